Source: an optimization exercise on an open RTL-to-GDS flow (aim: small area). Production flows keep margins and buffers that such runs may drop. RTL that was checked went through simulation tests only; none was proved equivalent to the original. Runs are listed by start time; runs that overlapped did not see each other's results, and the first one shown may already differ from the original design. The series may have gaps, and a smaller design here may also do less where the tests do not look. No functional check of the RTL was part of runs 1, 3 to 13, 17 and 18. The clock port is modelled as an ideal driver; clocking choices that lean on that would not hold on a real chip.

## flow/run.sh

```bash
#!/bin/bash
# synth_recipe.tcl (not shown) runs the flow's synth.tcl, then flattens the netlist and writes it again
# the make line also repeats each setting of config.mk as NAME=value (left out here)
make -C /OpenROAD-flow-scripts/flow DESIGN_CONFIG=/design/flow/config.mk WORK_HOME=/design/flow/orfs CLKGATE_MAP_FILE= SYNTH_SCRIPT=/design/flow/synth_recipe.tcl finish
```

## flow/config.mk

```make
export PLATFORM = sky130hd
export DESIGN_NAME = top
export DESIGN_NICKNAME = top
export VERILOG_FILES = /design/flow/design.v
export SDC_FILE = /design/flow/constraint.sdc
export NUM_CORES = 4
export LEC_CHECK = 0
export CAP_MARGIN = 20
export CORE_MARGIN = 2
export CORE_UTILIZATION = 40
export SLEW_MARGIN = 20
```

## flow/constraint.sdc

```tcl
create_clock -name core_clock -period 30.0 [get_ports {clk}]
set_input_delay 6.0000 -clock core_clock [delete_from_list [all_inputs] [get_ports {clk}]]
set_output_delay 6.0000 -clock core_clock [all_outputs]
set_load 0.01 [all_outputs]
```

## flow/design.v

```verilog
module clk_generator
	#(parameter CLK_PER_BIT=200) (
	    input wire clk,
	    input wire rst,
	    input wire enable,
	    output reg out_clk,
	    output wire rise,
	    output wire fall);
    reg [30:0] cnt;
    wire [30:0] cnt_inc = enable ? cnt + 1 : 31'd0;
    wire toggle = (cnt_inc >= CLK_PER_BIT);
    assign rise = toggle & ~out_clk;
    assign fall = toggle &  out_clk;
    always @(posedge clk)
    begin
		if (rst) begin
			cnt <= 0;
			out_clk <= 0;
		end else if (toggle) begin
			cnt <= 0;
			out_clk <= ~out_clk;
		end else begin
			cnt <= cnt_inc;
		end
    end
endmodule
module uart_tx_8n1 (
    input wire clk,
    input wire rst,
    input wire baud_tick,
    input wire en,
    input wire [7:0] data,
    output reg busy,
    output reg uart_tx
);
    parameter UART_HIGH = 1'b1;
    parameter UART_LOW = 1'b0;
    wire [0:9] send_data = {UART_LOW, data[0],data[1],data[2],data[3],data[4],data[5],data[6],data[7], UART_HIGH};
    reg [4:0] counter;  
    always @ (posedge clk) begin
        if (rst) begin
            busy <= 0;               
            uart_tx <= UART_HIGH;    
            counter <= 0;
        end else if (baud_tick) begin
            if (busy==1)
            begin
                uart_tx <= send_data[counter];
                counter <= counter + 1;
                if(counter==9) busy <= 0;
            end else begin
                counter <= 0;
                busy <= en;
            end
        end
    end
endmodule
module SPI (
    input wire clk,
    input wire rst,
    input wire spi_miso,
    input wire en,
    input wire rw,
    input wire [0:7] wdata,
    output wire [0:7] rdata,
    input wire [0:5] address,
    output reg busy,
    output wire spi_clk,
    output reg spi_cs,
    output reg spi_mosi
);
    wire spi_clk_gen;
    wire spi_clk_rise;
    wire spi_clk_fall;
    clk_generator spi_clk_generator(
	.clk( clk ),
	.rst( rst ),
	.enable (1'b1),
	.out_clk (spi_clk_gen),
	.rise (spi_clk_rise),
	.fall (spi_clk_fall)
    );
    parameter SPI_HIGH = 1'b1;
    parameter SPI_LOW = 1'b0;
    parameter STATE_IDLE = 0;
    parameter STATE_SENDADDRESS = 1;
    parameter STATE_SENDDATA = 2;
    parameter STATE_READDATA = 3;
    reg internal_busy;
    assign spi_clk = spi_cs || spi_clk_gen || ~internal_busy;  
    wire [0:7] send_address = {rw, SPI_LOW, address[0],address[1],address[2],address[3],address[4],address[5]};
    reg [0:7] read_data;
    assign rdata = read_data;
    reg [4:0] counter;
    reg [2:0] state;
    always @ (posedge clk) begin
        if (rst) begin
            busy <= 0;  
            internal_busy <= 0;
            spi_cs <= 1;  
            read_data <= 0;
            counter <= 0;
            state <= 0;
        end else if (spi_clk_rise) begin
            if (internal_busy==1) begin
                if(state == STATE_READDATA) begin
                        read_data[counter] <= spi_miso;
                end
                if (counter==7) begin
                    case (state)
                        STATE_SENDADDRESS : begin
                            state <= (rw==0)? STATE_SENDDATA : STATE_READDATA;
                            counter <= 0;
                        end
                        default : begin
                            state <= STATE_IDLE;
                            internal_busy <= 0;
                        end
                    endcase
                end
                else begin
                    counter <= counter + 1;
                end
            end else begin
                counter <= 0;
                if(state == STATE_IDLE) begin
                    spi_cs <= 1;
                    state <= STATE_SENDADDRESS;
                end
                else begin
                    state <= STATE_SENDADDRESS;
                    busy <= en;
                    spi_cs <= ~en;
                    internal_busy <= en;
                end
            end
        end
    end
    always @ (posedge clk) begin
        if (rst) begin
            spi_mosi <= 0;
        end else if (spi_clk_fall) begin
            if (internal_busy==1) begin
                case (state)
                    STATE_SENDADDRESS : begin
                        spi_mosi <= send_address[counter];
                    end
                    STATE_SENDDATA : begin
                        spi_mosi <= wdata[counter];
                    end
                    STATE_READDATA : begin
                        spi_mosi <= 0;
                    end
                endcase
            end
        end
    end
endmodule
module threshold
	#(parameter THRESHOLD=35) (
    input signed [15:0] data_x,
    output is_over_threshold
);
assign is_over_threshold = (data_x > THRESHOLD) | (data_x < -THRESHOLD);
endmodule
module mavg
	#(parameter N=10) (
    input clk,
    input rst,
    input update,
    input signed [15:0] data_x,
    output reg signed [15:0] data_out
);
reg[15:0] mem[0:N-1];  
integer i;
always @(posedge clk) begin  
  if (rst) begin
    for ( i = 0; i < N; i = i + 1) begin
        mem[i] <= 0;
    end
  end else if (update) begin
    mem[0]<=data_x;
    for ( i = 1; i < N; i = i + 1) begin
        mem[i] <= mem[i-1];
    end
  end
end
always @* begin
    data_out = 0;
    for ( i = 0; i < N; i = i + 1) begin
        data_out = data_out + ( mem[i] / N );
    end
end
endmodule
module processing (
    input clk,
    input rst,
    input update,
    input [15:0] data_x,
    output signed [15:0] data_mavg_out,  
    output thres_val
);
    threshold thres(data_mavg_out, thres_val);
    mavg movavg(clk, rst, update, data_x, data_mavg_out);
endmodule
module top(
    input clk,
    input rst,
    input spi_miso,
    output uart_tx,
    output spi_clk,
    output spi_cs,
    output spi_mosi,
    output led_green,
    output led_blue
);
    reg [7:0] data_x0;
    reg [7:0] data_x1;
    wire [15:0] data_x = {data_x1, data_x0};
    assign led_blue = data_x[15];
    wire signed [15:0] data_mavg;
    reg [7:0] state;
    wire update_data = (state == STATE_UPDATE_DATA);
    processing proc(clk, rst, update_data, data_x, data_mavg, led_green);
    wire baud_clk;
    wire baud_tick;
    reg uart_send_enable;
    reg [7:0] uart_send_data;
    wire uart_busy;
    clk_generator #( .CLK_PER_BIT(625) ) uart_baud_clk_generator(clk, rst, 1'b1, baud_clk, baud_tick, );
    uart_tx_8n1 uart(  clk, rst, baud_tick,
		    uart_send_enable,
		    uart_send_data,
		    uart_busy,
		    uart_tx       );
    parameter SENSOR_ADDRESS_ID = 6'h00;  
    parameter SENSOR_ADDRESS_POWER_CTL = 6'b101101; 
    parameter SENSOR_ADDRESS_DATA_FORMAT = 6'b110001; 
    parameter SENSOR_ADDRESS_DATAX0 = 6'b110010; 
    parameter SENSOR_ADDRESS_DATAX1 = 6'h33;  
    parameter SENSOR_ADDRESS_DATAZ0 = 6'h36;
    parameter SENSOR_ADDRESS_BWRATE = 6'h2C;
    parameter DATA_FOR_POWER_CTRL = 8'b00001000;  
    parameter DATA_FOR_DATA_FORMAT = 8'b00000001;  
    reg [0:7] set_spi_data;
    wire [0:7] spi_rdata;
    reg spi_enable;
    reg spi_rw;  
    wire [0:7] spi_data = (spi_rw) ? spi_rdata : set_spi_data;
    wire spi_busy;
    reg [0:5] spi_address;
    SPI spi_sensor(
        .clk( clk ),
        .rst( rst ),
        .spi_miso (spi_miso),
        .en (spi_enable),
        .rw (spi_rw),
        .wdata (set_spi_data),
        .rdata (spi_rdata),
        .address (spi_address),
        .busy (spi_busy),
        .spi_clk (spi_clk),
        .spi_cs (spi_cs),
        .spi_mosi (spi_mosi)
    );
    reg[11:0] wait_cnt;  
    parameter STATE_IDLE = 0;
    parameter STATE_START_WAIT= 1;
    parameter STATE_INIT1_START= 2;
    parameter STATE_INIT1_WAIT= 3;
    parameter STATE_INIT2_START= 4;
    parameter STATE_INIT2_WAIT= 5;
    parameter STATE_START_READ_SPI = 6;
    parameter STATE_WAIT_READ_SPI = 7;
    parameter STATE_START_READ_SPI_2 = 8;
    parameter STATE_WAIT_READ_SPI_2 = 9;
    parameter STATE_UPDATE_DATA = 10;
    parameter STATE_START_SEND_UART_SEP = 11;
    parameter STATE_WAIT_SEND_UART_SEP = 12;
    parameter STATE_START_SEND_UART = 13;
    parameter STATE_WAIT_SEND_UART = 14;
    parameter STATE_START_SEND_UART_2 = 15;
    parameter STATE_WAIT_SEND_UART_2 = 16;
    parameter UART_SEP = 10;
    always @(posedge clk)
    begin
      if (rst) begin
        state <= STATE_START_WAIT;
        wait_cnt <= 0;
        data_x0 <= 0;
        data_x1 <= 0;
        set_spi_data <= 8'b10101010;
        spi_enable <= 0;
        spi_rw <= 1;
        spi_address <= 0;
        uart_send_enable <= 1;
        uart_send_data <= 0;
      end else begin
        case (state)
            STATE_START_WAIT : begin
                    state <= STATE_INIT1_START;
            end
            STATE_INIT1_START : begin
                if(spi_busy == 0 && spi_enable == 0)
                begin
                    spi_rw <= 0;
                    set_spi_data <= DATA_FOR_DATA_FORMAT;
                    spi_address <= SENSOR_ADDRESS_DATA_FORMAT;
                    spi_enable <= 1;
                end
                else if(spi_busy == 1 && spi_enable == 1)
                begin
                    spi_enable <= 0;
                    state <= STATE_INIT1_WAIT;
                end
            end
            STATE_INIT1_WAIT : begin
                if(spi_busy == 0)
                begin
                    wait_cnt <= wait_cnt + 1;
                    if(wait_cnt == 0) begin
                        state <= STATE_INIT2_START;
                    end
                end
            end
            STATE_INIT2_START : begin
                if(spi_busy == 0 && spi_enable == 0)
                begin
                    spi_rw <= 0;
                    set_spi_data <= DATA_FOR_POWER_CTRL;  
                    spi_address <= SENSOR_ADDRESS_POWER_CTL;
                    spi_enable <= 1;
                end
                else if(spi_busy == 1 && spi_enable == 1)
                begin
                    spi_enable <= 0;
                    state <= STATE_INIT2_WAIT;
                end
            end
            STATE_INIT2_WAIT : begin
                if(spi_busy == 0)
                begin
                    wait_cnt <= wait_cnt + 1;
                    if(wait_cnt == 0) begin
                        state <= STATE_IDLE;
                    end
                end
            end
            STATE_IDLE : begin
                wait_cnt <= wait_cnt + 1;
                if(wait_cnt == 0) begin
                    state <= STATE_START_READ_SPI;
                end
            end
            STATE_START_READ_SPI : begin
                if(spi_busy == 0 && spi_enable == 0)
                begin
                    spi_rw <= 1;
                    set_spi_data <= 0;
                    spi_address <= SENSOR_ADDRESS_DATAX0;
                    spi_enable <= 1;
                end
                else if(spi_busy == 1 && spi_enable == 1)
                begin
                    spi_enable <= 0;
                    state <= STATE_WAIT_READ_SPI;
                end
            end
            STATE_WAIT_READ_SPI : begin
                if(spi_busy == 0)
                begin
                    data_x0 <= spi_data;
                    state <= STATE_START_READ_SPI_2;
                end
            end
            STATE_START_READ_SPI_2 : begin
                if(spi_busy == 0 && spi_enable == 0)
                begin
                    spi_rw <= 1;
                    set_spi_data <= 0;
                    spi_address <= SENSOR_ADDRESS_DATAX1;
                    spi_enable <= 1;
                end
                else if(spi_busy == 1 && spi_enable == 1)
                begin
                    spi_enable <= 0;
                    state <= STATE_WAIT_READ_SPI_2;
                end
            end
            STATE_WAIT_READ_SPI_2 : begin
                if(spi_busy == 0)
                begin
                    data_x1 <= spi_data;
                    state <= STATE_UPDATE_DATA;
                end
            end
            STATE_UPDATE_DATA : begin
                state <= STATE_START_SEND_UART_SEP;
            end
            STATE_START_SEND_UART_SEP : begin
                if(uart_busy == 0 && uart_send_enable == 0)
                begin
                    uart_send_data <= UART_SEP;
                    uart_send_enable <= 1;
                end
                else if(uart_busy == 1 && uart_send_enable == 1)
                begin
                    uart_send_enable <= 0;
                    state <= STATE_WAIT_SEND_UART_SEP;
                end
            end
            STATE_WAIT_SEND_UART_SEP : begin
                if(uart_busy == 0)
                begin
                    state <= STATE_START_SEND_UART;
                end
            end
            STATE_START_SEND_UART : begin
                if(uart_busy == 0 && uart_send_enable == 0)
                begin
                    uart_send_data <= data_mavg[15:8];
                    uart_send_enable <= 1;
                end
                else if(uart_busy == 1 && uart_send_enable == 1)
                begin
                    uart_send_enable <= 0;
                    state <= STATE_WAIT_SEND_UART;
                end
            end
            STATE_WAIT_SEND_UART : begin
                if(uart_busy == 0)
                begin
                    state <= STATE_START_SEND_UART_2;
                end
            end
            STATE_START_SEND_UART_2 : begin
                if(uart_busy == 0 && uart_send_enable == 0)
                begin
                    uart_send_data <= data_mavg[7:0];
                    uart_send_enable <= 1;
                end
                else if(uart_busy == 1 && uart_send_enable == 1)
                begin
                    uart_send_enable <= 0;
                    state <= STATE_WAIT_SEND_UART_2;
                end
            end
            STATE_WAIT_SEND_UART_2 : begin
                if(uart_busy == 0)
                begin
                    state <= STATE_START_WAIT;
                end
            end
            default : begin
            end
        endcase
      end
    end
endmodule
```

==> parameters.txt, run 1 <==
Parameter                              Value

Status
  Run status ... no timing/DRC/antenna violations

Clock network
  Root cell of the clock tree ... clkbuf_16
  Number of buffers added by the clock tree synthesis step ... 41
  TritonCTS clock tree ... yes
  Clock transition time at the flip-flop clock pins of the worst setup and hold paths ... 0.06 ns
  Post-CTS setup buffer count ... 0
  Maximum buffer depth of the clock tree ... 3
  Number of buffers inserted for hold repair after clock tree synthesis ... 0
  Post-CTS Resized ... 0
  Worst skew pair latency ... 0.64 ns
  Sink count of the clock tree ... 302
  Number of levels the H-tree was split into ... 2

Finish
  Final Util ... 0.420
  Commonest non-fill, non-tap cell in the layout ... nand2_1
  Diode count ... 0
  Storage cell area ... 0.00605 mm²
  Final nets ... ~7400
  Fin area ... 0.0528 mm²
  Share of cells above drive strength 1 ... 0.0603
  Most frequent cells in the layout ... nand2_1, nor2_1, a21oi_1
  Total area of multi-input combinational cells ... 0.0416 mm²
  Growth of design area from synthesis to finish ... 4.22%
  Fillcell total ... around 13000

Timing
  Final Hold Vio Count ... 0
  Final period demand of the worst path ... roughly 25 ns
  Worst Clk Skew ... 0.0549 ns
  Ratio of final minimum period to clock period ... 0.848
  Count of final max-slew check failures ... 0
  Worst-case hold slack ... around 0.45 ns
  Max Freq ... 39.3 MHz
  Relative slew margins ... 0.281
  Setup TNS after final layout ... 0 ns
  Transition time at the pin with the least slew margin ... 1.08 ns
  Final-report setup violation count ... 0
  Setup repair after global routing missed its margin ... false

Drt
  DRC violation count after routing ... 0
  Final routed wirelength across all metal layers ... 166 mm
  Vias per cell ... 6.37
  Post-detailed-route count of antenna-violating nets ... 0
  Post-detailed-route wirelength per cell ... 18.6 µm
  Via count ... around 57000
  Violation count after the first detailed-route iteration ... roughly 5500
  First-pass iteration count of the detailed router ... 6

Place
  Count of input and output buffers ... 8
  Routability Congestion ... about 0.95
  Cell Area, Placed ... a little over 0.05 mm²
  Post-DP HPWL ... 126 mm

Hold path
  Hold Startpoint ... spi_address[0]$_SDFFE_PP0P_
  Hold path endpoint ... spi_address[0]$_SDFFE_PP0P_
  HP Class ... reg -> reg
  Hold depth ... 2

Critical path
  Worst Path Class, Setup ... reg -> out
  Required time worst endpoint ... 24.00 ns
  CP startpoint kind ... register
  Kind of end point of the critical path ... primary output
  Critical path's slowest cell ... dfxtp_1
  Register-to-register setup slack ... 11.95 ns
  Crit-path max FO ... 27
  Worst Path Arrival ... approximately 19 ns
  Reg-to-reg critical path startpoint ... proc.movavg.mem[6][13]$_SDFFE_PP0P_
  Highest cell delay on the worst timing path ... 0.97 ns
  Endpoint of the worst-slack reg-to-reg timing path ... uart_send_data[7]$_SDFFE_PP0P_
  FF-to-FF path depth ... 55
  Library cell appearing most often on the critical path ... a21oi_1

Floorplan
  Die Outline Area ... between 0.1 and 0.15 mm²
  Area of the core region ... 0.126 mm²
  Initial cell density of the core ... 0.403
  Boundary Pins ... 9
  Number of cell rows ... 130
  Width of the die ... 360 µm
  Y dimension of the die ... 360 µm

GRT
  Largest net degree at the start of global routing ... 97
  Vias in the first global route ... 51200
  First-pass GRT wire length ... 272 mm
  Global routing usage summed across all routing layers ... 0.244
  Global route total overflow ... 0
  Antenna violations before repair ... 1

Logic synthesis
  Number of enable-type register cells in the synthesized netlist ... 0
  Seq/Total Area, Yosys ... 0.119
  Cells after synthesis ... 7546
  Number of register bits inferred by synthesis ... 302
  Count of distinct cell types in the synthesized netlist ... approximately 150
  Netlist area before placement ... 0.0506 mm²
  Async set-or-reset flop fraction in the synthesized netlist ... 0
  Post-synthesis area per instance ... ~6.7 µm²
  Count of yosys warnings during synthesis ... 7
  Main flop type after synthesis ... dfxtp_1

Run
  Number of violations of the max-capacitance limit ... 0
==> critical path: cells and delay by family, from the launching register on <==
kind | cells | cell delay (ns)
fa+ha+maj | 7 | 3.29
mux | 3 | 1.18
flops | 1 | 0.97
buf+inv | 4 | 0.95
xor+xnor | 2 | 0.66
simple gates | 11 | 4.03
compound gates | 28 | 7.69
==> per-layer routing <==
layer	vias to the layer above	wire length [µm]	GRT usage
met1	26800	76600	0.344
met5	-	12	0
li1	27700	-	-
met4	2	3800	0.0615
met2	2019	74600	0.394
met3	243	10600	0.0256
==> stage by stage <==
| step | setup slack (ns) | instances |
|---|---|---|
| floorplan | 9.68 | 7589 |
| detailed placement | 5.47 | 8836 |
| global route | 3.09 | 8910 |
| CTS | 4.73 | 8910 |
| global placement | 5.36 | 8836 |
| finish | 4.57 | 8910 |
==> logic make-up after synthesis <==
group / count (synthesis) / synth area share
simple gates: 3203 / 0.318
buf+inv: 803 / 0.0640
flops: 302 / 0.119
other cells: 1 / 0.0000741
fa+ha+maj: 194 / 0.0609
xor+xnor: 313 / 0.0544
mux: 115 / 0.0239
compound gates: 2615 / 0.359
==> worst max path at each step <==
stage	depth (start not counted)	end	start	slack, ns
2_1_floorplan	58	led_green	proc.movavg.mem[3][13]$_SDFFE_PP0P_	9.68
3_5_place_dp	55	led_green	proc.movavg.mem[6][13]$_SDFFE_PP0P_	5.47
4_1_cts	55	led_green	proc.movavg.mem[6][13]$_SDFFE_PP0P_	4.73
3_3_place_gp	56	led_green	proc.movavg.mem[6][13]$_SDFFE_PP0P_	5.36
6_report	55	led_green	proc.movavg.mem[6][13]$_SDFFE_PP0P_	4.57
5_1_grt	55	led_green	proc.movavg.mem[6][13]$_SDFFE_PP0P_	3.09
==> cell usage after synthesis, types with 45 or more instances <==
cell type	number	area, µm²
nor2b_1	81	507
mux2i_1	83	831
nand3b_1	46	345
nand2_1	919	3450
nand2b_1	79	494
and3_1	120	751
o211ai_1	113	848
buf_2	85	425
or3_1	91	569
o21ai_0	444	2220
nand4_1	106	663
nand3_1	281	1410
xnor2_1	223	1950
and2_1	104	651
or2_2	71	444
nor3_1	267	1340
a211oi_1	103	773
ha_1	52	651
a21oi_1	650	3250
nor2_1	686	2570
fa_1	101	2020
a21o_1	81	608
o22ai_1	75	469
o31ai_1	68	510
dfxtp_1	302	6050
o21a_1	82	616
a31oi_1	127	795
o2111ai_1	45	394
nor4_1	106	663
xor2_1	88	771
inv_1	318	1190
clkbuf_1	320	1200
==> flip-flops by register name, summed over array words and instances, names as in the netlist, 8 cells and up <==
name and flops:
spi_sensor.spi_clk_generator.cnt 31, proc.movavg.mem 160, wait_cnt 12, data_x1 8, data_x0 8, uart_send_data 8, uart_baud_clk_generator.cnt 31, spi_sensor.read_data 8
==> cell type report <==
cell class | instances | area share
clock buffers | 55 | 0.0214
clock inverters | 19 | 0.00493
inverters | 351 | 0.0252
multi-input cells | 6484 | 0.787
flip-flops and latches | 302 | 0.115
well taps | 1650 | 0.0391
repair buffers | 49 | 0.00749
Power of run 1 is not shown: the default activity estimate is doubtful for this run.
==> run 2: changes to the inputs <==
==> flow/design.v (replaced) <==
module top(
    input clk,
    input rst,
    input spi_miso,
    output uart_tx,
    output spi_clk,
    output spi_cs,
    output spi_mosi,
    output led_green,
    output led_blue
);
    reg [5:0] p;     
    reg [2:0] s;     
    reg [4:0] u;     
    wire pt   = (p == 6'd49);
    wire rise = pt & (s == 3'd3);               
    wire tick = (p == 6'd24) & (u == 5'd12);    
    wire oclk = s[2];                           
    always @(posedge clk) begin
        if (rst) begin
            p <= 6'd0;
            s <= 3'd0;
            u <= 5'd0;
        end else begin
            p <= pt ? 6'd0 : p + 6'd1;
            if (pt) begin
                s <= s + 3'd1;
                u <= (u == 5'd24) ? 5'd0 : u + 5'd1;
            end
        end
    end
    reg [6:0] m;
    reg       r1;    
    reg [3:0] b;     
    wire frame_end = tick & (b == 4'd9);
    always @(posedge clk) begin
        if (rst) begin
            m <= 7'd0;
        end else if (m < 7'd107) begin
            if (rise) m <= (m == 7'd20 && r1) ? 7'd31 : m + 7'd1;
        end else if (m == 7'd110) begin
            if (rise) m <= 7'd2;
        end else if (frame_end) begin
            m <= m + 7'd1;
        end
    end
    always @(posedge clk) begin
        if (rst)
            r1 <= 1'b1;
        else if (frame_end && m == 7'd107)
            r1 <= 1'b0;
    end
    reg        in_tr;
    reg [4:0]  j;
    reg [1:0]  tr;
    always @* begin
        in_tr = 1'b1;
        tr = 2'd0;
        j = 5'd0;
        if (m >= 7'd2 && m <= 7'd19) begin
            tr = 2'd0; j = m - 7'd2;
        end else if (m >= 7'd31 && m <= 7'd48) begin
            tr = 2'd1; j = m - 7'd31;
        end else if (m >= 7'd70 && m <= 7'd87) begin
            tr = 2'd2; j = m - 7'd70;
        end else if (m >= 7'd89 && m <= 7'd106) begin
            tr = 2'd3; j = m - 7'd89;
        end else begin
            in_tr = 1'b0;
        end
    end
    function [15:0] frame(input [1:0] t);
        case (t)
            2'd0: frame = 16'h3101;
            2'd1: frame = 16'h2D08;
            2'd2: frame = 16'hB200;
            default: frame = 16'hB300;
        endcase
    endfunction
    reg mosi;
    reg [4:0] k;
    always @* begin
        k = oclk ? j - 5'd1 : j;
        if (m <= 7'd1)
            mosi = 1'b0;
        else if (in_tr) begin
            if (oclk && j == 5'd0)
                mosi = (tr == 2'd1);             
            else if (k >= 5'd15)
                mosi = frame(tr) >> 0;
            else
                mosi = frame(tr) >> (15 - k);
        end else if (m >= 7'd20 && m <= 7'd30)
            mosi = 1'b1;
        else
            mosi = 1'b0;
    end
    assign spi_mosi = mosi;
    assign spi_cs   = ~(in_tr && j <= 5'd16);
    assign spi_clk  = ~(in_tr && j <= 5'd15 && !oclk);
    wire run = r1 | (m >= 7'd107 && m <= 7'd109);
    always @(posedge clk) begin
        if (rst)
            b <= 4'd10;
        else if (tick) begin
            if (b == 4'd10)
                b <= run ? 4'd0 : 4'd10;
            else
                b <= b + 4'd1;
        end
    end
    reg [15:0] sum;
    wire data_bit = r1 ? 1'b0 :
                    (m == 7'd107) ? (b == 4'd3 || b == 4'd5) :
                    sum[8];
    assign uart_tx = (b == 4'd1) ? 1'b0 :
                     (b >= 4'd2 && b <= 4'd9) ? data_bit : 1'b1;
    wire urot = tick && b >= 4'd2 && b <= 4'd9 && (m == 7'd108 || m == 7'd109);
    reg  [12:0] d;       
    reg  [3:0]  r;       
    reg         pend;    
    reg         blue, green;
    wire rd1  = rise && m >= 7'd78 && m <= 7'd85;     
    wire rd2  = rise && m >= 7'd97 && m <= 7'd104;    
    wire rdq  = rise && m >= 7'd100 && m <= 7'd104;   
    wire slot0 = (s == 3'd4);                         
    wire post = (m == 7'd105) && slot0 && (p < 6'd8);  
    wire       dvb = rd2 ? spi_miso : d[12];
    wire [4:0] r5  = {r, dvb};
    wire       qb  = (r5 >= 5'd10);
    wire [4:0] rn  = qb ? r5 - 5'd10 : r5;
    reg  [7:0] c;        
    reg        xpend, act;
    wire       xact = act && (c < 8'd13);
    always @(posedge clk) begin
        if (rd1)
            d <= {d[11:0], spi_miso};
        else if (rdq || post)
            d <= {d[11:0], qb};
        else if (xact)
            d <= {d[12], d[12:1]};
    end
    always @(posedge clk) begin
        if (rd2 || post)
            r <= rn[3:0];
        else if (m < 7'd97)
            r <= 4'd0;
    end
    always @(posedge clk) begin
        if (rise && m == 7'd97)
            pend <= spi_miso;
    end
    reg [129:0] ring;
    always @(posedge clk) begin
        ring <= {ring[128:0], xact ? d[0] : (ring[129] & (m != 7'd0))};
    end
    always @(posedge clk) begin
        if (rst) begin
            c <= 8'd0;
            xpend <= 1'b0;
            act <= 1'b0;
        end else begin
            if (act && c == 8'd15)
                c <= 8'd3;
            else if (c == 8'd129)
                c <= 8'd0;
            else
                c <= c + 8'd1;
            if (m == 7'd105 && slot0 && p == 6'd8)
                xpend <= 1'b1;
            else if (c == 8'd129)
                xpend <= 1'b0;
            if (xpend && c == 8'd129)
                act <= 1'b1;
            else if (c == 8'd15)
                act <= 1'b0;
        end
    end
    reg  bw, cy;
    wire nb  = xact & d[0];
    wire ob  = xact & ring[129];
    wire db  = nb ^ ob ^ bw;
    wire sb  = sum[0] ^ db ^ cy;
    always @(posedge clk) begin
        if (act) begin
            bw <= (~nb & ob) | (~(nb ^ ob) & bw);
            cy <= (sum[0] & db) | (cy & (sum[0] ^ db));
        end else begin
            bw <= 1'b0;
            cy <= 1'b0;
        end
    end
    always @(posedge clk) begin
        if (act)
            sum <= {sb, sum[15:1]};
        else if (urot)
            sum <= {sum[0], sum[15:1]};
        else if (m == 7'd0)
            sum <= {1'b0, sum[15:1]};
    end
    always @(posedge clk) begin
        if (rst) begin
            blue <= 1'b0;
            green <= 1'b0;
        end else if (m == 7'd107 && slot0) begin
            if (p == 6'd0) blue <= pend;
            if (p == 6'd1) green <= (sum >= 16'd36) && (sum <= 16'd65500);
        end
    end
    assign led_blue  = blue;
    assign led_green = green;
endmodule
==> run 2 against run 1 <==
Still clean. Via count decreased by 91%. Final cell count fell by 90%. Critical path depth fell by 39. Utilization grew 3.3 points. Non-clock buffer count down 38. Synthesized cell count fell by 91%. Register-to-register slack improved by 15 ns. Global-route usage is 10 points lower. Clock-buffer cell count fell by 26. First-iteration DRC count fell by 94%. Final area down 84%. Setup slack improved by 14 ns. Critical path type unchanged.
==> parameters.txt, run 2 <==
Parameter                              Value

Logic synthesis
  Cell type with the highest aggregate area in the netlist ... dfxtp_1
  Cells after synthesis ... 674
  Count of yosys warnings during synthesis ... 1
  Post-synth top area share ... 0.445
  Post-synthesis area per instance ... about 11 µm²
  Count of distinct cell types in the synthesized netlist ... slightly below 100
  Number of register bits inferred by synthesis ... 204
  Main flop type after synthesis ... dfxtp_1
  Seq/Total Area, Yosys ... 0.578
  Top cells by count, synth ... dfxtp_1, nor2_1, nand2_1, edfxtp_1, ha_1
  Netlist area before placement ... 0.00765 mm²
  Number of enable-type register cells in the synthesized netlist ... 34
  Most used standard cell by instance count after synthesis ... dfxtp_1
  Biggest area contributors in the synthesized netlist ... dfxtp_1, edfxtp_1, ha_1
  Async set-or-reset flop fraction in the synthesized netlist ... 0

Timing
  Setup TNS after final layout ... 0 ns
  Setup repair after global routing missed its margin ... false
  Max Freq ... 88.0 MHz
  Relative slew margins ... 0.322
  Ratio of final minimum period to clock period ... 0.379
  Worst Clk Skew ... 0.0120 ns
  Transition time at the pin with the least slew margin ... 1.02 ns
  Worst-case hold slack ... 0.321 ns
  Final Hold Vio Count ... 0
  Final-report setup violation count ... 0
  Final period demand of the worst path ... 11.36 ns
  Count of final max-slew check failures ... 0

Finish
  Register bank with the most flops ... ring
  Fillcell total ... roughly 1800
  Final nets ... slightly above 700
  Number of flip-flops under the largest register name ... 130
  Fin area ... 0.00851 mm²
  Share of cells above drive strength 1 ... 0.120
  Commonest non-fill, non-tap cell in the layout ... dfxtp_1
  Growth of design area from synthesis to finish ... 11.2%
  Diode count ... 0
  Most frequent cells in the layout ... dfxtp_1, nor2_1, nand2_1
  Final Util ... 0.453
  Registers with the most flip-flops ... ring (130), sum (16), d (13)

Critical path
  CP startpoint kind ... register
  Family of cells with the greatest summed delay on the critical path ... compound AO/OA/AOI/OAI gates
  Chain of cells forming the critical path ... clkinv_1, ha_1, nand2b_1, o311ai_4, o32ai_1, or3_1, ha_1, nand2_1, o21ai_0, a221o_2, o32ai_4, o221ai_2, a2bb2oi_2, o31ai_1, a31o_1, clkdlybuf4s50_1
  Highest cell delay on the worst timing path ... 0.67 ns
  Worst path bufs/invs ... 2
  Crit-path max FO ... 16
  Critical path's slowest cell ... dfxtp_1
  Worst Path Class, Setup ... reg -> out
  Required time worst endpoint ... 24.00 ns
  Kind of end point of the critical path ... primary output
  Register-to-register setup slack ... about 27 ns
  Library cell appearing most often on the critical path ... ha_1
  Worst Path Arrival ... 5.36 ns

Drt
  Violation count after the first detailed-route iteration ... 334
  First-pass iteration count of the detailed router ... 4
  Post-detailed-route count of antenna-violating nets ... 0
  Vias per cell ... 5.24
  DRC violation count after routing ... 0
  Post-detailed-route wirelength per cell ... 15.3 µm
  Via count ... 4861
  Final routed wirelength across all metal layers ... 14.2 mm

Clock network
  Number of levels the H-tree was split into ... 1
  Post-CTS setup buffer count ... 0
  Worst skew pair latency ... 0.49 ns
  Number of buffers added by the clock tree synthesis step ... 21
  Number of buffers inserted for hold repair after clock tree synthesis ... 0
  Root cell of the clock tree ... clkbuf_16
  Sink count of the clock tree ... roughly 200
  Post-CTS Resized ... 0
  Clock transition time at the flip-flop clock pins of the worst setup and hold paths ... 0.06 ns
  TritonCTS clock tree ... yes
  Maximum buffer depth of the clock tree ... 3

GRT
  First-pass GRT wire length ... around 24 mm
  Vias in the first global route ... 4863
  Global route total overflow ... 0
  Antenna violations before repair ... 0
  Global routing usage summed across all routing layers ... 0.144
  Largest net degree at the start of global routing ... 32

Floorplan
  Area of the core region ... approximately 0.019 mm²
  Initial cell density of the core ... 0.408
  Die Outline Area ... around 0.02 mm²
  Width of the die ... around 140 µm
  Boundary Pins ... 9
  Y dimension of the die ... 142 µm
  Number of cell rows ... 50

Place
  Post-DP HPWL ... 9.52 mm
  Cell Area, Placed ... around 0.0079 mm²
  Count of input and output buffers ... 8
  Routability Congestion ... 0.864

Run
  Number of violations of the max-capacitance limit ... 0

Hold path
  HP Class ... reg -> reg

Status
  Run status ... no timing/DRC/antenna violations
run 2: cell count changes after synthesis, moves of 102 or more:
cell      previous run  this run
nand2_1            919        40
nor2_1             686        59
a21oi_1            650        24
o21ai_0            444        19
clkbuf_1           320        11
inv_1              318        26
nand3_1            281        19
nor3_1             267        18
xnor2_1            223        12
dfxtp_1            302       170
a31oi_1            127         5
and3_1             120         3
o211ai_1           113         4
nor4_1             106         4
run 2: layout make-up:
| class | instances | area [µm²] | share of cell area |
|---|---|---|---|
| repair buffers | 11 | 103 | 0.0121 |
| inverters | 29 | 111 | 0.0131 |
| well taps | 234 | 293 | 0.0344 |
| clock buffers | 29 | 566 | 0.0665 |
| clock inverters | 9 | 75.1 | 0.00882 |
| multi-input cells | 412 | 2940 | 0.345 |
| flip-flops and latches | 204 | 4420 | 0.520 |
run 2: worst reg2reg max path, stage by stage, from the launching register on:
cell	delay [ns]
dfxtp_1	0.67
clkinv_1	0.43
ha_1	0.34
a21bo_2	0.25
nor3_1	0.07
nor4b_1	0.33
mux2_2	0.41
o31ai_1	0.29
a21oi_2	0.16
nor2b_1	0.15
a211oi_1	0.06
run 2: cell families (layout without fill, tap and decap cells):
group,Yosys count,count (layout),share of synthesized area
AOI/OAI and AO/OA,124,124,0.129
muxes,21,21,0.0296
and+or+nand+nor,215,215,0.149
adders and majority gates,30,30,0.0510
DFF,204,204,0.578
xor gates and xnor gates,22,22,0.0252
buffers and inverters,58,78,0.0381
run 2: per-layer routing:
| metal | vias to the layer above | routed length, µm | GRT usage |
|---|---|---|---|
| met4 | 0 | 421 | 0.0495 |
| met5 | - | 0 | 0 |
| met2 | 93 | 6430 | 0.235 |
| li1 | 2404 | - | - |
| met1 | 2328 | 6810 | 0.192 |
| met3 | 36 | 533 | 0.0259 |
run 2: worst paths after layout:
check	from	endpoint	cells after the start
max	m[2]$_SDFFE_PP0P_	spi_mosi	16
min	ring[54]$_DFF_P_	ring[55]$_DFF_P_	0
max reg2reg	m[2]$_SDFFE_PP0P_	r[2]$_SDFFCE_PN0P_	10
min reg2reg	ring[54]$_DFF_P_	ring[55]$_DFF_P_	0
run 2: per-stage QoR:
stage / setup slack [ns] / instances
after floorplan: 20.27 / 674
after global placement: 19.39 / 890
after detailed placement: 19.25 / 890
after CTS: 18.71 / 928
after global routing: 18.35 / 928
final: 18.64 / 928
Power of run 2 is not shown: the default activity estimate is doubtful for this run.
==> run 3: changes to the inputs <==
==> flow/design.v (replaced) <==
module top(
    input clk,
    input rst,
    input spi_miso,
    output uart_tx,
    output spi_clk,
    output spi_cs,
    output spi_mosi,
    output led_green,
    output led_blue
);
    reg [5:0] p;     
    reg [2:0] s;     
    reg [4:0] u;     
    wire pt   = (p == 6'd49);
    wire rise = pt & (s == 3'd3);               
    wire tick = (p == 6'd24) & (u == 5'd12);    
    wire oclk = s[2];                           
    always @(posedge clk) begin
        if (rst) begin
            p <= 6'd0;
            s <= 3'd0;
            u <= 5'd0;
        end else begin
            p <= pt ? 6'd0 : p + 6'd1;
            if (pt) begin
                s <= s + 3'd1;
                u <= (u == 5'd24) ? 5'd0 : u + 5'd1;
            end
        end
    end
    localparam PRE = 3'd0, GAP = 3'd1, UART = 3'd2,
               INIT1 = 3'd4, INIT2 = 3'd5, READ1 = 3'd6, READ2 = 3'd7;
    reg [2:0] sg;
    reg [4:0] j;
    reg       r1;    
    reg [3:0] b;     
    wire frame_end = tick & (b == 4'd9);
    always @(posedge clk) begin
        if (rst) begin
            sg <= PRE;
            j <= 5'd0;
        end else if (sg == UART) begin
            if (frame_end) begin
                if (j == 5'd2) begin sg <= PRE; j <= 5'd1; end
                else j <= j + 5'd1;
            end
        end else if (rise) begin
            j <= j + 5'd1;
            case (sg)
                PRE:   if (j == 5'd1) begin sg <= INIT1; j <= 5'd0; end
                INIT1: if (j == (r1 ? 5'd18 : 5'd28)) begin sg <= INIT2; j <= 5'd0; end
                INIT2: if (j == 5'd31) begin sg <= GAP; j <= 5'd0; end
                GAP:   if (j == 5'd6) begin sg <= READ1; j <= 5'd0; end
                READ1: if (j == 5'd18) begin sg <= READ2; j <= 5'd0; end
                READ2: if (j == 5'd17) begin sg <= UART; j <= 5'd0; end
                default: ;
            endcase
        end
    end
    always @(posedge clk) begin
        if (rst)
            r1 <= 1'b1;
        else if (frame_end && sg == UART && j == 5'd0)
            r1 <= 1'b0;
    end
    wire clr = (sg == PRE) && (j == 5'd0);      
    function [15:0] frame(input [1:0] t);
        case (t)
            2'd0: frame = 16'h3101;
            2'd1: frame = 16'h2D08;
            2'd2: frame = 16'hB200;
            default: frame = 16'hB300;
        endcase
    endfunction
    wire [1:0] tr = sg[1:0];
    wire       intr = sg[2];
    reg mosi;
    always @(posedge clk) begin
        if (rst)
            mosi <= 1'b0;
        else if (pt && s == 3'd7 && intr && j <= 5'd15)
            mosi <= frame(tr) >> (5'd15 - j);
    end
    assign spi_mosi = mosi;
    assign spi_cs   = ~(intr && j <= 5'd16);
    assign spi_clk  = ~(intr && j <= 5'd15 && !oclk);
    wire run = r1 | (sg == UART);
    always @(posedge clk) begin
        if (rst)
            b <= 4'd10;
        else if (tick) begin
            if (b == 4'd10)
                b <= run ? 4'd0 : 4'd10;
            else
                b <= b + 4'd1;
        end
    end
    reg [15:0] sum;
    wire data_bit = r1 ? 1'b0 :
                    (j == 5'd0) ? (b == 4'd3 || b == 4'd5) :
                    sum[8];
    assign uart_tx = (b == 4'd1) ? 1'b0 :
                     (b >= 4'd2 && b <= 4'd9) ? data_bit : 1'b1;
    wire urot = tick && b >= 4'd2 && b <= 4'd9 && sg == UART && j != 5'd0;
    reg  [12:0] d;       
    reg  [3:0]  r;       
    reg         pend;    
    reg         blue, green;
    wire bits = rise && j >= 5'd8 && j <= 5'd15;      
    wire rd1  = bits && sg == READ1;                  
    wire rd2  = bits && sg == READ2;                  
    wire rdq  = rd2 && j >= 5'd11;                    
    wire post = pt && sg == READ2 && j == 5'd16;      
    wire       dvb = rd2 ? spi_miso : d[12];
    wire [4:0] r5  = {r, dvb};
    wire       qb  = (r5 >= 5'd10);
    wire [4:0] rn  = qb ? r5 - 5'd10 : r5;
    reg  [7:0] c;        
    reg        xpend, act;
    wire       xact = act && (c < 8'd13);
    always @(posedge clk) begin
        if (rd1)
            d <= {d[11:0], spi_miso};
        else if (rdq || post)
            d <= {d[11:0], qb};
        else if (xact)
            d <= {d[12], d[12:1]};
    end
    always @(posedge clk) begin
        if (rd2 || post)
            r <= rn[3:0];
        else if (sg != READ2)
            r <= 4'd0;
    end
    always @(posedge clk) begin
        if (rd2 && j == 5'd8)
            pend <= spi_miso;
    end
    reg [129:0] ring;
    always @(posedge clk) begin
        ring <= {ring[128:0], xact ? d[0] : (ring[129] & ~clr)};
    end
    always @(posedge clk) begin
        if (rst) begin
            c <= 8'd0;
            xpend <= 1'b0;
            act <= 1'b0;
        end else begin
            if (act && c == 8'd15)
                c <= 8'd3;
            else if (c == 8'd129)
                c <= 8'd0;
            else
                c <= c + 8'd1;
            if (rise && sg == READ2 && j == 5'd16)
                xpend <= 1'b1;
            else if (c == 8'd129)
                xpend <= 1'b0;
            if (xpend && c == 8'd129)
                act <= 1'b1;
            else if (c == 8'd15)
                act <= 1'b0;
        end
    end
    reg  bw, cy;
    wire nb  = xact & d[0];
    wire ob  = xact & ring[129];
    wire db  = nb ^ ob ^ bw;
    wire sb  = sum[0] ^ db ^ cy;
    always @(posedge clk) begin
        if (act) begin
            bw <= (~nb & ob) | (~(nb ^ ob) & bw);
            cy <= (sum[0] & db) | (cy & (sum[0] ^ db));
        end else begin
            bw <= 1'b0;
            cy <= 1'b0;
        end
    end
    always @(posedge clk) begin
        if (act)
            sum <= {sb, sum[15:1]};
        else if (urot)
            sum <= {sum[0], sum[15:1]};
        else if (clr)
            sum <= {1'b0, sum[15:1]};
    end
    always @(posedge clk) begin
        if (rst) begin
            blue <= 1'b0;
            green <= 1'b0;
        end else if (sg == UART) begin
            blue <= pend;
            if (j == 5'd0 && p != 6'd0)
                green <= (sum >= 16'd36) && (sum <= 16'd65500);
        end
    end
    assign led_blue  = blue;
    assign led_green = green;
endmodule
--- a/flow/config.mk
+++ b/flow/config.mk
@@ -8,4 +8,5 @@
 export CAP_MARGIN = 20
 export CORE_MARGIN = 2
 export CORE_UTILIZATION = 40
+export CTS_BUF_LIST = sky130_fd_sc_hd__clkbuf_4
 export SLEW_MARGIN = 20
==> run 3 against run 2 <==
Wire length decreased by 19%. Non-clock buffer count decreased by 2. Via count decreased by 15%. Sequential cell count increased by 2. Final area decreased by 11%. Critical path depth decreased by 8. Die area decreased by 13%. Clock skew increased by 0.020 ns. Hold slack got worse by 0.015 ns. Largest cell class unchanged.
==> parameters.txt, run 3 <==
Parameter                              Value

Finish
  Most frequent cells in the layout ... dfxtp_1, clkbuf_4, nor2_1
  Final nets ... 612
  Registers with the most flip-flops ... ring (130), sum (16), d (13)
  Growth of design area from synthesis to finish ... 14.3%
  Register bank with the most flops ... ring
  Number of flip-flops under the largest register name ... 130
  Fillcell total ... 1490
  Share of cells above drive strength 1 ... 0.165
  Commonest non-fill, non-tap cell in the layout ... dfxtp_1
  Diode count ... 0

Clock network
  Maximum buffer depth of the clock tree ... 3
  TritonCTS clock tree ... yes
  Root cell of the clock tree ... clkbuf_4
  Number of levels the H-tree was split into ... 2
  Post-CTS Resized ... 0
  Sink count of the clock tree ... just over 200
  Number of buffers added by the clock tree synthesis step ... between 50 and 60
  Number of buffers inserted for hold repair after clock tree synthesis ... 0
  Clock transition time at the flip-flop clock pins of the worst setup and hold paths ... 0.07 ns
  Post-CTS setup buffer count ... 0
  Worst skew pair latency ... 0.63 ns

Critical path
  Endpoint of the worst-slack reg-to-reg timing path ... sum[12]$_DFFE_PP_
  Register-to-register setup slack ... 27.09 ns
  Worst Path Arrival ... 3.13 ns
  Kind of end point of the critical path ... primary output
  Worst Path Class, Setup ... reg -> out
  FF-to-FF path depth ... 5
  CP startpoint kind ... register
  Reg-to-reg critical path startpoint ... j[0]$_SDFFE_PP0P_
  Crit-path max FO ... 13
  Required time worst endpoint ... approximately 24 ns

Logic synthesis
  Top cells by count, synth ... dfxtp_1, nor2_1, edfxtp_1, nand2_1, inv_1
  Number of enable-type register cells in the synthesized netlist ... 34
  Seq/Total Area, Yosys ... 0.673
  Netlist area before placement ... 0.00663 mm²
  Cell type with the highest aggregate area in the netlist ... dfxtp_1
  Count of distinct cell types in the synthesized netlist ... between 60 and 70
  Main flop type after synthesis ... dfxtp_1
  Most used standard cell by instance count after synthesis ... dfxtp_1
  Post-synth top area share ... 0.519
  Number of register bits inferred by synthesis ... around 200
  Async set-or-reset flop fraction in the synthesized netlist ... 0
  Post-synthesis area per instance ... 12.3 µm²
  Biggest area contributors in the synthesized netlist ... dfxtp_1, edfxtp_1, ha_1
  Cells after synthesis ... 540
  Count of yosys warnings during synthesis ... 1

Drt
  Final routed wirelength across all metal layers ... approximately 12 mm
  Post-detailed-route wirelength per cell ... 13.7 µm
  Violation count after the first detailed-route iteration ... 174
  DRC violation count after routing ... 0
  Via count ... 4120
  First-pass iteration count of the detailed router ... 4
  Vias per cell ... 4.88
  Post-detailed-route count of antenna-violating nets ... 0

Timing
  Final period demand of the worst path ... 9.13 ns
  Final-report setup violation count ... 0
  Ratio of final minimum period to clock period ... 0.304
  Count of final max-slew check failures ... 0
  Final Hold Vio Count ... 0
  Setup repair after global routing missed its margin ... false
  Worst Clk Skew ... 0.0323 ns
  Setup TNS after final layout ... 0 ns
  Max Freq ... 110 MHz
  Transition time at the pin with the least slew margin ... 0.901 ns
  Relative slew margins ... 0.398

Floorplan
  Width of the die ... roughly 130 µm
  Y dimension of the die ... roughly 130 µm
  Number of cell rows ... 47
  Initial cell density of the core ... 0.404
  Area of the core region ... 0.0164 mm²
  Boundary Pins ... 9
  Die Outline Area ... approximately 0.018 mm²

Hold path
  HP Class ... reg -> reg
  Hold Startpoint ... ring[6]$_DFF_P_
  Hold path endpoint ... ring[7]$_DFF_P_
  Hold depth ... 0

GRT
  Antenna violations before repair ... 0
  Global routing usage summed across all routing layers ... 0.138
  Vias in the first global route ... 4158
  Largest net degree at the start of global routing ... 24
  First-pass GRT wire length ... 19.8 mm
  Global route total overflow ... 0

Place
  Post-DP HPWL ... 7.05 mm
  Count of input and output buffers ... 8
  Routability Congestion ... between 0.8 and 0.9

Status
  Run status ... no timing/DRC/antenna violations

Run
  Number of violations of the max-capacitance limit ... 0
==> run 3: changes by cell type after synthesis, moves of 7 or more <==
cell      delta
a21oi_1      -9
ha_1         -7
nor3_1      -11
o21ai_0      -8
nand2b_1     -8
nor2_1      -13
buf_2        -7
nand2_1      -7
==> run 3: layout make-up <==
cell class              count  area (µm²)  area share
clock buffers              77         578      0.0763
clock inverters            15        67.6     0.00891
inverters                  30         113      0.0149
multi-input cells         288        1990       0.263
flip-flops and latches    206        4460       0.589
well taps                 220         275      0.0363
repair buffers              9        87.6      0.0116
==> run 3: worst max-delay path by stage <==
| stage | startpoint | endpoint | slack (ns) | cells past startpoint |
|---|---|---|---|---|
| 2_1_floorplan | j[0]$_SDFFE_PP0P_ | uart_tx | 22.10 | 8 |
| 3_3_place_gp | j[0]$_SDFFE_PP0P_ | uart_tx | 21.60 | 8 |
| 3_5_place_dp | j[0]$_SDFFE_PP0P_ | uart_tx | 21.56 | 8 |
| 4_1_cts | j[0]$_SDFFE_PP0P_ | uart_tx | 20.84 | 8 |
| 5_1_grt | j[0]$_SDFFE_PP0P_ | uart_tx | 20.67 | 8 |
| 6_report | j[0]$_SDFFE_PP0P_ | uart_tx | 20.87 | 8 |
==> run 3: per-layer routing <==
| layer | vias up | track usage | wire length, µm |
|---|---|---|---|
| li1 | 2030 | - | - |
| met1 | 1943 | 0.176 | 5430 |
| met2 | 108 | 0.205 | 5060 |
| met4 | 0 | 0.0765 | 446 |
| met3 | 39 | 0.0464 | 626 |
| met5 | - | 0 | 0 |
==> run 3: worst max-delay path, stage by stage, from the launching register on <==
cell and delay [ns]:
dfxtp_1 0.44, inv_1 0.14, ha_1 0.20, or4b_2 0.66, nor3_1 0.21, a21oi_1 0.06
nor2_1 0.12, o32a_1 0.15, clkdlybuf4s50_1 0.53
==> run 3: stage by stage <==
stage	area, µm²	hold slack (ns)	utilization	std cells	worst slack (ns)
6_report	7580	0.306	0.462	845	20.87
5_1_grt	7580	0.323	0.462	845	20.67
4_1_cts	7580	0.317	0.462	845	20.84
3_5_place_dp	6930	0.312	0.423	753	21.56
3_3_place_gp	6930	0.312	0.423	753	21.60
2_1_floorplan	6630	0.310	-	540	22.10
==> run 3: cells by family (layout without fill, tap and decap cells) <==
family / after synthesis / after routing / share of synthesized area
XOR/XNOR: 14 / 14 / 0.0185
flip-flops: 206 / 206 / 0.673
buffers and inverters: 46 / 131 / 0.0262
AO/OA/AOI/OAI: 78 / 78 / 0.0866
multiplexers: 17 / 17 / 0.0279
adder cells (fa/ha/maj): 23 / 23 / 0.0457
AND/OR/NAND/NOR: 156 / 156 / 0.122
Power of run 3 is not shown: the default activity estimate is doubtful for this run.
==> run 4: changes to the inputs <==
--- a/flow/config.mk
+++ b/flow/config.mk
@@ -8,5 +8,4 @@
 export CAP_MARGIN = 20
 export CORE_MARGIN = 2
 export CORE_UTILIZATION = 40
-export CTS_BUF_LIST = sky130_fd_sc_hd__clkbuf_4
 export SLEW_MARGIN = 20
==> run 4 against run 3 <==
Still clean. Final area grew 0.40%. Sequential share of layout area shrank 0.23 points. Setup slack gained 0.15 ns. Critical path depth is the same.
==> parameters.txt, run 4 <==
Parameter                              Value

Status
  Run status ... no timing/DRC/antenna violations

Critical path
  Worst Path Class, Setup ... reg -> out
  Endpoint of the worst-slack reg-to-reg timing path ... sum[14]$_DFFE_PP_
  Worst Path Arrival ... about 3 ns
  Chain of cells forming the critical path ... inv_1, ha_1, or4b_2, nor3_1, a21oi_1, nor2_1, o32a_1, clkdlybuf4s50_1
  FF-to-FF path depth ... 5
  Required time worst endpoint ... between 20 and 25 ns
  Critical path's slowest cell ... or4b_2
  Kind of end point of the critical path ... primary output
  CP startpoint kind ... register
  Worst path bufs/invs ... 2
  Reg-to-reg critical path startpoint ... j[0]$_SDFFE_PP0P_
  Highest cell delay on the worst timing path ... roughly 0.66 ns
  Crit-path max FO ... 13
  Register-to-register setup slack ... 27.10 ns
  Family of cells with the greatest summed delay on the critical path ... simple AND/OR/NAND/NOR gates

Drt
  First-pass iteration count of the detailed router ... 4
  Post-detailed-route count of antenna-violating nets ... 0
  Violation count after the first detailed-route iteration ... 204
  DRC violation count after routing ... 0
  Final routed wirelength across all metal layers ... 11.0 mm
  Via count ... 3912
  Post-detailed-route wirelength per cell ... 13.9 µm
  Vias per cell ... 4.95

Floorplan
  Number of cell rows ... 47
  Width of the die ... 133 µm
  Boundary Pins ... 9
  Y dimension of the die ... ~130 µm
  Initial cell density of the core ... 0.404
  Area of the core region ... 0.0164 mm²
  Die Outline Area ... 0.0176 mm²

Finish
  Final nets ... between 500 and 600
  Most frequent cells in the layout ... dfxtp_1, nor2_1, edfxtp_1
  Share of cells above drive strength 1 ... 0.0982
  Number of flip-flops under the largest register name ... 130
  Diode count ... 0
  Growth of design area from synthesis to finish ... 14.7%
  Fillcell total ... 1457
  Register bank with the most flops ... ring
  Total area of multi-input combinational cells ... 0.00199 mm²
  Registers with the most flip-flops ... ring (130), sum (16), d (13)
  Commonest non-fill, non-tap cell in the layout ... dfxtp_1
  Storage cell area ... 0.00446 mm²

Place
  Count of input and output buffers ... 8
  Pre-CTS WS ... roughly 22 ns
  Routability Congestion ... 0.803
  Post-DP HPWL ... roughly 7.0 mm

Clock network
  TritonCTS clock tree ... yes
  Sink count of the clock tree ... 206
  Worst skew pair latency ... roughly 0.48 ns
  Maximum buffer depth of the clock tree ... 3
  Post-CTS Resized ... 0
  Number of buffers inserted for hold repair after clock tree synthesis ... 0
  Number of levels the H-tree was split into ... 1
  Clock transition time at the flip-flop clock pins of the worst setup and hold paths ... 0.06 ns
  Post-CTS setup buffer count ... 0
  Root cell of the clock tree ... clkbuf_16
  Number of buffers added by the clock tree synthesis step ... 21

GRT
  Largest net degree at the start of global routing ... 24
  Global route total overflow ... 0
  Vias in the first global route ... 3856
  First-pass GRT wire length ... 18.8 mm
  Antenna violations before repair ... 0
  Global routing usage summed across all routing layers ... 0.128

Timing
  Count of final max-slew check failures ... 0
  Setup repair after global routing missed its margin ... false
  Max Freq ... approximately 110 MHz
  Transition time at the pin with the least slew margin ... around 0.90 ns
  Ratio of final minimum period to clock period ... 0.299
  Relative slew margins ... 0.400
  Setup TNS after final layout ... 0 ns
  PnR worst setup slack ... 21.02 ns
  Final Hold Vio Count ... 0
  Final period demand of the worst path ... 8.98 ns
  Worst Clk Skew ... 0.00729 ns
  Final-report setup violation count ... 0

Logic synthesis
  Cell type with the highest aggregate area in the netlist ... dfxtp_1
  Count of distinct cell types in the synthesized netlist ... 64
  Seq/Total Area, Yosys ... 0.673
  Top cells by count, synth ... dfxtp_1, nor2_1, edfxtp_1, nand2_1, inv_1
  Biggest area contributors in the synthesized netlist ... dfxtp_1, edfxtp_1, ha_1
  Post-synthesis area per instance ... 12.3 µm²
  Number of register bits inferred by synthesis ... 206
  Post-synth top area share ... 0.519
  Most used standard cell by instance count after synthesis ... dfxtp_1
  Async set-or-reset flop fraction in the synthesized netlist ... 0
  Cells after synthesis ... 540
  Count of yosys warnings during synthesis ... 1
  Netlist area before placement ... 0.00663 mm²
  Main flop type after synthesis ... dfxtp_1
  Number of enable-type register cells in the synthesized netlist ... 34

Hold path
  Hold depth ... 0
  Hold Startpoint ... ring[28]$_DFF_P_
  Hold path endpoint ... ring[29]$_DFF_P_
  HP Class ... reg -> reg

Run
  Number of violations of the max-capacitance limit ... 0
run 4: cell counts after synthesis:
No cell type changed its count.
run 4: worst max path at each step:
stage                      start  cells after the start  endpoint  slack, ns
2_1_floorplan  j[0]$_SDFFE_PP0P_                      8   uart_tx      22.10
3_3_place_gp   j[0]$_SDFFE_PP0P_                      8   uart_tx      21.60
3_5_place_dp   j[0]$_SDFFE_PP0P_                      8   uart_tx      21.56
4_1_cts        j[0]$_SDFFE_PP0P_                      8   uart_tx      21.02
5_1_grt        j[0]$_SDFFE_PP0P_                      8   uart_tx      20.86
6_report       j[0]$_SDFFE_PP0P_                      8   uart_tx      21.02
run 4: routing by layer:
layer | share of wire | vias up | wire [µm] | global-route usage
met4 | 0.037 | 0 | 411 | 0.0579
li1 | - | 1943 | - | -
met3 | 0.043 | 33 | 470 | 0.0211
met5 | 0 | - | 0 | 0
met1 | 0.48 | 1844 | 5300 | 0.174
met2 | 0.44 | 92 | 4820 | 0.200
run 4: cells by family (layout without fill, tap and decap cells):
kind of cell | after synthesis | in the layout | synth area share
flip-flops | 206 | 206 | 0.673
AND/OR/NAND/NOR | 156 | 156 | 0.122
AO/OA/AOI/OAI | 78 | 78 | 0.0866
buffers and inverters | 46 | 76 | 0.0262
adder cells (fa/ha/maj) | 23 | 23 | 0.0457
multiplexers | 17 | 17 | 0.0279
XOR/XNOR | 14 | 14 | 0.0185
run 4: final cells by class:
type,count,area share
tap,220,0.0362
clock buffer,26,0.0756
inverter,30,0.0148
multi-input combinational,288,0.262
clock inverter,11,0.0132
timing repair buffer,9,0.0115
sequential,206,0.587
run 4: stage by stage:
step                      hold WS [ns]  std cells  instance area, µm²  utilization
after floorplan                  0.310        540                6630            -
after global placement           0.312        753                6930        0.423
after detailed placement         0.312        753                6930        0.423
after CTS                        0.324        790                7610        0.464
after global routing             0.328        790                7610        0.464
final                            0.321        790                7610        0.464
Power of run 4 is not shown: the default activity estimate is doubtful for this run.
==> run 5: changes to the inputs <==
--- a/flow/config.mk
+++ b/flow/config.mk
@@ -8,4 +8,5 @@
 export CAP_MARGIN = 20
 export CORE_MARGIN = 2
 export CORE_UTILIZATION = 40
+export CTS_BUF_LIST = sky130_fd_sc_hd__clkbuf_8
 export SLEW_MARGIN = 20
==> run 5 against run 4 <==
Sequential share of layout area is 0.077 points higher. Fmax fell by 0.79%. Non-clock buffer count unchanged. Area after synthesis stayed put. Global-route usage rose by 0.41 points. Utilization decreased by 0.061 points. Critical endpoint unchanged. Via count grew 1.9%. Final area is 0.13% lower. Final cell count grew 2.5%. Synthesized cell count did not move. Wire length grew 1.7%. Setup slack worse by 0.072 ns.
==> parameters.txt, run 5 <==
Parameter                              Value

Status
  Run status ... no timing/DRC/antenna violations

Finish
  Share of cells above drive strength 1 ... 0.115
  Number of flip-flops under the largest register name ... 130
  Final nets ... 592
  Fillcell total ... about 1500
  Diode count ... 0
  Growth of design area from synthesis to finish ... 14.6%
  Register bank with the most flops ... ring
  Registers with the most flip-flops ... ring (130), sum (16), d (13)
  Most frequent cells in the layout ... dfxtp_1, nor2_1, inv_1
  Commonest non-fill, non-tap cell in the layout ... dfxtp_1

Clock network
  Clock transition time at the flip-flop clock pins of the worst setup and hold paths ... about 0.06 ns
  Worst skew pair latency ... 0.54 ns
  Sink count of the clock tree ... 206
  Number of buffers inserted for hold repair after clock tree synthesis ... 0
  Maximum buffer depth of the clock tree ... 3
  Number of levels the H-tree was split into ... 1
  Post-CTS Resized ... 0
  Post-CTS setup buffer count ... 0
  Root cell of the clock tree ... clkbuf_8
  TritonCTS clock tree ... yes
  Number of buffers added by the clock tree synthesis step ... 31

Place
  Count of input and output buffers ... 8
  Post-DP HPWL ... 7.05 mm
  Routability Congestion ... 0.803

Logic synthesis
  Count of distinct cell types in the synthesized netlist ... 64
  Cells after synthesis ... 540
  Number of register bits inferred by synthesis ... 206
  Count of yosys warnings during synthesis ... 1
  Most used standard cell by instance count after synthesis ... dfxtp_1
  Top cells by count, synth ... dfxtp_1, nor2_1, edfxtp_1, nand2_1, inv_1
  Post-synthesis area per instance ... 12.3 µm²
  Netlist area before placement ... 0.00663 mm²
  Async set-or-reset flop fraction in the synthesized netlist ... 0
  Number of enable-type register cells in the synthesized netlist ... 34
  Post-synth top area share ... 0.519
  Seq/Total Area, Yosys ... 0.673
  Main flop type after synthesis ... dfxtp_1
  Biggest area contributors in the synthesized netlist ... dfxtp_1, edfxtp_1, ha_1
  Cell type with the highest aggregate area in the netlist ... dfxtp_1

Timing
  Final period demand of the worst path ... 9.05 ns
  Setup repair after global routing missed its margin ... false
  Transition time at the pin with the least slew margin ... 0.902 ns
  Setup TNS after final layout ... 0 ns
  Worst Clk Skew ... 0.0263 ns
  Count of final max-slew check failures ... 0
  Max Freq ... 110 MHz
  Final-report setup violation count ... 0
  Final Hold Vio Count ... 0
  Ratio of final minimum period to clock period ... 0.302
  Relative slew margins ... 0.397

Hold path
  Hold path endpoint ... ring[60]$_DFF_P_
  Hold depth ... 0
  Hold Startpoint ... ring[59]$_DFF_P_
  HP Class ... reg -> reg

Run
  Number of violations of the max-capacitance limit ... 0

Critical path
  Required time worst endpoint ... between 20 and 25 ns
  Worst Path Arrival ... between 3 and 4 ns
  Highest cell delay on the worst timing path ... 0.66 ns
  Worst Path Class, Setup ... reg -> out
  CP startpoint kind ... register
  Register-to-register setup slack ... 27.08 ns
  Endpoint of the worst-slack reg-to-reg timing path ... sum[11]$_DFFE_PP_
  Kind of end point of the critical path ... primary output
  Critical path's slowest cell ... or4b_2
  Crit-path max FO ... 13
  Reg-to-reg critical path startpoint ... j[0]$_SDFFE_PP0P_
  Chain of cells forming the critical path ... inv_1, ha_1, or4b_2, nor3_1, a21oi_1, nor2_1, o32a_1, clkdlybuf4s50_1
  FF-to-FF path depth ... 5

Drt
  Violation count after the first detailed-route iteration ... between 150 and 200
  Post-detailed-route wirelength per cell ... between 10 and 15 µm
  Post-detailed-route count of antenna-violating nets ... 0
  Via count ... 3988
  First-pass iteration count of the detailed router ... 4
  Vias per cell ... 4.92
  DRC violation count after routing ... 0
  Final routed wirelength across all metal layers ... 11.2 mm

Floorplan
  Area of the core region ... 0.0164 mm²
  Boundary Pins ... 9
  Number of cell rows ... 47
  Die Outline Area ... 0.0176 mm²
  Initial cell density of the core ... 0.404
  Width of the die ... 133 µm
  Y dimension of the die ... 133 µm

GRT
  First-pass GRT wire length ... 19.3 mm
  Vias in the first global route ... 3983
  Global routing usage summed across all routing layers ... 0.132
  Antenna violations before repair ... 0
  Largest net degree at the start of global routing ... 24
  Global route total overflow ... 0
run 5: cell counts after synthesis:
No cell type changed its count.
run 5: metal layers:
layer	GRT usage	vias to the layer above	share of wire
met3	0.0272	35	0.041
met5	0	-	0
met1	0.175	1898	0.48
met2	0.204	94	0.44
li1	-	1961	-
met4	0.0681	0	0.037
run 5: through the flow:
stage	cell area, µm²	worst slack (ns)	hold slack, ns	util	std cells
finish	7600	20.95	0.318	0.463	810
detailed placement	6930	21.56	0.312	0.423	753
global placement	6930	21.60	0.312	0.423	753
floorplan	6630	22.10	0.310	-	540
CTS	7600	20.93	0.321	0.463	810
global route	7600	20.77	0.327	0.463	810
run 5: critical path: cells and delay by family, from the launching register on:
kind            cells  cell delay, ns
buf+inv             2            0.67
flops               1            0.44
simple gates        3            0.99
fa+ha+maj           1            0.20
compound gates      2            0.21
run 5: how the worst max path moves through the flow:
stage | from | to | slack (ns) | cells past startpoint
finish | j[0]$_SDFFE_PP0P_ | uart_tx | 20.95 | 8
global route | j[0]$_SDFFE_PP0P_ | uart_tx | 20.77 | 8
CTS | j[0]$_SDFFE_PP0P_ | uart_tx | 20.93 | 8
detailed placement | j[0]$_SDFFE_PP0P_ | uart_tx | 21.56 | 8
global placement | j[0]$_SDFFE_PP0P_ | uart_tx | 21.60 | 8
floorplan | j[0]$_SDFFE_PP0P_ | uart_tx | 22.10 | 8
run 5: cell families after synthesis:
logic type / after synthesis / share of synthesized area
buf+inv: 46 / 0.0262
flops: 206 / 0.673
xor+xnor: 14 / 0.0185
mux: 17 / 0.0279
fa+ha+maj: 23 / 0.0457
compound gates: 78 / 0.0866
simple gates: 156 / 0.122
run 5: final cells by class:
cell class	instances	area, µm²	share of cell area
sequential	206	4460	0.587
inverter	30	113	0.0148
tap	220	275	0.0362
clock inverter	18	129	0.0170
multi-input combinational	288	1990	0.262
timing repair buffer	9	87.6	0.0115
clock buffer	39	537	0.0706
Power of run 5 is not shown: the default activity estimate is doubtful for this run.
==> run 6: changes to the inputs <==
--- a/flow/config.mk
+++ b/flow/config.mk
@@ -8,5 +8,6 @@
 export CAP_MARGIN = 20
 export CORE_MARGIN = 2
 export CORE_UTILIZATION = 40
-export CTS_BUF_LIST = sky130_fd_sc_hd__clkbuf_8
+export CTS_CLUSTER_DIAMETER = 100
+export CTS_CLUSTER_SIZE = 20
 export SLEW_MARGIN = 20
==> run 6 against run 5 <==
Fmax up 0.92%. Setup slack better by 0.083 ns. Wire length down 3.5%. Sequential share of layout area up 1.9 points. Final area down 3.1%. Via count down 3.5%. Non-clock buffer count unchanged. Global-route usage down 0.61 points. Synthesized cell count unchanged. Sequential cell count unchanged. Critical path type unchanged. Highest routed layer unchanged.
==> parameters.txt, run 6 <==
Parameter                              Value

Status
  Run status ... no timing/DRC/antenna violations

Finish
  Register bank with the most flops ... ring
  Growth of design area from synthesis to finish ... 11.0%
  Share of cells above drive strength 1 ... 0.0701
  Registers with the most flip-flops ... ring (130), sum (16), d (13)
  Number of flip-flops under the largest register name ... 130
  Final nets ... roughly 580
  Commonest non-fill, non-tap cell in the layout ... dfxtp_1
  Diode count ... 0
  Most frequent cells in the layout ... dfxtp_1, nor2_1, edfxtp_1
  Fin area ... 0.00736 mm²
  Final Util ... 0.449

GRT
  Antenna violations before repair ... 0
  Vias in the first global route ... 3804
  Largest net degree at the start of global routing ... 24
  First-pass GRT wire length ... 18.5 mm
  Global routing usage summed across all routing layers ... 0.126
  Global route total overflow ... 0

Drt
  Vias per cell ... 4.96
  Post-detailed-route wirelength per cell ... 13.9 µm
  Via count ... 3849
  First-pass iteration count of the detailed router ... 4
  Post-detailed-route count of antenna-violating nets ... 0
  DRC violation count after routing ... 0
  Violation count after the first detailed-route iteration ... 169
  Final routed wirelength across all metal layers ... 10.8 mm

Floorplan
  Die Outline Area ... 0.0176 mm²
  Boundary Pins ... 9
  Y dimension of the die ... 133 µm
  Initial cell density of the core ... 0.404
  Width of the die ... 133 µm
  Area of the core region ... 0.0164 mm²
  Number of cell rows ... 47

Timing
  Ratio of final minimum period to clock period ... 0.299
  Transition time at the pin with the least slew margin ... 0.906 ns
  Setup TNS after final layout ... 0 ns
  Final period demand of the worst path ... 8.97 ns
  Max Freq ... 112 MHz
  Worst Clk Skew ... 0.0131 ns
  Final Hold Vio Count ... 0
  Relative slew margins ... 0.394
  Final-report setup violation count ... 0
  PnR worst setup slack ... ~21 ns
  Count of final max-slew check failures ... 0
  Setup repair after global routing missed its margin ... false

Logic synthesis
  Count of distinct cell types in the synthesized netlist ... 64
  Netlist area before placement ... 0.00663 mm²
  Post-synthesis area per instance ... between 10 and 15 µm²
  Cell type with the highest aggregate area in the netlist ... dfxtp_1
  Number of enable-type register cells in the synthesized netlist ... 34
  Top cells by count, synth ... dfxtp_1, nor2_1, edfxtp_1, nand2_1, inv_1
  Async set-or-reset flop fraction in the synthesized netlist ... 0
  Most used standard cell by instance count after synthesis ... dfxtp_1
  Biggest area contributors in the synthesized netlist ... dfxtp_1, edfxtp_1, ha_1
  Count of yosys warnings during synthesis ... 1
  Cells after synthesis ... 540
  Number of register bits inferred by synthesis ... 206
  Main flop type after synthesis ... dfxtp_1
  Seq/Total Area, Yosys ... 0.673
  Post-synth top area share ... 0.519

Place
  Count of input and output buffers ... 8
  Routability Congestion ... around 0.80
  Pre-CTS WS ... around 22 ns
  Cell Area, Placed ... 0.00693 mm²
  Post-DP HPWL ... approximately 7.0 mm

Clock network
  Clock transition time at the flip-flop clock pins of the worst setup and hold paths ... 0.09 ns
  Post-CTS Resized ... 0
  Number of levels the H-tree was split into ... 1
  Number of buffers inserted for hold repair after clock tree synthesis ... 0
  Maximum buffer depth of the clock tree ... 3
  Sink count of the clock tree ... ~210
  Number of buffers added by the clock tree synthesis step ... 14
  Root cell of the clock tree ... clkbuf_16
  TritonCTS clock tree ... yes
  Worst skew pair latency ... 0.45 ns
  Post-CTS setup buffer count ... 0

Critical path
  Kind of end point of the critical path ... primary output
  Required time worst endpoint ... between 20 and 25 ns
  Crit-path max FO ... 13
  Worst Path Arrival ... 2.97 ns
  CP startpoint kind ... register
  Worst Path Class, Setup ... reg -> out

Run
  Number of violations of the max-capacitance limit ... 0

Hold path
  HP Class ... reg -> reg
run 6: cell count changes in the layout (fill, tap and decap cells not counted), sizes merged:
cell,before,now
clkinv,5,2
clkinvlp,1,0
inv,40,29
clkbuf,39,22
bufinv,2,0
run 6: worst paths after layout:
check | from | endpoint | slack, ns | depth (start not counted)
max reg2reg | j[0]$_SDFFE_PP0P_ | sum[14]$_DFFE_PP_ | 27.09 | 5
min | ring[14]$_DFF_P_ | ring[15]$_DFF_P_ | 0.32 | 0
max | j[0]$_SDFFE_PP0P_ | uart_tx | 21.03 | 8
min reg2reg | ring[14]$_DFF_P_ | ring[15]$_DFF_P_ | 0.32 | 0
run 6: cell type report:
cell class / count / area, µm²
sequential: 206 / 4460
fill: 1479 / 9040
timing repair buffer: 9 / 87.6
clock inverter: 1 / 16.3
tap: 220 / 275
multi-input combinational: 288 / 1990
clock buffer: 22 / 412
inverter: 30 / 113
run 6: worst max-delay path, stage by stage, from the launching register on:
cell             delay [ns]
dfxtp_1                0.45
inv_1                  0.14
ha_1                   0.20
or4b_2                 0.66
nor3_1                 0.21
a21oi_1                0.06
nor2_1                 0.12
o32a_1                 0.15
clkdlybuf4s50_1        0.53
run 6: layer usage:
metal | wire (µm) | global-route usage
met1 | 5340 | 0.173
met2 | 4800 | 0.200
met3 | 350 | 0.0184
met4 | 313 | 0.0502
met5 | 0 | 0
run 6: kinds of logic after synthesis:
group | after synthesis | share of synthesized area
fa+ha+maj | 23 | 0.0457
mux | 17 | 0.0279
buf+inv | 46 | 0.0262
compound gates | 78 | 0.0866
simple gates | 156 | 0.122
flops | 206 | 0.673
xor+xnor | 14 | 0.0185
run 6: per-stage QoR:
step	hold slack [ns]	instances
final	0.316	776
after global routing	0.316	776
after CTS	0.322	776
after detailed placement	0.312	753
after global placement	0.312	753
after floorplan	0.310	540
Power of run 6 is not shown: the default activity estimate is doubtful for this run.
==> run 7: changes to the inputs <==
--- a/flow/config.mk
+++ b/flow/config.mk
@@ -8,6 +8,6 @@
 export CAP_MARGIN = 20
 export CORE_MARGIN = 2
 export CORE_UTILIZATION = 40
-export CTS_CLUSTER_DIAMETER = 100
-export CTS_CLUSTER_SIZE = 20
+export CTS_CLUSTER_DIAMETER = 150
+export CTS_CLUSTER_SIZE = 25
 export SLEW_MARGIN = 20
==> run 7 against run 6 <==
Still clean. Hold slack got worse by 0.0085 ns. Synthesized cell count did not move. Utilization fell by 0.41 points.
==> parameters.txt, run 7 <==
Parameter                              Value

Clock network
  Clock transition time at the flip-flop clock pins of the worst setup and hold paths ... approximately 0.1 ns
  Post-CTS setup buffer count ... 0
  Number of buffers inserted for hold repair after clock tree synthesis ... 0
  TritonCTS clock tree ... yes
  Number of buffers added by the clock tree synthesis step ... 12
  Post-CTS Resized ... 0
  Maximum buffer depth of the clock tree ... 3
  Worst skew pair latency ... 0.45 ns
  Sink count of the clock tree ... ~200
  Root cell of the clock tree ... clkbuf_16
  Number of levels the H-tree was split into ... 1

Timing
  Max Freq ... around 110 MHz
  Final-report setup violation count ... 0
  Worst Clk Skew ... around 0.020 ns
  Final period demand of the worst path ... 8.99 ns
  Final Hold Vio Count ... 0
  Count of final max-slew check failures ... 0
  Setup TNS after final layout ... 0 ns
  Worst-case hold slack ... 0.307 ns
  Transition time at the pin with the least slew margin ... 0.910 ns
  Setup repair after global routing missed its margin ... false
  Relative slew margins ... 0.391
  Ratio of final minimum period to clock period ... 0.300

Critical path
  Crit-path max FO ... 13
  Worst Path Arrival ... 2.99 ns
  Worst setup startpoint ... j[0]$_SDFFE_PP0P_
  CP startpoint kind ... register
  Chain of cells forming the critical path ... inv_1, ha_1, or4b_2, nor3_1, a21oi_1, nor2_1, o32a_1, clkdlybuf4s50_1
  Worst Path Class, Setup ... reg -> out
  Highest cell delay on the worst timing path ... between 0.6 and 0.7 ns
  Required time worst endpoint ... 24.00 ns
  Critical path's slowest cell ... or4b_2
  Reg-to-reg critical path startpoint ... j[0]$_SDFFE_PP0P_
  Kind of end point of the critical path ... primary output
  Worst path bufs/invs ... 2
  Family of cells with the greatest summed delay on the critical path ... simple AND/OR/NAND/NOR gates

Drt
  First-pass iteration count of the detailed router ... 4
  Vias per cell ... 4.98
  Post-detailed-route wirelength per cell ... approximately 14 µm
  Via count ... 3837
  DRC violation count after routing ... 0
  Post-detailed-route count of antenna-violating nets ... 0
  Violation count after the first detailed-route iteration ... 176
  Final routed wirelength across all metal layers ... 10.8 mm

Logic synthesis
  Netlist area before placement ... 0.00663 mm²
  Cell type with the highest aggregate area in the netlist ... dfxtp_1
  Most used standard cell by instance count after synthesis ... dfxtp_1
  Async set-or-reset flop fraction in the synthesized netlist ... 0
  Seq/Total Area, Yosys ... 0.673
  Post-synthesis area per instance ... roughly 12 µm²
  Cells after synthesis ... 540
  Number of register bits inferred by synthesis ... a little over 200
  Count of distinct cell types in the synthesized netlist ... 64
  Main flop type after synthesis ... dfxtp_1
  Number of enable-type register cells in the synthesized netlist ... 34
  Post-synth top area share ... 0.519
  Biggest area contributors in the synthesized netlist ... dfxtp_1, edfxtp_1, ha_1
  Count of yosys warnings during synthesis ... 1
  Top cells by count, synth ... dfxtp_1, nor2_1, edfxtp_1, nand2_1, inv_1

GRT
  Largest net degree at the start of global routing ... 27
  Vias in the first global route ... 3744
  First-pass GRT wire length ... 18.6 mm
  Global route total overflow ... 0
  Antenna violations before repair ... 0
  Global routing usage summed across all routing layers ... 0.126

Hold path
  HP Class ... reg -> reg
  Hold Startpoint ... ring[14]$_DFF_P_

Floorplan
  Area of the core region ... about 0.016 mm²
  Initial cell density of the core ... 0.404
  Y dimension of the die ... 133 µm
  Die Outline Area ... 0.0176 mm²
  Width of the die ... 133 µm
  Boundary Pins ... 9
  Number of cell rows ... 47

Finish
  Final nets ... approximately 570
  Diode count ... 0
  Most frequent cells in the layout ... dfxtp_1, nor2_1, edfxtp_1
  Commonest non-fill, non-tap cell in the layout ... dfxtp_1
  Share of cells above drive strength 1 ... 0.0653
  Finished Layout Cells ... between 700 and 800
  Register bank with the most flops ... ring
  Registers with the most flip-flops ... ring (130), sum (16), d (13)
  Number of flip-flops under the largest register name ... 130
  Final Util ... 0.445
  Growth of design area from synthesis to finish ... 9.98%

Run
  Number of violations of the max-capacitance limit ... 0

Place
  Routability Congestion ... between 0.8 and 0.9
  Count of input and output buffers ... 8
  Post-DP HPWL ... roughly 7.0 mm
  Cells after DPL ... 753

Status
  Run status ... no timing/DRC/antenna violations
run 7: cell count changes in the layout (fill, tap and decap cells not counted):
cell and delta:
clkbuf_1 -2, inv_16 +1, clkbuf_8 -1, clkbuf_16 -2, clkinv_8 -1
run 7: path summary, 6_finish.rpt:
kind / to / slack [ns] / cells past startpoint
setup / recovery: uart_tx / 21.01 / 8
hold / removal: ring[15]$_DFF_P_ / 0.31 / 0
setup reg to reg: sum[14]$_DFFE_PP_ / 27.07 / 5
hold reg to reg: ring[15]$_DFF_P_ / 0.31 / 0
run 7: kinds of logic (layout without fill, tap and decap cells):
group / after synthesis / after routing / synth area share
adder cells (fa/ha/maj): 23 / 23 / 0.0457
flip-flops: 206 / 206 / 0.673
buffers and inverters: 46 / 57 / 0.0262
AND/OR/NAND/NOR: 156 / 156 / 0.122
XOR/XNOR: 14 / 14 / 0.0185
multiplexers: 17 / 17 / 0.0279
AO/OA/AOI/OAI: 78 / 78 / 0.0866
run 7: layer usage:
metal	GRT usage	part of all wire	vias up
li1	-	-	1910
met1	0.174	0.49	1835
met2	0.200	0.44	69
met3	0.0199	0.035	23
met4	0.0520	0.031	0
met5	0	0	-
run 7: area by class of cell:
class                   instances  area [µm²]
inverters                      30         113
clock buffers                  17         340
multi-input cells             288        1990
flip-flops and latches        206        4460
fillers                      1473        9110
well taps                     220         275
repair buffers                  9        87.6
clock inverters                 1        20.0
run 7: metrics by stage:
stage               setup slack (ns)  area [µm²]
floorplan                      22.10        6630
global placement               21.60        6930
detailed placement             21.56        6930
CTS                            21.02        7290
global route                   20.84        7290
finish                         21.01        7290
Power of run 7 is not shown: the default activity estimate is doubtful for this run.
==> run 8: changes to the inputs <==
--- a/flow/config.mk
+++ b/flow/config.mk
@@ -9,5 +9,5 @@
 export CORE_MARGIN = 2
 export CORE_UTILIZATION = 40
 export CTS_CLUSTER_DIAMETER = 150
-export CTS_CLUSTER_SIZE = 25
+export CTS_CLUSTER_SIZE = 30
 export SLEW_MARGIN = 20
==> run 8 against run 7 <==
Setup slack got worse by 0.0032 ns. Clock-buffer cell count decreased by 4. Sequential cell count unchanged.
==> parameters.txt, run 8 <==
Parameter                              Value

GRT
  Antenna violations before repair ... 0
  First-pass GRT wire length ... about 18 mm
  Global route total overflow ... 0
  Vias in the first global route ... 3700
  Largest net degree at the start of global routing ... 32
  Global routing usage summed across all routing layers ... 0.124

Clock network
  Number of buffers added by the clock tree synthesis step ... 10
  Root cell of the clock tree ... clkbuf_16
  Worst skew pair latency ... 0.46 ns
  Post-CTS setup buffer count ... 0
  Number of levels the H-tree was split into ... 1
  Post-CTS Resized ... 0
  Maximum buffer depth of the clock tree ... 3
  Sink count of the clock tree ... a little over 200
  TritonCTS clock tree ... yes
  Clock transition time at the flip-flop clock pins of the worst setup and hold paths ... 0.12 ns
  Number of buffers inserted for hold repair after clock tree synthesis ... 0

Timing
  Max Freq ... 111 MHz
  Worst-case hold slack ... 0.321 ns
  Final period demand of the worst path ... between 8 and 9 ns
  Setup TNS after final layout ... 0 ns
  Worst Clk Skew ... 0.0141 ns
  Final-report setup violation count ... 0
  Setup repair after global routing missed its margin ... false
  Relative slew margins ... 0.408
  Ratio of final minimum period to clock period ... 0.300
  Transition time at the pin with the least slew margin ... about 0.88 ns
  Final Hold Vio Count ... 0
  Count of final max-slew check failures ... 0

Finish
  Number of flip-flops under the largest register name ... 130
  Growth of design area from synthesis to finish ... 9.19%
  Final nets ... between 500 and 600
  Finished Layout Cells ... 768
  Commonest non-fill, non-tap cell in the layout ... dfxtp_1
  Share of cells above drive strength 1 ... 0.0620
  Most frequent cells in the layout ... dfxtp_1, nor2_1, edfxtp_1
  Registers with the most flip-flops ... ring (130), sum (16), d (13)
  Diode count ... 0
  Register bank with the most flops ... ring

Logic synthesis
  Netlist area before placement ... 0.00663 mm²
  Number of register bits inferred by synthesis ... 206
  Post-synth top area share ... 0.519
  Main flop type after synthesis ... dfxtp_1
  Count of distinct cell types in the synthesized netlist ... 64
  Cell type with the highest aggregate area in the netlist ... dfxtp_1
  Count of yosys warnings during synthesis ... 1
  Post-synthesis area per instance ... 12.3 µm²
  Biggest area contributors in the synthesized netlist ... dfxtp_1, edfxtp_1, ha_1
  Cells after synthesis ... 540
  Seq/Total Area, Yosys ... 0.673
  Most used standard cell by instance count after synthesis ... dfxtp_1
  Async set-or-reset flop fraction in the synthesized netlist ... 0
  Number of enable-type register cells in the synthesized netlist ... 34
  Top cells by count, synth ... dfxtp_1, nor2_1, edfxtp_1, nand2_1, inv_1

Floorplan
  Y dimension of the die ... 133 µm
  Initial cell density of the core ... 0.404
  Width of the die ... between 100 and 150 µm
  Number of cell rows ... 47
  Area of the core region ... 0.0164 mm²
  Die Outline Area ... roughly 0.018 mm²
  Boundary Pins ... 9

Critical path
  Endpoint of the worst-slack reg-to-reg timing path ... sum[4]$_DFFE_PP_
  CP startpoint kind ... register
  Worst Path Arrival ... 2.99 ns
  Crit-path max FO ... 13
  Required time worst endpoint ... around 24 ns
  Register-to-register setup slack ... 27.09 ns
  Worst setup startpoint ... j[0]$_SDFFE_PP0P_
  Reg-to-reg critical path startpoint ... j[0]$_SDFFE_PP0P_
  Worst Path Class, Setup ... reg -> out
  FF-to-FF path depth ... 5
  Kind of end point of the critical path ... primary output

Run
  Number of violations of the max-capacitance limit ... 0

Hold path
  HP Class ... reg -> reg
  Hold path endpoint ... ring[22]$_DFF_P_
  Hold Startpoint ... ring[21]$_DFF_P_
  Hold depth ... 0

Drt
  First-pass iteration count of the detailed router ... 4
  Final routed wirelength across all metal layers ... 10.6 mm
  DRC violation count after routing ... 0
  Post-detailed-route count of antenna-violating nets ... 0
  Vias per cell ... 4.93
  Post-detailed-route wirelength per cell ... 13.8 µm
  Via count ... 3788
  Violation count after the first detailed-route iteration ... 193

Status
  Run status ... no timing/DRC/antenna violations

Place
  Post-DP HPWL ... between 7 and 8 mm
  Routability Congestion ... 0.803
  Cells after DPL ... 753
  Count of input and output buffers ... 8
[run 8: critical path, cell delays in order (launching register included)]
cell and delay (ns):
dfxtp_1 0.46, inv_1 0.14, ha_1 0.20, or4b_2 0.66, nor3_1 0.21, a21oi_1 0.06
nor2_1 0.12, o32a_1 0.15, clkdlybuf4s50_1 0.53
[run 8: cell type report]
type / instances / area [µm²]
fill: 1493 / 9170
sequential: 206 / 4460
multi-input combinational: 288 / 1990
tap: 220 / 275
clock buffer: 13 / 262
inverter: 30 / 113
timing repair buffer: 9 / 87.6
clock inverter: 2 / 46.3
[run 8: worst max-delay path by stage]
stage               to  slack (ns)
2_1_floorplan  uart_tx       22.10
3_3_place_gp   uart_tx       21.60
3_5_place_dp   uart_tx       21.56
4_1_cts        uart_tx       21.02
5_1_grt        uart_tx       20.84
6_report       uart_tx       21.01
[run 8: per-stage QoR]
step / instance area [µm²] / setup slack (ns) / util
floorplan: 6630 / 22.10 / -
global placement: 6930 / 21.60 / 0.423
detailed placement: 6930 / 21.56 / 0.423
CTS: 7240 / 21.02 / 0.441
global route: 7240 / 20.84 / 0.441
finish: 7240 / 21.01 / 0.441
[run 8: per-layer routing]
layer / GRT usage / vias to the layer above / share of wire
met5: 0 / - / 0
li1: - / 1908 / -
met3: 0.0199 / 19 / 0.037
met4: 0.0436 / 0 / 0.027
met1: 0.172 / 1796 / 0.49
met2: 0.198 / 65 / 0.45
[run 8: cell families after synthesis]
group	after synthesis	synth area share
AOI/OAI and AO/OA	78	0.0866
muxes	17	0.0279
DFF	206	0.673
xor gates and xnor gates	14	0.0185
buffers and inverters	46	0.0262
and+or+nand+nor	156	0.122
adders and majority gates	23	0.0457
Power of run 8 is not shown: the default activity estimate is doubtful for this run.
==> run 9: changes to the inputs <==
--- a/flow/config.mk
+++ b/flow/config.mk
@@ -7,7 +7,7 @@
 export LEC_CHECK = 0
 export CAP_MARGIN = 20
 export CORE_MARGIN = 2
-export CORE_UTILIZATION = 40
+export CORE_UTILIZATION = 60
 export CTS_CLUSTER_DIAMETER = 150
 export CTS_CLUSTER_SIZE = 30
 export SLEW_MARGIN = 20
==> run 9 against run 8 <==
Non-clock buffer count up 1. Largest cell class unchanged. Global-route usage up 5.3 points. Hold slack better by 0.010 ns.
==> parameters.txt, run 9 <==
Parameter                              Value

Floorplan
  Initial cell density of the core ... 0.615
  Die Outline Area ... between 0.01 and 0.015 mm²
  Boundary Pins ... 9
  Number of cell rows ... 38
  Y dimension of the die ... 109 µm
  Width of the die ... around 110 µm
  Area of the core region ... 0.0108 mm²

Drt
  Post-detailed-route wirelength per cell ... 14.9 µm
  Via count ... 3819
  Vias per cell ... 5.53
  Post-detailed-route count of antenna-violating nets ... 0
  DRC violation count after routing ... 0
  First-pass iteration count of the detailed router ... 5
  Violation count after the first detailed-route iteration ... 230
  Final routed wirelength across all metal layers ... slightly above 10 mm

Timing
  Max Freq ... 111 MHz
  Transition time at the pin with the least slew margin ... 0.601 ns
  Ratio of final minimum period to clock period ... 0.299
  Worst Clk Skew ... roughly 0.015 ns
  Setup repair after global routing missed its margin ... false
  Setup TNS after final layout ... 0 ns
  Count of final max-slew check failures ... 0
  Final Hold Vio Count ... 0
  Final period demand of the worst path ... 8.97 ns
  Final-report setup violation count ... 0
  Relative slew margins ... 0.595

Critical path
  Family of cells with the greatest summed delay on the critical path ... simple AND/OR/NAND/NOR gates
  Highest cell delay on the worst timing path ... 0.67 ns
  Worst path bufs/invs ... 2
  Worst Path Arrival ... 2.97 ns
  Critical path's slowest cell ... or4b_2
  Kind of end point of the critical path ... primary output
  CP startpoint kind ... register
  Crit-path max FO ... 13
  Chain of cells forming the critical path ... inv_1, ha_1, or4b_2, nor3_1, a21oi_1, nor2_1, o32a_1, clkdlybuf4s50_1
  Required time worst endpoint ... 24.00 ns
  Worst Path Class, Setup ... reg -> out

Finish
  Final nets ... 572
  Register bank with the most flops ... ring
  Diode count ... 0
  Registers with the most flip-flops ... ring (130), sum (16), d (13)
  Fillcell total ... 803
  Share of cells above drive strength 1 ... 0.0636
  Commonest non-fill, non-tap cell in the layout ... dfxtp_1
  Growth of design area from synthesis to finish ... 7.47%
  Most frequent cells in the layout ... dfxtp_1, nor2_1, edfxtp_1
  Number of flip-flops under the largest register name ... 130

GRT
  Global routing usage summed across all routing layers ... 0.178
  First-pass GRT wire length ... 16.9 mm
  Antenna violations before repair ... 0
  Global route total overflow ... 0
  Largest net degree at the start of global routing ... 32
  Vias in the first global route ... 3543

Logic synthesis
  Biggest area contributors in the synthesized netlist ... dfxtp_1, edfxtp_1, ha_1
  Cell type with the highest aggregate area in the netlist ... dfxtp_1
  Top cells by count, synth ... dfxtp_1, nor2_1, edfxtp_1, nand2_1, inv_1
  Most used standard cell by instance count after synthesis ... dfxtp_1
  Async set-or-reset flop fraction in the synthesized netlist ... 0
  Count of yosys warnings during synthesis ... 1
  Cells after synthesis ... 540
  Seq/Total Area, Yosys ... 0.673
  Number of register bits inferred by synthesis ... 206
  Post-synthesis area per instance ... 12.3 µm²
  Post-synth top area share ... 0.519
  Netlist area before placement ... 0.00663 mm²
  Main flop type after synthesis ... dfxtp_1
  Count of distinct cell types in the synthesized netlist ... 64
  Number of enable-type register cells in the synthesized netlist ... 34

Place
  Post-DP HPWL ... a little under 7 mm
  Count of input and output buffers ... 8
  Routability Congestion ... 0.885

Hold path
  HP Class ... reg -> reg

Clock network
  Clock transition time at the flip-flop clock pins of the worst setup and hold paths ... 0.11 ns
  Sink count of the clock tree ... 206
  Number of buffers inserted for hold repair after clock tree synthesis ... 0
  Number of levels the H-tree was split into ... 1
  TritonCTS clock tree ... yes
  Post-CTS Resized ... 0
  Maximum buffer depth of the clock tree ... 3
  Number of buffers added by the clock tree synthesis step ... 10
  Worst skew pair latency ... 0.49 ns
  Post-CTS setup buffer count ... 0
  Root cell of the clock tree ... clkbuf_8

Run
  Number of violations of the max-capacitance limit ... 0

Status
  Run status ... no timing/DRC/antenna violations
-- run 9: worst paths after layout --
kind | start | endpoint | slack, ns | cells after the start
max | j[0]$_SDFFE_PP0P_ | uart_tx | 21.03 | 8
min reg2reg | ring[97]$_DFF_P_ | ring[98]$_DFF_P_ | 0.33 | 0
max reg2reg | j[0]$_SDFFE_PP0P_ | sum[11]$_DFFE_PP_ | 27.08 | 5
min | ring[97]$_DFF_P_ | ring[98]$_DFF_P_ | 0.33 | 0
-- run 9: area by class of cell --
cell class	count	area, µm²	share of cell area
flip-flops and latches	206	4460	0.626
multi-input cells	288	1990	0.280
clock buffers	15	256	0.0360
well taps	140	175	0.0246
inverters	30	113	0.0158
repair buffers	10	95.1	0.0133
clock inverters	1	30.0	0.00421
-- run 9: logic make-up (layout without fill, tap and decap cells) --
family | Yosys count | count (layout) | share of synthesized area
flops | 206 | 206 | 0.673
fa+ha+maj | 23 | 23 | 0.0457
buf+inv | 46 | 56 | 0.0262
mux | 17 | 17 | 0.0279
simple gates | 156 | 156 | 0.122
compound gates | 78 | 78 | 0.0866
xor+xnor | 14 | 14 | 0.0185
-- run 9: worst reg2reg max path, stage by stage (launching register included) --
cell	delay [ns]
dfxtp_1	0.46
inv_1	0.14
ha_1	0.21
or4b_2	0.67
nor4_1	0.49
a211o_1	0.58
-- run 9: metrics by stage --
stage	cell area (µm²)	worst slack [ns]	util	hold slack, ns	cells
after floorplan	6630	22.10	-	0.310	540
after global placement	6840	21.60	0.634	0.311	674
after detailed placement	6840	21.56	0.634	0.312	674
after CTS	7130	21.02	0.660	0.328	690
after global routing	7130	20.87	0.660	0.333	690
final	7130	21.03	0.660	0.331	690
-- run 9: metal layers --
layer  vias to the layer above  global-route usage  part of all wire
li1                       1907                   -                 -
met1                      1833               0.255              0.51
met2                        62               0.281              0.44
met3                        17              0.0269             0.035
met4                         0              0.0495             0.019
met5                         -                   0                 0
Power of run 9 is not shown: the default activity estimate is doubtful for this run.
==> run 10: changes to the inputs <==
--- a/flow/design.v
+++ b/flow/design.v
@@ -12,21 +12,25 @@
     reg [5:0] p;     
     reg [2:0] s;     
     reg [4:0] u;     
-    wire pt   = (p == 6'd49);
+    localparam [5:0] P24 = 6'd48, P49 = 6'd9;    
+    localparam [4:0] U12 = 5'd5,  U24 = 5'd20;   
+    wire pt   = (p == P49);
     wire rise = pt & (s == 3'd3);               
-    wire tick = (p == 6'd24) & (u == 5'd12);    
+    wire tick = (p == P24) & (u == U12);        
     wire oclk = s[2];                           
     always @(posedge clk) begin
-        if (rst) begin
+        if (rst || pt)
             p <= 6'd0;
+        else
+            p <= {p[4:0], ~(p[5] ^ p[4])};
+    end
+    always @(posedge clk) begin
+        if (rst) begin
             s <= 3'd0;
             u <= 5'd0;
-        end else begin
-            p <= pt ? 6'd0 : p + 6'd1;
-            if (pt) begin
-                s <= s + 3'd1;
-                u <= (u == 5'd24) ? 5'd0 : u + 5'd1;
-            end
+        end else if (pt) begin
+            s <= s + 3'd1;
+            u <= (u == U24) ? 5'd0 : {u[3:0], ~(u[4] ^ u[2])};
         end
     end
     localparam PRE = 3'd0, GAP = 3'd1, UART = 3'd2,
@@ -39,23 +43,30 @@
     always @(posedge clk) begin
         if (rst) begin
             sg <= PRE;
-            j <= 5'd0;
+            j <= 5'd30;
         end else if (sg == UART) begin
             if (frame_end) begin
-                if (j == 5'd2) begin sg <= PRE; j <= 5'd1; end
+                if (j == 5'd2) begin sg <= PRE; j <= 5'd31; end
                 else j <= j + 5'd1;
             end
         end else if (rise) begin
-            j <= j + 5'd1;
-            case (sg)
-                PRE:   if (j == 5'd1) begin sg <= INIT1; j <= 5'd0; end
-                INIT1: if (j == (r1 ? 5'd18 : 5'd28)) begin sg <= INIT2; j <= 5'd0; end
-                INIT2: if (j == 5'd31) begin sg <= GAP; j <= 5'd0; end
-                GAP:   if (j == 5'd6) begin sg <= READ1; j <= 5'd0; end
-                READ1: if (j == 5'd18) begin sg <= READ2; j <= 5'd0; end
-                READ2: if (j == 5'd17) begin sg <= UART; j <= 5'd0; end
-                default: ;
-            endcase
+            if (j == 5'd17 && sg[2]) begin
+                case (sg)
+                    INIT1:   j <= r1 ? 5'd31 : 5'd21;
+                    INIT2:   begin sg <= GAP; j <= 5'd11; end
+                    READ1:   j <= 5'd31;
+                    default: begin sg <= UART; j <= 5'd0; end
+                endcase
+            end else begin
+                j <= j + 5'd1;
+                if (j == 5'd31)
+                    case (sg)
+                        PRE:     sg <= INIT1;
+                        INIT1:   sg <= INIT2;
+                        GAP:     sg <= READ1;
+                        default: sg <= READ2;
+                    endcase
+            end
         end
     end
     always @(posedge clk) begin
@@ -64,7 +75,7 @@
         else if (frame_end && sg == UART && j == 5'd0)
             r1 <= 1'b0;
     end
-    wire clr = (sg == PRE) && (j == 5'd0);      
+    wire clr = (sg == PRE) && (j == 5'd30);     
     function [15:0] frame(input [1:0] t);
         case (t)
             2'd0: frame = 16'h3101;
==> run 10 against run 9 <==
Still clean on timing, DRC and antenna. Utilization grew 0.65 points. Final cell count shrank 2.9%. Global-route usage grew 0.52 points. Setup slack gained 0.0072 ns. Final area shrank 2.5%. Sequential cell count is the same. First-iteration DRC count shrank 4.3%. Register-to-register slack is essentially flat. Fmax is essentially flat. Non-clock buffer count shrank 1. Sequential share of layout area grew 1.6 points. Wire length shrank 2.1%.
==> parameters.txt, run 10 <==
Parameter                              Value

Critical path
  Critical path's slowest cell ... or4b_1
  Worst Path Class, Setup ... reg -> out
  Required time worst endpoint ... 24.00 ns
  Family of cells with the greatest summed delay on the critical path ... simple AND/OR/NAND/NOR gates
  Worst path bufs/invs ... 2
  Crit-path max FO ... 10
  Highest cell delay on the worst timing path ... 0.54 ns
  Chain of cells forming the critical path ... inv_1, ha_1, or4b_1, nor3_1, a21oi_1, o21ai_0, o31a_1, clkdlybuf4s50_1
  Kind of end point of the critical path ... primary output
  CP startpoint kind ... register
  Worst Path Arrival ... 2.97 ns

Logic synthesis
  Post-synthesis area per instance ... 12.3 µm²
  Biggest area contributors in the synthesized netlist ... dfxtp_1, edfxtp_1, ha_1
  Count of yosys warnings during synthesis ... 1
  Post-synth top area share ... 0.531
  Count of distinct cell types in the synthesized netlist ... 58
  Most used standard cell by instance count after synthesis ... dfxtp_1
  Cells after synthesis ... approximately 530
  Number of register bits inferred by synthesis ... 206
  Number of enable-type register cells in the synthesized netlist ... 34
  Netlist area before placement ... 0.00648 mm²
  Async set-or-reset flop fraction in the synthesized netlist ... 0
  Top cells by count, synth ... dfxtp_1, nand2_1, edfxtp_1, nor2_1, a21oi_1
  Seq/Total Area, Yosys ... 0.689
  Main flop type after synthesis ... dfxtp_1
  Cell type with the highest aggregate area in the netlist ... dfxtp_1

Finish
  Diode count ... 0
  Final Util ... 0.667
  Storage cell area ... between 0.004 and 0.005 mm²
  Number of flip-flops under the largest register name ... 130
  Fillcell total ... between 700 and 800
  Commonest non-fill, non-tap cell in the layout ... dfxtp_1
  Registers with the most flip-flops ... ring (130), sum (16), d (13)
  Total area of multi-input combinational cells ... 0.00185 mm²
  Growth of design area from synthesis to finish ... 7.18%
  Share of cells above drive strength 1 ... 0.0581
  Register bank with the most flops ... ring
  Final nets ... approximately 550
  Most frequent cells in the layout ... dfxtp_1, nand2_1, edfxtp_1

Floorplan
  Area of the core region ... approximately 0.010 mm²
  Width of the die ... 108 µm
  Number of cell rows ... 37
  Boundary Pins ... 9
  Initial cell density of the core ... 0.622
  Die Outline Area ... around 0.012 mm²
  Y dimension of the die ... 108 µm

Clock network
  Sink count of the clock tree ... 206
  Number of buffers inserted for hold repair after clock tree synthesis ... 0
  Maximum buffer depth of the clock tree ... 3
  Worst skew pair latency ... about 0.48 ns
  Number of levels the H-tree was split into ... 1
  Clock transition time at the flip-flop clock pins of the worst setup and hold paths ... 0.10 ns
  Number of buffers added by the clock tree synthesis step ... 10
  Post-CTS Resized ... 0
  Root cell of the clock tree ... clkbuf_8
  Post-CTS setup buffer count ... 0
  TritonCTS clock tree ... yes

Timing
  Count of final max-slew check failures ... 0
  Relative slew margins ... 0.490
  Final period demand of the worst path ... 8.97 ns
  Setup repair after global routing missed its margin ... false
  Max Freq ... 112 MHz
  Worst-case hold slack ... 0.322 ns
  Ratio of final minimum period to clock period ... 0.299
  Final-report setup violation count ... 0
  Transition time at the pin with the least slew margin ... 0.762 ns
  Worst Clk Skew ... 0.0169 ns
  Setup TNS after final layout ... 0 ns
  PnR worst setup slack ... 21.03 ns
  Final Hold Vio Count ... 0

GRT
  Largest net degree at the start of global routing ... 41
  Antenna violations before repair ... 0
  First-pass GRT wire length ... between 15 and 20 mm
  Global routing usage summed across all routing layers ... 0.183
  Global route total overflow ... 0
  Vias in the first global route ... 3508

Drt
  DRC violation count after routing ... 0
  Via count ... around 3700
  Post-detailed-route count of antenna-violating nets ... 0
  Post-detailed-route wirelength per cell ... 15.0 µm
  Final routed wirelength across all metal layers ... around 10 mm
  Vias per cell ... 5.49
  First-pass iteration count of the detailed router ... 4
  Violation count after the first detailed-route iteration ... 220

Hold path
  HP Class ... reg -> reg

Place
  Pre-CTS WS ... 21.58 ns
  Routability Congestion ... just under 0.9
  Count of input and output buffers ... 8
  Post-DP HPWL ... 6.58 mm

Run
  Number of violations of the max-capacitance limit ... 0

Status
  Run status ... no timing/DRC/antenna violations
-- run 10: cell count changes in the layout (fill, tap and decap cells not counted), moves of 4 or more --
cell	previous run	this run
a21oi_1	15	29
and2_1	5	1
inv_1	29	23
nand2_1	33	43
nand3_1	15	11
nor2_1	46	31
nor3_1	7	15
nor3b_1	1	6
o211a_1	4	0
o211ai_1	4	0
-- run 10: through the flow --
step           area, µm²  std cells
4_1_cts             6950        670
3_5_place_dp        6660        654
2_1_floorplan       6480        528
5_1_grt             6950        670
3_3_place_gp        6660        654
6_report            6950        670
-- run 10: kinds of logic (layout without fill, tap and decap cells) --
| logic type | count (synthesis) | count (layout) | synth area share |
|---|---|---|---|
| flops | 206 | 206 | 0.689 |
| simple gates | 154 | 154 | 0.125 |
| compound gates | 83 | 83 | 0.0838 |
| buf+inv | 42 | 48 | 0.0255 |
| fa+ha+maj | 20 | 20 | 0.0409 |
| mux | 15 | 15 | 0.0253 |
| xor+xnor | 8 | 8 | 0.0108 |
-- run 10: routing by layer --
layer  global-route usage  part of all wire  wire [µm]  up-vias
met3               0.0271             0.035        352       13
met2                0.288              0.45       4530       55
met4               0.0430             0.016        156        0
li1                     -                 -          -     1844
met5                    0                 0          0        -
met1                0.270              0.50       5000     1766
-- run 10: final cells by class --
| class | count | area share |
|---|---|---|
| timing repair buffer | 9 | 0.0126 |
| sequential | 206 | 0.643 |
| tap | 136 | 0.0245 |
| clock inverter | 1 | 0.00432 |
| clock buffer | 15 | 0.0369 |
| multi-input combinational | 280 | 0.267 |
| inverter | 23 | 0.0124 |
-- run 10: path summary, 6_finish.rpt --
| kind | slack, ns | end | cells past startpoint | start |
|---|---|---|---|---|
| max reg2reg | 27.07 | d[7]$_DFFE_PP_ | 7 | j[0]$_SDFFE_PP0P_ |
| min reg2reg | 0.32 | ring[31]$_DFF_P_ | 0 | ring[30]$_DFF_P_ |
| max | 21.03 | uart_tx | 8 | j[0]$_SDFFE_PP0P_ |
| min | 0.32 | ring[31]$_DFF_P_ | 0 | ring[30]$_DFF_P_ |
Power of run 10 is not shown: the default activity estimate is doubtful for this run.
==> run 11: changes to the inputs <==
--- a/flow/config.mk
+++ b/flow/config.mk
@@ -7,7 +7,7 @@
 export LEC_CHECK = 0
 export CAP_MARGIN = 20
 export CORE_MARGIN = 2
-export CORE_UTILIZATION = 60
-export CTS_CLUSTER_DIAMETER = 150
+export CORE_UTILIZATION = 70
+export CTS_CLUSTER_DIAMETER = 100
 export CTS_CLUSTER_SIZE = 30
 export SLEW_MARGIN = 20
==> run 11 against run 10 <==
Register-to-register slack gained 0.05 ns. Clock skew grew 0.0037 ns. Sequential cell count is the same. Clock-buffer cell count shrank 1. Fmax shrank 0.86%. Critical path depth is the same. Final cell count shrank 4.0%. Wire length grew 13%.
==> parameters.txt, run 11 <==
Parameter                              Value

Clock network
  Post-CTS setup buffer count ... 0
  Number of buffers inserted for hold repair after clock tree synthesis ... 0
  Number of buffers added by the clock tree synthesis step ... 10
  Number of levels the H-tree was split into ... 1
  Maximum buffer depth of the clock tree ... 3
  Clock transition time at the flip-flop clock pins of the worst setup and hold paths ... 0.11 ns
  Sink count of the clock tree ... 206
  Root cell of the clock tree ... clkbuf_8
  Worst skew pair latency ... between 0.4 and 0.5 ns
  Post-CTS Resized ... 0
  TritonCTS clock tree ... yes

Logic synthesis
  Post-synth top area share ... 0.531
  Seq/Total Area, Yosys ... 0.689
  Count of yosys warnings during synthesis ... 1
  Async set-or-reset flop fraction in the synthesized netlist ... 0
  Count of distinct cell types in the synthesized netlist ... 58
  Number of register bits inferred by synthesis ... 206
  Netlist area before placement ... 0.00648 mm²
  Top cells by count, synth ... dfxtp_1, nand2_1, edfxtp_1, nor2_1, a21oi_1
  Cell type with the highest aggregate area in the netlist ... dfxtp_1
  Biggest area contributors in the synthesized netlist ... dfxtp_1, edfxtp_1, ha_1
  Number of enable-type register cells in the synthesized netlist ... 34
  Cells after synthesis ... 528
  Post-synthesis area per instance ... 12.3 µm²
  Main flop type after synthesis ... dfxtp_1
  Most used standard cell by instance count after synthesis ... dfxtp_1

Place
  Routability Congestion ... between 0.8 and 0.9
  Post-DP HPWL ... ~7.1 mm
  Count of input and output buffers ... 8

Finish
  Register bank with the most flops ... ring
  Fillcell total ... 569
  Registers with the most flip-flops ... ring (130), sum (16), d (13)
  Commonest non-fill, non-tap cell in the layout ... dfxtp_1
  Most frequent cells in the layout ... dfxtp_1, nand2_1, edfxtp_1
  Share of cells above drive strength 1 ... 0.0583
  Diode count ... 0
  Number of flip-flops under the largest register name ... 130
  Final nets ... 553
  Growth of design area from synthesis to finish ... 6.51%

Drt
  Violation count after the first detailed-route iteration ... 134
  Via count ... 3715
  Post-detailed-route count of antenna-violating nets ... 0
  First-pass iteration count of the detailed router ... 4
  Post-detailed-route wirelength per cell ... about 18 µm
  Final routed wirelength across all metal layers ... approximately 11 mm
  DRC violation count after routing ... 0
  Vias per cell ... about 5.8

Critical path
  Kind of end point of the critical path ... primary output
  Worst path bufs/invs ... 2
  Worst Path Class, Setup ... reg -> out
  Required time worst endpoint ... 24.00 ns
  Critical path's slowest cell ... or4b_1
  Reg-to-reg critical path startpoint ... j[0]$_SDFFE_PP0P_
  Chain of cells forming the critical path ... inv_1, ha_1, or4b_1, nor3_1, a21oi_1, o21ai_0, o31a_1, clkdlybuf4s50_1
  Worst Path Arrival ... slightly above 3 ns
  Crit-path max FO ... 10
  Family of cells with the greatest summed delay on the critical path ... simple AND/OR/NAND/NOR gates
  CP startpoint kind ... register
  Highest cell delay on the worst timing path ... roughly 0.56 ns
  Worst setup startpoint ... j[0]$_SDFFE_PP0P_

Timing
  Final period demand of the worst path ... 9.04 ns
  Max Freq ... 111 MHz
  Count of final max-slew check failures ... 0
  Setup repair after global routing missed its margin ... false
  Worst Clk Skew ... 0.0206 ns
  Final Hold Vio Count ... 0
  Transition time at the pin with the least slew margin ... 0.727 ns
  Relative slew margins ... 0.511
  Setup TNS after final layout ... 0 ns
  Final-report setup violation count ... 0
  Ratio of final minimum period to clock period ... 0.301

Run
  Number of violations of the max-capacitance limit ... 0

GRT
  First-pass GRT wire length ... 18.9 mm
  Antenna violations before repair ... 0
  Global routing usage summed across all routing layers ... 0.240
  Vias in the first global route ... 3742
  Global route total overflow ... 0
  Largest net degree at the start of global routing ... 41

Floorplan
  Area of the core region ... 0.00911 mm²
  Y dimension of the die ... 100 µm
  Number of cell rows ... 35
  Width of the die ... ~100 µm
  Boundary Pins ... 9
  Die Outline Area ... 0.0100 mm²
  Initial cell density of the core ... 0.712

Hold path
  Hold Startpoint ... ring[46]$_DFF_P_
  HP Class ... reg -> reg

Status
  Run status ... no timing/DRC/antenna violations
-- run 11: cell counts after synthesis --
No cell type changed its count.
-- run 11: worst paths after layout --
kind,cells past startpoint,slack [ns],end
max reg2reg,7,27.12,d[6]$_DFFE_PP_
min reg2reg,0,0.33,ring[47]$_DFF_P_
min,0,0.33,ring[47]$_DFF_P_
max,8,20.96,uart_tx
-- run 11: stage by stage --
stage / hold WS (ns) / setup WS [ns] / area, µm² / std cells / util
global placement: 0.312 / 21.61 / 6630 / 629 / 0.728
detailed placement: 0.312 / 21.50 / 6630 / 629 / 0.728
CTS: 0.331 / 20.97 / 6900 / 643 / 0.758
global route: 0.336 / 20.76 / 6900 / 643 / 0.758
floorplan: 0.310 / 22.14 / 6480 / 528 / -
finish: 0.330 / 20.96 / 6900 / 643 / 0.758
-- run 11: per-layer routing --
layer,vias up,wire (µm),track usage,share of wire
met2,86,5410,0.403,0.47
met3,22,512,0.0453,0.045
met1,1768,5260,0.326,0.46
met5,-,0,0,0
li1,1839,-,-,-
met4,0,206,0.0569,0.018
-- run 11: area by class of cell --
cell class                      instances  area [µm²]  area share
Clock buffer                           14         274      0.0397
Inverter                               23        86.3      0.0125
Multi-Input combinational cell        280        1850       0.268
Sequential cell                       206        4460       0.647
Tap cell                              111         139      0.0201
Timing Repair Buffer                    9        87.6      0.0127
-- run 11: worst register-to-register path, cell delays in order (launching register included) --
cell      delay (ns)
dfxtp_1         0.42
inv_1           0.19
ha_1            0.22
nor4bb_1        0.35
o21ai_0         0.23
o22ai_1         0.24
nand2_1         0.35
nand2_1         0.54
-- run 11: cell families after synthesis --
kind of cell	share of synthesized area
flops	0.689
simple gates	0.125
compound gates	0.0838
buf+inv	0.0255
fa+ha+maj	0.0409
mux	0.0253
xor+xnor	0.0108
Power of run 11 is not shown: the default activity estimate is doubtful for this run.
==> run 12: changes to the inputs <==
--- a/flow/design.v
+++ b/flow/design.v
@@ -115,18 +115,18 @@
                      (b >= 4'd2 && b <= 4'd9) ? data_bit : 1'b1;
     wire urot = tick && b >= 4'd2 && b <= 4'd9 && sg == UART && j != 5'd0;
     reg  [12:0] d;       
-    reg  [3:0]  r;       
+    reg  [2:0]  r;       
     reg         pend;    
     reg         blue, green;
     wire bits = rise && j >= 5'd8 && j <= 5'd15;      
-    wire rd1  = bits && sg == READ1;                  
+    wire rd1  = bits && sg == READ1 && j != 5'd15;    
     wire rd2  = bits && sg == READ2;                  
-    wire rdq  = rd2 && j >= 5'd11;                    
-    wire post = pt && sg == READ2 && j == 5'd16;      
+    wire rdq  = rd2 && j >= 5'd10;                    
+    wire post = pt && sg == READ2 && j == 5'd16 && s != 3'd3;  
     wire       dvb = rd2 ? spi_miso : d[12];
-    wire [4:0] r5  = {r, dvb};
-    wire       qb  = (r5 >= 5'd10);
-    wire [4:0] rn  = qb ? r5 - 5'd10 : r5;
+    wire [3:0] r4  = {r, dvb};
+    wire       qb  = (r4 >= 4'd5);
+    wire [3:0] rn  = qb ? r4 - 4'd5 : r4;
     reg  [7:0] c;        
     reg        xpend, act;
     wire       xact = act && (c < 8'd13);
@@ -140,9 +140,9 @@
     end
     always @(posedge clk) begin
         if (rd2 || post)
-            r <= rn[3:0];
+            r <= rn[2:0];
         else if (sg != READ2)
-            r <= 4'd0;
+            r <= 3'd0;
     end
     always @(posedge clk) begin
         if (rd2 && j == 5'd8)
==> run 12 against run 11 <==
Sequential share of layout area fell by 0.26 points. Non-clock buffer count unchanged. Fmax down 1.3%. Via count down 0.65%. Utilization is 0.21 points lower. Synthesized cell count decreased by 1.7%. Area after synthesis hardly changed. Die area about the same. Clock-buffer cell count unchanged. Setup slack worse by 0.12 ns. Highest routed layer unchanged. Global-route usage is 1.6 points lower. Wire length is 5.4% lower. Critical endpoint unchanged.
==> parameters.txt, run 12 <==
Parameter                              Value

Critical path
  Kind of end point of the critical path ... primary output
  Register-to-register setup slack ... 27.04 ns
  CP startpoint kind ... register
  Worst Path Arrival ... approximately 3.2 ns
  Reg-to-reg critical path startpoint ... s[0]$_SDFFE_PP0N_
  Required time worst endpoint ... 24.00 ns
  Highest cell delay on the worst timing path ... 0.69 ns
  FF-to-FF path depth ... 11
  Critical path depth ... 8
  Worst Path Class, Setup ... reg -> out
  Family of cells with the greatest summed delay on the critical path ... simple AND/OR/NAND/NOR gates
  Critical path's slowest cell ... or4b_2
  Endpoint of the worst-slack reg-to-reg timing path ... d[0]$_DFFE_PP_
  Chain of cells forming the critical path ... inv_1, ha_1, or4b_2, nor3_1, a21oi_1, o21ai_0, o31a_1, clkdlybuf4s50_1
  Crit-path max FO ... 9
  Worst path bufs/invs ... 2

Timing
  Relative slew margins ... 0.371
  Ratio of final minimum period to clock period ... 0.305
  Setup repair after global routing missed its margin ... false
  Worst-case hold slack ... 0.331 ns
  Final Hold Vio Count ... 0
  Count of final max-slew check failures ... 0
  Final-report setup violation count ... 0
  Transition time at the pin with the least slew margin ... about 0.94 ns
  Max Freq ... approximately 110 MHz
  Setup TNS after final layout ... 0 ns
  Final period demand of the worst path ... around 9.2 ns
  Worst Clk Skew ... ~0.015 ns

Drt
  Post-detailed-route count of antenna-violating nets ... 0
  Vias per cell ... slightly below 6
  Via count ... ~3700
  Met1 layer wirelength in the final routing ... approximately 5 mm
  Final routed wirelength across all metal layers ... 10.8 mm
  DR top layer ... met4
  First-pass iteration count of the detailed router ... 5
  Routed wire length on met2 ... 4.96 mm
  Detailed-routed wire length on met3 ... approximately 580 µm
  DRC violation count after routing ... 0
  Violation count after the first detailed-route iteration ... 295
  Post-detailed-route wirelength per cell ... about 17 µm

Clock network
  Post-CTS Resized ... 0
  Worst skew pair latency ... 0.49 ns
  Number of levels the H-tree was split into ... 1
  TritonCTS clock tree ... yes
  Maximum buffer depth of the clock tree ... 3
  Sink count of the clock tree ... 205
  Number of buffers added by the clock tree synthesis step ... 10
  Clock transition time at the flip-flop clock pins of the worst setup and hold paths ... about 0.11 ns
  Post-CTS setup buffer count ... 0
  Root cell of the clock tree ... clkbuf_8
  Number of buffers inserted for hold repair after clock tree synthesis ... 0

Logic synthesis
  Seq/Total Area, Yosys ... 0.684
  Count of yosys warnings during synthesis ... 1
  Biggest area contributors in the synthesized netlist ... dfxtp_1, edfxtp_1, ha_1
  Cell type with the highest aggregate area in the netlist ... dfxtp_1
  Post-synth top area share ... 0.531
  Top cells by count, synth ... dfxtp_1, nand2_1, edfxtp_1, nor2_1
  Number of register bits inferred by synthesis ... about 210
  Count of distinct cell types in the synthesized netlist ... 68
  Async set-or-reset flop fraction in the synthesized netlist ... 0
  Most used standard cell by instance count after synthesis ... dfxtp_1
  Number of enable-type register cells in the synthesized netlist ... 33
  Main flop type after synthesis ... dfxtp_1
  Netlist area before placement ... roughly 0.0065 mm²
  Cells after synthesis ... 519
  Post-synthesis area per instance ... 12.5 µm²

Finish
  Registers with the most flip-flops ... ring (130), sum (16), d (13)
  Final nets ... ~550
  Share of cells above drive strength 1 ... 0.0802
  Fillcell total ... 585
  Most frequent cells in the layout ... dfxtp_1, nand2_1, edfxtp_1
  Register bank with the most flops ... ring
  Commonest non-fill, non-tap cell in the layout ... dfxtp_1
  Diode count ... 0
  Growth of design area from synthesis to finish ... 6.24%
  Number of flip-flops under the largest register name ... 130

Floorplan
  Die Outline Area ... 0.0100 mm²
  Y dimension of the die ... 100 µm
  Width of the die ... roughly 100 µm
  Number of cell rows ... 35
  Initial cell density of the core ... 0.711
  Boundary Pins ... 9
  Area of the core region ... 0.00911 mm²

Place
  Routability Congestion ... 0.880
  Count of input and output buffers ... 8
  Post-DP HPWL ... approximately 6.9 mm

Hold path
  HP Class ... reg -> reg
  Hold path endpoint ... ring[57]$_DFF_P_
  Hold depth ... 0
  Hold Startpoint ... ring[56]$_DFF_P_

GRT
  Global route total overflow ... 0
  First-pass GRT wire length ... 17.9 mm
  Largest net degree at the start of global routing ... 39
  Vias in the first global route ... 3573
  Antenna violations before repair ... 0
  Global routing usage summed across all routing layers ... 0.223

Status
  Run status ... no timing/DRC/antenna violations

Run
  Number of violations of the max-capacitance limit ... 0
==> run 12: layout make-up <==
class | count | area (µm²) | area share
clock buffers | 14 | 253 | 0.0367
clock inverters | 1 | 7.51 | 0.00109
inverters | 23 | 86.3 | 0.0125
multi-input cells | 272 | 1880 | 0.273
flip-flops and latches | 205 | 4430 | 0.644
well taps | 111 | 139 | 0.0202
repair buffers | 9 | 87.6 | 0.0127
==> run 12: per-stage QoR <==
step	worst slack [ns]	area [µm²]	std cells	utilization
after floorplan	22.03	6480	519	-
after detailed placement	21.40	6620	620	0.727
after CTS	20.84	6880	635	0.755
after global placement	21.53	6620	620	0.727
final	20.84	6880	635	0.756
after global routing	20.67	6880	635	0.756
==> run 12: kinds of logic (layout without fill, tap and decap cells) <==
logic type               after synthesis  in the layout  share of synthesized area
adder cells (fa/ha/maj)               21             21                     0.0429
buffers and inverters                 42             47                     0.0270
multiplexers                          17             17                     0.0286
AO/OA/AOI/OAI                         77             77                     0.0817
AND/OR/NAND/NOR                      148            148                      0.123
flip-flops                           205            205                      0.684
XOR/XNOR                               9              9                     0.0122
==> run 12: worst max path at each step <==
stage	from	end	slack (ns)
2_1_floorplan	j[0]$_SDFFE_PP0P_	uart_tx	22.03
3_3_place_gp	j[0]$_SDFFE_PP0P_	uart_tx	21.53
3_5_place_dp	j[0]$_SDFFE_PP0P_	uart_tx	21.40
4_1_cts	j[0]$_SDFFE_PP0P_	uart_tx	20.84
5_1_grt	j[0]$_SDFFE_PP0P_	uart_tx	20.67
6_report	j[0]$_SDFFE_PP0P_	uart_tx	20.84
==> run 12: layer usage <==
layer,vias up,GRT usage
met5,-,0
met4,0,0.0453
met1,1760,0.327
met2,102,0.352
met3,24,0.0432
li1,1805,-
Power of run 12 is not shown: the default activity estimate is doubtful for this run.
==> run 13: changes to the inputs <==
--- a/flow/config.mk
+++ b/flow/config.mk
@@ -7,7 +7,7 @@
 export LEC_CHECK = 0
 export CAP_MARGIN = 20
 export CORE_MARGIN = 2
-export CORE_UTILIZATION = 70
-export CTS_CLUSTER_DIAMETER = 100
-export CTS_CLUSTER_SIZE = 30
+export CORE_UTILIZATION = 80
+export CTS_CLUSTER_DIAMETER = 80
+export CTS_CLUSTER_SIZE = 32
 export SLEW_MARGIN = 20
==> run 13 against run 12 <==
Sequential cell count unchanged. First-iteration DRC count up 61%. Critical path depth unchanged.
==> parameters.txt, run 13 <==
Parameter                              Value

Floorplan
  Die Outline Area ... just under 0.009 mm²
  Boundary Pins ... 9
  Width of the die ... 94 µm
  Y dimension of the die ... 94 µm
  Number of cell rows ... 32
  Initial cell density of the core ... 0.830
  Area of the core region ... 0.00781 mm²

Drt
  DR top layer ... met4
  First-pass iteration count of the detailed router ... 5
  Vias per cell ... 6.73
  Met1 layer wirelength in the final routing ... 5.49 mm
  Final routed wirelength across all metal layers ... 15.1 mm
  Via count ... 4222
  Detailed-routed wire length on met3 ... 1.17 mm
  Post-detailed-route count of antenna-violating nets ... 0
  Routed wire length on met2 ... ~7.3 mm
  DRC violation count after routing ... 0
  Violation count after the first detailed-route iteration ... 475
  Post-detailed-route wirelength per cell ... 24.0 µm

Clock network
  Number of buffers added by the clock tree synthesis step ... 10
  Worst skew pair latency ... 0.49 ns
  Post-CTS setup buffer count ... 0
  Sink count of the clock tree ... 205
  Root cell of the clock tree ... clkbuf_8
  Number of buffers inserted for hold repair after clock tree synthesis ... 0
  Maximum buffer depth of the clock tree ... 3
  Number of levels the H-tree was split into ... 1
  Clock transition time at the flip-flop clock pins of the worst setup and hold paths ... 0.12 ns
  TritonCTS clock tree ... yes
  Post-CTS Resized ... 0

Finish
  Finished Layout Cells ... 627
  Growth of design area from synthesis to finish ... 6.58%
  Final nets ... around 550
  Commonest non-fill, non-tap cell in the layout ... dfxtp_1
  Diode count ... 0
  Share of cells above drive strength 1 ... 0.0838
  Number of flip-flops under the largest register name ... 130
  Registers with the most flip-flops ... ring (130), sum (16), d (13)
  Most frequent cells in the layout ... dfxtp_1, nand2_1, edfxtp_1
  Register bank with the most flops ... ring

GRT
  Antenna violations before repair ... 0
  Vias in the first global route ... 4208
  Global route total overflow ... 0
  Global routing usage summed across all routing layers ... 0.359
  First-pass GRT wire length ... 23.5 mm
  Largest net degree at the start of global routing ... 39

Critical path
  Kind of end point of the critical path ... primary output
  Worst Path Arrival ... 3.31 ns
  Required time worst endpoint ... 24.00 ns
  CP startpoint kind ... register
  Register-to-register setup slack ... 26.72 ns
  FF-to-FF path depth ... 11
  Crit-path max FO ... 9
  Worst Path Class, Setup ... reg -> out

Place
  Count of input and output buffers ... 8
  Post-DP HPWL ... 8.89 mm
  Cells after DPL ... 611
  Routability Congestion ... 0.847
  Pre-CTS WS ... 21.39 ns

Logic synthesis
  Count of yosys warnings during synthesis ... 1
  Biggest area contributors in the synthesized netlist ... dfxtp_1, edfxtp_1, ha_1
  Main flop type after synthesis ... dfxtp_1
  Most used standard cell by instance count after synthesis ... dfxtp_1
  Number of register bits inferred by synthesis ... 205
  Netlist area before placement ... roughly 0.0065 mm²
  Count of distinct cell types in the synthesized netlist ... a little under 70
  Async set-or-reset flop fraction in the synthesized netlist ... 0
  Cells after synthesis ... 519
  Post-synthesis area per instance ... between 10 and 15 µm²
  Top cells by count, synth ... dfxtp_1, nand2_1, edfxtp_1, nor2_1
  Cell type with the highest aggregate area in the netlist ... dfxtp_1
  Number of enable-type register cells in the synthesized netlist ... 33
  Post-synth top area share ... 0.531
  Seq/Total Area, Yosys ... 0.684

Timing
  Final Hold Vio Count ... 0
  Count of final max-slew check failures ... 0
  Max Freq ... 107 MHz
  Setup TNS after final layout ... 0 ns
  Ratio of final minimum period to clock period ... 0.310
  Worst Clk Skew ... 0.0259 ns
  Setup repair after global routing missed its margin ... false
  Final-report setup violation count ... 0
  Final period demand of the worst path ... between 9 and 10 ns
  PnR worst setup slack ... between 20 and 25 ns
  Relative slew margins ... 0.360
  Transition time at the pin with the least slew margin ... 0.958 ns

Hold path
  HP Class ... reg -> reg
  Hold depth ... 0

Status
  Run status ... no timing/DRC/antenna violations

Run
  Number of violations of the max-capacitance limit ... 0
==> run 13: cells by family after synthesis <==
kind of cell,count (synthesis),share of synthesized area
simple gates,148,0.123
fa+ha+maj,21,0.0429
buf+inv,42,0.0270
mux,17,0.0286
xor+xnor,9,0.0122
flops,205,0.684
compound gates,77,0.0817
==> run 13: final timing paths <==
path | startpoint | end
max | j[0]$_SDFFE_PP0P_ | uart_tx
min | ring[11]$_DFF_P_ | ring[12]$_DFF_P_
max reg2reg | s[0]$_SDFFE_PP0N_ | d[0]$_DFFE_PP_
min reg2reg | ring[11]$_DFF_P_ | ring[12]$_DFF_P_
==> run 13: cell type report <==
| class | count | area, µm² |
|---|---|---|
| Sequential cell | 205 | 4430 |
| Multi-Input combinational cell | 272 | 1880 |
| Fill cell | 297 | 901 |
| Clock buffer | 13 | 249 |
| Tap cell | 102 | 128 |
| Timing Repair Buffer | 10 | 95.1 |
| Inverter | 23 | 86.3 |
| Clock inverter | 2 | 37.5 |
==> run 13: worst max-delay path: stages (launching register included) <==
cell and delay [ns]:
dfxtp_1 0.43, inv_1 0.18, ha_1 0.23, or4b_2 0.71
nor3_1 0.25, a21oi_1 0.07, o21ai_0 0.21, o31a_1 0.18
clkdlybuf4s50_1 0.57
==> run 13: layer usage <==
| metal | up-vias | global-route usage |
|---|---|---|
| met2 | 330 | 0.598 |
| met5 | - | 0 |
| met3 | 104 | 0.0610 |
| met4 | 0 | 0.209 |
| met1 | 1979 | 0.441 |
| li1 | 1809 | - |
==> run 13: metrics by stage <==
stage               instance area [µm²]   util  hold WS, ns
floorplan                          6480      -        0.310
global placement                   6610  0.846        0.313
finish                             6910  0.885        0.324
CTS                                6890  0.883        0.332
global route                       6910  0.885        0.335
detailed placement                 6610  0.846        0.312
Power of run 13 is not shown: the default activity estimate is doubtful for this run.
==> run 14: changes to the inputs <==
--- a/flow/design.v
+++ b/flow/design.v
@@ -33,46 +33,49 @@
             u <= (u == U24) ? 5'd0 : {u[3:0], ~(u[4] ^ u[2])};
         end
     end
-    localparam PRE = 3'd0, GAP = 3'd1, UART = 3'd2,
-               INIT1 = 3'd4, INIT2 = 3'd5, READ1 = 3'd6, READ2 = 3'd7;
+    localparam PRE = 3'b000, INIT1 = 3'b100, INIT2 = 3'b101, GAP = 3'b001,
+               READ1 = 3'b110, READ2 = 3'b111, UART = 3'b010;
     reg [2:0] sg;
     reg [4:0] j;
     reg       r1;    
     reg [3:0] b;     
-    wire frame_end = tick & (b == 4'd9);
+    wire intr      = sg[2];                      
+    wire uart      = (sg == UART);
+    wire frame_end = tick & (b == 4'd15);
+    wire jump      = rise && intr && j == 5'd17;
+    wire advance   = (rise && j == 5'd31) ||
+                     (jump && sg[0]) ||
+                     (uart && frame_end && j == 5'd30);
     always @(posedge clk) begin
         if (rst) begin
             sg <= PRE;
             j <= 5'd30;
-        end else if (sg == UART) begin
-            if (frame_end) begin
-                if (j == 5'd2) begin sg <= PRE; j <= 5'd31; end
-                else j <= j + 5'd1;
-            end
-        end else if (rise) begin
-            if (j == 5'd17 && sg[2]) begin
+        end else begin
+            if (jump) begin
+                case (sg[1:0])
+                    2'b00:   j <= r1 ? 5'd31 : 5'd21;    
+                    2'b01:   j <= 5'd11;                 
+                    2'b10:   j <= 5'd31;                 
+                    default: j <= 5'd28;                 
+                endcase
+            end else if (uart ? frame_end : rise)
+                j <= j + 5'd1;
+            if (advance)
                 case (sg)
-                    INIT1:   j <= r1 ? 5'd31 : 5'd21;
-                    INIT2:   begin sg <= GAP; j <= 5'd11; end
-                    READ1:   j <= 5'd31;
-                    default: begin sg <= UART; j <= 5'd0; end
+                    PRE:     sg <= INIT1;
+                    INIT1:   sg <= INIT2;
+                    INIT2:   sg <= GAP;
+                    GAP:     sg <= READ1;
+                    READ1:   sg <= READ2;
+                    READ2:   sg <= UART;
+                    default: sg <= PRE;
                 endcase
-            end else begin
-                j <= j + 5'd1;
-                if (j == 5'd31)
-                    case (sg)
-                        PRE:     sg <= INIT1;
-                        INIT1:   sg <= INIT2;
-                        GAP:     sg <= READ1;
-                        default: sg <= READ2;
-                    endcase
-            end
         end
     end
     always @(posedge clk) begin
         if (rst)
             r1 <= 1'b1;
-        else if (frame_end && sg == UART && j == 5'd0)
+        else if (frame_end && uart && j == 5'd28)
             r1 <= 1'b0;
     end
     wire clr = (sg == PRE) && (j == 5'd30);     
@@ -85,7 +88,6 @@
         endcase
     endfunction
     wire [1:0] tr = sg[1:0];
-    wire       intr = sg[2];
     reg mosi;
     always @(posedge clk) begin
         if (rst)
@@ -96,24 +98,23 @@
     assign spi_mosi = mosi;
     assign spi_cs   = ~(intr && j <= 5'd16);
     assign spi_clk  = ~(intr && j <= 5'd15 && !oclk);
-    wire run = r1 | (sg == UART);
+    wire run = r1 | uart;
     always @(posedge clk) begin
         if (rst)
-            b <= 4'd10;
+            b <= 4'd0;
         else if (tick) begin
-            if (b == 4'd10)
-                b <= run ? 4'd0 : 4'd10;
+            if (b == 4'd0)
+                b <= run ? 4'd6 : 4'd0;
             else
                 b <= b + 4'd1;
         end
     end
     reg [15:0] sum;
     wire data_bit = r1 ? 1'b0 :
-                    (j == 5'd0) ? (b == 4'd3 || b == 4'd5) :
+                    (j == 5'd28) ? (b[0] & ~b[2]) :      
                     sum[8];
-    assign uart_tx = (b == 4'd1) ? 1'b0 :
-                     (b >= 4'd2 && b <= 4'd9) ? data_bit : 1'b1;
-    wire urot = tick && b >= 4'd2 && b <= 4'd9 && sg == UART && j != 5'd0;
+    assign uart_tx = b[3] ? data_bit : (b != 4'd7);
+    wire urot = tick && b[3] && uart && j != 5'd28;
     reg  [12:0] d;       
     reg  [2:0]  r;       
     reg         pend;    
@@ -200,9 +201,9 @@
         if (rst) begin
             blue <= 1'b0;
             green <= 1'b0;
-        end else if (sg == UART) begin
+        end else if (uart) begin
             blue <= pend;
-            if (j == 5'd0 && p != 6'd0)
+            if (j == 5'd28 && p != 6'd0)
                 green <= (sum >= 16'd36) && (sum <= 16'd65500);
         end
     end
--- a/flow/config.mk
+++ b/flow/config.mk
@@ -7,7 +7,7 @@
 export LEC_CHECK = 0
 export CAP_MARGIN = 20
 export CORE_MARGIN = 2
-export CORE_UTILIZATION = 80
-export CTS_CLUSTER_DIAMETER = 80
-export CTS_CLUSTER_SIZE = 32
+export CORE_UTILIZATION = 70
+export CTS_CLUSTER_DIAMETER = 100
+export CTS_CLUSTER_SIZE = 30
 export SLEW_MARGIN = 20
==> run 14 against run 13 <==
Largest cell class unchanged. Hold slack got worse by 0.0066 ns. Area after synthesis decreased by 0.25%. Synthesized cell count decreased by 1.3%.
==> parameters.txt, run 14 <==
Parameter                              Value

GRT
  Largest net degree at the start of global routing ... 37
  Global route total overflow ... 0
  Antenna violations before repair ... 0
  Vias in the first global route ... 3715
  First-pass GRT wire length ... 18.7 mm
  Global routing usage summed across all routing layers ... 0.234

Logic synthesis
  Netlist area before placement ... about 0.0065 mm²
  Seq/Total Area, Yosys ... 0.686
  Biggest area contributors in the synthesized netlist ... dfxtp_1, edfxtp_1, ha_1
  Most used standard cell by instance count after synthesis ... dfxtp_1
  Fraction of the mapped netlist area in simple logic gates ... 0.125
  Async set-or-reset flop fraction in the synthesized netlist ... 0
  Number of register bits inferred by synthesis ... 205
  Adder-cell area share of the yosys netlist ... 0.0507
  Post-synth top area share ... 0.533
  Count of distinct cell types in the synthesized netlist ... 57
  Largest family of logic cells by synthesized area ... simple AND/OR/NAND/NOR gates
  Number of enable-type register cells in the synthesized netlist ... 33
  Top cells by count, synth ... dfxtp_1, edfxtp_1, nand2_1, nor2_1, a21oi_1
  Main flop type after synthesis ... dfxtp_1
  Cell type with the highest aggregate area in the netlist ... dfxtp_1
  Post-synthesis compound-gate area fraction ... 0.0689
  Share of the synthesized netlist area taken by xor and xnor gates ... 0.0108
  Count of yosys warnings during synthesis ... 1
  Post-synthesis area per instance ... 12.6 µm²
  Cells after synthesis ... about 500
  Portion of netlist area occupied by mux cells ... 0.0343

Finish
  Share of cells above drive strength 1 ... 0.0574
  Final nets ... 547
  Register bank with the most flops ... ring
  Growth of design area from synthesis to finish ... 7.03%
  Number of flip-flops under the largest register name ... 130
  Most frequent cells in the layout ... dfxtp_1, edfxtp_1, nand2_1, nor2_1, a21oi_1
  Fillcell total ... 552
  Diode count ... 0
  Registers with the most flip-flops ... ring (130), sum (16), d (13)
  Commonest non-fill, non-tap cell in the layout ... dfxtp_1

Hold path
  HP Class ... reg -> reg

Drt
  Via count ... 3627
  Post-detailed-route wirelength per cell ... 17.9 µm
  Post-detailed-route count of antenna-violating nets ... 0
  Final routed wirelength across all metal layers ... 11.3 mm
  Vias per cell ... 5.72
  First-pass iteration count of the detailed router ... 4
  DRC violation count after routing ... 0
  Violation count after the first detailed-route iteration ... 223

Place
  Count of input and output buffers ... 8
  Routability Congestion ... 0.898
  Post-DP HPWL ... just under 7 mm

Timing
  Transition time at the pin with the least slew margin ... 0.771 ns
  Ratio of final minimum period to clock period ... 0.286
  Final Hold Vio Count ... 0
  Max Freq ... 117 MHz
  Setup repair after global routing missed its margin ... false
  Worst Clk Skew ... 0.0199 ns
  Final period demand of the worst path ... approximately 8.6 ns
  Final-report setup violation count ... 0
  Relative slew margins ... 0.486
  Setup TNS after final layout ... 0 ns
  Count of final max-slew check failures ... 0

Critical path
  Worst setup startpoint ... j[1]$_SDFFE_PP1P_
  Required time worst endpoint ... around 24 ns
  CP startpoint kind ... register
  Kind of end point of the critical path ... primary output
  Worst Path Arrival ... 2.57 ns
  Chain of cells forming the critical path ... inv_1, ha_1, nand4_1, nor3_1, a21oi_1, o21ai_0, o21a_1, clkdlybuf4s50_1
  Worst Path Class, Setup ... reg -> out
  Reg-to-reg critical path startpoint ... s[0]$_SDFFE_PP0N_
  Crit-path max FO ... 11
  Endpoint of the worst-slack reg-to-reg timing path ... d[0]$_DFFE_PP_
  FF-to-FF path depth ... 11
  Critical path's slowest cell ... clkdlybuf4s50_1
  CP Capture Point ... uart_tx
  Register-to-register setup slack ... between 20 and 30 ns
  Highest cell delay on the worst timing path ... 0.52 ns

Clock network
  Post-CTS Resized ... 0
  Number of buffers added by the clock tree synthesis step ... 10
  Post-CTS setup buffer count ... 0
  Root cell of the clock tree ... clkbuf_8
  Maximum buffer depth of the clock tree ... 3
  Worst skew pair latency ... 0.49 ns
  Number of levels the H-tree was split into ... 1
  Clock transition time at the flip-flop clock pins of the worst setup and hold paths ... 0.12 ns
  Number of buffers inserted for hold repair after clock tree synthesis ... 0
  TritonCTS clock tree ... yes
  Sink count of the clock tree ... 205

Floorplan
  Y dimension of the die ... between 100 and 150 µm
  Boundary Pins ... 9
  Area of the core region ... 0.00911 mm²
  Initial cell density of the core ... 0.710
  Number of cell rows ... 35
  Die Outline Area ... ~0.01 mm²
  Width of the die ... 100 µm

Status
  Run status ... no timing/DRC/antenna violations

Run
  Number of violations of the max-capacitance limit ... 0
==> run 14: final cells by class <==
type	count	area [µm²]	area share
timing repair buffer	9	87.6	0.0127
clock buffer	15	258	0.0373
multi-input combinational	268	1880	0.271
clock inverter	1	30.0	0.00434
sequential	205	4430	0.641
inverter	25	93.8	0.0136
tap	111	139	0.0201
==> run 14: through the flow <==
stage / setup WS (ns) / cells / hold WS (ns) / instance area (µm²) / utilization
floorplan: 22.55 / 512 / 0.310 / 6460 / -
global placement: 22.01 / 618 / 0.310 / 6630 / 0.728
detailed placement: 21.93 / 618 / 0.312 / 6630 / 0.728
CTS: 21.43 / 634 / 0.324 / 6920 / 0.759
global route: 21.14 / 634 / 0.333 / 6920 / 0.759
finish: 21.43 / 634 / 0.318 / 6920 / 0.759
==> run 14: worst min path at each step <==
stage / from / end / slack, ns / depth (start not counted)
2_1_floorplan: ring[99]$_DFF_P_ / ring[100]$_DFF_P_ / 0.31 / 0
3_3_place_gp: ring[125]$_DFF_P_ / ring[126]$_DFF_P_ / 0.31 / 0
3_5_place_dp: ring[92]$_DFF_P_ / ring[93]$_DFF_P_ / 0.31 / 0
4_1_cts: ring[6]$_DFF_P_ / ring[7]$_DFF_P_ / 0.32 / 0
5_1_grt: ring[11]$_DFF_P_ / ring[12]$_DFF_P_ / 0.33 / 0
6_report: ring[6]$_DFF_P_ / ring[7]$_DFF_P_ / 0.32 / 0
==> run 14: cell families after synthesis <==
group                      Yosys count
DFF                                205
and+or+nand+nor                    149
AOI/OAI and AO/OA                   69
buffers and inverters               39
adders and majority gates           25
muxes                               17
xor gates and xnor gates             8
==> run 14: metal layers <==
layer / vias to the layer above / part of all wire / GRT usage
met1: 1762 / 0.49 / 0.335
met2: 63 / 0.46 / 0.383
li1: 1786 / - / -
met5: - / 0 / 0
met4: 0 / 0.021 / 0.0622
met3: 16 / 0.031 / 0.0306
==> run 14: worst max-delay path, delay by kind of cell (launching register included) <==
family	cells	cell delay, ns
and+or+nand+nor	2	0.41
DFF	1	0.43
adders and majority gates	1	0.25
buffers and inverters	2	0.65
AOI/OAI and AO/OA	3	0.33
Power of run 14 is not shown: the default activity estimate is doubtful for this run.
==> run 15: changes to the inputs <==
==> flow/flow/run.sh (new file) <==
#!/bin/bash
# Layout flow: the standard ORFS flow (standard synthesis unchanged) with
#  - clock tree synthesis without dummy loads and with larger sink clusters,
#  - the smallest buffer on the ports,
#  - cells on paths with slack downsized after clock tree synthesis.
# Each tool's output goes to the ORFS logs under orfs/logs; make's own output
# goes to flow_make.log in the work folder.
set -euo pipefail
here=$(cd "$(dirname "$0")" && pwd)
export CTS_ARGS="-sink_clustering_enable -repair_clock_nets -dont_use_dummy_load -sink_clustering_size 30 -sink_clustering_max_diameter 100"
export BUFFER_PORTS_ARGS="-buffer_cell sky130_fd_sc_hd__buf_1"
export POST_CTS_TCL="$here/post_cts.tcl"
bash standard.sh finish > flow_make.log 2>&1
==> flow/flow/post_cts.tcl (new file) <==
# Downsize cells wherever the timing slack allows, then legalize again.
estimate_parasitics -placement
repair_timing -recover_power 100
detailed_placement
check_placement -verbose
==> flow/standard.sh (new file) <==
#!/bin/bash
# synth_recipe.tcl (not shown) runs the flow's synth.tcl, then flattens the netlist and writes it again
# the make line also repeats each setting of config.mk as NAME=value (left out here)
make -C /OpenROAD-flow-scripts/flow DESIGN_CONFIG=/design/flow/config.mk WORK_HOME=/design/flow/orfs CLKGATE_MAP_FILE= SYNTH_SCRIPT=/design/flow/synth_recipe.tcl "${@:-finish}"
--- a/flow/config.mk
+++ b/flow/config.mk
@@ -8,6 +8,4 @@
 export CAP_MARGIN = 20
 export CORE_MARGIN = 2
 export CORE_UTILIZATION = 70
-export CTS_CLUSTER_DIAMETER = 100
-export CTS_CLUSTER_SIZE = 30
 export SLEW_MARGIN = 20
removed: flow/run.sh
==> run 15 against run 14 <==
Final area down 2.6%. Wire length down 5.9%. Utilization down 2.0 points. Critical path depth unchanged.
==> parameters.txt, run 15 <==
Parameter                              Value

Drt
  Via count ... 3539
  First-pass iteration count of the detailed router ... 4
  Vias per cell ... 5.64
  Post-detailed-route wirelength per cell ... 17.0 µm
  DRC violation count after routing ... 0
  Final routed wirelength across all metal layers ... 10.7 mm
  Violation count after the first detailed-route iteration ... 179
  Post-detailed-route count of antenna-violating nets ... 0

Place
  Routability Congestion ... 0.894
  Cells after DPL ... 618
  Post-DP HPWL ... 6.76 mm
  Count of input and output buffers ... 8

GRT
  First-pass GRT wire length ... 17.4 mm
  Vias in the first global route ... 3510
  Global routing usage summed across all routing layers ... 0.221
  Global route total overflow ... 0
  Antenna violations before repair ... 0
  Largest net degree at the start of global routing ... 37

Logic synthesis
  Cells after synthesis ... slightly above 500
  Post-synthesis area per instance ... ~13 µm²
  Netlist area before placement ... 0.00646 mm²
  Main flop type after synthesis ... dfxtp_1
  Async set-or-reset flop fraction in the synthesized netlist ... 0
  Number of enable-type register cells in the synthesized netlist ... 33
  Seq/Total Area, Yosys ... 0.686
  Count of yosys warnings during synthesis ... 1
  Post-synth top area share ... 0.533
  Biggest area contributors in the synthesized netlist ... dfxtp_1, edfxtp_1, ha_1
  Most used standard cell by instance count after synthesis ... dfxtp_1
  Count of distinct cell types in the synthesized netlist ... 57
  Number of register bits inferred by synthesis ... 205
  Cell type with the highest aggregate area in the netlist ... dfxtp_1
  Top cells by count, synth ... dfxtp_1, edfxtp_1, nand2_1, nor2_1, a21oi_1

Floorplan
  Y dimension of the die ... between 100 and 150 µm
  Number of cell rows ... 35
  Area of the core region ... just over 0.009 mm²
  Die Outline Area ... 0.0100 mm²
  Width of the die ... ~100 µm
  Boundary Pins ... 9
  Initial cell density of the core ... 0.710

Finish
  Storage cell area ... between 0.004 and 0.005 mm²
  Final nets ... 547
  Finished Layout Cells ... 628
  Number of flip-flops under the largest register name ... 130
  Most frequent cells in the layout ... dfxtp_1, edfxtp_1, nor2_1
  Share of cells above drive strength 1 ... 0.0387
  Total area of multi-input combinational cells ... ~0.0018 mm²
  Registers with the most flip-flops ... ring (130), sum (16), d (13)
  Growth of design area from synthesis to finish ... 4.28%
  Diode count ... 0
  Commonest non-fill, non-tap cell in the layout ... dfxtp_1
  Register bank with the most flops ... ring
  Fillcell total ... 611

Critical path
  Endpoint of the worst-slack reg-to-reg timing path ... d[5]$_DFFE_PP_
  Required time worst endpoint ... 24.00 ns
  Highest cell delay on the worst timing path ... 0.43 ns
  Worst setup startpoint ... j[1]$_SDFFE_PP1P_
  Worst Path Class, Setup ... reg -> out
  Reg-to-reg critical path startpoint ... s[0]$_SDFFE_PP0N_
  CP startpoint kind ... register
  Crit-path max FO ... 11
  FF-to-FF path depth ... 7
  Kind of end point of the critical path ... primary output
  Register-to-register setup slack ... approximately 27 ns
  Critical path's slowest cell ... dfxtp_1
  Worst Path Arrival ... 2.25 ns
  Chain of cells forming the critical path ... inv_1, ha_1, nand4_1, nor3_1, a21oi_1, o21ai_0, o21a_1, buf_1
  CP Capture Point ... uart_tx

Status
  Run status ... no timing/DRC/antenna violations

Clock network
  Clock transition time at the flip-flop clock pins of the worst setup and hold paths ... ~0.12 ns
  Worst skew pair latency ... around 0.48 ns
  TritonCTS clock tree ... yes
  Sink count of the clock tree ... 205

Timing
  Final Hold Vio Count ... 0
  Setup repair after global routing missed its margin ... false
  Worst Clk Skew ... just over 0.03 ns
  Final period demand of the worst path ... 8.25 ns
  Ratio of final minimum period to clock period ... 0.275
  Transition time at the pin with the least slew margin ... 0.932 ns
  Max Freq ... 121 MHz
  Final-report setup violation count ... 0
  Worst-case hold slack ... 0.314 ns
  Relative slew margins ... 0.376
  Setup TNS after final layout ... 0 ns
  Count of final max-slew check failures ... 0

Hold path
  Hold depth ... 0
  HP Class ... reg -> reg

Run
  Number of violations of the max-capacitance limit ... 0
==> run 15: cell types whose count changed in the layout (fill, tap and decap cells not counted), sizes merged <==
cell | previous run | this run
clkdlybuf4s50 | 8 | 0
buf | 1 | 8
bufinv | 1 | 0
clkbuf | 15 | 11
==> run 15: kinds of logic after synthesis <==
| kind of cell | share of synthesized area |
|---|---|
| compound gates | 0.0689 |
| xor+xnor | 0.0108 |
| fa+ha+maj | 0.0507 |
| buf+inv | 0.0238 |
| flops | 0.686 |
| mux | 0.0343 |
| simple gates | 0.125 |
==> run 15: layout make-up <==
type                            count  area share
Timing Repair Buffer                9     0.00520
Sequential cell                   205       0.658
Inverter                           25      0.0139
Tap cell                          111      0.0206
Multi-Input combinational cell    268       0.270
Clock buffer                       10      0.0321
==> run 15: metrics by stage <==
step	instance area, µm²	utilization	setup slack (ns)
6_report	6740	0.740	21.75
3_5_place_dp	6580	0.722	22.27
3_3_place_gp	6580	0.722	22.38
2_1_floorplan	6460	-	22.55
5_1_grt	6740	0.740	21.56
==> run 15: critical path, delay by kind of cell (launching register included) <==
family,cells,cell delay [ns]
simple gates,2,0.46
compound gates,3,0.36
buf+inv,2,0.26
fa+ha+maj,1,0.26
flops,1,0.43
==> run 15: worst min path at each step <==
stage,startpoint,end,slack (ns)
2_1_floorplan,ring[99]$_DFF_P_,ring[100]$_DFF_P_,0.31
3_3_place_gp,ring[125]$_DFF_P_,ring[126]$_DFF_P_,0.31
3_5_place_dp,ring[94]$_DFF_P_,ring[95]$_DFF_P_,0.31
5_1_grt,ring[5]$_DFF_P_,ring[6]$_DFF_P_,0.33
6_report,ring[5]$_DFF_P_,ring[6]$_DFF_P_,0.31
==> run 15: per-layer routing <==
layer	GRT usage	up-vias	routed length (µm)
met5	0	-	0
li1	-	1783	-
met2	0.361	53	5070
met4	0.0643	0	159
met3	0.0313	16	333
met1	0.312	1687	5090
Power of run 15 is not shown: the default activity estimate is doubtful for this run.
==> run 16: changes to the inputs <==
--- a/flow/config.mk
+++ b/flow/config.mk
@@ -7,5 +7,5 @@
 export LEC_CHECK = 0
 export CAP_MARGIN = 20
 export CORE_MARGIN = 2
-export CORE_UTILIZATION = 70
+export CORE_UTILIZATION = 85
 export SLEW_MARGIN = 20
==> run 16 against run 15 <==
The flow now stops in detailed placement. Synthesized cell count unchanged. Area after synthesis unchanged.
==> parameters.txt, run 16 <==
Parameter                              Value

Status
  Run status ... aborted with a tool error
  Terminating stage of the flow ... detailed placement
  First Err ... [ERROR DPL-0033] detailed placement checks failed during check placement.

Floorplan
  Number of cell rows ... 31
  Initial cell density of the core ... 0.886
  Boundary Pins ... 9
  Y dimension of the die ... 91.2 µm
  Width of the die ... 91.2 µm

Logic synthesis
  Cells after synthesis ... 512
  Post-synthesis area per instance ... around 13 µm²
  Count of distinct cell types in the synthesized netlist ... 57
  Async set-or-reset flop fraction in the synthesized netlist ... 0
  Top cells by count, synth ... dfxtp_1, edfxtp_1, nand2_1, nor2_1, a21oi_1
  Biggest area contributors in the synthesized netlist ... dfxtp_1, edfxtp_1, ha_1
  Number of register bits inferred by synthesis ... 205
  Number of enable-type register cells in the synthesized netlist ... 33
  Post-synth top area share ... 0.533
  Main flop type after synthesis ... dfxtp_1
  Most used standard cell by instance count after synthesis ... dfxtp_1
  Seq/Total Area, Yosys ... 0.686
  Count of yosys warnings during synthesis ... 1
  Netlist area before placement ... 0.00646 mm²
  Cell type with the highest aggregate area in the netlist ... dfxtp_1

Place
  Routability Congestion ... about 0.9
  Count of input and output buffers ... 8
  Post-DP HPWL ... between 10 and 15 mm
-- run 16: cell counts after synthesis --
No cell type changed its count.
-- run 16: cells by family after synthesis --
kind of cell    synth area share
fa+ha+maj                 0.0507
flops                      0.686
mux                       0.0343
xor+xnor                  0.0108
buf+inv                   0.0238
compound gates            0.0689
simple gates               0.125
-- run 16: metrics by stage --
step	setup slack (ns)	hold slack, ns
2_1_floorplan	22.55	0.310
3_3_place_gp	22.37	0.309
-- run 16: worst min path at each step --
stage                 startpoint           endpoint  slack (ns)  cells past startpoint
2_1_floorplan   ring[99]$_DFF_P_  ring[100]$_DFF_P_        0.31                      0
3_3_place_gp   ring[111]$_DFF_P_  ring[112]$_DFF_P_        0.31                      0
==> run 17: changes to the inputs <==
==> flow/design.v: back to that of run 12 <==
--- a/flow/config.mk
+++ b/flow/config.mk
@@ -7,5 +7,5 @@
 export LEC_CHECK = 0
 export CAP_MARGIN = 20
 export CORE_MARGIN = 2
-export CORE_UTILIZATION = 85
+export CORE_UTILIZATION = 70
 export SLEW_MARGIN = 20
==> run 17 against run 16 <==
Now clean on timing, DRC and antenna. Synthesized cell count rose by 1.4%. Area after synthesis rose by 0.25%.
==> parameters.txt, run 17 <==
Parameter                              Value

GRT
  First-pass GRT wire length ... ~17 mm
  Global routing usage summed across all routing layers ... 0.212
  Antenna violations before repair ... 0
  Vias in the first global route ... 3436
  Global route total overflow ... 0
  Largest net degree at the start of global routing ... 39

Place
  Pre-CTS WS ... about 22 ns
  Routability Congestion ... 0.902
  Post-DP HPWL ... about 6.6 mm
  Count of input and output buffers ... 8

Hold path
  Hold depth ... 0
  HP Class ... reg -> reg

Logic synthesis
  Count of distinct cell types in the synthesized netlist ... 68
  Cells after synthesis ... slightly above 500
  Cell type with the highest aggregate area in the netlist ... dfxtp_1
  Largest family of logic cells by synthesized area ... simple AND/OR/NAND/NOR gates
  Portion of netlist area occupied by mux cells ... 0.0286
  Main flop type after synthesis ... dfxtp_1
  Post-synth top area share ... 0.531
  Biggest area contributors in the synthesized netlist ... dfxtp_1, edfxtp_1, ha_1
  Top cells by count, synth ... dfxtp_1, nand2_1, edfxtp_1, nor2_1
  Adder-cell area share of the yosys netlist ... 0.0429
  Number of register bits inferred by synthesis ... about 210
  Post-synthesis compound-gate area fraction ... 0.0817
  Most used standard cell by instance count after synthesis ... dfxtp_1
  Netlist area before placement ... 0.00648 mm²
  Seq/Total Area, Yosys ... 0.684
  Share of the synthesized netlist area taken by xor and xnor gates ... 0.0122
  Post-synthesis area per instance ... 12.5 µm²
  Async set-or-reset flop fraction in the synthesized netlist ... 0
  Count of yosys warnings during synthesis ... 1
  Number of enable-type register cells in the synthesized netlist ... 33
  Fraction of the mapped netlist area in simple logic gates ... 0.123

Drt
  Final routed wirelength across all metal layers ... between 10 and 15 mm
  Post-detailed-route count of antenna-violating nets ... 0
  Violation count after the first detailed-route iteration ... 213
  DRC violation count after routing ... 0
  Post-detailed-route wirelength per cell ... roughly 16 µm
  Vias per cell ... 5.76
  Via count ... 3634
  First-pass iteration count of the detailed router ... 5

Critical path
  Critical path's slowest cell ... or4b_2
  Required time worst endpoint ... 24.00 ns
  Worst Path Arrival ... ~2.8 ns
  Endpoint of the worst-slack reg-to-reg timing path ... sum[1]$_DFFE_PP_
  Register-to-register setup slack ... around 27 ns
  Kind of end point of the critical path ... primary output
  Reg-to-reg critical path startpoint ... p[0]$_SDFF_PP0_
  Worst setup startpoint ... j[0]$_SDFFE_PP0P_
  Worst Path Class, Setup ... reg -> out
  CP startpoint kind ... register
  CP Capture Point ... uart_tx
  Chain of cells forming the critical path ... inv_1, ha_1, or4b_2, nor3_1, a21oi_1, o21ai_0, o31a_1, buf_1
  Highest cell delay on the worst timing path ... 0.70 ns
  Crit-path max FO ... 9
  FF-to-FF path depth ... 5

Floorplan
  Die Outline Area ... 0.0100 mm²
  Y dimension of the die ... roughly 100 µm
  Boundary Pins ... 9
  Area of the core region ... 0.00911 mm²
  Initial cell density of the core ... 0.711
  Number of cell rows ... 35
  Width of the die ... around 100 µm

Status
  Run status ... no timing/DRC/antenna violations

Finish
  Final nets ... 546
  Growth of design area from synthesis to finish ... 4.52%
  Final Util ... 0.744
  Registers with the most flip-flops ... ring (130), sum (16), d (13)
  Number of flip-flops under the largest register name ... 130
  Diode count ... 0
  Commonest non-fill, non-tap cell in the layout ... dfxtp_1
  Share of cells above drive strength 1 ... 0.0712
  Register bank with the most flops ... ring
  Fillcell total ... 609
  Most frequent cells in the layout ... dfxtp_1, nand2_1, edfxtp_1

Timing
  Transition time at the pin with the least slew margin ... 0.954 ns
  Final-report setup violation count ... 0
  Max Freq ... roughly 110 MHz
  Final Hold Vio Count ... 0
  Setup TNS after final layout ... 0 ns
  Count of final max-slew check failures ... 0
  Worst-case hold slack ... 0.311 ns
  Final period demand of the worst path ... 8.80 ns
  Setup repair after global routing missed its margin ... false
  Worst Clk Skew ... 0.0315 ns
  Relative slew margins ... 0.362
  PnR worst setup slack ... 21.20 ns
  Ratio of final minimum period to clock period ... 0.293

Run
  Number of violations of the max-capacitance limit ... 0

Clock network
  Sink count of the clock tree ... 205
  Worst skew pair latency ... roughly 0.48 ns
  TritonCTS clock tree ... yes
  Clock transition time at the flip-flop clock pins of the worst setup and hold paths ... 0.12 ns
==> run 17: cell types whose count changed after synthesis, sizes merged, moves of 4 or more <==
cell	previous run	this run
ha	23	19
or3	7	1
nand2	31	45
nor3	16	12
==> run 17: metal layers <==
layer  vias up  GRT usage  routed length [µm]
li1       1804          -                   -
met4         0     0.0527                 172
met1      1735      0.312                4850
met2        84      0.333                4650
met3        11     0.0327                 390
met5         -          0                   0
==> run 17: cell families (layout without fill, tap and decap cells) <==
| kind of cell | Yosys count | in the layout |
|---|---|---|
| adder cells (fa/ha/maj) | 21 | 21 |
| buffers and inverters | 42 | 43 |
| multiplexers | 17 | 17 |
| AO/OA/AOI/OAI | 77 | 77 |
| XOR/XNOR | 9 | 9 |
| AND/OR/NAND/NOR | 148 | 148 |
| flip-flops | 205 | 205 |
==> run 17: worst min path at each step <==
stage	from	endpoint	slack (ns)
after floorplan	ring[99]$_DFF_P_	ring[100]$_DFF_P_	0.31
final	ring[84]$_DFF_P_	ring[85]$_DFF_P_	0.31
after detailed placement	ring[118]$_DFF_P_	ring[119]$_DFF_P_	0.31
after global routing	ring[124]$_DFF_P_	ring[125]$_DFF_P_	0.32
after global placement	ring[112]$_DFF_P_	ring[113]$_DFF_P_	0.31
==> run 17: stage by stage <==
step / instances / area [µm²]
after floorplan: 519 / 6480
after global placement: 620 / 6570
after detailed placement: 620 / 6570
after global routing: 631 / 6770
final: 631 / 6770
==> run 17: cell type report <==
cell class                 instances  area, µm²  share of cell area
clock buffer                      10        216              0.0320
inverter                          23       86.3              0.0127
multi-input combinational        272       1860               0.274
sequential                       205       4430               0.655
tap                              111        139              0.0205
timing repair buffer              10       40.0             0.00591
==> run 17: worst max-delay path, delay by kind of cell (launching register included) <==
| kind | cells | cell delay [ns] |
|---|---|---|
| flops | 1 | 0.42 |
| fa+ha+maj | 1 | 0.23 |
| compound gates | 3 | 0.37 |
| buf+inv | 2 | 0.32 |
| simple gates | 2 | 0.98 |
Power of run 17 is not shown: the default activity estimate is doubtful for this run.
==> run 18: changes to the inputs <==
--- a/flow/design.v
+++ b/flow/design.v
@@ -33,46 +33,49 @@
             u <= (u == U24) ? 5'd0 : {u[3:0], ~(u[4] ^ u[2])};
         end
     end
-    localparam PRE = 3'd0, GAP = 3'd1, UART = 3'd2,
-               INIT1 = 3'd4, INIT2 = 3'd5, READ1 = 3'd6, READ2 = 3'd7;
+    localparam PRE = 3'b000, INIT1 = 3'b100, INIT2 = 3'b101, GAP = 3'b001,
+               READ1 = 3'b110, READ2 = 3'b111, UART = 3'b010;
     reg [2:0] sg;
     reg [4:0] j;
     reg       r1;    
     reg [3:0] b;     
-    wire frame_end = tick & (b == 4'd9);
+    wire intr      = sg[2];                      
+    wire uart      = (sg == UART);
+    wire frame_end = tick & (b == 4'd15);
+    wire jump      = rise && intr && j == 5'd17;
+    wire advance   = (rise && j == 5'd31) ||
+                     (jump && sg[0]) ||
+                     (uart && frame_end && j == 5'd30);
     always @(posedge clk) begin
         if (rst) begin
             sg <= PRE;
             j <= 5'd30;
-        end else if (sg == UART) begin
-            if (frame_end) begin
-                if (j == 5'd2) begin sg <= PRE; j <= 5'd31; end
-                else j <= j + 5'd1;
-            end
-        end else if (rise) begin
-            if (j == 5'd17 && sg[2]) begin
+        end else begin
+            if (jump) begin
+                case (sg[1:0])
+                    2'b00:   j <= r1 ? 5'd31 : 5'd21;    
+                    2'b01:   j <= 5'd11;                 
+                    2'b10:   j <= 5'd31;                 
+                    default: j <= 5'd28;                 
+                endcase
+            end else if (uart ? frame_end : rise)
+                j <= j + 5'd1;
+            if (advance)
                 case (sg)
-                    INIT1:   j <= r1 ? 5'd31 : 5'd21;
-                    INIT2:   begin sg <= GAP; j <= 5'd11; end
-                    READ1:   j <= 5'd31;
-                    default: begin sg <= UART; j <= 5'd0; end
+                    PRE:     sg <= INIT1;
+                    INIT1:   sg <= INIT2;
+                    INIT2:   sg <= GAP;
+                    GAP:     sg <= READ1;
+                    READ1:   sg <= READ2;
+                    READ2:   sg <= UART;
+                    default: sg <= PRE;
                 endcase
-            end else begin
-                j <= j + 5'd1;
-                if (j == 5'd31)
-                    case (sg)
-                        PRE:     sg <= INIT1;
-                        INIT1:   sg <= INIT2;
-                        GAP:     sg <= READ1;
-                        default: sg <= READ2;
-                    endcase
-            end
         end
     end
     always @(posedge clk) begin
         if (rst)
             r1 <= 1'b1;
-        else if (frame_end && sg == UART && j == 5'd0)
+        else if (frame_end && uart && j == 5'd28)
             r1 <= 1'b0;
     end
     wire clr = (sg == PRE) && (j == 5'd30);     
@@ -85,7 +88,6 @@
         endcase
     endfunction
     wire [1:0] tr = sg[1:0];
-    wire       intr = sg[2];
     reg mosi;
     always @(posedge clk) begin
         if (rst)
@@ -96,24 +98,23 @@
     assign spi_mosi = mosi;
     assign spi_cs   = ~(intr && j <= 5'd16);
     assign spi_clk  = ~(intr && j <= 5'd15 && !oclk);
-    wire run = r1 | (sg == UART);
-    always @(posedge clk) begin
-        if (rst)
-            b <= 4'd10;
+    wire run = r1 | uart;
+    always @(posedge clk) begin
+        if (rst)
+            b <= 4'd0;
         else if (tick) begin
-            if (b == 4'd10)
-                b <= run ? 4'd0 : 4'd10;
+            if (b == 4'd0)
+                b <= run ? 4'd6 : 4'd0;
             else
                 b <= b + 4'd1;
         end
     end
     reg [15:0] sum;
     wire data_bit = r1 ? 1'b0 :
-                    (j == 5'd0) ? (b == 4'd3 || b == 4'd5) :
+                    (j == 5'd28) ? (b[0] & ~b[2]) :      
                     sum[8];
-    assign uart_tx = (b == 4'd1) ? 1'b0 :
-                     (b >= 4'd2 && b <= 4'd9) ? data_bit : 1'b1;
-    wire urot = tick && b >= 4'd2 && b <= 4'd9 && sg == UART && j != 5'd0;
+    assign uart_tx = b[3] ? data_bit : (b != 4'd7);
+    wire urot = tick && b[3] && uart && j != 5'd28;
     reg  [12:0] d;       
     reg  [2:0]  r;       
     reg         pend;    
@@ -127,9 +128,12 @@
     wire [3:0] r4  = {r, dvb};
     wire       qb  = (r4 >= 4'd5);
     wire [3:0] rn  = qb ? r4 - 4'd5 : r4;
-    reg  [7:0] c;        
-    reg        xpend, act;
-    wire       xact = act && (c < 8'd13);
+    localparam [7:0] C3 = 8'd7, C12 = 8'd67, C15 = 8'd28, C129 = 8'd242;
+    reg  [7:0] c;
+    reg  [1:0] xs;
+    wire       wrap = (c == C129);
+    wire       act  = xs[1];
+    wire       xact = (xs == 2'd2);
     always @(posedge clk) begin
         if (rd1)
             d <= {d[11:0], spi_miso};
@@ -153,26 +157,22 @@
         ring <= {ring[128:0], xact ? d[0] : (ring[129] & ~clr)};
     end
     always @(posedge clk) begin
-        if (rst) begin
+        if (rst || wrap)
             c <= 8'd0;
-            xpend <= 1'b0;
-            act <= 1'b0;
-        end else begin
-            if (act && c == 8'd15)
-                c <= 8'd3;
-            else if (c == 8'd129)
-                c <= 8'd0;
-            else
-                c <= c + 8'd1;
-            if (rise && sg == READ2 && j == 5'd16)
-                xpend <= 1'b1;
-            else if (c == 8'd129)
-                xpend <= 1'b0;
-            if (xpend && c == 8'd129)
-                act <= 1'b1;
-            else if (c == 8'd15)
-                act <= 1'b0;
-        end
+        else if (xs == 2'd3 && c == C15)
+            c <= C3;         
+        else
+            c <= {c[6:0], ~(c[7] ^ c[5] ^ c[4] ^ c[3])};
+    end
+    always @(posedge clk) begin
+        if (rst)
+            xs <= 2'd0;
+        else case (xs)
+            2'd0: if (rise && sg == READ2 && j == 5'd16) xs <= 2'd1;
+            2'd1: if (wrap) xs <= 2'd2;
+            2'd2: if (c == C12) xs <= 2'd3;
+            default: if (c == C15) xs <= 2'd0;
+        endcase
     end
     reg  bw, cy;
     wire nb  = xact & d[0];
@@ -200,9 +200,9 @@
         if (rst) begin
             blue <= 1'b0;
             green <= 1'b0;
-        end else if (sg == UART) begin
+        end else if (uart) begin
             blue <= pend;
-            if (j == 5'd0 && p != 6'd0)
+            if (j == 5'd28 && p != 6'd0)
                 green <= (sum >= 16'd36) && (sum <= 16'd65500);
         end
     end
==> run 18 against run 17 <==
Clock-buffer cell count unchanged. Sequential share of layout area fell by 0.20 points. Synthesized cell count is 1.3% lower. First-iteration DRC count is 7.5% lower. Setup slack improved by 0.59 ns. Via count is 2.9% lower. Final area increased by 0.31%. Critical path depth decreased by 2. Register-to-register slack worse by 0.61 ns. Utilization up 0.23 points. Largest cell class unchanged.
==> parameters.txt, run 18 <==
Parameter                              Value

Floorplan
  Initial cell density of the core ... 0.712
  Width of the die ... 100 µm
  Area of the core region ... 0.00911 mm²
  Number of cell rows ... 35
  Y dimension of the die ... 100 µm
  Die Outline Area ... 0.0101 mm²
  Boundary Pins ... 9

Drt
  Violation count after the first detailed-route iteration ... 197
  DRC violation count after routing ... 0
  Met1 layer wirelength in the final routing ... 5.20 mm
  Routed wire length on met2 ... 5.06 mm
  DR top layer ... met4
  Final routed wirelength across all metal layers ... 10.8 mm
  Via count ... 3530
  Detailed-routed wire length on met3 ... 343 µm
  Post-detailed-route count of antenna-violating nets ... 0
  Post-detailed-route wirelength per cell ... 17.1 µm
  Vias per cell ... 5.63
  First-pass iteration count of the detailed router ... 4

GRT
  Global route total overflow ... 0
  Largest net degree at the start of global routing ... 31
  Global routing usage summed across all routing layers ... 0.225
  Vias in the first global route ... 3454
  First-pass GRT wire length ... 17.9 mm
  Antenna violations before repair ... 0

Logic synthesis
  Cell type with the highest aggregate area in the netlist ... dfxtp_1
  Netlist area before placement ... ~0.0065 mm²
  Most used standard cell by instance count after synthesis ... dfxtp_1
  Post-synthesis area per instance ... ~13 µm²
  Cells after synthesis ... 512
  Count of yosys warnings during synthesis ... 1
  Number of enable-type register cells in the synthesized netlist ... 33
  Top cells by count, synth ... dfxtp_1, edfxtp_1, nor2_1, nand2_1
  Biggest area contributors in the synthesized netlist ... dfxtp_1, edfxtp_1, ha_1
  Count of distinct cell types in the synthesized netlist ... 66
  Async set-or-reset flop fraction in the synthesized netlist ... 0
  Number of register bits inferred by synthesis ... 205
  Main flop type after synthesis ... dfxtp_1
  Seq/Total Area, Yosys ... 0.684
  Post-synth top area share ... 0.531

Critical path
  Register-to-register setup slack ... 26.41 ns
  Endpoint of the worst-slack reg-to-reg timing path ... d[11]$_DFFE_PP_
  Reg-to-reg critical path startpoint ... p[4]$_SDFF_PP0_
  Worst setup startpoint ... j[2]$_SDFFE_PP1P_
  Crit-path max FO ... 18
  CP startpoint kind ... register
  Worst Path Class, Setup ... reg -> out
  Required time worst endpoint ... 24.00 ns
  CP Capture Point ... uart_tx
  Kind of end point of the critical path ... primary output
  Worst Path Arrival ... 2.20 ns
  FF-to-FF path depth ... 7

Finish
  Final Util ... 0.746
  Final nets ... 548
  Share of cells above drive strength 1 ... 0.0484
  Register bank with the most flops ... ring
  Diode count ... 0
  Number of flip-flops under the largest register name ... 130
  Registers with the most flip-flops ... ring (130), sum (16), d (13)
  Growth of design area from synthesis to finish ... 4.73%
  Most frequent cells in the layout ... dfxtp_1, edfxtp_1, nor2_1
  Commonest non-fill, non-tap cell in the layout ... dfxtp_1

Timing
  Ratio of final minimum period to clock period ... 0.273
  Final Hold Vio Count ... 0
  Worst Clk Skew ... 0.0189 ns
  Max Freq ... 122 MHz
  Setup TNS after final layout ... 0 ns
  Count of final max-slew check failures ... 0
  Setup repair after global routing missed its margin ... false
  Transition time at the pin with the least slew margin ... 0.826 ns
  Final period demand of the worst path ... 8.20 ns
  Worst-case hold slack ... approximately 0.32 ns
  Relative slew margins ... 0.450
  Final-report setup violation count ... 0

Place
  Post-DP HPWL ... slightly below 7 mm
  Routability Congestion ... 0.826
  Count of input and output buffers ... 8

Clock network
  Sink count of the clock tree ... 205
  TritonCTS clock tree ... yes
  Worst skew pair latency ... 0.47 ns
  Clock transition time at the flip-flop clock pins of the worst setup and hold paths ... roughly 0.12 ns

Status
  Run status ... no timing/DRC/antenna violations

Hold path
  HP Class ... reg -> reg

Run
  Number of violations of the max-capacitance limit ... 0
-- run 18: routing by layer --
| metal | up-vias | global-route usage |
|---|---|---|
| met5 | - | 0 |
| met4 | 0 | 0.0558 |
| met3 | 12 | 0.0355 |
| met2 | 60 | 0.359 |
| met1 | 1680 | 0.327 |
| li1 | 1778 | - |
-- run 18: worst min path at each step --
| stage | startpoint | endpoint | slack [ns] | depth (start not counted) |
|---|---|---|---|---|
| global route | ring[101]$_DFF_P_ | ring[102]$_DFF_P_ | 0.32 | 0 |
| floorplan | ring[99]$_DFF_P_ | ring[100]$_DFF_P_ | 0.31 | 0 |
| global placement | ring[108]$_DFF_P_ | ring[109]$_DFF_P_ | 0.31 | 0 |
| finish | ring[101]$_DFF_P_ | ring[102]$_DFF_P_ | 0.32 | 0 |
| detailed placement | ring[43]$_DFF_P_ | ring[44]$_DFF_P_ | 0.31 | 0 |
-- run 18: final cells by class --
| cell class | count | area, µm² |
|---|---|---|
| Timing Repair Buffer | 9 | 35.0 |
| Clock buffer | 10 | 216 |
| Multi-Input combinational cell | 267 | 1880 |
| Sequential cell | 205 | 4430 |
| Tap cell | 111 | 139 |
| Inverter | 25 | 93.8 |
| Fill cell | 595 | 2310 |
-- run 18: kinds of logic after synthesis --
family,synth area share
mux,0.0284
xor+xnor,0.00945
fa+ha+maj,0.0544
buf+inv,0.0253
flops,0.684
simple gates,0.130
compound gates,0.0689
-- run 18: stage by stage --
stage          worst slack [ns]  cell area, µm²  cells
5_1_grt                   21.56            6790    627
2_1_floorplan             22.50            6490    512
3_3_place_gp              22.37            6590    617
6_report                  21.80            6790    627
3_5_place_dp              22.33            6590    617
-- run 18: critical path, cell delays in order (launching register included) --
cell and delay (ns):
dfxtp_1 0.68, nand4_1 0.34, nor3_1 0.22, a21oi_1 0.05, o21ai_0 0.15, o21a_1 0.14, buf_1 0.14
Power of run 18 is not shown: the default activity estimate is doubtful for this run.
==> run 19: changes to the inputs <==
--- a/flow/design.v
+++ b/flow/design.v
@@ -128,12 +128,9 @@
     wire [3:0] r4  = {r, dvb};
     wire       qb  = (r4 >= 4'd5);
     wire [3:0] rn  = qb ? r4 - 4'd5 : r4;
-    localparam [7:0] C3 = 8'd7, C12 = 8'd67, C15 = 8'd28, C129 = 8'd242;
-    reg  [7:0] c;
-    reg  [1:0] xs;
-    wire       wrap = (c == C129);
-    wire       act  = xs[1];
-    wire       xact = (xs == 2'd2);
+    reg  [7:0] c;        
+    reg        xpend, act;
+    wire       xact = act && (c < 8'd13);
     always @(posedge clk) begin
         if (rd1)
             d <= {d[11:0], spi_miso};
@@ -157,22 +154,26 @@
         ring <= {ring[128:0], xact ? d[0] : (ring[129] & ~clr)};
     end
     always @(posedge clk) begin
-        if (rst || wrap)
+        if (rst) begin
             c <= 8'd0;
-        else if (xs == 2'd3 && c == C15)
-            c <= C3;         
-        else
-            c <= {c[6:0], ~(c[7] ^ c[5] ^ c[4] ^ c[3])};
-    end
-    always @(posedge clk) begin
-        if (rst)
-            xs <= 2'd0;
-        else case (xs)
-            2'd0: if (rise && sg == READ2 && j == 5'd16) xs <= 2'd1;
-            2'd1: if (wrap) xs <= 2'd2;
-            2'd2: if (c == C12) xs <= 2'd3;
-            default: if (c == C15) xs <= 2'd0;
-        endcase
+            xpend <= 1'b0;
+            act <= 1'b0;
+        end else begin
+            if (act && c == 8'd15)
+                c <= 8'd3;
+            else if (c == 8'd129)
+                c <= 8'd0;
+            else
+                c <= c + 8'd1;
+            if (rise && sg == READ2 && j == 5'd16)
+                xpend <= 1'b1;
+            else if (c == 8'd129)
+                xpend <= 1'b0;
+            if (xpend && c == 8'd129)
+                act <= 1'b1;
+            else if (c == 8'd15)
+                act <= 1'b0;
+        end
     end
     reg  bw, cy;
     wire nb  = xact & d[0];
--- a/flow/flow/run.sh
+++ b/flow/flow/run.sh
@@ -7,7 +7,7 @@
 # goes to flow_make.log in the work folder.
 set -euo pipefail
 here=$(cd "$(dirname "$0")" && pwd)
-export CTS_ARGS="-sink_clustering_enable -repair_clock_nets -dont_use_dummy_load -sink_clustering_size 30 -sink_clustering_max_diameter 100"
+export CTS_ARGS="-sink_clustering_enable -repair_clock_nets -dont_use_dummy_load -sink_clustering_size 34 -sink_clustering_max_diameter 100"
 export BUFFER_PORTS_ARGS="-buffer_cell sky130_fd_sc_hd__buf_1"
 export POST_CTS_TCL="$here/post_cts.tcl"
 bash standard.sh finish > flow_make.log 2>&1
==> run 19 against run 18 <==
Highest routed layer unchanged. Sequential cell count did not move. Fmax fell by 0.70%. Final cell count rose by 0.16%. Still clean. Global-route usage rose by 0.51 points. Non-clock buffer count did not move. First-iteration DRC count fell by 24%. Setup slack got worse by 0.058 ns. Via count rose by 0.25%. Register-to-register slack improved by 0.24 ns. Utilization fell by 0.59 points. Hold slack got worse by 0.069 ns.
==> parameters.txt, run 19 <==
Parameter                              Value

Finish
  Fillcell total ... 599
  Growth of design area from synthesis to finish ... 4.28%
  Number of flip-flops under the largest register name ... 130
  Storage cell area ... 0.00443 mm²
  Fin area ... 0.00674 mm²
  Total area of multi-input combinational cells ... 0.00182 mm²
  Final nets ... roughly 550
  Diode count ... 0
  Commonest non-fill, non-tap cell in the layout ... dfxtp_1
  Most frequent cells in the layout ... dfxtp_1, edfxtp_1, nor2_1
  Register bank with the most flops ... ring
  Registers with the most flip-flops ... ring (130), sum (16), d (13)
  Share of cells above drive strength 1 ... 0.0368

Logic synthesis
  Cell type with the highest aggregate area in the netlist ... dfxtp_1
  Seq/Total Area, Yosys ... 0.686
  Number of enable-type register cells in the synthesized netlist ... 33
  Main flop type after synthesis ... dfxtp_1
  Cells after synthesis ... 512
  Netlist area before placement ... 0.00646 mm²
  Post-synth top area share ... 0.533
  Count of distinct cell types in the synthesized netlist ... 57
  Biggest area contributors in the synthesized netlist ... dfxtp_1, edfxtp_1, ha_1
  Post-synthesis area per instance ... 12.6 µm²
  Count of yosys warnings during synthesis ... 1
  Number of register bits inferred by synthesis ... about 200
  Most used standard cell by instance count after synthesis ... dfxtp_1
  Async set-or-reset flop fraction in the synthesized netlist ... 0
  Top cells by count, synth ... dfxtp_1, edfxtp_1, nand2_1, nor2_1, a21oi_1

Critical path
  Worst path bufs/invs ... 2
  Critical path's slowest cell ... dfxtp_1
  Reg-to-reg critical path startpoint ... s[0]$_SDFFE_PP0N_
  Worst setup startpoint ... j[1]$_SDFFE_PP1P_
  Chain of cells forming the critical path ... inv_1, ha_1, nand4_1, nor3_1, a21oi_1, o21ai_0, o21a_1, buf_1
  Highest cell delay on the worst timing path ... 0.43 ns
  Crit-path max FO ... 11
  Worst Path Arrival ... 2.26 ns
  Required time worst endpoint ... roughly 24 ns
  CP startpoint kind ... register
  Kind of end point of the critical path ... primary output
  Worst Path Class, Setup ... reg -> out
  Family of cells with the greatest summed delay on the critical path ... simple AND/OR/NAND/NOR gates

Clock network
  Sink count of the clock tree ... approximately 200
  Worst skew pair latency ... 0.48 ns
  Clock transition time at the flip-flop clock pins of the worst setup and hold paths ... roughly 0.12 ns
  TritonCTS clock tree ... yes

Drt
  Post-detailed-route count of antenna-violating nets ... 0
  Vias per cell ... about 5.6
  Violation count after the first detailed-route iteration ... 150
  Final routed wirelength across all metal layers ... about 11 mm
  Via count ... around 3500
  DRC violation count after routing ... 0
  Post-detailed-route wirelength per cell ... 17.5 µm
  First-pass iteration count of the detailed router ... 4

Timing
  Worst-case hold slack ... about 0.25 ns
  Final Hold Vio Count ... 0
  Final period demand of the worst path ... 8.26 ns
  Setup TNS after final layout ... 0 ns
  Setup repair after global routing missed its margin ... false
  Final-report setup violation count ... 0
  Count of final max-slew check failures ... 0
  Worst Clk Skew ... 0.0648 ns
  Max Freq ... 121 MHz
  Transition time at the pin with the least slew margin ... 0.909 ns
  Relative slew margins ... 0.386
  Ratio of final minimum period to clock period ... 0.275

Place
  Cell Area, Placed ... around 0.0066 mm²
  Count of input and output buffers ... 8
  Routability Congestion ... 0.894
  Post-DP HPWL ... between 6 and 7 mm

GRT
  Fraction of met3 tracks used by global routing ... 0.0334
  Largest net degree at the start of global routing ... 37
  Antenna violations before repair ... 0
  Vias in the first global route ... 3477
  First-pass GRT wire length ... around 18 mm
  Global route total overflow ... 0
  Met2 demand-to-capacity share in global routing ... 0.386
  Global routing met1 resource utilization ... 0.322
  Peak-usage layer in the global routing report ... met2
  Global routing usage summed across all routing layers ... 0.230

Floorplan
  Area of the core region ... 0.00911 mm²
  Initial cell density of the core ... 0.710
  Boundary Pins ... 9
  Number of cell rows ... 35
  Y dimension of the die ... 100 µm
  Width of the die ... 100 µm
  Die Outline Area ... 0.0100 mm²

Hold path
  Hold Startpoint ... ring[85]$_DFF_P_
  HP Class ... reg -> reg

Run
  Number of violations of the max-capacitance limit ... 0

Status
  Run status ... no timing/DRC/antenna violations
-- run 19: cell count changes after synthesis, sizes merged, moves of 3 or more --
cell / previous run / this run
nand4: 12 / 8
nor3: 12 / 16
or3: 3 / 7
a211oi: 8 / 5
buf: 5 / 2
or3b: 3 / 0
-- run 19: worst reg2reg max path, delay by kind of cell (launching register included) --
family | cells | cell delay [ns]
simple gates | 4 | 1.85
flops | 1 | 0.39
mux | 1 | 0.48
fa+ha+maj | 2 | 0.39
-- run 19: metrics by stage --
step,instances,util,setup slack [ns]
final,628,0.740,21.74
after global placement,618,0.722,22.38
after detailed placement,618,0.722,22.27
after floorplan,512,-,22.55
after global routing,628,0.740,21.56
-- run 19: path summary, 6_finish.rpt --
check                     end  cells past startpoint  slack [ns]
max                   uart_tx                      8       21.74
max reg2reg    d[8]$_DFFE_PP_                      7       26.65
min reg2reg  ring[86]$_DFF_P_                      0        0.25
min          ring[86]$_DFF_P_                      0        0.25
-- run 19: cell families (layout without fill, tap and decap cells) --
family / Yosys count / after routing / share of synthesized area
flip-flops: 205 / 205 / 0.686
AND/OR/NAND/NOR: 149 / 149 / 0.125
AO/OA/AOI/OAI: 69 / 69 / 0.0689
buffers and inverters: 39 / 44 / 0.0238
adder cells (fa/ha/maj): 25 / 25 / 0.0507
multiplexers: 17 / 17 / 0.0343
XOR/XNOR: 8 / 8 / 0.0108
-- run 19: layout make-up --
class                      count  share of cell area
clock buffer                  10              0.0321
multi-input combinational    268               0.270
sequential                   205               0.658
inverter                      25              0.0139
timing repair buffer           9             0.00520
tap                          111              0.0206
-- run 19: per-layer routing --
metal	routed length [µm]	up-vias
met5	0	-
met4	146	0
met3	357	12
met2	5330	55
met1	5150	1689
li1	-	1783
Power of run 19 is not shown: the default activity estimate is doubtful for this run.
==> run 20: changes to the inputs <==
--- a/flow/flow/run.sh
+++ b/flow/flow/run.sh
@@ -7,7 +7,7 @@
 # goes to flow_make.log in the work folder.
 set -euo pipefail
 here=$(cd "$(dirname "$0")" && pwd)
-export CTS_ARGS="-sink_clustering_enable -repair_clock_nets -dont_use_dummy_load -sink_clustering_size 34 -sink_clustering_max_diameter 100"
+export CTS_ARGS="-sink_clustering_enable -repair_clock_nets -dont_use_dummy_load -sink_clustering_size 34 -sink_clustering_max_diameter 60"
 export BUFFER_PORTS_ARGS="-buffer_cell sky130_fd_sc_hd__buf_1"
 export POST_CTS_TCL="$here/post_cts.tcl"
 bash standard.sh finish > flow_make.log 2>&1
==> run 20 against run 19 <==
Area after synthesis unchanged. Critical endpoint unchanged. Hold slack better by 0.0052 ns. Register-to-register slack about the same. Largest cell class unchanged. Via count up 0.62%. Utilization up 0.55 points. Final cell count up 0.32%. Wire length down 3.0%. Final area up 0.74%. Sequential cell count unchanged.
==> parameters.txt, run 20 <==
Parameter                              Value

GRT
  First-pass GRT wire length ... 17.2 mm
  Global routing usage summed across all routing layers ... 0.218
  Largest net degree at the start of global routing ... 37
  Vias in the first global route ... 3449
  Global route total overflow ... 0
  Antenna violations before repair ... 0

Finish
  Growth of design area from synthesis to finish ... 5.05%
  Most frequent cells in the layout ... dfxtp_1, edfxtp_1, nor2_1
  Register bank with the most flops ... ring
  Final nets ... 549
  Registers with the most flip-flops ... ring (130), sum (16), d (13)
  Total area of multi-input combinational cells ... 0.00182 mm²
  Fillcell total ... roughly 580
  Commonest non-fill, non-tap cell in the layout ... dfxtp_1
  Share of cells above drive strength 1 ... 0.0424
  Number of flip-flops under the largest register name ... 130
  Storage cell area ... between 0.004 and 0.005 mm²
  Diode count ... 0

Logic synthesis
  Async set-or-reset flop fraction in the synthesized netlist ... 0
  Count of yosys warnings during synthesis ... 1
  Count of distinct cell types in the synthesized netlist ... 57
  Biggest area contributors in the synthesized netlist ... dfxtp_1, edfxtp_1, ha_1
  Post-synth top area share ... 0.533
  Post-synthesis area per instance ... 12.6 µm²
  Number of enable-type register cells in the synthesized netlist ... 33
  Number of register bits inferred by synthesis ... 205
  Most used standard cell by instance count after synthesis ... dfxtp_1
  Cell type with the highest aggregate area in the netlist ... dfxtp_1
  Top cells by count, synth ... dfxtp_1, edfxtp_1, nand2_1, nor2_1, a21oi_1
  Netlist area before placement ... 0.00646 mm²
  Cells after synthesis ... about 500
  Main flop type after synthesis ... dfxtp_1
  Seq/Total Area, Yosys ... 0.686

Critical path
  Reg-to-reg critical path startpoint ... s[0]$_SDFFE_PP0N_
  CP startpoint kind ... register
  Kind of end point of the critical path ... primary output
  Register-to-register setup slack ... approximately 27 ns
  Crit-path max FO ... 11
  Worst Path Arrival ... 2.18 ns
  Required time worst endpoint ... 24.00 ns
  FF-to-FF path depth ... 7
  Endpoint of the worst-slack reg-to-reg timing path ... d[11]$_DFFE_PP_
  Worst Path Class, Setup ... reg -> out

Hold path
  HP Class ... reg -> reg
  Hold depth ... 0
  Hold Startpoint ... ring[109]$_DFF_P_
  Hold path endpoint ... ring[110]$_DFF_P_

Timing
  Worst Clk Skew ... 0.107 ns
  Relative slew margins ... 0.370
  Final period demand of the worst path ... 8.18 ns
  Transition time at the pin with the least slew margin ... 0.932 ns
  Worst-case hold slack ... between 0.2 and 0.3 ns
  Ratio of final minimum period to clock period ... 0.273
  Setup TNS after final layout ... 0 ns
  Count of final max-slew check failures ... 0
  PnR worst setup slack ... ~22 ns
  Final Hold Vio Count ... 0
  Final-report setup violation count ... 0
  Setup repair after global routing missed its margin ... false
  Max Freq ... 122 MHz

Floorplan
  Area of the core region ... 0.00911 mm²
  Width of the die ... between 100 and 150 µm
  Number of cell rows ... 35
  Initial cell density of the core ... 0.710
  Boundary Pins ... 9
  Y dimension of the die ... 100 µm
  Die Outline Area ... between 0.01 and 0.015 mm²

Drt
  Post-detailed-route wirelength per cell ... 16.9 µm
  Final routed wirelength across all metal layers ... about 11 mm
  DR top layer ... met4
  DRC violation count after routing ... 0
  Violation count after the first detailed-route iteration ... around 170
  Routed wire length on met2 ... 5.15 mm
  Met1 layer wirelength in the final routing ... just over 5 mm
  Vias per cell ... 5.65
  Post-detailed-route count of antenna-violating nets ... 0
  First-pass iteration count of the detailed router ... 4
  Detailed-routed wire length on met3 ... 249 µm
  Via count ... 3561

Status
  Run status ... no timing/DRC/antenna violations

Clock network
  Sink count of the clock tree ... 205
  Worst skew pair latency ... 0.52 ns
  Clock transition time at the flip-flop clock pins of the worst setup and hold paths ... 0.12 ns
  TritonCTS clock tree ... yes

Place
  Post-DP HPWL ... 6.76 mm
  Routability Congestion ... ~0.9
  Pre-CTS WS ... 22.27 ns
  Count of input and output buffers ... 8

Run
  Number of violations of the max-capacitance limit ... 0
## run 20: cell counts after synthesis
Identical to the previous run, type by type.
## run 20: cells by family after synthesis
family / after synthesis / synth area share
AO/OA/AOI/OAI: 69 / 0.0689
XOR/XNOR: 8 / 0.0108
adder cells (fa/ha/maj): 25 / 0.0507
buffers and inverters: 39 / 0.0238
flip-flops: 205 / 0.686
multiplexers: 17 / 0.0343
AND/OR/NAND/NOR: 149 / 0.125
## run 20: stage by stage
| step | utilization | cells | instance area [µm²] |
|---|---|---|---|
| floorplan | - | 512 | 6460 |
| global placement | 0.722 | 618 | 6580 |
| detailed placement | 0.722 | 618 | 6580 |
| global route | 0.745 | 630 | 6790 |
| finish | 0.745 | 630 | 6790 |
## run 20: worst max path at each step
stage	start	endpoint	slack (ns)	cells after the start
3_3_place_gp	spi_miso	d[0]$_DFFE_PP_	22.38	8
5_1_grt	j[1]$_SDFFE_PP1P_	uart_tx	21.66	8
2_1_floorplan	spi_miso	d[0]$_DFFE_PP_	22.55	7
6_report	j[1]$_SDFFE_PP1P_	uart_tx	21.82	8
3_5_place_dp	j[1]$_SDFFE_PP1P_	uart_tx	22.27	8
## run 20: critical path, cell delays in order (launching register included)
cell and delay, ns:
dfxtp_1 0.40, inv_1 0.12, ha_1 0.26, nand4_1 0.25, nor3_1 0.23, a21oi_1 0.06, o21ai_0 0.16, o21a_1 0.14
buf_1 0.14
## run 20: per-layer routing
layer	up-vias	track usage
li1	1782	-
met1	1715	0.302
met2	53	0.364
met3	11	0.0313
met4	0	0.0632
met5	-	0
## run 20: layout make-up
class,count,share of cell area
Clock buffer,12,0.0392
Inverter,25,0.0138
Multi-Input combinational cell,268,0.268
Sequential cell,205,0.653
Tap cell,111,0.0205
Timing Repair Buffer,9,0.00516
Power of run 20 is not shown: the default activity estimate is doubtful for this run.
==> run 21: changes to the inputs <==
--- a/flow/flow/run.sh
+++ b/flow/flow/run.sh
@@ -7,7 +7,7 @@
 # goes to flow_make.log in the work folder.
 set -euo pipefail
 here=$(cd "$(dirname "$0")" && pwd)
-export CTS_ARGS="-sink_clustering_enable -repair_clock_nets -dont_use_dummy_load -sink_clustering_size 34 -sink_clustering_max_diameter 60"
+export CTS_ARGS="-sink_clustering_enable -repair_clock_nets -dont_use_dummy_load -sink_clustering_size 30 -sink_clustering_max_diameter 60"
 export BUFFER_PORTS_ARGS="-buffer_cell sky130_fd_sc_hd__buf_1"
 export POST_CTS_TCL="$here/post_cts.tcl"
 bash standard.sh finish > flow_make.log 2>&1
--- a/flow/config.mk
+++ b/flow/config.mk
@@ -7,5 +7,5 @@
 export LEC_CHECK = 0
 export CAP_MARGIN = 20
 export CORE_MARGIN = 2
-export CORE_UTILIZATION = 70
+export CORE_UTILIZATION = 75
 export SLEW_MARGIN = 20
==> run 21 against run 20 <==
Still clean. Area after synthesis unchanged. Register-to-register slack got worse by 0.16 ns. Hold slack improved by 0.067 ns. Via count increased by 6.3%. Wire length increased by 17%. Utilization increased by 7.2 points. Die area decreased by 6.4%. Sequential cell count unchanged.
==> parameters.txt, run 21 <==
Parameter                              Value

Status
  Run status ... no timing/DRC/antenna violations

Timing
  Setup TNS after final layout ... 0 ns
  Transition time at the pin with the least slew margin ... 0.998 ns
  Count of final max-slew check failures ... 0
  Max Freq ... roughly 120 MHz
  Final-report setup violation count ... 0
  Worst-case hold slack ... ~0.32 ns
  Final Hold Vio Count ... 0
  Setup repair after global routing missed its margin ... false
  Relative slew margins ... 0.325
  Final period demand of the worst path ... 8.18 ns
  Ratio of final minimum period to clock period ... 0.273
  PnR worst setup slack ... 21.82 ns
  Worst Clk Skew ... 0.0632 ns

Finish
  Diode count ... 0
  Share of cells above drive strength 1 ... 0.0443
  Commonest non-fill, non-tap cell in the layout ... dfxtp_1
  Growth of design area from synthesis to finish ... 4.94%
  Final Util ... 0.817
  Register bank with the most flops ... ring
  Final nets ... 549
  Most frequent cells in the layout ... dfxtp_1, edfxtp_1, nor2_1
  Registers with the most flip-flops ... ring (130), sum (16), d (13)
  Number of flip-flops under the largest register name ... 130

Drt
  First-pass iteration count of the detailed router ... 5
  Final routed wirelength across all metal layers ... between 10 and 15 mm
  Via count ... roughly 3800
  Post-detailed-route wirelength per cell ... ~20 µm
  Post-detailed-route count of antenna-violating nets ... 0
  Violation count after the first detailed-route iteration ... about 260
  Vias per cell ... 6.07
  DRC violation count after routing ... 0

GRT
  Vias in the first global route ... between 3000 and 4000
  Antenna violations before repair ... 0
  Largest net degree at the start of global routing ... 37
  Global route total overflow ... 0
  First-pass GRT wire length ... 20.7 mm
  Global routing usage summed across all routing layers ... 0.278

Place
  Count of input and output buffers ... 8
  Pre-CTS WS ... 22.26 ns
  Routability Congestion ... 0.881
  Post-DP HPWL ... 7.76 mm

Floorplan
  Width of the die ... 96.8 µm
  Area of the core region ... 0.00830 mm²
  Y dimension of the die ... 96.8 µm
  Die Outline Area ... 0.00938 mm²
  Initial cell density of the core ... 0.779
  Number of cell rows ... 33
  Boundary Pins ... 9

Critical path
  CP startpoint kind ... register
  Kind of end point of the critical path ... primary output
  Register-to-register setup slack ... about 27 ns
  Endpoint of the worst-slack reg-to-reg timing path ... d[4]$_DFFE_PP_
  Worst Path Class, Setup ... reg -> out
  Reg-to-reg critical path startpoint ... s[0]$_SDFFE_PP0N_
  Required time worst endpoint ... 24.00 ns
  FF-to-FF path depth ... 7
  Crit-path max FO ... 11
  Worst Path Arrival ... 2.18 ns

Logic synthesis
  Number of enable-type register cells in the synthesized netlist ... 33
  Adder-cell area share of the yosys netlist ... 0.0507
  Largest family of logic cells by synthesized area ... simple AND/OR/NAND/NOR gates
  Netlist area before placement ... 0.00646 mm²
  Biggest area contributors in the synthesized netlist ... dfxtp_1, edfxtp_1, ha_1
  Seq/Total Area, Yosys ... 0.686
  Number of register bits inferred by synthesis ... 205
  Count of distinct cell types in the synthesized netlist ... 57
  Post-synthesis compound-gate area fraction ... 0.0689
  Cells after synthesis ... around 510
  Main flop type after synthesis ... dfxtp_1
  Count of yosys warnings during synthesis ... 1
  Portion of netlist area occupied by mux cells ... 0.0343
  Post-synth top area share ... 0.533
  Top cells by count, synth ... dfxtp_1, edfxtp_1, nand2_1, nor2_1, a21oi_1
  Most used standard cell by instance count after synthesis ... dfxtp_1
  Cell type with the highest aggregate area in the netlist ... dfxtp_1
  Post-synthesis area per instance ... 12.6 µm²
  Async set-or-reset flop fraction in the synthesized netlist ... 0
  Share of the synthesized netlist area taken by xor and xnor gates ... 0.0108
  Fraction of the mapped netlist area in simple logic gates ... 0.125

Hold path
  Hold path endpoint ... ring[15]$_DFF_P_
  Hold depth ... 0
  Hold Startpoint ... ring[14]$_DFF_P_
  HP Class ... reg -> reg

Clock network
  Worst skew pair latency ... 0.49 ns
  Sink count of the clock tree ... 205
  TritonCTS clock tree ... yes
  Clock transition time at the flip-flop clock pins of the worst setup and hold paths ... 0.10 ns

Run
  Number of violations of the max-capacitance limit ... 0
run 21: logic make-up after synthesis:
kind of cell    Yosys count
simple gates            149
flops                   205
mux                      17
compound gates           69
buf+inv                  39
xor+xnor                  8
fa+ha+maj                25
run 21: metal layers:
layer | GRT usage | wire (µm) | share of wire
met1 | 0.385 | 5370 | 0.43
met2 | 0.446 | 5980 | 0.48
met3 | 0.0491 | 760 | 0.061
met4 | 0.103 | 352 | 0.028
met5 | 0 | 0 | 0
run 21: layout make-up:
type,instances,area (µm²)
clock buffer,12,267
inverter,25,93.8
sequential,205,4430
fill,453,1520
timing repair buffer,9,35.0
tap,105,131
multi-input combinational,268,1820
run 21: worst max-delay path, stage by stage, from the launching register on:
cell and delay, ns:
dfxtp_1 0.41, inv_1 0.13, ha_1 0.27, nand4_1 0.23, nor3_1 0.22, a21oi_1 0.05
o21ai_0 0.15, o21a_1 0.14, buf_1 0.14
run 21: how the worst max path moves through the flow:
stage	start	end	slack (ns)
floorplan	spi_miso	d[0]$_DFFE_PP_	22.55
global placement	spi_miso	d[0]$_DFFE_PP_	22.39
detailed placement	spi_miso	d[0]$_DFFE_PP_	22.26
global route	j[1]$_SDFFE_PP1P_	uart_tx	21.59
finish	j[0]$_SDFFE_PP0P_	uart_tx	21.82
run 21: stage by stage:
stage                     instances  area (µm²)
after floorplan                 512        6460
after global placement          612        6570
after detailed placement        612        6570
after global routing            624        6780
final                           624        6780
Power of run 21 is not shown: the default activity estimate is doubtful for this run.
==> run 22: changes to the inputs <==
==> flow/flow/run.sh (replaced) <==
#!/bin/bash
# Layout flow: the standard ORFS flow with these changes:
#  - synthesis maps the logic for area (flow/synth.tcl); registers unchanged,
#  - clock tree synthesis without dummy loads and with larger sink clusters,
#  - the smallest buffer on the ports,
#  - cells on paths with slack downsized after clock tree synthesis.
# Each tool's output goes to the ORFS logs under orfs/logs; make's own output
# goes to synth_make.log and flow_make.log in the work folder.
set -euo pipefail
work=$(pwd)
here=$(cd "$(dirname "$0")" && pwd)
export CTS_ARGS="-sink_clustering_enable -repair_clock_nets -dont_use_dummy_load -sink_clustering_size 30 -sink_clustering_max_diameter 100"
export BUFFER_PORTS_ARGS="-buffer_cell sky130_fd_sc_hd__buf_1"
export POST_CTS_TCL="$here/post_cts.tcl"
make -C "$FLOW_HOME" DESIGN_CONFIG="$work/config.mk" WORK_HOME="$work/orfs" \
  CLKGATE_MAP_FILE= SYNTH_SCRIPT="$here/synth.tcl" synth > synth_make.log 2>&1
bash standard.sh finish > flow_make.log 2>&1
==> flow/flow/synth.tcl (new file) <==
# The standard synthesis (synth_recipe.tcl), with one change: the logic is
# mapped by ABC with an area-oriented script, and adders are left to ABC
# instead of being mapped to adder cells first.  Registers are untouched.
proc synth {args} { yosys synth -nofsm -noshare {*}$args }
proc abc {args} {
  set out {}
  set skip 0
  foreach a $args {
    if {$skip} { set skip 0; continue }
    if {[lsearch {-script -D -constr} $a] >= 0} { set skip 1; continue }
    lappend out $a
  }
  yosys abc {*}$out -script "+strash;dc2;dch,-f;map,-a;mfs2;strash;dch,-f;map,-a"
}
set ::env(ADDER_MAP_FILE) ""
source $::env(SCRIPTS_DIR)/synth.tcl
# left out here: clear keep_hierarchy, flatten, clean up, hide names made inside functions, write 1_2_yosys.v
--- a/flow/config.mk
+++ b/flow/config.mk
@@ -7,5 +7,5 @@
 export LEC_CHECK = 0
 export CAP_MARGIN = 20
 export CORE_MARGIN = 2
-export CORE_UTILIZATION = 75
+export CORE_UTILIZATION = 70
 export SLEW_MARGIN = 20
==> run 22 against run 21 <==
Still clean on timing, DRC and antenna. Clock skew shrank 0.026 ns. Fmax decreased by 0.89%. Register-to-register slack lost 0.57 ns. Non-clock buffer count down 1. Via count is 7.9% lower. Die area is 2.4% lower. Final cell count grew 3.7%. First-iteration DRC count is 16% lower. Final area is 7.7% lower. Wire length fell by 19%. Sequential cell count stayed put.
==> parameters.txt, run 22 <==
Parameter                              Value

Critical path
  Reg-to-reg critical path startpoint ... p[4]$_SDFF_PP0_
  Worst Path Class, Setup ... reg -> out
  Worst setup startpoint ... j[2]$_SDFFE_PP1P_
  Chain of cells forming the critical path ... clkinv_1, nor3_1, clkinv_1, nor2_1, o21ai_0, o2111ai_1, o21ai_0, buf_1
  Worst Path Arrival ... 2.25 ns
  Critical path's slowest cell ... dfxtp_1
  Crit-path max FO ... 9
  Kind of end point of the critical path ... primary output
  Required time worst endpoint ... 24.00 ns
  Highest cell delay on the worst timing path ... 0.50 ns
  CP startpoint kind ... register

Finish
  Most frequent cells in the layout ... dfxtp_1, nor2_1, clkinv_1
  Register bank with the most flops ... ring
  Growth of design area from synthesis to finish ... 6.43%
  Share of cells above drive strength 1 ... 0.0240
  Fillcell total ... 515
  Final nets ... 547
  Diode count ... 0
  Number of flip-flops under the largest register name ... between 100 and 150
  Registers with the most flip-flops ... ring (130), sum (16), d (13)
  Commonest non-fill, non-tap cell in the layout ... dfxtp_1

GRT
  Global route total overflow ... 0
  Global routing usage summed across all routing layers ... 0.235
  First-pass GRT wire length ... 16.5 mm
  Vias in the first global route ... 3479
  Antenna violations before repair ... 0
  Largest net degree at the start of global routing ... 31

Drt
  Vias per cell ... 5.39
  First-pass iteration count of the detailed router ... 4
  Post-detailed-route wirelength per cell ... 15.6 µm
  Final routed wirelength across all metal layers ... 10.1 mm
  Via count ... 3487
  Violation count after the first detailed-route iteration ... 215
  DRC violation count after routing ... 0
  Post-detailed-route count of antenna-violating nets ... 0

Clock network
  TritonCTS clock tree ... yes
  Worst skew pair latency ... 0.48 ns
  Clock transition time at the flip-flop clock pins of the worst setup and hold paths ... 0.11 ns
  Sink count of the clock tree ... ~200

Timing
  Max Freq ... 121 MHz
  Setup repair after global routing missed its margin ... false
  Transition time at the pin with the least slew margin ... 0.764 ns
  Worst Clk Skew ... 0.0377 ns
  Final period demand of the worst path ... around 8.3 ns
  Setup TNS after final layout ... 0 ns
  Final-report setup violation count ... 0
  Relative slew margins ... 0.489
  Final Hold Vio Count ... 0
  Ratio of final minimum period to clock period ... 0.275
  Count of final max-slew check failures ... 0

Hold path
  Hold Startpoint ... ring[17]$_DFF_P_
  HP Class ... reg -> reg

Logic synthesis
  Number of enable-type register cells in the synthesized netlist ... 33
  Number of register bits inferred by synthesis ... 205
  Seq/Total Area, Yosys ... 0.754
  Async set-or-reset flop fraction in the synthesized netlist ... 0
  Cell type with the highest aggregate area in the netlist ... dfxtp_1
  Top cells by count, synth ... dfxtp_1, nor2_1, clkinv_1, nand2_1, edfxtp_1
  Biggest area contributors in the synthesized netlist ... dfxtp_1, edfxtp_1, nor2_1
  Most used standard cell by instance count after synthesis ... dfxtp_1
  Count of yosys warnings during synthesis ... 1
  Netlist area before placement ... 0.00588 mm²
  Cells after synthesis ... 524
  Post-synthesis area per instance ... 11.2 µm²
  Main flop type after synthesis ... dfxtp_1
  Count of distinct cell types in the synthesized netlist ... 29
  Post-synth top area share ... 0.586

Floorplan
  Y dimension of the die ... 95.6 µm
  Initial cell density of the core ... 0.719
  Boundary Pins ... 9
  Width of the die ... between 90 and 100 µm
  Area of the core region ... 0.00818 mm²
  Die Outline Area ... 0.00915 mm²
  Number of cell rows ... 33

Run
  Number of violations of the max-capacitance limit ... 0

Status
  Run status ... no timing/DRC/antenna violations

Place
  Count of input and output buffers ... 8
  Post-DP HPWL ... 6.45 mm
  Routability Congestion ... 0.888
## run 22: path summary, 6_finish.rpt
check | to | slack, ns | cells after the start
worst max register to register | d[5]$_DFFE_PP_ | 25.93 | 15
worst min-delay path | ring[18]$_DFF_P_ | 0.31 | 0
worst max-delay path | uart_tx | 21.75 | 8
worst min register to register | ring[18]$_DFF_P_ | 0.31 | 0
## run 22: through the flow
step | cell area [µm²] | setup WS, ns | instances | util | hold WS [ns]
final | 6260 | 21.75 | 647 | 0.765 | 0.314
after floorplan | 5880 | 22.63 | 524 | - | 0.310
after detailed placement | 6040 | 22.23 | 637 | 0.739 | 0.312
after global placement | 6040 | 22.36 | 637 | 0.739 | 0.312
after global routing | 6260 | 21.52 | 647 | 0.765 | 0.314
## run 22: logic make-up after synthesis
family / after synthesis / share of synthesized area
buffers and inverters: 65 / 0.0415
and+or+nand+nor: 179 / 0.129
AOI/OAI and AO/OA: 73 / 0.0726
DFF: 205 / 0.754
xor gates and xnor gates: 2 / 0.00298
## run 22: critical path, delay by kind of cell, from the launching register on
kind	cells	cell delay [ns]
simple gates	2	0.50
buf+inv	3	0.42
compound gates	3	0.36
flops	1	0.50
## run 22: cell type report
class | instances | area [µm²] | share of cell area
Multi-Input combinational cell | 254 | 1200 | 0.192
Clock buffer | 10 | 216 | 0.0346
Timing Repair Buffer | 8 | 30.0 | 0.00480
Tap cell | 105 | 131 | 0.0210
Inverter | 65 | 244 | 0.0390
Sequential cell | 205 | 4430 | 0.709
## run 22: routing by layer
metal,vias to the layer above,share of wire,global-route usage
met5,-,0,0
met2,74,0.48,0.395
met1,1608,0.45,0.306
met4,0,0.036,0.0905
li1,1774,-,-
met3,31,0.036,0.0395
Power of run 22 is not shown: the default activity estimate is doubtful for this run.
==> run 23: changes to the inputs <==
--- a/flow/flow/run.sh
+++ b/flow/flow/run.sh
@@ -9,7 +9,7 @@
 set -euo pipefail
 work=$(pwd)
 here=$(cd "$(dirname "$0")" && pwd)
-export CTS_ARGS="-sink_clustering_enable -repair_clock_nets -dont_use_dummy_load -sink_clustering_size 30 -sink_clustering_max_diameter 100"
+export CTS_ARGS="-sink_clustering_enable -repair_clock_nets -dont_use_dummy_load -sink_clustering_size 32 -sink_clustering_max_diameter 100"
 export BUFFER_PORTS_ARGS="-buffer_cell sky130_fd_sc_hd__buf_1"
 export POST_CTS_TCL="$here/post_cts.tcl"
 make -C "$FLOW_HOME" DESIGN_CONFIG="$work/config.mk" WORK_HOME="$work/orfs" \
==> run 23 against run 22 <==
Wire length shrank 0.88%. Non-clock buffer count is the same. Highest routed layer unchanged. Critical endpoint unchanged. Sequential cell count did not move. Hold slack lost 0.033 ns. Global-route usage fell by 0.065 points. Setup slack improved by 0.024 ns. Utilization is the same.
==> parameters.txt, run 23 <==
Parameter                              Value

Finish
  Growth of design area from synthesis to finish ... 6.43%
  Fin area ... about 0.0063 mm²
  Diode count ... 0
  Share of cells above drive strength 1 ... 0.0240
  Registers with the most flip-flops ... ring (130), sum (16), d (13)
  Final nets ... 547
  Most frequent cells in the layout ... dfxtp_1, nor2_1, clkinv_1
  Number of flip-flops under the largest register name ... 130
  Register bank with the most flops ... ring
  Commonest non-fill, non-tap cell in the layout ... dfxtp_1

Timing
  Transition time at the pin with the least slew margin ... 0.768 ns
  Worst Clk Skew ... 0.0462 ns
  Worst-case hold slack ... around 0.28 ns
  Final Hold Vio Count ... 0
  Final period demand of the worst path ... 8.23 ns
  Final-report setup violation count ... 0
  Setup TNS after final layout ... 0 ns
  Setup repair after global routing missed its margin ... false
  Max Freq ... 122 MHz
  Count of final max-slew check failures ... 0
  Ratio of final minimum period to clock period ... 0.274
  Relative slew margins ... 0.487

Clock network
  Clock transition time at the flip-flop clock pins of the worst setup and hold paths ... 0.11 ns
  Worst skew pair latency ... 0.48 ns
  Sink count of the clock tree ... slightly above 200
  TritonCTS clock tree ... yes

Floorplan
  Area of the core region ... between 0.008 and 0.009 mm²
  Width of the die ... 95.6 µm
  Number of cell rows ... 33
  Y dimension of the die ... roughly 96 µm
  Initial cell density of the core ... 0.719
  Die Outline Area ... 0.00915 mm²
  Boundary Pins ... 9

Critical path
  Worst Path Class, Setup ... reg -> out
  Reg-to-reg critical path startpoint ... p[4]$_SDFF_PP0_
  Endpoint of the worst-slack reg-to-reg timing path ... d[9]$_DFFE_PP_
  Family of cells with the greatest summed delay on the critical path ... flip-flops
  Register-to-register setup slack ... roughly 26 ns
  Required time worst endpoint ... 24.00 ns
  Highest cell delay on the worst timing path ... slightly below 0.5 ns
  Critical path's slowest cell ... dfxtp_1
  Crit-path max FO ... 9
  Worst path bufs/invs ... 3
  Chain of cells forming the critical path ... clkinv_1, nor3_1, clkinv_1, nor2_1, o21ai_0, o2111ai_1, o21ai_0, buf_1
  CP startpoint kind ... register
  FF-to-FF path depth ... 15
  Worst Path Arrival ... 2.23 ns
  Kind of end point of the critical path ... primary output

Logic synthesis
  Count of yosys warnings during synthesis ... 1
  Most used standard cell by instance count after synthesis ... dfxtp_1
  Netlist area before placement ... 0.00588 mm²
  Number of enable-type register cells in the synthesized netlist ... 33
  Main flop type after synthesis ... dfxtp_1
  Post-synthesis area per instance ... around 11 µm²
  Top cells by count, synth ... dfxtp_1, nor2_1, clkinv_1, nand2_1, edfxtp_1
  Seq/Total Area, Yosys ... 0.754
  Biggest area contributors in the synthesized netlist ... dfxtp_1, edfxtp_1, nor2_1
  Count of distinct cell types in the synthesized netlist ... 29
  Async set-or-reset flop fraction in the synthesized netlist ... 0
  Post-synth top area share ... 0.586
  Cell type with the highest aggregate area in the netlist ... dfxtp_1
  Number of register bits inferred by synthesis ... 205
  Cells after synthesis ... approximately 520

Run
  Number of violations of the max-capacitance limit ... 0

Place
  Post-DP HPWL ... 6.45 mm
  Count of input and output buffers ... 8
  Routability Congestion ... 0.888
  Cell Area, Placed ... 0.00604 mm²

GRT
  Vias in the first global route ... 3520
  First-pass GRT wire length ... 16.5 mm
  Antenna violations before repair ... 0
  Largest net degree at the start of global routing ... 33
  Global route total overflow ... 0
  Global routing usage summed across all routing layers ... 0.234

Status
  Run status ... no timing/DRC/antenna violations

Hold path
  Hold path endpoint ... ring[14]$_DFF_P_
  Hold depth ... 0
  HP Class ... reg -> reg
  Hold Startpoint ... ring[13]$_DFF_P_

Drt
  Final routed wirelength across all metal layers ... 10.0 mm
  Via count ... 3494
  DRC violation count after routing ... 0
  Post-detailed-route wirelength per cell ... 15.5 µm
  Post-detailed-route count of antenna-violating nets ... 0
  Violation count after the first detailed-route iteration ... 233
  Vias per cell ... between 5 and 6
  First-pass iteration count of the detailed router ... 5
## run 23: cell counts after synthesis
No cell type changed its count.
## run 23: cells by family after synthesis
group | count (synthesis) | synth area share
and+or+nand+nor | 179 | 0.129
xor gates and xnor gates | 2 | 0.00298
buffers and inverters | 65 | 0.0415
AOI/OAI and AO/OA | 73 | 0.0726
DFF | 205 | 0.754
## run 23: per-stage QoR
step | instances | utilization | setup slack [ns]
after floorplan | 524 | - | 22.63
after global placement | 637 | 0.739 | 22.36
after detailed placement | 637 | 0.739 | 22.23
after global routing | 647 | 0.765 | 21.49
final | 647 | 0.765 | 21.77
## run 23: worst max-delay path by stage
stage / from / to / slack, ns / depth (start not counted)
after floorplan: j[2]$_SDFFE_PP1P_ / uart_tx / 22.63 / 7
after global placement: j[2]$_SDFFE_PP1P_ / uart_tx / 22.36 / 8
after detailed placement: rst / u[2]$_SDFFE_PP0N_ / 22.23 / 4
after global routing: j[2]$_SDFFE_PP1P_ / uart_tx / 21.49 / 8
final: j[2]$_SDFFE_PP1P_ / uart_tx / 21.77 / 8
## run 23: layout make-up
type | instances | area [µm²]
Inverter | 65 | 244
Sequential cell | 205 | 4430
Multi-Input combinational cell | 254 | 1200
Tap cell | 105 | 131
Clock buffer | 10 | 216
Fill cell | 524 | 1920
Timing Repair Buffer | 8 | 30.0
## run 23: per-layer routing
| layer | up-vias | track usage | part of all wire |
|---|---|---|---|
| met5 | - | 0 | 0 |
| li1 | 1770 | - | - |
| met3 | 25 | 0.0395 | 0.037 |
| met4 | 0 | 0.0821 | 0.027 |
| met1 | 1626 | 0.306 | 0.45 |
| met2 | 73 | 0.397 | 0.48 |
Power of run 23 is not shown: the default activity estimate is doubtful for this run.
==> run 24: changes to the inputs <==
--- a/flow/flow/run.sh
+++ b/flow/flow/run.sh
@@ -9,7 +9,7 @@
 set -euo pipefail
 work=$(pwd)
 here=$(cd "$(dirname "$0")" && pwd)
-export CTS_ARGS="-sink_clustering_enable -repair_clock_nets -dont_use_dummy_load -sink_clustering_size 32 -sink_clustering_max_diameter 100"
+export CTS_ARGS="-sink_clustering_enable -repair_clock_nets -dont_use_dummy_load -sink_clustering_size 30 -sink_clustering_max_diameter 100"
 export BUFFER_PORTS_ARGS="-buffer_cell sky130_fd_sc_hd__buf_1"
 export POST_CTS_TCL="$here/post_cts.tcl"
 make -C "$FLOW_HOME" DESIGN_CONFIG="$work/config.mk" WORK_HOME="$work/orfs" \
--- a/flow/config.mk
+++ b/flow/config.mk
@@ -7,5 +7,5 @@
 export LEC_CHECK = 0
 export CAP_MARGIN = 20
 export CORE_MARGIN = 2
-export CORE_UTILIZATION = 70
+export CORE_UTILIZATION = 60
 export SLEW_MARGIN = 20
==> run 24 against run 23 <==
Utilization fell by 11 points. Still clean on timing, DRC and antenna. Die area grew 16%. Clock skew is 0.025 ns lower. Largest cell class unchanged. Hold slack improved by 0.039 ns. Non-clock buffer count stayed put. Sequential share of layout area down 0.39 points. Area after synthesis is the same. Global-route usage decreased by 5.9 points.
==> parameters.txt, run 24 <==
Parameter                              Value

Drt
  Post-detailed-route wirelength per cell ... 13.3 µm
  DRC violation count after routing ... 0
  Vias per cell ... 5.10
  Violation count after the first detailed-route iteration ... between 100 and 150
  Post-detailed-route count of antenna-violating nets ... 0
  Via count ... 3443
  Final routed wirelength across all metal layers ... 9.00 mm
  First-pass iteration count of the detailed router ... 4

Timing
  Count of final max-slew check failures ... 0
  Worst Clk Skew ... 0.0215 ns
  Relative slew margins ... 0.521
  Setup TNS after final layout ... 0 ns
  Final period demand of the worst path ... 8.16 ns
  Worst-case hold slack ... approximately 0.32 ns
  Transition time at the pin with the least slew margin ... 0.717 ns
  Ratio of final minimum period to clock period ... 0.272
  Setup repair after global routing missed its margin ... false
  Final-report setup violation count ... 0
  Final Hold Vio Count ... 0
  Max Freq ... 123 MHz

Run
  Number of violations of the max-capacitance limit ... 0

Logic synthesis
  Most used standard cell by instance count after synthesis ... dfxtp_1
  Number of register bits inferred by synthesis ... 205
  Netlist area before placement ... 0.00588 mm²
  Async set-or-reset flop fraction in the synthesized netlist ... 0
  Cells after synthesis ... about 520
  Main flop type after synthesis ... dfxtp_1
  Seq/Total Area, Yosys ... 0.754
  Count of yosys warnings during synthesis ... 1
  Cell type with the highest aggregate area in the netlist ... dfxtp_1
  Top cells by count, synth ... dfxtp_1, nor2_1, clkinv_1, nand2_1, edfxtp_1
  Number of enable-type register cells in the synthesized netlist ... 33
  Post-synth top area share ... 0.586
  Post-synthesis area per instance ... 11.2 µm²
  Biggest area contributors in the synthesized netlist ... dfxtp_1, edfxtp_1, nor2_1
  Count of distinct cell types in the synthesized netlist ... 29

GRT
  Global route total overflow ... 0
  Antenna violations before repair ... 0
  Largest net degree at the start of global routing ... 31
  Vias in the first global route ... 3265
  Global routing usage summed across all routing layers ... 0.176
  First-pass GRT wire length ... 14.8 mm

Floorplan
  Area of the core region ... 0.00964 mm²
  Boundary Pins ... 9
  Initial cell density of the core ... 0.610
  Number of cell rows ... 36
  Width of the die ... 103 µm
  Y dimension of the die ... 103 µm
  Die Outline Area ... roughly 0.011 mm²

Clock network
  Clock transition time at the flip-flop clock pins of the worst setup and hold paths ... 0.10 ns
  Worst skew pair latency ... 0.47 ns
  TritonCTS clock tree ... yes
  Sink count of the clock tree ... 205

Critical path
  CP startpoint kind ... register
  Required time worst endpoint ... 24.00 ns
  Worst Path Arrival ... 2.16 ns
  Kind of end point of the critical path ... primary output
  Crit-path max FO ... 9
  Worst Path Class, Setup ... reg -> out

Finish
  Most frequent cells in the layout ... dfxtp_1, nor2_1, clkinv_1
  Growth of design area from synthesis to finish ... 7.02%
  Number of flip-flops under the largest register name ... 130
  Diode count ... 0
  Finished Layout Cells ... 675
  Register bank with the most flops ... ring
  Commonest non-fill, non-tap cell in the layout ... dfxtp_1
  Registers with the most flip-flops ... ring (130), sum (16), d (13)
  Share of cells above drive strength 1 ... 0.0240
  Final nets ... around 550

Place
  Post-DP HPWL ... 6.10 mm
  Count of input and output buffers ... 8
  Cells after DPL ... 665
  Routability Congestion ... 0.951

Hold path
  HP Class ... reg -> reg

Status
  Run status ... no timing/DRC/antenna violations
run 24: cell counts after synthesis:
Identical to the previous run, type by type.
run 24: critical path, stage by stage (launching register included):
cell	delay, ns
dfxtp_1	0.51
clkinv_1	0.14
nor3_1	0.22
clkinv_1	0.13
nor2_1	0.23
o21ai_0	0.14
o2111ai_1	0.08
o21ai_0	0.10
buf_1	0.14
run 24: per-stage QoR:
step / worst slack [ns] / area (µm²) / util
final: 21.84 / 6290 / 0.653
after global placement: 22.32 / 6080 / 0.630
after detailed placement: 22.14 / 6080 / 0.630
after global routing: 21.66 / 6290 / 0.653
after floorplan: 22.63 / 5880 / -
run 24: cell type report:
class,count,area [µm²]
repair buffers,8,30.0
multi-input cells,254,1200
fillers,749,3350
well taps,133,166
flip-flops and latches,205,4430
inverters,65,244
clock buffers,10,216
run 24: metal layers:
metal | wire length (µm) | vias to the layer above | global-route usage
li1 | - | 1763 | -
met1 | 4470 | 1598 | 0.242
met2 | 4050 | 60 | 0.288
met3 | 251 | 22 | 0.0305
met4 | 233 | 0 | 0.0506
met5 | 0 | - | 0
run 24: kinds of logic after synthesis:
| logic type | share of synthesized area |
|---|---|
| buffers and inverters | 0.0415 |
| AND/OR/NAND/NOR | 0.129 |
| AO/OA/AOI/OAI | 0.0726 |
| flip-flops | 0.754 |
| XOR/XNOR | 0.00298 |
run 24: final timing paths:
check	start	to	slack [ns]	cells past startpoint
hold / removal	ring[77]$_DFF_P_	ring[78]$_DFF_P_	0.32	0
setup reg to reg	p[4]$_SDFF_PP0_	d[7]$_DFFE_PP_	25.74	15
setup / recovery	j[2]$_SDFFE_PP1P_	uart_tx	21.84	8
hold reg to reg	ring[77]$_DFF_P_	ring[78]$_DFF_P_	0.32	0
Power of run 24 is not shown: the default activity estimate is doubtful for this run.
==> run 25: changes to the inputs <==
--- a/flow/flow/run.sh
+++ b/flow/flow/run.sh
@@ -9,7 +9,7 @@
 set -euo pipefail
 work=$(pwd)
 here=$(cd "$(dirname "$0")" && pwd)
-export CTS_ARGS="-sink_clustering_enable -repair_clock_nets -dont_use_dummy_load -sink_clustering_size 30 -sink_clustering_max_diameter 100"
+export CTS_ARGS="-sink_clustering_enable -repair_clock_nets -dont_use_dummy_load -sink_clustering_size 28 -sink_clustering_max_diameter 150"
 export BUFFER_PORTS_ARGS="-buffer_cell sky130_fd_sc_hd__buf_1"
 export POST_CTS_TCL="$here/post_cts.tcl"
 make -C "$FLOW_HOME" DESIGN_CONFIG="$work/config.mk" WORK_HOME="$work/orfs" \
--- a/flow/config.mk
+++ b/flow/config.mk
@@ -7,5 +7,5 @@
 export LEC_CHECK = 0
 export CAP_MARGIN = 20
 export CORE_MARGIN = 2
-export CORE_UTILIZATION = 60
+export CORE_UTILIZATION = 70
 export SLEW_MARGIN = 20
==> run 25 against run 24 <==
Utilization grew 12 points. Non-clock buffer count is the same. Register-to-register slack is essentially flat. Hold slack lost 0.032 ns. Area after synthesis is the same. Largest cell class unchanged. Final cell count shrank 4.0%. Clock-buffer cell count grew 1. Critical endpoint unchanged. Sequential cell count is the same. Still clean. Fmax shrank 0.91%.
==> parameters.txt, run 25 <==
Parameter                              Value

Logic synthesis
  Seq/Total Area, Yosys ... 0.754
  Netlist area before placement ... 0.00588 mm²
  Count of yosys warnings during synthesis ... 1
  Number of register bits inferred by synthesis ... approximately 210
  Most used standard cell by instance count after synthesis ... dfxtp_1
  Cells after synthesis ... roughly 520
  Biggest area contributors in the synthesized netlist ... dfxtp_1, edfxtp_1, nor2_1
  Post-synthesis area per instance ... 11.2 µm²
  Main flop type after synthesis ... dfxtp_1
  Count of distinct cell types in the synthesized netlist ... 29
  Async set-or-reset flop fraction in the synthesized netlist ... 0
  Post-synth top area share ... 0.586
  Cell type with the highest aggregate area in the netlist ... dfxtp_1
  Number of enable-type register cells in the synthesized netlist ... 33
  Top cells by count, synth ... dfxtp_1, nor2_1, clkinv_1, nand2_1, edfxtp_1

Place
  Routability Congestion ... between 0.8 and 0.9
  Post-DP HPWL ... 6.45 mm
  Count of input and output buffers ... 8

Clock network
  Sink count of the clock tree ... 205
  Clock transition time at the flip-flop clock pins of the worst setup and hold paths ... 0.09 ns
  TritonCTS clock tree ... yes
  Worst skew pair latency ... ~0.47 ns

Drt
  Post-detailed-route wirelength per cell ... 15.5 µm
  First-pass iteration count of the detailed router ... 5
  Met1 layer wirelength in the final routing ... roughly 4.4 mm
  Detailed-routed wire length on met3 ... between 400 and 500 µm
  Via count ... 3527
  Post-detailed-route count of antenna-violating nets ... 0
  DR top layer ... met4
  Vias per cell ... 5.44
  DRC violation count after routing ... 0
  Routed wire length on met2 ... 4.90 mm
  Violation count after the first detailed-route iteration ... 257
  Final routed wirelength across all metal layers ... roughly 10 mm

Timing
  Setup repair after global routing missed its margin ... false
  Final Hold Vio Count ... 0
  Count of final max-slew check failures ... 0
  Worst Clk Skew ... 0.0525 ns
  Transition time at the pin with the least slew margin ... between 0.7 and 0.8 ns
  Ratio of final minimum period to clock period ... 0.274
  Setup TNS after final layout ... 0 ns
  Relative slew margins ... 0.504
  Final period demand of the worst path ... 8.23 ns
  Max Freq ... 121 MHz
  Final-report setup violation count ... 0

Floorplan
  Boundary Pins ... 9
  Y dimension of the die ... 95.6 µm
  Initial cell density of the core ... 0.719
  Area of the core region ... 0.00818 mm²
  Number of cell rows ... 33
  Width of the die ... around 96 µm
  Die Outline Area ... 0.00915 mm²

Finish
  Most frequent cells in the layout ... dfxtp_1, nor2_1, clkinv_1
  Registers with the most flip-flops ... ring (130), sum (16), d (13)
  Storage cell area ... 0.00443 mm²
  Number of flip-flops under the largest register name ... 130
  Diode count ... 0
  Share of cells above drive strength 1 ... 0.0258
  Fillcell total ... 502
  Final nets ... 548
  Commonest non-fill, non-tap cell in the layout ... dfxtp_1
  Register bank with the most flops ... ring
  Growth of design area from synthesis to finish ... 6.85%
  Total area of multi-input combinational cells ... 0.00120 mm²

Critical path
  Kind of end point of the critical path ... primary output
  Chain of cells forming the critical path ... clkinv_1, nor3_1, clkinv_1, nor2_1, o21ai_0, o2111ai_1, o21ai_0, buf_1
  Highest cell delay on the worst timing path ... 0.49 ns
  Worst setup startpoint ... j[2]$_SDFFE_PP1P_
  Critical path's slowest cell ... dfxtp_1
  Endpoint of the worst-slack reg-to-reg timing path ... d[5]$_DFFE_PP_
  Required time worst endpoint ... between 20 and 25 ns
  Register-to-register setup slack ... about 26 ns
  FF-to-FF path depth ... 15
  Crit-path max FO ... 9
  Worst Path Arrival ... 2.23 ns
  Worst Path Class, Setup ... reg -> out
  Reg-to-reg critical path startpoint ... p[4]$_SDFF_PP0_
  CP startpoint kind ... register

Status
  Run status ... no timing/DRC/antenna violations

Hold path
  Hold depth ... 0
  Hold path endpoint ... ring[28]$_DFF_P_
  Hold Startpoint ... ring[27]$_DFF_P_
  HP Class ... reg -> reg

Run
  Number of violations of the max-capacitance limit ... 0

GRT
  Global routing usage summed across all routing layers ... 0.234
  Vias in the first global route ... about 3500
  Global route total overflow ... 0
  Largest net degree at the start of global routing ... 29
  First-pass GRT wire length ... 16.5 mm
  Antenna violations before repair ... 0
run 25: cell counts after synthesis:
No cell type changed its count.
run 25: cells by family (layout without fill, tap and decap cells):
group                  count (synthesis)  after routing  share of synthesized area
XOR/XNOR                               2              2                    0.00298
AND/OR/NAND/NOR                      179            179                      0.129
flip-flops                           205            205                      0.754
buffers and inverters                 65             84                     0.0415
AO/OA/AOI/OAI                         73             73                     0.0726
run 25: final cells by class:
cell class,instances,area share
clock buffer,11,0.0384
timing repair buffer,8,0.00478
tap,105,0.0209
multi-input combinational,254,0.191
sequential,205,0.706
inverter,65,0.0388
run 25: worst max path at each step:
stage	endpoint	depth (start not counted)
5_1_grt	uart_tx	8
2_1_floorplan	uart_tx	7
3_3_place_gp	uart_tx	8
3_5_place_dp	u[2]$_SDFFE_PP0N_	4
6_report	uart_tx	8
run 25: per-stage QoR:
stage	hold WS (ns)	setup WS, ns	util	std cells	instance area (µm²)
6_report	0.289	21.77	0.768	648	6280
5_1_grt	0.284	21.52	0.768	648	6280
3_5_place_dp	0.312	22.23	0.739	637	6040
3_3_place_gp	0.312	22.36	0.739	637	6040
2_1_floorplan	0.310	22.63	-	524	5880
run 25: layer usage:
metal	vias to the layer above	GRT usage
met4	0	0.0893
met5	-	0
met3	33	0.0411
met1	1627	0.306
met2	92	0.390
li1	1775	-
run 25: worst max-delay path, delay by kind of cell (launching register included):
kind                   cells  cell delay [ns]
AO/OA/AOI/OAI              3             0.36
AND/OR/NAND/NOR            2             0.49
buffers and inverters      3             0.43
flip-flops                 1             0.49
Power of run 25 is not shown: the default activity estimate is doubtful for this run.
==> run 26: changes to the inputs <==
--- a/flow/flow/run.sh
+++ b/flow/flow/run.sh
@@ -9,7 +9,7 @@
 set -euo pipefail
 work=$(pwd)
 here=$(cd "$(dirname "$0")" && pwd)
-export CTS_ARGS="-sink_clustering_enable -repair_clock_nets -dont_use_dummy_load -sink_clustering_size 28 -sink_clustering_max_diameter 150"
+export CTS_ARGS="-sink_clustering_enable -repair_clock_nets -dont_use_dummy_load -sink_clustering_size 34 -sink_clustering_max_diameter 80"
 export BUFFER_PORTS_ARGS="-buffer_cell sky130_fd_sc_hd__buf_1"
 export POST_CTS_TCL="$here/post_cts.tcl"
 make -C "$FLOW_HOME" DESIGN_CONFIG="$work/config.mk" WORK_HOME="$work/orfs" \
==> run 26 against run 25 <==
Still clean. Die area stayed put. Synthesized cell count stayed put. Global-route usage is 0.79 points lower. Final area is 0.40% lower. Sequential share of layout area is 0.28 points higher. Area after synthesis stayed put. Critical endpoint unchanged. Highest routed layer unchanged.
==> parameters.txt, run 26 <==
Parameter                              Value

Hold path
  HP Class ... reg -> reg

Floorplan
  Y dimension of the die ... 95.6 µm
  Width of the die ... around 96 µm
  Area of the core region ... 0.00818 mm²
  Number of cell rows ... 33
  Boundary Pins ... 9
  Die Outline Area ... between 0.009 and 0.01 mm²
  Initial cell density of the core ... 0.719

GRT
  Peak-usage layer in the global routing report ... met2
  Antenna violations before repair ... 0
  Met2 demand-to-capacity share in global routing ... 0.370
  First-pass GRT wire length ... 16.0 mm
  Fraction of met3 tracks used by global routing ... 0.0427
  Global route total overflow ... 0
  Global routing usage summed across all routing layers ... 0.226
  Global routing met1 resource utilization ... 0.305
  Vias in the first global route ... 3441
  Largest net degree at the start of global routing ... 35

Logic synthesis
  Most used standard cell by instance count after synthesis ... dfxtp_1
  Async set-or-reset flop fraction in the synthesized netlist ... 0
  Number of enable-type register cells in the synthesized netlist ... 33
  Number of register bits inferred by synthesis ... 205
  Count of yosys warnings during synthesis ... 1
  Post-synth top area share ... 0.586
  Post-synthesis area per instance ... about 11 µm²
  Main flop type after synthesis ... dfxtp_1
  Biggest area contributors in the synthesized netlist ... dfxtp_1, edfxtp_1, nor2_1
  Netlist area before placement ... 0.00588 mm²
  Cell type with the highest aggregate area in the netlist ... dfxtp_1
  Cells after synthesis ... ~520
  Top cells by count, synth ... dfxtp_1, nor2_1, clkinv_1, nand2_1, edfxtp_1
  Count of distinct cell types in the synthesized netlist ... 29
  Seq/Total Area, Yosys ... 0.754

Timing
  Final period demand of the worst path ... about 8.2 ns
  Ratio of final minimum period to clock period ... 0.275
  Count of final max-slew check failures ... 0
  Worst Clk Skew ... 0.0436 ns
  Setup TNS after final layout ... 0 ns
  Final Hold Vio Count ... 0
  Setup repair after global routing missed its margin ... false
  Transition time at the pin with the least slew margin ... between 0.7 and 0.8 ns
  Relative slew margins ... 0.494
  Max Freq ... 121 MHz
  Final-report setup violation count ... 0

Clock network
  Sink count of the clock tree ... 205
  Worst skew pair latency ... 0.48 ns
  Clock transition time at the flip-flop clock pins of the worst setup and hold paths ... 0.11 ns
  TritonCTS clock tree ... yes

Critical path
  Crit-path max FO ... 9
  Worst Path Arrival ... 2.24 ns
  Worst Path Class, Setup ... reg -> out
  Kind of end point of the critical path ... primary output
  Required time worst endpoint ... 24.00 ns
  CP startpoint kind ... register

Finish
  Commonest non-fill, non-tap cell in the layout ... dfxtp_1
  Most frequent cells in the layout ... dfxtp_1, nor2_1, clkinv_1
  Growth of design area from synthesis to finish ... 6.43%
  Diode count ... 0
  Register bank with the most flops ... ring
  Number of flip-flops under the largest register name ... 130
  Final nets ... 547
  Registers with the most flip-flops ... ring (130), sum (16), d (13)
  Share of cells above drive strength 1 ... 0.0240

Drt
  Violation count after the first detailed-route iteration ... 282
  Post-detailed-route count of antenna-violating nets ... 0
  Final routed wirelength across all metal layers ... 9.76 mm
  Post-detailed-route wirelength per cell ... about 15 µm
  DRC violation count after routing ... 0
  Via count ... between 3000 and 4000
  First-pass iteration count of the detailed router ... 5
  Vias per cell ... 5.44

Status
  Run status ... no timing/DRC/antenna violations

Place
  Post-DP HPWL ... 6.45 mm
  Routability Congestion ... approximately 0.89
  Count of input and output buffers ... 8

Run
  Number of violations of the max-capacitance limit ... 0
[run 26: cell counts after synthesis]
No cell type changed its count.
[run 26: worst paths after layout]
| path | startpoint | to | slack (ns) | cells after the start |
|---|---|---|---|---|
| max reg2reg | p[4]$_SDFF_PP0_ | d[9]$_DFFE_PP_ | 25.95 | 15 |
| min reg2reg | ring[21]$_DFF_P_ | ring[22]$_DFF_P_ | 0.29 | 0 |
| min | ring[21]$_DFF_P_ | ring[22]$_DFF_P_ | 0.29 | 0 |
| max | j[2]$_SDFFE_PP1P_ | uart_tx | 21.76 | 8 |
[run 26: cell families (layout without fill, tap and decap cells)]
group | count (synthesis) | in the layout | synth area share
AND/OR/NAND/NOR | 179 | 179 | 0.129
buffers and inverters | 65 | 83 | 0.0415
AO/OA/AOI/OAI | 73 | 73 | 0.0726
XOR/XNOR | 2 | 2 | 0.00298
flip-flops | 205 | 205 | 0.754
[run 26: cell type report]
type                            instances  area, µm²
Inverter                               65        244
Timing Repair Buffer                    8       30.0
Sequential cell                       205       4430
Clock buffer                           10        216
Fill cell                             519       1920
Multi-Input combinational cell        254       1200
Tap cell                              105        131
[run 26: routing by layer]
layer	part of all wire	routed length [µm]
met4	0.025	243
met5	0	0
met1	0.46	4500
met3	0.036	356
met2	0.48	4660
[run 26: critical path, stage by stage, from the launching register on]
cell and delay, ns:
dfxtp_1 0.50, clkinv_1 0.14, nor3_1 0.21, clkinv_1 0.14
nor2_1 0.27, o21ai_0 0.16, o2111ai_1 0.10, o21ai_0 0.10
buf_1 0.14
[run 26: metrics by stage]
stage / utilization / setup WS (ns) / std cells / instance area [µm²] / hold WS, ns
detailed placement: 0.739 / 22.23 / 637 / 6040 / 0.312
finish: 0.765 / 21.76 / 647 / 6260 / 0.287
floorplan: - / 22.63 / 524 / 5880 / 0.310
global placement: 0.739 / 22.36 / 637 / 6040 / 0.312
global route: 0.765 / 21.49 / 647 / 6260 / 0.285
Power of run 26 is not shown: the default activity estimate is doubtful for this run.
==> run 27: changes to the inputs <==
--- a/flow/flow/run.sh
+++ b/flow/flow/run.sh
@@ -9,7 +9,7 @@
 set -euo pipefail
 work=$(pwd)
 here=$(cd "$(dirname "$0")" && pwd)
-export CTS_ARGS="-sink_clustering_enable -repair_clock_nets -dont_use_dummy_load -sink_clustering_size 34 -sink_clustering_max_diameter 80"
+export CTS_ARGS="-sink_clustering_enable -repair_clock_nets -dont_use_dummy_load -sink_clustering_size 36 -sink_clustering_max_diameter 70"
 export BUFFER_PORTS_ARGS="-buffer_cell sky130_fd_sc_hd__buf_1"
 export POST_CTS_TCL="$here/post_cts.tcl"
 make -C "$FLOW_HOME" DESIGN_CONFIG="$work/config.mk" WORK_HOME="$work/orfs" \
==> run 27 against run 26 <==
Final cell count unchanged. Register-to-register slack worse by 0.03 ns. Wire length about the same. Synthesized cell count unchanged. Critical path depth unchanged. Clock-buffer cell count unchanged. Still clean on timing, DRC and antenna. Area after synthesis unchanged. Non-clock buffer count unchanged. Clock skew up 0.00063 ns.
==> parameters.txt, run 27 <==
Parameter                              Value

Logic synthesis
  Biggest area contributors in the synthesized netlist ... dfxtp_1, edfxtp_1, nor2_1
  Most used standard cell by instance count after synthesis ... dfxtp_1
  Count of distinct cell types in the synthesized netlist ... 29
  Main flop type after synthesis ... dfxtp_1
  Seq/Total Area, Yosys ... 0.754
  Netlist area before placement ... about 0.0059 mm²
  Post-synth top area share ... 0.586
  Number of enable-type register cells in the synthesized netlist ... 33
  Cells after synthesis ... 524
  Post-synthesis area per instance ... ~11 µm²
  Number of register bits inferred by synthesis ... 205
  Count of yosys warnings during synthesis ... 1
  Cell type with the highest aggregate area in the netlist ... dfxtp_1
  Top cells by count, synth ... dfxtp_1, nor2_1, clkinv_1, nand2_1, edfxtp_1
  Async set-or-reset flop fraction in the synthesized netlist ... 0

Hold path
  Hold depth ... 0
  HP Class ... reg -> reg
  Hold Startpoint ... ring[116]$_DFF_P_

Finish
  Commonest non-fill, non-tap cell in the layout ... dfxtp_1
  Growth of design area from synthesis to finish ... 6.43%
  Final nets ... around 550
  Finished Layout Cells ... 647
  Share of cells above drive strength 1 ... 0.0240
  Register bank with the most flops ... ring
  Diode count ... 0
  Number of flip-flops under the largest register name ... between 100 and 150
  Fin area ... 0.00626 mm²
  Registers with the most flip-flops ... ring (130), sum (16), d (13)
  Most frequent cells in the layout ... dfxtp_1, nor2_1, clkinv_1

Timing
  Final period demand of the worst path ... 8.23 ns
  Final-report setup violation count ... 0
  Setup TNS after final layout ... 0 ns
  Max Freq ... 122 MHz
  Worst Clk Skew ... 0.0442 ns
  Ratio of final minimum period to clock period ... 0.274
  Setup repair after global routing missed its margin ... false
  Final Hold Vio Count ... 0
  Transition time at the pin with the least slew margin ... 0.767 ns
  Count of final max-slew check failures ... 0
  Relative slew margins ... 0.487
  PnR worst setup slack ... 21.77 ns

Run
  Number of violations of the max-capacitance limit ... 0

Drt
  Via count ... 3519
  DRC violation count after routing ... 0
  Final routed wirelength across all metal layers ... a little under 10 mm
  First-pass iteration count of the detailed router ... 4
  Post-detailed-route wirelength per cell ... 15.1 µm
  Vias per cell ... 5.44
  Post-detailed-route count of antenna-violating nets ... 0
  Violation count after the first detailed-route iteration ... 269

Critical path
  Register-to-register setup slack ... 25.92 ns
  Worst Path Class, Setup ... reg -> out
  Required time worst endpoint ... around 24 ns
  Crit-path max FO ... 9
  Worst setup startpoint ... j[2]$_SDFFE_PP1P_
  FF-to-FF path depth ... 15
  CP startpoint kind ... register
  CP Capture Point ... uart_tx
  Worst Path Arrival ... 2.23 ns
  Kind of end point of the critical path ... primary output
  Endpoint of the worst-slack reg-to-reg timing path ... d[4]$_DFFE_PP_
  Reg-to-reg critical path startpoint ... p[4]$_SDFF_PP0_

Clock network
  Clock transition time at the flip-flop clock pins of the worst setup and hold paths ... roughly 0.11 ns
  TritonCTS clock tree ... yes
  Worst skew pair latency ... 0.48 ns
  Sink count of the clock tree ... 205

Place
  Cell Area, Placed ... 0.00604 mm²
  Cells after DPL ... 637
  Pre-CTS WS ... 22.23 ns
  Count of input and output buffers ... 8
  Routability Congestion ... 0.888
  Post-DP HPWL ... 6.45 mm

GRT
  Largest net degree at the start of global routing ... 37
  Global route total overflow ... 0
  Global routing usage summed across all routing layers ... 0.227
  First-pass GRT wire length ... approximately 16 mm
  Antenna violations before repair ... 0
  Vias in the first global route ... 3458

Floorplan
  Die Outline Area ... 0.00915 mm²
  Boundary Pins ... 9
  Area of the core region ... 0.00818 mm²
  Initial cell density of the core ... 0.719
  Width of the die ... 95.6 µm
  Number of cell rows ... 33
  Y dimension of the die ... 95.6 µm

Status
  Run status ... no timing/DRC/antenna violations
## run 27: kinds of logic after synthesis
family,share of synthesized area
AO/OA/AOI/OAI,0.0726
XOR/XNOR,0.00298
buffers and inverters,0.0415
flip-flops,0.754
AND/OR/NAND/NOR,0.129
## run 27: per-stage QoR
stage	hold WS (ns)	utilization
detailed placement	0.312	0.739
global placement	0.312	0.739
floorplan	0.310	-
global route	0.311	0.765
finish	0.306	0.765
## run 27: worst max-delay path, cell delays in order (launching register included)
cell and delay [ns]:
dfxtp_1 0.50, clkinv_1 0.14, nor3_1 0.21, clkinv_1 0.14, nor2_1 0.28, o21ai_0 0.16, o2111ai_1 0.10, o21ai_0 0.10
buf_1 0.14
## run 27: how the worst min path moves through the flow
stage	endpoint	slack (ns)
3_3_place_gp	ring[81]$_DFF_P_	0.31
3_5_place_dp	ring[50]$_DFF_P_	0.31
2_1_floorplan	ring[100]$_DFF_P_	0.31
5_1_grt	ring[117]$_DFF_P_	0.31
6_report	ring[117]$_DFF_P_	0.31
## run 27: routing by layer
layer / track usage / up-vias / share of wire
li1: - / 1772 / -
met1: 0.306 / 1625 / 0.46
met2: 0.379 / 99 / 0.47
met3: 0.0379 / 23 / 0.043
met4: 0.0738 / 0 / 0.029
met5: 0 / - / 0
## run 27: layout make-up
cell class | count | area [µm²]
sequential | 205 | 4430
fill | 513 | 1920
multi-input combinational | 254 | 1200
inverter | 65 | 244
clock buffer | 10 | 216
tap | 105 | 131
timing repair buffer | 8 | 30.0
Power of run 27 is not shown: the default activity estimate is doubtful for this run.
==> run 28: changes to the inputs <==
--- a/flow/flow/run.sh
+++ b/flow/flow/run.sh
@@ -9,7 +9,7 @@
 set -euo pipefail
 work=$(pwd)
 here=$(cd "$(dirname "$0")" && pwd)
-export CTS_ARGS="-sink_clustering_enable -repair_clock_nets -dont_use_dummy_load -sink_clustering_size 36 -sink_clustering_max_diameter 70"
+export CTS_ARGS="-sink_clustering_enable -repair_clock_nets -dont_use_dummy_load -sink_clustering_size 36 -sink_clustering_max_diameter 80"
 export BUFFER_PORTS_ARGS="-buffer_cell sky130_fd_sc_hd__buf_1"
 export POST_CTS_TCL="$here/post_cts.tcl"
 make -C "$FLOW_HOME" DESIGN_CONFIG="$work/config.mk" WORK_HOME="$work/orfs" \
--- a/flow/config.mk
+++ b/flow/config.mk
@@ -7,5 +7,5 @@
 export LEC_CHECK = 0
 export CAP_MARGIN = 20
 export CORE_MARGIN = 2
-export CORE_UTILIZATION = 70
+export CORE_UTILIZATION = 60
 export SLEW_MARGIN = 20
==> run 28 against run 27 <==
Still clean on timing, DRC and antenna. Fmax grew 0.57%. Register-to-register slack lost 0.13 ns. Die area grew 16%. Critical path depth is the same. Global-route usage shrank 4.9 points. Final cell count grew 4.5%. Sequential share of layout area shrank 0.67 points. Clock-buffer cell count grew 1. Sequential cell count is the same. Via count shrank 2.1%. Largest cell class unchanged.
==> parameters.txt, run 28 <==
Parameter                              Value

Drt
  Post-detailed-route count of antenna-violating nets ... 0
  DRC violation count after routing ... 0
  Vias per cell ... between 5 and 6
  Final routed wirelength across all metal layers ... approximately 9 mm
  First-pass iteration count of the detailed router ... 4
  Via count ... about 3400
  Violation count after the first detailed-route iteration ... 147
  Post-detailed-route wirelength per cell ... 13.6 µm

Floorplan
  Initial cell density of the core ... 0.610
  Boundary Pins ... 9
  Width of the die ... 103 µm
  Y dimension of the die ... 103 µm
  Die Outline Area ... 0.0106 mm²
  Area of the core region ... 0.00964 mm²
  Number of cell rows ... 36

Timing
  Max Freq ... 122 MHz
  Transition time at the pin with the least slew margin ... 0.709 ns
  Setup repair after global routing missed its margin ... false
  Worst-case hold slack ... roughly 0.28 ns
  Relative slew margins ... 0.524
  Final-report setup violation count ... 0
  Count of final max-slew check failures ... 0
  Final Hold Vio Count ... 0
  Setup TNS after final layout ... 0 ns
  Ratio of final minimum period to clock period ... 0.273
  Worst Clk Skew ... between 0.06 and 0.07 ns
  Final period demand of the worst path ... 8.18 ns

Status
  Run status ... no timing/DRC/antenna violations

Critical path
  Endpoint of the worst-slack reg-to-reg timing path ... d[1]$_DFFE_PP_
  Kind of end point of the critical path ... primary output
  Required time worst endpoint ... roughly 24 ns
  Worst Path Class, Setup ... reg -> out
  Reg-to-reg critical path startpoint ... p[4]$_SDFF_PP0_
  Crit-path max FO ... 9
  Register-to-register setup slack ... 25.79 ns
  FF-to-FF path depth ... 15
  Worst Path Arrival ... 2.18 ns
  CP startpoint kind ... register

Logic synthesis
  Biggest area contributors in the synthesized netlist ... dfxtp_1, edfxtp_1, nor2_1
  Async set-or-reset flop fraction in the synthesized netlist ... 0
  Netlist area before placement ... 0.00588 mm²
  Count of yosys warnings during synthesis ... 1
  Top cells by count, synth ... dfxtp_1, nor2_1, clkinv_1, nand2_1, edfxtp_1
  Most used standard cell by instance count after synthesis ... dfxtp_1
  Number of register bits inferred by synthesis ... 205
  Cell type with the highest aggregate area in the netlist ... dfxtp_1
  Post-synthesis area per instance ... 11.2 µm²
  Seq/Total Area, Yosys ... 0.754
  Cells after synthesis ... 524
  Post-synth top area share ... 0.586
  Number of enable-type register cells in the synthesized netlist ... 33
  Count of distinct cell types in the synthesized netlist ... 29
  Main flop type after synthesis ... dfxtp_1

GRT
  Global route total overflow ... 0
  Vias in the first global route ... roughly 3300
  First-pass GRT wire length ... 15.0 mm
  Largest net degree at the start of global routing ... 37
  Antenna violations before repair ... 0
  Global routing usage summed across all routing layers ... 0.179

Finish
  Registers with the most flip-flops ... ring (130), sum (16), d (13)
  Number of flip-flops under the largest register name ... 130
  Register bank with the most flops ... ring
  Final nets ... 548
  Fillcell total ... 746
  Commonest non-fill, non-tap cell in the layout ... dfxtp_1
  Share of cells above drive strength 1 ... 0.0258
  Total area of multi-input combinational cells ... between 0.001 and 0.0015 mm²
  Diode count ... 0
  Storage cell area ... 0.00443 mm²
  Finished Layout Cells ... 676
  Growth of design area from synthesis to finish ... 7.45%
  Most frequent cells in the layout ... dfxtp_1, nor2_1, clkinv_1
  Final Util ... 0.655

Clock network
  Sink count of the clock tree ... 205
  TritonCTS clock tree ... yes
  Clock transition time at the flip-flop clock pins of the worst setup and hold paths ... about 0.12 ns
  Worst skew pair latency ... 0.49 ns

Place
  Cells after DPL ... 665
  Routability Congestion ... 0.951
  Post-DP HPWL ... 6.10 mm
  Count of input and output buffers ... 8

Hold path
  HP Class ... reg -> reg
  Hold path endpoint ... ring[18]$_DFF_P_
  Hold Startpoint ... ring[17]$_DFF_P_
  Hold depth ... 0

Run
  Number of violations of the max-capacitance limit ... 0
-- run 28: cell counts after synthesis --
Identical to the previous run, type by type.
-- run 28: worst max-delay path by stage --
stage	from	to	slack, ns	depth (start not counted)
floorplan	j[2]$_SDFFE_PP1P_	uart_tx	22.63	7
global placement	rst	u[2]$_SDFFE_PP0N_	22.32	4
detailed placement	rst	u[2]$_SDFFE_PP0N_	22.14	4
global route	j[2]$_SDFFE_PP1P_	uart_tx	21.65	8
finish	j[2]$_SDFFE_PP1P_	uart_tx	21.82	8
-- run 28: cell type report --
class | count | share of cell area
clock buffers | 11 | 0.0382
inverters | 65 | 0.0386
multi-input cells | 254 | 0.190
repair buffers | 8 | 0.00475
well taps | 133 | 0.0263
flip-flops and latches | 205 | 0.702
-- run 28: per-layer routing --
metal,global-route usage,vias to the layer above,share of wire
met5,0,-,0
met1,0.244,1611,0.50
met4,0.0628,0,0.030
met2,0.289,45,0.44
met3,0.0305,24,0.024
li1,-,1764,-
-- run 28: logic make-up (layout without fill, tap and decap cells) --
logic type | after synthesis | count (layout) | share of synthesized area
DFF | 205 | 205 | 0.754
and+or+nand+nor | 179 | 179 | 0.129
AOI/OAI and AO/OA | 73 | 73 | 0.0726
buffers and inverters | 65 | 84 | 0.0415
xor gates and xnor gates | 2 | 2 | 0.00298
-- run 28: critical path, cell delays in order (launching register included) --
cell       delay (ns)
dfxtp_1          0.51
clkinv_1         0.14
nor3_1           0.21
clkinv_1         0.13
nor2_1           0.24
o21ai_0          0.14
o2111ai_1        0.08
o21ai_0          0.11
buf_1            0.14
-- run 28: through the flow --
stage	cell area, µm²	setup slack, ns
final	6320	21.82
after global routing	6320	21.65
after detailed placement	6080	22.14
after global placement	6080	22.32
after floorplan	5880	22.63
Power of run 28 is not shown: the default activity estimate is doubtful for this run.
==> run 29: changes to the inputs <==
--- a/flow/flow/run.sh
+++ b/flow/flow/run.sh
@@ -9,7 +9,7 @@
 set -euo pipefail
 work=$(pwd)
 here=$(cd "$(dirname "$0")" && pwd)
-export CTS_ARGS="-sink_clustering_enable -repair_clock_nets -dont_use_dummy_load -sink_clustering_size 36 -sink_clustering_max_diameter 80"
+export CTS_ARGS="-sink_clustering_enable -repair_clock_nets -dont_use_dummy_load -sink_clustering_size 36 -sink_clustering_max_diameter 80 -distance_between_buffers 1000 -branching_point_buffers_distance 1000"
 export BUFFER_PORTS_ARGS="-buffer_cell sky130_fd_sc_hd__buf_1"
 export POST_CTS_TCL="$here/post_cts.tcl"
 make -C "$FLOW_HOME" DESIGN_CONFIG="$work/config.mk" WORK_HOME="$work/orfs" \
--- a/flow/config.mk
+++ b/flow/config.mk
@@ -7,5 +7,5 @@
 export LEC_CHECK = 0
 export CAP_MARGIN = 20
 export CORE_MARGIN = 2
-export CORE_UTILIZATION = 60
+export CORE_UTILIZATION = 70
 export SLEW_MARGIN = 20
==> run 29 against run 28 <==
Still clean on timing, DRC and antenna. Fmax is 0.57% lower. Register-to-register slack better by 0.15 ns. Critical path depth stayed put. Synthesized cell count stayed put. Critical path type unchanged. Critical endpoint unchanged. Highest routed layer unchanged.
==> parameters.txt, run 29 <==
Parameter                              Value

Status
  Run status ... no timing/DRC/antenna violations

Run
  Number of violations of the max-capacitance limit ... 0

Clock network
  TritonCTS clock tree ... yes
  Clock transition time at the flip-flop clock pins of the worst setup and hold paths ... between 0.1 and 0.15 ns
  Worst skew pair latency ... 0.47 ns
  Sink count of the clock tree ... 205

Critical path
  Endpoint of the worst-slack reg-to-reg timing path ... d[4]$_DFFE_PP_
  Worst setup startpoint ... j[2]$_SDFFE_PP1P_
  Highest cell delay on the worst timing path ... 0.50 ns
  Kind of end point of the critical path ... primary output
  Family of cells with the greatest summed delay on the critical path ... flip-flops
  Worst path bufs/invs ... 3
  Critical path's slowest cell ... dfxtp_1
  Worst Path Arrival ... around 2.2 ns
  CP startpoint kind ... register
  Crit-path max FO ... 9
  Reg-to-reg critical path startpoint ... p[4]$_SDFF_PP0_
  Chain of cells forming the critical path ... clkinv_1, nor3_1, clkinv_1, nor2_1, o21ai_0, o2111ai_1, o21ai_0, buf_1
  Worst Path Class, Setup ... reg -> out
  FF-to-FF path depth ... 15
  Required time worst endpoint ... between 20 and 25 ns
  Register-to-register setup slack ... 25.94 ns

Timing
  Max Freq ... 122 MHz
  Worst-case hold slack ... 0.313 ns
  Transition time at the pin with the least slew margin ... 0.752 ns
  Final period demand of the worst path ... between 8 and 9 ns
  Ratio of final minimum period to clock period ... 0.274
  Final-report setup violation count ... 0
  Count of final max-slew check failures ... 0
  Setup TNS after final layout ... 0 ns
  Setup repair after global routing missed its margin ... false
  Final Hold Vio Count ... 0
  Relative slew margins ... 0.497
  Worst Clk Skew ... 0.0290 ns

Finish
  Diode count ... 0
  Register bank with the most flops ... ring
  Growth of design area from synthesis to finish ... 6.00%
  Share of cells above drive strength 1 ... 0.0222
  Registers with the most flip-flops ... ring (130), sum (16), d (13)
  Final nets ... 546
  Most frequent cells in the layout ... dfxtp_1, nor2_1, clkinv_1
  Number of flip-flops under the largest register name ... 130
  Fillcell total ... ~520
  Commonest non-fill, non-tap cell in the layout ... dfxtp_1

Floorplan
  Area of the core region ... 0.00818 mm²
  Boundary Pins ... 9
  Initial cell density of the core ... 0.719
  Number of cell rows ... 33
  Width of the die ... 95.6 µm
  Y dimension of the die ... 95.6 µm
  Die Outline Area ... 0.00915 mm²

GRT
  Largest net degree at the start of global routing ... 37
  First-pass GRT wire length ... 16.0 mm
  Global route total overflow ... 0
  Vias in the first global route ... 3438
  Antenna violations before repair ... 0
  Global routing usage summed across all routing layers ... 0.226

Logic synthesis
  Async set-or-reset flop fraction in the synthesized netlist ... 0
  Post-synth top area share ... 0.586
  Post-synthesis area per instance ... about 11 µm²
  Biggest area contributors in the synthesized netlist ... dfxtp_1, edfxtp_1, nor2_1
  Cells after synthesis ... 524
  Netlist area before placement ... roughly 0.0059 mm²
  Top cells by count, synth ... dfxtp_1, nor2_1, clkinv_1, nand2_1, edfxtp_1
  Number of enable-type register cells in the synthesized netlist ... 33
  Most used standard cell by instance count after synthesis ... dfxtp_1
  Count of yosys warnings during synthesis ... 1
  Number of register bits inferred by synthesis ... 205
  Count of distinct cell types in the synthesized netlist ... 29
  Cell type with the highest aggregate area in the netlist ... dfxtp_1
  Seq/Total Area, Yosys ... 0.754
  Main flop type after synthesis ... dfxtp_1

Drt
  Post-detailed-route wirelength per cell ... roughly 15 µm
  Final routed wirelength across all metal layers ... a little under 10 mm
  DRC violation count after routing ... 0
  First-pass iteration count of the detailed router ... 5
  Vias per cell ... ~5.5
  Via count ... approximately 3500
  Violation count after the first detailed-route iteration ... 244
  Post-detailed-route count of antenna-violating nets ... 0

Hold path
  Hold depth ... 0
  Hold Startpoint ... ring[21]$_DFF_P_
  Hold path endpoint ... ring[22]$_DFF_P_
  HP Class ... reg -> reg

Place
  Count of input and output buffers ... 8
  Post-DP HPWL ... 6.45 mm
  Routability Congestion ... 0.888
[run 29: cell counts after synthesis]
Identical to the previous run, type by type.
[run 29: worst register-to-register path: stages (launching register included)]
cell      delay [ns]
dfxtp_1         0.34
nor2_1          0.10
clkinv_1        0.08
nor3_1          0.15
clkinv_1        0.12
nor3_1          0.27
clkinv_1        0.23
nor2_1          0.17
clkinv_1        0.17
nor3_1          0.29
a22oi_1         0.22
nor2_1          0.19
clkinv_1        0.09
nand2_1         0.32
clkinv_1        0.45
nand2_1         0.55
[run 29: kinds of logic after synthesis]
| family | Yosys count | share of synthesized area |
|---|---|---|
| buf+inv | 65 | 0.0415 |
| compound gates | 73 | 0.0726 |
| simple gates | 179 | 0.129 |
| flops | 205 | 0.754 |
| xor+xnor | 2 | 0.00298 |
[run 29: cell type report]
type,instances,area [µm²],share of cell area
timing repair buffer,8,30.0,0.00482
tap,105,131,0.0211
inverter,65,244,0.0391
multi-input combinational,254,1200,0.193
clock buffer,9,191,0.0307
sequential,205,4430,0.712
[run 29: per-stage QoR]
| stage | worst slack, ns | util | area (µm²) | cells |
|---|---|---|---|---|
| 6_report | 21.77 | 0.762 | 6230 | 646 |
| 5_1_grt | 21.51 | 0.762 | 6230 | 646 |
| 3_5_place_dp | 22.23 | 0.739 | 6040 | 637 |
| 3_3_place_gp | 22.36 | 0.739 | 6040 | 637 |
| 2_1_floorplan | 22.63 | - | 5880 | 524 |
[run 29: worst max-delay path by stage]
stage                              endpoint  slack [ns]  depth (start not counted)
final                               uart_tx       21.77                          8
after global routing                uart_tx       21.51                          8
after global placement              uart_tx       22.36                          8
after detailed placement  u[2]$_SDFFE_PP0N_       22.23                          4
after floorplan                     uart_tx       22.63                          7
[run 29: metal layers]
metal / up-vias / wire length [µm] / share of wire / GRT usage
met5: - / 0 / 0 / 0
met4: 0 / 232 / 0.024 / 0.0643
met3: 29 / 402 / 0.041 / 0.0451
met2: 80 / 4630 / 0.48 / 0.375
met1: 1656 / 4440 / 0.46 / 0.305
li1: 1772 / - / - / -
Power of run 29 is not shown: the default activity estimate is doubtful for this run.
==> run 30: changes to the inputs <==
--- a/flow/flow/run.sh
+++ b/flow/flow/run.sh
@@ -9,7 +9,7 @@
 set -euo pipefail
 work=$(pwd)
 here=$(cd "$(dirname "$0")" && pwd)
-export CTS_ARGS="-sink_clustering_enable -repair_clock_nets -dont_use_dummy_load -sink_clustering_size 36 -sink_clustering_max_diameter 80 -distance_between_buffers 1000 -branching_point_buffers_distance 1000"
+export CTS_ARGS="-sink_clustering_enable -repair_clock_nets -dont_use_dummy_load -sink_clustering_size 30 -sink_clustering_max_diameter 100 -distance_between_buffers 1000 -branching_point_buffers_distance 1000"
 export BUFFER_PORTS_ARGS="-buffer_cell sky130_fd_sc_hd__buf_1"
 export POST_CTS_TCL="$here/post_cts.tcl"
 make -C "$FLOW_HOME" DESIGN_CONFIG="$work/config.mk" WORK_HOME="$work/orfs" \
==> run 30 against run 29 <==
Still clean. Wire length grew 3.9%. Register-to-register slack is essentially flat. First-iteration DRC count shrank 12%. Critical path depth is the same. Non-clock buffer count is the same. Final area grew 0.40%. Fmax shrank 0.25%. Utilization grew 0.31 points. Die area is the same. Area after synthesis is the same. Sequential cell count is the same. Setup slack lost 0.020 ns. Critical endpoint unchanged. Highest routed layer unchanged.
==> parameters.txt, run 30 <==
Parameter                              Value

Drt
  Final routed wirelength across all metal layers ... around 10 mm
  Post-detailed-route wirelength per cell ... approximately 16 µm
  First-pass iteration count of the detailed router ... 4
  Vias per cell ... 5.39
  Post-detailed-route count of antenna-violating nets ... 0
  Violation count after the first detailed-route iteration ... around 220
  Via count ... ~3500
  DRC violation count after routing ... 0

GRT
  Global routing met1 resource utilization ... 0.306
  Met2 demand-to-capacity share in global routing ... 0.395
  Fraction of met3 tracks used by global routing ... 0.0395
  Global routing usage summed across all routing layers ... 0.235
  Vias in the first global route ... 3479
  First-pass GRT wire length ... 16.5 mm
  Antenna violations before repair ... 0
  Peak-usage layer in the global routing report ... met2
  Largest net degree at the start of global routing ... 31
  Global route total overflow ... 0

Critical path
  Required time worst endpoint ... 24.00 ns
  Register-to-register setup slack ... 25.93 ns
  CP startpoint kind ... register
  Crit-path max FO ... 9
  Worst Path Class, Setup ... reg -> out
  Worst Path Arrival ... 2.25 ns
  Kind of end point of the critical path ... primary output

Floorplan
  Width of the die ... 95.6 µm
  Number of cell rows ... 33
  Area of the core region ... 0.00818 mm²
  Initial cell density of the core ... 0.719
  Boundary Pins ... 9
  Y dimension of the die ... 95.6 µm
  Die Outline Area ... a little over 0.009 mm²

Timing
  Count of final max-slew check failures ... 0
  Worst Clk Skew ... 0.0377 ns
  Setup repair after global routing missed its margin ... false
  Final-report setup violation count ... 0
  Max Freq ... ~120 MHz
  Final period demand of the worst path ... 8.25 ns
  Ratio of final minimum period to clock period ... 0.275
  Relative slew margins ... 0.489
  Setup TNS after final layout ... 0 ns
  Final Hold Vio Count ... 0
  Transition time at the pin with the least slew margin ... 0.764 ns

Logic synthesis
  Seq/Total Area, Yosys ... 0.754
  Post-synth top area share ... 0.586
  Cell type with the highest aggregate area in the netlist ... dfxtp_1
  Biggest area contributors in the synthesized netlist ... dfxtp_1, edfxtp_1, nor2_1
  Main flop type after synthesis ... dfxtp_1
  Count of distinct cell types in the synthesized netlist ... 29
  Number of enable-type register cells in the synthesized netlist ... 33
  Count of yosys warnings during synthesis ... 1
  Top cells by count, synth ... dfxtp_1, nor2_1, clkinv_1, nand2_1, edfxtp_1
  Cells after synthesis ... around 520
  Async set-or-reset flop fraction in the synthesized netlist ... 0
  Post-synthesis area per instance ... between 10 and 15 µm²
  Number of register bits inferred by synthesis ... 205
  Most used standard cell by instance count after synthesis ... dfxtp_1
  Netlist area before placement ... 0.00588 mm²

Place
  Post-DP HPWL ... 6.45 mm
  Count of input and output buffers ... 8
  Routability Congestion ... 0.888

Finish
  Share of cells above drive strength 1 ... 0.0240
  Diode count ... 0
  Most frequent cells in the layout ... dfxtp_1, nor2_1, clkinv_1
  Commonest non-fill, non-tap cell in the layout ... dfxtp_1
  Registers with the most flip-flops ... ring (130), sum (16), d (13)
  Number of flip-flops under the largest register name ... 130
  Growth of design area from synthesis to finish ... 6.43%
  Fillcell total ... 515
  Final nets ... 547
  Register bank with the most flops ... ring

Clock network
  Worst skew pair latency ... 0.48 ns
  Sink count of the clock tree ... 205
  TritonCTS clock tree ... yes
  Clock transition time at the flip-flop clock pins of the worst setup and hold paths ... 0.11 ns

Hold path
  HP Class ... reg -> reg

Run
  Number of violations of the max-capacitance limit ... 0

Status
  Run status ... no timing/DRC/antenna violations
[run 30: cell count changes in the layout (fill, tap and decap cells not counted)]
cell / change
clkbuf_16: +1
[run 30: critical path, cell delays in order (launching register included)]
cell,delay [ns]
dfxtp_1,0.50
clkinv_1,0.14
nor3_1,0.21
clkinv_1,0.14
nor2_1,0.29
o21ai_0,0.16
o2111ai_1,0.10
o21ai_0,0.10
buf_1,0.14
[run 30: kinds of logic (layout without fill, tap and decap cells)]
logic type / Yosys count / after routing / share of synthesized area
simple gates: 179 / 179 / 0.129
buf+inv: 65 / 83 / 0.0415
flops: 205 / 205 / 0.754
xor+xnor: 2 / 2 / 0.00298
compound gates: 73 / 73 / 0.0726
[run 30: cell type report]
type / instances / area, µm² / share of cell area
sequential: 205 / 4430 / 0.709
multi-input combinational: 254 / 1200 / 0.192
inverter: 65 / 244 / 0.0390
clock buffer: 10 / 216 / 0.0346
tap: 105 / 131 / 0.0210
timing repair buffer: 8 / 30.0 / 0.00480
[run 30: layer usage]
| metal | share of wire | wire length [µm] | vias up |
|---|---|---|---|
| li1 | - | - | 1774 |
| met1 | 0.45 | 4560 | 1608 |
| met2 | 0.48 | 4800 | 74 |
| met3 | 0.036 | 362 | 31 |
| met4 | 0.036 | 364 | 0 |
| met5 | 0 | 0 | - |
[run 30: worst paths after layout]
path,end,cells after the start,start
worst min register to register,ring[18]$_DFF_P_,0,ring[17]$_DFF_P_
worst max-delay path,uart_tx,8,j[2]$_SDFFE_PP1P_
worst min-delay path,ring[18]$_DFF_P_,0,ring[17]$_DFF_P_
worst max register to register,d[5]$_DFFE_PP_,15,p[4]$_SDFF_PP0_
[run 30: through the flow]
step | cells | hold slack, ns | utilization | cell area [µm²] | setup WS, ns
finish | 647 | 0.314 | 0.765 | 6260 | 21.75
detailed placement | 637 | 0.312 | 0.739 | 6040 | 22.23
floorplan | 524 | 0.310 | - | 5880 | 22.63
global placement | 637 | 0.312 | 0.739 | 6040 | 22.36
global route | 647 | 0.314 | 0.765 | 6260 | 21.52
Power of run 30 is not shown: the default activity estimate is doubtful for this run.
==> run 31: changes to the inputs <==
--- a/flow/flow/run.sh
+++ b/flow/flow/run.sh
@@ -9,7 +9,7 @@
 set -euo pipefail
 work=$(pwd)
 here=$(cd "$(dirname "$0")" && pwd)
-export CTS_ARGS="-sink_clustering_enable -repair_clock_nets -dont_use_dummy_load -sink_clustering_size 30 -sink_clustering_max_diameter 100 -distance_between_buffers 1000 -branching_point_buffers_distance 1000"
+export CTS_ARGS="-sink_clustering_enable -repair_clock_nets -dont_use_dummy_load -sink_clustering_size 36 -sink_clustering_max_diameter 80"
 export BUFFER_PORTS_ARGS="-buffer_cell sky130_fd_sc_hd__buf_1"
 export POST_CTS_TCL="$here/post_cts.tcl"
 make -C "$FLOW_HOME" DESIGN_CONFIG="$work/config.mk" WORK_HOME="$work/orfs" \
==> run 31 against run 30 <==
Setup slack improved by 0.020 ns. Fmax increased by 0.25%. Area after synthesis unchanged. Non-clock buffer count unchanged. Largest cell class unchanged.
==> parameters.txt, run 31 <==
Parameter                              Value

Status
  Run status ... no timing/DRC/antenna violations

Critical path
  Endpoint of the worst-slack reg-to-reg timing path ... d[4]$_DFFE_PP_
  CP Capture Point ... uart_tx
  Worst setup startpoint ... j[2]$_SDFFE_PP1P_
  Crit-path max FO ... 9
  Worst Path Class, Setup ... reg -> out
  CP startpoint kind ... register
  FF-to-FF path depth ... 15
  Register-to-register setup slack ... 25.94 ns
  Worst Path Arrival ... 2.23 ns
  Reg-to-reg critical path startpoint ... p[4]$_SDFF_PP0_
  Required time worst endpoint ... 24.00 ns
  Kind of end point of the critical path ... primary output

Timing
  Relative slew margins ... 0.497
  Count of final max-slew check failures ... 0
  Max Freq ... 122 MHz
  Transition time at the pin with the least slew margin ... 0.752 ns
  Final Hold Vio Count ... 0
  Final-report setup violation count ... 0
  Setup TNS after final layout ... 0 ns
  Ratio of final minimum period to clock period ... 0.274
  Worst Clk Skew ... about 0.029 ns
  Final period demand of the worst path ... 8.23 ns
  Setup repair after global routing missed its margin ... false

Logic synthesis
  Biggest area contributors in the synthesized netlist ... dfxtp_1, edfxtp_1, nor2_1
  Main flop type after synthesis ... dfxtp_1
  Cell type with the highest aggregate area in the netlist ... dfxtp_1
  Count of yosys warnings during synthesis ... 1
  Most used standard cell by instance count after synthesis ... dfxtp_1
  Top cells by count, synth ... dfxtp_1, nor2_1, clkinv_1, nand2_1, edfxtp_1
  Async set-or-reset flop fraction in the synthesized netlist ... 0
  Count of distinct cell types in the synthesized netlist ... 29
  Seq/Total Area, Yosys ... 0.754
  Number of register bits inferred by synthesis ... roughly 210
  Post-synth top area share ... 0.586
  Cells after synthesis ... around 520
  Netlist area before placement ... 0.00588 mm²
  Post-synthesis area per instance ... about 11 µm²
  Number of enable-type register cells in the synthesized netlist ... 33

GRT
  First-pass GRT wire length ... 16.0 mm
  Global route total overflow ... 0
  Global routing usage summed across all routing layers ... 0.226
  Antenna violations before repair ... 0
  Vias in the first global route ... between 3000 and 4000
  Largest net degree at the start of global routing ... 37

Drt
  Vias per cell ... approximately 5.5
  First-pass iteration count of the detailed router ... 5
  DRC violation count after routing ... 0
  Final routed wirelength across all metal layers ... 9.71 mm
  Post-detailed-route count of antenna-violating nets ... 0
  Violation count after the first detailed-route iteration ... 244
  Post-detailed-route wirelength per cell ... about 15 µm
  Via count ... 3537

Floorplan
  Boundary Pins ... 9
  Initial cell density of the core ... 0.719
  Area of the core region ... 0.00818 mm²
  Y dimension of the die ... between 90 and 100 µm
  Number of cell rows ... 33
  Width of the die ... about 96 µm
  Die Outline Area ... 0.00915 mm²

Finish
  Share of cells above drive strength 1 ... 0.0222
  Commonest non-fill, non-tap cell in the layout ... dfxtp_1
  Number of flip-flops under the largest register name ... 130
  Register bank with the most flops ... ring
  Growth of design area from synthesis to finish ... 6.00%
  Most frequent cells in the layout ... dfxtp_1, nor2_1, clkinv_1
  Registers with the most flip-flops ... ring (130), sum (16), d (13)
  Final nets ... 546
  Fin area ... 0.00623 mm²
  Diode count ... 0

Place
  Post-DP HPWL ... about 6.4 mm
  Cell Area, Placed ... just over 0.006 mm²
  Count of input and output buffers ... 8
  Routability Congestion ... approximately 0.89

Clock network
  TritonCTS clock tree ... yes
  Sink count of the clock tree ... 205
  Clock transition time at the flip-flop clock pins of the worst setup and hold paths ... 0.12 ns
  Worst skew pair latency ... 0.47 ns

Hold path
  HP Class ... reg -> reg

Run
  Number of violations of the max-capacitance limit ... 0
## run 31: worst min path at each step
stage | slack [ns] | start | end | cells after the start
floorplan | 0.31 | ring[99]$_DFF_P_ | ring[100]$_DFF_P_ | 0
global placement | 0.31 | ring[80]$_DFF_P_ | ring[81]$_DFF_P_ | 0
detailed placement | 0.31 | ring[49]$_DFF_P_ | ring[50]$_DFF_P_ | 0
global route | 0.31 | ring[21]$_DFF_P_ | ring[22]$_DFF_P_ | 0
finish | 0.31 | ring[21]$_DFF_P_ | ring[22]$_DFF_P_ | 0
## run 31: layout make-up
type / instances / area (µm²)
clock buffers: 9 / 191
fillers: 521 / 1940
inverters: 65 / 244
multi-input cells: 254 / 1200
flip-flops and latches: 205 / 4430
well taps: 105 / 131
repair buffers: 8 / 30.0
## run 31: stage by stage
step	worst slack (ns)	hold WS, ns	util	cells
floorplan	22.63	0.310	-	524
global placement	22.36	0.312	0.739	637
detailed placement	22.23	0.312	0.739	637
global route	21.51	0.313	0.762	646
finish	21.77	0.313	0.762	646
## run 31: worst max-delay path, cell delays in order, from the launching register on
cell,delay [ns]
dfxtp_1,0.50
clkinv_1,0.14
nor3_1,0.21
clkinv_1,0.14
nor2_1,0.27
o21ai_0,0.16
o2111ai_1,0.10
o21ai_0,0.10
buf_1,0.14
## run 31: cell families after synthesis
kind of cell | share of synthesized area
flip-flops | 0.754
AND/OR/NAND/NOR | 0.129
AO/OA/AOI/OAI | 0.0726
buffers and inverters | 0.0415
XOR/XNOR | 0.00298
## run 31: routing by layer
layer,global-route usage,wire length [µm],part of all wire
met2,0.375,4630,0.48
met5,0,0,0
met4,0.0643,232,0.024
met3,0.0451,402,0.041
met1,0.305,4440,0.46
Power of run 31 is not shown: the default activity estimate is doubtful for this run.
==> run 32: changes to the inputs <==
--- a/flow/design.v
+++ b/flow/design.v
@@ -109,12 +109,16 @@
                 b <= b + 4'd1;
         end
     end
-    reg [15:0] sum;
+    reg  txd;            
+    reg  nxt;            
     wire data_bit = r1 ? 1'b0 :
                     (j == 5'd28) ? (b[0] & ~b[2]) :      
-                    sum[8];
+                    txd;
     assign uart_tx = b[3] ? data_bit : (b != 4'd7);
-    wire urot = tick && b[3] && uart && j != 5'd28;
+    always @(posedge clk) begin
+        if (tick)
+            txd <= nxt;
+    end
     reg  [12:0] d;       
     reg  [2:0]  r;       
     reg         pend;    
@@ -128,15 +132,18 @@
     wire [3:0] r4  = {r, dvb};
     wire       qb  = (r4 >= 4'd5);
     wire [3:0] rn  = qb ? r4 - 4'd5 : r4;
-    reg  [7:0] c;        
-    reg        xpend, act;
-    wire       xact = act && (c < 8'd13);
+    reg  [3:0] ck, cw;
+    reg  [1:0] xs;       
+    wire xrev  = (xs == 2'd2);
+    wire start = (ck == 4'd0) && (cw == 4'd0);
+    wire cend  = (cw == 4'd9);
+    wire tend  = (ck == 4'd12) && cend;
     always @(posedge clk) begin
         if (rd1)
             d <= {d[11:0], spi_miso};
         else if (rdq || post)
             d <= {d[11:0], qb};
-        else if (xact)
+        else if (xrev && cend)
             d <= {d[12], d[12:1]};
     end
     always @(posedge clk) begin
@@ -149,53 +156,57 @@
         if (rd2 && j == 5'd8)
             pend <= spi_miso;
     end
-    reg [129:0] ring;
-    always @(posedge clk) begin
-        ring <= {ring[128:0], xact ? d[0] : (ring[129] & ~clr)};
-    end
-    always @(posedge clk) begin
-        if (rst) begin
-            c <= 8'd0;
-            xpend <= 1'b0;
-            act <= 1'b0;
+    reg  [129:0] ring;
+    wire rin = xrev ? (cend ? d[0] : ring[128]) : (ring[129] & ~clr);
+    always @(posedge clk) begin
+        ring <= {ring[128:0], rin};
+    end
+    always @(posedge clk) begin
+        if (rst) begin
+            ck <= 4'd0;
+            cw <= 4'd0;
+            xs <= 2'd0;
         end else begin
-            if (act && c == 8'd15)
-                c <= 8'd3;
-            else if (c == 8'd129)
-                c <= 8'd0;
-            else
-                c <= c + 8'd1;
-            if (rise && sg == READ2 && j == 5'd16)
-                xpend <= 1'b1;
-            else if (c == 8'd129)
-                xpend <= 1'b0;
-            if (xpend && c == 8'd129)
-                act <= 1'b1;
-            else if (c == 8'd15)
-                act <= 1'b0;
-        end
-    end
-    reg  bw, cy;
-    wire nb  = xact & d[0];
-    wire ob  = xact & ring[129];
-    wire db  = nb ^ ob ^ bw;
-    wire sb  = sum[0] ^ db ^ cy;
-    always @(posedge clk) begin
-        if (act) begin
-            bw <= (~nb & ob) | (~(nb ^ ob) & bw);
-            cy <= (sum[0] & db) | (cy & (sum[0] ^ db));
-        end else begin
-            bw <= 1'b0;
-            cy <= 1'b0;
-        end
-    end
-    always @(posedge clk) begin
-        if (act)
-            sum <= {sb, sum[15:1]};
-        else if (urot)
-            sum <= {sum[0], sum[15:1]};
-        else if (clr)
-            sum <= {1'b0, sum[15:1]};
+            cw <= cend ? 4'd0 : cw + 4'd1;
+            if (cend)
+                ck <= (ck == 4'd12) ? 4'd0 : ck + 4'd1;
+            case (xs)
+                2'd0: if (rise && sg == READ2 && j == 5'd16) xs <= 2'd1;
+                2'd1: if (tend) xs <= 2'd2;
+                2'd2: if (tend) xs <= 2'd3;
+                default: xs <= 2'd0;
+            endcase
+        end
+    end
+    reg  [4:0] acc;
+    always @(posedge clk) begin
+        acc <= (cw == 4'd0 ? (ck == 4'd0 ? 5'd0 : {1'b0, acc[4:1]}) : acc) + {4'd0, rin};
+    end
+    wire [2:0] m   = b[2:0] + 3'd1;
+    wire       hi  = (j == 5'd29);
+    wire       top = hi && m[2];                       
+    wire [3:0] tgt = top ? 4'd0 : {hi, m} + 4'd1;
+    always @(posedge clk) begin
+        if (cw == 4'd0 && ck == tgt)
+            nxt <= top ? acc[m[1:0]] : acc[0];
+    end
+    reg  ge, gt;
+    wire sbit = acc[0];
+    always @(posedge clk) begin
+        if (xrev && cw == 4'd0 && ck != 4'd0) begin
+            case (ck)
+                4'd1: begin ge <= 1'b0;       gt <= sbit;        end  
+                4'd2: begin ge <= 1'b0;       gt <= gt | sbit;   end  
+                4'd3, 4'd4, 4'd5:
+                      begin ge <= ge | sbit;  gt <= gt & sbit;   end  
+                4'd6: begin ge <= ge & sbit;  gt <= gt | sbit;   end  
+                default:
+                      begin ge <= ge | sbit;  gt <= gt & sbit;   end  
+            endcase
+        end else if (xs == 2'd3) begin
+            ge <= ge | (acc[3:0] != 4'd0);
+            gt <= gt & (acc[3:0] == 4'd15);
+        end
     end
     always @(posedge clk) begin
         if (rst) begin
@@ -204,7 +215,7 @@
         end else if (uart) begin
             blue <= pend;
             if (j == 5'd28 && p != 6'd0)
-                green <= (sum >= 16'd36) && (sum <= 16'd65500);
+                green <= ge && !gt;
         end
     end
     assign led_blue  = blue;
==> run 32 against run 31 <==
Hold slack gained 0.0090 ns. Highest routed layer unchanged. Via count grew 14%. Sequential share of layout area shrank 6.1 points. Register-to-register slack gained 0.35 ns. Die area shrank 1.8%. Still clean. Non-clock buffer count grew 2. Critical path depth is the same. Clock skew shrank 0.0075 ns. Largest cell class unchanged. Clock-buffer cell count grew 8.
==> parameters.txt, run 32 <==
Parameter                              Value

Timing
  Count of final max-slew check failures ... 0
  Max Freq ... ~120 MHz
  Setup TNS after final layout ... 0 ns
  Transition time at the pin with the least slew margin ... about 0.66 ns
  Relative slew margins ... 0.561
  Setup repair after global routing missed its margin ... false
  Final period demand of the worst path ... 8.10 ns
  Final-report setup violation count ... 0
  Ratio of final minimum period to clock period ... 0.270
  Final Hold Vio Count ... 0
  Worst Clk Skew ... approximately 0.022 ns

Floorplan
  Width of the die ... approximately 95 µm
  Number of cell rows ... 33
  Boundary Pins ... 9
  Initial cell density of the core ... 0.713
  Y dimension of the die ... roughly 95 µm
  Die Outline Area ... 0.00898 mm²
  Area of the core region ... 0.00809 mm²

Logic synthesis
  Post-synthesis area per instance ... between 10 and 15 µm²
  Count of distinct cell types in the synthesized netlist ... 28
  Async set-or-reset flop fraction in the synthesized netlist ... 0
  Biggest area contributors in the synthesized netlist ... dfxtp_1, edfxtp_1, clkinv_1
  Portion of netlist area occupied by mux cells ... 0
  Count of yosys warnings during synthesis ... 1
  Fraction of the mapped netlist area in simple logic gates ... 0.131
  Number of enable-type register cells in the synthesized netlist ... 21
  Netlist area before placement ... 0.00577 mm²
  Seq/Total Area, Yosys ... 0.717
  Main flop type after synthesis ... dfxtp_1
  Cells after synthesis ... about 550
  Most used standard cell by instance count after synthesis ... dfxtp_1
  Adder-cell area share of the yosys netlist ... 0
  Post-synthesis compound-gate area fraction ... 0.0967
  Number of register bits inferred by synthesis ... a little under 200
  Cell type with the highest aggregate area in the netlist ... dfxtp_1
  Post-synth top area share ... 0.607
  Share of the synthesized netlist area taken by xor and xnor gates ... 0.00759
  Largest family of logic cells by synthesized area ... simple AND/OR/NAND/NOR gates
  Top cells by count, synth ... dfxtp_1, clkinv_1, nand2_1, nor2_1, a21oi_1

GRT
  Antenna violations before repair ... 0
  Largest net degree at the start of global routing ... 20
  First-pass GRT wire length ... around 21 mm
  Global routing usage summed across all routing layers ... 0.316
  Global route total overflow ... 0
  Vias in the first global route ... approximately 4000

Finish
  Share of cells above drive strength 1 ... 0.0348
  Number of flip-flops under the largest register name ... between 100 and 150
  Register bank with the most flops ... ring
  Most frequent cells in the layout ... dfxtp_1, clkinv_1, nand2_1
  Growth of design area from synthesis to finish ... 10.1%
  Final nets ... 580
  Registers with the most flip-flops ... ring (130), d (13), p (6)
  Commonest non-fill, non-tap cell in the layout ... dfxtp_1
  Fillcell total ... 462
  Diode count ... 0

Drt
  Via count ... slightly above 4000
  Final routed wirelength across all metal layers ... 12.7 mm
  First-pass iteration count of the detailed router ... 6
  Post-detailed-route wirelength per cell ... ~19 µm
  Post-detailed-route count of antenna-violating nets ... 0
  Violation count after the first detailed-route iteration ... slightly above 400
  Vias per cell ... around 6
  DRC violation count after routing ... 0

Critical path
  CP startpoint kind ... register
  Highest cell delay on the worst timing path ... around 0.36 ns
  Crit-path max FO ... 5
  Chain of cells forming the critical path ... clkinv_1, nor2_1, nand2_1, nor2_1, o21ai_0, o2111ai_1, o21ai_0, buf_1
  Worst Path Arrival ... 2.10 ns
  FF-to-FF path depth ... 14
  Worst Path Class, Setup ... reg -> out
  Endpoint of the worst-slack reg-to-reg timing path ... d[8]$_DFFE_PP_
  Reg-to-reg critical path startpoint ... p[1]$_SDFF_PP0_
  Register-to-register setup slack ... 26.29 ns
  Critical path's slowest cell ... dfxtp_1
  Kind of end point of the critical path ... primary output
  Required time worst endpoint ... approximately 24 ns

Place
  Routability Congestion ... 0.821
  Post-DP HPWL ... 7.52 mm
  Count of input and output buffers ... 8

Hold path
  HP Class ... reg -> reg
  Hold depth ... 0
  Hold path endpoint ... ring[77]$_DFF_P_
  Hold Startpoint ... ring[76]$_DFF_P_

Clock network
  Clock transition time at the flip-flop clock pins of the worst setup and hold paths ... 0.07 ns
  TritonCTS clock tree ... yes
  Worst skew pair latency ... 0.53 ns
  Sink count of the clock tree ... 196

Status
  Run status ... no timing/DRC/antenna violations

Run
  Number of violations of the max-capacitance limit ... 0
run 32: per-layer routing:
metal | wire length (µm) | vias up | GRT usage
li1 | - | 1875 | -
met1 | 5020 | 1885 | 0.379
met3 | 950 | 58 | 0.0990
met5 | 0 | - | 0
met2 | 6040 | 230 | 0.502
met4 | 688 | 0 | 0.184
run 32: area by class of cell:
| class | count | area (µm²) | area share |
|---|---|---|---|
| clock buffers | 17 | 414 | 0.0652 |
| inverters | 74 | 278 | 0.0437 |
| multi-input cells | 278 | 1360 | 0.214 |
| flip-flops and latches | 196 | 4130 | 0.651 |
| well taps | 105 | 131 | 0.0207 |
| repair buffers | 10 | 38.8 | 0.00611 |
run 32: kinds of logic after synthesis:
| family | Yosys count |
|---|---|
| DFF | 196 |
| and+or+nand+nor | 181 |
| AOI/OAI and AO/OA | 92 |
| buffers and inverters | 74 |
| xor gates and xnor gates | 5 |
run 32: worst max-delay path by stage:
stage                     slack (ns)  cells past startpoint              start           endpoint
after floorplan                22.73                      7  j[2]$_SDFFE_PP1P_            uart_tx
after global placement         22.33                      4                rst  u[0]$_SDFFE_PP0N_
after detailed placement       22.23                      4                rst  u[0]$_SDFFE_PP0N_
after global routing           21.71                      8  j[2]$_SDFFE_PP1P_            uart_tx
final                          21.90                      8  j[2]$_SDFFE_PP1P_            uart_tx
run 32: worst max-delay path, delay by kind of cell, from the launching register on:
kind	cells	cell delay, ns
and+or+nand+nor	3	0.60
buffers and inverters	2	0.30
DFF	1	0.36
AOI/OAI and AO/OA	3	0.32
run 32: through the flow:
| step | hold WS, ns | utilization | setup WS (ns) | instances | cell area (µm²) |
|---|---|---|---|---|---|
| after floorplan | 0.310 | - | 22.73 | 548 | 5770 |
| after global routing | 0.326 | 0.785 | 21.71 | 680 | 6350 |
| after global placement | 0.311 | 0.734 | 22.33 | 662 | 5940 |
| after detailed placement | 0.312 | 0.734 | 22.23 | 662 | 5940 |
| final | 0.323 | 0.785 | 21.90 | 680 | 6350 |
Power of run 32 is not shown: the default activity estimate is doubtful for this run.
==> run 33: changes to the inputs <==
--- a/flow/flow/run.sh
+++ b/flow/flow/run.sh
@@ -9,7 +9,7 @@
 set -euo pipefail
 work=$(pwd)
 here=$(cd "$(dirname "$0")" && pwd)
-export CTS_ARGS="-sink_clustering_enable -repair_clock_nets -dont_use_dummy_load -sink_clustering_size 36 -sink_clustering_max_diameter 80"
+export CTS_ARGS="-sink_clustering_enable -repair_clock_nets -dont_use_dummy_load -sink_clustering_size 30 -sink_clustering_max_diameter 100"
 export BUFFER_PORTS_ARGS="-buffer_cell sky130_fd_sc_hd__buf_1"
 export POST_CTS_TCL="$here/post_cts.tcl"
 make -C "$FLOW_HOME" DESIGN_CONFIG="$work/config.mk" WORK_HOME="$work/orfs" \
==> run 33 against run 32 <==
Register-to-register slack is essentially flat. Still clean. Sequential share of layout area did not move. Global-route usage unchanged. Final cell count is the same. Area after synthesis unchanged. Critical endpoint unchanged. Via count unchanged.
==> parameters.txt, run 33 <==
Parameter                              Value

Logic synthesis
  Most used standard cell by instance count after synthesis ... dfxtp_1
  Biggest area contributors in the synthesized netlist ... dfxtp_1, edfxtp_1, clkinv_1
  Count of yosys warnings during synthesis ... 1
  Main flop type after synthesis ... dfxtp_1
  Seq/Total Area, Yosys ... 0.717
  Top cells by count, synth ... dfxtp_1, clkinv_1, nand2_1, nor2_1, a21oi_1
  Async set-or-reset flop fraction in the synthesized netlist ... 0
  Number of enable-type register cells in the synthesized netlist ... 21
  Cell type with the highest aggregate area in the netlist ... dfxtp_1
  Number of register bits inferred by synthesis ... 196
  Netlist area before placement ... 0.00577 mm²
  Post-synth top area share ... 0.607
  Cells after synthesis ... 548
  Post-synthesis area per instance ... 10.5 µm²
  Count of distinct cell types in the synthesized netlist ... 28

Timing
  Count of final max-slew check failures ... 0
  Final-report setup violation count ... 0
  Final Hold Vio Count ... 0
  Worst Clk Skew ... 0.0215 ns
  Max Freq ... 123 MHz
  Setup TNS after final layout ... 0 ns
  Ratio of final minimum period to clock period ... 0.270
  Transition time at the pin with the least slew margin ... 0.658 ns
  Final period demand of the worst path ... 8.10 ns
  Relative slew margins ... 0.561
  Setup repair after global routing missed its margin ... false
  Worst-case hold slack ... ~0.32 ns

Critical path
  Chain of cells forming the critical path ... clkinv_1, nor2_1, nand2_1, nor2_1, o21ai_0, o2111ai_1, o21ai_0, buf_1
  Highest cell delay on the worst timing path ... 0.36 ns
  Family of cells with the greatest summed delay on the critical path ... simple AND/OR/NAND/NOR gates
  Kind of end point of the critical path ... primary output
  Worst path bufs/invs ... 2
  Register-to-register setup slack ... 26.29 ns
  Required time worst endpoint ... 24.00 ns
  Reg-to-reg critical path startpoint ... p[1]$_SDFF_PP0_
  CP startpoint kind ... register
  Worst Path Arrival ... 2.10 ns
  Crit-path max FO ... 5
  FF-to-FF path depth ... 14
  Endpoint of the worst-slack reg-to-reg timing path ... d[8]$_DFFE_PP_
  Worst Path Class, Setup ... reg -> out
  Critical path's slowest cell ... dfxtp_1

Finish
  Storage cell area ... 0.00413 mm²
  Most frequent cells in the layout ... dfxtp_1, clkinv_1, nand2_1
  Growth of design area from synthesis to finish ... 10.1%
  Registers with the most flip-flops ... ring (130), d (13), p (6)
  Total area of multi-input combinational cells ... 0.00136 mm²
  Fillcell total ... 462
  Diode count ... 0
  Share of cells above drive strength 1 ... 0.0348
  Number of flip-flops under the largest register name ... 130
  Final nets ... 580
  Final Util ... 0.785
  Register bank with the most flops ... ring
  Finished Layout Cells ... 680
  Commonest non-fill, non-tap cell in the layout ... dfxtp_1

Clock network
  Clock transition time at the flip-flop clock pins of the worst setup and hold paths ... ~0.070 ns
  Worst skew pair latency ... 0.53 ns
  Sink count of the clock tree ... 196
  TritonCTS clock tree ... yes

Floorplan
  Initial cell density of the core ... 0.713
  Die Outline Area ... 0.00898 mm²
  Area of the core region ... about 0.0081 mm²
  Y dimension of the die ... 94.8 µm
  Width of the die ... between 90 and 100 µm
  Number of cell rows ... 33
  Boundary Pins ... 9

Drt
  First-pass iteration count of the detailed router ... 6
  Violation count after the first detailed-route iteration ... roughly 410
  DR top layer ... met4
  DRC violation count after routing ... 0
  Post-detailed-route count of antenna-violating nets ... 0
  Post-detailed-route wirelength per cell ... around 19 µm
  Routed wire length on met2 ... 6.04 mm
  Detailed-routed wire length on met3 ... 950 µm
  Final routed wirelength across all metal layers ... 12.7 mm
  Met1 layer wirelength in the final routing ... ~5.0 mm
  Via count ... 4048
  Vias per cell ... 5.95

Place
  Post-DP HPWL ... 7.52 mm
  Routability Congestion ... ~0.82
  Cells after DPL ... 662
  Count of input and output buffers ... 8

Hold path
  Hold path endpoint ... ring[77]$_DFF_P_
  HP Class ... reg -> reg
  Hold Startpoint ... ring[76]$_DFF_P_
  Hold depth ... 0

Run
  Number of violations of the max-capacitance limit ... 0

GRT
  Largest net degree at the start of global routing ... 20
  Antenna violations before repair ... 0
  Vias in the first global route ... between 3000 and 4000
  Global routing usage summed across all routing layers ... 0.316
  First-pass GRT wire length ... 20.7 mm
  Global route total overflow ... 0

Status
  Run status ... no timing/DRC/antenna violations
==> run 33: cell counts in the layout (fill, tap and decap cells not counted) <==
No cell type changed its count.
==> run 33: worst register-to-register path: cells and delay by family (launching register included) <==
| kind | cells | cell delay, ns |
|---|---|---|
| flops | 1 | 0.31 |
| buf+inv | 4 | 1.13 |
| compound gates | 3 | 0.53 |
| simple gates | 7 | 1.37 |
==> run 33: cell type report <==
class,instances,share of cell area
flip-flops and latches,196,0.651
multi-input cells,278,0.214
clock buffers,17,0.0652
inverters,74,0.0437
well taps,105,0.0207
repair buffers,10,0.00611
==> run 33: metrics by stage <==
step	setup slack [ns]	instance area, µm²
global placement	22.33	5940
detailed placement	22.23	5940
global route	21.71	6350
finish	21.90	6350
floorplan	22.73	5770
==> run 33: logic make-up (layout without fill, tap and decap cells) <==
logic type,count (synthesis),count (layout),synth area share
XOR/XNOR,5,5,0.00759
AO/OA/AOI/OAI,92,92,0.0968
buffers and inverters,74,101,0.0482
AND/OR/NAND/NOR,181,181,0.131
flip-flops,196,196,0.717
==> run 33: worst max-delay path by stage <==
stage                           start                end  slack [ns]  depth (start not counted)
floorplan           j[2]$_SDFFE_PP1P_            uart_tx       22.73                          7
global placement                  rst  u[0]$_SDFFE_PP0N_       22.33                          4
detailed placement                rst  u[0]$_SDFFE_PP0N_       22.23                          4
global route        j[2]$_SDFFE_PP1P_            uart_tx       21.71                          8
finish              j[2]$_SDFFE_PP1P_            uart_tx       21.90                          8
==> run 33: metal layers <==
metal | track usage | vias to the layer above
met3 | 0.0990 | 58
li1 | - | 1875
met2 | 0.502 | 230
met4 | 0.184 | 0
met5 | 0 | -
met1 | 0.379 | 1885
Power of run 33 is not shown: the default activity estimate is doubtful for this run.
==> run 34: changes to the inputs <==
--- a/flow/flow/run.sh
+++ b/flow/flow/run.sh
@@ -9,7 +9,7 @@
 set -euo pipefail
 work=$(pwd)
 here=$(cd "$(dirname "$0")" && pwd)
-export CTS_ARGS="-sink_clustering_enable -repair_clock_nets -dont_use_dummy_load -sink_clustering_size 30 -sink_clustering_max_diameter 100"
+export CTS_ARGS="-sink_clustering_enable -repair_clock_nets -dont_use_dummy_load -sink_clustering_size 30 -sink_clustering_max_diameter 100 -sink_clustering_levels 2"
 export BUFFER_PORTS_ARGS="-buffer_cell sky130_fd_sc_hd__buf_1"
 export POST_CTS_TCL="$here/post_cts.tcl"
 make -C "$FLOW_HOME" DESIGN_CONFIG="$work/config.mk" WORK_HOME="$work/orfs" \
==> run 34 against run 33 <==
Critical path depth did not move. First-iteration DRC count did not move. Fmax did not move. Wire length did not move. Via count did not move. Final cell count did not move. Clock-buffer cell count did not move. Die area did not move. Critical path type unchanged.
==> parameters.txt, run 34 <==
Parameter                              Value

Timing
  Final-report setup violation count ... 0
  Final period demand of the worst path ... 8.10 ns
  Relative slew margins ... 0.561
  Transition time at the pin with the least slew margin ... 0.658 ns
  Max Freq ... around 120 MHz
  Count of final max-slew check failures ... 0
  Setup repair after global routing missed its margin ... false
  Setup TNS after final layout ... 0 ns
  PnR worst setup slack ... 21.90 ns
  Worst Clk Skew ... 0.0215 ns
  Final Hold Vio Count ... 0
  Ratio of final minimum period to clock period ... 0.270

Drt
  Post-detailed-route wirelength per cell ... around 19 µm
  Violation count after the first detailed-route iteration ... 411
  Post-detailed-route count of antenna-violating nets ... 0
  Via count ... 4048
  Vias per cell ... 5.95
  DRC violation count after routing ... 0
  First-pass iteration count of the detailed router ... 6
  Final routed wirelength across all metal layers ... approximately 13 mm

Logic synthesis
  Post-synth top area share ... 0.607
  Top cells by count, synth ... dfxtp_1, clkinv_1, nand2_1, nor2_1, a21oi_1
  Number of register bits inferred by synthesis ... 196
  Count of distinct cell types in the synthesized netlist ... 28
  Count of yosys warnings during synthesis ... 1
  Most used standard cell by instance count after synthesis ... dfxtp_1
  Netlist area before placement ... a little under 0.006 mm²
  Biggest area contributors in the synthesized netlist ... dfxtp_1, edfxtp_1, clkinv_1
  Async set-or-reset flop fraction in the synthesized netlist ... 0
  Cells after synthesis ... 548
  Seq/Total Area, Yosys ... 0.717
  Main flop type after synthesis ... dfxtp_1
  Post-synthesis area per instance ... 10.5 µm²
  Cell type with the highest aggregate area in the netlist ... dfxtp_1
  Number of enable-type register cells in the synthesized netlist ... 21

Floorplan
  Width of the die ... 94.8 µm
  Area of the core region ... a little over 0.008 mm²
  Initial cell density of the core ... 0.713
  Die Outline Area ... 0.00898 mm²
  Y dimension of the die ... approximately 95 µm
  Number of cell rows ... 33
  Boundary Pins ... 9

GRT
  Antenna violations before repair ... 0
  Vias in the first global route ... 3989
  Largest net degree at the start of global routing ... 20
  Global route total overflow ... 0
  First-pass GRT wire length ... 20.7 mm
  Global routing usage summed across all routing layers ... 0.316

Finish
  Finished Layout Cells ... 680
  Number of flip-flops under the largest register name ... 130
  Growth of design area from synthesis to finish ... 10.1%
  Final nets ... 580
  Commonest non-fill, non-tap cell in the layout ... dfxtp_1
  Register bank with the most flops ... ring
  Registers with the most flip-flops ... ring (130), d (13), p (6)
  Most frequent cells in the layout ... dfxtp_1, clkinv_1, nand2_1
  Share of cells above drive strength 1 ... 0.0348
  Diode count ... 0

Critical path
  Register-to-register setup slack ... roughly 26 ns
  Crit-path max FO ... 5
  CP startpoint kind ... register
  Worst Path Class, Setup ... reg -> out
  Kind of end point of the critical path ... primary output
  Required time worst endpoint ... 24.00 ns
  Worst Path Arrival ... between 2 and 2.5 ns

Clock network
  Worst skew pair latency ... 0.53 ns
  TritonCTS clock tree ... yes
  Clock transition time at the flip-flop clock pins of the worst setup and hold paths ... 0.07 ns
  Sink count of the clock tree ... about 200

Run
  Number of violations of the max-capacitance limit ... 0

Place
  Cells after DPL ... 662
  Routability Congestion ... 0.821
  Count of input and output buffers ... 8
  Pre-CTS WS ... ~22 ns
  Post-DP HPWL ... 7.52 mm

Status
  Run status ... no timing/DRC/antenna violations

Hold path
  HP Class ... reg -> reg
-- run 34: logic make-up after synthesis --
group	synth area share
XOR/XNOR	0.00759
buffers and inverters	0.0482
AND/OR/NAND/NOR	0.131
flip-flops	0.717
AO/OA/AOI/OAI	0.0968
-- run 34: worst paths after layout --
path | from | end | cells after the start
hold / removal | ring[76]$_DFF_P_ | ring[77]$_DFF_P_ | 0
setup reg to reg | p[1]$_SDFF_PP0_ | d[8]$_DFFE_PP_ | 14
setup / recovery | j[2]$_SDFFE_PP1P_ | uart_tx | 8
hold reg to reg | ring[76]$_DFF_P_ | ring[77]$_DFF_P_ | 0
-- run 34: layer usage --
metal	global-route usage	share of wire
met5	0	0
met4	0.184	0.054
met3	0.0990	0.075
met2	0.502	0.48
met1	0.379	0.39
-- run 34: cell type report --
class / count / area, µm²
flip-flops and latches: 196 / 4130
multi-input cells: 278 / 1360
fillers: 462 / 1740
clock buffers: 17 / 414
inverters: 74 / 278
well taps: 105 / 131
repair buffers: 10 / 38.8
-- run 34: per-stage QoR --
stage / area [µm²] / hold WS, ns / utilization
5_1_grt: 6350 / 0.326 / 0.785
3_3_place_gp: 5940 / 0.311 / 0.734
3_5_place_dp: 5940 / 0.312 / 0.734
2_1_floorplan: 5770 / 0.310 / -
6_report: 6350 / 0.323 / 0.785
-- run 34: worst max-delay path, cell delays in order (launching register included) --
cell and delay (ns):
dfxtp_1 0.36, clkinv_1 0.16, nor2_1 0.22, nand2_1 0.14
nor2_1 0.24, o21ai_0 0.13, o2111ai_1 0.08, o21ai_0 0.11
buf_1 0.14
Power of run 34 is not shown: the default activity estimate is doubtful for this run.
==> run 35: changes to the inputs <==
--- a/flow/flow/run.sh
+++ b/flow/flow/run.sh
@@ -9,7 +9,7 @@
 set -euo pipefail
 work=$(pwd)
 here=$(cd "$(dirname "$0")" && pwd)
-export CTS_ARGS="-sink_clustering_enable -repair_clock_nets -dont_use_dummy_load -sink_clustering_size 30 -sink_clustering_max_diameter 100 -sink_clustering_levels 2"
+export CTS_ARGS="-sink_clustering_enable -repair_clock_nets -dont_use_dummy_load -sink_clustering_size 30 -sink_clustering_max_diameter 100 -sink_clustering_levels 1"
 export BUFFER_PORTS_ARGS="-buffer_cell sky130_fd_sc_hd__buf_1"
 export POST_CTS_TCL="$here/post_cts.tcl"
 make -C "$FLOW_HOME" DESIGN_CONFIG="$work/config.mk" WORK_HOME="$work/orfs" \
==> run 35 against run 34 <==
Still clean on timing, DRC and antenna. Wire length is the same. Utilization is the same. Global-route usage did not move. Clock skew unchanged. Critical path depth stayed put. Setup slack unchanged. Non-clock buffer count is the same. Fmax unchanged. Sequential cell count unchanged. Critical endpoint unchanged.
==> parameters.txt, run 35 <==
Parameter                              Value

Hold path
  Hold Startpoint ... ring[76]$_DFF_P_
  HP Class ... reg -> reg

Drt
  Post-detailed-route wirelength per cell ... about 19 µm
  Post-detailed-route count of antenna-violating nets ... 0
  Vias per cell ... between 5 and 6
  Via count ... 4048
  Final routed wirelength across all metal layers ... 12.7 mm
  DRC violation count after routing ... 0
  First-pass iteration count of the detailed router ... 6
  Violation count after the first detailed-route iteration ... 411

Place
  Routability Congestion ... between 0.8 and 0.9
  Post-DP HPWL ... 7.52 mm
  Count of input and output buffers ... 8

Logic synthesis
  Post-synth top area share ... 0.607
  Most used standard cell by instance count after synthesis ... dfxtp_1
  Cells after synthesis ... 548
  Seq/Total Area, Yosys ... 0.717
  Post-synthesis area per instance ... 10.5 µm²
  Post-synthesis compound-gate area fraction ... 0.0967
  Top cells by count, synth ... dfxtp_1, clkinv_1, nand2_1, nor2_1, a21oi_1
  Adder-cell area share of the yosys netlist ... 0
  Biggest area contributors in the synthesized netlist ... dfxtp_1, edfxtp_1, clkinv_1
  Main flop type after synthesis ... dfxtp_1
  Fraction of the mapped netlist area in simple logic gates ... 0.131
  Netlist area before placement ... 0.00577 mm²
  Largest family of logic cells by synthesized area ... simple AND/OR/NAND/NOR gates
  Cell type with the highest aggregate area in the netlist ... dfxtp_1
  Count of distinct cell types in the synthesized netlist ... 28
  Async set-or-reset flop fraction in the synthesized netlist ... 0
  Portion of netlist area occupied by mux cells ... 0
  Number of register bits inferred by synthesis ... around 200
  Number of enable-type register cells in the synthesized netlist ... 21
  Share of the synthesized netlist area taken by xor and xnor gates ... 0.00759
  Count of yosys warnings during synthesis ... 1

Floorplan
  Area of the core region ... 0.00809 mm²
  Number of cell rows ... 33
  Initial cell density of the core ... 0.713
  Y dimension of the die ... between 90 and 100 µm
  Boundary Pins ... 9
  Width of the die ... 94.8 µm
  Die Outline Area ... 0.00898 mm²

Finish
  Growth of design area from synthesis to finish ... 10.1%
  Final nets ... 580
  Register bank with the most flops ... ring
  Number of flip-flops under the largest register name ... 130
  Most frequent cells in the layout ... dfxtp_1, clkinv_1, nand2_1
  Share of cells above drive strength 1 ... 0.0348
  Registers with the most flip-flops ... ring (130), d (13), p (6)
  Diode count ... 0
  Commonest non-fill, non-tap cell in the layout ... dfxtp_1

GRT
  Largest net degree at the start of global routing ... 20
  First-pass GRT wire length ... 20.7 mm
  Global routing usage summed across all routing layers ... 0.316
  Vias in the first global route ... 3989
  Antenna violations before repair ... 0
  Global route total overflow ... 0

Timing
  Setup TNS after final layout ... 0 ns
  Final period demand of the worst path ... 8.10 ns
  Max Freq ... around 120 MHz
  Transition time at the pin with the least slew margin ... 0.658 ns
  Ratio of final minimum period to clock period ... 0.270
  Final-report setup violation count ... 0
  Relative slew margins ... 0.561
  Count of final max-slew check failures ... 0
  Worst-case hold slack ... 0.323 ns
  Setup repair after global routing missed its margin ... false
  Worst Clk Skew ... 0.0215 ns
  Final Hold Vio Count ... 0

Critical path
  Reg-to-reg critical path startpoint ... p[1]$_SDFF_PP0_
  Highest cell delay on the worst timing path ... 0.36 ns
  Required time worst endpoint ... around 24 ns
  Kind of end point of the critical path ... primary output
  Worst path bufs/invs ... 2
  Family of cells with the greatest summed delay on the critical path ... simple AND/OR/NAND/NOR gates
  Worst Path Class, Setup ... reg -> out
  Chain of cells forming the critical path ... clkinv_1, nor2_1, nand2_1, nor2_1, o21ai_0, o2111ai_1, o21ai_0, buf_1
  Worst setup startpoint ... j[2]$_SDFFE_PP1P_
  Crit-path max FO ... 5
  CP startpoint kind ... register
  Critical path's slowest cell ... dfxtp_1
  Worst Path Arrival ... 2.10 ns

Clock network
  TritonCTS clock tree ... yes
  Clock transition time at the flip-flop clock pins of the worst setup and hold paths ... 0.07 ns
  Sink count of the clock tree ... 196
  Worst skew pair latency ... ~0.53 ns

Status
  Run status ... no timing/DRC/antenna violations

Run
  Number of violations of the max-capacitance limit ... 0
-- run 35: cell counts in the layout (fill, tap and decap cells not counted) --
Identical to the previous run, type by type.
-- run 35: kinds of logic (layout without fill, tap and decap cells) --
group           count (synthesis)  in the layout
simple gates                  181            181
buf+inv                        74            101
xor+xnor                        5              5
compound gates                 92             92
flops                         196            196
-- run 35: layer usage --
| layer | routed length, µm | GRT usage |
|---|---|---|
| met5 | 0 | 0 |
| met4 | 688 | 0.184 |
| met3 | 950 | 0.0990 |
| met2 | 6040 | 0.502 |
| met1 | 5020 | 0.379 |
-- run 35: final timing paths --
path,slack (ns),endpoint,cells past startpoint
worst max-delay path,21.90,uart_tx,8
worst min register to register,0.32,ring[77]$_DFF_P_,0
worst max register to register,26.29,d[8]$_DFFE_PP_,14
worst min-delay path,0.32,ring[77]$_DFF_P_,0
-- run 35: per-stage QoR --
step                      cells  setup WS [ns]  instance area [µm²]  utilization
after floorplan             548          22.73                 5770            -
after global placement      662          22.33                 5940        0.734
after detailed placement    662          22.23                 5940        0.734
after global routing        680          21.71                 6350        0.785
final                       680          21.90                 6350        0.785
-- run 35: worst reg2reg max path: stages, from the launching register on --
cell and delay (ns):
dfxtp_1 0.31, nor2_1 0.16, clkinv_1 0.12, nor2_1 0.16, nand3_1 0.13, clkinv_1 0.12
nand2_1 0.15, nor3_1 0.22, nand2_1 0.15, o21ai_0 0.17, o21ai_0 0.20, nand2_1 0.40
clkinv_1 0.38, o21ai_0 0.16, clkbuf_1 0.51
-- run 35: cell type report --
type / count / area [µm²]
fillers: 462 / 1740
well taps: 105 / 131
flip-flops and latches: 196 / 4130
repair buffers: 10 / 38.8
multi-input cells: 278 / 1360
inverters: 74 / 278
clock buffers: 17 / 414
Power of run 35 is not shown: the default activity estimate is doubtful for this run.
==> run 36: changes to the inputs <==
--- a/flow/flow/run.sh
+++ b/flow/flow/run.sh
@@ -9,7 +9,7 @@
 set -euo pipefail
 work=$(pwd)
 here=$(cd "$(dirname "$0")" && pwd)
-export CTS_ARGS="-sink_clustering_enable -repair_clock_nets -dont_use_dummy_load -sink_clustering_size 30 -sink_clustering_max_diameter 100 -sink_clustering_levels 1"
+export CTS_ARGS="-sink_clustering_enable -repair_clock_nets -dont_use_dummy_load -sink_clustering_size 30 -sink_clustering_max_diameter 100 -buf_list sky130_fd_sc_hd__clkbuf_8"
 export BUFFER_PORTS_ARGS="-buffer_cell sky130_fd_sc_hd__buf_1"
 export POST_CTS_TCL="$here/post_cts.tcl"
 make -C "$FLOW_HOME" DESIGN_CONFIG="$work/config.mk" WORK_HOME="$work/orfs" \
==> run 36 against run 35 <==
Final area down 2.9%. Utilization shrank 2.3 points. Hold slack got worse by 0.0012 ns. Sequential cell count did not move. Still clean. Critical endpoint unchanged.
==> parameters.txt, run 36 <==
Parameter                              Value

Status
  Run status ... no timing/DRC/antenna violations

Logic synthesis
  Count of yosys warnings during synthesis ... 1
  Post-synthesis area per instance ... between 10 and 15 µm²
  Seq/Total Area, Yosys ... 0.717
  Cell type with the highest aggregate area in the netlist ... dfxtp_1
  Number of register bits inferred by synthesis ... approximately 200
  Most used standard cell by instance count after synthesis ... dfxtp_1
  Netlist area before placement ... 0.00577 mm²
  Cells after synthesis ... 548
  Count of distinct cell types in the synthesized netlist ... 28
  Async set-or-reset flop fraction in the synthesized netlist ... 0
  Post-synth top area share ... 0.607
  Number of enable-type register cells in the synthesized netlist ... 21
  Main flop type after synthesis ... dfxtp_1
  Top cells by count, synth ... dfxtp_1, clkinv_1, nand2_1, nor2_1, a21oi_1
  Biggest area contributors in the synthesized netlist ... dfxtp_1, edfxtp_1, clkinv_1

Place
  Count of input and output buffers ... 8
  Post-DP HPWL ... 7.52 mm
  Cells after DPL ... 662
  Routability Congestion ... 0.821
  Cell Area, Placed ... 0.00594 mm²

Timing
  Setup repair after global routing missed its margin ... false
  Count of final max-slew check failures ... 0
  Setup TNS after final layout ... 0 ns
  Ratio of final minimum period to clock period ... 0.267
  Final period demand of the worst path ... roughly 8 ns
  Final-report setup violation count ... 0
  Relative slew margins ... 0.225
  Max Freq ... 125 MHz
  Transition time at the pin with the least slew margin ... 1.15 ns
  Final Hold Vio Count ... 0
  Worst Clk Skew ... 0.0273 ns

Floorplan
  Y dimension of the die ... about 95 µm
  Boundary Pins ... 9
  Area of the core region ... 0.00809 mm²
  Initial cell density of the core ... 0.713
  Width of the die ... between 90 and 100 µm
  Number of cell rows ... 33
  Die Outline Area ... 0.00898 mm²

Critical path
  Family of cells with the greatest summed delay on the critical path ... simple AND/OR/NAND/NOR gates
  Worst Path Arrival ... 2.01 ns
  Highest cell delay on the worst timing path ... 0.36 ns
  Required time worst endpoint ... 24.00 ns
  Worst Path Class, Setup ... reg -> out
  Critical path's slowest cell ... dfxtp_1
  Register-to-register setup slack ... 26.28 ns
  CP startpoint kind ... register
  Kind of end point of the critical path ... primary output
  Worst path bufs/invs ... 2
  Crit-path max FO ... 5
  Chain of cells forming the critical path ... clkinv_1, nor2_1, nand2_1, nor2_1, o21ai_0, o2111ai_1, o21ai_0, buf_1

GRT
  Fraction of met3 tracks used by global routing ... 0.0790
  Global routing met1 resource utilization ... 0.359
  Global routing usage summed across all routing layers ... 0.281
  First-pass GRT wire length ... 18.7 mm
  Peak-usage layer in the global routing report ... met2
  Antenna violations before repair ... 0
  Largest net degree at the start of global routing ... 20
  Met2 demand-to-capacity share in global routing ... 0.456
  Global route total overflow ... 0
  Vias in the first global route ... about 3700

Finish
  Register bank with the most flops ... ring
  Finished Layout Cells ... roughly 680
  Final Util ... 0.762
  Number of flip-flops under the largest register name ... 130
  Diode count ... 0
  Fillcell total ... roughly 530
  Most frequent cells in the layout ... dfxtp_1, clkinv_1, nand2_1
  Final nets ... 579
  Commonest non-fill, non-tap cell in the layout ... dfxtp_1
  Registers with the most flip-flops ... ring (130), d (13), p (6)
  Fin area ... 0.00617 mm²
  Share of cells above drive strength 1 ... 0.0331
  Growth of design area from synthesis to finish ... 6.92%

Clock network
  TritonCTS clock tree ... yes
  Clock transition time at the flip-flop clock pins of the worst setup and hold paths ... 0.10 ns
  Worst skew pair latency ... 0.44 ns
  Sink count of the clock tree ... 196

Drt
  Post-detailed-route count of antenna-violating nets ... 0
  Vias per cell ... between 5 and 6
  Via count ... 3853
  Post-detailed-route wirelength per cell ... 16.8 µm
  Violation count after the first detailed-route iteration ... 353
  First-pass iteration count of the detailed router ... 6
  DRC violation count after routing ... 0
  Final routed wirelength across all metal layers ... 11.4 mm

Hold path
  HP Class ... reg -> reg

Run
  Number of violations of the max-capacitance limit ... 0
run 36: changes by cell type in the layout (fill, tap and decap cells not counted):
cell       change
clkbuf_16     -16
clkbuf_2       -1
clkbuf_8      +16
run 36: worst reg2reg max path, cell delays in order (launching register included):
cell,delay [ns]
dfxtp_1,0.32
nor2_1,0.16
clkinv_1,0.12
nor2_1,0.16
nand3_1,0.13
clkinv_1,0.12
nand2_1,0.15
nor3_1,0.22
nand2_1,0.15
o21ai_0,0.17
o21ai_0,0.20
nand2_1,0.40
clkinv_1,0.37
o21ai_0,0.16
clkbuf_1,0.53
run 36: final timing paths:
kind | startpoint | endpoint | depth (start not counted)
max | j[2]$_SDFFE_PP1P_ | uart_tx | 8
min | ring[76]$_DFF_P_ | ring[77]$_DFF_P_ | 0
max reg2reg | p[1]$_SDFF_PP0_ | d[8]$_DFFE_PP_ | 14
min reg2reg | ring[76]$_DFF_P_ | ring[77]$_DFF_P_ | 0
run 36: cell type report:
class	instances	area (µm²)	area share
clock buffer	17	234	0.0379
tap	105	131	0.0213
sequential	196	4130	0.670
multi-input combinational	278	1360	0.220
inverter	74	278	0.0450
timing repair buffer	9	33.8	0.00548
run 36: per-stage QoR:
step           hold slack (ns)  setup slack [ns]
6_report                 0.321             21.99
5_1_grt                  0.321             21.79
3_5_place_dp             0.312             22.23
3_3_place_gp             0.311             22.33
2_1_floorplan            0.310             22.73
run 36: cell families (layout without fill, tap and decap cells):
logic type	after synthesis	count (layout)	synth area share
flops	196	196	0.717
simple gates	181	181	0.131
compound gates	92	92	0.0968
buf+inv	74	100	0.0482
xor+xnor	5	5	0.00759
run 36: routing by layer:
metal / vias to the layer above / share of wire
met4: 0 / 0.026
met5: - / 0
met3: 35 / 0.051
met1: 1810 / 0.45
met2: 140 / 0.48
li1: 1868 / -
Power of run 36 is not shown: the default activity estimate is doubtful for this run.
==> run 37: changes to the inputs <==
--- a/flow/flow/run.sh
+++ b/flow/flow/run.sh
@@ -9,7 +9,7 @@
 set -euo pipefail
 work=$(pwd)
 here=$(cd "$(dirname "$0")" && pwd)
-export CTS_ARGS="-sink_clustering_enable -repair_clock_nets -dont_use_dummy_load -sink_clustering_size 30 -sink_clustering_max_diameter 100 -buf_list sky130_fd_sc_hd__clkbuf_8"
+export CTS_ARGS="-sink_clustering_enable -repair_clock_nets -dont_use_dummy_load -sink_clustering_size 30 -sink_clustering_max_diameter 100 -buf_list {sky130_fd_sc_hd__clkbuf_4 sky130_fd_sc_hd__clkbuf_8}"
 export BUFFER_PORTS_ARGS="-buffer_cell sky130_fd_sc_hd__buf_1"
 export POST_CTS_TCL="$here/post_cts.tcl"
 make -C "$FLOW_HOME" DESIGN_CONFIG="$work/config.mk" WORK_HOME="$work/orfs" \
==> run 37 against run 36 <==
Sequential share of layout area stayed put. Sequential cell count stayed put. Final cell count unchanged. Non-clock buffer count unchanged. Highest routed layer unchanged. Still clean. Area after synthesis unchanged. Global-route usage is the same. Critical path type unchanged. Register-to-register slack barely moved.
==> parameters.txt, run 37 <==
Parameter                              Value

Drt
  Violation count after the first detailed-route iteration ... roughly 350
  Post-detailed-route wirelength per cell ... 16.8 µm
  Post-detailed-route count of antenna-violating nets ... 0
  First-pass iteration count of the detailed router ... 6
  Final routed wirelength across all metal layers ... approximately 11 mm
  DRC violation count after routing ... 0
  Vias per cell ... roughly 5.7
  Via count ... 3853

Logic synthesis
  Number of register bits inferred by synthesis ... 196
  Cell type with the highest aggregate area in the netlist ... dfxtp_1
  Post-synth top area share ... 0.607
  Count of distinct cell types in the synthesized netlist ... 28
  Main flop type after synthesis ... dfxtp_1
  Cells after synthesis ... 548
  Async set-or-reset flop fraction in the synthesized netlist ... 0
  Number of enable-type register cells in the synthesized netlist ... 21
  Netlist area before placement ... 0.00577 mm²
  Most used standard cell by instance count after synthesis ... dfxtp_1
  Biggest area contributors in the synthesized netlist ... dfxtp_1, edfxtp_1, clkinv_1
  Top cells by count, synth ... dfxtp_1, clkinv_1, nand2_1, nor2_1, a21oi_1
  Post-synthesis area per instance ... 10.5 µm²
  Count of yosys warnings during synthesis ... 1
  Seq/Total Area, Yosys ... 0.717

Timing
  Final Hold Vio Count ... 0
  Final-report setup violation count ... 0
  Max Freq ... ~120 MHz
  Final period demand of the worst path ... 8.01 ns
  Transition time at the pin with the least slew margin ... 1.15 ns
  Count of final max-slew check failures ... 0
  Ratio of final minimum period to clock period ... 0.267
  Setup TNS after final layout ... 0 ns
  Worst Clk Skew ... 0.0273 ns
  Setup repair after global routing missed its margin ... false
  Relative slew margins ... 0.225

Critical path
  Worst Path Arrival ... 2.01 ns
  Worst Path Class, Setup ... reg -> out
  Highest cell delay on the worst timing path ... 0.36 ns
  Family of cells with the greatest summed delay on the critical path ... simple AND/OR/NAND/NOR gates
  Kind of end point of the critical path ... primary output
  Worst path bufs/invs ... 2
  Required time worst endpoint ... 24.00 ns
  Reg-to-reg critical path startpoint ... p[1]$_SDFF_PP0_
  Chain of cells forming the critical path ... clkinv_1, nor2_1, nand2_1, nor2_1, o21ai_0, o2111ai_1, o21ai_0, buf_1
  Worst setup startpoint ... j[2]$_SDFFE_PP1P_
  Crit-path max FO ... 5
  CP startpoint kind ... register
  Critical path's slowest cell ... dfxtp_1

Finish
  Registers with the most flip-flops ... ring (130), d (13), p (6)
  Commonest non-fill, non-tap cell in the layout ... dfxtp_1
  Share of cells above drive strength 1 ... 0.0331
  Number of flip-flops under the largest register name ... 130
  Finished Layout Cells ... 679
  Most frequent cells in the layout ... dfxtp_1, clkinv_1, nand2_1
  Diode count ... 0
  Register bank with the most flops ... ring
  Final Util ... 0.762
  Final nets ... 579
  Fin area ... 0.00617 mm²
  Growth of design area from synthesis to finish ... 6.92%
  Fillcell total ... 525

GRT
  Antenna violations before repair ... 0
  Vias in the first global route ... 3749
  Largest net degree at the start of global routing ... 20
  First-pass GRT wire length ... 18.7 mm
  Global routing usage summed across all routing layers ... 0.281
  Global route total overflow ... 0

Clock network
  Sink count of the clock tree ... slightly below 200
  Clock transition time at the flip-flop clock pins of the worst setup and hold paths ... 0.10 ns
  Worst skew pair latency ... 0.44 ns
  TritonCTS clock tree ... yes

Hold path
  Hold Startpoint ... ring[76]$_DFF_P_
  HP Class ... reg -> reg

Place
  Post-DP HPWL ... 7.52 mm
  Routability Congestion ... between 0.8 and 0.9
  Cells after DPL ... approximately 660
  Cell Area, Placed ... 0.00594 mm²
  Count of input and output buffers ... 8

Floorplan
  Y dimension of the die ... 94.8 µm
  Initial cell density of the core ... 0.713
  Boundary Pins ... 9
  Number of cell rows ... 33
  Width of the die ... around 95 µm
  Area of the core region ... 0.00809 mm²
  Die Outline Area ... 0.00898 mm²

Status
  Run status ... no timing/DRC/antenna violations

Run
  Number of violations of the max-capacitance limit ... 0
run 37: cell counts in the layout (fill, tap and decap cells not counted):
Identical to the previous run, type by type.
run 37: area by class of cell:
class,instances,area [µm²],share of cell area
repair buffers,9,33.8,0.00548
well taps,105,131,0.0213
clock buffers,17,234,0.0379
multi-input cells,278,1360,0.220
flip-flops and latches,196,4130,0.670
inverters,74,278,0.0450
run 37: layer usage:
layer,GRT usage,wire [µm]
met1,0.359,5120
met2,0.456,5440
met3,0.0790,579
met4,0.111,292
met5,0,0
run 37: worst paths after layout:
path | depth (start not counted) | slack (ns) | end
max | 8 | 21.99 | uart_tx
min | 0 | 0.32 | ring[77]$_DFF_P_
max reg2reg | 14 | 26.28 | d[8]$_DFFE_PP_
min reg2reg | 0 | 0.32 | ring[77]$_DFF_P_
run 37: logic make-up after synthesis:
logic type             share of synthesized area
AO/OA/AOI/OAI                             0.0968
AND/OR/NAND/NOR                            0.131
buffers and inverters                     0.0482
flip-flops                                 0.717
XOR/XNOR                                 0.00759
run 37: stage by stage:
| step | hold slack (ns) | setup slack, ns |
|---|---|---|
| finish | 0.321 | 21.99 |
| global route | 0.321 | 21.79 |
| detailed placement | 0.312 | 22.23 |
| global placement | 0.311 | 22.33 |
| floorplan | 0.310 | 22.73 |
Power of run 37 is not shown: the default activity estimate is doubtful for this run.
==> run 38: changes to the inputs <==
--- a/flow/flow/run.sh
+++ b/flow/flow/run.sh
@@ -9,7 +9,7 @@
 set -euo pipefail
 work=$(pwd)
 here=$(cd "$(dirname "$0")" && pwd)
-export CTS_ARGS="-sink_clustering_enable -repair_clock_nets -dont_use_dummy_load -sink_clustering_size 30 -sink_clustering_max_diameter 100 -buf_list {sky130_fd_sc_hd__clkbuf_4 sky130_fd_sc_hd__clkbuf_8}"
+export CTS_ARGS="-sink_clustering_enable -repair_clock_nets -dont_use_dummy_load -buf_list sky130_fd_sc_hd__clkbuf_8"
 export BUFFER_PORTS_ARGS="-buffer_cell sky130_fd_sc_hd__buf_1"
 export POST_CTS_TCL="$here/post_cts.tcl"
 make -C "$FLOW_HOME" DESIGN_CONFIG="$work/config.mk" WORK_HOME="$work/orfs" \
==> run 38 against run 37 <==
Sequential cell count did not move. Final area did not move. Register-to-register slack barely moved. Clock skew did not move. Global-route usage did not move. Synthesized cell count did not move. Clock-buffer cell count did not move. Wire length did not move. Non-clock buffer count did not move. Area after synthesis did not move. Fmax did not move.
==> parameters.txt, run 38 <==
Parameter                              Value

Critical path
  CP startpoint kind ... register
  Worst path bufs/invs ... 2
  Critical path depth ... 8
  Worst Path Arrival ... 2.01 ns
  Required time worst endpoint ... approximately 24 ns
  Kind of end point of the critical path ... primary output
  Register-to-register setup slack ... 26.28 ns
  Highest cell delay on the worst timing path ... 0.36 ns
  Worst Path Class, Setup ... reg -> out
  Reg-to-reg critical path startpoint ... p[1]$_SDFF_PP0_
  FF-to-FF path depth ... 14
  Chain of cells forming the critical path ... clkinv_1, nor2_1, nand2_1, nor2_1, o21ai_0, o2111ai_1, o21ai_0, buf_1
  Crit-path max FO ... 5
  Critical path's slowest cell ... dfxtp_1
  Endpoint of the worst-slack reg-to-reg timing path ... d[8]$_DFFE_PP_
  Family of cells with the greatest summed delay on the critical path ... simple AND/OR/NAND/NOR gates

Clock network
  TritonCTS clock tree ... yes
  Clock transition time at the flip-flop clock pins of the worst setup and hold paths ... 0.10 ns
  Worst skew pair latency ... between 0.4 and 0.5 ns
  Sink count of the clock tree ... between 150 and 200

Finish
  Number of flip-flops under the largest register name ... 130
  Fin area ... between 0.006 and 0.007 mm²
  Diode count ... 0
  Registers with the most flip-flops ... ring (130), d (13), p (6)
  Most frequent cells in the layout ... dfxtp_1, clkinv_1, nand2_1
  Register bank with the most flops ... ring
  Final nets ... 579
  Share of cells above drive strength 1 ... 0.0331
  Commonest non-fill, non-tap cell in the layout ... dfxtp_1
  Growth of design area from synthesis to finish ... 6.92%

Logic synthesis
  Cell type with the highest aggregate area in the netlist ... dfxtp_1
  Cells after synthesis ... around 550
  Main flop type after synthesis ... dfxtp_1
  Netlist area before placement ... ~0.0058 mm²
  Most used standard cell by instance count after synthesis ... dfxtp_1
  Post-synthesis area per instance ... 10.5 µm²
  Biggest area contributors in the synthesized netlist ... dfxtp_1, edfxtp_1, clkinv_1
  Seq/Total Area, Yosys ... 0.717
  Top cells by count, synth ... dfxtp_1, clkinv_1, nand2_1, nor2_1, a21oi_1
  Number of enable-type register cells in the synthesized netlist ... 21
  Post-synth top area share ... 0.607
  Number of register bits inferred by synthesis ... 196
  Count of distinct cell types in the synthesized netlist ... 28
  Async set-or-reset flop fraction in the synthesized netlist ... 0
  Count of yosys warnings during synthesis ... 1

Drt
  Violation count after the first detailed-route iteration ... between 300 and 400
  Post-detailed-route wirelength per cell ... 16.8 µm
  Via count ... between 3000 and 4000
  Vias per cell ... between 5 and 6
  DRC violation count after routing ... 0
  Post-detailed-route count of antenna-violating nets ... 0
  First-pass iteration count of the detailed router ... 6
  Final routed wirelength across all metal layers ... 11.4 mm

Timing
  Max Freq ... ~120 MHz
  Worst Clk Skew ... 0.0273 ns
  Final period demand of the worst path ... 8.01 ns
  Transition time at the pin with the least slew margin ... 1.15 ns
  Relative slew margins ... 0.225
  Final Hold Vio Count ... 0
  Count of final max-slew check failures ... 0
  Setup TNS after final layout ... 0 ns
  Final-report setup violation count ... 0
  Ratio of final minimum period to clock period ... 0.267
  Setup repair after global routing missed its margin ... false

GRT
  Global routing usage summed across all routing layers ... 0.281
  Global route total overflow ... 0
  Met2 demand-to-capacity share in global routing ... 0.456
  Vias in the first global route ... 3749
  Global routing met1 resource utilization ... 0.359
  Fraction of met3 tracks used by global routing ... 0.0790
  First-pass GRT wire length ... between 15 and 20 mm
  Peak-usage layer in the global routing report ... met2
  Largest net degree at the start of global routing ... 20
  Antenna violations before repair ... 0

Place
  Cell Area, Placed ... 0.00594 mm²
  Count of input and output buffers ... 8
  Post-DP HPWL ... 7.52 mm
  Routability Congestion ... ~0.8

Floorplan
  Number of cell rows ... 33
  Area of the core region ... 0.00809 mm²
  Die Outline Area ... 0.00898 mm²
  Y dimension of the die ... 94.8 µm
  Width of the die ... 94.8 µm
  Boundary Pins ... 9
  Initial cell density of the core ... 0.713

Hold path
  Hold path endpoint ... ring[77]$_DFF_P_
  Hold depth ... 0
  Hold Startpoint ... ring[76]$_DFF_P_
  HP Class ... reg -> reg

Run
  Number of violations of the max-capacitance limit ... 0

Status
  Run status ... no timing/DRC/antenna violations
==> run 38: cell type report <==
| class | instances | area, µm² |
|---|---|---|
| inverters | 74 | 278 |
| well taps | 105 | 131 |
| clock buffers | 17 | 234 |
| repair buffers | 9 | 33.8 |
| flip-flops and latches | 196 | 4130 |
| fillers | 525 | 1930 |
| multi-input cells | 278 | 1360 |
==> run 38: worst reg2reg max path, stage by stage, from the launching register on <==
cell and delay [ns]:
dfxtp_1 0.32, nor2_1 0.16, clkinv_1 0.12, nor2_1 0.16
nand3_1 0.13, clkinv_1 0.12, nand2_1 0.15, nor3_1 0.22
nand2_1 0.15, o21ai_0 0.17, o21ai_0 0.20, nand2_1 0.40
clkinv_1 0.37, o21ai_0 0.16, clkbuf_1 0.53
==> run 38: logic make-up after synthesis <==
group / synth area share
flops: 0.717
simple gates: 0.131
compound gates: 0.0968
buf+inv: 0.0482
xor+xnor: 0.00759
==> run 38: metal layers <==
metal  vias up  share of wire
met5         -              0
met4         0          0.026
met3        35          0.051
met2       140           0.48
met1      1810           0.45
li1       1868              -
==> run 38: per-stage QoR <==
stage	instances	hold WS [ns]	worst slack, ns	utilization
after global routing	679	0.321	21.79	0.762
after floorplan	548	0.310	22.73	-
after detailed placement	662	0.312	22.23	0.734
after global placement	662	0.311	22.33	0.734
final	679	0.321	21.99	0.762
==> run 38: how the worst max path moves through the flow <==
stage / start / end / slack [ns]
2_1_floorplan: j[2]$_SDFFE_PP1P_ / uart_tx / 22.73
3_3_place_gp: rst / u[0]$_SDFFE_PP0N_ / 22.33
3_5_place_dp: rst / u[0]$_SDFFE_PP0N_ / 22.23
5_1_grt: j[2]$_SDFFE_PP1P_ / uart_tx / 21.79
6_report: j[2]$_SDFFE_PP1P_ / uart_tx / 21.99
Power of run 38 is not shown: the default activity estimate is doubtful for this run.
==> run 39: changes to the inputs <==
--- a/flow/flow/run.sh
+++ b/flow/flow/run.sh
@@ -9,7 +9,7 @@
 set -euo pipefail
 work=$(pwd)
 here=$(cd "$(dirname "$0")" && pwd)
-export CTS_ARGS="-sink_clustering_enable -repair_clock_nets -dont_use_dummy_load -buf_list sky130_fd_sc_hd__clkbuf_8"
+export CTS_ARGS="-sink_clustering_enable -repair_clock_nets -dont_use_dummy_load -buf_list {sky130_fd_sc_hd__clkbuf_4 sky130_fd_sc_hd__clkbuf_8} -sink_buffer_max_cap_derate 1.0"
 export BUFFER_PORTS_ARGS="-buffer_cell sky130_fd_sc_hd__buf_1"
 export POST_CTS_TCL="$here/post_cts.tcl"
 make -C "$FLOW_HOME" DESIGN_CONFIG="$work/config.mk" WORK_HOME="$work/orfs" \
==> run 39 against run 38 <==
Final area fell by 0.10%. Wire length fell by 0.84%. Highest routed layer unchanged. Sequential cell count did not move. Non-clock buffer count did not move. Clock-buffer cell count did not move. Area after synthesis did not move. Setup slack got worse by 0.14 ns. Still clean on timing, DRC and antenna. Register-to-register slack barely moved. Clock skew rose by 0.0022 ns. Synthesized cell count did not move.
==> parameters.txt, run 39 <==
Parameter                              Value

Status
  Run status ... no timing/DRC/antenna violations

Logic synthesis
  Count of distinct cell types in the synthesized netlist ... 28
  Number of enable-type register cells in the synthesized netlist ... 21
  Post-synthesis area per instance ... roughly 11 µm²
  Cell type with the highest aggregate area in the netlist ... dfxtp_1
  Count of yosys warnings during synthesis ... 1
  Post-synth top area share ... 0.607
  Seq/Total Area, Yosys ... 0.717
  Biggest area contributors in the synthesized netlist ... dfxtp_1, edfxtp_1, clkinv_1
  Most used standard cell by instance count after synthesis ... dfxtp_1
  Number of register bits inferred by synthesis ... 196
  Top cells by count, synth ... dfxtp_1, clkinv_1, nand2_1, nor2_1, a21oi_1
  Netlist area before placement ... ~0.0058 mm²
  Cells after synthesis ... 548
  Main flop type after synthesis ... dfxtp_1
  Async set-or-reset flop fraction in the synthesized netlist ... 0

Timing
  Worst Clk Skew ... roughly 0.029 ns
  Max Freq ... 123 MHz
  Count of final max-slew check failures ... 0
  Ratio of final minimum period to clock period ... 0.272
  Final-report setup violation count ... 0
  Setup repair after global routing missed its margin ... false
  Relative slew margins ... 0.262
  Final period demand of the worst path ... 8.15 ns
  Final Hold Vio Count ... 0
  Setup TNS after final layout ... 0 ns
  Transition time at the pin with the least slew margin ... roughly 1.1 ns
  PnR worst setup slack ... 21.85 ns
  Worst-case hold slack ... 0.323 ns

Place
  Routability Congestion ... 0.821
  Count of input and output buffers ... 8
  Pre-CTS WS ... between 20 and 25 ns
  Post-DP HPWL ... 7.52 mm
  Cell Area, Placed ... 0.00594 mm²

Drt
  Vias per cell ... 5.65
  Post-detailed-route wirelength per cell ... 16.7 µm
  Violation count after the first detailed-route iteration ... 240
  First-pass iteration count of the detailed router ... 6
  Via count ... 3838
  DRC violation count after routing ... 0
  Post-detailed-route count of antenna-violating nets ... 0
  Final routed wirelength across all metal layers ... 11.3 mm

Floorplan
  Boundary Pins ... 9
  Die Outline Area ... 0.00898 mm²
  Number of cell rows ... 33
  Initial cell density of the core ... 0.713
  Width of the die ... 94.8 µm
  Area of the core region ... 0.00809 mm²
  Y dimension of the die ... 94.8 µm

Finish
  Fin area ... 0.00616 mm²
  Share of cells above drive strength 1 ... 0.0331
  Final nets ... between 500 and 600
  Growth of design area from synthesis to finish ... 6.81%
  Registers with the most flip-flops ... ring (130), d (13), p (6)
  Number of flip-flops under the largest register name ... 130
  Commonest non-fill, non-tap cell in the layout ... dfxtp_1
  Diode count ... 0
  Most frequent cells in the layout ... dfxtp_1, clkinv_1, nand2_1
  Register bank with the most flops ... ring

Run
  Number of violations of the max-capacitance limit ... 0

Hold path
  Hold Startpoint ... ring[44]$_DFF_P_
  Hold path endpoint ... ring[45]$_DFF_P_
  HP Class ... reg -> reg
  Hold depth ... 0

Critical path
  Worst path bufs/invs ... 2
  Highest cell delay on the worst timing path ... 0.36 ns
  Family of cells with the greatest summed delay on the critical path ... simple AND/OR/NAND/NOR gates
  Reg-to-reg critical path startpoint ... p[1]$_SDFF_PP0_
  Crit-path max FO ... 5
  Register-to-register setup slack ... ~26 ns
  Kind of end point of the critical path ... primary output
  Worst Path Class, Setup ... reg -> out
  Worst Path Arrival ... around 2.2 ns
  CP startpoint kind ... register
  Endpoint of the worst-slack reg-to-reg timing path ... d[8]$_DFFE_PP_
  Critical path's slowest cell ... dfxtp_1
  FF-to-FF path depth ... 14
  Chain of cells forming the critical path ... clkinv_1, nor2_1, nand2_1, nor2_1, o21ai_0, o2111ai_1, o21ai_0, buf_1
  Required time worst endpoint ... 24.00 ns

GRT
  Global routing usage summed across all routing layers ... 0.283
  Vias in the first global route ... 3810
  Antenna violations before repair ... 0
  Global route total overflow ... 0
  First-pass GRT wire length ... 18.9 mm
  Largest net degree at the start of global routing ... 20

Clock network
  TritonCTS clock tree ... yes
  Worst skew pair latency ... 0.58 ns
  Sink count of the clock tree ... 196
  Clock transition time at the flip-flop clock pins of the worst setup and hold paths ... 0.09 ns
[run 39: cell counts after synthesis]
No cell type changed its count.
[run 39: worst register-to-register path: stages (launching register included)]
cell and delay, ns:
dfxtp_1 0.32, nor2_1 0.17, clkinv_1 0.12, nor2_1 0.17, nand3_1 0.14, clkinv_1 0.12
nand2_1 0.15, nor3_1 0.23, nand2_1 0.15, o21ai_0 0.17, o21ai_0 0.20, nand2_1 0.40
clkinv_1 0.37, o21ai_0 0.15, clkbuf_1 0.52
[run 39: cell families after synthesis]
family,after synthesis,share of synthesized area
simple gates,181,0.131
buf+inv,74,0.0482
xor+xnor,5,0.00759
compound gates,92,0.0968
flops,196,0.717
[run 39: worst max-delay path by stage]
stage                       from                 to  depth (start not counted)
5_1_grt        j[2]$_SDFFE_PP1P_            uart_tx                          8
6_report       j[2]$_SDFFE_PP1P_            uart_tx                          8
2_1_floorplan  j[2]$_SDFFE_PP1P_            uart_tx                          7
3_5_place_dp                 rst  u[0]$_SDFFE_PP0N_                          4
3_3_place_gp                 rst  u[0]$_SDFFE_PP0N_                          4
[run 39: per-stage QoR]
stage / util / instances
after floorplan: - / 548
after global placement: 0.734 / 662
after detailed placement: 0.734 / 662
after global routing: 0.761 / 679
final: 0.761 / 679
[run 39: layer usage]
layer	GRT usage	wire (µm)
met2	0.449	5370
met1	0.359	4960
met5	0	0
met3	0.0790	643
met4	0.139	357
[run 39: area by class of cell]
cell class / instances / area, µm²
clock buffer: 17 / 228
sequential: 196 / 4130
timing repair buffer: 9 / 33.8
fill: 527 / 1930
tap: 105 / 131
inverter: 74 / 278
multi-input combinational: 278 / 1360
Power of run 39 is not shown: the default activity estimate is doubtful for this run.
==> run 40: changes to the inputs <==
--- a/flow/flow/run.sh
+++ b/flow/flow/run.sh
@@ -1,7 +1,7 @@
 #!/bin/bash
 # Layout flow: the standard ORFS flow with these changes:
 #  - synthesis maps the logic for area (flow/synth.tcl); registers unchanged,
-#  - clock tree synthesis without dummy loads and with larger sink clusters,
+#  - clock tree synthesis without dummy loads and with smaller clock buffers,
 #  - the smallest buffer on the ports,
 #  - cells on paths with slack downsized after clock tree synthesis.
 # Each tool's output goes to the ORFS logs under orfs/logs; make's own output
==> run 40 against run 39 <==
Still clean on timing, DRC and antenna. Via count did not move. Utilization is the same. Clock-buffer cell count unchanged. Area after synthesis did not move. Fmax did not move. Critical endpoint unchanged.
==> parameters.txt, run 40 <==
Parameter                              Value

Timing
  Max Freq ... between 100 and 150 MHz
  Final period demand of the worst path ... 8.15 ns
  Final Hold Vio Count ... 0
  Setup TNS after final layout ... 0 ns
  Worst Clk Skew ... 0.0295 ns
  Count of final max-slew check failures ... 0
  Ratio of final minimum period to clock period ... 0.272
  Transition time at the pin with the least slew margin ... approximately 1.1 ns
  Setup repair after global routing missed its margin ... false
  Relative slew margins ... 0.262
  Final-report setup violation count ... 0

GRT
  Largest net degree at the start of global routing ... 20
  Global routing usage summed across all routing layers ... 0.283
  Fraction of met3 tracks used by global routing ... 0.0790
  Peak-usage layer in the global routing report ... met2
  Met2 demand-to-capacity share in global routing ... 0.449
  Vias in the first global route ... roughly 3800
  Antenna violations before repair ... 0
  Global routing met1 resource utilization ... 0.359
  Global route total overflow ... 0
  First-pass GRT wire length ... 18.9 mm

Drt
  Post-detailed-route wirelength per cell ... ~17 µm
  Post-detailed-route count of antenna-violating nets ... 0
  First-pass iteration count of the detailed router ... 6
  DRC violation count after routing ... 0
  Violation count after the first detailed-route iteration ... 240
  Final routed wirelength across all metal layers ... 11.3 mm
  Via count ... 3838
  Vias per cell ... 5.65

Finish
  Registers with the most flip-flops ... ring (130), d (13), p (6)
  Final nets ... 579
  Commonest non-fill, non-tap cell in the layout ... dfxtp_1
  Growth of design area from synthesis to finish ... 6.81%
  Number of flip-flops under the largest register name ... 130
  Fin area ... 0.00616 mm²
  Register bank with the most flops ... ring
  Diode count ... 0
  Most frequent cells in the layout ... dfxtp_1, clkinv_1, nand2_1
  Share of cells above drive strength 1 ... 0.0331
  Fillcell total ... 527

Critical path
  Required time worst endpoint ... around 24 ns
  CP startpoint kind ... register
  Worst Path Class, Setup ... reg -> out
  Worst Path Arrival ... 2.15 ns
  Kind of end point of the critical path ... primary output
  Reg-to-reg critical path startpoint ... p[1]$_SDFF_PP0_
  Crit-path max FO ... 5
  Register-to-register setup slack ... 26.27 ns
  Endpoint of the worst-slack reg-to-reg timing path ... d[8]$_DFFE_PP_
  FF-to-FF path depth ... 14

Place
  Routability Congestion ... 0.821
  Cell Area, Placed ... 0.00594 mm²
  Count of input and output buffers ... 8
  Post-DP HPWL ... 7.52 mm

Floorplan
  Boundary Pins ... 9
  Width of the die ... 94.8 µm
  Die Outline Area ... approximately 0.009 mm²
  Number of cell rows ... 33
  Initial cell density of the core ... 0.713
  Y dimension of the die ... around 95 µm
  Area of the core region ... 0.00809 mm²

Logic synthesis
  Cells after synthesis ... 548
  Post-synthesis area per instance ... roughly 11 µm²
  Seq/Total Area, Yosys ... 0.717
  Biggest area contributors in the synthesized netlist ... dfxtp_1, edfxtp_1, clkinv_1
  Count of distinct cell types in the synthesized netlist ... 28
  Cell type with the highest aggregate area in the netlist ... dfxtp_1
  Netlist area before placement ... 0.00577 mm²
  Number of enable-type register cells in the synthesized netlist ... 21
  Most used standard cell by instance count after synthesis ... dfxtp_1
  Async set-or-reset flop fraction in the synthesized netlist ... 0
  Count of yosys warnings during synthesis ... 1
  Post-synth top area share ... 0.607
  Main flop type after synthesis ... dfxtp_1
  Top cells by count, synth ... dfxtp_1, clkinv_1, nand2_1, nor2_1, a21oi_1
  Number of register bits inferred by synthesis ... 196

Status
  Run status ... no timing/DRC/antenna violations

Run
  Number of violations of the max-capacitance limit ... 0

Hold path
  HP Class ... reg -> reg
  Hold Startpoint ... ring[44]$_DFF_P_
  Hold path endpoint ... ring[45]$_DFF_P_
  Hold depth ... 0

Clock network
  Sink count of the clock tree ... 196
  TritonCTS clock tree ... yes
  Worst skew pair latency ... slightly below 0.6 ns
  Clock transition time at the flip-flop clock pins of the worst setup and hold paths ... 0.09 ns
-- run 40: cell counts in the layout (fill, tap and decap cells not counted) --
No cell type changed its count.
-- run 40: routing by layer --
layer / vias to the layer above / wire length [µm]
met1: 1791 / 4960
met5: - / 0
met4: 0 / 357
met3: 35 / 643
li1: 1871 / -
met2: 141 / 5370
-- run 40: area by class of cell --
cell class | count | area, µm² | share of cell area
Clock buffer | 17 | 228 | 0.0370
Multi-Input combinational cell | 278 | 1360 | 0.220
Timing Repair Buffer | 9 | 33.8 | 0.00548
Inverter | 74 | 278 | 0.0451
Sequential cell | 196 | 4130 | 0.671
Tap cell | 105 | 131 | 0.0213
-- run 40: cell families (layout without fill, tap and decap cells) --
group / Yosys count / count (layout) / synth area share
flops: 196 / 196 / 0.717
xor+xnor: 5 / 5 / 0.00759
compound gates: 92 / 92 / 0.0968
simple gates: 181 / 181 / 0.131
buf+inv: 74 / 100 / 0.0482
-- run 40: through the flow --
| stage | setup slack (ns) | util | hold slack, ns | cells |
|---|---|---|---|---|
| final | 21.85 | 0.761 | 0.323 | 679 |
| after global routing | 21.64 | 0.761 | 0.323 | 679 |
| after detailed placement | 22.23 | 0.734 | 0.312 | 662 |
| after global placement | 22.33 | 0.734 | 0.311 | 662 |
| after floorplan | 22.73 | - | 0.310 | 548 |
-- run 40: worst max-delay path: stages (launching register included) --
cell,delay [ns]
dfxtp_1,0.36
clkinv_1,0.16
nor2_1,0.23
nand2_1,0.14
nor2_1,0.24
o21ai_0,0.13
o2111ai_1,0.08
o21ai_0,0.11
buf_1,0.14
-- run 40: worst max path at each step --
stage / start / endpoint / slack (ns) / depth (start not counted)
global placement: rst / u[0]$_SDFFE_PP0N_ / 22.33 / 4
detailed placement: rst / u[0]$_SDFFE_PP0N_ / 22.23 / 4
global route: j[2]$_SDFFE_PP1P_ / uart_tx / 21.64 / 8
finish: j[2]$_SDFFE_PP1P_ / uart_tx / 21.85 / 8
floorplan: j[2]$_SDFFE_PP1P_ / uart_tx / 22.73 / 7
Power of run 40 is not shown: the default activity estimate is doubtful for this run.
==> run 41: changes to the inputs <==
--- a/flow/design.v
+++ b/flow/design.v
@@ -9,20 +9,27 @@
     output led_green,
     output led_blue
 );
-    reg [5:0] p;     
+    reg [3:0] pl;    
+    reg [2:0] ph;    
     reg [2:0] s;     
     reg [4:0] u;     
-    localparam [5:0] P24 = 6'd48, P49 = 6'd9;    
+    localparam [3:0] L4 = 4'd14, L9 = 4'd9;      
+    localparam [2:0] H2 = 3'd3,  H4 = 3'd5;      
     localparam [4:0] U12 = 5'd5,  U24 = 5'd20;   
-    wire pt   = (p == P49);
+    wire pl9  = (pl == L9);
+    wire pt   = (ph == H4) & pl9;                            
     wire rise = pt & (s == 3'd3);               
-    wire tick = (p == P24) & (u == U12);        
+    wire tick = (ph == H2) & (pl == L4) & (u == U12);        
     wire oclk = s[2];                           
     always @(posedge clk) begin
-        if (rst || pt)
-            p <= 6'd0;
-        else
-            p <= {p[4:0], ~(p[5] ^ p[4])};
+        if (rst) begin
+            pl <= 4'd0;
+            ph <= 3'd0;
+        end else begin
+            pl <= pl9 ? 4'd0 : {pl[2:0], ~(pl[3] ^ pl[2])};
+            if (pl9)
+                ph <= (ph == H4) ? 3'd0 : {ph[1:0], ~(ph[2] ^ ph[1])};
+        end
     end
     always @(posedge clk) begin
         if (rst) begin
@@ -132,11 +139,11 @@
     wire [3:0] r4  = {r, dvb};
     wire       qb  = (r4 >= 4'd5);
     wire [3:0] rn  = qb ? r4 - 4'd5 : r4;
-    reg  [3:0] ck, cw;
+    reg  [3:0] ck;
+    wire [3:0] cw = pl;
     reg  [1:0] xs;       
     wire xrev  = (xs == 2'd2);
-    wire start = (ck == 4'd0) && (cw == 4'd0);
-    wire cend  = (cw == 4'd9);
+    wire cend  = pl9;
     wire tend  = (ck == 4'd12) && cend;
     always @(posedge clk) begin
         if (rd1)
@@ -164,10 +171,8 @@
     always @(posedge clk) begin
         if (rst) begin
             ck <= 4'd0;
-            cw <= 4'd0;
             xs <= 2'd0;
         end else begin
-            cw <= cend ? 4'd0 : cw + 4'd1;
             if (cend)
                 ck <= (ck == 4'd12) ? 4'd0 : ck + 4'd1;
             case (xs)
@@ -214,7 +219,7 @@
             green <= 1'b0;
         end else if (uart) begin
             blue <= pend;
-            if (j == 5'd28 && p != 6'd0)
+            if (j == 5'd28 && (ph != 3'd0 || pl != 4'd0))
                 green <= ge && !gt;
         end
     end
--- a/flow/flow/run.sh
+++ b/flow/flow/run.sh
@@ -1,7 +1,7 @@
 #!/bin/bash
 # Layout flow: the standard ORFS flow with these changes:
 #  - synthesis maps the logic for area (flow/synth.tcl); registers unchanged,
-#  - clock tree synthesis without dummy loads and with smaller clock buffers,
+#  - clock tree synthesis without dummy loads and with larger sink clusters,
 #  - the smallest buffer on the ports,
 #  - cells on paths with slack downsized after clock tree synthesis.
 # Each tool's output goes to the ORFS logs under orfs/logs; make's own output
==> run 41 against run 40 <==
Clock-buffer cell count did not move. Still clean. Critical path type unchanged. Fmax is 3.2% lower. Utilization down 0.22 points. Synthesized cell count rose by 2.0%. Sequential share of layout area is 0.79 points lower. Global-route usage grew 1.8 points. Final cell count increased by 1.8%. Via count up 4.6%. First-iteration DRC count rose by 80%. Hold slack got worse by 0.014 ns.
==> parameters.txt, run 41 <==
Parameter                              Value

Finish
  Number of flip-flops under the largest register name ... 130
  Growth of design area from synthesis to finish ... 6.88%
  Register bank with the most flops ... ring
  Storage cell area ... roughly 0.0041 mm²
  Fillcell total ... between 500 and 600
  Final Util ... 0.759
  Share of cells above drive strength 1 ... 0.0341
  Total area of multi-input combinational cells ... 0.00140 mm²
  Diode count ... 0
  Final nets ... 591
  Registers with the most flip-flops ... ring (130), d (13)
  Most frequent cells in the layout ... dfxtp_1, nor2_1, clkinv_1
  Finished Layout Cells ... a little under 700
  Commonest non-fill, non-tap cell in the layout ... dfxtp_1

Hold path
  HP Class ... reg -> reg
  Hold Startpoint ... ring[98]$_DFF_P_

Clock network
  Sink count of the clock tree ... 193
  Clock transition time at the flip-flop clock pins of the worst setup and hold paths ... 0.11 ns
  Worst skew pair latency ... 0.59 ns
  TritonCTS clock tree ... yes

Timing
  Worst-case hold slack ... 0.309 ns
  Transition time at the pin with the least slew margin ... 0.985 ns
  Count of final max-slew check failures ... 0
  Final Hold Vio Count ... 0
  Setup TNS after final layout ... 0 ns
  Max Freq ... 119 MHz
  Relative slew margins ... 0.338
  Worst Clk Skew ... 0.0524 ns
  Final-report setup violation count ... 0
  Setup repair after global routing missed its margin ... false
  Final period demand of the worst path ... 8.41 ns
  Ratio of final minimum period to clock period ... 0.280

Drt
  DRC violation count after routing ... 0
  Violation count after the first detailed-route iteration ... 432
  First-pass iteration count of the detailed router ... 5
  Via count ... ~4000
  Final routed wirelength across all metal layers ... roughly 12 mm
  Post-detailed-route count of antenna-violating nets ... 0
  Post-detailed-route wirelength per cell ... 17.8 µm
  Vias per cell ... 5.81

Critical path
  Worst Path Class, Setup ... reg -> out
  Highest cell delay on the worst timing path ... 0.43 ns
  CP startpoint kind ... register
  Family of cells with the greatest summed delay on the critical path ... simple AND/OR/NAND/NOR gates
  Chain of cells forming the critical path ... clkinv_1, nor2_1, clkinv_1, nor2_1, clkinv_1, nor2_1, o21ai_0, o2111ai_1, o21ai_0, buf_1
  Worst setup startpoint ... j[2]$_SDFFE_PP1P_
  Reg-to-reg critical path startpoint ... pl[1]$_SDFF_PP0_
  Worst Path Arrival ... 2.41 ns
  Critical path's slowest cell ... dfxtp_1
  Kind of end point of the critical path ... primary output
  Worst path bufs/invs ... 4
  Required time worst endpoint ... between 20 and 25 ns
  Crit-path max FO ... 6

Logic synthesis
  Number of register bits inferred by synthesis ... 193
  Seq/Total Area, Yosys ... 0.709
  Adder-cell area share of the yosys netlist ... 0
  Share of the synthesized netlist area taken by xor and xnor gates ... 0.00609
  Post-synthesis compound-gate area fraction ... 0.105
  Cells after synthesis ... 559
  Fraction of the mapped netlist area in simple logic gates ... 0.132
  Portion of netlist area occupied by mux cells ... 0
  Count of yosys warnings during synthesis ... 1
  Count of distinct cell types in the synthesized netlist ... 28
  Post-synthesis area per instance ... 10.3 µm²
  Cell type with the highest aggregate area in the netlist ... dfxtp_1
  Post-synth top area share ... 0.599
  Number of enable-type register cells in the synthesized netlist ... 21
  Most used standard cell by instance count after synthesis ... dfxtp_1
  Async set-or-reset flop fraction in the synthesized netlist ... 0
  Biggest area contributors in the synthesized netlist ... dfxtp_1, edfxtp_1, nor2_1
  Netlist area before placement ... ~0.0057 mm²
  Top cells by count, synth ... dfxtp_1, nor2_1, clkinv_1, a21oi_1, nand2_1
  Largest family of logic cells by synthesized area ... simple AND/OR/NAND/NOR gates
  Main flop type after synthesis ... dfxtp_1

Place
  Cells after DPL ... just under 700
  Count of input and output buffers ... 8
  Post-DP HPWL ... 8.14 mm
  Routability Congestion ... 0.878

Floorplan
  Width of the die ... 94.6 µm
  Number of cell rows ... 33
  Area of the core region ... 0.00809 mm²
  Y dimension of the die ... 94.6 µm
  Initial cell density of the core ... 0.710
  Die Outline Area ... 0.00895 mm²
  Boundary Pins ... 9

GRT
  First-pass GRT wire length ... between 20 and 25 mm
  Global routing usage summed across all routing layers ... 0.301
  Vias in the first global route ... 4051
  Largest net degree at the start of global routing ... 22
  Global route total overflow ... 0
  Antenna violations before repair ... 0

Run
  Number of violations of the max-capacitance limit ... 0

Status
  Run status ... no timing/DRC/antenna violations
## run 41: cell types whose count changed after synthesis, sizes merged, moves of 5 or more
cell   delta
o21ai    +13
a21oi    +16
nor3      -5
nor2     +30
o22ai     -8
nand2    -29
## run 41: final timing paths
| check | depth (start not counted) | slack, ns | end |
|---|---|---|---|
| worst max-delay path | 10 | 21.59 | uart_tx |
| worst min-delay path | 0 | 0.31 | ring[99]$_DFF_P_ |
| worst max register to register | 17 | 25.01 | d[10]$_DFFE_PP_ |
| worst min register to register | 0 | 0.31 | ring[99]$_DFF_P_ |
## run 41: final cells by class
type | instances | area share
Tap cell | 105 | 0.0214
Clock buffer | 17 | 0.0371
Multi-Input combinational cell | 292 | 0.227
Inverter | 74 | 0.0452
Timing Repair Buffer | 10 | 0.00611
Sequential cell | 193 | 0.663
## run 41: cells by family (layout without fill, tap and decap cells)
| family | Yosys count | after routing |
|---|---|---|
| buf+inv | 74 | 101 |
| flops | 193 | 193 |
| xor+xnor | 4 | 4 |
| simple gates | 181 | 181 |
| compound gates | 107 | 107 |
## run 41: routing by layer
metal / vias up / GRT usage / part of all wire / wire (µm)
met4: 0 / 0.171 / 0.040 / 491
li1: 1901 / - / - / -
met3: 43 / 0.0718 / 0.054 / 659
met1: 1895 / 0.353 / 0.40 / 4960
met2: 175 / 0.507 / 0.50 / 6200
met5: - / 0 / 0 / 0
## run 41: stage by stage
stage / setup WS, ns / instance area, µm²
floorplan: 22.51 / 5750
global placement: 22.27 / 5920
detailed placement: 22.19 / 5920
global route: 21.28 / 6140
finish: 21.59 / 6140
Power of run 41 is not shown: the default activity estimate is doubtful for this run.
==> run 42: changes to the inputs <==
--- a/flow/flow/run.sh
+++ b/flow/flow/run.sh
@@ -9,7 +9,7 @@
 set -euo pipefail
 work=$(pwd)
 here=$(cd "$(dirname "$0")" && pwd)
-export CTS_ARGS="-sink_clustering_enable -repair_clock_nets -dont_use_dummy_load -buf_list {sky130_fd_sc_hd__clkbuf_4 sky130_fd_sc_hd__clkbuf_8} -sink_buffer_max_cap_derate 1.0"
+export CTS_ARGS="-sink_clustering_enable -repair_clock_nets -dont_use_dummy_load -buf_list sky130_fd_sc_hd__clkbuf_8"
 export BUFFER_PORTS_ARGS="-buffer_cell sky130_fd_sc_hd__buf_1"
 export POST_CTS_TCL="$here/post_cts.tcl"
 make -C "$FLOW_HOME" DESIGN_CONFIG="$work/config.mk" WORK_HOME="$work/orfs" \
==> run 42 against run 41 <==
Largest cell class unchanged. Clock skew down 0.0013 ns. Highest routed layer unchanged. Wire length up 0.13%. Setup slack improved by 0.13 ns. Global-route usage is essentially flat. First-iteration DRC count up 2.1%. Die area unchanged. Still clean. Hold slack about the same. Non-clock buffer count stayed put. Fmax up 1.6%.
==> parameters.txt, run 42 <==
Parameter                              Value

Run
  Number of violations of the max-capacitance limit ... 0

Timing
  Final-report setup violation count ... 0
  Setup TNS after final layout ... 0 ns
  Worst Clk Skew ... 0.0511 ns
  Ratio of final minimum period to clock period ... 0.276
  Transition time at the pin with the least slew margin ... around 0.96 ns
  Relative slew margins ... 0.355
  Count of final max-slew check failures ... 0
  Max Freq ... 121 MHz
  Setup repair after global routing missed its margin ... false
  Final period demand of the worst path ... 8.29 ns
  Final Hold Vio Count ... 0

Finish
  Most frequent cells in the layout ... dfxtp_1, nor2_1, clkinv_1
  Fillcell total ... ~540
  Share of cells above drive strength 1 ... 0.0341
  Commonest non-fill, non-tap cell in the layout ... dfxtp_1
  Final nets ... 591
  Registers with the most flip-flops ... ring (130), d (13)
  Growth of design area from synthesis to finish ... 6.99%
  Number of flip-flops under the largest register name ... 130
  Diode count ... 0
  Register bank with the most flops ... ring
  Finished Layout Cells ... 691
  Storage cell area ... 0.00407 mm²
  Total area of multi-input combinational cells ... 0.00140 mm²

GRT
  Global routing usage summed across all routing layers ... 0.301
  Vias in the first global route ... 4061
  Global route total overflow ... 0
  Antenna violations before repair ... 0
  Largest net degree at the start of global routing ... 22
  First-pass GRT wire length ... 20.0 mm

Hold path
  Hold depth ... 0
  Hold path endpoint ... ring[99]$_DFF_P_
  HP Class ... reg -> reg
  Hold Startpoint ... ring[98]$_DFF_P_

Critical path
  CP startpoint kind ... register
  Reg-to-reg critical path startpoint ... pl[1]$_SDFF_PP0_
  Worst Path Arrival ... between 2 and 2.5 ns
  Register-to-register setup slack ... 24.93 ns
  Required time worst endpoint ... ~24 ns
  FF-to-FF path depth ... 17
  Endpoint of the worst-slack reg-to-reg timing path ... d[1]$_DFFE_PP_
  Worst Path Class, Setup ... reg -> out
  Kind of end point of the critical path ... primary output
  Crit-path max FO ... 6

Place
  Post-DP HPWL ... between 8 and 9 mm
  Cells after DPL ... 674
  Count of input and output buffers ... 8
  Routability Congestion ... 0.878

Logic synthesis
  Top cells by count, synth ... dfxtp_1, nor2_1, clkinv_1, a21oi_1, nand2_1
  Seq/Total Area, Yosys ... 0.709
  Most used standard cell by instance count after synthesis ... dfxtp_1
  Number of register bits inferred by synthesis ... 193
  Count of distinct cell types in the synthesized netlist ... 28
  Netlist area before placement ... 0.00575 mm²
  Post-synth top area share ... 0.599
  Cells after synthesis ... 559
  Biggest area contributors in the synthesized netlist ... dfxtp_1, edfxtp_1, nor2_1
  Cell type with the highest aggregate area in the netlist ... dfxtp_1
  Main flop type after synthesis ... dfxtp_1
  Count of yosys warnings during synthesis ... 1
  Async set-or-reset flop fraction in the synthesized netlist ... 0
  Number of enable-type register cells in the synthesized netlist ... 21
  Post-synthesis area per instance ... 10.3 µm²

Floorplan
  Area of the core region ... 0.00809 mm²
  Number of cell rows ... 33
  Initial cell density of the core ... 0.710
  Boundary Pins ... 9
  Y dimension of the die ... 94.6 µm
  Die Outline Area ... 0.00895 mm²
  Width of the die ... roughly 95 µm

Clock network
  Sink count of the clock tree ... between 150 and 200
  TritonCTS clock tree ... yes
  Clock transition time at the flip-flop clock pins of the worst setup and hold paths ... 0.11 ns
  Worst skew pair latency ... 0.45 ns

Drt
  Post-detailed-route wirelength per cell ... 17.8 µm
  First-pass iteration count of the detailed router ... 5
  Via count ... 3989
  Post-detailed-route count of antenna-violating nets ... 0
  Vias per cell ... approximately 5.8
  Violation count after the first detailed-route iteration ... roughly 440
  DRC violation count after routing ... 0
  Final routed wirelength across all metal layers ... 12.3 mm

Status
  Run status ... no timing/DRC/antenna violations
==> run 42: cell counts after synthesis <==
Identical to the previous run, type by type.
==> run 42: per-stage QoR <==
step | util | cell area [µm²] | hold WS [ns] | worst slack [ns]
2_1_floorplan | - | 5750 | 0.310 | 22.51
3_3_place_gp | 0.732 | 5920 | 0.312 | 22.27
3_5_place_dp | 0.732 | 5920 | 0.312 | 22.19
5_1_grt | 0.760 | 6150 | 0.305 | 21.43
6_report | 0.760 | 6150 | 0.309 | 21.71
==> run 42: worst max path at each step <==
stage | endpoint | slack [ns] | cells after the start | from
global route | uart_tx | 21.43 | 10 | j[2]$_SDFFE_PP1P_
finish | uart_tx | 21.71 | 10 | j[2]$_SDFFE_PP1P_
floorplan | uart_tx | 22.51 | 9 | j[2]$_SDFFE_PP1P_
global placement | uart_tx | 22.27 | 10 | j[2]$_SDFFE_PP1P_
detailed placement | uart_tx | 22.19 | 10 | j[2]$_SDFFE_PP1P_
==> run 42: final cells by class <==
class | instances | share of cell area
tap | 105 | 0.0214
multi-input combinational | 292 | 0.227
sequential | 193 | 0.662
timing repair buffer | 10 | 0.00610
inverter | 74 | 0.0452
clock buffer | 17 | 0.0380
==> run 42: logic make-up (layout without fill, tap and decap cells) <==
family,count (synthesis),in the layout,synth area share
compound gates,107,107,0.105
flops,193,193,0.709
simple gates,181,181,0.132
buf+inv,74,101,0.0483
xor+xnor,4,4,0.00610
==> run 42: worst max-delay path, cell delays in order, from the launching register on <==
cell and delay, ns:
dfxtp_1 0.43, clkinv_1 0.12, nor2_1 0.16, clkinv_1 0.12, nor2_1 0.19, clkinv_1 0.18
nor2_1 0.21, o21ai_0 0.12, o2111ai_1 0.08, o21ai_0 0.11, buf_1 0.14
==> run 42: metal layers <==
layer,global-route usage,part of all wire,up-vias
met2,0.511,0.51,173
met3,0.0670,0.052,49
met5,0,0,-
met1,0.352,0.40,1862
li1,-,-,1905
met4,0.169,0.039,0
Power of run 42 is not shown: the default activity estimate is doubtful for this run.
==> run 43: changes to the inputs <==
==> flow/flow/run.sh (replaced) <==
#!/bin/bash
# Layout flow: the standard ORFS flow with these changes:
#  - synthesis maps the logic for area (flow/synth.tcl); registers unchanged,
#  - clock tree synthesis without dummy loads and with smaller clock buffers,
#  - the smallest buffer on the ports,
#  - cells on paths with slack downsized after clock tree synthesis.
# Each tool's output goes to the ORFS logs under orfs/logs; make's own output
# goes to synth_make.log and flow_make.log in the work folder.
set -euo pipefail
work=$(pwd)
here=$(cd "$(dirname "$0")" && pwd)
export CTS_ARGS="-sink_clustering_enable -repair_clock_nets -dont_use_dummy_load -buf_list {sky130_fd_sc_hd__clkbuf_4 sky130_fd_sc_hd__clkbuf_8} -sink_buffer_max_cap_derate 1.0"
export BUFFER_PORTS_ARGS="-buffer_cell sky130_fd_sc_hd__buf_1"
export POST_CTS_TCL="$here/post_cts.tcl"
make -C "$FLOW_HOME" DESIGN_CONFIG="$work/config.mk" WORK_HOME="$work/orfs" \
  CLKGATE_MAP_FILE= SYNTH_SCRIPT="$here/synth.tcl" synth > synth_make.log 2>&1
bash standard.sh finish > flow_make.log 2>&1
==> run 43 against run 42 <==
Fmax is 1.5% lower. First-iteration DRC count decreased by 2.0%. Utilization fell by 0.077 points. Critical path type unchanged. Clock skew is 0.0013 ns higher. Wire length shrank 0.13%. Setup slack lost 0.13 ns. Via count increased by 0.63%.
==> parameters.txt, run 43 <==
Parameter                              Value

Status
  Run status ... no timing/DRC/antenna violations

Timing
  Setup TNS after final layout ... 0 ns
  Final-report setup violation count ... 0
  Transition time at the pin with the least slew margin ... approximately 0.98 ns
  Ratio of final minimum period to clock period ... 0.280
  Final period demand of the worst path ... 8.41 ns
  Worst Clk Skew ... between 0.05 and 0.06 ns
  Count of final max-slew check failures ... 0
  Relative slew margins ... 0.338
  Final Hold Vio Count ... 0
  Setup repair after global routing missed its margin ... false
  Max Freq ... approximately 120 MHz

Finish
  Share of cells above drive strength 1 ... 0.0341
  Commonest non-fill, non-tap cell in the layout ... dfxtp_1
  Final Util ... 0.759
  Final nets ... approximately 600
  Registers with the most flip-flops ... ring (130), d (13)
  Growth of design area from synthesis to finish ... 6.88%
  Most frequent cells in the layout ... dfxtp_1, nor2_1, clkinv_1
  Diode count ... 0
  Number of flip-flops under the largest register name ... 130
  Register bank with the most flops ... ring

Hold path
  Hold depth ... 0
  Hold path endpoint ... ring[99]$_DFF_P_
  Hold Startpoint ... ring[98]$_DFF_P_
  HP Class ... reg -> reg

Logic synthesis
  Largest family of logic cells by synthesized area ... simple AND/OR/NAND/NOR gates
  Post-synth top area share ... 0.599
  Most used standard cell by instance count after synthesis ... dfxtp_1
  Number of register bits inferred by synthesis ... 193
  Share of the synthesized netlist area taken by xor and xnor gates ... 0.00609
  Cell type with the highest aggregate area in the netlist ... dfxtp_1
  Post-synthesis area per instance ... 10.3 µm²
  Main flop type after synthesis ... dfxtp_1
  Count of yosys warnings during synthesis ... 1
  Post-synthesis compound-gate area fraction ... 0.105
  Async set-or-reset flop fraction in the synthesized netlist ... 0
  Biggest area contributors in the synthesized netlist ... dfxtp_1, edfxtp_1, nor2_1
  Count of distinct cell types in the synthesized netlist ... 28
  Portion of netlist area occupied by mux cells ... 0
  Cells after synthesis ... 559
  Number of enable-type register cells in the synthesized netlist ... 21
  Top cells by count, synth ... dfxtp_1, nor2_1, clkinv_1, a21oi_1, nand2_1
  Fraction of the mapped netlist area in simple logic gates ... 0.132
  Adder-cell area share of the yosys netlist ... 0
  Netlist area before placement ... 0.00575 mm²
  Seq/Total Area, Yosys ... 0.709

Drt
  Vias per cell ... 5.81
  Violation count after the first detailed-route iteration ... 432
  Final routed wirelength across all metal layers ... 12.3 mm
  Post-detailed-route count of antenna-violating nets ... 0
  DRC violation count after routing ... 0
  Via count ... 4014
  Post-detailed-route wirelength per cell ... 17.8 µm
  First-pass iteration count of the detailed router ... 5

Critical path
  Crit-path max FO ... 6
  Register-to-register setup slack ... about 25 ns
  Worst Path Class, Setup ... reg -> out
  Endpoint of the worst-slack reg-to-reg timing path ... d[10]$_DFFE_PP_
  Required time worst endpoint ... 24.00 ns
  Worst Path Arrival ... 2.41 ns
  Highest cell delay on the worst timing path ... 0.43 ns
  Reg-to-reg critical path startpoint ... pl[1]$_SDFF_PP0_
  Chain of cells forming the critical path ... clkinv_1, nor2_1, clkinv_1, nor2_1, clkinv_1, nor2_1, o21ai_0, o2111ai_1, o21ai_0, buf_1
  Critical path's slowest cell ... dfxtp_1
  CP startpoint kind ... register
  FF-to-FF path depth ... 17
  Kind of end point of the critical path ... primary output

GRT
  Largest net degree at the start of global routing ... 22
  Global route total overflow ... 0
  Global routing usage summed across all routing layers ... 0.301
  Antenna violations before repair ... 0
  First-pass GRT wire length ... 20.1 mm
  Vias in the first global route ... 4051

Clock network
  Clock transition time at the flip-flop clock pins of the worst setup and hold paths ... 0.11 ns
  Worst skew pair latency ... 0.59 ns
  Sink count of the clock tree ... 193
  TritonCTS clock tree ... yes

Place
  Count of input and output buffers ... 8
  Post-DP HPWL ... ~8.1 mm
  Routability Congestion ... 0.878

Floorplan
  Number of cell rows ... 33
  Boundary Pins ... 9
  Initial cell density of the core ... 0.710
  Area of the core region ... slightly above 0.008 mm²
  Y dimension of the die ... 94.6 µm
  Width of the die ... 94.6 µm
  Die Outline Area ... between 0.008 and 0.009 mm²

Run
  Number of violations of the max-capacitance limit ... 0
run 43: cell types whose count changed in the layout (fill, tap and decap cells not counted):
cell,before,now
clkbuf_8,17,16
clkbuf_4,0,1
run 43: worst max-delay path by stage:
stage	cells after the start	slack, ns	startpoint	end
2_1_floorplan	9	22.51	j[2]$_SDFFE_PP1P_	uart_tx
3_5_place_dp	10	22.19	j[2]$_SDFFE_PP1P_	uart_tx
6_report	10	21.59	j[2]$_SDFFE_PP1P_	uart_tx
5_1_grt	10	21.28	j[2]$_SDFFE_PP1P_	uart_tx
3_3_place_gp	10	22.27	j[2]$_SDFFE_PP1P_	uart_tx
run 43: logic make-up after synthesis:
family | Yosys count
flops | 193
simple gates | 181
xor+xnor | 4
buf+inv | 74
compound gates | 107
run 43: layout make-up:
cell class                      instances  area, µm²
Sequential cell                       193       4070
Inverter                               74        278
Timing Repair Buffer                   10       37.5
Multi-Input combinational cell        292       1400
Tap cell                              105        131
Fill cell                             540       1950
Clock buffer                           17        228
run 43: per-layer routing:
metal / up-vias / GRT usage / part of all wire
li1: 1901 / - / -
met1: 1895 / 0.353 / 0.40
met2: 175 / 0.507 / 0.50
met3: 43 / 0.0718 / 0.054
met4: 0 / 0.171 / 0.040
met5: - / 0 / 0
run 43: through the flow:
step                hold WS [ns]  setup WS (ns)  cells  instance area (µm²)
floorplan                  0.310          22.51    559                 5750
global placement           0.312          22.27    674                 5920
detailed placement         0.312          22.19    674                 5920
global route               0.315          21.28    691                 6140
finish                     0.309          21.59    691                 6140
run 43: critical path, delay by kind of cell, from the launching register on:
family / cells / cell delay (ns)
flops: 1 / 0.43
simple gates: 3 / 0.56
buf+inv: 4 / 0.55
compound gates: 3 / 0.32
Power of run 43 is not shown: the default activity estimate is doubtful for this run.
==> run 44: changes to the inputs <==
--- a/flow/design.v
+++ b/flow/design.v
@@ -126,16 +126,17 @@
         if (tick)
             txd <= nxt;
     end
-    reg  [12:0] d;       
+    reg  [6:0]  d;       
     reg  [2:0]  r;       
     reg         pend;    
     reg         blue, green;
+    reg         wq, wp;  
     wire bits = rise && j >= 5'd8 && j <= 5'd15;      
     wire rd1  = bits && sg == READ1 && j != 5'd15;    
     wire rd2  = bits && sg == READ2;                  
     wire rdq  = rd2 && j >= 5'd10;                    
     wire post = pt && sg == READ2 && j == 5'd16 && s != 3'd3;  
-    wire       dvb = rd2 ? spi_miso : d[12];
+    wire       dvb = rd2 ? spi_miso : d[6];
     wire [3:0] r4  = {r, dvb};
     wire       qb  = (r4 >= 4'd5);
     wire [3:0] rn  = qb ? r4 - 4'd5 : r4;
@@ -145,13 +146,12 @@
     wire xrev  = (xs == 2'd2);
     wire cend  = pl9;
     wire tend  = (ck == 4'd12) && cend;
-    always @(posedge clk) begin
-        if (rd1)
-            d <= {d[11:0], spi_miso};
-        else if (rdq || post)
-            d <= {d[11:0], qb};
-        else if (xrev && cend)
-            d <= {d[12], d[12:1]};
+    wire wnow  = wp && cend && (ck == 5'd23 - j);
+    always @(posedge clk) begin
+        if (rd1 || post)
+            d <= {d[5:0], rd1 ? spi_miso : qb};
+        else if (xrev && cend && j[4])
+            d <= {d[6], d[6:1]};
     end
     always @(posedge clk) begin
         if (rd2 || post)
@@ -163,8 +163,19 @@
         if (rd2 && j == 5'd8)
             pend <= spi_miso;
     end
+    always @(posedge clk) begin
+        if (rst)
+            wp <= 1'b0;
+        else if (rdq) begin
+            wq <= qb;
+            wp <= 1'b1;
+        end else if (wnow)
+            wp <= 1'b0;
+    end
     reg  [129:0] ring;
-    wire rin = xrev ? (cend ? d[0] : ring[128]) : (ring[129] & ~clr);
+    wire rin = xrev ? (j[4] ? ((cend && ck <= 4'd6) ? d[0] : ring[129])
+                            : (cend ? 1'b0 : ring[128]))
+                    : (wnow ? wq : (ring[129] & ~clr));
     always @(posedge clk) begin
         ring <= {ring[128:0], rin};
     end
@@ -176,7 +187,7 @@
             if (cend)
                 ck <= (ck == 4'd12) ? 4'd0 : ck + 4'd1;
             case (xs)
-                2'd0: if (rise && sg == READ2 && j == 5'd16) xs <= 2'd1;
+                2'd0: if (rise && sg == READ2 && (j == 5'd1 || j == 5'd16)) xs <= 2'd1;
                 2'd1: if (tend) xs <= 2'd2;
                 2'd2: if (tend) xs <= 2'd3;
                 default: xs <= 2'd0;
==> flow/flow/run.sh (replaced) <==
#!/bin/bash
# Layout flow: the standard ORFS flow with these changes:
#  - synthesis maps the logic for area (flow/synth.tcl); registers unchanged,
#  - clock tree synthesis without dummy loads and with larger sink clusters,
#  - the smallest buffer on the ports,
#  - cells on paths with slack downsized after clock tree synthesis.
# Each tool's output goes to the ORFS logs under orfs/logs; make's own output
# goes to synth_make.log and flow_make.log in the work folder.
set -euo pipefail
work=$(pwd)
here=$(cd "$(dirname "$0")" && pwd)
export CTS_ARGS="-sink_clustering_enable -repair_clock_nets -dont_use_dummy_load -buf_list sky130_fd_sc_hd__clkbuf_8"
export BUFFER_PORTS_ARGS="-buffer_cell sky130_fd_sc_hd__buf_1"
export POST_CTS_TCL="$here/post_cts.tcl"
make -C "$FLOW_HOME" DESIGN_CONFIG="$work/config.mk" WORK_HOME="$work/orfs" \
  CLKGATE_MAP_FILE= SYNTH_SCRIPT="$here/synth.tcl" synth > synth_make.log 2>&1
bash standard.sh finish > flow_make.log 2>&1
==> run 44 against run 43 <==
First-iteration DRC count grew 36%. Die area shrank 1.2%. Final area shrank 1.1%. Still clean on timing, DRC and antenna. Final cell count shrank 0.58%. Hold slack lost 0.017 ns. Fmax grew 0.19%. Sequential share of layout area shrank 1.4 points. Global-route usage grew 5.9 points. Wire length grew 19%. Area after synthesis shrank 1.2%. Register-to-register slack gained 1.1 ns.
==> parameters.txt, run 44 <==
Parameter                              Value

Logic synthesis
  Cell type with the highest aggregate area in the netlist ... dfxtp_1
  Portion of netlist area occupied by mux cells ... 0
  Seq/Total Area, Yosys ... 0.695
  Fraction of the mapped netlist area in simple logic gates ... 0.130
  Number of enable-type register cells in the synthesized netlist ... 16
  Main flop type after synthesis ... dfxtp_1
  Post-synth top area share ... 0.610
  Post-synthesis compound-gate area fraction ... 0.113
  Share of the synthesized netlist area taken by xor and xnor gates ... 0.00926
  Async set-or-reset flop fraction in the synthesized netlist ... 0
  Adder-cell area share of the yosys netlist ... 0
  Number of register bits inferred by synthesis ... 189
  Count of yosys warnings during synthesis ... 1
  Count of distinct cell types in the synthesized netlist ... 31
  Post-synthesis area per instance ... just over 10 µm²
  Most used standard cell by instance count after synthesis ... dfxtp_1
  Largest family of logic cells by synthesized area ... simple AND/OR/NAND/NOR gates
  Cells after synthesis ... 560
  Top cells by count, synth ... dfxtp_1, clkinv_1, nor2_1, nand2_1, o21ai_0
  Biggest area contributors in the synthesized netlist ... dfxtp_1, edfxtp_1, clkinv_1
  Netlist area before placement ... ~0.0057 mm²

Timing
  Final Hold Vio Count ... 0
  Setup TNS after final layout ... 0 ns
  Final period demand of the worst path ... 8.40 ns
  Setup repair after global routing missed its margin ... false
  Worst-case hold slack ... 0.292 ns
  Max Freq ... 119 MHz
  Worst Clk Skew ... 0.0435 ns
  Relative slew margins ... 0.399
  Ratio of final minimum period to clock period ... 0.280
  Final-report setup violation count ... 0
  Transition time at the pin with the least slew margin ... 0.893 ns
  Count of final max-slew check failures ... 0

Finish
  Commonest non-fill, non-tap cell in the layout ... dfxtp_1
  Number of flip-flops under the largest register name ... 130
  Diode count ... 0
  Share of cells above drive strength 1 ... 0.0359
  Growth of design area from synthesis to finish ... 6.99%
  Most frequent cells in the layout ... dfxtp_1, clkinv_1, nor2_1
  Final nets ... 590
  Total area of multi-input combinational cells ... between 0.001 and 0.0015 mm²
  Final Util ... 0.778
  Fillcell total ... 471
  Register bank with the most flops ... ring
  Registers with the most flip-flops ... ring (130), d (7)
  Storage cell area ... around 0.0039 mm²
  Finished Layout Cells ... 687

GRT
  Antenna violations before repair ... 1
  Global routing usage summed across all routing layers ... 0.360
  Largest net degree at the start of global routing ... 21
  First-pass GRT wire length ... 22.9 mm
  Global route total overflow ... 0
  Vias in the first global route ... 4277

Floorplan
  Die Outline Area ... 0.00885 mm²
  Width of the die ... 94.1 µm
  Area of the core region ... 0.00781 mm²
  Boundary Pins ... 9
  Initial cell density of the core ... 0.727
  Y dimension of the die ... 94.1 µm
  Number of cell rows ... 32

Drt
  DRC violation count after routing ... 0
  Violation count after the first detailed-route iteration ... 589
  Post-detailed-route count of antenna-violating nets ... 0
  Vias per cell ... 6.32
  Post-detailed-route wirelength per cell ... 21.4 µm
  Via count ... 4342
  First-pass iteration count of the detailed router ... 7
  Final routed wirelength across all metal layers ... approximately 15 mm

Hold path
  Hold Startpoint ... ring[67]$_DFF_P_
  Hold path endpoint ... ring[68]$_DFF_P_
  Hold depth ... 0
  HP Class ... reg -> reg

Place
  Routability Congestion ... 0.960
  Cells after DPL ... 670
  Post-DP HPWL ... approximately 10 mm
  Count of input and output buffers ... 8

Status
  Run status ... no timing/DRC/antenna violations

Critical path
  Worst Path Class, Setup ... reg -> out
  Endpoint of the worst-slack reg-to-reg timing path ... d[0]$_DFFE_PP_
  Highest cell delay on the worst timing path ... about 0.55 ns
  Reg-to-reg critical path startpoint ... pl[1]$_SDFF_PP0_
  Chain of cells forming the critical path ... clkinv_1, nor3_1, clkinv_1, nor2_1, nor2_1, nor2_1, nand2_1, a21oi_1, buf_1
  FF-to-FF path depth ... 18
  Library cell appearing most often on the critical path ... nor2_1
  Critical path's slowest cell ... dfxtp_1
  Worst Path Arrival ... 2.40 ns
  Crit-path max FO ... 11
  CP startpoint kind ... register
  Register-to-register setup slack ... 26.09 ns
  Kind of end point of the critical path ... primary output
  Required time worst endpoint ... ~24 ns

Clock network
  Worst skew pair latency ... ~0.48 ns
  TritonCTS clock tree ... yes
  Clock transition time at the flip-flop clock pins of the worst setup and hold paths ... about 0.12 ns
  Sink count of the clock tree ... 189

Run
  Number of violations of the max-capacitance limit ... 0
[run 44: final cells by class]
cell class / instances / area share
clock buffers: 17 / 0.0385
multi-input cells: 292 / 0.237
flip-flops and latches: 189 / 0.649
well taps: 102 / 0.0210
inverters: 79 / 0.0488
repair buffers: 8 / 0.00494
[run 44: metal layers]
| metal | global-route usage | vias up | wire, µm |
|---|---|---|---|
| met2 | 0.586 | 352 | 6950 |
| li1 | - | 1906 | - |
| met3 | 0.0995 | 115 | 1310 |
| met4 | 0.223 | 0 | 950 |
| met5 | 0 | - | 0 |
| met1 | 0.423 | 1969 | 5460 |
[run 44: cells by family (layout without fill, tap and decap cells)]
group | count (synthesis) | after routing
flip-flops | 189 | 189
AO/OA/AOI/OAI | 108 | 108
XOR/XNOR | 6 | 6
AND/OR/NAND/NOR | 178 | 178
buffers and inverters | 79 | 104
[run 44: per-stage QoR]
step	worst slack [ns]	area, µm²
floorplan	22.60	5680
global placement	22.23	5830
detailed placement	22.00	5830
global route	21.38	6070
finish	21.60	6070
[run 44: how the worst max path moves through the flow]
stage	start	slack, ns	end	cells past startpoint
after floorplan	j[4]$_SDFFE_PP1P_	22.60	uart_tx	8
after global placement	rst	22.23	ph[0]$_SDFFE_PP0N_	5
after detailed placement	rst	22.00	ph[0]$_SDFFE_PP0N_	5
after global routing	j[4]$_SDFFE_PP1P_	21.38	uart_tx	9
final	j[4]$_SDFFE_PP1P_	21.60	uart_tx	9
[run 44: critical path, delay by kind of cell, from the launching register on]
family / cells / cell delay (ns)
compound gates: 1 / 0.15
simple gates: 5 / 0.69
buf+inv: 3 / 0.56
flops: 1 / 0.55
Power of run 44 is not shown: the default activity estimate is doubtful for this run.
==> run 45: changes to the inputs <==
--- a/flow/config.mk
+++ b/flow/config.mk
@@ -7,5 +7,5 @@
 export LEC_CHECK = 0
 export CAP_MARGIN = 20
 export CORE_MARGIN = 2
-export CORE_UTILIZATION = 70
+export CORE_UTILIZATION = 65
 export SLEW_MARGIN = 20
==> run 45 against run 44 <==
Via count is 8.0% lower. Final cell count is 1.0% higher. Die area is 7.3% higher. First-iteration DRC count is 57% lower. Non-clock buffer count is 1 higher. Clock-buffer cell count stayed put. Register-to-register slack better by 0.19 ns. Critical endpoint unchanged.
==> parameters.txt, run 45 <==
Parameter                              Value

GRT
  First-pass GRT wire length ... 18.9 mm
  Global route total overflow ... 0
  Global routing usage summed across all routing layers ... 0.257
  Vias in the first global route ... 3886
  Antenna violations before repair ... 0
  Largest net degree at the start of global routing ... 21

Logic synthesis
  Post-synthesis compound-gate area fraction ... 0.113
  Netlist area before placement ... 0.00568 mm²
  Share of the synthesized netlist area taken by xor and xnor gates ... 0.00926
  Fraction of the mapped netlist area in simple logic gates ... 0.130
  Main flop type after synthesis ... dfxtp_1
  Async set-or-reset flop fraction in the synthesized netlist ... 0
  Count of distinct cell types in the synthesized netlist ... 31
  Top cells by count, synth ... dfxtp_1, clkinv_1, nor2_1, nand2_1, o21ai_0
  Biggest area contributors in the synthesized netlist ... dfxtp_1, edfxtp_1, clkinv_1
  Count of yosys warnings during synthesis ... 1
  Number of enable-type register cells in the synthesized netlist ... 16
  Largest family of logic cells by synthesized area ... simple AND/OR/NAND/NOR gates
  Portion of netlist area occupied by mux cells ... 0
  Adder-cell area share of the yosys netlist ... 0
  Cells after synthesis ... 560
  Cell type with the highest aggregate area in the netlist ... dfxtp_1
  Most used standard cell by instance count after synthesis ... dfxtp_1
  Number of register bits inferred by synthesis ... 189
  Seq/Total Area, Yosys ... 0.695
  Post-synth top area share ... 0.610
  Post-synthesis area per instance ... 10.1 µm²

Finish
  Diode count ... 0
  Registers with the most flip-flops ... ring (130), d (7)
  Share of cells above drive strength 1 ... 0.0341
  Final Util ... 0.707
  Most frequent cells in the layout ... dfxtp_1, clkinv_1, nor2_1
  Number of flip-flops under the largest register name ... 130
  Commonest non-fill, non-tap cell in the layout ... dfxtp_1
  Register bank with the most flops ... ring
  Final nets ... 591
  Fillcell total ... 601
  Growth of design area from synthesis to finish ... 7.10%

Clock network
  Sink count of the clock tree ... 189
  Worst skew pair latency ... 0.44 ns
  TritonCTS clock tree ... yes
  Clock transition time at the flip-flop clock pins of the worst setup and hold paths ... 0.10 ns

Timing
  Transition time at the pin with the least slew margin ... around 0.94 ns
  Max Freq ... 122 MHz
  Setup TNS after final layout ... 0 ns
  Relative slew margins ... 0.367
  Final-report setup violation count ... 0
  Setup repair after global routing missed its margin ... false
  Worst Clk Skew ... ~0.038 ns
  Count of final max-slew check failures ... 0
  Ratio of final minimum period to clock period ... 0.274
  Final Hold Vio Count ... 0
  Final period demand of the worst path ... between 8 and 9 ns

Critical path
  Chain of cells forming the critical path ... clkinv_1, nor3_1, clkinv_1, nor2_1, nor2_1, nor2_1, nand2_1, a21oi_1, buf_1
  Worst Path Arrival ... 2.22 ns
  Crit-path max FO ... 11
  Reg-to-reg critical path startpoint ... pl[1]$_SDFF_PP0_
  Kind of end point of the critical path ... primary output
  CP startpoint kind ... register
  Critical path's slowest cell ... dfxtp_1
  Worst Path Class, Setup ... reg -> out
  Worst setup startpoint ... j[4]$_SDFFE_PP1P_
  Highest cell delay on the worst timing path ... 0.55 ns
  Required time worst endpoint ... 24.00 ns
  Worst path bufs/invs ... 3
  Library cell appearing most often on the critical path ... nor2_1
  Family of cells with the greatest summed delay on the critical path ... simple AND/OR/NAND/NOR gates

Place
  Count of input and output buffers ... 8
  Post-DP HPWL ... 7.92 mm
  Routability Congestion ... between 0.9 and 1

Hold path
  HP Class ... reg -> reg
  Hold Startpoint ... ring[53]$_DFF_P_

Floorplan
  Boundary Pins ... 9
  Width of the die ... 97.5 µm
  Y dimension of the die ... 97.5 µm
  Area of the core region ... 0.00859 mm²
  Initial cell density of the core ... 0.661
  Number of cell rows ... 34
  Die Outline Area ... 0.00950 mm²

Drt
  Post-detailed-route count of antenna-violating nets ... 0
  Post-detailed-route wirelength per cell ... 16.9 µm
  Via count ... 3993
  DRC violation count after routing ... 0
  Vias per cell ... 5.75
  Violation count after the first detailed-route iteration ... 251
  First-pass iteration count of the detailed router ... 4
  Final routed wirelength across all metal layers ... between 10 and 15 mm

Run
  Number of violations of the max-capacitance limit ... 0

Status
  Run status ... no timing/DRC/antenna violations
==> run 45: cell counts after synthesis <==
Identical to the previous run, type by type.
==> run 45: logic make-up after synthesis <==
kind of cell              Yosys count
DFF                               189
and+or+nand+nor                   178
AOI/OAI and AO/OA                 108
buffers and inverters              79
xor gates and xnor gates            6
==> run 45: routing by layer <==
layer	wire, µm	up-vias	global-route usage
met4	387	0	0.146
met3	531	37	0.0705
met2	5760	153	0.415
met5	0	-	0
li1	-	1917	-
met1	5050	1886	0.311
==> run 45: final timing paths <==
kind | to | cells after the start | slack [ns]
setup / recovery | uart_tx | 9 | 21.78
setup reg to reg | d[0]$_DFFE_PP_ | 19 | 26.28
hold / removal | ring[54]$_DFF_P_ | 0 | 0.30
hold reg to reg | ring[54]$_DFF_P_ | 0 | 0.30
==> run 45: through the flow <==
step	hold slack (ns)	instance area, µm²	cells	worst slack, ns
final	0.298	6080	694	21.78
after global routing	0.298	6080	694	21.56
after detailed placement	0.312	5850	677	22.13
after global placement	0.311	5850	677	22.23
after floorplan	0.310	5680	560	22.60
==> run 45: cell type report <==
type                            instances  area, µm²  share of cell area
Sequential cell                       189       3940               0.649
Multi-Input combinational cell        292       1440               0.236
Inverter                               79        297              0.0488
Clock buffer                           17        234              0.0385
Tap cell                              108        135              0.0222
Timing Repair Buffer                    9       33.8             0.00556
==> run 45: worst reg2reg max path: cells and delay by family, from the launching register on <==
family	cells	cell delay [ns]
AO/OA/AOI/OAI	3	0.41
flip-flops	1	0.34
AND/OR/NAND/NOR	11	1.86
buffers and inverters	5	0.79
Power of run 45 is not shown: the default activity estimate is doubtful for this run.
==> run 46: changes to the inputs <==
--- a/flow/flow/run.sh
+++ b/flow/flow/run.sh
@@ -1,7 +1,7 @@
 #!/bin/bash
 # Layout flow: the standard ORFS flow with these changes:
 #  - synthesis maps the logic for area (flow/synth.tcl); registers unchanged,
-#  - clock tree synthesis without dummy loads and with larger sink clusters,
+#  - clock tree synthesis without dummy loads and with smaller clock buffers,
 #  - the smallest buffer on the ports,
 #  - cells on paths with slack downsized after clock tree synthesis.
 # Each tool's output goes to the ORFS logs under orfs/logs; make's own output
==> run 46 against run 45 <==
Highest routed layer unchanged. Via count did not move. Synthesized cell count unchanged. Critical path depth unchanged. Setup slack did not move. Non-clock buffer count stayed put. First-iteration DRC count unchanged.
==> parameters.txt, run 46 <==
Parameter                              Value

Floorplan
  Die Outline Area ... 0.00950 mm²
  Initial cell density of the core ... 0.661
  Area of the core region ... roughly 0.0086 mm²
  Width of the die ... 97.5 µm
  Number of cell rows ... 34
  Boundary Pins ... 9
  Y dimension of the die ... 97.5 µm

Critical path
  Kind of end point of the critical path ... primary output
  Required time worst endpoint ... about 24 ns
  Worst Path Class, Setup ... reg -> out
  Endpoint of the worst-slack reg-to-reg timing path ... d[0]$_DFFE_PP_
  Worst setup startpoint ... j[4]$_SDFFE_PP1P_
  Worst Path Arrival ... 2.22 ns
  CP startpoint kind ... register
  CP Capture Point ... uart_tx
  Register-to-register setup slack ... 26.28 ns
  Reg-to-reg critical path startpoint ... pl[1]$_SDFF_PP0_
  FF-to-FF path depth ... 19
  Crit-path max FO ... 11

GRT
  Global route total overflow ... 0
  First-pass GRT wire length ... 18.9 mm
  Largest net degree at the start of global routing ... 21
  Peak-usage layer in the global routing report ... met2
  Global routing usage summed across all routing layers ... 0.257
  Fraction of met3 tracks used by global routing ... 0.0705
  Vias in the first global route ... 3886
  Antenna violations before repair ... 0
  Global routing met1 resource utilization ... 0.311
  Met2 demand-to-capacity share in global routing ... 0.415

Logic synthesis
  Cell type with the highest aggregate area in the netlist ... dfxtp_1
  Seq/Total Area, Yosys ... 0.695
  Number of enable-type register cells in the synthesized netlist ... 16
  Biggest area contributors in the synthesized netlist ... dfxtp_1, edfxtp_1, clkinv_1
  Post-synthesis area per instance ... 10.1 µm²
  Number of register bits inferred by synthesis ... between 150 and 200
  Count of yosys warnings during synthesis ... 1
  Post-synth top area share ... 0.610
  Count of distinct cell types in the synthesized netlist ... 31
  Cells after synthesis ... 560
  Most used standard cell by instance count after synthesis ... dfxtp_1
  Netlist area before placement ... 0.00568 mm²
  Main flop type after synthesis ... dfxtp_1
  Top cells by count, synth ... dfxtp_1, clkinv_1, nor2_1, nand2_1, o21ai_0
  Async set-or-reset flop fraction in the synthesized netlist ... 0

Hold path
  Hold depth ... 0
  HP Class ... reg -> reg

Drt
  Post-detailed-route count of antenna-violating nets ... 0
  Via count ... 3993
  Final routed wirelength across all metal layers ... 11.7 mm
  First-pass iteration count of the detailed router ... 4
  DRC violation count after routing ... 0
  Violation count after the first detailed-route iteration ... 251
  Post-detailed-route wirelength per cell ... 16.9 µm
  Vias per cell ... 5.75

Run
  Number of violations of the max-capacitance limit ... 0

Timing
  Ratio of final minimum period to clock period ... 0.274
  Setup repair after global routing missed its margin ... false
  Transition time at the pin with the least slew margin ... between 0.9 and 1 ns
  Final Hold Vio Count ... 0
  Worst-case hold slack ... 0.298 ns
  Relative slew margins ... 0.367
  Final-report setup violation count ... 0
  Max Freq ... 122 MHz
  Worst Clk Skew ... around 0.038 ns
  Final period demand of the worst path ... 8.22 ns
  Count of final max-slew check failures ... 0
  Setup TNS after final layout ... 0 ns

Clock network
  TritonCTS clock tree ... yes
  Sink count of the clock tree ... 189
  Worst skew pair latency ... 0.44 ns
  Clock transition time at the flip-flop clock pins of the worst setup and hold paths ... 0.10 ns

Finish
  Register bank with the most flops ... ring
  Commonest non-fill, non-tap cell in the layout ... dfxtp_1
  Share of cells above drive strength 1 ... 0.0341
  Registers with the most flip-flops ... ring (130), d (7)
  Final nets ... around 600
  Growth of design area from synthesis to finish ... 7.10%
  Number of flip-flops under the largest register name ... 130
  Diode count ... 0
  Most frequent cells in the layout ... dfxtp_1, clkinv_1, nor2_1
  Fillcell total ... roughly 600

Place
  Routability Congestion ... approximately 0.92
  Post-DP HPWL ... 7.92 mm
  Count of input and output buffers ... 8

Status
  Run status ... no timing/DRC/antenna violations
run 46: cell counts after synthesis:
No cell type changed its count.
run 46: layout make-up:
class / instances / area [µm²] / share of cell area
sequential: 189 / 3940 / 0.649
timing repair buffer: 9 / 33.8 / 0.00556
multi-input combinational: 292 / 1440 / 0.236
inverter: 79 / 297 / 0.0488
clock buffer: 17 / 234 / 0.0385
tap: 108 / 135 / 0.0222
run 46: stage by stage:
step                area, µm²  setup WS (ns)   util  instances
floorplan                5680          22.60      -        560
global placement         5850          22.23  0.681        677
detailed placement       5850          22.13  0.681        677
global route             6080          21.56  0.707        694
finish                   6080          21.78  0.707        694
run 46: worst min-delay path by stage:
stage | from | end | slack, ns
3_5_place_dp | ring[113]$_DFF_P_ | ring[114]$_DFF_P_ | 0.31
5_1_grt | ring[53]$_DFF_P_ | ring[54]$_DFF_P_ | 0.30
3_3_place_gp | ring[25]$_DFF_P_ | ring[26]$_DFF_P_ | 0.31
6_report | ring[53]$_DFF_P_ | ring[54]$_DFF_P_ | 0.30
2_1_floorplan | ring[99]$_DFF_P_ | ring[100]$_DFF_P_ | 0.31
run 46: metal layers:
metal  part of all wire  vias up
met3              0.045       37
li1                   -     1917
met2               0.49      153
met5                  0        -
met4              0.033        0
met1               0.43     1886
run 46: critical path, stage by stage (launching register included):
cell and delay (ns):
dfxtp_1 0.55, clkinv_1 0.15, nor3_1 0.17, clkinv_1 0.21
nor2_1 0.22, nor2_1 0.06, nor2_1 0.08, nand2_1 0.05
a21oi_1 0.15, buf_1 0.17
run 46: cell families after synthesis:
group	count (synthesis)	share of synthesized area
xor gates and xnor gates	6	0.00926
AOI/OAI and AO/OA	108	0.113
buffers and inverters	79	0.0522
DFF	189	0.695
and+or+nand+nor	178	0.130
Power of run 46 is not shown: the default activity estimate is doubtful for this run.
==> run 47: changes to the inputs <==
--- a/flow/flow/synth.tcl
+++ b/flow/flow/synth.tcl
@@ -10,7 +10,7 @@
     if {[lsearch {-script -D -constr} $a] >= 0} { set skip 1; continue }
     lappend out $a
   }
-  yosys abc {*}$out -script "+strash;dc2;dch,-f;map,-a;mfs2;strash;dch,-f;map,-a"
+  yosys abc {*}$out -script "+strash;dc2;dch,-f;map,-a;mfs2,-a;strash;dc2;dch,-f;map,-a;mfs2,-a;strash;dch,-f;map,-a"
 }
 set ::env(ADDER_MAP_FILE) ""
 source $::env(SCRIPTS_DIR)/synth.tcl
==> run 47 against run 46 <==
Global-route usage decreased by 1.9 points. Final cell count shrank 1.2%. Hold slack got worse by 0.0095 ns. Utilization hardly changed. Wire length down 8.8%. Critical path depth is 1 higher. Synthesized cell count is 1.4% lower. Sequential share of layout area up 0.32 points. Via count shrank 5.2%. Die area shrank 0.48%.
==> parameters.txt, run 47 <==
Parameter                              Value

Critical path
  Reg-to-reg critical path startpoint ... pl[1]$_SDFF_PP0_
  Required time worst endpoint ... 24.00 ns
  Worst setup startpoint ... j[2]$_SDFFE_PP1P_
  Crit-path max FO ... 7
  Worst Path Arrival ... 2.36 ns
  Highest cell delay on the worst timing path ... 0.45 ns
  Kind of end point of the critical path ... primary output
  CP Capture Point ... uart_tx
  CP startpoint kind ... register
  FF-to-FF path depth ... 19
  Critical path's slowest cell ... dfxtp_1
  Endpoint of the worst-slack reg-to-reg timing path ... r[0]$_SDFFCE_PN0P_
  Worst Path Class, Setup ... reg -> out
  Register-to-register setup slack ... 25.51 ns
  Chain of cells forming the critical path ... clkinv_1, nor2_1, clkinv_1, nor2_1, clkinv_1, nor2_1, o21ai_0, o21ai_0, o22ai_1, buf_1

Floorplan
  Area of the core region ... 0.00855 mm²
  Y dimension of the die ... 97.2 µm
  Die Outline Area ... approximately 0.0095 mm²
  Width of the die ... 97.2 µm
  Initial cell density of the core ... 0.661
  Number of cell rows ... 34
  Boundary Pins ... 9

Timing
  Final period demand of the worst path ... 8.36 ns
  Transition time at the pin with the least slew margin ... between 1 and 1.5 ns
  Ratio of final minimum period to clock period ... 0.279
  Final Hold Vio Count ... 0
  Worst Clk Skew ... 0.0407 ns
  Final-report setup violation count ... 0
  Setup repair after global routing missed its margin ... false
  Setup TNS after final layout ... 0 ns
  Count of final max-slew check failures ... 0
  Relative slew margins ... 0.291
  Max Freq ... 120 MHz

Finish
  Register bank with the most flops ... ring
  Number of flip-flops under the largest register name ... 130
  Registers with the most flip-flops ... ring (130), d (7)
  Total area of multi-input combinational cells ... 0.00141 mm²
  Final nets ... 583
  Fillcell total ... 605
  Share of cells above drive strength 1 ... 0.0346
  Growth of design area from synthesis to finish ... 7.11%
  Finished Layout Cells ... just under 700
  Commonest non-fill, non-tap cell in the layout ... dfxtp_1
  Most frequent cells in the layout ... dfxtp_1, nor2_1, clkinv_1
  Diode count ... 0
  Storage cell area ... between 0.003 and 0.004 mm²

Logic synthesis
  Cell type with the highest aggregate area in the netlist ... dfxtp_1
  Number of register bits inferred by synthesis ... 189
  Netlist area before placement ... 0.00565 mm²
  Main flop type after synthesis ... dfxtp_1
  Seq/Total Area, Yosys ... 0.698
  Async set-or-reset flop fraction in the synthesized netlist ... 0
  Count of distinct cell types in the synthesized netlist ... 32
  Biggest area contributors in the synthesized netlist ... dfxtp_1, edfxtp_1, nor2_1
  Post-synthesis area per instance ... 10.2 µm²
  Count of yosys warnings during synthesis ... 1
  Top cells by count, synth ... dfxtp_1, nor2_1, clkinv_1, nand2_1, a21oi_1
  Most used standard cell by instance count after synthesis ... dfxtp_1
  Post-synth top area share ... 0.613
  Number of enable-type register cells in the synthesized netlist ... 16
  Cells after synthesis ... about 550

GRT
  Largest net degree at the start of global routing ... 23
  Global routing usage summed across all routing layers ... 0.238
  Global route total overflow ... 0
  First-pass GRT wire length ... 17.7 mm
  Antenna violations before repair ... 0
  Vias in the first global route ... between 3000 and 4000

Clock network
  Sink count of the clock tree ... around 190
  Clock transition time at the flip-flop clock pins of the worst setup and hold paths ... between 0.1 and 0.15 ns
  TritonCTS clock tree ... yes
  Worst skew pair latency ... 0.45 ns

Drt
  Via count ... 3787
  DRC violation count after routing ... 0
  First-pass iteration count of the detailed router ... 5
  Vias per cell ... around 5.5
  Post-detailed-route wirelength per cell ... roughly 16 µm
  Violation count after the first detailed-route iteration ... 206
  Post-detailed-route count of antenna-violating nets ... 0
  Final routed wirelength across all metal layers ... 10.7 mm

Run
  Number of violations of the max-capacitance limit ... 0

Place
  Count of input and output buffers ... 8
  Post-DP HPWL ... 7.10 mm
  Cells after DPL ... approximately 670
  Routability Congestion ... 0.913

Hold path
  HP Class ... reg -> reg

Status
  Run status ... no timing/DRC/antenna violations
==> run 47: stage by stage <==
step                      area [µm²]   util  hold WS [ns]  worst slack, ns
after floorplan                 5650      -         0.310            22.49
after global placement          5820  0.681         0.310            22.18
after detailed placement        5820  0.681         0.312            22.14
after global routing            6050  0.707         0.288            21.45
final                           6050  0.707         0.288            21.64
==> run 47: critical path: cells and delay by family, from the launching register on <==
family          cells  cell delay, ns
compound gates      3            0.28
flops               1            0.45
simple gates        3            0.66
buf+inv             4            0.55
==> run 47: metal layers <==
layer | up-vias | share of wire | track usage
li1 | 1881 | - | -
met2 | 124 | 0.45 | 0.372
met5 | - | 0 | 0
met1 | 1753 | 0.46 | 0.304
met4 | 0 | 0.036 | 0.120
met3 | 29 | 0.052 | 0.0691
==> run 47: cells by family after synthesis <==
logic type / count (synthesis) / share of synthesized area
AO/OA/AOI/OAI: 100 / 0.108
flip-flops: 189 / 0.698
buffers and inverters: 77 / 0.0512
AND/OR/NAND/NOR: 180 / 0.133
XOR/XNOR: 6 / 0.00930
==> run 47: final cells by class <==
| class | count | area share |
|---|---|---|
| Timing Repair Buffer | 9 | 0.00558 |
| Inverter | 77 | 0.0478 |
| Tap cell | 108 | 0.0223 |
| Clock buffer | 17 | 0.0387 |
| Sequential cell | 189 | 0.652 |
| Multi-Input combinational cell | 286 | 0.234 |
==> run 47: how the worst min path moves through the flow <==
stage	from	to	slack, ns	cells after the start
6_report	ring[106]$_DFF_P_	ring[107]$_DFF_P_	0.29	0
5_1_grt	ring[106]$_DFF_P_	ring[107]$_DFF_P_	0.29	0
3_5_place_dp	ring[75]$_DFF_P_	ring[76]$_DFF_P_	0.31	0
3_3_place_gp	ring[125]$_DFF_P_	ring[126]$_DFF_P_	0.31	0
2_1_floorplan	ring[99]$_DFF_P_	ring[100]$_DFF_P_	0.31	0
Power of run 47 is not shown: the default activity estimate is doubtful for this run.
==> run 48: changes to the inputs <==
--- a/flow/design.v
+++ b/flow/design.v
@@ -130,7 +130,7 @@
     reg  [2:0]  r;       
     reg         pend;    
     reg         blue, green;
-    reg         wq, wp;  
+    reg         wq;      
     wire bits = rise && j >= 5'd8 && j <= 5'd15;      
     wire rd1  = bits && sg == READ1 && j != 5'd15;    
     wire rd2  = bits && sg == READ2;                  
@@ -146,7 +146,7 @@
     wire xrev  = (xs == 2'd2);
     wire cend  = pl9;
     wire tend  = (ck == 4'd12) && cend;
-    wire wnow  = wp && cend && (ck == 5'd23 - j);
+    wire wnow  = sg == READ2 && j >= 5'd11 && j <= 5'd16 && cend && (ck == 5'd23 - j);
     always @(posedge clk) begin
         if (rd1 || post)
             d <= {d[5:0], rd1 ? spi_miso : qb};
@@ -164,13 +164,8 @@
             pend <= spi_miso;
     end
     always @(posedge clk) begin
-        if (rst)
-            wp <= 1'b0;
-        else if (rdq) begin
+        if (rdq)
             wq <= qb;
-            wp <= 1'b1;
-        end else if (wnow)
-            wp <= 1'b0;
     end
     reg  [129:0] ring;
     wire rin = xrev ? (j[4] ? ((cend && ck <= 4'd6) ? d[0] : ring[129])
==> run 48 against run 47 <==
Register-to-register slack gained 1.1 ns. Area after synthesis decreased by 1.5%. Sequential share of layout area rose by 0.59 points. Critical path type unchanged. Critical endpoint unchanged. Fmax increased by 2.5%. Clock-buffer cell count did not move. Final area is 1.4% lower. Non-clock buffer count unchanged. Final cell count decreased by 2.8%. First-iteration DRC count shrank 6.8%. Hold slack gained 0.0089 ns. Clock skew decreased by 0.0026 ns. Highest routed layer unchanged. Die area shrank 1.4%.
==> parameters.txt, run 48 <==
Parameter                              Value

Status
  Run status ... no timing/DRC/antenna violations

Drt
  DRC violation count after routing ... 0
  DR top layer ... met4
  Routed wire length on met2 ... ~4.5 mm
  Met1 layer wirelength in the final routing ... 4.65 mm
  Post-detailed-route wirelength per cell ... 14.9 µm
  Post-detailed-route count of antenna-violating nets ... 0
  Violation count after the first detailed-route iteration ... 192
  Detailed-routed wire length on met3 ... 618 µm
  Vias per cell ... 5.51
  Final routed wirelength across all metal layers ... roughly 10 mm
  Via count ... about 3700
  First-pass iteration count of the detailed router ... 4

Logic synthesis
  Count of distinct cell types in the synthesized netlist ... 27
  Cells after synthesis ... 536
  Count of yosys warnings during synthesis ... 1
  Seq/Total Area, Yosys ... 0.705
  Netlist area before placement ... 0.00557 mm²
  Cell type with the highest aggregate area in the netlist ... dfxtp_1
  Main flop type after synthesis ... dfxtp_1
  Number of register bits inferred by synthesis ... between 150 and 200
  Biggest area contributors in the synthesized netlist ... dfxtp_1, edfxtp_1, clkinv_1
  Top cells by count, synth ... dfxtp_1, clkinv_1, nor2_1, nand2_1, a21oi_1
  Number of enable-type register cells in the synthesized netlist ... 16
  Most used standard cell by instance count after synthesis ... dfxtp_1
  Async set-or-reset flop fraction in the synthesized netlist ... 0
  Post-synth top area share ... 0.619
  Post-synthesis area per instance ... 10.4 µm²

Timing
  Count of final max-slew check failures ... 0
  Setup TNS after final layout ... 0 ns
  Worst Clk Skew ... around 0.038 ns
  Final period demand of the worst path ... ~8.2 ns
  Setup repair after global routing missed its margin ... false
  Ratio of final minimum period to clock period ... 0.272
  Max Freq ... roughly 120 MHz
  Worst-case hold slack ... 0.297 ns
  Final Hold Vio Count ... 0
  Final-report setup violation count ... 0
  Relative slew margins ... 0.321
  Transition time at the pin with the least slew margin ... 1.01 ns

Floorplan
  Boundary Pins ... 9
  Width of the die ... 96.5 µm
  Die Outline Area ... around 0.0093 mm²
  Number of cell rows ... 33
  Initial cell density of the core ... 0.674
  Area of the core region ... 0.00826 mm²
  Y dimension of the die ... 96.5 µm

Run
  Number of violations of the max-capacitance limit ... 0

Finish
  Registers with the most flip-flops ... ring (130), d (7)
  Commonest non-fill, non-tap cell in the layout ... dfxtp_1
  Final nets ... 567
  Most frequent cells in the layout ... dfxtp_1, clkinv_1, nor2_1
  Diode count ... 0
  Fillcell total ... 601
  Share of cells above drive strength 1 ... 0.0320
  Growth of design area from synthesis to finish ... 7.17%
  Number of flip-flops under the largest register name ... 130
  Register bank with the most flops ... ring

Critical path
  Crit-path max FO ... 6
  Worst Path Arrival ... about 2.2 ns
  CP startpoint kind ... register
  Kind of end point of the critical path ... primary output
  Required time worst endpoint ... between 20 and 25 ns
  Worst Path Class, Setup ... reg -> out
  Register-to-register setup slack ... 26.64 ns

Place
  Routability Congestion ... 0.938
  Post-DP HPWL ... 6.81 mm
  Count of input and output buffers ... 8

Hold path
  HP Class ... reg -> reg

GRT
  Vias in the first global route ... 3450
  Antenna violations before repair ... 0
  Largest net degree at the start of global routing ... 19
  Global routing usage summed across all routing layers ... 0.235
  Global route total overflow ... 0
  First-pass GRT wire length ... 16.2 mm

Clock network
  TritonCTS clock tree ... yes
  Worst skew pair latency ... between 0.4 and 0.5 ns
  Sink count of the clock tree ... 188
  Clock transition time at the flip-flop clock pins of the worst setup and hold paths ... 0.10 ns
==> run 48: kinds of logic after synthesis <==
family	count (synthesis)	share of synthesized area
buf+inv	81	0.0546
compound gates	103	0.110
flops	188	0.705
xor+xnor	8	0.0126
simple gates	156	0.117
==> run 48: final timing paths <==
kind	start	end	depth (start not counted)
worst max-delay path	j[2]$_SDFFE_PP1P_	uart_tx	8
worst min-delay path	ring[61]$_DFF_P_	ring[62]$_DFF_P_	0
worst max register to register	pl[1]$_SDFF_PP0_	r[0]$_SDFFCE_PN0P_	17
worst min register to register	ring[61]$_DFF_P_	ring[62]$_DFF_P_	0
==> run 48: layout make-up <==
cell class	count	area (µm²)	share of cell area
repair buffers	9	33.8	0.00566
multi-input cells	267	1340	0.224
well taps	105	131	0.0220
inverters	81	304	0.0510
clock buffers	17	234	0.0392
flip-flops and latches	188	3920	0.658
==> run 48: metal layers <==
metal,vias to the layer above,GRT usage
li1,1838,-
met1,1693,0.306
met2,124,0.371
met3,18,0.0737
met4,0,0.0880
met5,-,0
==> run 48: per-stage QoR <==
stage / util / setup slack [ns] / cell area [µm²] / std cells
6_report: 0.722 / 21.84 / 5960 / 667
5_1_grt: 0.722 / 21.64 / 5960 / 667
3_5_place_dp: 0.694 / 22.32 / 5730 / 650
3_3_place_gp: 0.694 / 22.37 / 5730 / 650
2_1_floorplan: - / 22.70 / 5570 / 536
==> run 48: critical path, stage by stage, from the launching register on <==
cell	delay [ns]
dfxtp_1	0.40
clkinv_1	0.20
nor2_1	0.25
nand2_1	0.19
nor2_1	0.25
o21ai_0	0.13
o2111ai_1	0.09
o21ai_0	0.11
buf_1	0.13
Power of run 48 is not shown: the default activity estimate is doubtful for this run.

afterwards: timing with drivers on the ports:
The results above use ideal ports. As a check the final layouts listed here were re-extracted and re-timed, cells and wires unchanged.
Step 1 sets driving cells, clkbuf_16 on the clock port and buf_2 on the other inputs (assumed; they add their load-dependent delay and slew).
Step 2 times the ports against the registers' clock, not the clock port: input delays grow and output delays shrink by t, the midpoint of the rising clock arrivals with the driver on.
Three values: no drivers, after step 1, after step 2; two values: the first two.
run	t (ns)	slack for setup (ns)	worst hold slack (ns)	clock arrival spread, ns	cell pins on the clock port's net
run 1	0.679	4.572 / 4.508 / 5.187	0.446 / 0.446 / 0.446	0.055 / 0.056	1
run 2	0.522	18.636 / 18.595 / 19.117	0.321 / 0.321 / 0.321	0.015 / 0.015	1
run 3	0.651	20.875 / 20.840 / 21.491	0.306 / 0.306 / 0.306	0.033 / 0.033	1
run 4	0.508	21.022 / 20.983 / 21.491	0.321 / 0.321 / 0.321	0.011 / 0.012	1
run 5	0.566	20.950 / 20.914 / 21.480	0.318 / 0.318 / 0.318	0.029 / 0.029	1
run 6	0.484	21.033 / 20.994 / 21.478	0.316 / 0.316 / 0.316	0.019 / 0.018	1
run 7	0.486	21.014 / 20.975 / 21.462	0.307 / 0.307 / 0.307	0.026 / 0.027	1
run 8	0.494	21.011 / 20.975 / 21.469	0.321 / 0.321 / 0.321	0.014 / 0.014	1
run 9	0.510	21.026 / 20.994 / 21.504	0.331 / 0.331 / 0.331	0.017 / 0.017	1
run 10	0.500	21.034 / 21.001 / 21.502	0.322 / 0.322 / 0.322	0.021 / 0.021	1
run 11	0.508	20.956 / 20.922 / 21.430	0.330 / 0.330 / 0.330	0.023 / 0.023	1
run 12	0.515	20.837 / 20.803 / 21.318	0.331 / 0.331 / 0.331	0.017 / 0.016	1
run 13	0.514	20.687 / 20.655 / 21.169	0.324 / 0.324 / 0.324	0.026 / 0.026	1
run 14	0.508	21.427 / 21.395 / 21.902	0.318 / 0.318 / 0.318	0.023 / 0.023	1
run 15	0.496	21.753 / 21.721 / 22.217	0.314 / 0.314 / 0.314	0.031 / 0.031	1
run 17	0.490	21.203 / 21.170 / 21.660	0.311 / 0.311 / 0.311	0.036 / 0.036	1
run 18	0.498	21.798 / 21.761 / 22.260	0.320 / 0.320 / 0.320	0.021 / 0.021	1
run 19	0.486	21.739 / 21.708 / 22.194	0.251 / 0.251 / 0.251	0.068 / 0.069	1
run 20	0.504	21.822 / 21.786 / 22.289	0.256 / 0.256 / 0.256	0.115 / 0.115	1
run 21	0.495	21.823 / 21.789 / 22.147	0.323 / 0.323 / 0.323	0.063 / 0.063	1
run 22	0.490	21.750 / 21.719 / 22.174	0.314 / 0.314 / 0.314	0.037 / 0.038	1
run 23	0.495	21.773 / 21.739 / 22.187	0.282 / 0.282 / 0.282	0.047 / 0.047	1
run 24	0.487	21.840 / 21.809 / 22.162	0.321 / 0.321 / 0.321	0.025 / 0.024	1
run 25	0.478	21.766 / 21.735 / 22.207	0.289 / 0.289 / 0.289	0.052 / 0.052	1
run 26	0.487	21.759 / 21.728 / 22.161	0.287 / 0.287 / 0.287	0.045 / 0.045	1
run 27	0.489	21.770 / 21.739 / 22.156	0.306 / 0.306 / 0.306	0.045 / 0.045	1
run 28	0.493	21.817 / 21.782 / 22.076	0.280 / 0.280 / 0.280	0.065 / 0.064	1
run 29	0.489	21.770 / 21.738 / 22.193	0.313 / 0.313 / 0.313	0.029 / 0.030	1
run 30	0.490	21.750 / 21.719 / 22.174	0.314 / 0.314 / 0.314	0.037 / 0.038	1
run 31	0.489	21.770 / 21.738 / 22.193	0.313 / 0.313 / 0.313	0.029 / 0.030	1
run 32	0.556	21.902 / 21.868 / 22.150	0.323 / 0.323 / 0.323	0.026 / 0.026	1
run 33	0.556	21.902 / 21.868 / 22.150	0.323 / 0.323 / 0.323	0.026 / 0.026	1
run 34	0.556	21.902 / 21.868 / 22.150	0.323 / 0.323 / 0.323	0.026 / 0.026	1
run 35	0.556	21.902 / 21.868 / 22.150	0.323 / 0.323 / 0.323	0.026 / 0.026	1
run 36	0.467	21.991 / 21.959 / 22.159	0.321 / 0.321 / 0.321	0.035 / 0.035	1
run 37	0.467	21.991 / 21.959 / 22.159	0.321 / 0.321 / 0.321	0.035 / 0.035	1
run 38	0.467	21.991 / 21.959 / 22.159	0.321 / 0.321 / 0.321	0.035 / 0.035	1
run 39	0.597	21.853 / 21.823 / 22.166	0.323 / 0.323 / 0.323	0.035 / 0.035	1
run 40	0.597	21.853 / 21.823 / 22.166	0.323 / 0.323 / 0.323	0.035 / 0.035	1
run 41	0.597	21.586 / 21.553 / 22.123	0.309 / 0.309 / 0.309	0.053 / 0.053	1
run 42	0.462	21.715 / 21.682 / 22.117	0.309 / 0.309 / 0.309	0.051 / 0.051	1
run 43	0.597	21.586 / 21.553 / 22.123	0.309 / 0.309 / 0.309	0.053 / 0.053	1
run 44	0.483	21.602 / 21.567 / 21.881	0.292 / 0.292 / 0.292	0.056 / 0.056	1
run 45	0.454	21.777 / 21.742 / 22.042	0.298 / 0.298 / 0.298	0.044 / 0.044	1
run 46	0.454	21.777 / 21.742 / 22.042	0.298 / 0.298 / 0.298	0.044 / 0.044	1
run 47	0.454	21.642 / 21.608 / 21.934	0.288 / 0.288 / 0.288	0.060 / 0.059	1
run 48	0.457	21.843 / 21.810 / 21.940	0.297 / 0.297 / 0.297	0.038 / 0.039	1
After both steps every run listed still meets setup and hold.
